From an optimization exercise on the open Yosys and OpenROAD flow, aimed at small area, a short achievable clock period and few clock cycles per item; shortcuts taken in it are not production practice. At most, simulation tests tie the RTL to the original design; equivalence was not proved. The runs stand in the order in which they began. Some may have run side by side, so a run need not build on the results above it, and the first need not be the original design. Not every run is shown, and edits may drop behaviour that the tests do not exercise. The RTL of runs 6 to 15, 22, 23, 27 and 28 was laid out without a check of its function.

[design/flow/run.sh]
#!/bin/bash
# synth_recipe.tcl (not shown) runs the flow's synth.tcl, then flattens the netlist and writes it again
# the make line also repeats each setting of config.mk as NAME=value (left out here)
make -C /OpenROAD-flow-scripts/flow DESIGN_CONFIG=/design/flow/config.mk WORK_HOME=/design/flow/orfs CLKGATE_MAP_FILE= SYNTH_SCRIPT=/design/flow/synth_recipe.tcl finish
[design/flow/config.mk]
export PLATFORM = sky130hd
export DESIGN_NAME = LWC
export DESIGN_NICKNAME = LWC
export VERILOG_FILES = /design/flow/design.v
export SDC_FILE = /design/flow/constraint.sdc
export NUM_CORES = 4
export LEC_CHECK = 0
export CAP_MARGIN = 20
export CORE_MARGIN = 2
export CORE_UTILIZATION = 40
export SLEW_MARGIN = 20
[design/flow/constraint.sdc]
create_clock -name core_clock -period 5.5 [get_ports {clk}]
set_input_delay 1.1000 -clock core_clock [delete_from_list [all_inputs] [get_ports {clk}]]
set_output_delay 1.1000 -clock core_clock [all_outputs]
set_load 0.01 [all_outputs]
[design/flow/design.v]
module state_reg ( 
   so,
   si, skinnys, clk, rst, enc, se
   ) ;
   parameter initial_value = 0;
   parameter width = 32;   
   output reg [width-1:0] so;
   input [width-1:0]      si, skinnys;
   input 	     clk, rst, enc, se;
   always @ (posedge clk) begin
	   if (enc) begin
			if (se) so <= (rst) ? initial_value : si;
			else so <= skinnys;
		end
		else begin
		   so <= so;
		end
   end
endmodule  
module key_reg ( 
   so,
   si, skinnys, sld, clk, rst, enc, se
   ) ;
   parameter initial_value = 0;
   parameter width = 32;   
   output reg [width-1:0] so;
   input [width-1:0]      si, skinnys, sld;
   input 	     clk, rst, enc, se;
   always @ (posedge clk) begin
	   if (enc) begin
         if (se) so <= rst ? sld : si;
         else so <= skinnys;
      end
		else begin
		   so <= so;
		end
   end
endmodule  
module state_update_32b ( 
   state, pdo,
   skinny_state, pdi, clk, rst, enc, se, decrypt
   ) ;
	parameter clock_gate = 0;
   output [127:0] state;
   output [31:0]  pdo;   
   input  [127:0] skinny_state;
   input [31:0]   pdi;
   input 	  clk, rst, enc, se;
   input [3:0]	  decrypt;   
   wire [127:0]   si;
   wire [31:0]   gofs;
   wire [31:0] 	  state_buf;   
   wire [31:0] 	  pdi_eff;
   assign pdi_eff[7:0] = decrypt[0]   ? pdo[7:0] : pdi[7:0];
   assign pdi_eff[15:8] = decrypt[1]  ? pdo[15:8] : pdi[15:8];
   assign pdi_eff[23:16] = decrypt[2] ? pdo[23:16] : pdi[23:16];
   assign pdi_eff[31:24] = decrypt[3] ? pdo[31:24] : pdi[31:24];
   assign si = {state[95:0], pdi_eff^state[127:96]};
   assign state_buf = state[127:96];
   assign gofs[7:0] = {state_buf[0]^state_buf[7],state_buf[7:1]};
   assign gofs[15:8] = {state_buf[8]^state_buf[15],state_buf[15:9]};
   assign gofs[23:16] = {state_buf[16]^state_buf[23],state_buf[23:17]};
   assign gofs[31:24] = {state_buf[24]^state_buf[31],state_buf[31:25]};
   assign pdo = pdi ^ gofs;   
   generate
	if (clock_gate == 1) begin
      state_reg_cg s0 (.so(state[31:0])  ,.si(si[31:0])  ,.skinnys(skinny_state[31:0])  ,.clk(clk),.rst(rst),.enc(enc),.se(se));
      state_reg_cg s1 (.so(state[63:32]) ,.si(si[63:32]) ,.skinnys(skinny_state[63:32]) ,.clk(clk),.rst(rst),.enc(enc),.se(se));
      state_reg_cg s2 (.so(state[95:64]) ,.si(si[95:64]) ,.skinnys(skinny_state[95:64]) ,.clk(clk),.rst(rst),.enc(enc),.se(se));
      state_reg_cg s3 (.so(state[127:96]),.si(si[127:96]),.skinnys(skinny_state[127:96]),.clk(clk),.rst(rst),.enc(enc),.se(se));
   end
	else begin
      state_reg s0 (.so(state[31:0])  ,.si(si[31:0])  ,.skinnys(skinny_state[31:0])  ,.clk(clk),.rst(rst),.enc(enc),.se(se));
      state_reg s1 (.so(state[63:32]) ,.si(si[63:32]) ,.skinnys(skinny_state[63:32]) ,.clk(clk),.rst(rst),.enc(enc),.se(se));
      state_reg s2 (.so(state[95:64]) ,.si(si[95:64]) ,.skinnys(skinny_state[95:64]) ,.clk(clk),.rst(rst),.enc(enc),.se(se));
      state_reg s3 (.so(state[127:96]),.si(si[127:96]),.skinnys(skinny_state[127:96]),.clk(clk),.rst(rst),.enc(enc),.se(se));   
	end
	endgenerate
endmodule  
module tkx_update_32b ( 
   tkx,
   skinny_tkx, skinny_tkx_revert, sdi, clk, rst, enc, se
   ) ;
	parameter clock_gate = 0;
   output [127:0] tkx;
   input [127:0]  skinny_tkx;
   input [127:0]  skinny_tkx_revert;   
   input [31:0]   sdi;
   input 	  clk, rst, enc, se;
   wire [127:0]   si;
   assign si = skinny_tkx_revert;   
   generate
	if (clock_gate == 1) begin   
      key_reg_cg tkx0 (.so(tkx[31:0]),  .si(si[31:0]),  .skinnys(skinny_tkx[31:0]),  .sld(sdi),       .clk(clk),.rst(rst),.enc(enc),.se(se));
      key_reg_cg tkx1 (.so(tkx[63:32]), .si(si[63:32]), .skinnys(skinny_tkx[63:32]), .sld(tkx[31:0]), .clk(clk),.rst(rst),.enc(enc),.se(se));
      key_reg_cg tkx2 (.so(tkx[95:064]),.si(si[95:64]), .skinnys(skinny_tkx[95:64]), .sld(tkx[63:32]),.clk(clk),.rst(rst),.enc(enc),.se(se));
      key_reg_cg tkx3 (.so(tkx[127:96]),.si(si[127:96]),.skinnys(skinny_tkx[127:96]),.sld(tkx[95:64]),.clk(clk),.rst(rst),.enc(enc),.se(se));	 
   end
	else begin
   	key_reg tkx0 (.so(tkx[31:0]),  .si(si[31:0]),  .skinnys(skinny_tkx[31:0]),  .sld(sdi),       .clk(clk),.rst(rst),.enc(enc),.se(se));
      key_reg tkx1 (.so(tkx[63:32]), .si(si[63:32]), .skinnys(skinny_tkx[63:32]), .sld(tkx[31:0]), .clk(clk),.rst(rst),.enc(enc),.se(se));
      key_reg tkx2 (.so(tkx[95:064]),.si(si[95:64]), .skinnys(skinny_tkx[95:64]), .sld(tkx[63:32]),.clk(clk),.rst(rst),.enc(enc),.se(se));
      key_reg tkx3 (.so(tkx[127:96]),.si(si[127:96]),.skinnys(skinny_tkx[127:96]),.sld(tkx[95:64]),.clk(clk),.rst(rst),.enc(enc),.se(se));	 
	end
	endgenerate
endmodule  
module tky_update_32b ( 
   tky,
   skinny_tky, skinny_tky_revert, pdi, clk, rst, enc, se
   ) ;
	parameter clock_gate = 0;
   output [127:0] tky;
   input [127:0]  skinny_tky;
   input [127:0]  skinny_tky_revert;   
   input [31:0]   pdi;
   input 	  clk, rst, enc, se;
   wire [127:0]   si;
   assign si = skinny_tky_revert;   
   generate
	if (clock_gate == 1) begin   
      key_reg_cg tky0 (.so(tky[31:0]),  .si(si[31:0]),  .skinnys(skinny_tky[31:0]),  .sld(pdi),       .clk(clk),.rst(rst),.enc(enc),.se(se));
      key_reg_cg tky1 (.so(tky[63:32]), .si(si[63:32]), .skinnys(skinny_tky[63:32]), .sld(tky[31:0]), .clk(clk),.rst(rst),.enc(enc),.se(se));
      key_reg_cg tky2 (.so(tky[95:064]),.si(si[95:64]), .skinnys(skinny_tky[95:64]), .sld(tky[63:32]),.clk(clk),.rst(rst),.enc(enc),.se(se));
      key_reg_cg tky3 (.so(tky[127:96]),.si(si[127:96]),.skinnys(skinny_tky[127:96]),.sld(tky[95:64]),.clk(clk),.rst(rst),.enc(enc),.se(se));	 
   end
	else begin
      key_reg tky0 (.so(tky[31:0]),  .si(si[31:0]),  .skinnys(skinny_tky[31:0]),  .sld(pdi),       .clk(clk),.rst(rst),.enc(enc),.se(se));
      key_reg tky1 (.so(tky[63:32]), .si(si[63:32]), .skinnys(skinny_tky[63:32]), .sld(tky[31:0]), .clk(clk),.rst(rst),.enc(enc),.se(se));
      key_reg tky2 (.so(tky[95:064]),.si(si[95:64]), .skinnys(skinny_tky[95:64]), .sld(tky[63:32]),.clk(clk),.rst(rst),.enc(enc),.se(se));
      key_reg tky3 (.so(tky[127:96]),.si(si[127:96]),.skinnys(skinny_tky[127:96]),.sld(tky[95:64]),.clk(clk),.rst(rst),.enc(enc),.se(se));
	end
	endgenerate
endmodule  
module tkz_update_32b ( 
   tkz,
   skinny_tkz, skinny_tkz_revert, clk, rst, enc, se
   ) ;
	parameter clock_gate = 0;
   output [63:0] tkz;
   input [63:0]  skinny_tkz;
   input [63:0]  skinny_tkz_revert;   
   input 	  clk, rst, enc, se;
   wire [63:0]   si;
   assign si = skinny_tkz_revert;   
   generate
	if (clock_gate == 1) begin 
      state_reg_cg #(.initial_value(32'h00000000)) tkz0 (.so(tkz[31:0]),  .si(si[31:0]),  .skinnys(skinny_tkz[31:0]),  .clk(clk),.rst(rst),.enc(enc),.se(se));
      state_reg_cg #(.initial_value(32'h01000000)) tkz1 (.so(tkz[63:32]), .si(si[63:32]), .skinnys(skinny_tkz[63:32]), .clk(clk),.rst(rst),.enc(enc),.se(se));
   end
	else begin
	end
   	state_reg #(.initial_value(32'h00000000)) tkz0 (.so(tkz[31:0]),  .si(si[31:0]),  .skinnys(skinny_tkz[31:0]),  .clk(clk),.rst(rst),.enc(enc),.se(se));
      state_reg #(.initial_value(32'h01000000)) tkz1 (.so(tkz[63:32]), .si(si[63:32]), .skinnys(skinny_tkz[63:32]), .clk(clk),.rst(rst),.enc(enc),.se(se));
	endgenerate
endmodule  
module SBox (
   input  [7:0] X,
   output [7:0] Y
   ) ;
   wire [39:0] P;
   wire [31:0] O;
   assign P[7:0] = X;
   genvar i;
   generate
      for (i = 0; i < 4; i = i + 1) begin : GEN
         assign O[8*i+7:8*i+4] = {P[8*i+7:8*i+5], P[8*i+4] ^ ~(P[8*i+7] | P[8*i+6])};
         assign O[8*i+3:8*i+0] = {P[8*i+3:8*i+1], P[8*i+0] ^ ~(P[8*i+3] | P[8*i+2])};
         assign P[8*i+15:8*i+8] = {O[8*i+2], O[8*i+1], O[8*i+7], O[8*i+6],
                                   O[8*i+4], O[8*i+0], O[8*i+3], O[8*i+5]};
      end
   endgenerate
   assign Y = {O[31:27], O[25], O[26], O[24]};
endmodule  
module ShiftRows (
   input  [127:0] X,
   output [127:0] Y
   ) ;
   assign Y[127:96] = X[127:96];
   assign Y[ 95:64] = {X[71:64], X[95:72]};
   assign Y[ 63:32] = {X[47:32], X[63:48]};
   assign Y[ 31: 0] = {X[23: 0], X[31:24]};
endmodule  
module MixColumns (
   input  [127:0] X,
   output [127:0] Y
   ) ;
   wire [7:0] c1_x2x1 = X[ 95: 88] ^ X[63:56];
   wire [7:0] c2_x2x1 = X[ 87: 80] ^ X[55:48];
   wire [7:0] c3_x2x1 = X[ 79: 72] ^ X[47:40];
   wire [7:0] c4_x2x1 = X[ 71: 64] ^ X[39:32];
   wire [7:0] c1_x2x0 = X[127:120] ^ X[63:56];
   wire [7:0] c2_x2x0 = X[119:112] ^ X[55:48];
   wire [7:0] c3_x2x0 = X[111:104] ^ X[47:40];
   wire [7:0] c4_x2x0 = X[103: 96] ^ X[39:32];
   assign Y[127:120] = c1_x2x0 ^ X[31:24];
   assign Y[ 95: 88] = X[127:120];
   assign Y[ 63: 56] = c1_x2x1;
   assign Y[ 31: 24] = c1_x2x0;
   assign Y[119:112] = c2_x2x0 ^ X[23:16];
   assign Y[ 87: 80] = X[119:112];
   assign Y[ 55: 48] = c2_x2x1;
   assign Y[ 23: 16] = c2_x2x0;
   assign Y[111:104] = c3_x2x0 ^ X[15:8];
   assign Y[ 79: 72] = X[111:104];
   assign Y[ 47: 40] = c3_x2x1;
   assign Y[ 15:  8] = c3_x2x0;
   assign Y[103: 96] = c4_x2x0 ^ X[7:0];
   assign Y[ 71: 64] = X[103:96];
   assign Y[ 39: 32] = c4_x2x1;
   assign Y[  7:  0] = c4_x2x0;
endmodule  
module Permutation (
   input  [127:0] X,
   output [127:0] Y
   ) ;
   assign Y[127:120] = X[ 55: 48];
   assign Y[119:112] = X[  7:  0];
   assign Y[111:104] = X[ 63: 56];
   assign Y[103: 96] = X[ 23: 16];
   assign Y[ 95: 88] = X[ 47: 40];
   assign Y[ 87: 80] = X[ 15:  8];
   assign Y[ 79: 72] = X[ 31: 24];
   assign Y[ 71: 64] = X[ 39: 32];
   assign Y[ 63: 56] = X[127:120];
   assign Y[ 55: 48] = X[119:112];
   assign Y[ 47: 40] = X[111:104];
   assign Y[ 39: 32] = X[103: 96];
   assign Y[ 31: 24] = X[ 95: 88];
   assign Y[ 23: 16] = X[ 87: 80];
   assign Y[ 15:  8] = X[ 79: 72];
   assign Y[  7:  0] = X[ 71: 64];
endmodule  
module HPermutation (
   input  [63:0] X,
   output [63:0] Y
   ) ;
   assign Y[63:56] = X[55:48];
   assign Y[55:48] = X[ 7: 0];
   assign Y[47:40] = X[63:56];
   assign Y[39:32] = X[23:16];
   assign Y[31:24] = X[47:40];
   assign Y[23:16] = X[15: 8];
   assign Y[15: 8] = X[31:24];
   assign Y[ 7: 0] = X[39:32];
endmodule  
module RoundFunction (
   input  [383:0] ROUND_KEY,
   input  [127:0] ROUND_IN,
   output [127:0] ROUND_OUT,
   input  [5:0]   CONST_IN
   ) ;
   wire [127:0] substitution, const_addition, key_addition, shiftrows;
   genvar i;
   generate
      for (i = 0; i < 16; i = i + 1) begin : GEN
         SBox S (.X(ROUND_IN[8*i+7:8*i]), .Y(substitution[8*i+7:8*i]));
      end
   endgenerate
   assign const_addition = substitution ^
                           {4'h0, CONST_IN[3:0], 30'h0, CONST_IN[5:4], 30'h0, 1'b1, 57'h0};
   assign key_addition[127:64] = const_addition[127:64] ^ ROUND_KEY[383:320] ^
                                 ROUND_KEY[255:192] ^ ROUND_KEY[127:64];
   assign key_addition[63:0]   = const_addition[63:0];
   ShiftRows SR (.X(key_addition), .Y(shiftrows));
   MixColumns MC (.X(shiftrows), .Y(ROUND_OUT));
endmodule  
module KeyExpansion (
   input  [319:0] KEY,
   output [319:0] ROUND_KEY
   ) ;
   wire [319:0] permuted_key;
   HPermutation P1 (.X(KEY[319:256]), .Y(permuted_key[319:256]));
   assign ROUND_KEY[319:256] = permuted_key[319:256];
   Permutation P2 (.X(KEY[255:128]), .Y(permuted_key[255:128]));
   Permutation P3 (.X(KEY[127:0]), .Y(permuted_key[127:0]));
   genvar i;
   generate
      for (i = 0; i < 8; i = i + 1) begin : LFSR
         assign ROUND_KEY[128+64+8*i+7:128+64+8*i] =
                {permuted_key[128+64+8*i+6:128+64+8*i],
                 permuted_key[128+64+8*i+7] ^ permuted_key[128+64+8*i+5]};
         assign ROUND_KEY[64+8*i+7:64+8*i] =
                {permuted_key[64+8*i] ^ permuted_key[64+8*i+6],
                 permuted_key[64+8*i+7:64+8*i+1]};
      end
   endgenerate
   assign ROUND_KEY[191:128] = permuted_key[191:128];
   assign ROUND_KEY[63:0]    = permuted_key[63:0];
endmodule  
module lfsr_gf56 ( 
   so,
   si, domain
   ) ;
   output [63:0] so;
   input [55:0]  si;
   input [7:0] 	  domain;
   wire [55:0] 	  lfsr, lfsrs, lfsrn;
   assign lfsr = {si[7:0],
		  si[15:8],
		  si[23:16],
		  si[31:24],
		  si[39:32],
		  si[47:40],
		  si[55:48]
		  };
   assign lfsrs = {lfsr[54:0],lfsr[55]};
   assign lfsrn = lfsrs ^ {lfsr[55],2'b0,lfsr[55],1'b0,lfsr[55],2'b0};   
   assign so = {lfsrn[7:0],
		lfsrn[15:8],
		lfsrn[23:16],
		lfsrn[31:24],
		lfsrn[39:32],
		lfsrn[47:40],
		lfsrn[55:48],
		domain};   
endmodule  
module lfsr2_20 ( 
   so,
   si
   ) ;
   output [127:0] so;
   input [127:0]  si;
   wire [7:0] 	  m [15:0];
   wire [7:0] 	  z [15:0];
   assign m[0] = si[7:0];
   assign m[1] = si[15:8];
   assign m[2] = si[23:16];
   assign m[3] = si[31:24];
   assign m[4] = si[39:32];
   assign m[5] = si[47:40];
   assign m[6] = si[55:48];
   assign m[7] = si[63:56];
   assign m[8] = si[71:64];
   assign m[9] = si[79:72];
   assign m[10] = si[87:80];
   assign m[11] = si[95:88];
   assign m[12] = si[103:96];
   assign m[13] = si[111:104];
   assign m[14] = si[119:112];
   assign m[15] = si[127:120];
   assign z[0] = {m[0][3]^m[0][5]^m[0][7], m[0][2]^m[0][4]^m[0][6], m[0][1]^m[0][3]^m[0][5], m[0][0]^m[0][2]^m[0][4], m[0][1]^m[0][3]^m[0][5]^m[0][7], m[0][0]^m[0][2]^m[0][4]^m[0][6], m[0][1]^m[0][3]^m[0][7], m[0][0]^m[0][2]^m[0][6]};
   assign z[1] = {m[1][3]^m[1][5]^m[1][7], m[1][2]^m[1][4]^m[1][6], m[1][1]^m[1][3]^m[1][5], m[1][0]^m[1][2]^m[1][4], m[1][1]^m[1][3]^m[1][5]^m[1][7], m[1][0]^m[1][2]^m[1][4]^m[1][6], m[1][1]^m[1][3]^m[1][7], m[1][0]^m[1][2]^m[1][6]};
   assign z[2] = {m[2][3]^m[2][5]^m[2][7], m[2][2]^m[2][4]^m[2][6], m[2][1]^m[2][3]^m[2][5], m[2][0]^m[2][2]^m[2][4], m[2][1]^m[2][3]^m[2][5]^m[2][7], m[2][0]^m[2][2]^m[2][4]^m[2][6], m[2][1]^m[2][3]^m[2][7], m[2][0]^m[2][2]^m[2][6]};
   assign z[3] = {m[3][3]^m[3][5]^m[3][7], m[3][2]^m[3][4]^m[3][6], m[3][1]^m[3][3]^m[3][5], m[3][0]^m[3][2]^m[3][4], m[3][1]^m[3][3]^m[3][5]^m[3][7], m[3][0]^m[3][2]^m[3][4]^m[3][6], m[3][1]^m[3][3]^m[3][7], m[3][0]^m[3][2]^m[3][6]};
   assign z[4] = {m[4][3]^m[4][5]^m[4][7], m[4][2]^m[4][4]^m[4][6], m[4][1]^m[4][3]^m[4][5], m[4][0]^m[4][2]^m[4][4], m[4][1]^m[4][3]^m[4][5]^m[4][7], m[4][0]^m[4][2]^m[4][4]^m[4][6], m[4][1]^m[4][3]^m[4][7], m[4][0]^m[4][2]^m[4][6]};
   assign z[5] = {m[5][3]^m[5][5]^m[5][7], m[5][2]^m[5][4]^m[5][6], m[5][1]^m[5][3]^m[5][5], m[5][0]^m[5][2]^m[5][4], m[5][1]^m[5][3]^m[5][5]^m[5][7], m[5][0]^m[5][2]^m[5][4]^m[5][6], m[5][1]^m[5][3]^m[5][7], m[5][0]^m[5][2]^m[5][6]};
   assign z[6] = {m[6][3]^m[6][5]^m[6][7], m[6][2]^m[6][4]^m[6][6], m[6][1]^m[6][3]^m[6][5], m[6][0]^m[6][2]^m[6][4], m[6][1]^m[6][3]^m[6][5]^m[6][7], m[6][0]^m[6][2]^m[6][4]^m[6][6], m[6][1]^m[6][3]^m[6][7], m[6][0]^m[6][2]^m[6][6]};
   assign z[7] = {m[7][3]^m[7][5]^m[7][7], m[7][2]^m[7][4]^m[7][6], m[7][1]^m[7][3]^m[7][5], m[7][0]^m[7][2]^m[7][4], m[7][1]^m[7][3]^m[7][5]^m[7][7], m[7][0]^m[7][2]^m[7][4]^m[7][6], m[7][1]^m[7][3]^m[7][7], m[7][0]^m[7][2]^m[7][6]};
   assign z[8] = {m[8][3]^m[8][5]^m[8][7], m[8][2]^m[8][4]^m[8][6], m[8][1]^m[8][3]^m[8][5], m[8][0]^m[8][2]^m[8][4], m[8][1]^m[8][3]^m[8][5]^m[8][7], m[8][0]^m[8][2]^m[8][4]^m[8][6], m[8][1]^m[8][3]^m[8][7], m[8][0]^m[8][2]^m[8][6]};
   assign z[9] = {m[9][3]^m[9][5]^m[9][7], m[9][2]^m[9][4]^m[9][6], m[9][1]^m[9][3]^m[9][5], m[9][0]^m[9][2]^m[9][4], m[9][1]^m[9][3]^m[9][5]^m[9][7], m[9][0]^m[9][2]^m[9][4]^m[9][6], m[9][1]^m[9][3]^m[9][7], m[9][0]^m[9][2]^m[9][6]};
   assign z[10] = {m[10][3]^m[10][5]^m[10][7], m[10][2]^m[10][4]^m[10][6], m[10][1]^m[10][3]^m[10][5], m[10][0]^m[10][2]^m[10][4], m[10][1]^m[10][3]^m[10][5]^m[10][7], m[10][0]^m[10][2]^m[10][4]^m[10][6], m[10][1]^m[10][3]^m[10][7], m[10][0]^m[10][2]^m[10][6]};
   assign z[11] = {m[11][3]^m[11][5]^m[11][7], m[11][2]^m[11][4]^m[11][6], m[11][1]^m[11][3]^m[11][5], m[11][0]^m[11][2]^m[11][4], m[11][1]^m[11][3]^m[11][5]^m[11][7], m[11][0]^m[11][2]^m[11][4]^m[11][6], m[11][1]^m[11][3]^m[11][7], m[11][0]^m[11][2]^m[11][6]};
   assign z[12] = {m[12][3]^m[12][5]^m[12][7], m[12][2]^m[12][4]^m[12][6], m[12][1]^m[12][3]^m[12][5], m[12][0]^m[12][2]^m[12][4], m[12][1]^m[12][3]^m[12][5]^m[12][7], m[12][0]^m[12][2]^m[12][4]^m[12][6], m[12][1]^m[12][3]^m[12][7], m[12][0]^m[12][2]^m[12][6]};
   assign z[13] = {m[13][3]^m[13][5]^m[13][7], m[13][2]^m[13][4]^m[13][6], m[13][1]^m[13][3]^m[13][5], m[13][0]^m[13][2]^m[13][4], m[13][1]^m[13][3]^m[13][5]^m[13][7], m[13][0]^m[13][2]^m[13][4]^m[13][6], m[13][1]^m[13][3]^m[13][7], m[13][0]^m[13][2]^m[13][6]};
   assign z[14] = {m[14][3]^m[14][5]^m[14][7], m[14][2]^m[14][4]^m[14][6], m[14][1]^m[14][3]^m[14][5], m[14][0]^m[14][2]^m[14][4], m[14][1]^m[14][3]^m[14][5]^m[14][7], m[14][0]^m[14][2]^m[14][4]^m[14][6], m[14][1]^m[14][3]^m[14][7], m[14][0]^m[14][2]^m[14][6]};
   assign z[15] = {m[15][3]^m[15][5]^m[15][7], m[15][2]^m[15][4]^m[15][6], m[15][1]^m[15][3]^m[15][5], m[15][0]^m[15][2]^m[15][4], m[15][1]^m[15][3]^m[15][5]^m[15][7], m[15][0]^m[15][2]^m[15][4]^m[15][6], m[15][1]^m[15][3]^m[15][7], m[15][0]^m[15][2]^m[15][6]};
   assign so = {z[15],
		z[14],
		z[13],
		z[12],
		z[11],
		z[10],
		z[9],
		z[8],
		z[7],
		z[6],
		z[5],
		z[4],
		z[3],
		z[2],
		z[1],
		z[0]};
endmodule  
module lfsr3_20 ( 
   so,
   si
   ) ;
   output [127:0] so;
   input [127:0]  si;
   wire [7:0] 	  m [15:0];
   wire [7:0] 	  z [15:0];
   assign m[0] = si[7:0];
   assign m[1] = si[15:8];
   assign m[2] = si[23:16];
   assign m[3] = si[31:24];
   assign m[4] = si[39:32];
   assign m[5] = si[47:40];
   assign m[6] = si[55:48];
   assign m[7] = si[63:56];
   assign m[8] = si[71:64];
   assign m[9] = si[79:72];
   assign m[10] = si[87:80];
   assign m[11] = si[95:88];
   assign m[12] = si[103:96];
   assign m[13] = si[111:104];
   assign m[14] = si[119:112];
   assign m[15] = si[127:120];
   assign z[0] =  {m[0][5] ^ m[0][3], m[0][4] ^ m[0][2], m[0][3] ^ m[0][1], m[0][2] ^ m[0][0], m[0][7] ^ m[0][5] ^ m[0][1], m[0][6] ^ m[0][4] ^ m[0][0], m[0][7] ^ m[0][3], m[0][6] ^ m[0][2]};
   assign z[1] =  {m[1][5] ^ m[1][3], m[1][4] ^ m[1][2], m[1][3] ^ m[1][1], m[1][2] ^ m[1][0], m[1][7] ^ m[1][5] ^ m[1][1], m[1][6] ^ m[1][4] ^ m[1][0], m[1][7] ^ m[1][3], m[1][6] ^ m[1][2]};
   assign z[2] =  {m[2][5] ^ m[2][3], m[2][4] ^ m[2][2], m[2][3] ^ m[2][1], m[2][2] ^ m[2][0], m[2][7] ^ m[2][5] ^ m[2][1], m[2][6] ^ m[2][4] ^ m[2][0], m[2][7] ^ m[2][3], m[2][6] ^ m[2][2]};
   assign z[3] =  {m[3][5] ^ m[3][3], m[3][4] ^ m[3][2], m[3][3] ^ m[3][1], m[3][2] ^ m[3][0], m[3][7] ^ m[3][5] ^ m[3][1], m[3][6] ^ m[3][4] ^ m[3][0], m[3][7] ^ m[3][3], m[3][6] ^ m[3][2]};
   assign z[4] =  {m[4][5] ^ m[4][3], m[4][4] ^ m[4][2], m[4][3] ^ m[4][1], m[4][2] ^ m[4][0], m[4][7] ^ m[4][5] ^ m[4][1], m[4][6] ^ m[4][4] ^ m[4][0], m[4][7] ^ m[4][3], m[4][6] ^ m[4][2]};
   assign z[5] =  {m[5][5] ^ m[5][3], m[5][4] ^ m[5][2], m[5][3] ^ m[5][1], m[5][2] ^ m[5][0], m[5][7] ^ m[5][5] ^ m[5][1], m[5][6] ^ m[5][4] ^ m[5][0], m[5][7] ^ m[5][3], m[5][6] ^ m[5][2]};
   assign z[6] =  {m[6][5] ^ m[6][3], m[6][4] ^ m[6][2], m[6][3] ^ m[6][1], m[6][2] ^ m[6][0], m[6][7] ^ m[6][5] ^ m[6][1], m[6][6] ^ m[6][4] ^ m[6][0], m[6][7] ^ m[6][3], m[6][6] ^ m[6][2]};
   assign z[7] =  {m[7][5] ^ m[7][3], m[7][4] ^ m[7][2], m[7][3] ^ m[7][1], m[7][2] ^ m[7][0], m[7][7] ^ m[7][5] ^ m[7][1], m[7][6] ^ m[7][4] ^ m[7][0], m[7][7] ^ m[7][3], m[7][6] ^ m[7][2]};
   assign z[8] =  {m[8][5] ^ m[8][3], m[8][4] ^ m[8][2], m[8][3] ^ m[8][1], m[8][2] ^ m[8][0], m[8][7] ^ m[8][5] ^ m[8][1], m[8][6] ^ m[8][4] ^ m[8][0], m[8][7] ^ m[8][3], m[8][6] ^ m[8][2]};
   assign z[9] =  {m[9][5] ^ m[9][3], m[9][4] ^ m[9][2], m[9][3] ^ m[9][1], m[9][2] ^ m[9][0], m[9][7] ^ m[9][5] ^ m[9][1], m[9][6] ^ m[9][4] ^ m[9][0], m[9][7] ^ m[9][3], m[9][6] ^ m[9][2]};
   assign z[10] =  {m[10][5] ^ m[10][3], m[10][4] ^ m[10][2], m[10][3] ^ m[10][1], m[10][2] ^ m[10][0], m[10][7] ^ m[10][5] ^ m[10][1], m[10][6] ^ m[10][4] ^ m[10][0], m[10][7] ^ m[10][3], m[10][6] ^ m[10][2]};
   assign z[11] =  {m[11][5] ^ m[11][3], m[11][4] ^ m[11][2], m[11][3] ^ m[11][1], m[11][2] ^ m[11][0], m[11][7] ^ m[11][5] ^ m[11][1], m[11][6] ^ m[11][4] ^ m[11][0], m[11][7] ^ m[11][3], m[11][6] ^ m[11][2]};
   assign z[12] =  {m[12][5] ^ m[12][3], m[12][4] ^ m[12][2], m[12][3] ^ m[12][1], m[12][2] ^ m[12][0], m[12][7] ^ m[12][5] ^ m[12][1], m[12][6] ^ m[12][4] ^ m[12][0], m[12][7] ^ m[12][3], m[12][6] ^ m[12][2]};
   assign z[13] =  {m[13][5] ^ m[13][3], m[13][4] ^ m[13][2], m[13][3] ^ m[13][1], m[13][2] ^ m[13][0], m[13][7] ^ m[13][5] ^ m[13][1], m[13][6] ^ m[13][4] ^ m[13][0], m[13][7] ^ m[13][3], m[13][6] ^ m[13][2]};
   assign z[14] =  {m[14][5] ^ m[14][3], m[14][4] ^ m[14][2], m[14][3] ^ m[14][1], m[14][2] ^ m[14][0], m[14][7] ^ m[14][5] ^ m[14][1], m[14][6] ^ m[14][4] ^ m[14][0], m[14][7] ^ m[14][3], m[14][6] ^ m[14][2]};
   assign z[15] =  {m[15][5] ^ m[15][3], m[15][4] ^ m[15][2], m[15][3] ^ m[15][1], m[15][2] ^ m[15][0], m[15][7] ^ m[15][5] ^ m[15][1], m[15][6] ^ m[15][4] ^ m[15][0], m[15][7] ^ m[15][3], m[15][6] ^ m[15][2]};
   assign so = {z[15],
		z[14],
		z[13],
		z[12],
		z[11],
		z[10],
		z[9],
		z[8],
		z[7],
		z[6],
		z[5],
		z[4],
		z[3],
		z[2],
		z[1],
		z[0]};
endmodule  
module pt8 ( 
   tk1o,
   tk1i
   ) ;
   output [127:0] tk1o;
   input  [127:0] tk1i;
   wire [127:0]   tk1 [7:0];   
   Permutation p0 (.Y(tk1[0]),.X(tk1i));
   Permutation p1 (.Y(tk1[1]),.X(tk1[0]));
   Permutation p2 (.Y(tk1[2]),.X(tk1[1]));
   Permutation p3 (.Y(tk1[3]),.X(tk1[2]));
   Permutation p4 (.Y(tk1[4]),.X(tk1[3]));
   Permutation p5 (.Y(tk1[5]),.X(tk1[4]));
   Permutation p6 (.Y(tk1[6]),.X(tk1[5]));
   Permutation p7 (.Y(tk1[7]),.X(tk1[6]));
   assign tk1o = tk1[7];
endmodule  
module pt4 ( 
   tk1o,
   tk1i
   ) ;
   output [63:0] tk1o;
   input  [63:0] tk1i;
   wire [63:0]   tk1 [3:0];   
   HPermutation p0 (.Y(tk1[0]),.X(tk1i));
   HPermutation p1 (.Y(tk1[1]),.X(tk1[0]));
   HPermutation p2 (.Y(tk1[2]),.X(tk1[1]));
   HPermutation p3 (.Y(tk1[3]),.X(tk1[2]));
   assign tk1o = tk1[3];
endmodule  
module mode_top ( 
   pdo, counter,
   pdi, sdi, domain, decrypt, clk, srst, senc, sse, xrst, xenc, xse,
   yrst, yenc, yse, zrst, zenc, zse, correct_cnt, constant,
   tk1s
   ) ;
   output [31:0] pdo;
   output [55:0] counter;   
   input [31:0]  pdi;
   input [31:0]  sdi;
   input [7:0] 	 domain;
   input [3:0] 	 decrypt;   
   input 	 clk;
   input 	 srst, senc, sse;
   input 	 xrst, xenc, xse;
   input 	 yrst, yenc, yse;
   input 	 zrst, zenc, zse;
   input 	 correct_cnt;
   input [5:0] 	 constant;
   input 	 tk1s;
   wire [127:0]  tk1, tk2;
   wire [63:0] 	 tk3;
   wire [127:0]  tka, tkb;
   wire [63:0] 	 tkc;
   wire [127:0]  skinnyS;
   wire [127:0]  skinnyX, skinnyY;
   wire [63:0] 	 skinnyZ;
   wire [127:0]  S, TKX, TKY, TKZZ;
   wire [63:0] 	 TKZ, TKZN;   
   wire [55:0]  cin;   
   assign counter = TKZ[63:8];
   state_update_32b STATE (.state(S), .pdo(pdo), .skinny_state(skinnyS), .pdi(pdi),
			   .clk(clk), .rst(srst), .enc(senc), .se(sse), .decrypt(decrypt));
   tkx_update_32b TKEYX (.tkx(TKX), .skinny_tkx(skinnyX), .skinny_tkx_revert(tk2), .sdi(sdi),
			 .clk(clk), .rst(xrst), .enc(xenc), .se(xse));
   tky_update_32b TKEYY (.tky(TKY), .skinny_tky(skinnyY), .skinny_tky_revert(tk1), .pdi(pdi),
			 .clk(clk), .rst(yrst), .enc(yenc), .se(yse));
   tkz_update_32b TKEYZ (.tkz(TKZ), .skinny_tkz(TKZN), .skinny_tkz_revert(tk3),
			 .clk(clk), .rst(zrst), .enc(zenc), .se(zse));
   assign cin = correct_cnt ? TKZ[63:8] : tkc[63:8];
   assign TKZZ = tk1s ? {TKZ, 64'h0} : 128'h0;
   assign TKZN = skinnyZ;   
   pt8 permA (.tk1o(tka), .tk1i(TKX));
   pt8 permB (.tk1o(tkb), .tk1i(TKY));
   pt4 permC (.tk1o(tkc), .tk1i(TKZ));
   lfsr_gf56 CNT (.so(tk3), .si(cin), .domain(domain));
   lfsr3_20 LFSR2 (.so(tk1), .si(tkb));
   lfsr2_20 LFSR3 (.so(tk2), .si(tka));
   RoundFunction SKINNY (.ROUND_KEY({TKZZ, TKY, TKX}), 
			 .ROUND_IN(S), .ROUND_OUT(skinnyS), .CONST_IN(constant));
   KeyExpansion KEYEXP (.ROUND_KEY({skinnyZ, skinnyY, skinnyX}), .KEY({TKZ,TKY,TKX}));
endmodule  
module api ( 
   pdo_data, pdi, pdi_ready, sdi_ready, pdo_valid, do_last, domain, srst, senc,
   sse, xrst, xenc, xse, yrst, yenc, yse, zrst, zenc, zse,
   decrypt, correct_cnt, constant, tk1s,
   counter, pdi_data, pdo, sdi_data, pdi_valid, sdi_valid, pdo_ready, clk, rst
   ) ;
   parameter FINCONST = 7'b011010;
   parameter INITCTR = 56'h02000000000000;
parameter INITCTR2 = 56'h01000000000000;   
   parameter LDKEY = 4;
   parameter ACTKEY = 7;
   parameter ENC = 2;
   parameter DEC = 3;
   parameter SUCCESS = 14;
   parameter FAILURE = 15;
   parameter RSRVD1 = 0;
   parameter AD = 1;
   parameter NpubAD = 2; 
   parameter ADNpub = 3; 
   parameter PLAIN = 4; 
   parameter CIPHER = 5; 
   parameter CIPHERTAG = 6; 
   parameter RSRVD = 7; 
   parameter TAG = 8; 
   parameter RSRVD2 = 9; 
   parameter LENGTH = 10;
   parameter RSRVD3 = 11;  
   parameter KEY = 12; 
   parameter Npub = 13; 
   parameter Nsec = 14; 
   parameter ENCNsec = 15;
   parameter adnormal = 8;
   parameter adfinal = 24;
   parameter adpadded = 26;
   parameter msgnormal = 4;
   parameter msgfinal = 20;
   parameter msgpadded = 21;   
   parameter idle        = 0;
   parameter loadkey     = 1;
	parameter keyheader   = 2;   
   parameter storekey    = 3;
   parameter nonceheader = 4;
   parameter storen      = 5;
   parameter adheader    = 6;
   parameter adheader2   = 7;
   parameter msgheader   = 8;
   parameter storeadsf   = 9;
   parameter storeadtf   = 10;
   parameter storeadsp   = 11;
   parameter storeadtp   = 12;
   parameter storemf     = 13;
   parameter storemp     = 14;
   parameter encryptad   = 15;
   parameter encryptn    = 16;
   parameter encryptm    = 17;
   parameter outputtag0  = 18;
   parameter outputtag1  = 19;   
   parameter verifytag0  = 20;
   parameter verifytag1  = 21;
   parameter statuse     = 22;	
	parameter statusdf    = 23;	
	parameter statusds    = 24;	
   output reg [31:0] pdo_data, pdi;
   output reg        pdi_ready, sdi_ready, pdo_valid, do_last;
   output reg [7:0]  domain;
   output reg        srst, senc, sse;
   output reg        xrst, xenc, xse;
   output reg        yrst, yenc, yse;
   output reg        zrst, zenc, zse;
   output reg [3:0]  decrypt;
   output reg        correct_cnt;
   output  [5:0]       constant;   
   output reg        tk1s; 
   input [55:0]      counter;   
   input [31:0]      pdi_data, pdo, sdi_data;
   input             pdi_valid, sdi_valid, pdo_ready;
   input             clk, rst;
   reg [4:0]         fsm, fsmn;
   reg [15:0]         seglen, seglenn;  
   reg [3:0]         flags, flagsn;
   reg               dec, decn;
   reg [7:0]         nonce_domain, nonce_domainn;
   reg [5:0]         cnt, cntn;   
   reg               correct_cntn;
   reg               st0, st0n;
   reg               c2, c2n;
   reg               tk1sn;
   assign constant = cnt;   
   always @ (posedge clk) begin
      if (rst) begin
         fsm <= idle;
         seglen <= 0;
         flags <= 0;
         dec <= 0;
         correct_cnt <= 1;
         cnt <= 6'h01;   
         st0 <= 0;
         c2 <= 0;        
         tk1s <= 1;      
         nonce_domain <= adpadded;       
      end
      else begin
         fsm <= fsmn;
         seglen <= seglenn;
         flags <= flagsn;
         dec <= decn;
         cnt <= cntn;    
         nonce_domain <= nonce_domainn;
         st0 <= st0n;
         c2 <= c2n;
         tk1s <= tk1sn;  
         correct_cnt <= correct_cntn;    
      end
   end
   always @ ( counter or c2 or cnt or correct_cnt or dec or flags
	     or fsm or nonce_domain or pdi_data or sdi_data or pdi_valid or pdo
	     or pdo_ready or sdi_valid or seglen or st0 or tk1s) begin
      pdo_data <= 0;      
      pdi <= pdi_data;    
      do_last <= 0;		
      domain <= 0;         
      srst   <= 0;
      senc   <= 0;
      sse    <= 0;
      xrst   <= 0;
      xenc   <= 0;
      xse    <= 0;
      yrst   <= 0;
      yenc   <= 0;
      yse    <= 0;
      zrst   <= 0;
      zenc   <= 0;
      zse    <= 0;
      decrypt <= 0;      
      sdi_ready <= 0;
      pdi_ready <= 0;
      pdo_valid <= 0;
      tk1sn <= tk1s;      
      nonce_domainn <= nonce_domain;      
      fsmn <= fsm;
      seglenn <= seglen; 
      flagsn <= flags;
      decn <= dec;
      correct_cntn <= correct_cnt;
      st0n <= st0;
      c2n <= c2;           
      cntn <= cnt;      
      case (fsm) 
        idle: begin
		  pdi_ready <= 1;
	   srst <= 1;
	   sse <= 1;
	   senc <= 1;	   
           tk1sn <= 1;     
           nonce_domainn <= adpadded; 
           if (pdi_valid) begin
              pdi_ready <= 1;
              if (pdi_data[31:28] == ACTKEY) begin
                 fsmn <= loadkey;              
              end
              else if (pdi_data[31:28] == ENC) begin
                 zenc <= 1;        
                 zrst <= 1;
                 correct_cntn <= 1;           
                 zse <= 1;         
                 fsmn <= adheader;
                 decn <= 0;              
              end
              else if (pdi_data[31:28] == DEC) begin
                 zenc <= 1;        
                 zrst <= 1;
                 correct_cntn <= 1;           
                 zse <= 1;         
                 fsmn <= adheader;
                 decn <= 1;             
              end
           end     
        end  
		  loadkey: begin
           if (sdi_valid) begin
              sdi_ready <= 1;
              if (sdi_data[31:28] == LDKEY) begin
                 fsmn <= keyheader;               
              end             
           end
        end
        keyheader: begin
           if (sdi_valid) begin
              sdi_ready <= 1;
              if (sdi_data[31:28] == KEY) begin
                 fsmn <= storekey;               
              end             
           end
			  else if (pdi_valid) begin
			     if (pdi_data[31:28] == ENC) begin
                 zenc <= 1;        
                 zrst <= 1;
                 correct_cntn <= 1;           
                 zse <= 1;         
                 fsmn <= adheader;
                 decn <= 0;              
              end
              else if (pdi_data[31:28] == DEC) begin
                 zenc <= 1;        
                 zrst <= 1;
                 correct_cntn <= 1;           
                 zse <= 1;         
                 fsmn <= adheader;
                 decn <= 1;             
              end
			  end
        end
        storekey: begin
           if (sdi_valid) begin
              sdi_ready <= 1;
              xrst <= 1;
              xenc <= 1;
              xse <= 1;
              if (cnt == 5'h0F) begin
                 cntn <= 6'h01;
                 fsmn <= idle;           
              end
              else begin
                 cntn <= {cnt[4:0], cnt[5]^cnt[4]^1'b1};                
              end
           end
        end  
        nonceheader: begin
           if (pdi_valid) begin
              pdi_ready <= 1;
              if (pdi_data[31:28] == Npub) begin
                 fsmn <= storen;             
              end             
           end
        end
        storen: begin
           if (pdi_valid) begin
              pdi_ready <= 1;
              yenc <= 1;
              yse <= 1;
              yrst <= 1;              	      
              if (cnt == 5'h0F) begin
		 domain <= nonce_domain;
                 cntn <= 6'h01;
                 fsmn <= encryptn;               
              end
              else begin
                 cntn <= {cnt[4:0], cnt[5]^cnt[4]^1'b1};                
              end
           end
        end  
        adheader: begin
           if (pdi_valid) begin
              pdi_ready <= 1;
              if (pdi_data[31:28] == AD) begin
                 seglenn <= pdi_data[15:0];
                 flagsn <= pdi_data[27:24];              
                 if ((pdi_data[25] == 1) && (pdi_data[15:0] < 16)) begin
                    fsmn <= storeadsp;
                 end
                 else begin
                    fsmn <= storeadsf;
                 end
              end             
           end
        end  
        adheader2: begin
           if (pdi_valid) begin
              pdi_ready <= 1;
              if (pdi_data[31:28] == AD) begin
                 seglenn <= pdi_data[15:0];
                 flagsn <= pdi_data[27:24];              
                 if ((pdi_data[25] == 1) && (pdi_data[15:0] < 16)) begin
                    fsmn <= storeadtp;
                 end
                 else begin
                    fsmn <= storeadtf;
                 end
              end             
           end
        end  
        storeadsf: begin
           if (pdi_valid) begin
              pdi_ready <= 1;                 
              senc <= 1;
              sse <= 1;
				  if (cnt == 5'h01) begin
				     seglenn <= seglen - 16;
				  end	
              if (cnt == 5'h0F) begin
				     if (counter != INITCTR2) begin
		    xse <= 1;
		    xenc <= 1;		    
		 end 
                 cntn <= 6'h01;
		           zenc <= 1;
		           zse <= 1;
                 if (seglen == 0) begin		 
                 if (flags[1] == 1) begin
                    fsmn <= nonceheader;
		              nonce_domainn <= adfinal;
		              domain <= adfinal;		    
                 end
                 else begin
                    fsmn <= adheader2;
		              domain <= adnormal;		    
                 end
					  end
					  else if (seglen < 16) begin
					    fsmn <= storeadtp;
						 domain <= adnormal;
					  end
					  else begin
					    fsmn <= storeadtf;
						 domain <= adnormal;
					  end
              end
              else begin
                 cntn <= {cnt[4:0], cnt[5]^cnt[4]^1'b1};                
              end
           end     
        end     
        storeadsp: begin
           case (cnt) 
             6'h01: begin
                if (seglen > 0) begin
                   if (pdi_valid) begin
                      pdi_ready <= 1;                 
                      senc <= 1;
                      sse <= 1;
                      cntn <= {cnt[4:0], cnt[5]^cnt[4]^1'b1};           
                   end                     
                end  
                else begin
                   pdi <= 0;               
                   senc <= 1;
                   sse <= 1;
                   cntn <= {cnt[4:0], cnt[5]^cnt[4]^1'b1};                                 
                end  
             end  
             6'h03: begin
                if (seglen > 4) begin
                   if (pdi_valid) begin
                      pdi_ready <= 1;                 
                      senc <= 1;
                      sse <= 1;
                      cntn <= {cnt[4:0], cnt[5]^cnt[4]^1'b1};           
                   end                     
                end  
                else begin
                   pdi <= 0;               
                   senc <= 1;
                   sse <= 1;
                   cntn <= {cnt[4:0], cnt[5]^cnt[4]^1'b1};                                 
                end             
             end
             6'h07: begin
                if (seglen > 8) begin
                   if (pdi_valid) begin
                      pdi_ready <= 1;                 
                      senc <= 1;
                      sse <= 1;
                      cntn <= {cnt[4:0], cnt[5]^cnt[4]^1'b1};           
                   end                     
                end  
                else begin
                   pdi <= 0;               
                   senc <= 1;
                   sse <= 1;
                   cntn <= {cnt[4:0], cnt[5]^cnt[4]^1'b1};                                 
                end             
             end
             6'h0F: begin
				    if ((seglen <= 12) || pdi_valid) seglenn <= 0;
                if (seglen > 12) begin
                   if (pdi_valid) begin
						    if (counter != INITCTR2) begin
		    xse <= 1;
		    xenc <= 1;		    
		 end 
                      pdi_ready <= 1;
                      pdi <= {pdi_data[31:4],seglen[3:0]};                                 
                      senc <= 1;
                      sse <= 1;
		      zenc <= 1;
		      zse <= 1;	
	 	      domain <= adpadded;
		      nonce_domainn <= adpadded;		      
                      cntn <= 6'h01;
                      fsmn <= nonceheader;                    
                   end                     
                end  
                else begin
					 if (counter != INITCTR2) begin
		    xse <= 1;
		    xenc <= 1;		    
		 end 
                   pdi <= {28'h0,seglen[3:0]};                  
                   senc <= 1;
                   sse <= 1;
		   zenc <= 1;
		   zse <= 1;		 		   
	 	   domain <= (seglen == 0) ? nonce_domain : adpadded;
		   nonce_domainn <= adpadded;		      
                   cntn <= 6'h01;
                   fsmn <= nonceheader;               
                end                             
             end  
           endcase  
        end  
        storeadtf: begin
           if (pdi_valid) begin
              pdi_ready <= 1;                 
              yenc <= 1;
              yse <= 1;
              yrst <= 1;  
              if (cnt == 5'h01) begin
				     seglenn <= seglen - 16;
				  end				  
              if (cnt == 5'h0F) begin
                 cntn <= 6'h01;
		 if (flags[1] == 1) begin
		    nonce_domainn <= adfinal;		      
		 end
                 fsmn <= encryptad;
              end
              else begin
                 cntn <= {cnt[4:0], cnt[5]^cnt[4]^1'b1};                
              end
           end     
        end     
        storeadtp: begin
           case (cnt) 
             6'h01: begin
                if (seglen > 0) begin
                   if (pdi_valid) begin
                      pdi_ready <= 1;                 
                      yenc <= 1;
                      yse <= 1;
                      yrst <= 1;                      
                      cntn <= {cnt[4:0], cnt[5]^cnt[4]^1'b1};           
                   end                     
                end  
                else begin
                   pdi <= 0;
                   yenc <= 1;
                   yse <= 1;
                   yrst <= 1;                 
                   cntn <= {cnt[4:0], cnt[5]^cnt[4]^1'b1};                                 
                end  
             end  
             6'h03: begin
                if (seglen > 4) begin
                   if (pdi_valid) begin
                      pdi_ready <= 1;                 
                      yenc <= 1;
                      yse <= 1;
                      yrst <= 1;                      
                      cntn <= {cnt[4:0], cnt[5]^cnt[4]^1'b1};           
                   end                     
                end  
                else begin
                   pdi <= 0;               
                   yenc <= 1;
                   yse <= 1;
                   yrst <= 1;                 
                   cntn <= {cnt[4:0], cnt[5]^cnt[4]^1'b1};                                 
                end             
             end
             6'h07: begin
                if (seglen > 8) begin
                   if (pdi_valid) begin
                      pdi_ready <= 1;                 
                      yenc <= 1;
                      yse <= 1;
                      yrst <= 1;                      
                      cntn <= {cnt[4:0], cnt[5]^cnt[4]^1'b1};           
                   end                     
                end  
                else begin
                   pdi <= 0;               
                   yenc <= 1;
                   yse <= 1;
                   yrst <= 1;                 
                   cntn <= {cnt[4:0], cnt[5]^cnt[4]^1'b1};                                 
                end             
             end
             6'h0F: begin
				    if ((seglen <= 12) || pdi_valid) seglenn <= 0;
                if (seglen > 12) begin
                   if (pdi_valid) begin
                      pdi_ready <= 1;
                      pdi <= {pdi_data[31:4],seglen[3:0]};                 
                      yenc <= 1;
                      yse <= 1;
                      yrst <= 1;                      
                      cntn <= 6'h01;
		      nonce_domainn <= adpadded;		      
                      cntn <= 6'h01;                 		      
                      fsmn <= encryptad;                      
                   end                     
                end  
                else begin
                   pdi <= {28'h0,seglen[3:0]};                  
                   yenc <= 1;
                   yse <= 1;
                   yrst <= 1;    
		   nonce_domainn <= adpadded;		      
                   cntn <= 6'h01;
                   fsmn <= encryptad;                 
                end                             
             end  
           endcase  
        end  
        msgheader: begin
           if (pdi_valid) begin
              if (dec == 1) begin
                 if (pdi_data[31:28] == CIPHER) begin            
                    seglenn <= pdi_data[15:0];
                    flagsn <= pdi_data[27:24];           
                    if ((pdi_data[25] == 1) && (pdi_data[15:0] < 16)) begin
			              if (pdo_ready) begin
			        			  fsmn <= storemp;
			     			     pdi_ready <= 1;
			     			     pdo_valid <= 1;
			     			     pdo_data <= {PLAIN , pdi_data[27], 1'b0, pdi_data[25],pdi_data[25],pdi_data[23:0]};
			  			     end
		              end
                    else begin
		                 if (pdo_ready) begin
			  			        pdi_ready <= 1;
			  			        fsmn <= storemf;
			  			        pdo_valid <= 1;
		     			        pdo_data <= {PLAIN , pdi_data[27], 1'b0, pdi_data[25],pdi_data[25],pdi_data[23:0]};
							  end
		       		  end
                 end         
              end  
              else begin
		           seglenn <= pdi_data[15:0];
                 flagsn <= pdi_data[27:24];           
                 if ((pdi_data[25] == 1) && (pdi_data[15:0] < 16)) begin
		              if (pdo_ready) begin
			              fsmn <= storemp;
			              pdi_ready <= 1;
			              pdo_valid <= 1;
			              pdo_data <= {CIPHER , pdi_data[27], 1'b0, pdi_data[25],1'b0,pdi_data[23:0]};
		              end
				     end
                 else begin
		              if (pdo_ready) begin
		                 pdi_ready <= 1;
		                 fsmn <= storemf;
		                 pdo_valid <= 1;
		                 pdo_data <= {CIPHER , pdi_data[27], 1'b0, pdi_data[25],1'b0,pdi_data[23:0]};
						  end
     		        end  
              end  
           end  
        end  
        storemf: begin
           if (pdi_valid) begin
	           if (pdo_ready) begin
		           decrypt <= {dec,dec,dec,dec};		 
		           pdo_valid <= 1;
		           pdo_data <= pdo;		 
		           pdi_ready <= 1;                 
		           senc <= 1;
		           sse <= 1;
		           if (cnt == 5'h01) begin
		              seglenn <= seglen - 16;
		           end
		           if (cnt == 5'h0F) begin
		              zenc <= 1;
		              zse <= 1;
		              yenc <= 1;
		              yse <= 1;
		              xenc <= 1;
		              xse <= 1;
		              correct_cntn <= 1;	      
		              if ((seglen == 0) && (flags[1] == 1)) begin
		                 domain <= msgfinal;
		                 nonce_domainn <= adpadded;		       
		              end
		              else begin
		                 domain <= msgnormal;		       
		              end
                    cntn <= 6'h01;
                    fsmn <= encryptm;               
		           end
		           else begin
                    cntn <= {cnt[4:0], cnt[5]^cnt[4]^1'b1};                
		           end
              end  
	        end          
        end
        storemp: begin
           case (cnt) 
             6'h01: begin		
                if (seglen > 0) begin
		   if (pdo_ready) begin
                      if (pdi_valid) begin
			 pdo_valid <= 1;
			 case (seglen) 
			   1: begin
			      pdo_data <= {pdo[31:24],24'h0};
			      decrypt <= {dec,3'b0};		 
			   end
			   2: begin
			      pdo_data <= {pdo[31:16],16'h0};
			      decrypt <= {dec,dec,2'b0};		 
			   end
			   3: begin
			      pdo_data <= {pdo[31:8],8'h0};
			      decrypt <= {dec,dec,dec,1'b0};		 
			   end
			   default: begin
			      pdo_data <= pdo;		
			      decrypt <= {dec,dec,dec,dec};		 	      
			   end
			 endcase  
			 pdi_ready <= 1;                 
			 senc <= 1;
			 sse <= 1;
			 cntn <= {cnt[4:0], cnt[5]^cnt[4]^1'b1};           
                      end                     
                   end		   
		end		
                else begin
                   pdi <= 0;
                   senc <= 1;
                   sse <= 1;
                   cntn <= {cnt[4:0], cnt[5]^cnt[4]^1'b1};                                 
                end  
	     end  
             6'h03: begin
                if (seglen > 4) begin
		   if (pdo_ready) begin
                      if (pdi_valid) begin
			 pdo_valid <= 1;
			 case (seglen) 
			   5: begin
			      pdo_data <= {pdo[31:24],24'h0};		
			      decrypt <= {dec,3'b0};		 	      
			   end
			   6: begin
			      pdo_data <= {pdo[31:16],16'h0};
			      decrypt <= {dec,dec,2'b0};		 
			   end
			   7: begin
			      pdo_data <= {pdo[31:8],8'h0};
			      decrypt <= {dec,dec,dec,1'b0};		 
			   end
			   default: begin
			      pdo_data <= pdo;		
			      decrypt <= {dec,dec,dec,dec};		 	      
			   end
			 endcase  
			 pdi_ready <= 1;                 
			 senc <= 1;
			 sse <= 1;
			 cntn <= {cnt[4:0], cnt[5]^cnt[4]^1'b1};           
                      end               
		   end      
                end  
                else begin
                   pdi <= 0;               
                   senc <= 1;
                   sse <= 1;                  
                   cntn <= {cnt[4:0], cnt[5]^cnt[4]^1'b1};                                 
                end             
             end
             6'h07: begin
                if (seglen > 8) begin
		   if (pdo_ready) begin
                      if (pdi_valid) begin
			 pdo_valid <= 1;
			 case (seglen) 
			   9: begin
			      pdo_data <= {pdo[31:24],24'h0};		
			      decrypt <= {dec,3'b0};		 
			   end
			   10: begin
			      pdo_data <= {pdo[31:16],16'h0};
			      decrypt <= {dec,dec,2'b0};		 
			   end
			   11: begin
			      pdo_data <= {pdo[31:8],8'h0};
			      decrypt <= {dec,dec,dec,1'b0};		 
			   end
			   default: begin
			      pdo_data <= pdo;		
			      decrypt <= {dec,dec,dec,dec};		 	      
			   end
			 endcase  
			 pdi_ready <= 1;                 
			 senc <= 1;
			 sse <= 1;
			 cntn <= {cnt[4:0], cnt[5]^cnt[4]^1'b1};           
                      end               
		   end      
                end  
                else begin
                   pdi <= 0;               
                   senc <= 1;
                   sse <= 1;
                   cntn <= {cnt[4:0], cnt[5]^cnt[4]^1'b1};                                 
                end             
             end
             6'h0F: begin
				    if ((seglen <= 12) || (pdi_valid && pdo_ready)) seglenn <= 0;
                if (seglen > 12) begin
		   if (pdo_ready) begin		      
                      if (pdi_valid) begin
			 pdo_valid <= 1;
			 case (seglen) 
			   13: begin
			      pdo_data <= {pdo[31:24],24'h0};		
			      decrypt <= {dec,3'b0};		 	      
			   end
			   14: begin
			      pdo_data <= {pdo[31:16],16'h0};
			      decrypt <= {dec,dec,2'b0};		 
			   end
			   15: begin
			      pdo_data <= {pdo[31:8],8'h0};
			      decrypt <= {dec,dec,dec,1'b0};		 
			   end
			   default: begin
			      pdo_data <= pdo;		
			      decrypt <= {dec,dec,dec,dec};		 
			   end
			 endcase  
			 domain <= msgpadded;
			 zenc <= 1;
			 zse <= 1;
			 correct_cntn <= 1;	      
			 yenc <= 1;
			 yse <= 1;
			 xenc <= 1;
			 xse <= 1;	      	      		      
			 pdi_ready <= 1;
			 pdi <= {pdi_data[31:4],seglen[3:0]};                 
			 senc <= 1;
			 sse <= 1;
			 cntn <= 6'h01;
			 fsmn <= encryptm;               
                      end            
		   end         
                end  
                else begin
		   domain <= msgpadded;
		   zenc <= 1;
		   zse <= 1;
		   correct_cntn <= 1;	      
		   yenc <= 1;
		   yse <= 1;
		   xenc <= 1;
		   xse <= 1;	      	      		   
                   pdi <= {28'h0,seglen[3:0]};                  
                   senc <= 1;
                   sse <= 1;
                   cntn <= 6'h01;
                   fsmn <= encryptm;                  
                end                             
             end  
           endcase  
        end  
        encryptad: begin
           correct_cntn <= 0;
           tk1sn <= ~tk1s;         
           senc <= 1;
           xenc <= 1;
           yenc <= 1;
           zenc <= tk1s;
           cntn <= {cnt[4:0], cnt[5]^cnt[4]^1'b1};                                         
           if (cnt == FINCONST) begin
              cntn <= 6'h01;
				  if (seglen == 0) begin
              if (flags[1] == 1) begin
                 fsmn <= storeadsp;
                 seglenn <= 0;           
                 st0n <= 1;
                 c2n <= 0;               
              end
              else begin
				     correct_cntn <= 1;
		           zenc <= 1;
		           zse <= 1;		 
                 fsmn <= adheader;
                 c2n <= 1;                  
              end    
              end
              else if (seglen < 16) begin
				     correct_cntn <= 1;
				     fsmn <= storeadsp;
					  zenc <= 1;
		           zse <= 1;
                 c2n <= 1;
              end
              else begin
				     correct_cntn <= 1;
				     fsmn <= storeadsf;
					  zenc <= 1;
		           zse <= 1;
                 c2n <= 1;
              end				  
           end  
        end  
        encryptn: begin
           correct_cntn <= 0;
           tk1sn <= ~tk1s;         
           senc <= 1;
           xenc <= 1;
           yenc <= 1;
           zenc <= tk1s;
           cntn <= {cnt[4:0], cnt[5]^cnt[4]^1'b1};                                         
           if (cnt == FINCONST) begin
              cntn <= 6'h01;          
              fsmn <= msgheader;
	      zrst <= 1;
	      zenc <= 1;
	      zse <= 1;
	      correct_cntn <= 1;	      
              c2n <= 1;             
           end  
        end  
        encryptm: begin
           correct_cntn <= 0;
           tk1sn <= ~tk1s;         
           senc <= 1;
           xenc <= 1;
           yenc <= 1;
           zenc <= tk1s;
           cntn <= {cnt[4:0], cnt[5]^cnt[4]^1'b1};                                         
           if (cnt == FINCONST) begin
              cntn <= 6'h01;
              if (seglen == 0) begin				  
              if (flags[1] == 1) begin
                 if (dec == 1) begin
                    fsmn <= verifytag0;
                 end
                 else begin
                    fsmn <= outputtag0;
                 end
                 seglenn <= 0;           
                 st0n <= 1;
                 c2n <= 0;               
              end
              else begin
                 fsmn <= msgheader;
                 c2n <= 1;                  
              end
              end
              else if (seglen < 16) begin
                 fsmn <= storemp;
                 c2n <= 1;
              end
              else begin
                 fsmn <= storemf;
                 c2n <= 1;
              end				  
           end  
        end  
        outputtag0: begin
           if (pdo_ready) begin
              pdi <= 0;    
              pdo_valid <= 1;      
              pdo_data <= {TAG,4'h3,8'h0,16'h010};
              fsmn <= outputtag1;             
           end
        end
        outputtag1: begin
           if (pdo_ready) begin
              pdi <= 0;    
              senc <= 1;
              sse <= 1;
              pdo_valid <= 1;      
              pdo_data <= pdo;
              cntn <= {cnt[4:0], cnt[5]^cnt[4]^1'b1};
              if (cnt == 6'h0F) begin
                 fsmn <= statuse;
                 cntn <= 6'h01;
              end
           end  
        end  
		  statuse: begin
		     if (pdo_ready) begin
			     pdo_valid <= 1;
              pdo_data <= {SUCCESS, 28'h0};
				  do_last <= 1;
				  fsmn <= idle;
				  xse <= 1;
				  xenc <= 1;
			  end
		  end
        verifytag0: begin
           if (pdi_valid) begin
              if (pdi_data[31:28] == TAG) begin
                 fsmn <= verifytag1;
                 pdi_ready <= 1;
              end             
           end     
        end
        verifytag1: begin
           if (pdi_valid) begin
              pdi_ready <= 1;
              if (cnt == 6'h0F) begin
                 cntn <= 6'h01;
                 if ((pdo != 32'h0) || (dec == 0)) begin
                    fsmn <= statusdf;
                 end
                 else begin
                    fsmn <= statusds;
                 end  
              end  
              else begin
                 cntn <= {cnt[4:0], cnt[5]^cnt[4]^1'b1}; 
		           senc <= 1;
		           sse <= 1;
                 if (pdo != 32'h0) begin
                    decn <= 0;           
                 end
              end  
           end  
        end  
        statusds: begin
		     if (pdo_ready) begin
			     pdo_valid <= 1;
              pdo_data <= {SUCCESS, 28'h0};
				  do_last <= 1;
				  fsmn <= idle;
				  xse <= 1;
				  xenc <= 1;
		     end
        end	
        statusdf: begin
		     if (pdo_ready) begin
			     pdo_valid <= 1;
              pdo_data <= {FAILURE, 28'h0};
				  do_last <= 1;
				  fsmn <= idle;
				  xse <= 1;
				  xenc <= 1;
		     end
        end			  
      endcase  
   end
endmodule  
module LWC ( 
   do_data, pdi_ready, sdi_ready, do_valid, do_last,
   pdi_data, sdi_data, pdi_valid, sdi_valid, do_ready, clk, rst
   ) ;
   output [31:0] do_data;
   output 	 pdi_ready, sdi_ready, do_valid, do_last;
   input [31:0]  pdi_data, sdi_data;
   input 	 pdi_valid, sdi_valid, do_ready;
   input 	 clk, rst;
   wire [31:0] 	 pdo, pdi;
   wire [7:0] domain;
   wire [3:0] decrypt;
   wire		     srst, senc, sse;
   wire		     xrst, xenc, xse;
   wire		     yrst, yenc, yse;
   wire		     zrst, zenc, zse;
   wire 	     tk1s;   
   wire [55:0]      counter;
   wire [5:0] 	    constant;
   wire 	    correct_cnt;   
   mode_top datapath (
		      pdo, counter,
		      pdi, sdi_data, domain, decrypt, clk, srst, senc, sse, xrst, xenc, xse,
		      yrst, yenc, yse, zrst, zenc, zse, correct_cnt, constant, tk1s
		      ) ;
   api control (
		do_data, pdi, pdi_ready, sdi_ready, do_valid, do_last, domain,
		srst, senc, sse, xrst, xenc, xse, yrst, yenc, yse, zrst, zenc, zse, decrypt, correct_cnt, constant, tk1s,
		counter, pdi_data, pdo, sdi_data, pdi_valid, sdi_valid, do_ready,
		clk, rst
		) ;
endmodule  
==> impl_metrics.py, run 1 <==
metrics = {
    "floorplan": {
        "row_count": 110,
        "fp.dieH_um": 306,
        "coreArea_sq_um": 90100,
        "die_x_um": 306,
        "die_area_sq_um": 93500,
        "start_util": 0.404,
        "ioPinCount": 105,
    },
    "drt": {
        "dr.first_iter.drc_count": 5266,
        "drc_errors": 0,
        "num_vias": 33100,
        "drt.antenna.violating_nets": 0,
        "avgRoutedWirePerCell_um": 28.1,
        "via_per_inst": 6.13,
        "wl_mm": 152,
        "dr.pass1.iters": 7,
    },
    "synthesis": {
        "yosys_warnings": 9,
        "synth-seq-area-share": 0.387,
        "synth_flop_cell": "edfxtp_1",
        "synth_cells": 4245,
        "syn_nets": 4318,
        "ys_ff_latch": 480,
        "async_flop_share": 0,
        "synth_edf_count": 448,
        "synth.distinct_cells": 87,
        "syn_area_sq_um": 36400,
        "avgSynthCellArea_sq_um": 8.58,
    },
    "setup_path": {
        "endpoint_kind": "primary output",
        "r2r-start": "control.seglen[4]$_SDFFE_PP0P_",
        "crit_arrival_ps": 4270,
        "cp-start-kind": "flip-flop",
        "cp_max_fo": 8,
        "crit_required_ps": 4400,
        "critPathKind": "flip-flop to primary output",
        "ff2ff_setup_slack_ps": 180,
        "reg2reg_depth": 11,
        "worstReg2RegEnd": "datapath.TKEYY.genblk1.tky0.so[10]$_DFFE_PP_",
    },
    "global_routing": {
        "grt_usage": 0.317,
        "grt_max_degree": 193,
        "grt_pass1_wl_mm": 217,
        "grt_pass1_vias": 30400,
        "antenna_found_initial": 2,
        "gr-total-overflow": 0,
    },
    "final_layout": {
        "nets": 4245,
        "area_delta_synth_final_pct": 11.6,
        "drive_gt1_frac": 0.0609,
        "final_util": 0.451,
        "fillers": 8792,
    },
    "clock_network": {
        "cts_buffers": 57,
        "ctsLongestPathBuffers": 3,
        "root_buffer": "clkbuf_16",
        "clock-sinks": 480,
        "h-tree-depth": 2,
        "clock_latency_ps": 680,
        "clkTransAtPathRegs_ps": 60,
        "cts_hold_buf": 0,
        "cts_tree": "done",
    },
    "sta": {
        "report.final.slew_viol_count": 0,
        "relSlewSlack": 0.214,
        "fmax_mhz": 186,
        "worstMarginPinSlew_ps": 1170,
        "fin_crit_ps": 5370,
        "finalHoldViolations": 0,
        "rsz0062_at_grt": "false",
        "min_period_over_period": 0.977,
        "skew_ps": 47.5,
        "setup_viol": 0,
        "fin_setup_tns_ps": 0,
    },
    "place": {
        "port-buffer-count": 104,
        "routabilityCongestion": 1.03,
        "hpwlAfterDp_mm": 114,
    },
    "status": {
        "status": "timing/DRC/antenna clean",
    },
    "min_path": {
        "worst_hold_path_type": "flip-flop to flip-flop",
        "hp-start": "control.nonce_domain[1]$_SDFFE_PP1P_",
        "whs_endpoint": "control.nonce_domain[1]$_SDFFE_PP1P_",
        "holdPathStages": 2,
    },
    "flow_run": {
        "max_cap_violations": 0,
    },
}
-- layer usage --
layer	up-vias	global-route usage	part of all wire
li1	14800	-	-
met1	15900	0.448	0.41
met2	2028	0.455	0.41
met3	360	0.0555	0.11
met4	2	0.179	0.067
met5	-	0	0.000086
-- placed cells by master, fill, tap and decap left out, types with 57 or more instances in the layout --
cell	n
edfxtp_1	448
nor2_1	273
nand3_1	85
clkbuf_16	57
xnor2_1	580
a21oi_1	243
nand2_1	709
xor2_1	254
buf_4	100
mux2i_1	58
o31ai_1	135
clkdlybuf4s50_1	104
o21ai_0	452
-- through the flow --
stage	hold slack [ps]	area (sq um)	std cells	setup WS, ps
floorplan	443	36500	4245	-2350
global placement	479	38800	5288	-277
detailed placement	488	38800	5288	-243
CTS	503	40600	5394	29.3
global route	531	40600	5395	15.9
finish	505	40600	5397	125
-- kinds of logic (layout without fill, tap and decap cells) --
kind of cell,Yosys count,count (layout),share of synthesized area
AND/OR/NAND/NOR,1390,1390,0.171
AO/OA/AOI/OAI,1103,1103,0.184
XOR/XNOR,835,835,0.201
flip-flops,480,480,0.387
buffers and inverters,374,348,0.0391
multiplexers,59,59,0.0162
adder cells (fa/ha/maj),4,4,0.00137
other,0,2,0
-- synthesized netlist by cell type, drive strengths merged, types with 19 or more instances --
library cell | instances | area, sq um
a211oi | 31 | 233
a21oi | 248 | 1260
a31oi | 20 | 125
a32o | 19 | 190
and2 | 49 | 307
buf | 43 | 181
clkbuf | 307 | 1150
dfxtp | 32 | 641
edfxtp | 448 | 13500
inv | 23 | 86.3
mux2i | 58 | 581
nand2 | 711 | 2670
nand3 | 86 | 430
nand4 | 41 | 257
nor2 | 275 | 1030
nor2b | 22 | 138
nor3 | 34 | 170
nor4 | 30 | 218
o211ai | 38 | 285
o21ai | 457 | 2290
o31ai | 137 | 1030
or3 | 42 | 268
xnor2 | 580 | 5080
xor2 | 254 | 2220
-- worst max-delay path: stages, from the launching register on --
cell and delay (ps):
dfxtp_1 330, inv_1 110, ha_1 290, nor3b_4 330, a32o_1 310, a21oi_2 180
or4_1 560, buf_4 190, a32oi_4 330, xnor2_1 220, a22o_1 210, clkdlybuf4s50_1 540
-- what timing repair did --
item / in CTS / in global routing
resized for setup: 6 / 7
pin swaps: 1 / 0
endpoints found under the setup margin: 24 / 23
gates cloned: 0 / 0
buffers inserted: 0 / 1
-- registers in the layout (all words and copies together), names as in the netlist, 16 cells and up --
| name | flops |
|---|---|
| datapath.TKEYZ.tkz0.so | 32 |
| datapath.STATE.genblk1.s2.so | 32 |
| datapath.TKEYZ.tkz1.so | 32 |
| datapath.TKEYX.genblk1.tkx0.so | 32 |
| datapath.TKEYY.genblk1.tky1.so | 32 |
| datapath.STATE.genblk1.s0.so | 32 |
| datapath.STATE.genblk1.s1.so | 32 |
| datapath.TKEYY.genblk1.tky0.so | 32 |
| datapath.TKEYX.genblk1.tkx1.so | 32 |
| datapath.TKEYX.genblk1.tkx3.so | 32 |
| datapath.STATE.genblk1.s3.so | 32 |
| datapath.TKEYX.genblk1.tkx2.so | 32 |
| datapath.TKEYY.genblk1.tky3.so | 32 |
| control.seglen | 16 |
| datapath.TKEYY.genblk1.tky2.so | 32 |
-- area by class of cell --
class / instances / area, sq um / share of cell area
Clock buffer: 74 / 1500 / 0.0369
Tap cell: 1176 / 1470 / 0.0362
Multi-Input combinational cell: 3391 / 21100 / 0.519
Antenna cell: 2 / 5.00 / 0.000123
Sequential cell: 480 / 14100 / 0.347
Inverter: 24 / 90.1 / 0.00222
Timing Repair Buffer: 218 / 2070 / 0.0510
Clock inverter: 32 / 319 / 0.00785
-- worst max-delay path by stage --
stage,startpoint,endpoint,slack (ps)
2_1_floorplan,control.fsm[2]$_SDFFE_PP0P_,datapath.STATE.genblk1.s0.so[0]$_DFFE_PP_,-2350
3_3_place_gp,do_ready,datapath.TKEYY.genblk1.tky0.so[10]$_DFFE_PP_,-280
3_5_place_dp,do_ready,datapath.TKEYY.genblk1.tky0.so[10]$_DFFE_PP_,-240
4_1_cts,control.seglen[4]$_SDFFE_PP0P_,do_data[13],30
5_1_grt,control.seglen[4]$_SDFFE_PP0P_,do_data[3],20
6_report,control.seglen[4]$_SDFFE_PP0P_,do_data[3],130
Testbench counts, summed over its fixed seeds: cycles 62,602, bytes 18,726.
Power of run 1 is not shown: the default activity estimate is doubtful for this run.
==> run 2: changes to the inputs <==
==> design/flow/design.v (replaced) <==
module SBox (
   input  [7:0] X,
   output [7:0] Y
   ) ;
   wire [39:0] P;
   wire [31:0] O;
   assign P[7:0] = X;
   genvar i;
   generate
      for (i = 0; i < 4; i = i + 1) begin : GEN
         assign O[8*i+7:8*i+4] = {P[8*i+7:8*i+5], P[8*i+4] ^ ~(P[8*i+7] | P[8*i+6])};
         assign O[8*i+3:8*i+0] = {P[8*i+3:8*i+1], P[8*i+0] ^ ~(P[8*i+3] | P[8*i+2])};
         assign P[8*i+15:8*i+8] = {O[8*i+2], O[8*i+1], O[8*i+7], O[8*i+6],
                                   O[8*i+4], O[8*i+0], O[8*i+3], O[8*i+5]};
      end
   endgenerate
   assign Y = {O[31:27], O[25], O[26], O[24]};
endmodule  
module ShiftRows (
   input  [127:0] X,
   output [127:0] Y
   ) ;
   assign Y[127:96] = X[127:96];
   assign Y[ 95:64] = {X[71:64], X[95:72]};
   assign Y[ 63:32] = {X[47:32], X[63:48]};
   assign Y[ 31: 0] = {X[23: 0], X[31:24]};
endmodule  
module MixColumns (
   input  [127:0] X,
   output [127:0] Y
   ) ;
   wire [7:0] c1_x2x1 = X[ 95: 88] ^ X[63:56];
   wire [7:0] c2_x2x1 = X[ 87: 80] ^ X[55:48];
   wire [7:0] c3_x2x1 = X[ 79: 72] ^ X[47:40];
   wire [7:0] c4_x2x1 = X[ 71: 64] ^ X[39:32];
   wire [7:0] c1_x2x0 = X[127:120] ^ X[63:56];
   wire [7:0] c2_x2x0 = X[119:112] ^ X[55:48];
   wire [7:0] c3_x2x0 = X[111:104] ^ X[47:40];
   wire [7:0] c4_x2x0 = X[103: 96] ^ X[39:32];
   assign Y[127:120] = c1_x2x0 ^ X[31:24];
   assign Y[ 95: 88] = X[127:120];
   assign Y[ 63: 56] = c1_x2x1;
   assign Y[ 31: 24] = c1_x2x0;
   assign Y[119:112] = c2_x2x0 ^ X[23:16];
   assign Y[ 87: 80] = X[119:112];
   assign Y[ 55: 48] = c2_x2x1;
   assign Y[ 23: 16] = c2_x2x0;
   assign Y[111:104] = c3_x2x0 ^ X[15:8];
   assign Y[ 79: 72] = X[111:104];
   assign Y[ 47: 40] = c3_x2x1;
   assign Y[ 15:  8] = c3_x2x0;
   assign Y[103: 96] = c4_x2x0 ^ X[7:0];
   assign Y[ 71: 64] = X[103:96];
   assign Y[ 39: 32] = c4_x2x1;
   assign Y[  7:  0] = c4_x2x0;
endmodule  
module Permutation (
   input  [127:0] X,
   output [127:0] Y
   ) ;
   assign Y[127:120] = X[ 55: 48];
   assign Y[119:112] = X[  7:  0];
   assign Y[111:104] = X[ 63: 56];
   assign Y[103: 96] = X[ 23: 16];
   assign Y[ 95: 88] = X[ 47: 40];
   assign Y[ 87: 80] = X[ 15:  8];
   assign Y[ 79: 72] = X[ 31: 24];
   assign Y[ 71: 64] = X[ 39: 32];
   assign Y[ 63: 56] = X[127:120];
   assign Y[ 55: 48] = X[119:112];
   assign Y[ 47: 40] = X[111:104];
   assign Y[ 39: 32] = X[103: 96];
   assign Y[ 31: 24] = X[ 95: 88];
   assign Y[ 23: 16] = X[ 87: 80];
   assign Y[ 15:  8] = X[ 79: 72];
   assign Y[  7:  0] = X[ 71: 64];
endmodule  
module HPermutation (
   input  [63:0] X,
   output [63:0] Y
   ) ;
   assign Y[63:56] = X[55:48];
   assign Y[55:48] = X[ 7: 0];
   assign Y[47:40] = X[63:56];
   assign Y[39:32] = X[23:16];
   assign Y[31:24] = X[47:40];
   assign Y[23:16] = X[15: 8];
   assign Y[15: 8] = X[31:24];
   assign Y[ 7: 0] = X[39:32];
endmodule  
module lfsr_gf56 ( 
   so,
   si, domain
   ) ;
   output [63:0] so;
   input [55:0]  si;
   input [7:0] 	  domain;
   wire [55:0] 	  lfsr, lfsrs, lfsrn;
   assign lfsr = {si[7:0],
		  si[15:8],
		  si[23:16],
		  si[31:24],
		  si[39:32],
		  si[47:40],
		  si[55:48]
		  };
   assign lfsrs = {lfsr[54:0],lfsr[55]};
   assign lfsrn = lfsrs ^ {lfsr[55],2'b0,lfsr[55],1'b0,lfsr[55],2'b0};   
   assign so = {lfsrn[7:0],
		lfsrn[15:8],
		lfsrn[23:16],
		lfsrn[31:24],
		lfsrn[39:32],
		lfsrn[47:40],
		lfsrn[55:48],
		domain};   
endmodule  
module LWC ( 
   do_data, pdi_ready, sdi_ready, do_valid, do_last,
   pdi_data, sdi_data, pdi_valid, sdi_valid, do_ready, clk, rst
   ) ;
   output reg [31:0] do_data;
   output reg        pdi_ready, sdi_ready, do_valid, do_last;
   input [31:0]  pdi_data, sdi_data;
   input         pdi_valid, sdi_valid, do_ready;
   input         clk, rst;
   localparam IDLE = 5'd0,  KLD = 5'd1,  KHD = 5'd2,  KW  = 5'd3,
              ADH  = 5'd4,  ADS = 5'd5,  ADT = 5'd6,  NH  = 5'd7,
              NW   = 5'd8,  NWT = 5'd9,  MH  = 5'd10, MS  = 5'd11,
              TH   = 5'd12, TW  = 5'd13, ST  = 5'd14, VH  = 5'd15,
              VW   = 5'd16, VS  = 5'd17;
   localparam C_AD = 2'd0, C_N = 2'd1, C_M = 2'd2;
   reg [127:0] S, K, T3, NB, T2;
   reg [63:0]  Z;
   reg [4:0]   st;
   reg [1:0]   wc;
   reg [15:0]  seglen;
   reg         dec, fail, sclr;
   reg         tpart;
   reg         busy, first, par;
   reg [5:0]   rc;
   reg [1:0]   ctype;
   wire [127:0] tk2 = first ? NB : T2;
   wire [127:0] tk3 = first ? K  : T3;
   wire [63:0]  rk  = (par ? 64'h0 : Z) ^ tk2[127:64] ^ tk3[127:64];
   wire [127:0] sb, ka, sr, rout;
   genvar i;
   generate
      for (i = 0; i < 16; i = i + 1) begin : SBOXES
         SBox SB (.X(S[8*i+7:8*i]), .Y(sb[8*i+7:8*i]));
      end
   endgenerate
   assign ka[127:64] = sb[127:64] ^ rk ^ {4'h0, rc[3:0], 30'h0, rc[5:4], 24'h0};
   assign ka[63:0]   = sb[63:0] ^ {8'h02, 56'h0};
   ShiftRows  SR (.X(ka), .Y(sr));
   MixColumns MC (.X(sr), .Y(rout));
   wire [127:0] p2, p3, ks2, ks3;
   Permutation PT2 (.X(tk2), .Y(p2));
   Permutation PT3 (.X(tk3), .Y(p3));
   generate
      for (i = 0; i < 8; i = i + 1) begin : LFSRS
         assign ks2[64+8*i+7:64+8*i] = {p2[64+8*i+6:64+8*i], p2[64+8*i+7] ^ p2[64+8*i+5]};
         assign ks3[64+8*i+7:64+8*i] = {p3[64+8*i] ^ p3[64+8*i+6], p3[64+8*i+7:64+8*i+1]};
      end
   endgenerate
   assign ks2[63:0] = p2[63:0];
   assign ks3[63:0] = p3[63:0];
   wire [63:0] zp, zr, zr2, zr3, zr4, zrev;
   HPermutation HP0 (.X(Z),   .Y(zp));
   HPermutation HP1 (.X(zp),  .Y(zr));
   HPermutation HP2 (.X(zr),  .Y(zr2));
   HPermutation HP3 (.X(zr2), .Y(zr3));
   HPermutation HP4 (.X(zr3), .Y(zr4));
   assign zrev = zr4;                     
   reg  [7:0]  zdom;
   reg         zrevsel;
   wire [63:0] zsrc = zrevsel ? zrev : Z;
   wire [63:0] zstep;
   lfsr_gf56 CNT (.so(zstep), .si(zsrc[63:8]), .domain(zdom));
   localparam [63:0] ZINIT = 64'h0100_0000_0000_0000;
   wire [31:0] stop = S[127:96];
   wire [31:0] gofs = {stop[24]^stop[31], stop[31:25],
                       stop[16]^stop[23], stop[23:17],
                       stop[8]^stop[15],  stop[15:9],
                       stop[0]^stop[7],   stop[7:1]};
   wire        full   = |seglen[15:4];
   wire        blast  = ~|seglen[15:5] & (~seglen[4] | ~|seglen[3:0]);  
   wire        bpart  = ~full;                                          
   wire [3:0]  r4     = seglen[3:0];
   wire [3:0]  b0 = {wc, 2'b00};
   wire [3:0]  bmask = {full | (b0 < r4), full | ((b0 | 4'd1) < r4),
                        full | ((b0 | 4'd2) < r4), full | ((b0 | 4'd3) < r4)};
   wire        offered = bmask[3];
   wire [31:0] mask = {{8{bmask[3]}}, {8{bmask[2]}}, {8{bmask[1]}}, {8{bmask[0]}}};
   wire        j3part = (wc == 2'd3) & bpart;
   wire [31:0] pdo   = pdi_data ^ gofs;
   wire [31:0] wsel  = ((st == MS) & dec) ? pdo : pdi_data;
   wire [31:0] wm    = wsel & mask;
   wire [31:0] w     = {wm[31:4], j3part ? r4 : wm[3:0]};
   wire        last_rnd  = busy & (rc == 6'h1A);
   wire        can_start = ~busy | last_rnd;
   wire        pin = pdi_valid & pdi_ready;
   wire        sin = sdi_valid & sdi_ready;
   wire        dout = do_valid & do_ready;
   reg [4:0]   stn;
   reg         sh, sclrn, absw, nbsh, ksh, start;
   reg [1:0]   ctn;
   reg         wstep, zstepn, zinit;
   reg         endw;           
   always @* begin
      pdi_ready = 1'b0;
      sdi_ready = 1'b0;
      do_valid  = 1'b0;
      do_last   = 1'b0;
      do_data   = 32'h0;
      stn   = st;
      sh    = 1'b0;
      absw  = 1'b0;
      nbsh  = 1'b0;
      ksh   = 1'b0;
      start = 1'b0;
      ctn   = C_M;
      wstep = 1'b0;
      zstepn = 1'b0;
      zinit = 1'b0;
      zdom  = 8'h08;
      endw  = 1'b0;
      case (st)
        IDLE: begin
           pdi_ready = 1'b1;
        end
        KLD, KHD, KW: begin
           sdi_ready = 1'b1;
           ksh = (st == KW) & sdi_valid;
        end
        ADH, NH, VH: begin
           pdi_ready = 1'b1;
        end
        ADS: begin
           pdi_ready = offered & ~busy;
           sh   = ~busy & (pdi_valid | ~offered);
           absw = 1'b1;
           wstep = sh;
           endw = sh & (wc == 2'd3);
        end
        ADT: begin
           pdi_ready = offered;
           nbsh = pdi_valid | ~offered;
           wstep = nbsh;
           endw = nbsh & (wc == 2'd3);
        end
        NW: begin
           pdi_ready = 1'b1;
           nbsh = pdi_valid;
           wstep = nbsh;
           endw = nbsh & (wc == 2'd3);
        end
        MH: begin
           pdi_ready = do_ready;
           do_valid  = pdi_valid;
           do_data   = {dec ? 8'h43 : 8'h5A, pdi_data[23:0]};
        end
        MS: begin
           pdi_ready = offered & ~busy & do_ready;
           do_valid  = offered & ~busy & pdi_valid;
           do_data   = pdo & mask;
           sh   = ~busy & (offered ? (pdi_valid & do_ready) : 1'b1);
           absw = 1'b1;
           wstep = sh;
           endw = sh & (wc == 2'd3);
        end
        TH: begin
           do_valid = 1'b1;
           do_data  = 32'h8300_0010;
        end
        TW: begin
           do_valid = ~busy;
           do_data  = gofs;
           sh    = ~busy & do_ready;
           wstep = sh;
        end
        VW: begin
           pdi_ready = ~busy;
           sh    = ~busy & pdi_valid;
           wstep = sh;
        end
        ST, VS: begin
           do_valid = 1'b1;
           do_last  = 1'b1;
           do_data  = ((st == VS) & fail) ? 32'hF000_0000 : 32'hE000_0000;
        end
        default: ;
      endcase
      case (st)
        IDLE: if (pin) begin
           if (pdi_data[31:28] == 4'h7) stn = KLD;
           else if (pdi_data[31:28] == 4'h2 || pdi_data[31:28] == 4'h3) begin
              stn = ADH;
              zinit = 1'b1;
           end
        end
        KLD: if (sin && sdi_data[31:28] == 4'h4) stn = KHD;
        KHD: if (sin) stn = KW;
        KW:  if (sin && wc == 2'd3) stn = IDLE;
        ADH: if (pin) stn = ADS;
        ADS: if (endw) begin
           zstepn = 1'b1;
           zdom   = blast ? (bpart ? 8'd26 : 8'd24) : 8'd8;
           stn    = blast ? NH : ADT;
        end
        ADT: if (endw) begin
           start = 1'b1;
           ctn   = C_AD;
           stn   = blast ? NH : ADS;
        end
        NH:  if (pin) stn = NW;
        NW:  if (endw) begin
           if (can_start) begin
              start = 1'b1;
              ctn   = C_N;
              stn   = MH;
           end
           else stn = NWT;
        end
        NWT: if (can_start) begin
           start = 1'b1;
           ctn   = C_N;
           stn   = MH;
        end
        MH:  if (pin) stn = MS;
        MS:  if (endw) begin
           zstepn = 1'b1;
           zdom   = blast ? (bpart ? 8'd21 : 8'd20) : 8'd4;
           start  = 1'b1;
           ctn    = C_M;
           stn    = blast ? (dec ? VH : TH) : MS;
        end
        TH:  if (dout) stn = TW;
        TW:  if (sh && wc == 2'd3) stn = ST;
        ST:  if (dout) stn = IDLE;
        VH:  if (pin) stn = VW;
        VW:  if (sh && wc == 2'd3) stn = VS;
        VS:  if (dout) stn = IDLE;
        default: stn = IDLE;
      endcase
      zrevsel = last_rnd;
      if (last_rnd && ctype == C_AD) zdom = tpart ? 8'd26 : 8'd24;
   end
   always @(posedge clk) begin
      if (busy)
        S <= rout;
      else if (sh)
        S <= {S[95:0], ((absw & sclr & (st == ADS)) ? 32'h0 : stop) ^ (absw ? w : 32'h0)};
      T2 <= ks2;
      T3 <= ks3;
      if (nbsh) NB <= {NB[95:0], (st == ADT) ? w : pdi_data};
      if (ksh)  K  <= {K[95:0], sdi_data};
      if (last_rnd)
        Z <= (ctype == C_AD) ? zstep : (ctype == C_N) ? ZINIT : zrev;
      else if (busy & par)
        Z <= zp;
      else if (zstepn)
        Z <= zstep;
      else if (zinit)
        Z <= ZINIT;
   end
   always @(posedge clk) begin
      if (rst) begin
         st    <= IDLE;
         wc    <= 2'd0;
         busy  <= 1'b0;
         first <= 1'b0;
         par   <= 1'b0;
         rc    <= 6'h01;
         ctype <= C_M;
         seglen <= 16'h0;
         dec   <= 1'b0;
         fail  <= 1'b0;
         sclr  <= 1'b0;
         tpart <= 1'b0;
      end
      else begin
         st <= stn;
         if (st != stn) wc <= 2'd0;
         else if (wstep || ksh) wc <= wc + 2'd1;
         if (start) begin
            busy  <= 1'b1;
            first <= 1'b1;
            par   <= 1'b0;
            rc    <= 6'h01;
            ctype <= ctn;
         end
         else if (busy) begin
            first <= 1'b0;
            par   <= ~par;
            rc    <= {rc[4:0], rc[5] ^ rc[4] ^ 1'b1};
            if (last_rnd) busy <= 1'b0;
         end
         if (st == IDLE && pin) begin
            dec  <= pdi_data[28];
            fail <= 1'b0;
         end
         if ((st == ADH || st == MH) && pin) seglen <= pdi_data[15:0];
         if (st == ADH && pin) sclr <= 1'b1;
         if (endw && st != NW) begin
            seglen <= blast ? 16'h0 : seglen - 16'd16;
            if (st == ADS) sclr <= 1'b0;
            if (st == ADT) tpart <= bpart;
         end
         if (st == VW && sh && (pdo != 32'h0)) fail <= 1'b1;
      end
   end
endmodule  
==> run 2 against run 1 <==
  * Global-route usage is 6.1 points lower
  * Largest cell class is now sequential cells
  * Still clean
  * Non-clock buffer count is 74 lower
  * Via count down 26%
  * Synthesized cell count shrank 30%
  * Hold slack lost 65 ps
==> impl_metrics.py, run 2 <==
metrics = {
    "sta": {
        "worstMarginPinSlew_ps": 1160,
        "setup_viol": 0,
        "report.final.slew_viol_count": 0,
        "min_period_over_period": 0.924,
        "relSlewSlack": 0.225,
        "skew_ps": 40.3,
        "fmax_mhz": 197,
        "fin_ws_ps": 418,
        "finalHoldViolations": 0,
        "rsz0062_at_grt": "false",
        "fin_setup_tns_ps": 0,
        "fin_crit_ps": 5080,
        "holdWs_ps": 440,
    },
    "clock_network": {
        "cts_resized": 0,
        "clock-sinks": 742,
        "clock_latency_ps": 670,
        "ctsLongestPathBuffers": 3,
        "h-tree-depth": 3,
        "cts_tree": "done",
        "cts_hold_buf": 0,
        "root_buffer": "clkbuf_16",
        "postCtsSetupBuffers": 0,
        "clkTransAtPathRegs_ps": 60,
        "cts_buffers": 81,
    },
    "drt": {
        "drt.antenna.violating_nets": 0,
        "dr.pass1.iters": 6,
        "dr.first_iter.drc_count": 3127,
        "wl_mm": 121,
        "drc_errors": 0,
        "via_per_inst": 5.71,
        "avgRoutedWirePerCell_um": 28.2,
        "num_vias": 24400,
    },
    "final_layout": {
        "drive_gt1_frac": 0.163,
        "mostFrequentLayoutCells": "448 x edfxtp_1, 306 x mux2_2, 291 x dfxtp_1, 289 x xnor2_1, 226 x nand2_1",
        "fillers": 8196,
        "fin_cells": 4277,
        "final_common_cell": "edfxtp_1",
        "nets": 3107,
        "multi_input_area_sq_um": 16000,
        "area_delta_synth_final_pct": 14.1,
        "regArea_sq_um": 19300,
    },
    "setup_path": {
        "reg2reg_depth": 8,
        "crit_arrival_ps": 3980,
        "crit_required_ps": 4400,
        "crit_path_start": "st[3]$_SDFF_PP0_",
        "r2r-start": "st[0]$_SDFF_PP0_",
        "endpoint_kind": "primary output",
        "critPathKind": "flip-flop to primary output",
        "cp-start-kind": "flip-flop",
        "cp_max_fo": 28,
    },
    "floorplan": {
        "row_count": 110,
        "fp.dieH_um": 304,
        "ioPinCount": 105,
        "start_util": 0.402,
        "coreArea_sq_um": 89700,
        "die_x_um": 304,
        "die_area_sq_um": 92700,
    },
    "synthesis": {
        "synth.area.top_cells": "edfxtp_1 37%, dfxtp_1 16%, mux2_2 9.5%",
        "ys_ff_latch": 742,
        "avgSynthCellArea_sq_um": 12.2,
        "yosys_warnings": 1,
        "synth_flop_cell": "edfxtp_1",
        "synthMuxAreaShare": 0.117,
        "synth_largest_area_cell": "edfxtp_1",
        "synth_compound_area_frac": 0.0893,
        "synth_top_family_by_area": "XOR/XNOR gates",
        "async_flop_share": 0,
        "synth_common_cells": "448 x edfxtp_1, 306 x mux2_2, 294 x dfxtp_1",
        "netlist.area_leader.share": 0.373,
        "synthAdderAreaFrac": 0.00208,
        "synth_cells": 2970,
        "synth_edf_count": 448,
        "syn_nets": 3045,
        "yosysMostFrequentCell": "edfxtp_1",
        "synth-seq-area-share": 0.536,
        "synthXorXnorAreaFrac": 0.137,
        "syn_area_sq_um": 36100,
        "synth.distinct_cells": 84,
        "synthSimpleGateAreaFrac": 0.0952,
    },
    "place": {
        "place_ws_ps": 978,
        "routabilityCongestion": 0.926,
        "port-buffer-count": 104,
        "hpwlAfterDp_mm": 91.5,
        "dp.cells": 4125,
    },
    "global_routing": {
        "grt_pass1_wl_mm": 171,
        "grt_max_degree": 175,
        "gr-total-overflow": 0,
        "grt_pass1_vias": 23700,
        "antenna_found_initial": 7,
        "grt_usage": 0.256,
    },
    "min_path": {
        "holdPathStages": 0,
        "hp-start": "K[83]$_DFFE_PP_",
        "worst_hold_path_type": "flip-flop to flip-flop",
    },
    "status": {
        "status": "timing/DRC/antenna clean",
    },
    "flow_run": {
        "max_cap_violations": 0,
    },
}
[run 2: cell families after synthesis]
group / count (synthesis)
fa+ha+maj: 6
compound gates: 480
flops: 742
simple gates: 682
xor+xnor: 463
buf+inv: 213
mux: 384
[run 2: cell type report]
cell class                      instances  share of cell area
Sequential cell                       742               0.470
Multi-Input combinational cell       2015               0.387
Clock buffer                          108              0.0549
Tap cell                             1176              0.0357
Timing Repair Buffer                  144              0.0347
Clock inverter                         42              0.0130
Inverter                               48             0.00437
Antenna cell                            2            0.000122
[run 2: metal layers]
| metal | vias to the layer above | track usage | wire length (um) |
|---|---|---|---|
| li1 | 10900 | - | - |
| met1 | 12300 | 0.360 | 53300 |
| met2 | 1086 | 0.402 | 55100 |
| met3 | 183 | 0.0345 | 7450 |
| met4 | 2 | 0.0956 | 4900 |
| met5 | - | 0 | 12 |
[run 2: metrics by stage]
stage | util | cell area, sq um
after floorplan | - | 36100
after global placement | 0.428 | 38400
after detailed placement | 0.428 | 38400
after CTS | 0.459 | 41200
after global routing | 0.459 | 41200
final | 0.459 | 41200
[run 2: worst max-delay path, cell delays in order, from the launching register on]
cell	delay, ps
dfxtp_1	860
nor2b_1	470
nand3_1	870
o21ai_0	400
a22o_1	190
clkdlybuf4s50_1	530
[run 2: path summary, 6_finish.rpt]
| path | to | slack, ps |
|---|---|---|
| worst max-delay path | do_data[13] | 420 |
| worst min-delay path | K[115]$_DFFE_PP_ | 440 |
| worst max register to register | Z[37]$_DFFE_PP_ | 1640 |
| worst min register to register | K[115]$_DFFE_PP_ | 440 |
Testbench counts for the RTL of run 2, summed over its fixed seeds: cycles 61,408, bytes 18,726.
Power of run 2 is not shown: the default activity estimate is doubtful for this run.
==> run 3: changes to the inputs <==
--- a/design/flow/design.v
+++ b/design/flow/design.v
@@ -143,27 +143,13 @@
    wire [127:0] tk2 = first ? NB : T2;
    wire [127:0] tk3 = first ? K  : T3;
-   wire [63:0]  rk  = (par ? 64'h0 : Z) ^ tk2[127:64] ^ tk3[127:64];
-   wire [127:0] sb, ka, sr, rout;
-   genvar i;
-   generate
-      for (i = 0; i < 16; i = i + 1) begin : SBOXES
-         SBox SB (.X(S[8*i+7:8*i]), .Y(sb[8*i+7:8*i]));
-      end
-   endgenerate
-   assign ka[127:64] = sb[127:64] ^ rk ^ {4'h0, rc[3:0], 30'h0, rc[5:4], 24'h0};
-   assign ka[63:0]   = sb[63:0] ^ {8'h02, 56'h0};
-   ShiftRows  SR (.X(ka), .Y(sr));
-   MixColumns MC (.X(sr), .Y(rout));
-   wire [127:0] p2, p3, ks2, ks3;
-   Permutation PT2 (.X(tk2), .Y(p2));
-   Permutation PT3 (.X(tk3), .Y(p3));
-   generate
-      for (i = 0; i < 8; i = i + 1) begin : LFSRS
-         assign ks2[64+8*i+7:64+8*i] = {p2[64+8*i+6:64+8*i], p2[64+8*i+7] ^ p2[64+8*i+5]};
-         assign ks3[64+8*i+7:64+8*i] = {p3[64+8*i] ^ p3[64+8*i+6], p3[64+8*i+7:64+8*i+1]};
-      end
-   endgenerate
-   assign ks2[63:0] = p2[63:0];
-   assign ks3[63:0] = p3[63:0];
+   wire [63:0]  rk  = Z ^ tk2[127:64] ^ tk3[127:64];
+   wire [127:0] rout1, rout;
+   wire [5:0]   rc2 = {rc[4:0], rc[5] ^ rc[4] ^ 1'b1};
+   SkinnyRound RND1 (.X(S),     .RK(rk),  .RC(rc),  .Y(rout1));
+   wire [127:0] ks2a, ks3a, ks2, ks3;
+   TKStep KA (.T2(tk2),  .T3(tk3),  .N2(ks2a), .N3(ks3a));
+   TKStep KB (.T2(ks2a), .T3(ks3a), .N2(ks2),  .N3(ks3));
+   wire [63:0]  rkb = ks2a[127:64] ^ ks3a[127:64];
+   SkinnyRound RND2 (.X(rout1), .RK(rkb), .RC(rc2), .Y(rout));
    wire [63:0] zp, zr, zr2, zr3, zr4, zrev;
    HPermutation HP0 (.X(Z),   .Y(zp));
@@ -198,5 +184,5 @@
    wire [31:0] wm    = wsel & mask;
    wire [31:0] w     = {wm[31:4], j3part ? r4 : wm[3:0]};
-   wire        last_rnd  = busy & (rc == 6'h1A);
+   wire        last_rnd  = busy & (rc == 6'h2D);
    wire        can_start = ~busy | last_rnd;
    wire        pin = pdi_valid & pdi_ready;
@@ -358,5 +344,5 @@
       if (last_rnd)
         Z <= (ctype == C_AD) ? zstep : (ctype == C_N) ? ZINIT : zrev;
-      else if (busy & par)
+      else if (busy)
         Z <= zp;
       else if (zstepn)
@@ -394,5 +380,5 @@
             first <= 1'b0;
             par   <= ~par;
-            rc    <= {rc[4:0], rc[5] ^ rc[4] ^ 1'b1};
+            rc    <= {rc2[4:0], rc2[5] ^ rc2[4] ^ 1'b1};
             if (last_rnd) busy <= 1'b0;
          end
@@ -412,2 +398,37 @@
    end
 endmodule  
+module SkinnyRound (
+   input  [127:0] X,
+   input  [63:0]  RK,
+   input  [5:0]   RC,
+   output [127:0] Y
+   ) ;
+   wire [127:0] sb, ka, sr;
+   genvar i;
+   generate
+      for (i = 0; i < 16; i = i + 1) begin : SBOXES
+         SBox SB (.X(X[8*i+7:8*i]), .Y(sb[8*i+7:8*i]));
+      end
+   endgenerate
+   assign ka[127:64] = sb[127:64] ^ RK ^ {4'h0, RC[3:0], 30'h0, RC[5:4], 24'h0};
+   assign ka[63:0]   = sb[63:0] ^ {8'h02, 56'h0};
+   ShiftRows  SR (.X(ka), .Y(sr));
+   MixColumns MC (.X(sr), .Y(Y));
+endmodule  
+module TKStep (
+   input  [127:0] T2, T3,
+   output [127:0] N2, N3
+   ) ;
+   wire [127:0] p2, p3;
+   Permutation PT2 (.X(T2), .Y(p2));
+   Permutation PT3 (.X(T3), .Y(p3));
+   genvar i;
+   generate
+      for (i = 0; i < 8; i = i + 1) begin : LFSRS
+         assign N2[64+8*i+7:64+8*i] = {p2[64+8*i+6:64+8*i], p2[64+8*i+7] ^ p2[64+8*i+5]};
+         assign N3[64+8*i+7:64+8*i] = {p3[64+8*i] ^ p3[64+8*i+6], p3[64+8*i+7:64+8*i+1]};
+      end
+   endgenerate
+   assign N2[63:0] = p2[63:0];
+   assign N3[63:0] = p3[63:0];
+endmodule  
==> run 3 against run 2 <==
  * Count of clock-buffer cells in the layout up 8
  * Register-to-register slack worse by 1300 ps
  * Global-route usage grew 4.6 points
  * Non-clock buffer count up 108
  * Final cell count increased by 25%
==> impl_metrics.py, run 3 <==
metrics = {
    "status": {
        "status": "timing/DRC/antenna clean",
    },
    "flow_run": {
        "max_cap_violations": 0,
    },
    "synthesis": {
        "ys_ff_latch": 741,
        "syn_nets": 3795,
        "synth_flop_cell": "edfxtp_1",
        "synth.distinct_cells": 97,
        "syn_area_sq_um": 41700,
        "synth_largest_area_cell": "edfxtp_1",
        "netlist.area_leader.share": 0.323,
        "synth_cells": 3720,
        "yosysMostFrequentCell": "xnor2_1",
        "synth_common_cells": "472 x xnor2_1, 448 x edfxtp_1, 293 x dfxtp_1",
        "synth.area.top_cells": "edfxtp_1 32%, dfxtp_1 14%, xnor2_1 9.9%",
        "synth-seq-area-share": 0.464,
        "async_flop_share": 0,
        "synth_edf_count": 448,
        "yosys_warnings": 1,
        "avgSynthCellArea_sq_um": 11.2,
    },
    "setup_path": {
        "cp_common_cell": "buf_4",
        "endpoint_kind": "primary output",
        "cp-start-kind": "flip-flop",
        "worst_path_dominant_cell_family": "simple AND/OR/NAND/NOR gates",
        "reg2reg_depth": 14,
        "path_depth": 11,
        "crit_required_ps": 4400,
        "critPathKind": "flip-flop to primary output",
        "cp.buffers_inverters": 4,
        "crit_arrival_ps": 4140,
        "crit_chain": "nor4_1 > nor4b_1 > buf_4 > nand3_1 > buf_4 > nor2_1 > buf_4 > nand2b_1 > o21ai_0 > a22o_1 > clkdlybuf4s50_1",
        "cp_slowest_cell": "nor4_1",
        "cp_max_fo": 16,
        "slowest_delay_ps": 500,
    },
    "floorplan": {
        "die_area_sq_um": 107000,
        "row_count": 118,
        "fp.dieH_um": 327,
        "ioPinCount": 105,
        "coreArea_sq_um": 103000,
        "start_util": 0.403,
        "die_x_um": 327,
    },
    "clock_network": {
        "cts_tree": "done",
        "clock_latency_ps": 680,
        "clkTransAtPathRegs_ps": 60,
        "postCtsSetupBuffers": 0,
        "cts_buffers": 84,
        "ctsLongestPathBuffers": 3,
        "cts_resized": 0,
        "root_buffer": "clkbuf_16",
        "cts_hold_buf": 0,
        "h-tree-depth": 3,
        "clock-sinks": 741,
    },
    "final_layout": {
        "nets": 3954,
        "fin_cells": 5334,
        "mostFrequentLayoutCells": "470 x xnor2_1, 448 x edfxtp_1, 291 x dfxtp_1, 252 x nor2_1",
        "drive_gt1_frac": 0.148,
        "final_common_cell": "xnor2_1",
        "final_util": 0.461,
        "area_delta_synth_final_pct": 14.6,
    },
    "global_routing": {
        "grt_usage": 0.301,
        "antenna_found_initial": 17,
        "grt_max_degree": 188,
        "grt_pass1_wl_mm": 224,
        "gr-total-overflow": 0,
        "grt_pass1_vias": 28200,
    },
    "drt": {
        "via_per_inst": 5.67,
        "drc_errors": 0,
        "dr.pass1.iters": 6,
        "drt.antenna.violating_nets": 0,
        "num_vias": 30200,
        "avgRoutedWirePerCell_um": 30.7,
        "wl_mm": 164,
        "dr.first_iter.drc_count": 4095,
    },
    "sta": {
        "fin_setup_tns_ps": 0,
        "fmax_mhz": 191,
        "relSlewSlack": 0.260,
        "worstMarginPinSlew_ps": 1100,
        "rsz0062_at_grt": "false",
        "min_period_over_period": 0.953,
        "setup_viol": 0,
        "finalHoldViolations": 0,
        "fin_crit_ps": 5240,
        "skew_ps": 28.0,
        "report.final.slew_viol_count": 0,
    },
    "min_path": {
        "holdPathStages": 0,
        "worst_hold_path_type": "flip-flop to flip-flop",
    },
    "place": {
        "dp.cells": 5172,
        "hpwlAfterDp_mm": 132,
        "port-buffer-count": 104,
        "routabilityCongestion": 1.06,
    },
}
[run 3: cell types whose count changed after synthesis, moves of 39 or more]
cell | previous run | this run
a21oi_1 | 72 | 144
a22oi_1 | 26 | 65
inv_1 | 46 | 89
mux2_2 | 306 | 233
mux2i_1 | 78 | 172
nor2_1 | 122 | 254
nor2b_1 | 80 | 26
o21ai_0 | 174 | 220
xnor2_1 | 289 | 472
xor2_1 | 111 | 235
[run 3: cell type report]
type	instances	area, sq um
Clock buffer	116	2390
Timing Repair Buffer	252	2260
Multi-Input combinational cell	2710	21300
Inverter	90	343
Tap cell	1380	1730
Fill cell	9557	55700
Sequential cell	741	19300
Antenna cell	5	12.5
Clock inverter	40	450
[run 3: worst reg2reg max path: stages, from the launching register on]
cell and delay, ps:
edfxtp_1 580, o21ai_0 610, nand4_1 300, mux2i_1 380
xnor3_1 490, xor2_1 550, xnor2_1 250, nor2_1 160
xor2_1 320, a31oi_1 160, or2_1 250, xor2_1 250
xor2_1 280, xor2_1 100, mux2_2 270
[run 3: path summary, 6_finish.rpt]
kind,start,to,slack (ps)
setup / recovery,seglen[7]$_SDFFE_PP0P_,do_data[17],260
hold / removal,K[29]$_DFFE_PP_,K[61]$_DFFE_PP_,440
setup reg to reg,S[98]$_DFFE_PP_,S[97]$_DFFE_PP_,300
hold reg to reg,K[29]$_DFFE_PP_,K[61]$_DFFE_PP_,440
[run 3: cells by family after synthesis]
logic type                 Yosys count  share of synthesized area
and+or+nand+nor                    872                      0.100
xor gates and xnor gates           829                      0.212
DFF                                741                      0.464
AOI/OAI and AO/OA                  590                     0.0870
muxes                              413                      0.107
buffers and inverters              269                     0.0280
adders and majority gates            6                    0.00180
[run 3: metal layers]
| layer | part of all wire | GRT usage | routed length [um] |
|---|---|---|---|
| met4 | 0.061 | 0.169 | 10100 |
| met5 | 0.00070 | 0 | 115 |
| met2 | 0.43 | 0.449 | 71200 |
| met3 | 0.098 | 0.0697 | 16100 |
| met1 | 0.41 | 0.404 | 66600 |
[run 3: metrics by stage]
stage               cell area (sq um)  worst slack, ps  hold slack (ps)
finish                          47800              257              438
global route                    47800             3.61              452
global placement                44900              435              428
detailed placement              44900              530              429
floorplan                       41700              108              420
CTS                             47700              303              444
Testbench counts for the RTL of run 3, summed over its fixed seeds: cycles 34,408, bytes 18,726.
Power of run 3 is not shown: the default activity estimate is doubtful for this run.
==> run 4: changes to the inputs <==
==> design/flow/design.v: back to that of run 2 <==
--- a/design/flow/config.mk
+++ b/design/flow/config.mk
@@ -6,6 +6,8 @@
 export NUM_CORES = 4
 export LEC_CHECK = 0
+export ABC_CLOCK_PERIOD_IN_PS = 2800
 export CAP_MARGIN = 20
 export CORE_MARGIN = 2
 export CORE_UTILIZATION = 40
+export SETUP_SLACK_MARGIN = 2.5
 export SLEW_MARGIN = 20
==> run 4 against run 3 <==
  * First-iteration DRC count fell by 24%
  * Synthesized cell count fell by 20%
  * Global-route usage fell by 3.5 points
  * Non-clock buffer count increased by 94
  * Setup slack better by 1300 ps
  * Still clean
  * Critical endpoint is now do_data[31]
  * Via count decreased by 14%
  * Sequential share of layout area rose by 2.8 points
  * Final cell count down 16%
==> impl_metrics.py, run 4 <==
metrics = {
    "floorplan": {
        "die_x_um": 304,
        "ioPinCount": 105,
        "row_count": 110,
        "fp.dieH_um": 304,
        "start_util": 0.402,
        "coreArea_sq_um": 89700,
        "die_area_sq_um": 92700,
    },
    "global_routing": {
        "grt_pass1_vias": 24700,
        "grt_max_degree": 171,
        "grt_pass1_wl_mm": 179,
        "gr-total-overflow": 0,
        "antenna_found_initial": 7,
        "grt_usage": 0.267,
    },
    "setup_path": {
        "crit_arrival_ps": 2850,
        "worstReg2RegEnd": "seglen[11]$_SDFFE_PP0P_",
        "cp-start-kind": "flip-flop",
        "reg2reg_depth": 14,
        "ff2ff_setup_slack_ps": 2320,
        "critPathKind": "flip-flop to primary output",
        "endpoint_kind": "primary output",
        "r2r-start": "seglen[3]$_SDFFE_PP0P_",
        "cp_max_fo": 4,
        "crit_required_ps": 4400,
    },
    "final_layout": {
        "regArea_sq_um": 19400,
        "fillers": 7835,
        "drive_gt1_frac": 0.284,
        "final_common_cell": "edfxtp_1",
        "nets": 3317,
        "multi_input_area_sq_um": 17300,
        "mostFrequentLayoutCells": "448 x edfxtp_1, 304 x mux2_2, 277 x dfxtp_1, 271 x xnor2_1, 215 x nand2_1",
        "area_delta_synth_final_pct": 24.0,
    },
    "clock_network": {
        "clock-sinks": 742,
        "cts_tree": "done",
        "clock_latency_ps": 660,
        "ctsLongestPathBuffers": 3,
        "cts_buffers": 81,
        "clkTransAtPathRegs_ps": 60,
        "cts_hold_buf": 0,
        "h-tree-depth": 3,
        "root_buffer": "clkbuf_16",
    },
    "drt": {
        "via_per_inst": 5.75,
        "avgRoutedWirePerCell_um": 28.8,
        "dr.first_iter.drc_count": 3105,
        "drt.antenna.violating_nets": 0,
        "drc_errors": 0,
        "wl_mm": 129,
        "num_vias": 25800,
        "dr.pass1.iters": 6,
    },
    "sta": {
        "skew_ps": 37.1,
        "fin_crit_ps": 3950,
        "finalHoldViolations": 0,
        "fin_setup_tns_ps": 0,
        "rsz0062_at_grt": "true",
        "relSlewSlack": 0.279,
        "fmax_mhz": 253,
        "min_period_over_period": 0.718,
        "worstMarginPinSlew_ps": 1070,
        "report.final.slew_viol_count": 0,
        "setup_viol": 0,
    },
    "synthesis": {
        "async_flop_share": 0,
        "yosysMostFrequentCell": "edfxtp_1",
        "netlist.area_leader.share": 0.373,
        "synth-seq-area-share": 0.536,
        "synth.distinct_cells": 84,
        "yosys_warnings": 1,
        "synth_cells": 2970,
        "synth_flop_cell": "edfxtp_1",
        "syn_area_sq_um": 36100,
        "avgSynthCellArea_sq_um": 12.2,
        "synth.area.top_cells": "edfxtp_1 37%, dfxtp_1 16%, mux2_2 9.5%",
        "synth_largest_area_cell": "edfxtp_1",
        "synth_edf_count": 448,
        "synth_common_cells": "448 x edfxtp_1, 306 x mux2_2, 294 x dfxtp_1",
        "syn_nets": 3045,
        "ys_ff_latch": 742,
    },
    "place": {
        "routabilityCongestion": 0.941,
        "hpwlAfterDp_mm": 91.7,
        "port-buffer-count": 104,
    },
    "status": {
        "status": "timing/DRC/antenna clean",
    },
    "flow_run": {
        "max_cap_violations": 0,
    },
    "min_path": {
        "holdPathStages": 0,
        "hp-start": "NB[94]$_DFFE_PP_",
        "whs_endpoint": "NB[126]$_DFFE_PP_",
        "worst_hold_path_type": "flip-flop to flip-flop",
    },
}
[run 4: logic make-up (layout without fill, tap and decap cells)]
logic type                 count (synthesis)  after routing  synth area share
and+or+nand+nor                          682            689            0.0952
other                                      0              4                 0
adders and majority gates                  6              6           0.00208
AOI/OAI and AO/OA                        480            481            0.0893
DFF                                      742            742             0.536
muxes                                    384            384             0.117
buffers and inverters                    213            546            0.0242
xor gates and xnor gates                 463            463             0.137
[run 4: worst max-delay path by stage]
stage                     cells past startpoint  slack [ps]              end                   start
after floorplan                               7         550   Z[0]$_DFFE_PP_               pdi_valid
after detailed placement                      8        1270  Z[29]$_DFFE_PP_               pdi_valid
after global placement                        8        1310  Z[37]$_DFFE_PP_               pdi_valid
after global routing                         10        1500      do_data[31]  seglen[3]$_SDFFE_PP0P_
after CTS                                     9        1550      do_data[24]  seglen[3]$_SDFFE_PP0P_
final                                        10        1550      do_data[31]  seglen[3]$_SDFFE_PP0P_
[run 4: layout make-up]
type / count / area share
well taps: 1176 / 0.0329
repair buffers: 346 / 0.0807
multi-input cells: 2023 / 0.386
clock inverters: 37 / 0.00975
flip-flops and latches: 742 / 0.433
inverters: 48 / 0.00414
diodes: 4 / 0.000224
clock buffers: 115 / 0.0530
[run 4: stage by stage]
| step | hold slack [ps] | std cells | instance area [sq um] | worst slack [ps] | utilization |
|---|---|---|---|---|---|
| final | 442 | 4491 | 44800 | 1550 | 0.499 |
| after global routing | 451 | 4487 | 44800 | 1500 | 0.499 |
| after CTS | 441 | 4406 | 43200 | 1550 | 0.482 |
| after detailed placement | 428 | 4122 | 38500 | 1270 | 0.429 |
| after global placement | 422 | 4122 | 38500 | 1310 | 0.429 |
| after floorplan | 420 | 2970 | 36300 | 551 | - |
[run 4: worst max-delay path, stage by stage (launching register included)]
cell	delay [ps]
dfxtp_2	340
inv_2	50
ha_4	270
or4bb_4	550
and2_4	170
nor2_4	120
buf_12	120
nor2_4	40
a311oi_2	230
o21ai_1	140
buf_2	160
[run 4: what timing repair did]
| item | in CTS | in global routing |
|---|---|---|
| endpoints found under the setup margin | 506 | 263 |
| pin swaps | 62 | 92 |
| gates cloned | 14 | 15 |
| resized for setup | 327 | 196 |
| setup buffers | 118 | 66 |
[run 4: metal layers]
layer | routed length, um | track usage | vias up
met5 | 0 | 0 | -
met4 | 7060 | 0.118 | 0
met3 | 9630 | 0.0400 | 286
met1 | 54500 | 0.366 | 12900
li1 | - | - | 11300
met2 | 58100 | 0.420 | 1303
Testbench counts for the RTL of run 4, summed over its fixed seeds: cycles 61,408, bytes 18,726.
Power of run 4 is not shown: the default activity estimate is doubtful for this run.
==> run 5: changes to the inputs <==
==> design/flow/design.v: back to that of run 3 <==
--- a/design/flow/config.mk
+++ b/design/flow/config.mk
@@ -6,8 +6,8 @@
 export NUM_CORES = 4
 export LEC_CHECK = 0
-export ABC_CLOCK_PERIOD_IN_PS = 2800
+export ABC_CLOCK_PERIOD_IN_PS = 4500
 export CAP_MARGIN = 20
 export CORE_MARGIN = 2
 export CORE_UTILIZATION = 40
-export SETUP_SLACK_MARGIN = 2.5
+export SETUP_SLACK_MARGIN = 1.0
 export SLEW_MARGIN = 20
==> run 5 against run 4 <==
  * Critical path depth is 7 higher
  * Still clean on timing, DRC and antenna
  * Synthesized area up 15%
  * Routed wire length grew 29%
  * Largest cell class is now multi-input combinational cells
  * Flip-flop and latch count shrank 1
  * Hold slack gained 2.5 ps
  * First-iteration DRC count grew 35%
  * Cell area is 13% higher
  * Final cell count up 22%
  * Core utilization decreased by 1.1 points
  * Global-route usage up 3.8 points
  * Synthesized cell count is 25% higher
  * Non-clock buffer count grew 47
==> impl_metrics.py, run 5 <==
metrics = {
    "clock_network": {
        "cts_tree": "done",
        "h-tree-depth": 3,
        "root_buffer": "clkbuf_16",
        "cts_buffers": 84,
        "clock_latency_ps": 680,
        "cts_hold_buf": 0,
        "clock-sinks": 741,
        "clkTransAtPathRegs_ps": 70,
        "ctsLongestPathBuffers": 3,
    },
    "sta": {
        "relSlewSlack": 0.109,
        "holdWs_ps": 444,
        "fin_crit_ps": 4630,
        "finalHoldViolations": 0,
        "setup_viol": 0,
        "skew_ps": 39.0,
        "fin_setup_tns_ps": 0,
        "worstMarginPinSlew_ps": 1340,
        "rsz0062_at_grt": "true",
        "fmax_mhz": 216,
        "report.final.slew_viol_count": 0,
        "min_period_over_period": 0.841,
    },
    "status": {
        "status": "timing/DRC/antenna clean",
    },
    "floorplan": {
        "start_util": 0.403,
        "fp.dieH_um": 327,
        "die_area_sq_um": 107000,
        "ioPinCount": 105,
        "die_x_um": 327,
        "coreArea_sq_um": 103000,
        "row_count": 118,
    },
    "final_layout": {
        "nets": 4097,
        "final_common_cell": "edfxtp_1",
        "fillers": 9353,
        "area_delta_synth_final_pct": 21.1,
        "design_area_sq_um": 50500,
        "final_util": 0.488,
        "mostFrequentLayoutCells": "448 x edfxtp_1, 406 x xnor2_1, 288 x dfxtp_1, 263 x buf_4, 240 x nor2_1",
        "drive_gt1_frac": 0.233,
    },
    "synthesis": {
        "avgSynthCellArea_sq_um": 11.2,
        "synth.area.top_cells": "edfxtp_1 32%, dfxtp_1 14%, xnor2_1 9.9%",
        "synth_edf_count": 448,
        "synth-seq-area-share": 0.464,
        "netlist.area_leader.share": 0.323,
        "syn_nets": 3795,
        "yosys_warnings": 1,
        "synth_common_cells": "472 x xnor2_1, 448 x edfxtp_1, 293 x dfxtp_1",
        "synth.distinct_cells": 97,
        "async_flop_share": 0,
        "synth_flop_cell": "edfxtp_1",
        "yosysMostFrequentCell": "xnor2_1",
        "ys_ff_latch": 741,
        "syn_area_sq_um": 41700,
        "synth_largest_area_cell": "edfxtp_1",
        "synth_cells": 3720,
    },
    "setup_path": {
        "ff2ff_setup_slack_ps": 870,
        "endpoint_kind": "flip-flop",
        "crit_required_ps": 5920,
        "critPathKind": "flip-flop to flip-flop",
        "crit_arrival_ps": 5040,
        "cp-start-kind": "flip-flop",
        "cp_max_fo": 18,
    },
    "global_routing": {
        "grt_usage": 0.305,
        "grt_pass1_vias": 28800,
        "grt_pass1_wl_mm": 227,
        "antenna_found_initial": 6,
        "gr-total-overflow": 0,
        "grt_max_degree": 184,
    },
    "place": {
        "port-buffer-count": 104,
        "hpwlAfterDp_mm": 131,
        "routabilityCongestion": 1.05,
        "place_area_sq_um": 44700,
    },
    "drt": {
        "num_vias": 31200,
        "dr.first_iter.drc_count": 4184,
        "wl_mm": 167,
        "avgRoutedWirePerCell_um": 30.5,
        "via_per_inst": 5.69,
        "drc_errors": 0,
        "drt.antenna.violating_nets": 0,
        "dr.pass1.iters": 8,
    },
    "flow_run": {
        "max_cap_violations": 0,
    },
    "min_path": {
        "worst_hold_path_type": "flip-flop to flip-flop",
    },
}
-- run 5: cell types whose count changed in the layout (fill, tap and decap cells not counted), moves of 79 or more --
cell     change
xnor2_1    +135
nor2_1     +129
buf_4      +116
xor2_1     +104
o21ai_0     +93
a21oi_1     +79
-- run 5: cell families after synthesis --
logic type               after synthesis  share of synthesized area
AO/OA/AOI/OAI                        590                     0.0870
AND/OR/NAND/NOR                      872                      0.100
flip-flops                           741                      0.464
adder cells (fa/ha/maj)                6                    0.00180
XOR/XNOR                             829                      0.212
buffers and inverters                269                     0.0280
multiplexers                         413                      0.107
-- run 5: layout make-up --
type / instances / area (sq um) / share of cell area
flip-flops and latches: 741 / 19300 / 0.383
inverters: 90 / 342 / 0.00677
repair buffers: 393 / 3520 / 0.0697
multi-input cells: 2712 / 22700 / 0.451
clock buffers: 113 / 2330 / 0.0462
clock inverters: 44 / 467 / 0.00925
diodes: 5 / 12.5 / 0.000248
well taps: 1380 / 1730 / 0.0342
-- run 5: metrics by stage --
step | worst slack, ps | cells
after detailed placement | 445 | 5146
final | 873 | 5478
after global routing | 798 | 5473
after CTS | 974 | 5399
after floorplan | 1020 | 3720
after global placement | 435 | 5146
-- run 5: timing repair --
item / 4_1_cts / 5_1_grt
setup endpoints to repair: 92 / 75
pin swaps: 28 / 48
gates cloned: 3 / 3
buffers inserted: 93 / 71
hold endpoints to repair: 0 / 0
resized for setup: 135 / 175
-- run 5: worst max-delay path, stage by stage (launching register included) --
cell	delay (ps)
dfxtp_4	410
buf_12	150
buf_16	190
mux2_2	390
xnor2_1	280
xnor2_2	180
xor2_2	280
xor2_2	320
xor2_2	280
xnor2_4	140
nand3b_1	220
and4_1	230
or2_1	260
xor2_2	210
xor2_1	170
buf_4	170
xor2_1	160
mux2_4	270
-- run 5: path summary, 6_finish.rpt --
check,start,endpoint,cells past startpoint
max,first$_SDFFE_PP0P_,S[97]$_DFFE_PP_,17
min,NB[86]$_DFFE_PP_,NB[118]$_DFFE_PP_,0
max reg2reg,first$_SDFFE_PP0P_,S[97]$_DFFE_PP_,17
min reg2reg,NB[86]$_DFFE_PP_,NB[118]$_DFFE_PP_,0
-- run 5: per-layer routing --
layer  track usage  share of wire
met1         0.427           0.42
met2         0.468           0.44
met3        0.0516          0.088
met4         0.125          0.051
met5             0              0
Testbench counts for the RTL of run 5, summed over its fixed seeds: cycles 34,408, bytes 18,726.
Power of run 5 is not shown: the default activity estimate is doubtful for this run.
==> run 6: changes to the inputs <==
--- a/design/flow/design.v
+++ b/design/flow/design.v
@@ -120,9 +120,11 @@
    pdi_data, sdi_data, pdi_valid, sdi_valid, do_ready, clk, rst
    ) ;
-   output reg [31:0] do_data;
-   output reg        pdi_ready, sdi_ready, do_valid, do_last;
+   output [31:0] do_data;
+   output reg    pdi_ready, sdi_ready;
+   output        do_valid, do_last;
    input [31:0]  pdi_data, sdi_data;
    input         pdi_valid, sdi_valid, do_ready;
    input         clk, rst;
+   localparam R = 1;
    localparam IDLE = 5'd0,  KLD = 5'd1,  KHD = 5'd2,  KW  = 5'd3,
               ADH  = 5'd4,  ADS = 5'd5,  ADT = 5'd6,  NH  = 5'd7,
@@ -136,4 +138,6 @@
    reg [1:0]   wc;
    reg [15:0]  seglen;
+   reg [3:0]   bm;             
+   reg         blast, bpart, j3p;
    reg         dec, fail, sclr;
    reg         tpart;
@@ -141,25 +145,38 @@
    reg [5:0]   rc;
    reg [1:0]   ctype;
+   reg [31:0]  od;
+   reg         ov, ol;
+   assign do_data  = od;
+   assign do_valid = ov;
+   assign do_last  = ol;
    wire [127:0] tk2 = first ? NB : T2;
    wire [127:0] tk3 = first ? K  : T3;
-   wire [63:0]  rk  = Z ^ tk2[127:64] ^ tk3[127:64];
-   wire [127:0] rout1, rout;
+   wire [127:0] ks2a, ks3a, ks2, ks3, rout1, rout;
    wire [5:0]   rc2 = {rc[4:0], rc[5] ^ rc[4] ^ 1'b1};
-   SkinnyRound RND1 (.X(S),     .RK(rk),  .RC(rc),  .Y(rout1));
-   wire [127:0] ks2a, ks3a, ks2, ks3;
-   TKStep KA (.T2(tk2),  .T3(tk3),  .N2(ks2a), .N3(ks3a));
-   TKStep KB (.T2(ks2a), .T3(ks3a), .N2(ks2),  .N3(ks3));
-   wire [63:0]  rkb = ks2a[127:64] ^ ks3a[127:64];
-   SkinnyRound RND2 (.X(rout1), .RK(rkb), .RC(rc2), .Y(rout));
-   wire [63:0] zp, zr, zr2, zr3, zr4, zrev;
+   wire [63:0]  rk  = ((R == 1 && par) ? 64'h0 : Z) ^ tk2[127:64] ^ tk3[127:64];
+   wire         last_rnd;
+   SkinnyRound RND1 (.X(S), .RK(rk), .RC(rc), .Y(rout1));
+   TKStep KA (.T2(tk2), .T3(tk3), .N2(ks2a), .N3(ks3a));
+   generate
+      if (R == 2) begin : TWO
+         SkinnyRound RND2 (.X(rout1), .RK(ks2a[127:64] ^ ks3a[127:64]), .RC(rc2), .Y(rout));
+         TKStep KB (.T2(ks2a), .T3(ks3a), .N2(ks2), .N3(ks3));
+         assign last_rnd = busy & (rc == 6'h2D);
+      end
+      else begin : ONE
+         assign rout = rout1;
+         assign ks2  = ks2a;
+         assign ks3  = ks3a;
+         assign last_rnd = busy & (rc == 6'h1A);
+      end
+   endgenerate
+   wire [63:0] zp, zr, zr2, zr3, zrev;
    HPermutation HP0 (.X(Z),   .Y(zp));
    HPermutation HP1 (.X(zp),  .Y(zr));
    HPermutation HP2 (.X(zr),  .Y(zr2));
    HPermutation HP3 (.X(zr2), .Y(zr3));
-   HPermutation HP4 (.X(zr3), .Y(zr4));
-   assign zrev = zr4;                     
+   HPermutation HP4 (.X(zr3), .Y(zrev));    
    reg  [7:0]  zdom;
-   reg         zrevsel;
-   wire [63:0] zsrc = zrevsel ? zrev : Z;
+   wire [63:0] zsrc = last_rnd ? zrev : Z;
    wire [63:0] zstep;
    lfsr_gf56 CNT (.so(zstep), .si(zsrc[63:8]), .domain(zdom));
@@ -170,34 +187,27 @@
                        stop[8]^stop[15],  stop[15:9],
                        stop[0]^stop[7],   stop[7:1]};
-   wire        full   = |seglen[15:4];
-   wire        blast  = ~|seglen[15:5] & (~seglen[4] | ~|seglen[3:0]);  
-   wire        bpart  = ~full;                                          
-   wire [3:0]  r4     = seglen[3:0];
-   wire [3:0]  b0 = {wc, 2'b00};
-   wire [3:0]  bmask = {full | (b0 < r4), full | ((b0 | 4'd1) < r4),
-                        full | ((b0 | 4'd2) < r4), full | ((b0 | 4'd3) < r4)};
-   wire        offered = bmask[3];
-   wire [31:0] mask = {{8{bmask[3]}}, {8{bmask[2]}}, {8{bmask[1]}}, {8{bmask[0]}}};
-   wire        j3part = (wc == 2'd3) & bpart;
+   wire        offered = bm[3];
+   wire [31:0] mask = {{8{bm[3]}}, {8{bm[2]}}, {8{bm[1]}}, {8{bm[0]}}};
    wire [31:0] pdo   = pdi_data ^ gofs;
    wire [31:0] wsel  = ((st == MS) & dec) ? pdo : pdi_data;
    wire [31:0] wm    = wsel & mask;
-   wire [31:0] w     = {wm[31:4], j3part ? r4 : wm[3:0]};
-   wire        last_rnd  = busy & (rc == 6'h2D);
+   wire [31:0] w     = {wm[31:4], j3p ? seglen[3:0] : wm[3:0]};
    wire        can_start = ~busy | last_rnd;
+   wire        oready = ~ov | do_ready;
    wire        pin = pdi_valid & pdi_ready;
    wire        sin = sdi_valid & sdi_ready;
-   wire        dout = do_valid & do_ready;
    reg [4:0]   stn;
-   reg         sh, sclrn, absw, nbsh, ksh, start;
+   reg         sh, absw, nbsh, ksh, start;
    reg [1:0]   ctn;
    reg         wstep, zstepn, zinit;
    reg         endw;           
+   reg         emit, elast;
+   reg [31:0]  edata;
    always @* begin
       pdi_ready = 1'b0;
       sdi_ready = 1'b0;
-      do_valid  = 1'b0;
-      do_last   = 1'b0;
-      do_data   = 32'h0;
+      emit  = 1'b0;
+      elast = 1'b0;
+      edata = pdo & mask;
       stn   = st;
       sh    = 1'b0;
@@ -213,5 +223,5 @@
       endw  = 1'b0;
       case (st)
-        IDLE: begin
+        IDLE, ADH, NH, VH: begin
            pdi_ready = 1'b1;
         end
@@ -220,7 +230,4 @@
            ksh = (st == KW) & sdi_valid;
         end
-        ADH, NH, VH: begin
-           pdi_ready = 1'b1;
-        end
         ADS: begin
            pdi_ready = offered & ~busy;
@@ -243,13 +250,12 @@
         end
         MH: begin
-           pdi_ready = do_ready;
-           do_valid  = pdi_valid;
-           do_data   = {dec ? 8'h43 : 8'h5A, pdi_data[23:0]};
+           pdi_ready = oready;
+           emit  = pdi_valid & oready;
+           edata = {dec ? 8'h43 : 8'h5A, pdi_data[23:0]};
         end
         MS: begin
-           pdi_ready = offered & ~busy & do_ready;
-           do_valid  = offered & ~busy & pdi_valid;
-           do_data   = pdo & mask;
-           sh   = ~busy & (offered ? (pdi_valid & do_ready) : 1'b1);
+           pdi_ready = offered & ~busy & oready;
+           emit = offered & ~busy & pdi_valid & oready;
+           sh   = ~busy & (offered ? (pdi_valid & oready) : 1'b1);
            absw = 1'b1;
            wstep = sh;
@@ -257,11 +263,11 @@
         end
         TH: begin
-           do_valid = 1'b1;
-           do_data  = 32'h8300_0010;
+           emit  = oready;
+           edata = 32'h8300_0010;
         end
         TW: begin
-           do_valid = ~busy;
-           do_data  = gofs;
-           sh    = ~busy & do_ready;
+           emit  = ~busy & oready;
+           edata = gofs;
+           sh    = emit;
            wstep = sh;
         end
@@ -272,7 +278,7 @@
         end
         ST, VS: begin
-           do_valid = 1'b1;
-           do_last  = 1'b1;
-           do_data  = ((st == VS) & fail) ? 32'hF000_0000 : 32'hE000_0000;
+           emit  = oready;
+           elast = 1'b1;
+           edata = ((st == VS) & fail) ? 32'hF000_0000 : 32'hE000_0000;
         end
         default: ;
@@ -322,15 +328,31 @@
            stn    = blast ? (dec ? VH : TH) : MS;
         end
-        TH:  if (dout) stn = TW;
+        TH:  if (emit) stn = TW;
         TW:  if (sh && wc == 2'd3) stn = ST;
-        ST:  if (dout) stn = IDLE;
+        ST:  if (emit) stn = IDLE;
         VH:  if (pin) stn = VW;
         VW:  if (sh && wc == 2'd3) stn = VS;
-        VS:  if (dout) stn = IDLE;
+        VS:  if (emit) stn = IDLE;
         default: stn = IDLE;
       endcase
-      zrevsel = last_rnd;
       if (last_rnd && ctype == C_AD) zdom = tpart ? 8'd26 : 8'd24;
    end
+   reg [15:0] seglen_n;
+   reg [1:0]  wc_n;
+   always @* begin
+      seglen_n = seglen;
+      if ((st == ADH || st == MH) && pin) seglen_n = pdi_data[15:0];
+      else if (endw && st != NW) seglen_n = blast ? 16'h0 : seglen - 16'd16;
+      if (st != stn) wc_n = 2'd0;
+      else if (wstep || ksh) wc_n = wc + 2'd1;
+      else wc_n = wc;
+   end
+   wire        full_n = |seglen_n[15:4];
+   wire [3:0]  b0_n = {wc_n, 2'b00};
+   wire [3:0]  bm_n = {full_n | (b0_n < seglen_n[3:0]),
+                       full_n | ((b0_n | 4'd1) < seglen_n[3:0]),
+                       full_n | ((b0_n | 4'd2) < seglen_n[3:0]),
+                       full_n | ((b0_n | 4'd3) < seglen_n[3:0])};
+   wire        blast_n = ~|seglen_n[15:5] & (~seglen_n[4] | ~|seglen_n[3:0]);  
    always @(posedge clk) begin
       if (busy)
@@ -344,5 +366,5 @@
       if (last_rnd)
         Z <= (ctype == C_AD) ? zstep : (ctype == C_N) ? ZINIT : zrev;
-      else if (busy)
+      else if (busy & (R == 2 || par))
         Z <= zp;
       else if (zstepn)
@@ -350,4 +372,6 @@
       else if (zinit)
         Z <= ZINIT;
+      if (emit) od <= edata;
+      if (emit) ol <= elast;
    end
    always @(posedge clk) begin
@@ -361,13 +385,22 @@
          ctype <= C_M;
          seglen <= 16'h0;
+         bm    <= 4'h0;
+         blast <= 1'b1;
+         bpart <= 1'b1;
+         j3p   <= 1'b0;
          dec   <= 1'b0;
          fail  <= 1'b0;
          sclr  <= 1'b0;
          tpart <= 1'b0;
+         ov    <= 1'b0;
       end
       else begin
          st <= stn;
-         if (st != stn) wc <= 2'd0;
-         else if (wstep || ksh) wc <= wc + 2'd1;
+         wc <= wc_n;
+         seglen <= seglen_n;
+         bm    <= bm_n;
+         blast <= blast_n;
+         bpart <= ~full_n;
+         j3p   <= (wc_n == 2'd3) & ~full_n;
          if (start) begin
             busy  <= 1'b1;
@@ -380,5 +413,5 @@
             first <= 1'b0;
             par   <= ~par;
-            rc    <= {rc2[4:0], rc2[5] ^ rc2[4] ^ 1'b1};
+            rc    <= (R == 2) ? {rc2[4:0], rc2[5] ^ rc2[4] ^ 1'b1} : rc2;
             if (last_rnd) busy <= 1'b0;
          end
@@ -387,12 +420,10 @@
             fail <= 1'b0;
          end
-         if ((st == ADH || st == MH) && pin) seglen <= pdi_data[15:0];
          if (st == ADH && pin) sclr <= 1'b1;
-         if (endw && st != NW) begin
-            seglen <= blast ? 16'h0 : seglen - 16'd16;
-            if (st == ADS) sclr <= 1'b0;
-            if (st == ADT) tpart <= bpart;
-         end
+         if (endw && st == ADS) sclr <= 1'b0;
+         if (endw && st == ADT) tpart <= bpart;
          if (st == VW && sh && (pdo != 32'h0)) fail <= 1'b1;
+         if (emit) ov <= 1'b1;
+         else if (do_ready) ov <= 1'b0;
       end
    end
--- a/design/flow/config.mk
+++ b/design/flow/config.mk
@@ -6,8 +6,7 @@
 export NUM_CORES = 4
 export LEC_CHECK = 0
-export ABC_CLOCK_PERIOD_IN_PS = 4500
 export CAP_MARGIN = 20
 export CORE_MARGIN = 2
 export CORE_UTILIZATION = 40
-export SETUP_SLACK_MARGIN = 1.0
+export SETUP_SLACK_MARGIN = 2.6
 export SLEW_MARGIN = 20
==> run 6 against run 5 <==
  * Core utilization rose by 0.49 points
  * Synthesized cell count fell by 18%
  * Highest routed layer unchanged
  * Sequential share of layout area rose by 7.1 points
  * Via count fell by 18%
  * Flip-flop and latch count rose by 42
==> impl_metrics.py, run 6 <==
metrics = {
    "status": {
        "status": "timing/DRC/antenna clean",
    },
    "global_routing": {
        "grt_max_degree": 174,
        "grt_pass1_wl_mm": 174,
        "gr-total-overflow": 0,
        "antenna_found_initial": 7,
        "grt_pass1_vias": 24400,
        "grt_usage": 0.255,
    },
    "place": {
        "dp.cells": 4284,
        "hpwlAfterDp_mm": 89.3,
        "port-buffer-count": 104,
        "routabilityCongestion": 0.941,
    },
    "synthesis": {
        "synth_edf_count": 481,
        "yosysMostFrequentCell": "edfxtp_1",
        "avgSynthCellArea_sq_um": 12.1,
        "synth_common_cells": "481 x edfxtp_1, 318 x nand2_1, 305 x mux2_2",
        "synthAdderAreaFrac": 0.00202,
        "synthSimpleGateAreaFrac": 0.104,
        "async_flop_share": 0,
        "yosys_warnings": 1,
        "synth_compound_area_frac": 0.0787,
        "synth-seq-area-share": 0.553,
        "synth_cells": 3055,
        "syn_nets": 3130,
        "synthMuxAreaShare": 0.107,
        "synth_flop_cell": "edfxtp_1",
        "synth_largest_area_cell": "edfxtp_1",
        "syn_area_sq_um": 37100,
        "synth.area.top_cells": "edfxtp_1 39%, dfxtp_1 16%, mux2_2 9.3%",
        "ys_ff_latch": 783,
        "netlist.area_leader.share": 0.390,
        "synthXorXnorAreaFrac": 0.132,
        "synth.distinct_cells": 83,
        "synth_top_family_by_area": "XOR/XNOR gates",
    },
    "sta": {
        "min_period_over_period": 0.692,
        "rsz0062_at_grt": "true",
        "relSlewSlack": 0.382,
        "finalHoldViolations": 0,
        "report.final.slew_viol_count": 0,
        "worstMarginPinSlew_ps": 927,
        "setup_viol": 0,
        "skew_ps": 26.3,
        "holdWs_ps": 443,
        "fmax_mhz": 263,
        "fin_crit_ps": 3810,
    },
    "final_layout": {
        "drive_gt1_frac": 0.249,
        "mostFrequentLayoutCells": "481 x edfxtp_1, 316 x nand2_1, 305 x mux2_2, 294 x dfxtp_1, 221 x xnor2_1",
        "final_common_cell": "edfxtp_1",
        "fin_cells": 4602,
        "area_delta_synth_final_pct": 22.0,
        "fillers": 8136,
        "nets": 3359,
    },
    "clock_network": {
        "clock_latency_ps": 670,
        "root_buffer": "clkbuf_16",
        "cts_buffers": 86,
        "h-tree-depth": 3,
        "clock-sinks": 783,
        "cts_tree": "done",
        "ctsLongestPathBuffers": 3,
        "clkTransAtPathRegs_ps": 60,
    },
    "setup_path": {
        "ff2ff_setup_slack_ps": 1690,
        "endpoint_kind": "flip-flop",
        "slowest_delay_ps": 540,
        "cp-start-kind": "flip-flop",
        "crit_chain": "buf_6 > nor3_2 > and3_1 > nor2_1 > a221o_1 > a2111oi_4 > or4b_4 > nor2_4 > ha_4 > a21oi_4 > o211a_1 > a21oi_1 > a21oi_1",
        "r2r-start": "st[1]$_SDFF_PP0_",
        "cp_slowest_cell": "or4b_4",
        "worstReg2RegEnd": "bm[3]$_SDFF_PP0_",
        "worst_path_dominant_cell_family": "simple AND/OR/NAND/NOR gates",
        "reg2reg_depth": 13,
        "critPathKind": "flip-flop to flip-flop",
        "crit_required_ps": 6090,
        "crit_arrival_ps": 4400,
        "cp_max_fo": 10,
        "cp.buffers_inverters": 1,
        "cp_common_cell": "a21oi_1",
        "path_depth": 13,
    },
    "drt": {
        "wl_mm": 123,
        "top_layer": "met4",
        "dr.first_iter.drc_count": 3307,
        "via_per_inst": 5.56,
        "avgRoutedWirePerCell_um": 26.8,
        "num_vias": 25600,
        "met2_length_mm": 54.2,
        "drc_errors": 0,
        "drt.antenna.violating_nets": 0,
        "wl_met3_mm": 9.74,
        "wl_met1_mm": 53.7,
        "dr.pass1.iters": 8,
    },
    "min_path": {
        "holdPathStages": 0,
        "whs_endpoint": "K[105]$_DFFE_PP_",
        "worst_hold_path_type": "flip-flop to flip-flop",
        "hp-start": "K[73]$_DFFE_PP_",
    },
    "flow_run": {
        "max_cap_violations": 0,
    },
    "floorplan": {
        "ioPinCount": 105,
        "row_count": 111,
        "fp.dieH_um": 308,
        "start_util": 0.404,
        "die_area_sq_um": 95100,
        "die_x_um": 308,
        "coreArea_sq_um": 91800,
    },
}
==> run 6: per-stage QoR <==
stage / TNS [ps] / worst slack, ps / cell area, sq um / util
6_report: 0 / 1690 / 45200 / 0.492
5_1_grt: 0 / 1620 / 45200 / 0.492
4_1_cts: 0 / 1750 / 44200 / 0.481
3_5_place_dp: 0 / 303 / 39700 / 0.432
3_3_place_gp: 0 / 239 / 39700 / 0.432
2_1_floorplan: -1540 / -460 / 37200 / -
==> run 6: how the worst max path moves through the flow <==
stage	from	to
3_3_place_gp	sdi_data[28]	bm[1]$_SDFF_PP0_
6_report	st[1]$_SDFF_PP0_	bm[3]$_SDFF_PP0_
5_1_grt	st[0]$_SDFF_PP0_	bm[3]$_SDFF_PP0_
2_1_floorplan	sdi_valid	bm[1]$_SDFF_PP0_
4_1_cts	st[0]$_SDFF_PP0_	bm[1]$_SDFF_PP0_
3_5_place_dp	sdi_data[28]	bm[1]$_SDFF_PP0_
==> run 6: cell families (layout without fill, tap and decap cells) <==
| family | Yosys count | in the layout |
|---|---|---|
| AOI/OAI and AO/OA | 445 | 445 |
| other | 0 | 4 |
| xor gates and xnor gates | 452 | 452 |
| adders and majority gates | 6 | 6 |
| muxes | 358 | 358 |
| buffers and inverters | 219 | 518 |
| and+or+nand+nor | 792 | 793 |
| DFF | 783 | 783 |
==> run 6: what timing repair did <==
action,CTS,global route
pin swaps,35,58
gates resized for setup,168,113
hold buffers,0,0
setup buffers,93,52
endpoints found under the setup margin,490,302
cloned,7,2
==> run 6: area by class of cell <==
cell class | instances | area, sq um | area share
clock buffer | 138 | 2690 | 0.0594
multi-input combinational | 2054 | 16900 | 0.374
tap | 1243 | 1560 | 0.0344
sequential | 783 | 20500 | 0.454
clock inverter | 21 | 233 | 0.00515
antenna | 4 | 10.0 | 0.000221
timing repair buffer | 313 | 3130 | 0.0692
inverter | 46 | 185 | 0.00410
==> run 6: routing by layer <==
| metal | vias up | global-route usage |
|---|---|---|
| met4 | 0 | 0.0977 |
| met2 | 1203 | 0.390 |
| met5 | - | 0 |
| li1 | 11500 | - |
| met1 | 12700 | 0.363 |
| met3 | 222 | 0.0421 |
==> run 6: worst reg2reg max path, cell delays in order, from the launching register on <==
cell       delay (ps)
dfxtp_4           370
buf_6             150
nor3_2            500
and3_1            440
nor2_1            100
a221o_1           400
a2111oi_4         360
or4b_4            540
nor2_4            120
ha_4              220
a21oi_4           150
o211a_1           190
a21oi_1            50
a21oi_1           140
Power of run 6 is not shown: the default activity estimate is doubtful for this run.
==> run 7: changes to the inputs <==
--- a/design/flow/design.v
+++ b/design/flow/design.v
@@ -126,5 +126,5 @@
    input         pdi_valid, sdi_valid, do_ready;
    input         clk, rst;
-   localparam R = 1;
+   localparam R = 2;
    localparam IDLE = 5'd0,  KLD = 5'd1,  KHD = 5'd2,  KW  = 5'd3,
               ADH  = 5'd4,  ADS = 5'd5,  ADT = 5'd6,  NH  = 5'd7,
--- a/design/flow/config.mk
+++ b/design/flow/config.mk
@@ -9,4 +9,4 @@
 export CORE_MARGIN = 2
 export CORE_UTILIZATION = 40
-export SETUP_SLACK_MARGIN = 2.6
+export SETUP_SLACK_MARGIN = 1.3
 export SLEW_MARGIN = 20
==> run 7 against run 6 <==
  * Hold slack worse by 4.5 ps
  * Non-clock buffer count grew 277
  * Routed wire length is 51% higher
  * Final cell count is 26% higher
  * Global-route usage grew 6.6 points
  * Synthesized cell count increased by 26%
  * Synthesized area grew 17%
  * First-iteration DRC count rose by 37%
  * Largest cell class is now multi-input combinational cells
==> impl_metrics.py, run 7 <==
metrics = {
    "status": {
        "status": "timing/DRC/antenna clean",
    },
    "synthesis": {
        "synth.area.top_cells": "edfxtp_1 33%, dfxtp_1 14%, xnor2_1 9.2%",
        "syn_area_sq_um": 43400,
        "yosys_warnings": 1,
        "ys_ff_latch": 782,
        "synth_cells": 3852,
        "async_flop_share": 0,
        "yosysMostFrequentCell": "edfxtp_1",
        "syn_nets": 3927,
        "synth_edf_count": 481,
        "synth_largest_area_cell": "edfxtp_1",
        "avgSynthCellArea_sq_um": 11.3,
        "synth-seq-area-share": 0.471,
        "synth.distinct_cells": 98,
        "netlist.area_leader.share": 0.333,
        "synth_flop_cell": "edfxtp_1",
        "synth_common_cells": "481 x edfxtp_1, 455 x xnor2_1, 301 x dfxtp_1",
    },
    "floorplan": {
        "row_count": 120,
        "coreArea_sq_um": 107000,
        "fp.dieH_um": 333,
        "ioPinCount": 105,
        "start_util": 0.404,
        "die_x_um": 333,
        "die_area_sq_um": 111000,
    },
    "setup_path": {
        "crit_path_end": "S[113]$_DFFE_PP_",
        "crit_arrival_ps": 4990,
        "worst_path_dominant_cell_family": "XOR/XNOR gates",
        "cp-start-kind": "flip-flop",
        "endpoint_kind": "flip-flop",
        "cp_common_cell": "xnor3_2",
        "r2r-start": "first$_SDFFE_PP0P_",
        "crit_path_start": "first$_SDFFE_PP0P_",
        "cp_slowest_cell": "xnor3_2",
        "ff2ff_setup_slack_ps": 890,
        "path_depth": 15,
        "reg2reg_depth": 15,
        "worstReg2RegEnd": "S[113]$_DFFE_PP_",
        "cp_max_fo": 5,
        "crit_required_ps": 5880,
        "cp.buffers_inverters": 3,
        "critPathKind": "flip-flop to flip-flop",
        "slowest_delay_ps": 580,
        "crit_chain": "buf_4 > buf_12 > mux2_4 > xor2_4 > xnor3_2 > xnor3_2 > nor2b_4 > xnor3_2 > nor2_4 > mux2i_2 > buf_4 > xnor3_2 > xnor2_4 > xor2_1 > o21ai_1",
    },
    "global_routing": {
        "grt_max_degree": 156,
        "grt_usage": 0.321,
        "grt_pass1_wl_mm": 247,
        "grt_pass1_vias": 30600,
        "antenna_found_initial": 16,
        "gr-total-overflow": 0,
    },
    "flow_run": {
        "max_cap_violations": 0,
    },
    "drt": {
        "dr.first_iter.drc_count": 4538,
        "avgRoutedWirePerCell_um": 31.9,
        "via_per_inst": 5.81,
        "dr.pass1.iters": 5,
        "drt.antenna.violating_nets": 0,
        "drc_errors": 0,
        "wl_mm": 186,
        "num_vias": 33800,
    },
    "sta": {
        "report.final.slew_viol_count": 0,
        "skew_ps": 66.2,
        "worstMarginPinSlew_ps": 1120,
        "finalHoldViolations": 0,
        "rsz0062_at_grt": "true",
        "fin_ws_ps": 895,
        "min_period_over_period": 0.837,
        "setup_viol": 0,
        "fin_setup_tns_ps": 0,
        "fin_crit_ps": 4610,
        "fmax_mhz": 217,
        "holdWs_ps": 438,
        "relSlewSlack": 0.243,
    },
    "clock_network": {
        "h-tree-depth": 3,
        "cts_buffers": 88,
        "cts_hold_buf": 0,
        "clock-sinks": 782,
        "cts_tree": "done",
        "ctsLongestPathBuffers": 3,
        "clock_latency_ps": 710,
        "root_buffer": "clkbuf_16",
        "clkTransAtPathRegs_ps": 60,
    },
    "final_layout": {
        "final_common_cell": "edfxtp_1",
        "nets": 4404,
        "mostFrequentLayoutCells": "481 x edfxtp_1, 427 x buf_4, 331 x xnor2_1, 295 x dfxtp_1, 256 x nor2_1",
        "multi_input_area_sq_um": 25000,
        "fillers": 9293,
        "drive_gt1_frac": 0.297,
        "design_area_sq_um": 55800,
        "regArea_sq_um": 20500,
        "area_delta_synth_final_pct": 28.6,
    },
    "min_path": {
        "worst_hold_path_type": "flip-flop to flip-flop",
    },
    "place": {
        "routabilityCongestion": 1.05,
        "place_area_sq_um": 47000,
        "port-buffer-count": 104,
        "hpwlAfterDp_mm": 143,
        "place_ws_ps": 321,
    },
}
[run 7: cell types whose count changed in the layout (fill, tap and decap cells not counted), moves of 41 or more]
cell	before	now
nor2_1	119	256
xnor2_1	221	331
buf_4	152	427
xnor3_2	4	47
xnor2_2	30	94
nor2b_1	73	23
a21oi_1	61	127
a22oi_1	21	67
xor2_1	107	178
nand2_1	316	252
mux2i_1	53	127
o21ai_0	174	215
mux2_2	305	195
[run 7: how the worst min path moves through the flow]
stage,start,slack [ps],cells past startpoint,to
global route,NB[57]$_DFFE_PP_,450,0,NB[89]$_DFFE_PP_
floorplan,K[68]$_DFFE_PP_,420,0,K[100]$_DFFE_PP_
global placement,NB[57]$_DFFE_PP_,430,0,NB[89]$_DFFE_PP_
finish,NB[64]$_DFFE_PP_,440,0,NB[96]$_DFFE_PP_
CTS,NB[64]$_DFFE_PP_,440,0,NB[96]$_DFFE_PP_
detailed placement,NB[57]$_DFFE_PP_,430,0,NB[89]$_DFFE_PP_
[run 7: final cells by class]
| cell class | instances | share of cell area |
|---|---|---|
| multi-input combinational | 2792 | 0.448 |
| sequential | 782 | 0.367 |
| timing repair buffer | 590 | 0.0935 |
| clock buffer | 121 | 0.0445 |
| tap | 1403 | 0.0314 |
| clock inverter | 45 | 0.00993 |
| inverter | 75 | 0.00504 |
| antenna | 6 | 0.000269 |
[run 7: repair_timing]
item                                    4_1_cts  5_1_grt
hold endpoints to repair                      0        0
setup buffers                               137      173
pin swaps                                    74      138
cloned                                        2        3
endpoints found under the setup margin       99       92
gates resized for setup                     281      322
[run 7: logic make-up (layout without fill, tap and decap cells)]
logic type,after synthesis,count (layout),share of synthesized area
flops,782,782,0.471
xor+xnor,813,813,0.204
mux,389,389,0.0978
simple gates,952,952,0.105
fa+ha+maj,6,6,0.00173
buf+inv,278,831,0.0281
other cells,0,6,0
compound gates,632,632,0.0918
[run 7: metal layers]
metal	wire, um	up-vias	part of all wire	track usage
met5	22	-	0.00012	0
met4	12600	4	0.068	0.174
met3	17800	409	0.096	0.0572
met2	79300	1871	0.43	0.477
met1	75900	16900	0.41	0.445
li1	-	14600	-	-
[run 7: metrics by stage]
| step | utilization | std cells |
|---|---|---|
| 2_1_floorplan | - | 3852 |
| 6_report | 0.520 | 5814 |
| 5_1_grt | 0.520 | 5808 |
| 3_5_place_dp | 0.437 | 5327 |
| 3_3_place_gp | 0.437 | 5327 |
| 4_1_cts | 0.490 | 5632 |
Power of run 7 is not shown: the default activity estimate is doubtful for this run.
==> run 8: changes to the inputs <==
--- a/design/flow/design.v
+++ b/design/flow/design.v
@@ -137,4 +137,5 @@
    reg [4:0]   st;
    reg [1:0]   wc;
+   reg [1:0]   g;              
    reg [15:0]  seglen;
    reg [3:0]   bm;             
@@ -142,5 +143,5 @@
    reg         dec, fail, sclr;
    reg         tpart;
-   reg         busy, first, par;
+   reg         busy, par;
    reg [5:0]   rc;
    reg [1:0]   ctype;
@@ -150,6 +151,6 @@
    assign do_valid = ov;
    assign do_last  = ol;
-   wire [127:0] tk2 = first ? NB : T2;
-   wire [127:0] tk3 = first ? K  : T3;
+   wire [127:0] tk2 = T2;
+   wire [127:0] tk3 = T3;
    wire [127:0] ks2a, ks3a, ks2, ks3, rout1, rout;
    wire [5:0]   rc2 = {rc[4:0], rc[5] ^ rc[4] ^ 1'b1};
@@ -204,4 +205,7 @@
    reg         emit, elast;
    reg [31:0]  edata;
+   wire         ph = (g == wc);
+   wire [127:0] nb_n = {NB[95:0], nbsh ? ((st == ADT) ? w : pdi_data) : NB[127:96]};
+   wire [127:0] k_n  = {K[95:0], ksh ? sdi_data : K[127:96]};
    always @* begin
       pdi_ready = 1'b0;
@@ -226,7 +230,10 @@
            pdi_ready = 1'b1;
         end
-        KLD, KHD, KW: begin
+        KLD, KHD: begin
            sdi_ready = 1'b1;
-           ksh = (st == KW) & sdi_valid;
+        end
+        KW: begin
+           sdi_ready = ph;
+           ksh = ph & sdi_valid;
         end
         ADS: begin
@@ -238,12 +245,12 @@
         end
         ADT: begin
-           pdi_ready = offered;
-           nbsh = pdi_valid | ~offered;
+           pdi_ready = offered & ph;
+           nbsh = ph & (pdi_valid | ~offered);
            wstep = nbsh;
            endw = nbsh & (wc == 2'd3);
         end
         NW: begin
-           pdi_ready = 1'b1;
-           nbsh = pdi_valid;
+           pdi_ready = ph;
+           nbsh = ph & pdi_valid;
            wstep = nbsh;
            endw = nbsh & (wc == 2'd3);
@@ -255,7 +262,7 @@
         end
         MS: begin
-           pdi_ready = offered & ~busy & oready;
-           emit = offered & ~busy & pdi_valid & oready;
-           sh   = ~busy & (offered ? (pdi_valid & oready) : 1'b1);
+           pdi_ready = offered & ~busy & ph & oready;
+           emit = offered & ~busy & ph & pdi_valid & oready;
+           sh   = ~busy & ph & (offered ? (pdi_valid & oready) : 1'b1);
            absw = 1'b1;
            wstep = sh;
@@ -315,5 +322,5 @@
            else stn = NWT;
         end
-        NWT: if (can_start) begin
+        NWT: if (can_start && g == 2'd3) begin
            start = 1'b1;
            ctn   = C_N;
@@ -360,8 +367,8 @@
       else if (sh)
         S <= {S[95:0], ((absw & sclr & (st == ADS)) ? 32'h0 : stop) ^ (absw ? w : 32'h0)};
-      T2 <= ks2;
-      T3 <= ks3;
-      if (nbsh) NB <= {NB[95:0], (st == ADT) ? w : pdi_data};
-      if (ksh)  K  <= {K[95:0], sdi_data};
+      T2 <= start ? nb_n : ks2;
+      T3 <= start ? k_n : ks3;
+      NB <= nb_n;
+      K  <= k_n;
       if (last_rnd)
         Z <= (ctype == C_AD) ? zstep : (ctype == C_N) ? ZINIT : zrev;
@@ -378,7 +385,7 @@
       if (rst) begin
          st    <= IDLE;
+         g     <= 2'd0;
          wc    <= 2'd0;
          busy  <= 1'b0;
-         first <= 1'b0;
          par   <= 1'b0;
          rc    <= 6'h01;
@@ -397,4 +404,5 @@
       else begin
          st <= stn;
+         g  <= g + 2'd1;
          wc <= wc_n;
          seglen <= seglen_n;
@@ -405,5 +413,4 @@
          if (start) begin
             busy  <= 1'b1;
-            first <= 1'b1;
             par   <= 1'b0;
             rc    <= 6'h01;
@@ -411,5 +418,4 @@
          end
          else if (busy) begin
-            first <= 1'b0;
             par   <= ~par;
             rc    <= (R == 2) ? {rc2[4:0], rc2[5] ^ rc2[4] ^ 1'b1} : rc2;
--- a/design/flow/config.mk
+++ b/design/flow/config.mk
@@ -9,4 +9,4 @@
 export CORE_MARGIN = 2
 export CORE_UTILIZATION = 40
-export SETUP_SLACK_MARGIN = 1.3
+export SETUP_SLACK_MARGIN = 0.4
 export SLEW_MARGIN = 20
==> run 8 against run 7 <==
  * Critical path depth is 1 lower
  * Clock skew is 32 ps lower
  * Non-clock buffer count is 361 lower
  * Count of clock-buffer cells in the layout is 2 higher
  * Via count is 0.50% lower
  * Highest routed layer unchanged
  * Register-to-register slack worse by 360 ps
  * Routed wire length is 10% lower
  * Setup slack worse by 360 ps
  * First-iteration DRC count is 0.29% higher
  * Fmax is 7.2% lower
  * Global-route usage is 0.80 points lower
  * Flip-flop and latch count is 1 higher
==> impl_metrics.py, run 8 <==
metrics = {
    "floorplan": {
        "ioPinCount": 105,
        "row_count": 117,
        "die_area_sq_um": 105000,
        "start_util": 0.403,
        "coreArea_sq_um": 102000,
        "die_x_um": 324,
        "fp.dieH_um": 324,
    },
    "sta": {
        "fin_setup_tns_ps": 0,
        "rsz0062_at_grt": "false",
        "fin_crit_ps": 4960,
        "worstMarginPinSlew_ps": 1140,
        "report.final.slew_viol_count": 0,
        "holdWs_ps": 345,
        "setup_viol": 0,
        "fmax_mhz": 202,
        "skew_ps": 34.5,
        "relSlewSlack": 0.240,
        "finalHoldViolations": 0,
        "min_period_over_period": 0.902,
    },
    "synthesis": {
        "synth_cells": 4474,
        "synth_common_cells": "994 x nand2_1, 585 x xnor2_1, 558 x dfxtp_1",
        "ys_ff_latch": 783,
        "yosysMostFrequentCell": "nand2_1",
        "syn_nets": 4550,
        "synth_edf_count": 225,
        "avgSynthCellArea_sq_um": 9.14,
        "netlist.area_leader.share": 0.273,
        "synth.area.top_cells": "dfxtp_1 27%, edfxtp_1 17%, xnor2_1 13%",
        "synth_flop_cell": "dfxtp_1",
        "synth-seq-area-share": 0.438,
        "syn_area_sq_um": 40900,
        "synth_largest_area_cell": "dfxtp_1",
        "synth.distinct_cells": 106,
        "yosys_warnings": 1,
        "async_flop_share": 0,
    },
    "clock_network": {
        "root_buffer": "clkbuf_16",
        "ctsLongestPathBuffers": 3,
        "cts_buffers": 85,
        "h-tree-depth": 3,
        "cts_tree": "done",
        "cts_hold_buf": 0,
        "clkTransAtPathRegs_ps": 60,
        "clock_latency_ps": 680,
        "clock-sinks": 783,
    },
    "status": {
        "status": "timing/DRC/antenna clean",
    },
    "final_layout": {
        "nets": 4633,
        "area_delta_synth_final_pct": 14.5,
        "mostFrequentLayoutCells": "992 x nand2_1, 579 x xnor2_1, 557 x dfxtp_1, 326 x nor2_1, 238 x o21ai_0",
        "final_common_cell": "nand2_1",
        "fin_cells": 5994,
        "drive_gt1_frac": 0.0971,
    },
    "setup_path": {
        "cp_max_fo": 5,
        "crit_arrival_ps": 5400,
        "cp-start-kind": "flip-flop",
        "ff2ff_setup_slack_ps": 540,
        "endpoint_kind": "flip-flop",
        "crit_required_ps": 5940,
        "critPathKind": "flip-flop to flip-flop",
    },
    "global_routing": {
        "gr-total-overflow": 0,
        "grt_pass1_wl_mm": 231,
        "grt_usage": 0.313,
        "grt_pass1_vias": 31000,
        "grt_max_degree": 85,
        "antenna_found_initial": 8,
    },
    "drt": {
        "dr.first_iter.drc_count": 4551,
        "drt.antenna.violating_nets": 0,
        "avgRoutedWirePerCell_um": 27.8,
        "dr.pass1.iters": 8,
        "num_vias": 33600,
        "drc_errors": 0,
        "via_per_inst": 5.61,
        "wl_mm": 167,
    },
    "min_path": {
        "worst_hold_path_type": "flip-flop to flip-flop",
    },
    "place": {
        "port-buffer-count": 104,
        "dp.cells": 5831,
        "routabilityCongestion": 0.989,
        "hpwlAfterDp_mm": 133,
    },
    "flow_run": {
        "max_cap_violations": 0,
    },
}
-- run 8: per-stage QoR --
stage	worst slack (ps)	area, sq um	util
5_1_grt	416	46800	0.461
3_5_place_dp	311	43800	0.431
4_1_cts	443	46700	0.460
3_3_place_gp	310	43800	0.431
2_1_floorplan	467	40900	-
6_report	539	46800	0.461
-- run 8: what timing repair did --
action | 4_1_cts | 5_1_grt
setup endpoints to repair | 2 | 14
gates resized for setup | 1 | 8
setup buffers | 0 | 7
-- run 8: per-layer routing --
metal,vias to the layer above,track usage,wire length [um]
met2,1709,0.478,72400
met5,-,0,57
met3,319,0.0468,14000
li1,15300,-,-
met4,10,0.153,9590
met1,16300,0.433,70900
-- run 8: kinds of logic after synthesis --
| kind of cell | Yosys count | synth area share |
|---|---|---|
| AOI/OAI and AO/OA | 690 | 0.107 |
| xor gates and xnor gates | 877 | 0.208 |
| adders and majority gates | 7 | 0.00214 |
| buffers and inverters | 274 | 0.0263 |
| DFF | 783 | 0.438 |
| muxes | 134 | 0.0362 |
| and+or+nand+nor | 1709 | 0.182 |
-- run 8: area by class of cell --
type | instances | area, sq um
repair buffers | 229 | 2060
diodes | 1 | 2.50
clock buffers | 123 | 2520
inverters | 41 | 154
clock inverters | 32 | 428
flip-flops and latches | 783 | 17900
well taps | 1368 | 1710
multi-input cells | 3417 | 22000
fillers | 9864 | 54800
-- run 8: worst paths after layout --
path	depth (start not counted)	from	to
worst max-delay path	14	Z[43]$_DFFE_PP_	S[104]$_DFFE_PP_
worst max register to register	14	Z[43]$_DFFE_PP_	S[104]$_DFFE_PP_
worst min register to register	0	K[23]$_DFF_P_	K[55]$_DFF_P_
worst min-delay path	0	K[23]$_DFF_P_	K[55]$_DFF_P_
-- run 8: worst max-delay path, stage by stage (launching register included) --
cell	delay [ps]
edfxtp_1	440
xor2_1	500
xnor2_1	310
xnor3_1	460
xnor3_1	440
o21ai_1	100
or3_1	340
a211o_1	340
and4_4	210
or4_1	520
a211oi_2	250
xnor2_1	190
xor2_1	250
xnor2_1	100
mux2_2	270
Power of run 8 is not shown: the default activity estimate is doubtful for this run.
==> run 9: changes to the inputs <==
--- a/design/flow/config.mk
+++ b/design/flow/config.mk
@@ -9,4 +9,4 @@
 export CORE_MARGIN = 2
 export CORE_UTILIZATION = 40
-export SETUP_SLACK_MARGIN = 0.4
+export SETUP_SLACK_MARGIN = 0.8
 export SLEW_MARGIN = 20
==> run 9 against run 8 <==
  * First-iteration DRC count shrank 1.6%
  * Sequential share of layout area shrank 0.97 points
  * Global-route usage shrank 0.17 points
  * Final cell count grew 1.2%
  * Critical endpoint is now S[107]$_DFFE_PP_
  * Critical path depth is the same
  * Via count grew 1.3%
==> impl_metrics.py, run 9 <==
metrics = {
    "status": {
        "status": "timing/DRC/antenna clean",
    },
    "synthesis": {
        "syn_area_sq_um": 40900,
        "yosysMostFrequentCell": "nand2_1",
        "avgSynthCellArea_sq_um": 9.14,
        "async_flop_share": 0,
        "synth.area.top_cells": "dfxtp_1 27%, edfxtp_1 17%, xnor2_1 13%",
        "synth_largest_area_cell": "dfxtp_1",
        "synth_cells": 4474,
        "synth_edf_count": 225,
        "yosys_warnings": 1,
        "ys_ff_latch": 783,
        "synth-seq-area-share": 0.438,
        "netlist.area_leader.share": 0.273,
        "synth_flop_cell": "dfxtp_1",
        "syn_nets": 4550,
        "synth.distinct_cells": 106,
        "synth_common_cells": "994 x nand2_1, 585 x xnor2_1, 558 x dfxtp_1",
    },
    "clock_network": {
        "root_buffer": "clkbuf_16",
        "clkTransAtPathRegs_ps": 60,
        "cts_buffers": 83,
        "cts_tree": "done",
        "clock_latency_ps": 670,
        "clock-sinks": 783,
        "h-tree-depth": 3,
        "ctsLongestPathBuffers": 3,
    },
    "sta": {
        "worstMarginPinSlew_ps": 1150,
        "report.final.slew_viol_count": 0,
        "min_period_over_period": 0.852,
        "finalHoldViolations": 0,
        "rsz0062_at_grt": "true",
        "setup_viol": 0,
        "fin_setup_tns_ps": 0,
        "fin_crit_ps": 4690,
        "fmax_mhz": 213,
        "relSlewSlack": 0.236,
        "skew_ps": 45.4,
    },
    "floorplan": {
        "start_util": 0.403,
        "die_x_um": 324,
        "row_count": 117,
        "coreArea_sq_um": 102000,
        "die_area_sq_um": 105000,
        "ioPinCount": 105,
        "fp.dieH_um": 324,
    },
    "final_layout": {
        "fillers": 9705,
        "nets": 4707,
        "mostFrequentLayoutCells": "992 x nand2_1, 553 x dfxtp_1, 545 x xnor2_1, 323 x nor2_1, 231 x o21ai_0",
        "drive_gt1_frac": 0.131,
        "final_common_cell": "nand2_1",
        "area_delta_synth_final_pct": 17.5,
    },
    "global_routing": {
        "grt_pass1_vias": 30700,
        "gr-total-overflow": 0,
        "grt_max_degree": 187,
        "grt_usage": 0.312,
        "grt_pass1_wl_mm": 230,
        "antenna_found_initial": 6,
    },
    "drt": {
        "top_layer": "met5",
        "dr.first_iter.drc_count": 4477,
        "wl_met1_mm": 70.3,
        "dr.pass1.iters": 7,
        "via_per_inst": 5.61,
        "wl_mm": 168,
        "wl_met3_mm": 14.8,
        "met2_length_mm": 71.6,
        "avgRoutedWirePerCell_um": 27.6,
        "num_vias": 34000,
        "drc_errors": 0,
        "drt.antenna.violating_nets": 0,
    },
    "setup_path": {
        "crit_path_end": "S[107]$_DFFE_PP_",
        "ff2ff_setup_slack_ps": 810,
        "crit_arrival_ps": 5100,
        "cp_max_fo": 4,
        "worstReg2RegEnd": "S[107]$_DFFE_PP_",
        "crit_path_start": "Z[43]$_DFFE_PP_",
        "critPathKind": "flip-flop to flip-flop",
        "reg2reg_depth": 14,
        "cp-start-kind": "flip-flop",
        "crit_required_ps": 5910,
        "r2r-start": "Z[43]$_DFFE_PP_",
        "endpoint_kind": "flip-flop",
    },
    "min_path": {
        "hp-start": "NB[60]$_DFF_P_",
        "worst_hold_path_type": "flip-flop to flip-flop",
    },
    "place": {
        "port-buffer-count": 104,
        "hpwlAfterDp_mm": 132,
        "routabilityCongestion": 1.05,
    },
    "flow_run": {
        "max_cap_violations": 0,
    },
}
[run 9: changes by cell type in the layout (fill, tap and decap cells not counted), moves of 11 or more]
cell	previous run	this run
xor2_1	227	213
xnor2_2	14	39
xnor2_1	579	545
buf_4	118	191
xor2_2	4	15
[run 9: worst max-delay path, stage by stage, from the launching register on]
cell and delay (ps):
edfxtp_1 420, xor2_2 240, xnor2_2 390, xnor3_2 410, xnor3_2 380, o21ai_1 90
or3_1 340, a211o_1 320, and2_0 250, a21oi_1 360, nor2_1 180, xnor2_1 400
xnor2_1 190, xor2_1 170, mux2_2 260
[run 9: how the worst min path moves through the flow]
| stage | endpoint | depth (start not counted) |
|---|---|---|
| finish | NB[92]$_DFF_P_ | 0 |
| global route | NB[100]$_DFF_P_ | 0 |
| CTS | NB[92]$_DFF_P_ | 0 |
| detailed placement | NB[105]$_DFF_P_ | 0 |
| global placement | NB[49]$_DFF_P_ | 0 |
| floorplan | K[100]$_DFF_P_ | 0 |
[run 9: cells by family (layout without fill, tap and decap cells)]
logic type / count (synthesis) / in the layout / share of synthesized area
fa+ha+maj: 7 / 7 / 0.00214
buf+inv: 274 / 494 / 0.0263
other cells: 0 / 2 / 0
simple gates: 1709 / 1709 / 0.182
mux: 134 / 134 / 0.0362
compound gates: 690 / 690 / 0.107
xor+xnor: 877 / 877 / 0.208
flops: 783 / 783 / 0.438
[run 9: routing by layer]
metal,vias up,global-route usage
met2,1798,0.467
met5,-,0
met4,8,0.167
li1,15400,-
met3,361,0.0479
met1,16400,0.431
[run 9: repair_timing]
item / CTS / global route
pin swaps: 3 / 27
resized for setup: 26 / 106
endpoints found under the setup margin: 28 / 45
setup buffers: 10 / 63
hold buffers: 0 / 0
[run 9: final cells by class]
| cell class | count | area (sq um) | area share |
|---|---|---|---|
| multi-input combinational | 3417 | 22800 | 0.473 |
| clock buffer | 112 | 2440 | 0.0508 |
| sequential | 783 | 17900 | 0.373 |
| clock inverter | 36 | 398 | 0.00828 |
| tap | 1368 | 1710 | 0.0356 |
| antenna | 2 | 5.00 | 0.000104 |
| inverter | 41 | 154 | 0.00320 |
| timing repair buffer | 305 | 2660 | 0.0554 |
[run 9: metrics by stage]
stage               cells  cell area [sq um]   util  hold WS [ps]  setup WS [ps]
finish               6064              48100  0.473           346            813
global route         6062              48100  0.473           354            727
CTS                  5999              47000  0.462           346            760
detailed placement   5841              43900  0.432           334           94.6
global placement     5841              43900  0.432           332           83.4
floorplan            4474              40900      -           331            804
Power of run 9 is not shown: the default activity estimate is doubtful for this run.
==> run 10: changes to the inputs <==
==> design/flow/design.v (replaced) <==
module SBox (
   input  [7:0] X,
   output [7:0] Y
   ) ;
   wire [39:0] P;
   wire [31:0] O;
   assign P[7:0] = X;
   genvar i;
   generate
      for (i = 0; i < 4; i = i + 1) begin : GEN
         assign O[8*i+7:8*i+4] = {P[8*i+7:8*i+5], P[8*i+4] ^ ~(P[8*i+7] | P[8*i+6])};
         assign O[8*i+3:8*i+0] = {P[8*i+3:8*i+1], P[8*i+0] ^ ~(P[8*i+3] | P[8*i+2])};
         assign P[8*i+15:8*i+8] = {O[8*i+2], O[8*i+1], O[8*i+7], O[8*i+6],
                                   O[8*i+4], O[8*i+0], O[8*i+3], O[8*i+5]};
      end
   endgenerate
   assign Y = {O[31:27], O[25], O[26], O[24]};
endmodule  
module ShiftRows (
   input  [127:0] X,
   output [127:0] Y
   ) ;
   assign Y[127:96] = X[127:96];
   assign Y[ 95:64] = {X[71:64], X[95:72]};
   assign Y[ 63:32] = {X[47:32], X[63:48]};
   assign Y[ 31: 0] = {X[23: 0], X[31:24]};
endmodule  
module MixColumns (
   input  [127:0] X,
   output [127:0] Y
   ) ;
   wire [7:0] c1_x2x1 = X[ 95: 88] ^ X[63:56];
   wire [7:0] c2_x2x1 = X[ 87: 80] ^ X[55:48];
   wire [7:0] c3_x2x1 = X[ 79: 72] ^ X[47:40];
   wire [7:0] c4_x2x1 = X[ 71: 64] ^ X[39:32];
   wire [7:0] c1_x2x0 = X[127:120] ^ X[63:56];
   wire [7:0] c2_x2x0 = X[119:112] ^ X[55:48];
   wire [7:0] c3_x2x0 = X[111:104] ^ X[47:40];
   wire [7:0] c4_x2x0 = X[103: 96] ^ X[39:32];
   assign Y[127:120] = c1_x2x0 ^ X[31:24];
   assign Y[ 95: 88] = X[127:120];
   assign Y[ 63: 56] = c1_x2x1;
   assign Y[ 31: 24] = c1_x2x0;
   assign Y[119:112] = c2_x2x0 ^ X[23:16];
   assign Y[ 87: 80] = X[119:112];
   assign Y[ 55: 48] = c2_x2x1;
   assign Y[ 23: 16] = c2_x2x0;
   assign Y[111:104] = c3_x2x0 ^ X[15:8];
   assign Y[ 79: 72] = X[111:104];
   assign Y[ 47: 40] = c3_x2x1;
   assign Y[ 15:  8] = c3_x2x0;
   assign Y[103: 96] = c4_x2x0 ^ X[7:0];
   assign Y[ 71: 64] = X[103:96];
   assign Y[ 39: 32] = c4_x2x1;
   assign Y[  7:  0] = c4_x2x0;
endmodule  
module Permutation (
   input  [127:0] X,
   output [127:0] Y
   ) ;
   assign Y[127:120] = X[ 55: 48];
   assign Y[119:112] = X[  7:  0];
   assign Y[111:104] = X[ 63: 56];
   assign Y[103: 96] = X[ 23: 16];
   assign Y[ 95: 88] = X[ 47: 40];
   assign Y[ 87: 80] = X[ 15:  8];
   assign Y[ 79: 72] = X[ 31: 24];
   assign Y[ 71: 64] = X[ 39: 32];
   assign Y[ 63: 56] = X[127:120];
   assign Y[ 55: 48] = X[119:112];
   assign Y[ 47: 40] = X[111:104];
   assign Y[ 39: 32] = X[103: 96];
   assign Y[ 31: 24] = X[ 95: 88];
   assign Y[ 23: 16] = X[ 87: 80];
   assign Y[ 15:  8] = X[ 79: 72];
   assign Y[  7:  0] = X[ 71: 64];
endmodule  
module HPermutation (
   input  [63:0] X,
   output [63:0] Y
   ) ;
   assign Y[63:56] = X[55:48];
   assign Y[55:48] = X[ 7: 0];
   assign Y[47:40] = X[63:56];
   assign Y[39:32] = X[23:16];
   assign Y[31:24] = X[47:40];
   assign Y[23:16] = X[15: 8];
   assign Y[15: 8] = X[31:24];
   assign Y[ 7: 0] = X[39:32];
endmodule  
module lfsr_gf56 ( 
   so,
   si, domain
   ) ;
   output [63:0] so;
   input [55:0]  si;
   input [7:0] 	  domain;
   wire [55:0] 	  lfsr, lfsrs, lfsrn;
   assign lfsr = {si[7:0],
		  si[15:8],
		  si[23:16],
		  si[31:24],
		  si[39:32],
		  si[47:40],
		  si[55:48]
		  };
   assign lfsrs = {lfsr[54:0],lfsr[55]};
   assign lfsrn = lfsrs ^ {lfsr[55],2'b0,lfsr[55],1'b0,lfsr[55],2'b0};   
   assign so = {lfsrn[7:0],
		lfsrn[15:8],
		lfsrn[23:16],
		lfsrn[31:24],
		lfsrn[39:32],
		lfsrn[47:40],
		lfsrn[55:48],
		domain};   
endmodule  
module LWC ( 
   do_data, pdi_ready, sdi_ready, do_valid, do_last,
   pdi_data, sdi_data, pdi_valid, sdi_valid, do_ready, clk, rst
   ) ;
   output [31:0] do_data;
   output        pdi_ready, sdi_ready;
   output        do_valid, do_last;
   input [31:0]  pdi_data, sdi_data;
   input         pdi_valid, sdi_valid, do_ready;
   input         clk, rst;
   localparam R = 2;
   localparam IDLE = 0,  KLD = 1,  KHD = 2,  KW  = 3,
              ADH  = 4,  ADS = 5,  ADT = 6,  NH  = 7,
              NW   = 8,  NWT = 9,  MH  = 10, MS  = 11,
              TH   = 12, TW  = 13, ST  = 14, VH  = 15,
              VW   = 16, VS  = 17;
   localparam NS = 18;
   localparam C_AD = 2'd0, C_N = 2'd1, C_M = 2'd2;
   reg [127:0] S, K, T3, NB, T2;
   reg [63:0]  Z;
   reg [NS-1:0] st;
   reg [1:0]   g;              
   reg [1:0]   wc;             
   reg [11:0]  hi;             
   reg [3:0]   lo;             
   reg         full, blast;    
   reg         dec, fail, sclr;
   reg         tpart;
   reg         busy, par;
   reg [5:0]   rc;
   reg [1:0]   ctype;
   reg [31:0]  od;
   reg         ov, ol;
   assign do_data  = od;
   assign do_valid = ov;
   assign do_last  = ol;
   wire [127:0] ks2a, ks3a, ks2, ks3, rout1, rout;
   wire [5:0]   rc2 = {rc[4:0], rc[5] ^ rc[4] ^ 1'b1};
   wire [63:0]  rk  = ((R == 1 && par) ? 64'h0 : Z) ^ T2[127:64] ^ T3[127:64];
   wire         last_rnd;
   SkinnyRound RND1 (.X(S), .RK(rk), .RC(rc), .Y(rout1));
   TKStep KA (.T2(T2), .T3(T3), .N2(ks2a), .N3(ks3a));
   generate
      if (R == 2) begin : TWO
         SkinnyRound RND2 (.X(rout1), .RK(ks2a[127:64] ^ ks3a[127:64]), .RC(rc2), .Y(rout));
         TKStep KB (.T2(ks2a), .T3(ks3a), .N2(ks2), .N3(ks3));
         assign last_rnd = busy & (rc == 6'h2D);
      end
      else begin : ONE
         assign rout = rout1;
         assign ks2  = ks2a;
         assign ks3  = ks3a;
         assign last_rnd = busy & (rc == 6'h1A);
      end
   endgenerate
   wire [63:0] zp, zr, zr2, zr3, zrev;
   HPermutation HP0 (.X(Z),   .Y(zp));
   HPermutation HP1 (.X(zp),  .Y(zr));
   HPermutation HP2 (.X(zr),  .Y(zr2));
   HPermutation HP3 (.X(zr2), .Y(zr3));
   HPermutation HP4 (.X(zr3), .Y(zrev));    
   wire [31:0] stop = S[127:96];
   wire [31:0] gofs = {stop[24]^stop[31], stop[31:25],
                       stop[16]^stop[23], stop[23:17],
                       stop[8]^stop[15],  stop[15:9],
                       stop[0]^stop[7],   stop[7:1]};
   wire [1:0]  wi = wc;
   wire [3:0]  b0 = {wi, 2'b00};
   wire [3:0]  bm = {full | (b0 < lo), full | ((b0 | 4'd1) < lo),
                     full | ((b0 | 4'd2) < lo), full | ((b0 | 4'd3) < lo)};
   wire        off  = bm[3];                     
   wire        w3   = (wi == 2'd3);
   wire [31:0] mask = {{8{bm[3]}}, {8{bm[2]}}, {8{bm[1]}}, {8{bm[0]}}};
   wire [31:0] pdo  = pdi_data ^ gofs;
   wire [31:0] wm   = (st[MS] & dec ? pdo : pdi_data) & mask;
   wire [31:0] w    = {wm[31:4], (w3 & ~full) ? lo : wm[3:0]};
   wire        g3 = (g == 2'd3);
   wire        ph = (g == wi);
   wire        can_start = ~busy | last_rnd;
   wire        oready = ~ov | do_ready;
   wire x_ads = st[ADS] & ~busy & (pdi_valid | ~off);           
   wire x_adt = st[ADT] & ph & (pdi_valid | ~off);               
   wire x_nw  = st[NW] & ph & pdi_valid;                         
   wire x_ms  = st[MS] & ~busy & ph & (~off | (pdi_valid & oready));
   wire x_tw  = st[TW] & ~busy & oready;
   wire x_vw  = st[VW] & ~busy & pdi_valid;
   wire x_kw  = st[KW] & ph & sdi_valid;
   wire x_hdr = (st[IDLE] | st[ADH] | st[NH] | st[VH]) & pdi_valid;
   wire x_mh  = st[MH] & pdi_valid & oready;
   wire x_out = (st[TH] | st[ST] | st[VS]) & oready;
   assign pdi_ready = st[IDLE] | st[ADH] | st[NH] | st[VH]
                    | (st[ADS] & ~busy & off)
                    | ((st[ADT] | st[NW]) & ph & (off | st[NW]))
                    | (st[MS] & ~busy & ph & off & oready)
                    | (st[MH] & oready)
                    | (st[VW] & ~busy);
   assign sdi_ready = st[KLD] | st[KHD] | (st[KW] & ph);
   wire sh   = x_ads | x_ms | x_tw | x_vw;            
   wire nbsh = x_adt | x_nw;
   wire endb = (x_ads | x_adt | x_nw | x_ms) & w3;    
   wire start = g3 & ((x_adt | x_ms | (x_nw & can_start)) | (st[NWT] & can_start));
   wire emit  = x_mh | (x_ms & off) | x_tw | x_out;
   wire [3:0] inst = pdi_data[31:28];
   wire go_key = st[IDLE] & pdi_valid & (inst == 4'h7);
   wire go_op  = st[IDLE] & pdi_valid & (inst == 4'h2 || inst == 4'h3);
   reg [NS-1:0] stn;
   always @* begin
      stn = st;
      if (go_key) begin stn[IDLE] = 1'b0; stn[KLD] = 1'b1; end
      if (go_op)  begin stn[IDLE] = 1'b0; stn[ADH] = 1'b1; end
      if (st[KLD] & sdi_valid & (sdi_data[31:28] == 4'h4)) begin stn[KLD] = 1'b0; stn[KHD] = 1'b1; end
      if (st[KHD] & sdi_valid) begin stn[KHD] = 1'b0; stn[KW] = 1'b1; end
      if (x_kw & w3) begin stn[KW] = 1'b0; stn[IDLE] = 1'b1; end
      if (st[ADH] & pdi_valid) begin stn[ADH] = 1'b0; stn[ADS] = 1'b1; end
      if (x_ads & w3) begin stn[ADS] = 1'b0; stn[NH] = blast; stn[ADT] = ~blast; end
      if (x_adt & w3) begin stn[ADT] = 1'b0; stn[NH] = blast; stn[ADS] = ~blast; end
      if (st[NH] & pdi_valid) begin stn[NH] = 1'b0; stn[NW] = 1'b1; end
      if (x_nw & w3) begin stn[NW] = 1'b0; stn[MH] = can_start; stn[NWT] = ~can_start; end
      if (st[NWT] & can_start & g3) begin stn[NWT] = 1'b0; stn[MH] = 1'b1; end
      if (x_mh) begin stn[MH] = 1'b0; stn[MS] = 1'b1; end
      if (x_ms & w3 & blast) begin stn[MS] = 1'b0; stn[VH] = dec; stn[TH] = ~dec; end
      if (st[TH] & oready) begin stn[TH] = 1'b0; stn[TW] = 1'b1; end
      if (x_tw & w3) begin stn[TW] = 1'b0; stn[ST] = 1'b1; end
      if (st[ST] & oready) begin stn[ST] = 1'b0; stn[IDLE] = 1'b1; end
      if (st[VH] & pdi_valid) begin stn[VH] = 1'b0; stn[VW] = 1'b1; end
      if (x_vw & w3) begin stn[VW] = 1'b0; stn[VS] = 1'b1; end
      if (st[VS] & oready) begin stn[VS] = 1'b0; stn[IDLE] = 1'b1; end
   end
   wire [31:0] edata = ({32{st[MH]}} & {dec ? 8'h43 : 8'h5A, pdi_data[23:0]})
                     | ({32{st[MS]}} & pdo & mask)
                     | ({32{st[TH]}} & 32'h8300_0010)
                     | ({32{st[TW]}} & gofs)
                     | ({32{st[ST] | st[VS]}} & {3'b111, st[VS] & fail, 28'h0});
   wire        zstepn = (x_ads | x_ms) & w3;
   wire [7:0]  zdom = last_rnd ? (tpart ? 8'd26 : 8'd24)
                    : st[ADS] ? (blast ? (full ? 8'd24 : 8'd26) : 8'd8)
                    : (blast ? (full ? 8'd20 : 8'd21) : 8'd4);
   wire [63:0] zsrc = last_rnd ? zrev : Z;
   wire [63:0] zstep;
   lfsr_gf56 CNT (.so(zstep), .si(zsrc[63:8]), .domain(zdom));
   localparam [63:0] ZINIT = 64'h0100_0000_0000_0000;
   wire [127:0] nb_n = {NB[95:0], nbsh ? (st[ADT] ? w : pdi_data) : NB[127:96]};
   wire [127:0] k_n  = {K[95:0], x_kw ? sdi_data : K[127:96]};
   always @(posedge clk) begin
      if (busy)
        S <= rout;
      else if (sh)
        S <= {S[95:0], ((st[ADS] & sclr) ? 32'h0 : stop) ^ ((st[TW] | st[VW]) ? 32'h0 : w)};
      T2 <= start ? nb_n : ks2;
      T3 <= start ? k_n : ks3;
      NB <= nb_n;
      K  <= k_n;
      if (last_rnd)
        Z <= (ctype == C_AD) ? zstep : (ctype == C_N) ? ZINIT : zrev;
      else if (busy & (R == 2 || par))
        Z <= zp;
      else if (zstepn)
        Z <= zstep;
      else if (go_op)
        Z <= ZINIT;
      if (emit) od <= edata;
      if (emit) ol <= st[ST] | st[VS];
   end
   wire [11:0] hin  = pdi_data[15:4];
   wire [3:0]  lon  = pdi_data[3:0];
   wire        ldlen = (st[ADH] | st[MH]) & pdi_valid & (st[ADH] | oready);
   wire        endlen = (x_ads | x_adt | x_ms) & w3;
   always @(posedge clk) begin
      if (rst) begin
         st    <= {{(NS-1){1'b0}}, 1'b1};
         g     <= 2'd0;
         wc    <= 2'd0;
         busy  <= 1'b0;
         par   <= 1'b0;
         rc    <= 6'h01;
         ctype <= C_M;
         hi    <= 12'h0;
         lo    <= 4'h0;
         full  <= 1'b0;
         blast <= 1'b1;
         dec   <= 1'b0;
         fail  <= 1'b0;
         sclr  <= 1'b0;
         tpart <= 1'b0;
         ov    <= 1'b0;
      end
      else begin
         st <= stn;
         g  <= g + 2'd1;
         if (sh | nbsh | x_kw) wc <= wc + 2'd1;
         if (ldlen) begin
            hi    <= hin;
            lo    <= lon;
            full  <= |hin;
            blast <= ~|hin[11:1] & (~hin[0] | ~|lon);
         end
         else if (endlen) begin
            hi    <= blast ? 12'h0 : hi - 12'd1;
            full  <= ~blast & |hi[11:1];
            blast <= blast | (~|hi[11:2] & (hi[1] ? (~hi[0] & ~|lo) : hi[0]));
         end
         if (start) begin
            busy  <= 1'b1;
            par   <= 1'b0;
            rc    <= 6'h01;
            ctype <= st[ADT] ? C_AD : st[MS] ? C_M : C_N;
         end
         else if (busy) begin
            par   <= ~par;
            rc    <= (R == 2) ? {rc2[4:0], rc2[5] ^ rc2[4] ^ 1'b1} : rc2;
            if (last_rnd) busy <= 1'b0;
         end
         if (go_op) begin
            dec  <= pdi_data[28];
            fail <= 1'b0;
         end
         if (st[ADH] & pdi_valid) sclr <= 1'b1;
         if (x_ads & w3) sclr <= 1'b0;
         if (x_adt & w3) tpart <= ~full;
         if (x_vw && (pdo != 32'h0)) fail <= 1'b1;
         if (emit) ov <= 1'b1;
         else if (do_ready) ov <= 1'b0;
      end
   end
endmodule  
module SkinnyRound (
   input  [127:0] X,
   input  [63:0]  RK,
   input  [5:0]   RC,
   output [127:0] Y
   ) ;
   wire [127:0] sb, ka, sr;
   genvar i;
   generate
      for (i = 0; i < 16; i = i + 1) begin : SBOXES
         SBox SB (.X(X[8*i+7:8*i]), .Y(sb[8*i+7:8*i]));
      end
   endgenerate
   assign ka[127:64] = sb[127:64] ^ RK ^ {4'h0, RC[3:0], 30'h0, RC[5:4], 24'h0};
   assign ka[63:0]   = sb[63:0] ^ {8'h02, 56'h0};
   ShiftRows  SR (.X(ka), .Y(sr));
   MixColumns MC (.X(sr), .Y(Y));
endmodule  
module TKStep (
   input  [127:0] T2, T3,
   output [127:0] N2, N3
   ) ;
   wire [127:0] p2, p3;
   Permutation PT2 (.X(T2), .Y(p2));
   Permutation PT3 (.X(T3), .Y(p3));
   genvar i;
   generate
      for (i = 0; i < 8; i = i + 1) begin : LFSRS
         assign N2[64+8*i+7:64+8*i] = {p2[64+8*i+6:64+8*i], p2[64+8*i+7] ^ p2[64+8*i+5]};
         assign N3[64+8*i+7:64+8*i] = {p3[64+8*i] ^ p3[64+8*i+6], p3[64+8*i+7:64+8*i+1]};
      end
   endgenerate
   assign N2[63:0] = p2[63:0];
   assign N3[63:0] = p3[63:0];
endmodule  
--- a/design/flow/config.mk
+++ b/design/flow/config.mk
@@ -9,4 +9,4 @@
 export CORE_MARGIN = 2
 export CORE_UTILIZATION = 40
-export SETUP_SLACK_MARGIN = 0.8
+export SETUP_SLACK_MARGIN = 1.0
 export SLEW_MARGIN = 20
==> run 10 against run 9 <==
  * Setup slack improved by 190 ps
  * Via count decreased by 1.5%
  * Synthesized cell count decreased by 0.49%
  * Count of clock-buffer cells in the layout increased by 9
  * Flip-flop and latch count increased by 8
  * Core utilization increased by 0.92 points
  * Non-clock buffer count increased by 15
  * Global-route usage decreased by 1.1 points
  * Sequential share of layout area increased by 0.087 points
  * Synthesized area decreased by 0.77%
==> impl_metrics.py, run 10 <==
metrics = {
    "final_layout": {
        "antennaDiodeCount": 0,
        "nets": 4703,
        "final_util": 0.482,
        "drive_gt1_frac": 0.141,
        "area_delta_synth_final_pct": 19.1,
        "final_common_cell": "nand2_1",
        "fillers": 9388,
        "mostFrequentLayoutCells": "885 x nand2_1, 564 x dfxtp_1, 543 x xnor2_1, 485 x nor2_1, 252 x o21ai_0",
    },
    "drt": {
        "avgRoutedWirePerCell_um": 26.5,
        "dr.pass1.iters": 7,
        "num_vias": 33500,
        "wl_mm": 160,
        "via_per_inst": 5.54,
        "dr.first_iter.drc_count": 4244,
        "drt.antenna.violating_nets": 0,
        "drc_errors": 0,
    },
    "synthesis": {
        "synth.area.top_cells": "dfxtp_1 28%, edfxtp_1 17%, xnor2_1 13%",
        "synth_edf_count": 225,
        "synth_flop_cell": "dfxtp_1",
        "avgSynthCellArea_sq_um": 9.12,
        "synth-seq-area-share": 0.446,
        "yosysMostFrequentCell": "nand2_1",
        "yosys_warnings": 1,
        "syn_area_sq_um": 40600,
        "async_flop_share": 0,
        "synth_cells": 4452,
        "ys_ff_latch": 791,
        "synth_largest_area_cell": "dfxtp_1",
        "synth_common_cells": "891 x nand2_1, 603 x xnor2_1, 566 x dfxtp_1",
        "netlist.area_leader.share": 0.279,
        "syn_nets": 4528,
        "synth.distinct_cells": 100,
    },
    "sta": {
        "relSlewSlack": 0.186,
        "finalHoldViolations": 0,
        "rsz0062_at_grt": "true",
        "worstMarginPinSlew_ps": 1190,
        "fin_crit_ps": 4500,
        "skew_ps": 29.2,
        "setup_viol": 0,
        "min_period_over_period": 0.819,
        "report.final.slew_viol_count": 0,
        "fin_setup_tns_ps": 0,
        "fmax_mhz": 222,
    },
    "floorplan": {
        "fp.dieH_um": 323,
        "ioPinCount": 105,
        "die_area_sq_um": 104000,
        "coreArea_sq_um": 100000,
        "start_util": 0.405,
        "die_x_um": 323,
        "row_count": 116,
    },
    "setup_path": {
        "cp-start-kind": "flip-flop",
        "cp_max_fo": 6,
        "crit_chain": "xor2_1 > xnor2_2 > xor2_4 > xnor2_4 > nor2_2 > xnor2_4 > or4_4 > and4_1 > a2111o_1 > a22oi_2 > buf_6 > nor4_1 > a31o_1 > a2111o_1",
        "crit_required_ps": 5910,
        "slowest_delay_ps": 540,
        "critPathKind": "flip-flop to flip-flop",
        "crit_arrival_ps": 4910,
        "endpoint_kind": "flip-flop",
        "cp_slowest_cell": "or4_4",
    },
    "clock_network": {
        "root_buffer": "clkbuf_16",
        "clkTransAtPathRegs_ps": 60,
        "h-tree-depth": 3,
        "ctsLongestPathBuffers": 3,
        "clock-sinks": 791,
        "cts_tree": "done",
        "clock_latency_ps": 680,
        "cts_buffers": 83,
    },
    "place": {
        "routabilityCongestion": 1.05,
        "port-buffer-count": 104,
        "hpwlAfterDp_mm": 125,
    },
    "flow_run": {
        "max_cap_violations": 0,
    },
    "global_routing": {
        "grt_pass1_wl_mm": 222,
        "grt_max_degree": 178,
        "grt_pass1_vias": 30400,
        "grt_usage": 0.300,
        "gr-total-overflow": 0,
        "antenna_found_initial": 4,
    },
    "status": {
        "status": "timing/DRC/antenna clean",
    },
    "min_path": {
        "worst_hold_path_type": "flip-flop to flip-flop",
    },
}
run 10: final cells by class:
type                       count  area, sq um  area share
multi-input combinational   3383        22700       0.469
sequential                   791        18100       0.374
timing repair buffer         320         2790      0.0577
clock buffer                 121         2410      0.0497
tap                         1357         1700      0.0351
clock inverter                31          498      0.0103
inverter                      48          180     0.00373
run 10: per-stage QoR:
stage	hold slack, ps	cells	worst slack, ps	cell area, sq um
2_1_floorplan	331	4452	1330	40600
3_3_place_gp	331	5768	-306	43200
3_5_place_dp	335	5768	-279	43200
4_1_cts	330	5973	853	47000
5_1_grt	350	6051	930	48400
6_report	339	6051	998	48400
run 10: metal layers:
| metal | share of wire | global-route usage | vias to the layer above |
|---|---|---|---|
| met4 | 0.061 | 0.161 | 4 |
| met5 | 0.00013 | 0 | - |
| met1 | 0.41 | 0.410 | 16300 |
| met2 | 0.43 | 0.446 | 1670 |
| met3 | 0.097 | 0.0622 | 321 |
| li1 | - | - | 15300 |
run 10: path summary, 6_finish.rpt:
check | startpoint | to | slack [ps] | cells after the start
max | Z[46]$_DFFE_PP_ | S[112]$_DFFE_PP_ | 1000 | 14
min | NB[94]$_DFF_P_ | NB[126]$_DFF_P_ | 340 | 0
max reg2reg | Z[46]$_DFFE_PP_ | S[112]$_DFFE_PP_ | 1000 | 14
min reg2reg | NB[94]$_DFF_P_ | NB[126]$_DFF_P_ | 340 | 0
run 10: critical path: cells and delay by family, from the launching register on:
family | cells | cell delay [ps]
flops | 1 | 480
buf+inv | 1 | 150
xor+xnor | 5 | 1570
simple gates | 4 | 940
compound gates | 4 | 1060
run 10: cell families (layout without fill, tap and decap cells):
logic type                 count (synthesis)  after routing  share of synthesized area
and+or+nand+nor                         1686           1686                      0.175
xor gates and xnor gates                 893            893                      0.210
DFF                                      791            791                      0.446
AOI/OAI and AO/OA                        640            640                     0.0983
buffers and inverters                    278            520                     0.0268
muxes                                    157            157                     0.0418
adders and majority gates                  7              7                    0.00216
run 10: what timing repair did:
action,in CTS,in global routing
pin swaps,14,49
buffers inserted,53,78
setup endpoints to repair,50,41
hold buffers,0,0
resized for setup,66,126
Power of run 10 is not shown: the default activity estimate is doubtful for this run.
==> run 11: changes to the inputs <==
--- a/design/flow/design.v
+++ b/design/flow/design.v
@@ -126,5 +126,5 @@
    input         pdi_valid, sdi_valid, do_ready;
    input         clk, rst;
-   localparam R = 2;
+   localparam R = 1;
    localparam IDLE = 0,  KLD = 1,  KHD = 2,  KW  = 3,
               ADH  = 4,  ADS = 5,  ADT = 6,  NH  = 7,
--- a/design/flow/config.mk
+++ b/design/flow/config.mk
@@ -9,4 +9,4 @@
 export CORE_MARGIN = 2
 export CORE_UTILIZATION = 40
-export SETUP_SLACK_MARGIN = 1.0
+export SETUP_SLACK_MARGIN = 2.6
 export SLEW_MARGIN = 20
==> run 11 against run 10 <==
  * Clock skew decreased by 7.1 ps
  * First-iteration DRC count decreased by 26%
  * Fmax increased by 35%
  * Synthesized area decreased by 14%
  * Critical endpoint is now pdi_ready
==> impl_metrics.py, run 11 <==
metrics = {
    "global_routing": {
        "grt_max_degree": 83,
        "antenna_found_initial": 8,
        "gr-total-overflow": 0,
        "grt_usage": 0.258,
        "grt_pass1_vias": 25000,
        "grt_pass1_wl_mm": 171,
    },
    "final_layout": {
        "area_delta_synth_final_pct": 28.2,
        "nets": 3561,
        "final_common_cell": "dfxtp_1",
        "drive_gt1_frac": 0.278,
        "mostFrequentLayoutCells": "558 x dfxtp_1, 402 x xnor2_1, 345 x mux2_2, 240 x nor2_1, 225 x edfxtp_1",
    },
    "sta": {
        "relSlewSlack": 0.132,
        "fin_ws_ps": 2160,
        "rsz0062_at_grt": "true",
        "fmax_mhz": 299,
        "worstMarginPinSlew_ps": 1300,
        "min_period_over_period": 0.607,
        "setup_viol": 0,
        "fin_crit_ps": 3340,
        "fin_setup_tns_ps": 0,
        "skew_ps": 22.1,
        "finalHoldViolations": 0,
        "report.final.slew_viol_count": 0,
    },
    "setup_path": {
        "cp_slowest_cell": "dfxtp_1",
        "crit_chain": "nor2b_1 > a221oi_2 > o2111ai_2 > buf_2",
        "worst_path_dominant_cell_family": "flip-flops",
        "crit_required_ps": 4400,
        "critPathKind": "flip-flop to primary output",
        "cp-start-kind": "flip-flop",
        "crit_arrival_ps": 2240,
        "cp_max_fo": 9,
        "cp.buffers_inverters": 1,
        "endpoint_kind": "primary output",
        "slowest_delay_ps": 630,
    },
    "synthesis": {
        "synth.area.top_cells": "dfxtp_1 32%, edfxtp_1 19%, mux2_2 11%",
        "synth_edf_count": 225,
        "synth_common_cells": "567 x dfxtp_1, 416 x xnor2_1, 357 x mux2_2",
        "synth_flop_cell": "dfxtp_1",
        "async_flop_share": 0,
        "syn_nets": 3307,
        "synth_largest_area_cell": "dfxtp_1",
        "ys_ff_latch": 792,
        "avgSynthCellArea_sq_um": 10.8,
        "synth-seq-area-share": 0.517,
        "synth.distinct_cells": 74,
        "yosys_warnings": 1,
        "netlist.area_leader.share": 0.324,
        "yosysMostFrequentCell": "dfxtp_1",
        "syn_area_sq_um": 35000,
        "synth_cells": 3231,
    },
    "clock_network": {
        "cts_buffers": 82,
        "clock_latency_ps": 670,
        "root_buffer": "clkbuf_16",
        "clkTransAtPathRegs_ps": 70,
        "cts_tree": "done",
        "clock-sinks": 792,
        "ctsLongestPathBuffers": 3,
        "h-tree-depth": 3,
        "cts_hold_buf": 0,
    },
    "place": {
        "hpwlAfterDp_mm": 81.2,
        "routabilityCongestion": 0.948,
        "place_ws_ps": 1510,
        "port-buffer-count": 104,
    },
    "flow_run": {
        "max_cap_violations": 0,
    },
    "floorplan": {
        "row_count": 108,
        "fp.dieH_um": 300,
        "ioPinCount": 105,
        "die_x_um": 300,
        "coreArea_sq_um": 86800,
        "die_area_sq_um": 90000,
        "start_util": 0.404,
    },
    "drt": {
        "num_vias": 26500,
        "avgRoutedWirePerCell_um": 26.3,
        "drc_errors": 0,
        "wl_mm": 124,
        "via_per_inst": 5.64,
        "dr.first_iter.drc_count": 3152,
        "dr.pass1.iters": 6,
        "drt.antenna.violating_nets": 0,
    },
    "min_path": {
        "worst_hold_path_type": "flip-flop to flip-flop",
    },
    "status": {
        "status": "timing/DRC/antenna clean",
    },
}
run 11: cell families after synthesis:
group	count (synthesis)	synth area share
AO/OA/AOI/OAI	511	0.0938
XOR/XNOR	524	0.134
adder cells (fa/ha/maj)	7	0.00250
buffers and inverters	247	0.0285
flip-flops	792	0.517
multiplexers	391	0.125
AND/OR/NAND/NOR	759	0.0996
run 11: repair_timing:
item / 4_1_cts / 5_1_grt
endpoints found under the setup margin: 518 / 572
gates cloned: 42 / 35
buffers inserted: 101 / 55
resized for setup: 183 / 239
pin swaps: 24 / 88
run 11: metal layers:
layer / GRT usage / part of all wire / wire (um)
met4: 0.119 / 0.059 / 7340
met2: 0.399 / 0.44 / 54200
met1: 0.345 / 0.41 / 51300
met3: 0.0558 / 0.088 / 10900
met5: 0 / 0.00061 / 75
run 11: cell type report:
cell class	instances	area, sq um
tap	1155	1450
timing repair buffer	360	4700
antenna	3	7.51
sequential	792	18100
fill	7520	41800
clock buffer	113	2370
inverter	42	158
clock inverter	38	558
multi-input combinational	2207	17500
run 11: metrics by stage:
step / hold slack (ps) / util / instance area, sq um / instances
floorplan: 327 / - / 35100 / 3231
global placement: 329 / 0.428 / 37100 / 4322
detailed placement: 333 / 0.428 / 37200 / 4323
CTS: 340 / 0.493 / 42800 / 4617
global route: 352 / 0.518 / 44900 / 4707
finish: 337 / 0.518 / 44900 / 4710
run 11: path summary, 6_finish.rpt:
check / startpoint / end / slack [ps] / cells past startpoint
min reg2reg: NB[88]$_DFF_P_ / NB[120]$_DFF_P_ / 340 / 0
min: NB[88]$_DFF_P_ / NB[120]$_DFF_P_ / 340 / 0
max reg2reg: wc[0]$_SDFFE_PP0P_ / T3[64]$_DFF_P_ / 2240 / 16
max: st[5]$_SDFFE_PP0P_ / pdi_ready / 2160 / 4
Power of run 11 is not shown: the default activity estimate is doubtful for this run.
==> run 12: changes to the inputs <==
--- a/design/flow/design.v
+++ b/design/flow/design.v
@@ -126,5 +126,5 @@
    input         pdi_valid, sdi_valid, do_ready;
    input         clk, rst;
-   localparam R = 1;
+   localparam R = 2;
    localparam IDLE = 0,  KLD = 1,  KHD = 2,  KW  = 3,
               ADH  = 4,  ADS = 5,  ADT = 6,  NH  = 7,
@@ -347,5 +347,5 @@
    output [127:0] Y
    ) ;
-   wire [127:0] sb, ka, sr;
+   wire [127:0] sb, sr, mc, kv, ksr, kmc;
    genvar i;
    generate
@@ -354,8 +354,10 @@
       end
    endgenerate
-   assign ka[127:64] = sb[127:64] ^ RK ^ {4'h0, RC[3:0], 30'h0, RC[5:4], 24'h0};
-   assign ka[63:0]   = sb[63:0] ^ {8'h02, 56'h0};
-   ShiftRows  SR (.X(ka), .Y(sr));
-   MixColumns MC (.X(sr), .Y(Y));
+   ShiftRows  SR (.X(sb), .Y(sr));
+   MixColumns MC (.X(sr), .Y(mc));
+   assign kv = {RK ^ {4'h0, RC[3:0], 30'h0, RC[5:4], 24'h0}, 8'h02, 56'h0};
+   ShiftRows  KSR (.X(kv), .Y(ksr));
+   MixColumns KMC (.X(ksr), .Y(kmc));
+   assign Y = mc ^ kmc;
 endmodule  
 module TKStep (
--- a/design/flow/config.mk
+++ b/design/flow/config.mk
@@ -9,4 +9,4 @@
 export CORE_MARGIN = 2
 export CORE_UTILIZATION = 40
-export SETUP_SLACK_MARGIN = 2.6
+export SETUP_SLACK_MARGIN = 1.0
 export SLEW_MARGIN = 20
==> run 12 against run 11 <==
  * Still clean
  * Die area grew 14%
  * Hold slack gained 2.3 ps
  * Final cell count is 25% higher
  * Non-clock buffer count is 103 lower
  * Via count up 23%
  * First-iteration DRC count increased by 34%
  * Setup slack worse by 1100 ps
  * Critical path depth rose by 9
  * Register-to-register slack lost 1200 ps
  * Critical path type is now flip-flop to flip-flop
==> impl_metrics.py, run 12 <==
metrics = {
    "sta": {
        "fmax_mhz": 223,
        "report.final.slew_viol_count": 0,
        "min_period_over_period": 0.815,
        "holdWs_ps": 339,
        "setup_viol": 0,
        "rsz0062_at_grt": "true",
        "relSlewSlack": 0.135,
        "fin_setup_tns_ps": 0,
        "worstMarginPinSlew_ps": 1260,
        "fin_crit_ps": 4480,
        "finalHoldViolations": 0,
        "skew_ps": 29.4,
    },
    "floorplan": {
        "ioPinCount": 105,
        "start_util": 0.402,
        "coreArea_sq_um": 99700,
        "die_area_sq_um": 103000,
        "row_count": 116,
        "fp.dieH_um": 321,
        "die_x_um": 321,
    },
    "final_layout": {
        "fin_cells": 5883,
        "area_delta_synth_final_pct": 16.7,
        "final_common_cell": "nand2_1",
        "nets": 4585,
        "mostFrequentLayoutCells": "885 x nand2_1, 564 x dfxtp_1, 546 x xnor2_1, 452 x nor2_1, 254 x o21ai_0",
        "drive_gt1_frac": 0.116,
    },
    "synthesis": {
        "netlist.area_leader.share": 0.282,
        "ys_ff_latch": 791,
        "synth.distinct_cells": 89,
        "synth_edf_count": 225,
        "synth_flop_cell": "dfxtp_1",
        "async_flop_share": 0,
        "synth_largest_area_cell": "dfxtp_1",
        "avgSynthCellArea_sq_um": 9.13,
        "syn_area_sq_um": 40100,
        "synth-seq-area-share": 0.451,
        "yosysMostFrequentCell": "nand2_1",
        "synth_common_cells": "887 x nand2_1, 585 x xnor2_1, 566 x dfxtp_1",
        "synth.area.top_cells": "dfxtp_1 28%, edfxtp_1 17%, xnor2_1 13%",
        "syn_nets": 4472,
        "synth_cells": 4396,
        "yosys_warnings": 1,
    },
    "drt": {
        "num_vias": 32700,
        "dr.first_iter.drc_count": 4237,
        "wl_mm": 156,
        "dr.pass1.iters": 6,
        "via_per_inst": 5.56,
        "drc_errors": 0,
        "avgRoutedWirePerCell_um": 26.6,
        "drt.antenna.violating_nets": 0,
    },
    "status": {
        "status": "timing/DRC/antenna clean",
    },
    "global_routing": {
        "gr-total-overflow": 0,
        "grt_pass1_wl_mm": 217,
        "grt_usage": 0.296,
        "grt_pass1_vias": 30000,
        "antenna_found_initial": 8,
        "grt_max_degree": 105,
    },
    "setup_path": {
        "cp_slowest_cell": "xnor2_1",
        "slowest_delay_ps": 640,
        "crit_arrival_ps": 4880,
        "crit_chain": "xnor2_1 > xnor2_1 > xnor2_1 > xnor2_1 > nor2_1 > xnor2_4 > nor2_1 > xnor2_2 > nor2b_1 > xnor2_2 > xnor2_2 > xnor2_1 > mux2_2",
        "critPathKind": "flip-flop to flip-flop",
        "cp_max_fo": 6,
        "crit_required_ps": 5900,
        "endpoint_kind": "flip-flop",
        "cp-start-kind": "flip-flop",
        "cp_common_cell": "xnor2_1",
    },
    "place": {
        "port-buffer-count": 104,
        "routabilityCongestion": 1.05,
        "hpwlAfterDp_mm": 123,
        "dp.cells": 5634,
    },
    "flow_run": {
        "max_cap_violations": 0,
    },
    "clock_network": {
        "clock_latency_ps": 680,
        "clkTransAtPathRegs_ps": 70,
        "root_buffer": "clkbuf_16",
        "h-tree-depth": 3,
        "cts_hold_buf": 0,
        "cts_buffers": 85,
        "cts_tree": "done",
        "clock-sinks": 791,
        "ctsLongestPathBuffers": 3,
    },
    "min_path": {
        "worst_hold_path_type": "flip-flop to flip-flop",
    },
}
==> run 12: cell families after synthesis <==
family,Yosys count,share of synthesized area
XOR/XNOR,889,0.211
multiplexers,153,0.0410
AO/OA/AOI/OAI,621,0.0937
flip-flops,791,0.451
buffers and inverters,279,0.0268
adder cells (fa/ha/maj),7,0.00218
AND/OR/NAND/NOR,1656,0.174
==> run 12: layout make-up <==
class / count / area, sq um
fillers: 9445 / 52900
multi-input cells: 3326 / 21600
flip-flops and latches: 791 / 18100
clock buffers: 122 / 2460
repair buffers: 257 / 2260
well taps: 1298 / 1620
clock inverters: 35 / 554
inverters: 48 / 180
diodes: 6 / 15.0
==> run 12: routing by layer <==
layer / track usage / share of wire / routed length, um
met1: 0.395 / 0.41 / 64000
met2: 0.446 / 0.43 / 67600
met3: 0.0602 / 0.093 / 14500
met4: 0.165 / 0.065 / 10100
met5: 0 / 0.00047 / 73
==> run 12: repair_timing <==
item                                    CTS  global route
hold endpoints to repair                  0             0
endpoints found under the setup margin   27            37
pin swaps                                 6            16
resized for setup                        22            71
cloned                                    0             0
setup buffers                            43            43
==> run 12: path summary, 6_finish.rpt <==
check                           slack [ps]       startpoint               end  cells after the start
worst max register to register        1020  Z[19]$_DFFE_PP_  S[124]$_DFFE_PP_                     13
worst min-delay path                   340    K[15]$_DFF_P_     K[47]$_DFF_P_                      0
worst max-delay path                  1020  Z[19]$_DFFE_PP_  S[124]$_DFFE_PP_                     13
worst min register to register         340    K[15]$_DFF_P_     K[47]$_DFF_P_                      0
==> run 12: metrics by stage <==
step / instance area (sq um) / worst slack [ps] / utilization
2_1_floorplan: 40100 / 1310 / -
3_3_place_gp: 42500 / 850 / 0.427
3_5_place_dp: 42600 / 793 / 0.427
4_1_cts: 46000 / 953 / 0.462
5_1_grt: 46800 / 955 / 0.469
6_report: 46800 / 1020 / 0.469
==> run 12: worst max-delay path: cells and delay by family, from the launching register on <==
| family | cells | cell delay [ps] |
|---|---|---|
| flops | 1 | 600 |
| xor+xnor | 9 | 2700 |
| mux | 1 | 300 |
| simple gates | 3 | 600 |
Power of run 12 is not shown: the default activity estimate is doubtful for this run.
==> run 13: changes to the inputs <==
--- a/design/flow/design.v
+++ b/design/flow/design.v
@@ -126,5 +126,5 @@
    input         pdi_valid, sdi_valid, do_ready;
    input         clk, rst;
-   localparam R = 2;
+   localparam R = 1;
    localparam IDLE = 0,  KLD = 1,  KHD = 2,  KW  = 3,
               ADH  = 4,  ADS = 5,  ADT = 6,  NH  = 7,
--- a/design/flow/config.mk
+++ b/design/flow/config.mk
@@ -9,4 +9,4 @@
 export CORE_MARGIN = 2
 export CORE_UTILIZATION = 40
-export SETUP_SLACK_MARGIN = 1.0
+export SETUP_SLACK_MARGIN = 2.6
 export SLEW_MARGIN = 20
==> run 13 against run 12 <==
  * Still clean
  * Critical path type is now flip-flop to primary output
  * Register-to-register slack gained 1500 ps
  * Global-route usage is 5.4 points lower
  * Cell area shrank 12%
==> impl_metrics.py, run 13 <==
metrics = {
    "final_layout": {
        "area_delta_synth_final_pct": 16.6,
        "nets": 3414,
        "fillers": 7960,
        "mostFrequentLayoutCells": "555 x dfxtp_1, 404 x xnor2_1, 357 x mux2_2, 232 x nand2_1, 225 x edfxtp_1",
        "final_common_cell": "dfxtp_1",
        "drive_gt1_frac": 0.205,
        "regArea_sq_um": 18100,
        "multi_input_area_sq_um": 16600,
        "design_area_sq_um": 41000,
    },
    "floorplan": {
        "coreArea_sq_um": 86900,
        "fp.dieH_um": 300,
        "ioPinCount": 105,
        "row_count": 108,
        "start_util": 0.405,
        "die_area_sq_um": 90300,
        "die_x_um": 300,
    },
    "synthesis": {
        "synth.distinct_cells": 69,
        "synth_cells": 3247,
        "syn_area_sq_um": 35200,
        "synth-seq-area-share": 0.515,
        "synth_edf_count": 225,
        "synth_largest_area_cell": "dfxtp_1",
        "yosysMostFrequentCell": "dfxtp_1",
        "synth_common_cells": "567 x dfxtp_1, 413 x xnor2_1, 357 x mux2_2",
        "ys_ff_latch": 792,
        "avgSynthCellArea_sq_um": 10.8,
        "syn_nets": 3323,
        "netlist.area_leader.share": 0.323,
        "synth_flop_cell": "dfxtp_1",
        "yosys_warnings": 1,
        "async_flop_share": 0,
        "synth.area.top_cells": "dfxtp_1 32%, edfxtp_1 19%, mux2_2 11%",
    },
    "clock_network": {
        "h-tree-depth": 3,
        "clkTransAtPathRegs_ps": 60,
        "cts_buffers": 79,
        "ctsLongestPathBuffers": 3,
        "clock_latency_ps": 670,
        "root_buffer": "clkbuf_16",
        "clock-sinks": 792,
        "cts_tree": "done",
        "cts_hold_buf": 0,
    },
    "setup_path": {
        "crit_required_ps": 4400,
        "endpoint_kind": "primary output",
        "cp_max_fo": 7,
        "cp-start-kind": "flip-flop",
        "crit_arrival_ps": 2110,
        "critPathKind": "flip-flop to primary output",
    },
    "sta": {
        "fin_crit_ps": 3210,
        "min_period_over_period": 0.584,
        "report.final.slew_viol_count": 0,
        "skew_ps": 39.2,
        "setup_viol": 0,
        "finalHoldViolations": 0,
        "fmax_mhz": 311,
        "worstMarginPinSlew_ps": 1080,
        "fin_setup_tns_ps": 0,
        "holdWs_ps": 334,
        "relSlewSlack": 0.279,
        "rsz0062_at_grt": "true",
    },
    "drt": {
        "dr.first_iter.drc_count": 2955,
        "drt.antenna.violating_nets": 0,
        "avgRoutedWirePerCell_um": 24.8,
        "dr.pass1.iters": 6,
        "num_vias": 25300,
        "wl_mm": 113,
        "via_per_inst": 5.55,
        "drc_errors": 0,
    },
    "min_path": {
        "worst_hold_path_type": "flip-flop to flip-flop",
    },
    "global_routing": {
        "gr-total-overflow": 0,
        "grt_usage": 0.242,
        "grt_max_degree": 126,
        "grt_pass1_wl_mm": 160,
        "antenna_found_initial": 5,
        "grt_pass1_vias": 23300,
    },
    "place": {
        "hpwlAfterDp_mm": 80.6,
        "routabilityCongestion": 0.959,
        "port-buffer-count": 104,
        "place_area_sq_um": 37100,
    },
    "flow_run": {
        "max_cap_violations": 0,
    },
    "status": {
        "status": "timing/DRC/antenna clean",
    },
}
run 13: changes by cell type in the layout (fill, tap and decap cells not counted), sizes merged, moves of 30 or more:
cell / delta
nand2: -653
mux2i: -30
nor2b: +47
nor2: -248
xnor2: -193
o21ai: -101
buf: -41
mux2: +268
xor2: -141
a221oi: +53
run 13: metal layers:
metal,GRT usage,wire length [um]
met5,0,24
met1,0.329,47700
met3,0.0478,9610
met2,0.377,50700
met4,0.0961,4980
run 13: final timing paths:
check | startpoint | to | slack (ps) | depth (start not counted)
max reg2reg | wc[0]$_SDFFE_PP0P_ | T2[11]$_DFF_P_ | 2550 | 9
min | NB[24]$_DFF_P_ | NB[56]$_DFF_P_ | 330 | 0
max | st[11]$_SDFFE_PP0P_ | pdi_ready | 2290 | 5
min reg2reg | NB[24]$_DFF_P_ | NB[56]$_DFF_P_ | 330 | 0
run 13: per-stage QoR:
stage,util,setup WS (ps),cells
after floorplan,-,2570,3247
after global placement,0.427,1550,4320
after detailed placement,0.427,1530,4320
after CTS,0.465,2280,4514
after global routing,0.472,2230,4556
final,0.472,2290,4559
run 13: cell type report:
class                           count  area share
Sequential cell                   792       0.442
Multi-Input combinational cell   2213       0.404
Clock buffer                      110      0.0560
Timing Repair Buffer              216      0.0499
Tap cell                         1155      0.0352
Clock inverter                     34     0.00891
Inverter                           35     0.00345
Timing Repair inverter              1    0.000183
Antenna cell                        3    0.000183
run 13: logic make-up after synthesis:
group | Yosys count | synth area share
buffers and inverters | 248 | 0.0288
multiplexers | 391 | 0.124
AO/OA/AOI/OAI | 563 | 0.0991
AND/OR/NAND/NOR | 720 | 0.0970
flip-flops | 792 | 0.515
adder cells (fa/ha/maj) | 7 | 0.00249
XOR/XNOR | 526 | 0.133
run 13: critical path, cell delays in order, from the launching register on:
cell,delay (ps)
dfxtp_4,420
clkinvlp_4,140
nor4_4,390
a221oi_2,120
o2111ai_2,220
buf_2,160
run 13: timing repair:
action | in CTS | in global routing
setup buffers | 45 | 38
pin swaps | 13 | 8
endpoints found under the setup margin | 548 | 510
gates cloned | 5 | 4
resized for setup | 72 | 46
Power of run 13 is not shown: the default activity estimate is doubtful for this run.
==> run 14: changes to the inputs <==
--- a/design/flow/design.v
+++ b/design/flow/design.v
@@ -126,5 +126,5 @@
    input         pdi_valid, sdi_valid, do_ready;
    input         clk, rst;
-   localparam R = 1;
+   localparam R = 2;
    localparam IDLE = 0,  KLD = 1,  KHD = 2,  KW  = 3,
               ADH  = 4,  ADS = 5,  ADT = 6,  NH  = 7,
@@ -147,9 +147,4 @@
    reg [5:0]   rc;
    reg [1:0]   ctype;
-   reg [31:0]  od;
-   reg         ov, ol;
-   assign do_data  = od;
-   assign do_valid = ov;
-   assign do_last  = ol;
    wire [127:0] ks2a, ks3a, ks2, ks3, rout1, rout;
    wire [5:0]   rc2 = {rc[4:0], rc[5] ^ rc[4] ^ 1'b1};
@@ -195,5 +190,5 @@
    wire        ph = (g == wi);
    wire        can_start = ~busy | last_rnd;
-   wire        oready = ~ov | do_ready;
+   wire        oready = do_ready;
    wire x_ads = st[ADS] & ~busy & (pdi_valid | ~off);           
    wire x_adt = st[ADT] & ph & (pdi_valid | ~off);               
@@ -217,5 +212,7 @@
    wire endb = (x_ads | x_adt | x_nw | x_ms) & w3;    
    wire start = g3 & ((x_adt | x_ms | (x_nw & can_start)) | (st[NWT] & can_start));
-   wire emit  = x_mh | (x_ms & off) | x_tw | x_out;
+   assign do_valid = (st[MH] & pdi_valid) | (st[MS] & ~busy & ph & off & pdi_valid)
+                   | (st[TW] & ~busy) | st[TH] | st[ST] | st[VS];
+   assign do_last  = st[ST] | st[VS];
    wire [3:0] inst = pdi_data[31:28];
    wire go_key = st[IDLE] & pdi_valid & (inst == 4'h7);
@@ -244,5 +241,5 @@
       if (st[VS] & oready) begin stn[VS] = 1'b0; stn[IDLE] = 1'b1; end
    end
-   wire [31:0] edata = ({32{st[MH]}} & {dec ? 8'h43 : 8'h5A, pdi_data[23:0]})
+   assign do_data    = ({32{st[MH]}} & {dec ? 8'h43 : 8'h5A, pdi_data[23:0]})
                      | ({32{st[MS]}} & pdo & mask)
                      | ({32{st[TH]}} & 32'h8300_0010)
@@ -276,6 +273,4 @@
       else if (go_op)
         Z <= ZINIT;
-      if (emit) od <= edata;
-      if (emit) ol <= st[ST] | st[VS];
    end
    wire [11:0] hin  = pdi_data[15:4];
@@ -300,5 +295,4 @@
          sclr  <= 1'b0;
          tpart <= 1'b0;
-         ov    <= 1'b0;
       end
       else begin
@@ -336,6 +330,4 @@
          if (x_adt & w3) tpart <= ~full;
          if (x_vw && (pdo != 32'h0)) fail <= 1'b1;
-         if (emit) ov <= 1'b1;
-         else if (do_ready) ov <= 1'b0;
       end
    end
--- a/design/flow/config.mk
+++ b/design/flow/config.mk
@@ -9,4 +9,4 @@
 export CORE_MARGIN = 2
 export CORE_UTILIZATION = 40
-export SETUP_SLACK_MARGIN = 2.6
+export SETUP_SLACK_MARGIN = 1.0
 export SLEW_MARGIN = 20
==> run 14 against run 13 <==
  * Synthesized area increased by 13%
  * Non-clock buffer count increased by 76
  * Sequential share of layout area fell by 7.5 points
  * Final cell count up 30%
  * Critical path type is now flip-flop to flip-flop
==> impl_metrics.py, run 14 <==
metrics = {
    "status": {
        "status": "timing/DRC/antenna clean",
    },
    "global_routing": {
        "grt_usage": 0.307,
        "gr-total-overflow": 0,
        "grt_pass1_vias": 30100,
        "grt_pass1_wl_mm": 223,
        "antenna_found_initial": 7,
        "grt_max_degree": 97,
    },
    "sta": {
        "fin_crit_ps": 4580,
        "skew_ps": 27.6,
        "relSlewSlack": 0.249,
        "worstMarginPinSlew_ps": 1120,
        "fmax_mhz": 218,
        "fin_ws_ps": 916,
        "setup_viol": 0,
        "finalHoldViolations": 0,
        "report.final.slew_viol_count": 0,
        "fin_setup_tns_ps": 0,
        "rsz0062_at_grt": "true",
        "min_period_over_period": 0.833,
    },
    "min_path": {
        "worst_hold_path_type": "flip-flop to flip-flop",
        "hp-start": "NB[19]$_DFF_P_",
    },
    "floorplan": {
        "die_area_sq_um": 102000,
        "row_count": 115,
        "die_x_um": 319,
        "coreArea_sq_um": 98400,
        "start_util": 0.404,
        "fp.dieH_um": 319,
        "ioPinCount": 105,
    },
    "final_layout": {
        "final_common_cell": "nand2_1",
        "drive_gt1_frac": 0.128,
        "design_area_sq_um": 46500,
        "nets": 4633,
        "mostFrequentLayoutCells": "892 x nand2_1, 561 x dfxtp_1, 559 x xnor2_1, 508 x nor2_1, 211 x xor2_1",
        "area_delta_synth_final_pct": 17.2,
        "fillers": 9455,
    },
    "synthesis": {
        "synth_compound_area_frac": 0.0956,
        "yosys_warnings": 1,
        "synth_top_family_by_area": "XOR/XNOR gates",
        "synth.area.top_cells": "dfxtp_1 28%, edfxtp_1 15%, xnor2_1 13%",
        "synthSimpleGateAreaFrac": 0.189,
        "synth_edf_count": 192,
        "async_flop_share": 0,
        "synth_flop_cell": "dfxtp_1",
        "synthAdderAreaFrac": 0.00221,
        "netlist.area_leader.share": 0.285,
        "syn_area_sq_um": 39700,
        "synth_common_cells": "895 x nand2_1, 611 x xnor2_1, 565 x dfxtp_1",
        "synth-seq-area-share": 0.430,
        "synth_largest_area_cell": "dfxtp_1",
        "avgSynthCellArea_sq_um": 9.01,
        "yosysMostFrequentCell": "nand2_1",
        "synthMuxAreaShare": 0.0386,
        "ys_ff_latch": 757,
        "synth.distinct_cells": 103,
        "synth_cells": 4409,
        "synthXorXnorAreaFrac": 0.218,
        "syn_nets": 4485,
    },
    "place": {
        "port-buffer-count": 104,
        "place_ws_ps": 361,
        "hpwlAfterDp_mm": 126,
        "routabilityCongestion": 1.01,
        "place_area_sq_um": 42200,
    },
    "clock_network": {
        "clock-sinks": 757,
        "ctsLongestPathBuffers": 3,
        "cts_hold_buf": 0,
        "root_buffer": "clkbuf_16",
        "clkTransAtPathRegs_ps": 70,
        "clock_latency_ps": 660,
        "cts_tree": "done",
        "h-tree-depth": 3,
        "cts_buffers": 81,
    },
    "drt": {
        "dr.pass1.iters": 8,
        "dr.first_iter.drc_count": 4319,
        "num_vias": 33200,
        "avgRoutedWirePerCell_um": 27.3,
        "drt.antenna.violating_nets": 0,
        "drc_errors": 0,
        "via_per_inst": 5.62,
        "wl_mm": 161,
    },
    "flow_run": {
        "max_cap_violations": 0,
    },
    "setup_path": {
        "crit_arrival_ps": 5050,
        "crit_required_ps": 5970,
        "critPathKind": "flip-flop to flip-flop",
        "endpoint_kind": "flip-flop",
        "cp_slowest_cell": "edfxtp_1",
        "crit_chain": "or3_4 > nand4_1 > xor2_2 > buf_4 > buf_4 > nand3_1 > nor3b_2 > xnor2_2 > xnor3_2 > xnor2_4 > o41a_1 > nand4_1 > or2_1 > xor3_1 > xor2_1 > a21oi_2",
        "slowest_delay_ps": 480,
        "cp_max_fo": 5,
        "cp-start-kind": "flip-flop",
        "r2r-start": "S[127]$_DFFE_PP_",
        "crit_path_start": "S[127]$_DFFE_PP_",
    },
}
[run 14: changes by cell type in the layout (fill, tap and decap cells not counted), moves of 50 or more]
cell and delta:
a21oi_1 -50, nand2_1 +660, xnor2_1 +155, xnor2_2 +50, xor2_1 +109, mux2_2 -265
nor2_1 +304, buf_4 +82
[run 14: layout make-up]
type,instances,area (sq um),share of cell area
Antenna cell,3,7.51,0.000161
Clock buffer,116,2330,0.0501
Clock inverter,33,330,0.00710
Inverter,40,150,0.00323
Multi-Input combinational cell,3385,22500,0.483
Sequential cell,757,17100,0.367
Tap cell,1287,1610,0.0346
Timing Repair Buffer,292,2540,0.0546
[run 14: routing by layer]
layer | up-vias | global-route usage | share of wire
met5 | - | 0 | 0.00028
met4 | 8 | 0.150 | 0.062
met3 | 363 | 0.0573 | 0.097
met2 | 1885 | 0.473 | 0.44
met1 | 15900 | 0.413 | 0.41
li1 | 15000 | - | -
[run 14: logic make-up after synthesis]
kind of cell / count (synthesis)
xor gates and xnor gates: 896
adders and majority gates: 7
muxes: 141
and+or+nand+nor: 1755
DFF: 757
buffers and inverters: 267
AOI/OAI and AO/OA: 586
[run 14: per-stage QoR]
stage	utilization	hold WS [ps]	instances
detailed placement	0.429	334	5659
global placement	0.429	333	5659
CTS	0.463	340	5854
floorplan	-	331	4409
global route	0.473	345	5910
finish	0.473	333	5913
[run 14: critical path: cells and delay by family (launching register included)]
kind	cells	cell delay [ps]
AND/OR/NAND/NOR	6	1270
flip-flops	1	480
buffers and inverters	2	290
XOR/XNOR	6	1640
AO/OA/AOI/OAI	2	700
[run 14: worst paths after layout]
check	endpoint	slack [ps]	depth (start not counted)
worst max register to register	S[120]$_DFFE_PP_	920	16
worst min-delay path	NB[51]$_DFF_P_	330	0
worst min register to register	NB[51]$_DFF_P_	330	0
worst max-delay path	S[120]$_DFFE_PP_	920	16
[run 14: timing repair]
action / 4_1_cts / 5_1_grt
resized for setup: 51 / 88
gates cloned: 0 / 0
endpoints found under the setup margin: 47 / 53
setup buffers: 46 / 56
pin swaps: 7 / 29
Power of run 14 is not shown: the default activity estimate is doubtful for this run.
==> run 15: changes to the inputs <==
--- a/design/flow/config.mk
+++ b/design/flow/config.mk
@@ -9,4 +9,4 @@
 export CORE_MARGIN = 2
 export CORE_UTILIZATION = 40
-export SETUP_SLACK_MARGIN = 1.0
+export SETUP_SLACK_MARGIN = 1.3
 export SLEW_MARGIN = 20
==> run 15 against run 14 <==
  * Routed wire length grew 1.6%
  * Sequential share of layout area shrank 1.9 points
  * Count of clock-buffer cells in the layout up 8
  * Synthesized area unchanged
  * Cell area rose by 5.4%
  * Register-to-register slack improved by 200 ps
  * Critical path depth shrank 1
  * Flip-flop and latch count stayed put
  * Synthesized cell count did not move
  * Clock skew increased by 23 ps
  * Final cell count grew 2.0%
  * Highest routed layer is now met4
==> impl_metrics.py, run 15 <==
metrics = {
    "sta": {
        "fin_setup_tns_ps": 0,
        "skew_ps": 50.2,
        "worstMarginPinSlew_ps": 1050,
        "finalHoldViolations": 0,
        "report.final.slew_viol_count": 0,
        "setup_viol": 0,
        "min_period_over_period": 0.797,
        "relSlewSlack": 0.297,
        "fmax_mhz": 228,
        "fin_crit_ps": 4390,
        "rsz0062_at_grt": "true",
    },
    "clock_network": {
        "ctsLongestPathBuffers": 3,
        "clock_latency_ps": 680,
        "clkTransAtPathRegs_ps": 60,
        "root_buffer": "clkbuf_16",
        "cts_buffers": 83,
        "h-tree-depth": 3,
        "cts_hold_buf": 0,
        "cts_tree": "done",
        "clock-sinks": 757,
    },
    "global_routing": {
        "grt_max_degree": 105,
        "grt_usage": 0.309,
        "antenna_found_initial": 3,
        "gr-total-overflow": 0,
        "grt_pass1_vias": 31300,
        "grt_pass1_wl_mm": 225,
    },
    "floorplan": {
        "coreArea_sq_um": 98400,
        "ioPinCount": 105,
        "start_util": 0.404,
        "die_area_sq_um": 102000,
        "row_count": 115,
        "fp.dieH_um": 319,
        "die_x_um": 319,
    },
    "final_layout": {
        "mostFrequentLayoutCells": "886 x nand2_1, 560 x dfxtp_1, 497 x xnor2_1, 494 x nor2_1, 280 x buf_4",
        "nets": 4746,
        "fillers": 9260,
        "area_delta_synth_final_pct": 23.6,
        "final_common_cell": "nand2_1",
        "drive_gt1_frac": 0.185,
    },
    "place": {
        "port-buffer-count": 104,
        "hpwlAfterDp_mm": 127,
        "routabilityCongestion": 1.04,
    },
    "flow_run": {
        "max_cap_violations": 0,
    },
    "synthesis": {
        "synth_largest_area_cell": "dfxtp_1",
        "ys_ff_latch": 757,
        "synth_flop_cell": "dfxtp_1",
        "syn_area_sq_um": 39700,
        "synth_common_cells": "895 x nand2_1, 611 x xnor2_1, 565 x dfxtp_1",
        "netlist.area_leader.share": 0.285,
        "synth.distinct_cells": 103,
        "avgSynthCellArea_sq_um": 9.01,
        "yosysMostFrequentCell": "nand2_1",
        "async_flop_share": 0,
        "synth-seq-area-share": 0.430,
        "synth_cells": 4409,
        "synth.area.top_cells": "dfxtp_1 28%, edfxtp_1 15%, xnor2_1 13%",
        "syn_nets": 4485,
        "synth_edf_count": 192,
        "yosys_warnings": 1,
    },
    "min_path": {
        "worst_hold_path_type": "flip-flop to flip-flop",
    },
    "setup_path": {
        "slowest_delay_ps": 480,
        "cp_max_fo": 4,
        "crit_chain": "or3_4 > nand4_4 > xor2_4 > buf_6 > a211o_4 > and3_4 > nor2_8 > xnor3_2 > xnor2_4 > a221oi_4 > or3b_4 > and4_4 > or3_4 > and3_4 > o31ai_2",
        "cp-start-kind": "flip-flop",
        "endpoint_kind": "flip-flop",
        "cp_slowest_cell": "edfxtp_1",
        "crit_arrival_ps": 4850,
        "crit_required_ps": 5960,
        "critPathKind": "flip-flop to flip-flop",
    },
    "drt": {
        "dr.first_iter.drc_count": 4164,
        "drc_errors": 0,
        "avgRoutedWirePerCell_um": 27.2,
        "wl_mm": 164,
        "via_per_inst": 5.64,
        "num_vias": 34000,
        "dr.pass1.iters": 9,
        "drt.antenna.violating_nets": 0,
    },
    "status": {
        "status": "timing/DRC/antenna clean",
    },
}
[run 15: cell count changes in the layout (fill, tap and decap cells not counted), sizes merged, moves of 3 or more]
cell,change
inv,-4
buf,+110
dlymetal6s2s,+7
clkbuf,+8
bufinv,+3
dlygate4sd2,+5
clkdlybuf4s50,-13
[run 15: critical path: cells and delay by family, from the launching register on]
kind	cells	cell delay, ps
AOI/OAI and AO/OA	3	630
xor gates and xnor gates	3	780
and+or+nand+nor	8	2130
buffers and inverters	1	150
DFF	1	480
[run 15: through the flow]
step	std cells	hold WS (ps)	setup WS [ps]	util	cell area [sq um]
floorplan	4409	331	1420	-	39700
global placement	5662	331	585	0.429	42200
detailed placement	5662	335	579	0.429	42200
CTS	5948	331	1200	0.481	47400
global route	6027	342	1040	0.499	49100
finish	6029	337	1110	0.499	49100
[run 15: logic make-up after synthesis]
| group | share of synthesized area |
|---|---|
| compound gates | 0.0956 |
| xor+xnor | 0.218 |
| fa+ha+maj | 0.00221 |
| buf+inv | 0.0269 |
| flops | 0.430 |
| mux | 0.0386 |
| simple gates | 0.189 |
[run 15: timing repair]
action / CTS / global route
buffers inserted: 131 / 78
cloned: 0 / 1
endpoints found under the setup margin: 95 / 70
endpoints found under the hold margin: 0 / 0
gates resized for setup: 197 / 203
pin swaps: 55 / 91
[run 15: metal layers]
layer  part of all wire  wire length, um  track usage
met3              0.098            16000       0.0577
met1               0.40            65500        0.411
met2               0.43            69900        0.463
met4              0.077            12600        0.196
met5                  0                0            0
[run 15: area by class of cell]
| cell class | instances | area (sq um) | share of cell area |
|---|---|---|---|
| timing repair buffer | 402 | 3410 | 0.0696 |
| tap | 1287 | 1610 | 0.0328 |
| clock buffer | 124 | 2480 | 0.0506 |
| inverter | 40 | 153 | 0.00311 |
| clock inverter | 31 | 460 | 0.00938 |
| antenna | 2 | 5.00 | 0.000102 |
| multi-input combinational | 3386 | 23900 | 0.486 |
| sequential | 757 | 17100 | 0.348 |
[run 15: final timing paths]
path	startpoint	endpoint	slack [ps]	cells past startpoint
worst max register to register	S[59]$_DFFE_PP_	S[104]$_DFFE_PP_	1110	15
worst min-delay path	K[61]$_DFF_P_	K[93]$_DFF_P_	340	0
worst max-delay path	S[59]$_DFFE_PP_	S[104]$_DFFE_PP_	1110	15
worst min register to register	K[61]$_DFF_P_	K[93]$_DFF_P_	340	0
Power of run 15 is not shown: the default activity estimate is doubtful for this run.
==> run 16: changes to the inputs <==
--- a/design/flow/design.v
+++ b/design/flow/design.v
@@ -147,4 +147,6 @@
    reg [5:0]   rc;
    reg [1:0]   ctype;
+   reg [1:0]   twc;            
+   reg         tth, ttw, tst, tvs;    
    wire [127:0] ks2a, ks3a, ks2, ks3, rout1, rout;
    wire [5:0]   rc2 = {rc[4:0], rc[5] ^ rc[4] ^ 1'b1};
@@ -191,19 +193,21 @@
    wire        can_start = ~busy | last_rnd;
    wire        oready = do_ready;
-   wire x_ads = st[ADS] & ~busy & (pdi_valid | ~off);           
+   wire tbusy = tth | ttw | tst | tvs;
+   wire adsok = st[ADS] & ~busy & ~tth & (pdi_valid | ~off);
+   wire x_ads = adsok & (~ttw | oready);                        
    wire x_adt = st[ADT] & ph & (pdi_valid | ~off);               
    wire x_nw  = st[NW] & ph & pdi_valid;                         
    wire x_ms  = st[MS] & ~busy & ph & (~off | (pdi_valid & oready));
-   wire x_tw  = st[TW] & ~busy & oready;
+   wire twok  = ttw & ~busy & (~st[ADS] | (~tth & (pdi_valid | ~off)));
+   wire x_tw  = twok & oready;
    wire x_vw  = st[VW] & ~busy & pdi_valid;
    wire x_kw  = st[KW] & ph & sdi_valid;
    wire x_hdr = (st[IDLE] | st[ADH] | st[NH] | st[VH]) & pdi_valid;
-   wire x_mh  = st[MH] & pdi_valid & oready;
-   wire x_out = (st[TH] | st[ST] | st[VS]) & oready;
+   wire x_mh  = st[MH] & ~tbusy & pdi_valid & oready;
    assign pdi_ready = st[IDLE] | st[ADH] | st[NH] | st[VH]
-                    | (st[ADS] & ~busy & off)
+                    | (st[ADS] & ~busy & ~tth & off & (~ttw | oready))
                     | ((st[ADT] | st[NW]) & ph & (off | st[NW]))
                     | (st[MS] & ~busy & ph & off & oready)
-                    | (st[MH] & oready)
+                    | (st[MH] & ~tbusy & oready)
                     | (st[VW] & ~busy);
    assign sdi_ready = st[KLD] | st[KHD] | (st[KW] & ph);
@@ -212,7 +216,7 @@
    wire endb = (x_ads | x_adt | x_nw | x_ms) & w3;    
    wire start = g3 & ((x_adt | x_ms | (x_nw & can_start)) | (st[NWT] & can_start));
-   assign do_valid = (st[MH] & pdi_valid) | (st[MS] & ~busy & ph & off & pdi_valid)
-                   | (st[TW] & ~busy) | st[TH] | st[ST] | st[VS];
-   assign do_last  = st[ST] | st[VS];
+   assign do_valid = (st[MH] & ~tbusy & pdi_valid) | (st[MS] & ~busy & ph & off & pdi_valid)
+                   | twok | tth | tst | tvs;
+   assign do_last  = tst | tvs;
    wire [3:0] inst = pdi_data[31:28];
    wire go_key = st[IDLE] & pdi_valid & (inst == 4'h7);
@@ -233,17 +237,13 @@
       if (st[NWT] & can_start & g3) begin stn[NWT] = 1'b0; stn[MH] = 1'b1; end
       if (x_mh) begin stn[MH] = 1'b0; stn[MS] = 1'b1; end
-      if (x_ms & w3 & blast) begin stn[MS] = 1'b0; stn[VH] = dec; stn[TH] = ~dec; end
-      if (st[TH] & oready) begin stn[TH] = 1'b0; stn[TW] = 1'b1; end
-      if (x_tw & w3) begin stn[TW] = 1'b0; stn[ST] = 1'b1; end
-      if (st[ST] & oready) begin stn[ST] = 1'b0; stn[IDLE] = 1'b1; end
+      if (x_ms & w3 & blast) begin stn[MS] = 1'b0; stn[VH] = dec; stn[IDLE] = ~dec; end
       if (st[VH] & pdi_valid) begin stn[VH] = 1'b0; stn[VW] = 1'b1; end
-      if (x_vw & w3) begin stn[VW] = 1'b0; stn[VS] = 1'b1; end
-      if (st[VS] & oready) begin stn[VS] = 1'b0; stn[IDLE] = 1'b1; end
+      if (x_vw & w3) begin stn[VW] = 1'b0; stn[IDLE] = 1'b1; end
    end
-   assign do_data    = ({32{st[MH]}} & {dec ? 8'h43 : 8'h5A, pdi_data[23:0]})
-                     | ({32{st[MS]}} & pdo & mask)
-                     | ({32{st[TH]}} & 32'h8300_0010)
-                     | ({32{st[TW]}} & gofs)
-                     | ({32{st[ST] | st[VS]}} & {3'b111, st[VS] & fail, 28'h0});
+   assign do_data    = tbusy ? (({32{tth}} & 32'h8300_0010)
+                              | ({32{ttw}} & gofs)
+                              | ({32{tst | tvs}} & {3'b111, tvs & fail, 28'h0}))
+                     : (({32{st[MH]}} & {dec ? 8'h43 : 8'h5A, pdi_data[23:0]})
+                              | ({32{st[MS]}} & pdo & mask));
    wire        zstepn = (x_ads | x_ms) & w3;
    wire [7:0]  zdom = last_rnd ? (tpart ? 8'd26 : 8'd24)
@@ -260,5 +260,5 @@
         S <= rout;
       else if (sh)
-        S <= {S[95:0], ((st[ADS] & sclr) ? 32'h0 : stop) ^ ((st[TW] | st[VW]) ? 32'h0 : w)};
+        S <= {S[95:0], (x_ads | x_ms) ? (((st[ADS] & sclr) ? 32'h0 : stop) ^ w) : stop};
       T2 <= start ? nb_n : ks2;
       T3 <= start ? k_n : ks3;
@@ -271,5 +271,5 @@
       else if (zstepn)
         Z <= zstep;
-      else if (go_op)
+      else if (go_op & ~busy)
         Z <= ZINIT;
    end
@@ -295,9 +295,23 @@
          sclr  <= 1'b0;
          tpart <= 1'b0;
+         twc   <= 2'd0;
+         tth   <= 1'b0;
+         ttw   <= 1'b0;
+         tst   <= 1'b0;
+         tvs   <= 1'b0;
       end
       else begin
          st <= stn;
          g  <= g + 2'd1;
-         if (sh | nbsh | x_kw) wc <= wc + 2'd1;
+         if (x_ads | x_ms | x_vw | nbsh | x_kw) wc <= wc + 2'd1;
+         if (x_tw) twc <= twc + 2'd1;
+         if (x_ms & w3 & blast & ~dec) tth <= 1'b1;
+         else if (tth & oready) tth <= 1'b0;
+         if (tth & oready) ttw <= 1'b1;
+         else if (x_tw & (twc == 2'd3)) ttw <= 1'b0;
+         if (x_tw & (twc == 2'd3)) tst <= 1'b1;
+         else if (oready) tst <= 1'b0;
+         if (x_vw & w3) tvs <= 1'b1;
+         else if (oready) tvs <= 1'b0;
          if (ldlen) begin
             hi    <= hin;
@@ -315,5 +329,5 @@
             par   <= 1'b0;
             rc    <= 6'h01;
-            ctype <= st[ADT] ? C_AD : st[MS] ? C_M : C_N;
+            ctype <= st[ADT] ? C_AD : (st[MS] & ~blast) ? C_M : C_N;
          end
          else if (busy) begin
@@ -322,8 +336,6 @@
             if (last_rnd) busy <= 1'b0;
          end
-         if (go_op) begin
-            dec  <= pdi_data[28];
-            fail <= 1'b0;
-         end
+         if (go_op) dec <= pdi_data[28];
+         if (x_ms & w3 & blast) fail <= 1'b0;
          if (st[ADH] & pdi_valid) sclr <= 1'b1;
          if (x_ads & w3) sclr <= 1'b0;
--- a/design/flow/config.mk
+++ b/design/flow/config.mk
@@ -8,5 +8,5 @@
 export CAP_MARGIN = 20
 export CORE_MARGIN = 2
-export CORE_UTILIZATION = 40
-export SETUP_SLACK_MARGIN = 1.3
+export CORE_UTILIZATION = 55
+export SETUP_SLACK_MARGIN = 1.0
 export SLEW_MARGIN = 20
==> run 16 against run 15 <==
  * Register-to-register slack lost 50 ps
  * Critical path type unchanged
  * Largest cell class unchanged
  * Routed wire length shrank 4.1%
  * First-iteration DRC count grew 11%
  * Global-route usage grew 10 points
  * Still clean on timing, DRC and antenna
==> impl_metrics.py, run 16 <==
metrics = {
    "status": {
        "status": "timing/DRC/antenna clean",
    },
    "drt": {
        "wl_mm": 157,
        "dr.pass1.iters": 7,
        "dr.first_iter.drc_count": 4630,
        "drt.antenna.violating_nets": 0,
        "avgRoutedWirePerCell_um": 28.3,
        "via_per_inst": 5.97,
        "num_vias": 33200,
        "drc_errors": 0,
    },
    "min_path": {
        "worst_hold_path_type": "flip-flop to flip-flop",
    },
    "final_layout": {
        "mostFrequentLayoutCells": "946 x nand2_1, 563 x dfxtp_1, 531 x xnor2_1, 424 x nor2_1, 225 x o21ai_0",
        "nets": 4620,
        "drive_gt1_frac": 0.121,
        "area_delta_synth_final_pct": 16.1,
        "final_common_cell": "nand2_1",
    },
    "sta": {
        "skew_ps": 46.5,
        "report.final.slew_viol_count": 0,
        "fin_crit_ps": 4440,
        "fmax_mhz": 225,
        "min_period_over_period": 0.807,
        "relSlewSlack": 0.184,
        "setup_viol": 0,
        "fin_setup_tns_ps": 0,
        "rsz0062_at_grt": "true",
        "worstMarginPinSlew_ps": 1190,
        "finalHoldViolations": 0,
    },
    "synthesis": {
        "avgSynthCellArea_sq_um": 8.98,
        "netlist.area_leader.share": 0.286,
        "synth_largest_area_cell": "dfxtp_1",
        "yosysMostFrequentCell": "nand2_1",
        "synth-seq-area-share": 0.432,
        "synth_cells": 4416,
        "synth_edf_count": 192,
        "synth.distinct_cells": 93,
        "synth.area.top_cells": "dfxtp_1 29%, edfxtp_1 15%, xnor2_1 13%",
        "syn_area_sq_um": 39700,
        "synth_common_cells": "950 x nand2_1, 571 x xnor2_1, 567 x dfxtp_1",
        "syn_nets": 4493,
        "async_flop_share": 0,
        "yosys_warnings": 1,
        "synth_flop_cell": "dfxtp_1",
        "ys_ff_latch": 759,
    },
    "clock_network": {
        "ctsLongestPathBuffers": 3,
        "cts_hold_buf": 0,
        "clock_latency_ps": 670,
        "root_buffer": "clkbuf_16",
        "clkTransAtPathRegs_ps": 70,
        "cts_tree": "done",
        "cts_buffers": 81,
        "h-tree-depth": 3,
        "clock-sinks": 759,
    },
    "floorplan": {
        "fp.dieH_um": 273,
        "coreArea_sq_um": 71500,
        "die_area_sq_um": 74300,
        "row_count": 98,
        "start_util": 0.555,
        "ioPinCount": 105,
        "die_x_um": 273,
    },
    "setup_path": {
        "cp-start-kind": "flip-flop",
        "crit_required_ps": 5730,
        "endpoint_kind": "flip-flop",
        "cp_max_fo": 5,
        "critPathKind": "flip-flop to flip-flop",
        "crit_arrival_ps": 4670,
    },
    "place": {
        "port-buffer-count": 104,
        "hpwlAfterDp_mm": 123,
        "routabilityCongestion": 1.09,
    },
    "global_routing": {
        "grt_pass1_wl_mm": 218,
        "grt_busiest_layer": "met2",
        "grt_max_degree": 84,
        "antenna_found_initial": 12,
        "grt_pass1_vias": 30200,
        "gr-total-overflow": 0,
        "grt_usage": 0.414,
        "grtUsageMet1": 0.533,
        "gr-usage-met2": 0.637,
        "grt_use_met3": 0.0852,
    },
    "flow_run": {
        "max_cap_violations": 0,
    },
}
-- run 16: cell types whose count changed in the layout (fill, tap and decap cells not counted), moves of 38 or more --
cell,change
nand2_1,+60
buf_4,-114
xnor2_2,-72
nor2_1,-70
o21ai_0,+66
xor2_1,+38
a21oi_1,+47
-- run 16: critical path, stage by stage (launching register included) --
cell,delay (ps)
edfxtp_1,440
or3_4,430
nand4_2,130
mux2i_2,290
mux2i_1,270
xnor2_1,170
buf_4,210
xnor3_2,300
xor3_2,480
xnor2_1,480
xnor2_1,190
xor2_1,170
nand2_1,80
o21ai_0,390
-- run 16: logic make-up (layout without fill, tap and decap cells) --
family	after synthesis	count (layout)	synth area share
XOR/XNOR	872	872	0.214
adder cells (fa/ha/maj)	8	8	0.00252
AND/OR/NAND/NOR	1708	1708	0.183
flip-flops	759	759	0.432
buffers and inverters	269	464	0.0263
multiplexers	152	152	0.0413
AO/OA/AOI/OAI	648	648	0.101
other	0	4	0
-- run 16: metrics by stage --
step	instances	util	hold slack, ps	setup slack [ps]	instance area [sq um]
after detailed placement	5322	0.584	335	601	41700
after floorplan	4416	-	331	1090	39700
after global placement	5322	0.584	332	690	41700
after global routing	5561	0.644	327	941	46000
after CTS	5520	0.633	319	872	45200
final	5565	0.644	326	1060	46000
-- run 16: cell type report --
class	instances	area, sq um
diodes	4	10.0
clock buffers	114	2370
clock inverters	37	465
fillers	6042	25500
inverters	38	143
multi-input cells	3388	22400
flip-flops and latches	759	17100
well taps	950	1190
repair buffers	275	2380
-- run 16: routing by layer --
| layer | vias to the layer above | wire length, um |
|---|---|---|
| met4 | 12 | 12200 |
| li1 | 15000 | - |
| met5 | - | 77 |
| met3 | 403 | 15600 |
| met2 | 1875 | 69000 |
| met1 | 15900 | 60400 |
-- run 16: timing repair --
| action | in CTS | in global routing |
|---|---|---|
| buffers inserted | 47 | 41 |
| pin swaps | 7 | 16 |
| gates resized for setup | 64 | 89 |
| gates cloned | 0 | 0 |
| endpoints found under the hold margin | 0 | 0 |
| endpoints found under the setup margin | 55 | 68 |
-- run 16: worst paths after layout --
kind	slack (ps)	cells after the start	start	endpoint
max	1060	13	S[62]$_DFFE_PP_	S[109]$_DFFE_PP_
min	330	0	NB[73]$_DFF_P_	NB[105]$_DFF_P_
max reg2reg	1060	13	S[62]$_DFFE_PP_	S[109]$_DFFE_PP_
min reg2reg	330	0	NB[73]$_DFF_P_	NB[105]$_DFF_P_
Testbench counts for the RTL of run 16, summed over its fixed seeds: cycles 33,956, bytes 18,726.
Power of run 16 is not shown: the default activity estimate is doubtful for this run.
==> run 17: changes to the inputs <==
--- a/design/flow/config.mk
+++ b/design/flow/config.mk
@@ -8,5 +8,5 @@
 export CAP_MARGIN = 20
 export CORE_MARGIN = 2
-export CORE_UTILIZATION = 55
+export CORE_UTILIZATION = 40
 export SETUP_SLACK_MARGIN = 1.0
 export SLEW_MARGIN = 20
==> run 17 against run 16 <==
  * Critical path type unchanged
  * Cell area up 0.55%
  * Non-clock buffer count down 28
  * Synthesized cell count unchanged
  * Routed wire length about the same
  * Critical path depth unchanged
  * Largest cell class unchanged
  * Core utilization down 17 points
  * Global-route usage down 12 points
  * Still clean on timing, DRC and antenna
  * Synthesized area unchanged
  * Final cell count up 5.4%
  * First-iteration DRC count down 17%
  * Die area up 37%
  * Register-to-register slack worse by 70 ps
==> impl_metrics.py, run 17 <==
metrics = {
    "floorplan": {
        "die_area_sq_um": 102000,
        "start_util": 0.404,
        "row_count": 115,
        "ioPinCount": 105,
        "die_x_um": 319,
        "fp.dieH_um": 319,
        "coreArea_sq_um": 98300,
    },
    "final_layout": {
        "final_common_cell": "nand2_1",
        "drive_gt1_frac": 0.116,
        "mostFrequentLayoutCells": "946 x nand2_1, 563 x dfxtp_1, 522 x xnor2_1, 425 x nor2_1, 228 x o21ai_0",
        "area_delta_synth_final_pct": 16.7,
        "nets": 4591,
    },
    "sta": {
        "worstMarginPinSlew_ps": 1240,
        "fmax_mhz": 222,
        "fin_setup_tns_ps": 0,
        "fin_crit_ps": 4510,
        "skew_ps": 26.8,
        "relSlewSlack": 0.169,
        "min_period_over_period": 0.819,
        "setup_viol": 0,
        "report.final.slew_viol_count": 0,
        "finalHoldViolations": 0,
        "rsz0062_at_grt": "true",
    },
    "status": {
        "status": "timing/DRC/antenna clean",
    },
    "synthesis": {
        "synth_flop_cell": "dfxtp_1",
        "synth_common_cells": "950 x nand2_1, 571 x xnor2_1, 567 x dfxtp_1",
        "synth.area.top_cells": "dfxtp_1 29%, edfxtp_1 15%, xnor2_1 13%",
        "synth_cells": 4416,
        "yosys_warnings": 1,
        "synth_edf_count": 192,
        "synth_largest_area_cell": "dfxtp_1",
        "async_flop_share": 0,
        "syn_nets": 4493,
        "avgSynthCellArea_sq_um": 8.98,
        "syn_area_sq_um": 39700,
        "synth-seq-area-share": 0.432,
        "ys_ff_latch": 759,
        "netlist.area_leader.share": 0.286,
        "synth.distinct_cells": 93,
        "yosysMostFrequentCell": "nand2_1",
    },
    "place": {
        "routabilityCongestion": 1.03,
        "port-buffer-count": 104,
        "hpwlAfterDp_mm": 123,
    },
    "min_path": {
        "worst_hold_path_type": "flip-flop to flip-flop",
    },
    "drt": {
        "num_vias": 32700,
        "wl_mm": 157,
        "drt.antenna.violating_nets": 0,
        "dr.pass1.iters": 9,
        "via_per_inst": 5.57,
        "avgRoutedWirePerCell_um": 26.8,
        "drc_errors": 0,
        "dr.first_iter.drc_count": 3862,
    },
    "clock_network": {
        "cts_buffers": 80,
        "cts_tree": "done",
        "ctsLongestPathBuffers": 3,
        "clock-sinks": 759,
        "clkTransAtPathRegs_ps": 70,
        "root_buffer": "clkbuf_16",
        "clock_latency_ps": 670,
        "h-tree-depth": 3,
    },
    "setup_path": {
        "endpoint_kind": "flip-flop",
        "crit_arrival_ps": 4910,
        "critPathKind": "flip-flop to flip-flop",
        "cp_max_fo": 5,
        "cp-start-kind": "flip-flop",
        "ff2ff_setup_slack_ps": 990,
        "crit_required_ps": 5910,
    },
    "global_routing": {
        "antenna_found_initial": 13,
        "grt_max_degree": 193,
        "gr-total-overflow": 0,
        "grt_pass1_vias": 29900,
        "grt_pass1_wl_mm": 218,
        "grt_usage": 0.299,
    },
    "flow_run": {
        "max_cap_violations": 0,
    },
}
==> run 17: cells by family after synthesis <==
family,after synthesis,share of synthesized area
AO/OA/AOI/OAI,648,0.101
XOR/XNOR,872,0.214
adder cells (fa/ha/maj),8,0.00252
buffers and inverters,269,0.0263
flip-flops,759,0.432
multiplexers,152,0.0413
AND/OR/NAND/NOR,1708,0.183
==> run 17: cell type report <==
cell class                 count  area [sq um]
antenna                        2          5.00
clock buffer                 106          2290
clock inverter                41           447
fill                        9444         52000
inverter                      38           143
multi-input combinational   3388         22400
sequential                   759         17100
tap                         1287          1610
timing repair buffer         247          2230
==> run 17: critical path, cell delays in order, from the launching register on <==
cell,delay [ps]
edfxtp_1,510
xor2_2,310
xnor2_2,180
xnor3_2,390
xnor3_1,470
nor2_1,200
xnor3_1,420
xnor2_4,190
and3_1,220
or4_1,510
and4_1,270
o211a_1,250
o2111ai_1,170
o311ai_1,120
==> run 17: worst paths after layout <==
| path | startpoint | end | cells after the start |
|---|---|---|---|
| setup / recovery | Z[51]$_DFFE_PP_ | S[112]$_DFFE_PP_ | 13 |
| hold / removal | NB[24]$_DFF_P_ | NB[56]$_DFF_P_ | 0 |
| setup reg to reg | Z[51]$_DFFE_PP_ | S[112]$_DFFE_PP_ | 13 |
| hold reg to reg | NB[24]$_DFF_P_ | NB[56]$_DFF_P_ | 0 |
==> run 17: per-stage QoR <==
stage | std cells | setup slack, ps | hold WS (ps) | util | instance area [sq um]
after floorplan | 4416 | 1090 | 331 | - | 39700
after global placement | 5652 | 383 | 333 | 0.429 | 42200
after detailed placement | 5652 | 385 | 335 | 0.429 | 42200
after CTS | 5827 | 982 | 339 | 0.462 | 45400
after global routing | 5866 | 878 | 348 | 0.471 | 46300
final | 5868 | 993 | 340 | 0.471 | 46300
==> run 17: per-layer routing <==
metal	vias up	track usage	wire length, um
met5	-	0	121
met4	18	0.158	9940
met3	360	0.0654	15300
met2	1614	0.453	68100
met1	15700	0.397	63800
li1	15000	-	-
==> run 17: what timing repair did <==
| action | in CTS | in global routing |
|---|---|---|
| pin swaps | 4 | 14 |
| setup buffers | 28 | 39 |
| hold buffers | 0 | 0 |
| cloned | 0 | 0 |
| endpoints found under the setup margin | 103 | 76 |
| gates resized for setup | 52 | 99 |
Power of run 17 is not shown: the default activity estimate is doubtful for this run.
==> run 18: changes to the inputs <==
--- a/design/flow/config.mk
+++ b/design/flow/config.mk
@@ -6,7 +6,8 @@
 export NUM_CORES = 4
 export LEC_CHECK = 0
+export ABC_AREA = 1
 export CAP_MARGIN = 20
 export CORE_MARGIN = 2
-export CORE_UTILIZATION = 40
+export CORE_UTILIZATION = 55
 export SETUP_SLACK_MARGIN = 1.0
 export SLEW_MARGIN = 20
==> run 18 against run 17 <==
  * Die area decreased by 26%
  * Fmax down 1.7%
  * Synthesized area increased by 1.3%
  * Synthesized cell count is 20% higher
  * Still clean on timing, DRC and antenna
  * First-iteration DRC count rose by 60%
  * Flip-flop and latch count unchanged
  * Highest routed layer unchanged
  * Non-clock buffer count shrank 97
  * Setup slack lost 78 ps
  * Cell area is 2.7% lower
  * Routed wire length increased by 13%
==> impl_metrics.py, run 18 <==
metrics = {
    "status": {
        "status": "timing/DRC/antenna clean",
    },
    "synthesis": {
        "synth_edf_count": 192,
        "netlist.area_leader.share": 0.282,
        "syn_area_sq_um": 40200,
        "avgSynthCellArea_sq_um": 7.60,
        "synth_common_cells": "1824 x nand2_1, 567 x dfxtp_1, 417 x inv_1",
        "yosysMostFrequentCell": "nand2_1",
        "synth_cells": 5284,
        "synth_largest_area_cell": "dfxtp_1",
        "synth-seq-area-share": 0.426,
        "yosys_warnings": 1,
        "synth.distinct_cells": 62,
        "synth.area.top_cells": "dfxtp_1 28%, nand2_1 17%, edfxtp_1 14%",
        "async_flop_share": 0,
        "synth_flop_cell": "dfxtp_1",
        "syn_nets": 5361,
        "ys_ff_latch": 759,
    },
    "setup_path": {
        "endpoint_kind": "flip-flop",
        "crit_arrival_ps": 4920,
        "reg2reg_depth": 17,
        "critPathKind": "flip-flop to flip-flop",
        "crit_required_ps": 5840,
        "cp_max_fo": 4,
        "cp-start-kind": "flip-flop",
    },
    "clock_network": {
        "h-tree-depth": 3,
        "root_buffer": "clkbuf_16",
        "clock_latency_ps": 680,
        "cts_buffers": 79,
        "clkTransAtPathRegs_ps": 60,
        "ctsLongestPathBuffers": 3,
        "cts_tree": "done",
        "clock-sinks": 759,
    },
    "sta": {
        "min_period_over_period": 0.834,
        "setup_viol": 0,
        "rsz0062_at_grt": "true",
        "fmax_mhz": 218,
        "report.final.slew_viol_count": 0,
        "fin_crit_ps": 4580,
        "finalHoldViolations": 0,
        "relSlewSlack": 0.150,
        "worstMarginPinSlew_ps": 1260,
        "fin_setup_tns_ps": 0,
        "skew_ps": 43.1,
    },
    "drt": {
        "dr.pass1.iters": 9,
        "drt.antenna.violating_nets": 0,
        "top_layer": "met5",
        "met2_length_mm": 75.9,
        "wl_met1_mm": 65.4,
        "wl_mm": 178,
        "wl_met3_mm": 20.8,
        "num_vias": 38200,
        "drc_errors": 0,
        "avgRoutedWirePerCell_um": 28.0,
        "via_per_inst": 6.01,
        "dr.first_iter.drc_count": 6164,
    },
    "final_layout": {
        "area_delta_synth_final_pct": 12.1,
        "drive_gt1_frac": 0.0735,
        "fillers": 6457,
        "final_common_cell": "nand2_1",
        "nets": 5412,
        "mostFrequentLayoutCells": "1822 x nand2_1, 564 x dfxtp_1, 414 x inv_1, 365 x nand3_1, 271 x xor2_1",
    },
    "place": {
        "hpwlAfterDp_mm": 143,
        "port-buffer-count": 104,
        "routabilityCongestion": 1.07,
    },
    "min_path": {
        "holdPathStages": 0,
        "worst_hold_path_type": "flip-flop to flip-flop",
    },
    "global_routing": {
        "grt_pass1_wl_mm": 244,
        "grt_max_degree": 194,
        "grt_usage": 0.464,
        "antenna_found_initial": 7,
        "grt_pass1_vias": 33900,
        "gr-total-overflow": 0,
    },
    "floorplan": {
        "coreArea_sq_um": 72600,
        "fp.dieH_um": 274,
        "die_area_sq_um": 75200,
        "row_count": 99,
        "start_util": 0.554,
        "ioPinCount": 105,
        "die_x_um": 274,
    },
    "flow_run": {
        "max_cap_violations": 0,
    },
}
run 18: what timing repair did:
item | in CTS | in global routing
gates resized for setup | 1 | 14
hold buffers | 0 | 0
endpoints found under the setup margin | 6 | 44
pin swaps | 0 | 0
hold endpoints to repair | 0 | 0
buffers inserted | 0 | 2
cloned | 0 | 0
run 18: routing by layer:
layer,track usage,vias up
met2,0.696,2546
li1,-,17200
met4,0.348,4
met3,0.102,551
met5,0,-
met1,0.587,17900
run 18: logic make-up (layout without fill, tap and decap cells):
family	Yosys count	after routing	share of synthesized area
simple gates	2686	2686	0.284
flops	759	759	0.426
buf+inv	625	741	0.0593
compound gates	624	624	0.0933
xor+xnor	581	581	0.135
fa+ha+maj	8	8	0.00249
mux	1	1	0.000249
other cells	0	4	0
run 18: layout make-up:
type	instances	area [sq um]	area share
antenna	4	10.0	0.000222
sequential	759	17100	0.380
inverter	445	1680	0.0374
timing repair buffer	150	1440	0.0319
tap	959	1200	0.0266
clock inverter	41	532	0.0118
multi-input combinational	3900	20800	0.461
clock buffer	105	2280	0.0506
run 18: worst max-delay path, cell delays in order (launching register included):
cell      delay (ps)
edfxtp_1         450
nand2_1          100
nand2_1           80
xnor2_1          760
nand3_2          380
nand2_4          210
nand2_2           70
nand2_2          180
nand2_1           90
nand2_2          120
nand2_1           70
nand2_1           80
nand3_1           90
nand2_2          170
xor2_1           250
or2_2            150
nand3_1          230
o21ai_0          760
run 18: path summary, 6_finish.rpt:
kind / startpoint / endpoint / slack (ps)
max: Z[43]$_DFFE_PP_ / S[109]$_DFFE_PP_ / 920
min: K[58]$_DFF_P_ / K[90]$_DFF_P_ / 320
max reg2reg: Z[43]$_DFFE_PP_ / S[109]$_DFFE_PP_ / 920
min reg2reg: K[58]$_DFF_P_ / K[90]$_DFF_P_ / 320
run 18: stage by stage:
| step | setup WS, ps | area, sq um | hold WS (ps) | instances | util |
|---|---|---|---|---|---|
| final | 916 | 45100 | 322 | 6363 | 0.621 |
| after global routing | 984 | 45000 | 328 | 6359 | 0.621 |
| after CTS | 1010 | 45000 | 322 | 6357 | 0.619 |
| after detailed placement | 697 | 42100 | 337 | 6211 | 0.581 |
| after global placement | 822 | 42100 | 333 | 6211 | 0.581 |
| after floorplan | 1030 | 40200 | 331 | 5284 | - |
Power of run 18 is not shown: the default activity estimate is doubtful for this run.
==> run 19: changes to the inputs <==
--- a/design/flow/design.v
+++ b/design/flow/design.v
@@ -194,21 +194,23 @@
    wire        oready = do_ready;
    wire tbusy = tth | ttw | tst | tvs;
-   wire adsok = st[ADS] & ~busy & ~tth & (pdi_valid | ~off);
-   wire x_ads = adsok & (~ttw | oready);                        
+   wire adsok = st[ADS] & ~busy & ~tth & ph & (pdi_valid | ~off);
+   wire tagok = ~ttw | (twc > wc) | ((twc == wc) & oready);
+   wire x_ads = adsok & tagok;                                  
    wire x_adt = st[ADT] & ph & (pdi_valid | ~off);               
    wire x_nw  = st[NW] & ph & pdi_valid;                         
    wire x_ms  = st[MS] & ~busy & ph & (~off | (pdi_valid & oready));
-   wire twok  = ttw & ~busy & (~st[ADS] | (~tth & (pdi_valid | ~off)));
+   wire tph   = (g == twc);
+   wire twok  = ttw & ~busy & tph;
    wire x_tw  = twok & oready;
-   wire x_vw  = st[VW] & ~busy & pdi_valid;
+   wire x_vw  = st[VW] & ~busy & ph & pdi_valid;
    wire x_kw  = st[KW] & ph & sdi_valid;
    wire x_hdr = (st[IDLE] | st[ADH] | st[NH] | st[VH]) & pdi_valid;
    wire x_mh  = st[MH] & ~tbusy & pdi_valid & oready;
    assign pdi_ready = st[IDLE] | st[ADH] | st[NH] | st[VH]
-                    | (st[ADS] & ~busy & ~tth & off & (~ttw | oready))
+                    | (st[ADS] & ~busy & ~tth & ph & off & tagok)
                     | ((st[ADT] | st[NW]) & ph & (off | st[NW]))
                     | (st[MS] & ~busy & ph & off & oready)
                     | (st[MH] & ~tbusy & oready)
-                    | (st[VW] & ~busy);
+                    | (st[VW] & ~busy & ph);
    assign sdi_ready = st[KLD] | st[KHD] | (st[KW] & ph);
    wire sh   = x_ads | x_ms | x_tw | x_vw;            
@@ -257,8 +259,5 @@
    wire [127:0] k_n  = {K[95:0], x_kw ? sdi_data : K[127:96]};
    always @(posedge clk) begin
-      if (busy)
-        S <= rout;
-      else if (sh)
-        S <= {S[95:0], (x_ads | x_ms) ? (((st[ADS] & sclr) ? 32'h0 : stop) ^ w) : stop};
+      S <= busy ? rout : {S[95:0], (x_ads | x_ms) ? (((st[ADS] & sclr) ? 32'h0 : stop) ^ w) : stop};
       T2 <= start ? nb_n : ks2;
       T3 <= start ? k_n : ks3;
--- a/design/flow/config.mk
+++ b/design/flow/config.mk
@@ -6,5 +6,4 @@
 export NUM_CORES = 4
 export LEC_CHECK = 0
-export ABC_AREA = 1
 export CAP_MARGIN = 20
 export CORE_MARGIN = 2
==> run 19 against run 18 <==
  * Still clean
  * Non-clock buffer count grew 40
  * Register-to-register slack gained 160 ps
  * Clock skew grew 5.2 ps
  * Critical path type unchanged
  * Highest routed layer unchanged
==> impl_metrics.py, run 19 <==
metrics = {
    "status": {
        "status": "timing/DRC/antenna clean",
    },
    "drt": {
        "wl_mm": 151,
        "dr.first_iter.drc_count": 4365,
        "dr.pass1.iters": 7,
        "avgRoutedWirePerCell_um": 28.3,
        "via_per_inst": 5.94,
        "num_vias": 31600,
        "drc_errors": 0,
        "drt.antenna.violating_nets": 0,
    },
    "final_layout": {
        "mostFrequentLayoutCells": "919 x nand2_1, 670 x dfxtp_1, 575 x xnor2_1, 423 x nor2_1, 268 x o21ai_0",
        "area_delta_synth_final_pct": 14.1,
        "final_common_cell": "nand2_1",
        "nets": 4453,
        "drive_gt1_frac": 0.107,
    },
    "place": {
        "routabilityCongestion": 1.05,
        "port-buffer-count": 104,
        "hpwlAfterDp_mm": 119,
    },
    "sta": {
        "finalHoldViolations": 0,
        "relSlewSlack": 0.0501,
        "setup_viol": 0,
        "worstMarginPinSlew_ps": 1410,
        "skew_ps": 48.3,
        "min_period_over_period": 0.805,
        "report.final.slew_viol_count": 0,
        "fin_setup_tns_ps": 0,
        "fmax_mhz": 226,
        "fin_crit_ps": 4430,
        "rsz0062_at_grt": "true",
    },
    "setup_path": {
        "endpoint_kind": "flip-flop",
        "critPathKind": "flip-flop to flip-flop",
        "reg2reg_depth": 11,
        "crit_arrival_ps": 4920,
        "cp-start-kind": "flip-flop",
        "cp_max_fo": 5,
        "crit_required_ps": 5990,
    },
    "synthesis": {
        "syn_nets": 4408,
        "synth_cells": 4329,
        "avgSynthCellArea_sq_um": 8.78,
        "syn_area_sq_um": 38000,
        "async_flop_share": 0,
        "synth_common_cells": "921 x nand2_1, 695 x dfxtp_1, 602 x xnor2_1",
        "ys_ff_latch": 759,
        "synth.distinct_cells": 97,
        "synth-seq-area-share": 0.417,
        "yosysMostFrequentCell": "nand2_1",
        "netlist.area_leader.share": 0.366,
        "synth_flop_cell": "dfxtp_1",
        "synth_largest_area_cell": "dfxtp_1",
        "yosys_warnings": 1,
        "synth.area.top_cells": "dfxtp_1 37%, xnor2_1 14%, nand2_1 9.1%",
        "synth_edf_count": 64,
    },
    "global_routing": {
        "grt_pass1_vias": 28300,
        "grt_max_degree": 193,
        "grt_pass1_wl_mm": 207,
        "antenna_found_initial": 5,
        "grt_busiest_layer": "met2",
        "gr-usage-met2": 0.619,
        "grt_use_met3": 0.0861,
        "gr-total-overflow": 0,
        "grt_usage": 0.416,
        "grtUsageMet1": 0.552,
    },
    "floorplan": {
        "ioPinCount": 105,
        "die_area_sq_um": 71200,
        "die_x_um": 267,
        "coreArea_sq_um": 68500,
        "row_count": 96,
        "start_util": 0.555,
        "fp.dieH_um": 267,
    },
    "clock_network": {
        "clock-sinks": 759,
        "clkTransAtPathRegs_ps": 60,
        "h-tree-depth": 3,
        "root_buffer": "clkbuf_16",
        "clock_latency_ps": 680,
        "cts_buffers": 79,
        "cts_tree": "done",
        "ctsLongestPathBuffers": 3,
    },
    "min_path": {
        "holdPathStages": 0,
        "worst_hold_path_type": "flip-flop to flip-flop",
    },
    "flow_run": {
        "max_cap_violations": 0,
    },
}
-- run 19: cell types whose count changed after synthesis, moves of 196 or more --
| cell | previous run | this run |
|---|---|---|
| xnor2_1 | 269 | 602 |
| inv_1 | 417 | 47 |
| nor2_1 | 231 | 427 |
| nand2_1 | 1824 | 921 |
| nand3_1 | 369 | 39 |
-- run 19: timing repair --
item,in CTS,in global routing
gates cloned,0,1
endpoints found under the setup margin,47,59
pin swaps,2,11
resized for setup,34,86
hold buffers,0,0
buffers inserted,5,13
-- run 19: routing by layer --
layer | vias to the layer above | share of wire
li1 | 14400 | -
met1 | 15000 | 0.40
met2 | 1790 | 0.42
met3 | 418 | 0.10
met4 | 2 | 0.077
met5 | - | 0.000060
-- run 19: critical path: stages, from the launching register on --
cell,delay [ps]
edfxtp_1,540
xnor2_1,620
xnor2_1,380
xnor2_1,790
xor2_1,420
nand3_1,260
and4_4,280
o22ai_1,250
o41ai_4,180
xnor2_1,270
xnor2_1,150
a21oi_1,90
-- run 19: metrics by stage --
stage	instances	hold slack (ps)	setup slack, ps	util	instance area [sq um]
after detailed placement	5155	335	639	0.582	39900
after global placement	5155	332	663	0.582	39900
after floorplan	4329	331	1240	-	38000
after CTS	5303	332	955	0.626	42900
after global routing	5318	338	887	0.634	43400
final	5320	332	1070	0.634	43400
-- run 19: area by class of cell --
type | instances | area (sq um)
Tap cell | 882 | 1100
Inverter | 47 | 176
Clock buffer | 112 | 2310
Timing Repair Buffer | 190 | 1770
Sequential cell | 759 | 15900
Antenna cell | 2 | 5.00
Multi-Input combinational cell | 3297 | 21700
Fill cell | 5919 | 25100
Clock inverter | 31 | 474
-- run 19: cell families after synthesis --
| group | count (synthesis) | share of synthesized area |
|---|---|---|
| AOI/OAI and AO/OA | 589 | 0.0946 |
| buffers and inverters | 274 | 0.0283 |
| DFF | 759 | 0.417 |
| adders and majority gates | 10 | 0.00329 |
| muxes | 157 | 0.0451 |
| xor gates and xnor gates | 890 | 0.228 |
| and+or+nand+nor | 1650 | 0.184 |
-- run 19: worst paths after layout --
kind / startpoint / endpoint / slack [ps]
worst max-delay path: Z[37]$_DFFE_PP_ / S[97]$_DFF_P_ / 1070
worst min-delay path: K[64]$_DFF_P_ / K[96]$_DFF_P_ / 330
worst max register to register: Z[37]$_DFFE_PP_ / S[97]$_DFF_P_ / 1070
worst min register to register: K[64]$_DFF_P_ / K[96]$_DFF_P_ / 330
Testbench counts for the RTL of run 19, summed over its fixed seeds: cycles 34,200, bytes 18,726.
Power of run 19 is not shown: the default activity estimate is doubtful for this run.
==> run 20: changes to the inputs <==
--- a/design/flow/config.mk
+++ b/design/flow/config.mk
@@ -6,4 +6,5 @@
 export NUM_CORES = 4
 export LEC_CHECK = 0
+export ABC_AREA = 1
 export CAP_MARGIN = 20
 export CORE_MARGIN = 2
==> run 20 against run 19 <==
  * Routed wire length increased by 8.0%
  * Flip-flop and latch count unchanged
  * Cell area decreased by 0.35%
  * Core utilization decreased by 0.55 points
  * Die area increased by 1.1%
  * Fmax increased by 1.3%
  * Critical endpoint is now S[108]$_DFF_P_
==> impl_metrics.py, run 20 <==
metrics = {
    "synthesis": {
        "yosysMostFrequentCell": "nand2_1",
        "syn_area_sq_um": 38400,
        "netlist.area_leader.share": 0.362,
        "avgSynthCellArea_sq_um": 7.55,
        "synth.area.top_cells": "dfxtp_1 36%, nand2_1 17%, xor2_1 7.3%",
        "synth_flop_cell": "dfxtp_1",
        "synth_largest_area_cell": "dfxtp_1",
        "synth_common_cells": "1713 x nand2_1, 695 x dfxtp_1, 390 x inv_1",
        "yosys_warnings": 1,
        "syn_nets": 5169,
        "synth_edf_count": 64,
        "ys_ff_latch": 759,
        "async_flop_share": 0,
        "synth.distinct_cells": 65,
        "synth_cells": 5090,
        "synth-seq-area-share": 0.412,
    },
    "place": {
        "port-buffer-count": 104,
        "routabilityCongestion": 1.10,
        "dp.cells": 5982,
        "hpwlAfterDp_mm": 130,
        "place_ws_ps": 859,
    },
    "floorplan": {
        "coreArea_sq_um": 68800,
        "die_area_sq_um": 72000,
        "fp.dieH_um": 268,
        "die_x_um": 268,
        "start_util": 0.558,
        "row_count": 96,
        "ioPinCount": 105,
    },
    "clock_network": {
        "clkTransAtPathRegs_ps": 70,
        "cts_buffers": 79,
        "clock-sinks": 759,
        "h-tree-depth": 3,
        "ctsLongestPathBuffers": 3,
        "cts_tree": "done",
        "clock_latency_ps": 680,
        "root_buffer": "clkbuf_16",
    },
    "status": {
        "status": "timing/DRC/antenna clean",
    },
    "drt": {
        "num_vias": 35800,
        "drt.antenna.violating_nets": 0,
        "dr.first_iter.drc_count": 5047,
        "via_per_inst": 5.83,
        "wl_mm": 163,
        "dr.pass1.iters": 9,
        "drc_errors": 0,
        "avgRoutedWirePerCell_um": 26.5,
    },
    "sta": {
        "relSlewSlack": 0.187,
        "fin_crit_ps": 4370,
        "min_period_over_period": 0.795,
        "setup_viol": 0,
        "fin_setup_tns_ps": 0,
        "skew_ps": 73.7,
        "report.final.slew_viol_count": 0,
        "worstMarginPinSlew_ps": 1220,
        "fin_ws_ps": 1130,
        "fmax_mhz": 229,
        "finalHoldViolations": 0,
        "rsz0062_at_grt": "false",
    },
    "final_layout": {
        "drive_gt1_frac": 0.0721,
        "final_common_cell": "nand2_1",
        "area_delta_synth_final_pct": 12.5,
        "fin_cells": 6136,
        "nets": 5212,
        "mostFrequentLayoutCells": "1711 x nand2_1, 694 x dfxtp_1, 388 x inv_1, 321 x xor2_1, 311 x nand3_1",
    },
    "setup_path": {
        "cp-start-kind": "flip-flop",
        "endpoint_kind": "flip-flop",
        "critPathKind": "flip-flop to flip-flop",
        "crit_arrival_ps": 4830,
        "cp_max_fo": 4,
        "crit_required_ps": 5960,
    },
    "global_routing": {
        "gr-total-overflow": 0,
        "grt_usage": 0.445,
        "antenna_found_initial": 7,
        "grt_pass1_wl_mm": 225,
        "grt_max_degree": 196,
        "grt_pass1_vias": 32200,
    },
    "flow_run": {
        "max_cap_violations": 0,
    },
    "min_path": {
        "worst_hold_path_type": "flip-flop to flip-flop",
    },
}
-- run 20: cell types whose count changed after synthesis, moves of 54 or more --
cell,delta
nand2_1,+792
nand2_2,+59
mux2_2,-99
mux2i_1,-54
inv_1,+343
xor2_1,+102
nor2_1,-219
o211ai_1,+59
nand3_1,+273
xnor2_1,-329
-- run 20: kinds of logic after synthesis --
group | count (synthesis) | synth area share
flip-flops | 759 | 0.412
XOR/XNOR | 643 | 0.159
AND/OR/NAND/NOR | 2440 | 0.265
buffers and inverters | 603 | 0.0599
AO/OA/AOI/OAI | 633 | 0.100
adder cells (fa/ha/maj) | 10 | 0.00326
multiplexers | 2 | 0.000553
-- run 20: worst paths after layout --
| check | end | cells after the start | start | slack [ps] |
|---|---|---|---|---|
| worst max-delay path | S[108]$_DFF_P_ | 19 | Z[47]$_DFFE_PP_ | 1130 |
| worst min-delay path | NB[91]$_DFF_P_ | 0 | NB[59]$_DFF_P_ | 330 |
| worst min register to register | NB[91]$_DFF_P_ | 0 | NB[59]$_DFF_P_ | 330 |
| worst max register to register | S[108]$_DFF_P_ | 19 | Z[47]$_DFFE_PP_ | 1130 |
-- run 20: area by class of cell --
class                      instances  area [sq um]
clock buffer                     112          2390
fill                            6296         25600
antenna                            7          17.5
sequential                       759         15800
inverter                         419          1580
clock inverter                    34           470
multi-input combinational       3728         20400
tap                              931          1160
timing repair buffer             146          1400
-- run 20: what timing repair did --
action                     in CTS  in global routing
setup endpoints to repair      10                 18
hold buffers                    0                  0
setup buffers                   0                  1
gates resized for setup         3                 10
-- run 20: critical path, stage by stage, from the launching register on --
cell and delay [ps]:
edfxtp_1 450, xnor2_1 450, xor2_1 640, nand3_1 230
nand2_2 170, nand2_1 140, nand2_2 130, nand2_1 80
nand3_1 80, nand3_1 110, nand2_1 170, nand4_1 180
nand2_2 150, a21oi_2 40, or2_1 210, nand2_2 110
xor2_2 160, nand2_1 280, nand2_1 140, nand2_1 210
-- run 20: stage by stage --
step                      utilization  area, sq um  hold WS (ps)
after global routing            0.628        43200           345
after floorplan                     -        38400           331
after global placement          0.586        40300           332
after detailed placement        0.586        40300           335
after CTS                       0.627        43200           330
final                           0.628        43200           334
-- run 20: routing by layer --
layer,track usage,wire (um),vias to the layer above
li1,-,-,16400
met1,0.575,62200,16800
met2,0.672,69300,2140
met3,0.0898,17800,437
met4,0.303,13200,4
met5,0,29,-
Power of run 20 is left out: the tool's default activity adds up to more than one toggle a clock period on the data nets, which glitch-free logic cannot reach.
==> run 21: changes to the inputs <==
--- a/design/flow/config.mk
+++ b/design/flow/config.mk
@@ -10,4 +10,5 @@
 export CORE_MARGIN = 2
 export CORE_UTILIZATION = 55
+export CTS_BUF_LIST = sky130_fd_sc_hd__clkbuf_4 sky130_fd_sc_hd__clkbuf_8
 export SETUP_SLACK_MARGIN = 1.0
 export SLEW_MARGIN = 20
==> run 21 against run 20 <==
  * Die area is the same
  * Fmax shrank 2.0%
  * Critical endpoint is now do_data[25]
  * Setup slack lost 91 ps
  * Hold slack lost 57 ps
  * Via count is essentially flat
  * Non-clock buffer count is the same
  * Still clean on timing, DRC and antenna
  * Register-to-register slack is essentially flat
==> impl_metrics.py, run 21 <==
metrics = {
    "place": {
        "hpwlAfterDp_mm": 130,
        "port-buffer-count": 104,
        "routabilityCongestion": 1.10,
    },
    "synthesis": {
        "synth_largest_area_cell": "dfxtp_1",
        "synth_flop_cell": "dfxtp_1",
        "yosys_warnings": 1,
        "synth_edf_count": 64,
        "synth.distinct_cells": 65,
        "netlist.area_leader.share": 0.362,
        "synth_cells": 5090,
        "synth.area.top_cells": "dfxtp_1 36%, nand2_1 17%, xor2_1 7.3%",
        "yosysMostFrequentCell": "nand2_1",
        "avgSynthCellArea_sq_um": 7.55,
        "syn_nets": 5169,
        "synth-seq-area-share": 0.412,
        "async_flop_share": 0,
        "synth_common_cells": "1713 x nand2_1, 695 x dfxtp_1, 390 x inv_1",
        "syn_area_sq_um": 38400,
        "ys_ff_latch": 759,
    },
    "setup_path": {
        "reg2reg_depth": 19,
        "crit_arrival_ps": 3360,
        "cp-start-kind": "flip-flop",
        "r2r-start": "Z[47]$_DFFE_PP_",
        "crit_required_ps": 4400,
        "worstReg2RegEnd": "S[108]$_DFF_P_",
        "cp_max_fo": 9,
        "critPathKind": "flip-flop to primary output",
        "crit_path_start": "lo[3]$_SDFFE_PP0P_",
        "endpoint_kind": "primary output",
        "crit_path_end": "do_data[25]",
        "ff2ff_setup_slack_ps": 1140,
    },
    "global_routing": {
        "grt_pass1_wl_mm": 225,
        "grt_usage": 0.443,
        "grt_max_degree": 196,
        "gr-total-overflow": 0,
        "grt_pass1_vias": 32500,
        "antenna_found_initial": 13,
    },
    "drt": {
        "num_vias": 35800,
        "avgRoutedWirePerCell_um": 26.1,
        "drt.antenna.violating_nets": 0,
        "via_per_inst": 5.77,
        "drc_errors": 0,
        "dr.pass1.iters": 9,
        "dr.first_iter.drc_count": 4993,
        "wl_mm": 162,
    },
    "floorplan": {
        "start_util": 0.558,
        "die_area_sq_um": 72000,
        "die_x_um": 268,
        "ioPinCount": 105,
        "row_count": 96,
        "coreArea_sq_um": 68800,
        "fp.dieH_um": 268,
    },
    "clock_network": {
        "cts_buffers": 119,
        "cts_tree": "done",
        "root_buffer": "clkbuf_8",
        "h-tree-depth": 3,
        "clock_latency_ps": 830,
        "ctsLongestPathBuffers": 3,
        "clkTransAtPathRegs_ps": 60,
        "clock-sinks": 759,
    },
    "sta": {
        "finalHoldViolations": 0,
        "fin_crit_ps": 4460,
        "worstMarginPinSlew_ps": 1170,
        "setup_viol": 0,
        "fin_setup_tns_ps": 0,
        "report.final.slew_viol_count": 0,
        "relSlewSlack": 0.219,
        "min_period_over_period": 0.811,
        "skew_ps": 98.2,
        "rsz0062_at_grt": "true",
        "fmax_mhz": 224,
    },
    "final_layout": {
        "final_common_cell": "nand2_1",
        "drive_gt1_frac": 0.0871,
        "final_util": 0.629,
        "area_delta_synth_final_pct": 12.6,
        "nets": 5252,
        "mostFrequentLayoutCells": "1711 x nand2_1, 692 x dfxtp_1, 388 x inv_1, 321 x xor2_1, 311 x nand3_1",
    },
    "status": {
        "status": "timing/DRC/antenna clean",
    },
    "min_path": {
        "worst_hold_path_type": "flip-flop to flip-flop",
    },
    "flow_run": {
        "max_cap_violations": 0,
    },
}
-- run 21: cell types whose count changed in the layout (fill, tap and decap cells not counted), moves of 5 or more --
cell	previous run	this run
clkbuf_4	0	36
clkbuf_1	9	0
bufinv_16	4	9
clkbuf_16	83	0
diode_2	7	2
clkbuf_8	20	153
dlymetal6s2s_1	2	7
inv_6	7	0
clkdlybuf4s50_1	102	96
-- run 21: how the worst min path moves through the flow --
stage                     slack, ps           start               to  cells past startpoint
after global placement          330  NB[50]$_DFF_P_   NB[82]$_DFF_P_                      0
after CTS                       270   K[62]$_DFF_P_    K[94]$_DFF_P_                      0
after detailed placement        330  NB[94]$_DFF_P_  NB[126]$_DFF_P_                      0
after global routing            290  NB[52]$_DFF_P_   NB[84]$_DFF_P_                      0
final                           280  NB[94]$_DFF_P_  NB[126]$_DFF_P_                      0
after floorplan                 330   K[68]$_DFF_P_   K[100]$_DFF_P_                      0
-- run 21: layer usage --
| layer | track usage | share of wire |
|---|---|---|
| met5 | 0 | 0.00070 |
| met4 | 0.326 | 0.087 |
| met1 | 0.560 | 0.38 |
| met3 | 0.108 | 0.11 |
| met2 | 0.659 | 0.42 |
-- run 21: through the flow --
step | instances | hold slack, ps | area [sq um] | setup WS, ps
2_1_floorplan | 5090 | 331 | 38400 | 1680
3_3_place_gp | 5982 | 332 | 40300 | 943
3_5_place_dp | 5982 | 335 | 40300 | 859
4_1_cts | 6200 | 272 | 43200 | 1040
5_1_grt | 6203 | 289 | 43300 | 908
6_report | 6203 | 277 | 43300 | 1040
-- run 21: critical path: stages, from the launching register on --
cell             delay (ps)
dfxtp_1                 330
inv_1                    80
ha_1                    330
nand2_1                  80
a21oi_1                 120
a21oi_1                 150
buf_4                   200
inv_1                   150
nor2_1                  160
inv_1                   110
o211ai_1                260
clkdlybuf4s50_1         610
-- run 21: area by class of cell --
cell class	instances	area, sq um
Tap cell	931	1160
Clock buffer	189	2380
Clock inverter	29	510
Antenna cell	2	5.00
Sequential cell	759	15800
Inverter	419	1580
Fill cell	6304	25600
Multi-Input combinational cell	3728	20400
Timing Repair Buffer	146	1410
-- run 21: timing repair --
action / 4_1_cts / 5_1_grt
buffers inserted: 0 / 1
gates cloned: 0 / 0
resized for setup: 13 / 9
pin swaps: 0 / 0
endpoints found under the setup margin: 20 / 20
hold buffers: 0 / 0
-- run 21: logic make-up after synthesis --
kind of cell / share of synthesized area
compound gates: 0.100
fa+ha+maj: 0.00326
mux: 0.000553
flops: 0.412
simple gates: 0.265
buf+inv: 0.0599
xor+xnor: 0.159
Power of run 21 is left out for the same reason.
==> run 22: changes to the inputs <==
--- a/design/flow/design.v
+++ b/design/flow/design.v
@@ -151,5 +151,5 @@
    wire [127:0] ks2a, ks3a, ks2, ks3, rout1, rout;
    wire [5:0]   rc2 = {rc[4:0], rc[5] ^ rc[4] ^ 1'b1};
-   wire [63:0]  rk  = ((R == 1 && par) ? 64'h0 : Z) ^ T2[127:64] ^ T3[127:64];
+   reg  [63:0]  rk;            
    wire         last_rnd;
    SkinnyRound RND1 (.X(S), .RK(rk), .RC(rc), .Y(rout1));
@@ -256,20 +256,22 @@
    lfsr_gf56 CNT (.so(zstep), .si(zsrc[63:8]), .domain(zdom));
    localparam [63:0] ZINIT = 64'h0100_0000_0000_0000;
+   wire [127:0] t2_n, t3_n;
+   wire [63:0]  z_n = last_rnd ? ((ctype == C_AD) ? zstep : (ctype == C_N) ? ZINIT : zrev)
+                    : (busy & (R == 2 || par)) ? zp
+                    : zstepn ? zstep
+                    : (go_op & ~busy) ? ZINIT : Z;
+   wire         par_n = start ? 1'b0 : busy ? ~par : par;
    wire [127:0] nb_n = {NB[95:0], nbsh ? (st[ADT] ? w : pdi_data) : NB[127:96]};
    wire [127:0] k_n  = {K[95:0], x_kw ? sdi_data : K[127:96]};
+   assign t2_n = start ? nb_n : ks2;
+   assign t3_n = start ? k_n : ks3;
    always @(posedge clk) begin
       S <= busy ? rout : {S[95:0], (x_ads | x_ms) ? (((st[ADS] & sclr) ? 32'h0 : stop) ^ w) : stop};
-      T2 <= start ? nb_n : ks2;
-      T3 <= start ? k_n : ks3;
+      T2 <= t2_n;
+      T3 <= t3_n;
+      rk <= ((R == 1) ? (par_n ? 64'h0 : z_n) : z_n) ^ t2_n[127:64] ^ t3_n[127:64];
       NB <= nb_n;
       K  <= k_n;
-      if (last_rnd)
-        Z <= (ctype == C_AD) ? zstep : (ctype == C_N) ? ZINIT : zrev;
-      else if (busy & (R == 2 || par))
-        Z <= zp;
-      else if (zstepn)
-        Z <= zstep;
-      else if (go_op & ~busy)
-        Z <= ZINIT;
+      Z <= z_n;
    end
    wire [11:0] hin  = pdi_data[15:4];
--- a/design/flow/config.mk
+++ b/design/flow/config.mk
@@ -10,5 +10,4 @@
 export CORE_MARGIN = 2
 export CORE_UTILIZATION = 55
-export CTS_BUF_LIST = sky130_fd_sc_hd__clkbuf_4 sky130_fd_sc_hd__clkbuf_8
 export SETUP_SLACK_MARGIN = 1.0
 export SLEW_MARGIN = 20
==> run 22 against run 21 <==
  * Still clean on timing, DRC and antenna
  * First-iteration DRC count shrank 2.2%
  * Synthesized cell count rose by 3.6%
  * Sequential share of layout area is 0.29 points higher
  * Critical path depth fell by 2
  * Critical endpoint is now do_data[7]
==> impl_metrics.py, run 22 <==
metrics = {
    "status": {
        "status": "timing/DRC/antenna clean",
    },
    "synthesis": {
        "netlist.area_leader.share": 0.415,
        "synth_edf_count": 0,
        "avgSynthCellArea_sq_um": 7.52,
        "yosys_warnings": 1,
        "synth_cells": 5271,
        "synth_largest_area_cell": "dfxtp_1",
        "ys_ff_latch": 823,
        "synth.distinct_cells": 60,
        "synth_flop_cell": "dfxtp_1",
        "synth.area.top_cells": "dfxtp_1 42%, nand2_1 17%, xor2_1 8.3%",
        "synth-seq-area-share": 0.415,
        "syn_nets": 5350,
        "syn_area_sq_um": 39700,
        "synth_common_cells": "1788 x nand2_1, 823 x dfxtp_1, 404 x inv_1",
        "async_flop_share": 0,
        "yosysMostFrequentCell": "nand2_1",
    },
    "clock_network": {
        "ctsLongestPathBuffers": 3,
        "cts_tree": "done",
        "clkTransAtPathRegs_ps": 60,
        "clock-sinks": 823,
        "root_buffer": "clkbuf_16",
        "clock_latency_ps": 700,
        "h-tree-depth": 3,
        "cts_buffers": 85,
        "cts_hold_buf": 0,
    },
    "setup_path": {
        "cp.buffers_inverters": 3,
        "cp_max_fo": 8,
        "slowest_delay_ps": 600,
        "reg2reg_depth": 20,
        "crit_arrival_ps": 3320,
        "ff2ff_setup_slack_ps": 1210,
        "worst_path_dominant_cell_family": "simple AND/OR/NAND/NOR gates",
        "crit_required_ps": 4400,
        "critPathKind": "flip-flop to primary output",
        "endpoint_kind": "primary output",
        "path_depth": 9,
        "cp-start-kind": "flip-flop",
        "cp_slowest_cell": "clkdlybuf4s50_1",
        "crit_chain": "nor2_1 > inv_1 > nor2_1 > nand2_1 > nor2_2 > inv_1 > or2_2 > o221ai_1 > clkdlybuf4s50_1",
    },
    "final_layout": {
        "final_util": 0.625,
        "fillers": 6495,
        "nets": 5398,
        "fin_cells": 6343,
        "mostFrequentLayoutCells": "1787 x nand2_1, 822 x dfxtp_1, 401 x inv_1, 375 x xor2_1, 304 x nand3_1",
        "area_delta_synth_final_pct": 12.6,
        "drive_gt1_frac": 0.0731,
        "final_common_cell": "nand2_1",
    },
    "global_routing": {
        "antenna_found_initial": 7,
        "grt_busiest_layer": "met2",
        "grt_max_degree": 144,
        "grt_pass1_wl_mm": 234,
        "grt_pass1_vias": 33700,
        "grt_use_met3": 0.0955,
        "grtUsageMet1": 0.533,
        "gr-usage-met2": 0.687,
        "gr-total-overflow": 0,
        "grt_usage": 0.442,
    },
    "drt": {
        "dr.pass1.iters": 8,
        "num_vias": 36900,
        "wl_mm": 168,
        "drc_errors": 0,
        "avgRoutedWirePerCell_um": 26.5,
        "via_per_inst": 5.82,
        "drt.antenna.violating_nets": 0,
        "dr.first_iter.drc_count": 4882,
    },
    "floorplan": {
        "row_count": 98,
        "fp.dieH_um": 273,
        "ioPinCount": 105,
        "coreArea_sq_um": 71500,
        "die_x_um": 273,
        "die_area_sq_um": 74300,
        "start_util": 0.555,
    },
    "sta": {
        "setup_viol": 0,
        "fin_setup_tns_ps": 0,
        "min_period_over_period": 0.803,
        "fin_ws_ps": 1080,
        "finalHoldViolations": 0,
        "report.final.slew_viol_count": 0,
        "rsz0062_at_grt": "true",
        "relSlewSlack": 0.186,
        "skew_ps": 68.4,
        "worstMarginPinSlew_ps": 1220,
        "fmax_mhz": 226,
        "fin_crit_ps": 4420,
    },
    "min_path": {
        "worst_hold_path_type": "flip-flop to flip-flop",
        "holdPathStages": 0,
    },
    "place": {
        "place_ws_ps": 858,
        "hpwlAfterDp_mm": 137,
        "dp.cells": 6179,
        "port-buffer-count": 104,
        "routabilityCongestion": 1.11,
    },
    "flow_run": {
        "max_cap_violations": 0,
    },
}
[run 22: changes by cell type after synthesis, moves of 15 or more]
cell      change
dfxtp_1     +128
buf_2        +30
o211ai_1     -15
clkbuf_1     -39
o221ai_1     +31
xnor2_1      -51
a21oi_1      -30
o21ai_0      +27
xor2_1       +54
nand2_1      +75
edfxtp_1     -64
o22ai_1      -16
a32oi_1      +26
[run 22: metrics by stage]
| stage | cell area, sq um | hold slack (ps) |
|---|---|---|
| after floorplan | 39700 | 326 |
| after global placement | 41400 | 332 |
| after detailed placement | 41400 | 333 |
| after CTS | 44600 | 306 |
| after global routing | 44600 | 332 |
| final | 44700 | 318 |
[run 22: worst paths after layout]
check,startpoint,endpoint
worst max-delay path,tvs$_SDFFE_PP0P_,do_data[7]
worst min-delay path,K[61]$_DFF_P_,K[93]$_DFF_P_
worst min register to register,K[61]$_DFF_P_,K[93]$_DFF_P_
worst max register to register,S[110]$_DFF_P_,S[110]$_DFF_P_
[run 22: metal layers]
metal / routed length [um] / vias up / share of wire
met5: 28 / - / 0.00017
met4: 15700 / 4 / 0.093
met3: 16600 / 539 / 0.099
met2: 73700 / 2154 / 0.44
met1: 62300 / 17300 / 0.37
li1: - / 17000 / -
[run 22: layout make-up]
| cell class | instances | area (sq um) | area share |
|---|---|---|---|
| clock buffers | 114 | 2380 | 0.0532 |
| diodes | 6 | 15.0 | 0.000336 |
| inverters | 435 | 1650 | 0.0370 |
| flip-flops and latches | 823 | 16500 | 0.369 |
| repair buffers | 153 | 1430 | 0.0321 |
| clock inverters | 41 | 763 | 0.0171 |
| multi-input cells | 3821 | 20700 | 0.465 |
| well taps | 950 | 1190 | 0.0266 |
[run 22: worst reg2reg max path, stage by stage, from the launching register on]
cell,delay (ps)
dfxtp_1,570
o21bai_1,160
nand2_2,230
xor2_1,600
inv_2,130
nand2_1,120
nand2_1,160
nand2_1,100
nand2_1,110
nor2_1,110
nand2_1,60
nand2_1,90
nor2_1,70
nor2_4,200
inv_1,90
or2_2,270
nand2_1,90
xor2_1,580
or2_2,220
nand3_1,70
nand2_1,180
[run 22: timing repair]
item                                    CTS  global route
pin swaps                                 0             0
buffers inserted                          0             3
endpoints found under the setup margin   15            32
resized for setup                         3             5
[run 22: cell families (layout without fill, tap and decap cells)]
logic type	Yosys count	after routing	share of synthesized area
mux	1	1	0.000252
fa+ha+maj	10	10	0.00316
other cells	0	6	0
xor+xnor	636	636	0.150
simple gates	2541	2541	0.269
compound gates	633	633	0.0998
flops	823	823	0.415
buf+inv	627	743	0.0627
Power of run 22 is left out for the same reason.
==> run 23: changes to the inputs <==
--- a/design/flow/config.mk
+++ b/design/flow/config.mk
@@ -10,4 +10,4 @@
 export CORE_MARGIN = 2
 export CORE_UTILIZATION = 55
-export SETUP_SLACK_MARGIN = 1.0
+export SETUP_SLACK_MARGIN = 1.25
 export SLEW_MARGIN = 20
==> run 23 against run 22 <==
  * Non-clock buffer count grew 5
  * Die area is the same
  * Global-route usage is essentially flat
  * Via count shrank 0.23%
  * Flip-flop and latch count is the same
  * Clock skew shrank 5.6 ps
  * Register-to-register slack gained 200 ps
  * Count of clock-buffer cells in the layout is the same
  * Routed wire length is essentially flat
  * First-iteration DRC count grew 0.41%
==> impl_metrics.py, run 23 <==
metrics = {
    "status": {
        "status": "timing/DRC/antenna clean",
    },
    "sta": {
        "relSlewSlack": 0.197,
        "worstMarginPinSlew_ps": 1200,
        "holdWs_ps": 317,
        "min_period_over_period": 0.759,
        "setup_viol": 0,
        "finalHoldViolations": 0,
        "fin_crit_ps": 4170,
        "fmax_mhz": 240,
        "report.final.slew_viol_count": 0,
        "fin_setup_tns_ps": 0,
        "rsz0062_at_grt": "true",
        "skew_ps": 62.8,
    },
    "setup_path": {
        "cp_max_fo": 8,
        "cp_slowest_cell": "clkdlybuf4s50_1",
        "critPathKind": "flip-flop to primary output",
        "cp_common_cell": "nand2_1",
        "crit_required_ps": 4400,
        "crit_chain": "inv_1 > ha_1 > nand2_1 > a21oi_1 > a21oi_2 > buf_4 > nand2_1 > o21ai_0 > clkdlybuf4s50_1",
        "reg2reg_depth": 22,
        "slowest_delay_ps": 610,
        "crit_arrival_ps": 3070,
        "endpoint_kind": "primary output",
        "cp-start-kind": "flip-flop",
    },
    "clock_network": {
        "ctsLongestPathBuffers": 3,
        "cts_buffers": 85,
        "clock_latency_ps": 690,
        "root_buffer": "clkbuf_16",
        "clkTransAtPathRegs_ps": 70,
        "cts_hold_buf": 0,
        "cts_tree": "done",
        "h-tree-depth": 3,
        "clock-sinks": 823,
    },
    "synthesis": {
        "synth_edf_count": 0,
        "ys_ff_latch": 823,
        "yosysMostFrequentCell": "nand2_1",
        "netlist.area_leader.share": 0.415,
        "avgSynthCellArea_sq_um": 7.52,
        "synth.area.top_cells": "dfxtp_1 42%, nand2_1 17%, xor2_1 8.3%",
        "synth_flop_cell": "dfxtp_1",
        "syn_nets": 5350,
        "synth_largest_area_cell": "dfxtp_1",
        "async_flop_share": 0,
        "synth-seq-area-share": 0.415,
        "synth_cells": 5271,
        "synth_common_cells": "1788 x nand2_1, 823 x dfxtp_1, 404 x inv_1",
        "yosys_warnings": 1,
        "synth.distinct_cells": 60,
        "syn_area_sq_um": 39700,
    },
    "global_routing": {
        "antenna_found_initial": 5,
        "grt_usage": 0.442,
        "grt_max_degree": 144,
        "gr-total-overflow": 0,
        "grt_pass1_wl_mm": 234,
        "grt_pass1_vias": 33700,
    },
    "drt": {
        "avgRoutedWirePerCell_um": 26.5,
        "num_vias": 36900,
        "dr.pass1.iters": 6,
        "drt.antenna.violating_nets": 0,
        "dr.first_iter.drc_count": 4902,
        "drc_errors": 0,
        "via_per_inst": 5.81,
        "wl_mm": 168,
    },
    "final_layout": {
        "final_common_cell": "nand2_1",
        "area_delta_synth_final_pct": 13.0,
        "drive_gt1_frac": 0.0773,
        "mostFrequentLayoutCells": "1784 x nand2_1, 818 x dfxtp_1, 401 x inv_1, 371 x xor2_1, 304 x nand3_1",
        "fillers": 6496,
        "nets": 5403,
    },
    "min_path": {
        "holdPathStages": 0,
        "worst_hold_path_type": "flip-flop to flip-flop",
    },
    "place": {
        "port-buffer-count": 104,
        "hpwlAfterDp_mm": 137,
        "routabilityCongestion": 1.11,
    },
    "floorplan": {
        "fp.dieH_um": 273,
        "die_x_um": 273,
        "row_count": 98,
        "start_util": 0.555,
        "die_area_sq_um": 74300,
        "coreArea_sq_um": 71500,
        "ioPinCount": 105,
    },
    "flow_run": {
        "max_cap_violations": 0,
    },
}
==> run 23: cell counts after synthesis <==
Identical to the previous run, type by type.
==> run 23: worst max-delay path: cells and delay by family (launching register included) <==
kind	cells	cell delay [ps]
fa+ha+maj	1	320
flops	1	330
simple gates	2	250
compound gates	3	670
buf+inv	3	830
==> run 23: timing repair <==
item                       4_1_cts  5_1_grt
setup endpoints to repair       33       55
setup buffers                    3        5
resized for setup               10       29
pin swaps                        0        4
==> run 23: area by class of cell <==
cell class                 count  area, sq um  share of cell area
antenna                        3         7.51            0.000168
clock buffer                 114         2380              0.0530
clock inverter                41          763              0.0170
inverter                     435         1650              0.0369
multi-input combinational   3821        20800               0.465
sequential                   823        16500               0.368
tap                          950         1190              0.0265
timing repair buffer         158         1500              0.0334
==> run 23: metal layers <==
metal | vias to the layer above | share of wire | global-route usage | wire [um]
met3 | 537 | 0.097 | 0.0957 | 16300
li1 | 17000 | - | - | -
met4 | 0 | 0.095 | 0.345 | 16100
met1 | 17200 | 0.37 | 0.534 | 62700
met2 | 2088 | 0.44 | 0.688 | 73300
met5 | - | 0 | 0 | 0
==> run 23: worst paths after layout <==
| path | slack (ps) | from | to |
|---|---|---|---|
| worst max-delay path | 1330 | lo[3]$_SDFFE_PP0P_ | do_data[18] |
| worst min-delay path | 320 | K[61]$_DFF_P_ | K[93]$_DFF_P_ |
| worst max register to register | 1410 | S[123]$_DFF_P_ | S[123]$_DFF_P_ |
| worst min register to register | 320 | K[61]$_DFF_P_ | K[93]$_DFF_P_ |
==> run 23: cells by family (layout without fill, tap and decap cells) <==
family | after synthesis | count (layout) | synth area share
compound gates | 633 | 633 | 0.0998
xor+xnor | 636 | 636 | 0.150
fa+ha+maj | 10 | 10 | 0.00316
buf+inv | 627 | 748 | 0.0627
flops | 823 | 823 | 0.415
mux | 1 | 1 | 0.000252
other cells | 0 | 3 | 0
simple gates | 2541 | 2541 | 0.269
==> run 23: per-stage QoR <==
stage,area (sq um),setup slack [ps],cells,util
3_5_place_dp,41400,858,6179,0.580
3_3_place_gp,41400,851,6179,0.580
2_1_floorplan,39700,2270,5271,-
5_1_grt,44800,1220,6342,0.627
6_report,44800,1330,6345,0.627
4_1_cts,44600,1220,6337,0.624
Power of run 23 is left out for the same reason.
==> run 24: changes to the inputs <==
--- a/design/flow/design.v
+++ b/design/flow/design.v
@@ -151,5 +151,5 @@
    wire [127:0] ks2a, ks3a, ks2, ks3, rout1, rout;
    wire [5:0]   rc2 = {rc[4:0], rc[5] ^ rc[4] ^ 1'b1};
-   reg  [63:0]  rk;            
+   wire [63:0]  rk  = ((R == 1 && par) ? 64'h0 : Z) ^ T2[127:64] ^ T3[127:64];
    wire         last_rnd;
    SkinnyRound RND1 (.X(S), .RK(rk), .RC(rc), .Y(rout1));
@@ -256,22 +256,20 @@
    lfsr_gf56 CNT (.so(zstep), .si(zsrc[63:8]), .domain(zdom));
    localparam [63:0] ZINIT = 64'h0100_0000_0000_0000;
-   wire [127:0] t2_n, t3_n;
-   wire [63:0]  z_n = last_rnd ? ((ctype == C_AD) ? zstep : (ctype == C_N) ? ZINIT : zrev)
-                    : (busy & (R == 2 || par)) ? zp
-                    : zstepn ? zstep
-                    : (go_op & ~busy) ? ZINIT : Z;
-   wire         par_n = start ? 1'b0 : busy ? ~par : par;
    wire [127:0] nb_n = {NB[95:0], nbsh ? (st[ADT] ? w : pdi_data) : NB[127:96]};
    wire [127:0] k_n  = {K[95:0], x_kw ? sdi_data : K[127:96]};
-   assign t2_n = start ? nb_n : ks2;
-   assign t3_n = start ? k_n : ks3;
    always @(posedge clk) begin
       S <= busy ? rout : {S[95:0], (x_ads | x_ms) ? (((st[ADS] & sclr) ? 32'h0 : stop) ^ w) : stop};
-      T2 <= t2_n;
-      T3 <= t3_n;
-      rk <= ((R == 1) ? (par_n ? 64'h0 : z_n) : z_n) ^ t2_n[127:64] ^ t3_n[127:64];
+      T2 <= start ? nb_n : ks2;
+      T3 <= start ? k_n : ks3;
       NB <= nb_n;
       K  <= k_n;
-      Z <= z_n;
+      if (last_rnd)
+        Z <= (ctype == C_AD) ? zstep : (ctype == C_N) ? ZINIT : zrev;
+      else if (busy & (R == 2 || par))
+        Z <= zp;
+      else if (zstepn)
+        Z <= zstep;
+      else if (go_op & ~busy)
+        Z <= ZINIT;
    end
    wire [11:0] hin  = pdi_data[15:4];
==> run 24 against run 23 <==
  * Still clean on timing, DRC and antenna
  * Via count decreased by 2.9%
  * Core utilization increased by 0.37 points
  * Non-clock buffer count decreased by 9
  * Highest routed layer is now met5
==> impl_metrics.py, run 24 <==
metrics = {
    "status": {
        "status": "timing/DRC/antenna clean",
    },
    "place": {
        "place_ws_ps": 859,
        "hpwlAfterDp_mm": 130,
        "place_area_sq_um": 40300,
        "routabilityCongestion": 1.10,
        "port-buffer-count": 104,
    },
    "synthesis": {
        "synthXorXnorAreaFrac": 0.159,
        "synth.distinct_cells": 65,
        "netlist.area_leader.share": 0.362,
        "ys_ff_latch": 759,
        "async_flop_share": 0,
        "synthMuxAreaShare": 0.000553,
        "synth-seq-area-share": 0.412,
        "yosysMostFrequentCell": "nand2_1",
        "synthSimpleGateAreaFrac": 0.265,
        "synthAdderAreaFrac": 0.00326,
        "synth_edf_count": 64,
        "synth.area.top_cells": "dfxtp_1 36%, nand2_1 17%, xor2_1 7.3%",
        "synth_flop_cell": "dfxtp_1",
        "synth_largest_area_cell": "dfxtp_1",
        "yosys_warnings": 1,
        "syn_area_sq_um": 38400,
        "synth_compound_area_frac": 0.100,
        "synth_common_cells": "1713 x nand2_1, 695 x dfxtp_1, 390 x inv_1",
        "syn_nets": 5169,
        "synth_cells": 5090,
        "avgSynthCellArea_sq_um": 7.55,
        "synth_top_family_by_area": "simple AND/OR/NAND/NOR gates",
    },
    "global_routing": {
        "grt_max_degree": 196,
        "grt_usage": 0.446,
        "grt_pass1_wl_mm": 226,
        "antenna_found_initial": 7,
        "gr-total-overflow": 0,
        "grt_pass1_vias": 32200,
    },
    "drt": {
        "drc_errors": 0,
        "drt.antenna.violating_nets": 0,
        "via_per_inst": 5.83,
        "dr.first_iter.drc_count": 5259,
        "num_vias": 35800,
        "wl_mm": 163,
        "avgRoutedWirePerCell_um": 26.5,
        "dr.pass1.iters": 8,
    },
    "clock_network": {
        "cts_tree": "done",
        "root_buffer": "clkbuf_16",
        "h-tree-depth": 3,
        "clock_latency_ps": 690,
        "clkTransAtPathRegs_ps": 70,
        "clock-sinks": 759,
        "ctsLongestPathBuffers": 3,
        "cts_buffers": 79,
        "cts_hold_buf": 0,
    },
    "sta": {
        "min_period_over_period": 0.759,
        "setup_viol": 0,
        "fmax_mhz": 240,
        "skew_ps": 74.4,
        "rsz0062_at_grt": "false",
        "holdWs_ps": 340,
        "fin_setup_tns_ps": 0,
        "report.final.slew_viol_count": 0,
        "worstMarginPinSlew_ps": 1130,
        "fin_crit_ps": 4170,
        "finalHoldViolations": 0,
        "fin_ws_ps": 1330,
        "relSlewSlack": 0.238,
    },
    "min_path": {
        "worst_hold_path_type": "flip-flop to flip-flop",
    },
    "floorplan": {
        "die_x_um": 268,
        "row_count": 96,
        "ioPinCount": 105,
        "die_area_sq_um": 72000,
        "fp.dieH_um": 268,
        "coreArea_sq_um": 68800,
        "start_util": 0.558,
    },
    "final_layout": {
        "design_area_sq_um": 43400,
        "area_delta_synth_final_pct": 12.9,
        "drive_gt1_frac": 0.0761,
        "final_common_cell": "nand2_1",
        "nets": 5216,
        "mostFrequentLayoutCells": "1711 x nand2_1, 694 x dfxtp_1, 386 x inv_1, 313 x xor2_1, 311 x nand3_1",
    },
    "setup_path": {
        "cp_max_fo": 8,
        "cp-start-kind": "flip-flop",
        "crit_arrival_ps": 3070,
        "crit_required_ps": 4400,
        "critPathKind": "flip-flop to primary output",
        "endpoint_kind": "primary output",
    },
    "flow_run": {
        "max_cap_violations": 0,
    },
}
-- run 24: cell types whose count changed after synthesis, moves of 14 or more --
cell / delta
dfxtp_1: -128
nand2_1: -75
edfxtp_1: +64
xor2_1: -54
xnor2_1: +51
clkbuf_1: +39
o221ai_1: -31
a21oi_1: +30
buf_2: -30
o21ai_0: -27
a32oi_1: -26
o22ai_1: +16
o211ai_1: +15
inv_1: -14
-- run 24: cell type report --
class,count,area (sq um)
timing repair inverter,1,5.00
multi-input combinational,3728,20500
inverter,419,1590
clock buffer,112,2390
clock inverter,34,470
fill,6276,25400
timing repair buffer,149,1430
antenna,6,15.0
tap,931,1160
sequential,759,15800
-- run 24: worst max-delay path: stages (launching register included) --
cell             delay, ps
dfxtp_1                320
nor2_2                 180
inv_1                  100
nor2_2                 180
nand2_1                170
nor2_4                 160
inv_1                   70
or2_2                  370
o211ai_1               260
clkdlybuf4s50_1        590
-- run 24: cell families after synthesis --
kind of cell	count (synthesis)
AND/OR/NAND/NOR	2440
multiplexers	2
flip-flops	759
XOR/XNOR	643
adder cells (fa/ha/maj)	10
buffers and inverters	603
AO/OA/AOI/OAI	633
-- run 24: final timing paths --
path	cells past startpoint	to	startpoint	slack (ps)
hold reg to reg	0	K[68]$_DFF_P_	K[36]$_DFF_P_	340
setup / recovery	9	do_data[4]	tst$_SDFFE_PP0P_	1330
setup reg to reg	19	S[108]$_DFF_P_	Z[0]$_DFFE_PP_	1360
hold / removal	0	K[68]$_DFF_P_	K[36]$_DFF_P_	340
-- run 24: per-layer routing --
layer / up-vias / track usage / part of all wire
met4: 4 / 0.302 / 0.081
met5: - / 0 / 0.00017
met2: 2142 / 0.674 / 0.43
met3: 442 / 0.0915 / 0.11
li1: 16400 / - / -
met1: 16800 / 0.574 / 0.38
-- run 24: per-stage QoR --
stage | util | std cells
global route | 0.630 | 6133
finish | 0.630 | 6139
detailed placement | 0.586 | 5982
floorplan | - | 5090
global placement | 0.586 | 5982
CTS | 0.628 | 6129
-- run 24: repair_timing --
action                     CTS  global route
setup endpoints to repair   25            60
pin swaps                    0             1
gates resized for setup     22            25
cloned                       0             1
setup buffers                1             3
Testbench counts for the RTL of run 24, summed over its fixed seeds: cycles 34,200, bytes 18,726.
Power of run 24 is left out for the same reason.
==> run 25: changes to the inputs <==
--- a/design/flow/config.mk
+++ b/design/flow/config.mk
@@ -9,5 +9,5 @@
 export CAP_MARGIN = 20
 export CORE_MARGIN = 2
-export CORE_UTILIZATION = 55
-export SETUP_SLACK_MARGIN = 1.25
+export CORE_UTILIZATION = 70
+export SETUP_SLACK_MARGIN = 1.0
 export SLEW_MARGIN = 20
==> run 25 against run 24 <==
  * Synthesized cell count did not move
  * The run now fails in global routing (5_1_grt)
  * Synthesized area is the same
==> impl_metrics.py, run 25 <==
metrics = {
    "synthesis": {
        "synth_edf_count": 64,
        "synth_flop_cell": "dfxtp_1",
        "synth_largest_area_cell": "dfxtp_1",
        "syn_area_sq_um": 38400,
        "netlist.area_leader.share": 0.362,
        "synth.distinct_cells": 65,
        "synth_cells": 5090,
        "yosys_warnings": 1,
        "ys_ff_latch": 759,
        "synth.area.top_cells": "dfxtp_1 36%, nand2_1 17%, xor2_1 7.3%",
        "async_flop_share": 0,
        "syn_nets": 5169,
        "synth-seq-area-share": 0.412,
        "yosysMostFrequentCell": "nand2_1",
        "synth_common_cells": "1713 x nand2_1, 695 x dfxtp_1, 390 x inv_1",
        "avgSynthCellArea_sq_um": 7.55,
    },
    "status": {
        "stop_stage": "global routing (5_1_grt)",
        "status": "aborted with a tool error",
        "error": "[ERROR GRT-0116] Global routing finished with congestion. Check the congestion regions in the DRC Viewer.",
    },
    "global_routing": {
        "grt_pass1_wl_mm": 286,
        "grt_max_degree": 155,
        "grt_usage": 0.697,
        "grt_pass1_vias": 41000,
        "gr-total-overflow": 8,
    },
    "clock_network": {
        "postCtsSetupBuffers": 0,
        "ctsLongestPathBuffers": 3,
        "root_buffer": "clkbuf_16",
        "cts_buffers": 75,
        "clock-sinks": 759,
        "h-tree-depth": 3,
    },
    "place": {
        "hpwlAfterDp_mm": 128,
        "port-buffer-count": 104,
        "routabilityCongestion": 1.14,
    },
    "floorplan": {
        "row_count": 85,
        "ioPinCount": 105,
        "die_x_um": 238,
        "fp.dieH_um": 238,
        "start_util": 0.711,
    },
}
==> run 25: cells by family after synthesis <==
kind of cell	after synthesis	synth area share
fa+ha+maj	10	0.00326
xor+xnor	643	0.159
simple gates	2440	0.265
compound gates	633	0.100
mux	2	0.000553
flops	759	0.412
buf+inv	603	0.0599
==> run 25: timing repair <==
action	4_1_cts
hold buffers	0
gates resized for setup	1
setup endpoints to repair	6
==> run 25: metal layers <==
metal  GRT overflow  global-route usage
met1              0               0.723
met2              2               0.899
met3              0               0.500
met4              6               0.660
met5              0              0.0658
==> run 25: through the flow <==
step	setup WS (ps)	hold WS [ps]	cell area, sq um	std cells
floorplan	1680	331	38400	5090
global placement	1180	333	40100	5755
detailed placement	1120	335	40100	5755
CTS	1020	345	42700	5888
==> run 25: worst min path at each step <==
stage	slack, ps	end	from
2_1_floorplan	330	K[100]$_DFF_P_	K[68]$_DFF_P_
3_3_place_gp	330	K[50]$_DFF_P_	K[18]$_DFF_P_
3_5_place_dp	340	NB[38]$_DFF_P_	NB[6]$_DFF_P_
4_1_cts	340	NB[47]$_DFF_P_	NB[15]$_DFF_P_
==> run 26: changes to the inputs <==
--- a/design/flow/config.mk
+++ b/design/flow/config.mk
@@ -9,5 +9,5 @@
 export CAP_MARGIN = 20
 export CORE_MARGIN = 2
-export CORE_UTILIZATION = 70
-export SETUP_SLACK_MARGIN = 1.0
+export CORE_UTILIZATION = 55
+export SETUP_SLACK_MARGIN = 1.5
 export SLEW_MARGIN = 20
==> run 26 against run 25 <==
  * The run now finishes clean
  * Synthesized cell count did not move
  * Synthesized area did not move
==> impl_metrics.py, run 26 <==
metrics = {
    "status": {
        "status": "timing/DRC/antenna clean",
    },
    "global_routing": {
        "grt_usage": 0.446,
        "antenna_found_initial": 11,
        "gr-total-overflow": 0,
        "grt_max_degree": 196,
        "grt_pass1_wl_mm": 226,
        "grt_pass1_vias": 32200,
    },
    "setup_path": {
        "crit_arrival_ps": 4550,
        "endpoint_kind": "flip-flop",
        "cp-start-kind": "flip-flop",
        "worst_path_dominant_cell_family": "XOR/XNOR gates",
        "crit_chain": "xnor2_1 > xor2_1 > xor2_1 > inv_1 > nor2_1 > nand3_1 > nand2_1 > nand2_1 > nand2_1 > nand2_2 > nand2_1 > xor2_2 > xor2_2 > nand2_2 > nand2_1 > nand2_1",
        "ff2ff_setup_slack_ps": 1410,
        "cp_slowest_cell": "xor2_1",
        "cp_max_fo": 6,
        "worstReg2RegEnd": "S[108]$_DFF_P_",
        "cp.buffers_inverters": 1,
        "r2r-start": "Z[6]$_DFFE_PP_",
        "slowest_delay_ps": 630,
        "cp_common_cell": "nand2_1",
        "crit_path_start": "Z[6]$_DFFE_PP_",
        "path_depth": 16,
        "critPathKind": "flip-flop to flip-flop",
        "crit_required_ps": 5960,
        "reg2reg_depth": 16,
    },
    "min_path": {
        "whs_endpoint": "NB[91]$_DFF_P_",
        "hp-start": "NB[59]$_DFF_P_",
        "worst_hold_path_type": "flip-flop to flip-flop",
        "holdPathStages": 0,
    },
    "floorplan": {
        "die_area_sq_um": 72000,
        "start_util": 0.558,
        "row_count": 96,
        "ioPinCount": 105,
        "coreArea_sq_um": 68800,
        "die_x_um": 268,
        "fp.dieH_um": 268,
    },
    "place": {
        "hpwlAfterDp_mm": 130,
        "port-buffer-count": 104,
        "routabilityCongestion": 1.10,
    },
    "synthesis": {
        "synth_common_cells": "1713 x nand2_1, 695 x dfxtp_1, 390 x inv_1",
        "syn_nets": 5169,
        "synth-seq-area-share": 0.412,
        "synth.area.top_cells": "dfxtp_1 36%, nand2_1 17%, xor2_1 7.3%",
        "synth_cells": 5090,
        "yosys_warnings": 1,
        "syn_area_sq_um": 38400,
        "async_flop_share": 0,
        "ys_ff_latch": 759,
        "synth_edf_count": 64,
        "synth.distinct_cells": 65,
        "synth_largest_area_cell": "dfxtp_1",
        "avgSynthCellArea_sq_um": 7.55,
        "netlist.area_leader.share": 0.362,
        "synth_flop_cell": "dfxtp_1",
        "yosysMostFrequentCell": "nand2_1",
    },
    "final_layout": {
        "area_delta_synth_final_pct": 14.5,
        "mostFrequentLayoutCells": "1703 x nand2_1, 682 x dfxtp_1, 381 x inv_1, 310 x nand3_1, 288 x xor2_1",
        "drive_gt1_frac": 0.0949,
        "nets": 5232,
        "final_common_cell": "nand2_1",
    },
    "drt": {
        "via_per_inst": 5.84,
        "num_vias": 35900,
        "drt.antenna.violating_nets": 0,
        "dr.pass1.iters": 6,
        "wl_mm": 163,
        "drc_errors": 0,
        "dr.first_iter.drc_count": 5097,
        "avgRoutedWirePerCell_um": 26.6,
    },
    "sta": {
        "report.final.slew_viol_count": 0,
        "fin_setup_tns_ps": 0,
        "fin_crit_ps": 4090,
        "relSlewSlack": 0.238,
        "min_period_over_period": 0.744,
        "rsz0062_at_grt": "true",
        "skew_ps": 74.5,
        "setup_viol": 0,
        "worstMarginPinSlew_ps": 1140,
        "finalHoldViolations": 0,
        "fmax_mhz": 244,
    },
    "clock_network": {
        "root_buffer": "clkbuf_16",
        "h-tree-depth": 3,
        "ctsLongestPathBuffers": 3,
        "cts_tree": "done",
        "cts_buffers": 79,
        "clock_latency_ps": 690,
        "clock-sinks": 759,
        "cts_hold_buf": 0,
        "clkTransAtPathRegs_ps": 70,
    },
    "flow_run": {
        "max_cap_violations": 0,
    },
}
-- run 26: cell counts after synthesis --
Identical to the previous run, type by type.
-- run 26: worst max path at each step --
stage / end / slack (ps)
detailed placement: Z[17]$_DFFE_PP_ / 860
global placement: Z[17]$_DFFE_PP_ / 940
finish: S[108]$_DFF_P_ / 1410
global route: S[108]$_DFF_P_ / 1390
floorplan: Z[0]$_DFFE_PP_ / 1680
CTS: do_data[7] / 1460
-- run 26: area by class of cell --
class	instances	area, sq um
clock buffer	112	2390
sequential	759	15900
antenna	5	12.5
multi-input combinational	3728	21000
timing repair buffer	164	1500
clock inverter	34	470
fill	6196	24800
timing repair inverter	2	10.0
tap	931	1160
inverter	419	1600
-- run 26: routing by layer --
layer | track usage | vias to the layer above | wire length [um] | part of all wire
met2 | 0.668 | 2154 | 69200 | 0.42
met5 | 0 | - | 83 | 0.00051
met1 | 0.569 | 16800 | 61900 | 0.38
li1 | - | 16400 | - | -
met4 | 0.312 | 12 | 13900 | 0.085
met3 | 0.103 | 486 | 18400 | 0.11
-- run 26: cell families (layout without fill, tap and decap cells) --
family	count (synthesis)	after routing	synth area share
AO/OA/AOI/OAI	633	633	0.100
XOR/XNOR	643	643	0.159
adder cells (fa/ha/maj)	10	10	0.00326
buffers and inverters	603	731	0.0599
flip-flops	759	759	0.412
multiplexers	2	2	0.000553
other	0	5	0
AND/OR/NAND/NOR	2440	2440	0.265
-- run 26: per-stage QoR --
step / cell area, sq um / worst slack, ps / hold slack [ps] / util / instances
floorplan: 38400 / 1680 / 331 / - / 5090
global placement: 40300 / 943 / 332 / 0.586 / 5982
detailed placement: 40300 / 859 / 335 / 0.586 / 5982
CTS: 43300 / 1460 / 330 / 0.629 / 6131
global route: 44000 / 1390 / 345 / 0.639 / 6149
finish: 44000 / 1410 / 333 / 0.639 / 6154
-- run 26: timing repair --
action | in CTS | in global routing
buffers inserted | 3 | 16
cloned | 0 | 2
gates resized for setup | 55 | 114
setup endpoints to repair | 47 | 168
pin swaps | 3 | 7
-- run 26: worst reg2reg max path: cells and delay by family (launching register included) --
kind | cells | cell delay (ps)
XOR/XNOR | 5 | 1880
AND/OR/NAND/NOR | 10 | 1340
flip-flops | 1 | 530
buffers and inverters | 1 | 100
Power of run 26 is left out for the same reason.
==> run 27: changes to the inputs <==
--- a/design/flow/design.v
+++ b/design/flow/design.v
@@ -148,4 +148,9 @@
    reg [1:0]   ctype;
    reg [1:0]   twc;            
+   reg [31:0]  od;             
+   reg         ov, ol;
+   assign do_data  = od;
+   assign do_valid = ov;
+   assign do_last  = ol;
    reg         tth, ttw, tst, tvs;    
    wire [127:0] ks2a, ks3a, ks2, ks3, rout1, rout;
@@ -192,5 +197,5 @@
    wire        ph = (g == wi);
    wire        can_start = ~busy | last_rnd;
-   wire        oready = do_ready;
+   wire        oready = ~ov | do_ready;    
    wire tbusy = tth | ttw | tst | tvs;
    wire adsok = st[ADS] & ~busy & ~tth & ph & (pdi_valid | ~off);
@@ -218,7 +223,7 @@
    wire endb = (x_ads | x_adt | x_nw | x_ms) & w3;    
    wire start = g3 & ((x_adt | x_ms | (x_nw & can_start)) | (st[NWT] & can_start));
-   assign do_valid = (st[MH] & ~tbusy & pdi_valid) | (st[MS] & ~busy & ph & off & pdi_valid)
+   wire   cvalid   = (st[MH] & ~tbusy & pdi_valid) | (st[MS] & ~busy & ph & off & pdi_valid)
                    | twok | tth | tst | tvs;
-   assign do_last  = tst | tvs;
+   wire   emit     = cvalid & oready;
    wire [3:0] inst = pdi_data[31:28];
    wire go_key = st[IDLE] & pdi_valid & (inst == 4'h7);
@@ -243,5 +248,5 @@
       if (x_vw & w3) begin stn[VW] = 1'b0; stn[IDLE] = 1'b1; end
    end
-   assign do_data    = tbusy ? (({32{tth}} & 32'h8300_0010)
+   wire [31:0] edata = tbusy ? (({32{tth}} & 32'h8300_0010)
                               | ({32{ttw}} & gofs)
                               | ({32{tst | tvs}} & {3'b111, tvs & fail, 28'h0}))
@@ -260,4 +265,8 @@
    always @(posedge clk) begin
       S <= busy ? rout : {S[95:0], (x_ads | x_ms) ? (((st[ADS] & sclr) ? 32'h0 : stop) ^ w) : stop};
+      if (emit) begin
+         od <= edata;
+         ol <= tst | tvs;
+      end
       T2 <= start ? nb_n : ks2;
       T3 <= start ? k_n : ks3;
@@ -295,4 +304,5 @@
          tpart <= 1'b0;
          twc   <= 2'd0;
+         ov    <= 1'b0;
          tth   <= 1'b0;
          ttw   <= 1'b0;
@@ -304,4 +314,6 @@
          g  <= g + 2'd1;
          if (x_ads | x_ms | x_vw | nbsh | x_kw) wc <= wc + 2'd1;
+         if (emit) ov <= 1'b1;
+         else if (do_ready) ov <= 1'b0;
          if (x_tw) twc <= twc + 2'd1;
          if (x_ms & w3 & blast & ~dec) tth <= 1'b1;
--- a/design/flow/config.mk
+++ b/design/flow/config.mk
@@ -10,4 +10,4 @@
 export CORE_MARGIN = 2
 export CORE_UTILIZATION = 55
-export SETUP_SLACK_MARGIN = 1.5
+export SETUP_SLACK_MARGIN = 1.8
 export SLEW_MARGIN = 20
==> run 27 against run 26 <==
  * Global-route usage is 0.19 points higher
  * Non-clock buffer count is 42 higher
  * Register-to-register slack better by 370 ps
  * Cell area is 7.0% higher
  * Final cell count is 3.1% higher
  * Via count is 3.2% higher
  * Synthesized area is 4.2% higher
  * Setup slack better by 370 ps
  * Hold slack worse by 18 ps
  * First-iteration DRC count is 7.4% higher
  * Still clean
  * Sequential share of layout area is 0.12 points lower
  * Count of clock-buffer cells in the layout is 4 higher
==> impl_metrics.py, run 27 <==
metrics = {
    "status": {
        "status": "timing/DRC/antenna clean",
    },
    "place": {
        "place_ws_ps": 959,
        "hpwlAfterDp_mm": 136,
        "routabilityCongestion": 1.08,
        "port-buffer-count": 104,
    },
    "setup_path": {
        "worstReg2RegEnd": "S[119]$_DFF_P_",
        "slowest_delay_ps": 520,
        "crit_chain": "xnor2_1 > xor2_2 > xor2_2 > xor2_2 > xor2_1 > inv_1 > nand2_1 > nand2_2 > xor2_2 > inv_1 > nand2_1 > nand2_1 > nand2_1 > a31oi_2",
        "r2r-start": "Z[53]$_DFFE_PP_",
        "cp_slowest_cell": "edfxtp_1",
        "crit_required_ps": 6050,
        "cp.buffers_inverters": 2,
        "endpoint_kind": "flip-flop",
        "crit_arrival_ps": 4270,
        "reg2reg_depth": 14,
        "critPathKind": "flip-flop to flip-flop",
        "worst_path_dominant_cell_family": "XOR/XNOR gates",
        "ff2ff_setup_slack_ps": 1780,
        "cp_max_fo": 4,
        "cp-start-kind": "flip-flop",
    },
    "drt": {
        "avgRoutedWirePerCell_um": 27.0,
        "via_per_inst": 5.84,
        "drt.antenna.violating_nets": 0,
        "drc_errors": 0,
        "num_vias": 37000,
        "wl_mm": 171,
        "dr.first_iter.drc_count": 5473,
        "dr.pass1.iters": 6,
    },
    "synthesis": {
        "yosys_warnings": 1,
        "syn_nets": 5283,
        "avgSynthCellArea_sq_um": 7.70,
        "synth_largest_area_cell": "dfxtp_1",
        "synth.distinct_cells": 67,
        "synth_common_cells": "1722 x nand2_1, 696 x dfxtp_1, 408 x inv_1",
        "synth_flop_cell": "dfxtp_1",
        "async_flop_share": 0,
        "synth_cells": 5204,
        "synth.area.top_cells": "dfxtp_1 35%, nand2_1 16%, edfxtp_1 7.3%",
        "netlist.area_leader.share": 0.348,
        "ys_ff_latch": 793,
        "synth_edf_count": 97,
        "yosysMostFrequentCell": "nand2_1",
        "synth-seq-area-share": 0.421,
        "syn_area_sq_um": 40000,
    },
    "sta": {
        "report.final.slew_viol_count": 0,
        "fin_ws_ps": 1780,
        "rsz0062_at_grt": "true",
        "relSlewSlack": 0.147,
        "fin_crit_ps": 3720,
        "finalHoldViolations": 0,
        "setup_viol": 0,
        "worstMarginPinSlew_ps": 1270,
        "skew_ps": 53.3,
        "fmax_mhz": 269,
        "min_period_over_period": 0.676,
        "fin_setup_tns_ps": 0,
    },
    "floorplan": {
        "fp.dieH_um": 274,
        "die_x_um": 274,
        "start_util": 0.558,
        "die_area_sq_um": 75000,
        "row_count": 98,
        "coreArea_sq_um": 71700,
        "ioPinCount": 105,
    },
    "min_path": {
        "hp-start": "K[94]$_DFF_P_",
        "worst_hold_path_type": "flip-flop to flip-flop",
        "whs_endpoint": "K[126]$_DFF_P_",
        "holdPathStages": 0,
    },
    "global_routing": {
        "grt_pass1_wl_mm": 236,
        "grt_pass1_vias": 33200,
        "grt_usage": 0.448,
        "gr-total-overflow": 0,
        "antenna_found_initial": 6,
        "grt_max_degree": 186,
    },
    "final_layout": {
        "mostFrequentLayoutCells": "1677 x nand2_1, 656 x dfxtp_1, 400 x inv_1, 311 x nand3_1, 245 x xor2_1",
        "fillers": 6163,
        "multi_input_area_sq_um": 22400,
        "drive_gt1_frac": 0.131,
        "nets": 5398,
        "regArea_sq_um": 16900,
        "area_delta_synth_final_pct": 17.5,
        "final_common_cell": "nand2_1",
    },
    "clock_network": {
        "cts_tree": "done",
        "ctsLongestPathBuffers": 3,
        "clock-sinks": 793,
        "root_buffer": "clkbuf_16",
        "h-tree-depth": 3,
        "clkTransAtPathRegs_ps": 70,
        "cts_hold_buf": 0,
        "clock_latency_ps": 700,
        "cts_buffers": 83,
    },
    "flow_run": {
        "max_cap_violations": 0,
    },
}
run 27: cell types whose count changed in the layout (fill, tap and decap cells not counted), moves of 20 or more:
| cell | delta |
|---|---|
| buf_4 | +39 |
| clkdlybuf4s50_1 | +24 |
| dfxtp_1 | -26 |
| dfxtp_2 | +25 |
| edfxtp_1 | +33 |
| nand2_1 | -26 |
| nand2_2 | +42 |
| nor2_1 | +31 |
| o221ai_1 | +20 |
| xnor2_1 | -36 |
| xnor2_2 | +21 |
| xor2_1 | -43 |
run 27: cell families after synthesis:
logic type / Yosys count / share of synthesized area
compound gates: 614 / 0.0928
xor+xnor: 638 / 0.155
fa+ha+maj: 10 / 0.00312
buf+inv: 624 / 0.0620
flops: 793 / 0.421
mux: 2 / 0.000531
simple gates: 2523 / 0.266
run 27: metal layers:
| layer | GRT usage | routed length, um | up-vias |
|---|---|---|---|
| li1 | - | - | 16900 |
| met1 | 0.571 | 65200 | 17300 |
| met2 | 0.668 | 71800 | 2334 |
| met3 | 0.101 | 18600 | 513 |
| met4 | 0.323 | 15600 | 4 |
| met5 | 0 | 27 | - |
run 27: worst reg2reg max path: cells and delay by family, from the launching register on:
family                    cells  cell delay, ps
and+or+nand+nor               5             560
xor gates and xnor gates      6            2060
buffers and inverters         2             180
AOI/OAI and AO/OA             1             260
DFF                           1             520
run 27: repair_timing:
item | 4_1_cts | 5_1_grt
buffers inserted | 12 | 43
gates resized for setup | 110 | 187
pin swaps | 8 | 39
setup endpoints to repair | 435 | 189
cloned | 3 | 1
run 27: cell type report:
type | count | share of cell area
Antenna cell | 8 | 0.000425
Timing Repair inverter | 1 | 0.000159
Tap cell | 950 | 0.0253
Clock inverter | 36 | 0.0114
Multi-Input combinational cell | 3790 | 0.476
Inverter | 444 | 0.0361
Timing Repair Buffer | 206 | 0.0404
Sequential cell | 793 | 0.359
Clock buffer | 116 | 0.0510
run 27: through the flow:
step | hold slack (ps) | std cells | util | area [sq um]
floorplan | 331 | 5204 | - | 40100
global placement | 333 | 6124 | 0.584 | 41900
detailed placement | 335 | 6124 | 0.584 | 41900
CTS | 310 | 6291 | 0.637 | 45700
global route | 320 | 6336 | 0.656 | 47100
finish | 315 | 6344 | 0.656 | 47100
run 27: worst max-delay path by stage:
stage | startpoint | end | slack, ps | cells after the start
2_1_floorplan | do_ready | Z[0]$_DFFE_PP_ | 1840 | 13
3_3_place_gp | do_ready | Z[7]$_DFFE_PP_ | 990 | 13
3_5_place_dp | do_ready | Z[63]$_DFFE_PP_ | 960 | 13
4_1_cts | do_ready | pdi_ready | 1680 | 8
5_1_grt | S[34]$_DFF_P_ | S[119]$_DFF_P_ | 1730 | 25
6_report | Z[53]$_DFFE_PP_ | S[119]$_DFF_P_ | 1780 | 14
Power of run 27 is left out for the same reason.
==> run 28: changes to the inputs <==
--- a/design/flow/config.mk
+++ b/design/flow/config.mk
@@ -10,4 +10,4 @@
 export CORE_MARGIN = 2
 export CORE_UTILIZATION = 55
-export SETUP_SLACK_MARGIN = 1.8
+export SETUP_SLACK_MARGIN = 2.0
 export SLEW_MARGIN = 20
==> run 28 against run 27 <==
  * Synthesized cell count unchanged
  * Setup slack improved by 180 ps
  * Register-to-register slack improved by 180 ps
  * Highest routed layer unchanged
  * Largest cell class unchanged
  * Critical path depth increased by 1
  * Die area unchanged
  * Synthesized area unchanged
  * Final cell count increased by 0.98%
  * Routed wire length about the same
  * Hold slack improved by 31 ps
  * Non-clock buffer count increased by 65
  * Via count increased by 1.3%
  * Count of clock-buffer cells in the layout decreased by 4
  * Critical path type unchanged
==> impl_metrics.py, run 28 <==
metrics = {
    "status": {
        "status": "timing/DRC/antenna clean",
    },
    "sta": {
        "fin_crit_ps": 3540,
        "setup_viol": 0,
        "finalHoldViolations": 0,
        "rsz0062_at_grt": "true",
        "skew_ps": 49.3,
        "worstMarginPinSlew_ps": 1300,
        "fin_setup_tns_ps": 0,
        "report.final.slew_viol_count": 0,
        "min_period_over_period": 0.644,
        "fmax_mhz": 282,
        "relSlewSlack": 0.129,
    },
    "global_routing": {
        "grt_usage": 0.443,
        "gr-total-overflow": 0,
        "antenna_found_initial": 10,
        "grt_max_degree": 137,
        "grt_pass1_wl_mm": 234,
        "grt_pass1_vias": 33400,
    },
    "synthesis": {
        "synth_cells": 5204,
        "yosys_warnings": 1,
        "yosysMostFrequentCell": "nand2_1",
        "synth.distinct_cells": 67,
        "async_flop_share": 0,
        "synth_largest_area_cell": "dfxtp_1",
        "synth_edf_count": 97,
        "ys_ff_latch": 793,
        "synth_flop_cell": "dfxtp_1",
        "synth-seq-area-share": 0.421,
        "netlist.area_leader.share": 0.348,
        "syn_nets": 5283,
        "syn_area_sq_um": 40000,
        "avgSynthCellArea_sq_um": 7.70,
        "synth_common_cells": "1722 x nand2_1, 696 x dfxtp_1, 408 x inv_1",
        "synth.area.top_cells": "dfxtp_1 35%, nand2_1 16%, edfxtp_1 7.3%",
    },
    "floorplan": {
        "die_x_um": 274,
        "fp.dieH_um": 274,
        "row_count": 98,
        "die_area_sq_um": 75000,
        "coreArea_sq_um": 71700,
        "start_util": 0.558,
        "ioPinCount": 105,
    },
    "final_layout": {
        "final_common_cell": "nand2_1",
        "drive_gt1_frac": 0.165,
        "nets": 5462,
        "design_area_sq_um": 48500,
        "mostFrequentLayoutCells": "1639 x nand2_1, 629 x dfxtp_1, 396 x inv_1, 298 x nand3_1, 229 x o21ai_0",
        "area_delta_synth_final_pct": 21.1,
        "fin_cells": 6406,
    },
    "setup_path": {
        "crit_chain": "buf_4 > nor2_4 > xor2_4 > buf_4 > xnor2_2 > xnor2_2 > xor2_2 > nand3b_1 > xnor2_2 > buf_4 > xor2_2 > xor2_2 > or2_1 > nand3_1 > o21ai_1",
        "r2r-start": "S[106]$_DFF_P_",
        "cp_slowest_cell": "xnor2_2",
        "worstReg2RegEnd": "S[106]$_DFF_P_",
        "ff2ff_setup_slack_ps": 1960,
        "reg2reg_depth": 15,
        "critPathKind": "flip-flop to flip-flop",
        "endpoint_kind": "flip-flop",
        "cp_max_fo": 5,
        "crit_required_ps": 5970,
        "slowest_delay_ps": 360,
        "cp-start-kind": "flip-flop",
        "crit_arrival_ps": 4020,
    },
    "min_path": {
        "holdPathStages": 0,
        "whs_endpoint": "K[71]$_DFF_P_",
        "worst_hold_path_type": "flip-flop to flip-flop",
        "hp-start": "K[39]$_DFF_P_",
    },
    "flow_run": {
        "max_cap_violations": 0,
    },
    "place": {
        "dp.cells": 6112,
        "hpwlAfterDp_mm": 133,
        "place_area_sq_um": 41800,
        "routabilityCongestion": 1.08,
        "port-buffer-count": 104,
    },
    "drt": {
        "drc_errors": 0,
        "avgRoutedWirePerCell_um": 26.7,
        "drt.antenna.violating_nets": 0,
        "via_per_inst": 5.85,
        "num_vias": 37500,
        "wl_mm": 171,
        "dr.first_iter.drc_count": 5122,
        "dr.pass1.iters": 6,
    },
    "clock_network": {
        "clock-sinks": 793,
        "cts_hold_buf": 0,
        "h-tree-depth": 3,
        "cts_buffers": 83,
        "root_buffer": "clkbuf_16",
        "cts_tree": "done",
        "clock_latency_ps": 690,
        "clkTransAtPathRegs_ps": 60,
        "ctsLongestPathBuffers": 3,
    },
}
run 28: routing by layer:
metal  vias up  routed length, um  GRT usage
met5         -                 70          0
met2      2387              71600      0.658
met3       552              19700     0.0946
met1     17600              63800      0.568
li1      17000                  -          -
met4        10              15900      0.327
run 28: repair_timing:
item / CTS / global route
pin swaps: 30 / 103
resized for setup: 194 / 304
setup endpoints to repair: 516 / 316
setup buffers: 44 / 87
cloned: 3 / 1
run 28: area by class of cell:
cell class,instances,area [sq um]
Fill cell,6106,23200
Multi-Input combinational cell,3789,23100
Sequential cell,793,17000
Timing Repair Buffer,271,2540
Clock buffer,112,2350
Inverter,444,1720
Tap cell,950,1190
Clock inverter,41,588
Antenna cell,5,12.5
Timing Repair inverter,1,7.51
run 28: metrics by stage:
stage | hold WS, ps | utilization | setup slack (ps)
2_1_floorplan | 331 | - | 2040
3_3_place_gp | 334 | 0.583 | 938
3_5_place_dp | 335 | 0.583 | 909
4_1_cts | 336 | 0.645 | 1840
5_1_grt | 346 | 0.676 | 1930
6_report | 345 | 0.676 | 1960
run 28: worst max-delay path by stage:
stage / from / endpoint / slack (ps)
2_1_floorplan: do_ready / Z[0]$_DFFE_PP_ / 2040
3_3_place_gp: do_ready / Z[18]$_DFFE_PP_ / 940
3_5_place_dp: do_ready / Z[43]$_DFFE_PP_ / 910
4_1_cts: Z[53]$_DFFE_PP_ / S[119]$_DFF_P_ / 1840
5_1_grt: S[122]$_DFF_P_ / S[120]$_DFF_P_ / 1930
6_report: S[106]$_DFF_P_ / S[106]$_DFF_P_ / 1960
run 28: cells by family (layout without fill, tap and decap cells):
logic type	Yosys count	in the layout	share of synthesized area
compound gates	614	614	0.0928
flops	793	793	0.421
mux	2	2	0.000531
xor+xnor	638	638	0.155
simple gates	2523	2525	0.266
other cells	0	5	0
buf+inv	624	869	0.0620
fa+ha+maj	10	10	0.00312
run 28: worst max-delay path: cells and delay by family, from the launching register on:
family / cells / cell delay [ps]
buffers and inverters: 3 / 570
AO/OA/AOI/OAI: 1 / 140
AND/OR/NAND/NOR: 4 / 680
XOR/XNOR: 7 / 1600
flip-flops: 1 / 350
Power of run 28 is left out for the same reason.
==> run 29: changes to the inputs <==
--- a/design/flow/design.v
+++ b/design/flow/design.v
@@ -148,9 +148,4 @@
    reg [1:0]   ctype;
    reg [1:0]   twc;            
-   reg [31:0]  od;             
-   reg         ov, ol;
-   assign do_data  = od;
-   assign do_valid = ov;
-   assign do_last  = ol;
    reg         tth, ttw, tst, tvs;    
    wire [127:0] ks2a, ks3a, ks2, ks3, rout1, rout;
@@ -197,5 +192,5 @@
    wire        ph = (g == wi);
    wire        can_start = ~busy | last_rnd;
-   wire        oready = ~ov | do_ready;    
+   wire        oready = do_ready;
    wire tbusy = tth | ttw | tst | tvs;
    wire adsok = st[ADS] & ~busy & ~tth & ph & (pdi_valid | ~off);
@@ -223,7 +218,7 @@
    wire endb = (x_ads | x_adt | x_nw | x_ms) & w3;    
    wire start = g3 & ((x_adt | x_ms | (x_nw & can_start)) | (st[NWT] & can_start));
-   wire   cvalid   = (st[MH] & ~tbusy & pdi_valid) | (st[MS] & ~busy & ph & off & pdi_valid)
+   assign do_valid = (st[MH] & ~tbusy & pdi_valid) | (st[MS] & ~busy & ph & off & pdi_valid)
                    | twok | tth | tst | tvs;
-   wire   emit     = cvalid & oready;
+   assign do_last  = tst | tvs;
    wire [3:0] inst = pdi_data[31:28];
    wire go_key = st[IDLE] & pdi_valid & (inst == 4'h7);
@@ -248,5 +243,5 @@
       if (x_vw & w3) begin stn[VW] = 1'b0; stn[IDLE] = 1'b1; end
    end
-   wire [31:0] edata = tbusy ? (({32{tth}} & 32'h8300_0010)
+   assign do_data    = tbusy ? (({32{tth}} & 32'h8300_0010)
                               | ({32{ttw}} & gofs)
                               | ({32{tst | tvs}} & {3'b111, tvs & fail, 28'h0}))
@@ -265,8 +260,4 @@
    always @(posedge clk) begin
       S <= busy ? rout : {S[95:0], (x_ads | x_ms) ? (((st[ADS] & sclr) ? 32'h0 : stop) ^ w) : stop};
-      if (emit) begin
-         od <= edata;
-         ol <= tst | tvs;
-      end
       T2 <= start ? nb_n : ks2;
       T3 <= start ? k_n : ks3;
@@ -304,5 +295,4 @@
          tpart <= 1'b0;
          twc   <= 2'd0;
-         ov    <= 1'b0;
          tth   <= 1'b0;
          ttw   <= 1'b0;
@@ -314,6 +304,4 @@
          g  <= g + 2'd1;
          if (x_ads | x_ms | x_vw | nbsh | x_kw) wc <= wc + 2'd1;
-         if (emit) ov <= 1'b1;
-         else if (do_ready) ov <= 1'b0;
          if (x_tw) twc <= twc + 2'd1;
          if (x_ms & w3 & blast & ~dec) tth <= 1'b1;
--- a/design/flow/config.mk
+++ b/design/flow/config.mk
@@ -10,4 +10,4 @@
 export CORE_MARGIN = 2
 export CORE_UTILIZATION = 55
-export SETUP_SLACK_MARGIN = 2.0
+export SETUP_SLACK_MARGIN = 1.8
 export SLEW_MARGIN = 20
==> run 29 against run 28 <==
  * Largest cell class unchanged
  * Critical path depth shrank 4
  * Clock skew grew 2.3 ps
  * Routed wire length shrank 4.6%
  * Still clean on timing, DRC and antenna
  * Sequential share of layout area shrank 0.090 points
  * Core utilization shrank 1.4 points
  * Synthesized area shrank 4.0%
==> impl_metrics.py, run 29 <==
metrics = {
    "status": {
        "status": "timing/DRC/antenna clean",
    },
    "final_layout": {
        "nets": 5301,
        "mostFrequentLayoutCells": "1672 x nand2_1, 655 x dfxtp_1, 374 x inv_1, 299 x nand3_1, 252 x xor2_1",
        "fillers": 6090,
        "area_delta_synth_final_pct": 18.6,
        "design_area_sq_um": 45600,
        "final_common_cell": "nand2_1",
        "drive_gt1_frac": 0.136,
        "fin_cells": 6222,
    },
    "global_routing": {
        "grt_usage": 0.443,
        "gr-total-overflow": 0,
        "antenna_found_initial": 8,
        "grt_pass1_vias": 32300,
        "grt_pass1_wl_mm": 225,
        "grt_max_degree": 196,
    },
    "sta": {
        "setup_viol": 0,
        "min_period_over_period": 0.669,
        "relSlewSlack": 0.166,
        "worstMarginPinSlew_ps": 1240,
        "fin_setup_tns_ps": 0,
        "rsz0062_at_grt": "true",
        "fin_ws_ps": 1820,
        "finalHoldViolations": 0,
        "fin_crit_ps": 3680,
        "skew_ps": 51.5,
        "report.final.slew_viol_count": 0,
        "fmax_mhz": 272,
    },
    "drt": {
        "num_vias": 36100,
        "dr.pass1.iters": 7,
        "dr.first_iter.drc_count": 5055,
        "avgRoutedWirePerCell_um": 26.2,
        "drt.antenna.violating_nets": 0,
        "drc_errors": 0,
        "wl_mm": 163,
        "via_per_inst": 5.81,
    },
    "clock_network": {
        "clock-sinks": 759,
        "clock_latency_ps": 680,
        "clkTransAtPathRegs_ps": 70,
        "ctsLongestPathBuffers": 3,
        "cts_tree": "done",
        "h-tree-depth": 3,
        "root_buffer": "clkbuf_16",
        "cts_buffers": 82,
    },
    "min_path": {
        "worst_hold_path_type": "flip-flop to flip-flop",
    },
    "synthesis": {
        "syn_nets": 5169,
        "synth_largest_area_cell": "dfxtp_1",
        "synth_cells": 5090,
        "synth-seq-area-share": 0.412,
        "syn_area_sq_um": 38400,
        "synth.area.top_cells": "dfxtp_1 36%, nand2_1 17%, xor2_1 7.3%",
        "synth_flop_cell": "dfxtp_1",
        "ys_ff_latch": 759,
        "synth_common_cells": "1713 x nand2_1, 695 x dfxtp_1, 390 x inv_1",
        "synth.distinct_cells": 65,
        "netlist.area_leader.share": 0.362,
        "avgSynthCellArea_sq_um": 7.55,
        "async_flop_share": 0,
        "yosysMostFrequentCell": "nand2_1",
        "synth_edf_count": 64,
        "yosys_warnings": 1,
    },
    "setup_path": {
        "ff2ff_setup_slack_ps": 1860,
        "cp_max_fo": 5,
        "endpoint_kind": "primary output",
        "crit_arrival_ps": 2580,
        "crit_required_ps": 4400,
        "critPathKind": "flip-flop to primary output",
        "cp-start-kind": "flip-flop",
    },
    "floorplan": {
        "fp.dieH_um": 268,
        "row_count": 96,
        "coreArea_sq_um": 68800,
        "ioPinCount": 105,
        "start_util": 0.558,
        "die_area_sq_um": 72000,
        "die_x_um": 268,
    },
    "flow_run": {
        "max_cap_violations": 0,
    },
    "place": {
        "place_area_sq_um": 40300,
        "dp.cells": 5983,
        "hpwlAfterDp_mm": 128,
        "routabilityCongestion": 1.09,
        "port-buffer-count": 104,
        "place_ws_ps": 1240,
    },
}
==> run 29: changes by cell type in the layout (fill, tap and decap cells not counted), moves of 18 or more <==
cell             delta
clkdlybuf4s50_1    -35
xor2_1             +24
nand2_1            +33
buf_4              -36
edfxtp_1           -33
o221ai_1           -23
dfxtp_1            +26
inv_1              -22
xnor2_1            +18
nor2_1             -24
nand2_2            -31
nand2_4            -32
dfxtp_2            -19
==> run 29: stage by stage <==
step	utilization	hold slack, ps
floorplan	-	331
global placement	0.586	333
detailed placement	0.586	335
CTS	0.641	318
global route	0.662	332
finish	0.662	322
==> run 29: timing repair <==
action                     in CTS  in global routing
pin swaps                      14                 45
hold endpoints to repair        0                  0
resized for setup             212                211
hold buffers                    0                  0
setup buffers                  26                 58
gates cloned                    0                  1
setup endpoints to repair      95                143
==> run 29: final timing paths <==
| check | from | to | cells after the start |
|---|---|---|---|
| worst max-delay path | full$_SDFFE_PP0P_ | do_data[29] | 11 |
| worst min-delay path | NB[28]$_DFF_P_ | NB[60]$_DFF_P_ | 0 |
| worst max register to register | S[42]$_DFF_P_ | S[123]$_DFF_P_ | 21 |
| worst min register to register | NB[28]$_DFF_P_ | NB[60]$_DFF_P_ | 0 |
==> run 29: metal layers <==
layer | up-vias | track usage | part of all wire
li1 | 16500 | - | -
met1 | 16900 | 0.568 | 0.38
met2 | 2177 | 0.666 | 0.42
met3 | 509 | 0.0899 | 0.11
met4 | 10 | 0.320 | 0.090
met5 | - | 0 | 0.00063
==> run 29: cell type report <==
type	instances	area [sq um]	share of cell area
diodes	1	2.50	0.0000549
clock buffers	123	2450	0.0537
clock inverters	29	438	0.00961
inverters	419	1610	0.0354
multi-input cells	3728	21900	0.481
flip-flops and latches	759	15900	0.349
well taps	931	1160	0.0256
repair buffers	231	2060	0.0453
repair inverters	1	5.00	0.000110
==> run 29: worst max-delay path: stages, from the launching register on <==
cell        delay [ps]
dfxtp_2            320
buf_6              130
clkinvlp_4         170
nand3_2            130
inv_4               60
a21oi_4            120
buf_6              130
clkinvlp_4         160
nor2_4             190
inv_4               70
o211ai_1           250
buf_2              190
==> run 29: kinds of logic after synthesis <==
group                    share of synthesized area
AO/OA/AOI/OAI                                0.100
XOR/XNOR                                     0.159
adder cells (fa/ha/maj)                    0.00326
buffers and inverters                       0.0599
flip-flops                                   0.412
multiplexers                              0.000553
AND/OR/NAND/NOR                              0.265
Testbench counts for the RTL of run 29, summed over its fixed seeds: cycles 34,200, bytes 18,726.
Power of run 29 is left out for the same reason.
==> run 30: changes to the inputs <==
--- a/design/flow/config.mk
+++ b/design/flow/config.mk
@@ -6,5 +6,4 @@
 export NUM_CORES = 4
 export LEC_CHECK = 0
-export ABC_AREA = 1
 export CAP_MARGIN = 20
 export CORE_MARGIN = 2
==> run 30 against run 29 <==
  * Critical path type is now flip-flop to flip-flop
  * Setup slack got worse by 500 ps
  * Synthesized area decreased by 1.1%
  * Routed wire length decreased by 6.1%
  * Global-route usage decreased by 2.5 points
  * Register-to-register slack got worse by 540 ps
==> impl_metrics.py, run 30 <==
metrics = {
    "sta": {
        "relSlewSlack": 0.143,
        "rsz0062_at_grt": "true",
        "min_period_over_period": 0.759,
        "report.final.slew_viol_count": 0,
        "fin_crit_ps": 4180,
        "fmax_mhz": 240,
        "worstMarginPinSlew_ps": 1280,
        "finalHoldViolations": 0,
        "fin_setup_tns_ps": 0,
        "skew_ps": 37.5,
        "setup_viol": 0,
    },
    "setup_path": {
        "critPathKind": "flip-flop to flip-flop",
        "crit_chain": "or3_1 > nand4_1 > xor2_4 > a211o_1 > a21o_1 > and2_1 > xnor3_2 > mux2_4 > a311o_1 > xnor2_2 > nand2b_4 > xnor2_4 > xnor3_1 > mux2_2",
        "cp_slowest_cell": "xnor3_2",
        "worst_path_dominant_cell_family": "XOR/XNOR gates",
        "cp_max_fo": 4,
        "ff2ff_setup_slack_ps": 1320,
        "cp-start-kind": "flip-flop",
        "endpoint_kind": "flip-flop",
        "cp.buffers_inverters": 0,
        "crit_required_ps": 6050,
        "crit_arrival_ps": 4720,
        "slowest_delay_ps": 460,
    },
    "floorplan": {
        "die_area_sq_um": 71200,
        "ioPinCount": 105,
        "coreArea_sq_um": 68500,
        "die_x_um": 267,
        "row_count": 96,
        "start_util": 0.555,
        "fp.dieH_um": 267,
    },
    "synthesis": {
        "synth_cells": 4329,
        "synth_edf_count": 64,
        "yosysMostFrequentCell": "nand2_1",
        "synth_largest_area_cell": "dfxtp_1",
        "yosys_warnings": 1,
        "synth-seq-area-share": 0.417,
        "syn_nets": 4408,
        "syn_area_sq_um": 38000,
        "synth_common_cells": "921 x nand2_1, 695 x dfxtp_1, 602 x xnor2_1",
        "async_flop_share": 0,
        "synth.distinct_cells": 97,
        "synth_flop_cell": "dfxtp_1",
        "synth.area.top_cells": "dfxtp_1 37%, xnor2_1 14%, nand2_1 9.1%",
        "avgSynthCellArea_sq_um": 8.78,
        "netlist.area_leader.share": 0.366,
        "ys_ff_latch": 759,
    },
    "clock_network": {
        "root_buffer": "clkbuf_16",
        "cts_hold_buf": 0,
        "clock-sinks": 759,
        "ctsLongestPathBuffers": 3,
        "cts_tree": "done",
        "h-tree-depth": 3,
        "clkTransAtPathRegs_ps": 60,
        "cts_buffers": 80,
        "clock_latency_ps": 660,
    },
    "global_routing": {
        "grt_pass1_wl_mm": 210,
        "gr-total-overflow": 0,
        "grt_max_degree": 205,
        "grt_pass1_vias": 29500,
        "grt_usage": 0.418,
        "antenna_found_initial": 9,
    },
    "min_path": {
        "worst_hold_path_type": "flip-flop to flip-flop",
    },
    "drt": {
        "drt.antenna.violating_nets": 0,
        "drc_errors": 0,
        "dr.pass1.iters": 7,
        "dr.first_iter.drc_count": 4347,
        "avgRoutedWirePerCell_um": 27.9,
        "via_per_inst": 5.92,
        "wl_mm": 153,
        "num_vias": 32600,
    },
    "final_layout": {
        "nets": 4633,
        "final_common_cell": "nand2_1",
        "area_delta_synth_final_pct": 24.1,
        "mostFrequentLayoutCells": "906 x nand2_1, 630 x dfxtp_1, 459 x xnor2_1, 406 x nor2_1, 227 x buf_4",
        "drive_gt1_frac": 0.218,
    },
    "flow_run": {
        "max_cap_violations": 0,
    },
    "place": {
        "hpwlAfterDp_mm": 117,
        "port-buffer-count": 104,
        "routabilityCongestion": 1.05,
    },
    "status": {
        "status": "timing/DRC/antenna clean",
    },
}
[run 30: cell count changes after synthesis, moves of 37 or more]
cell and change:
nand2_1 -792, inv_1 -343, xnor2_1 +329, nand3_1 -273, nor2_1 +219, xor2_1 -102, mux2_2 +99, nand2_2 -59
o211ai_1 -59, mux2i_1 +54, clkbuf_1 +49, o21ai_0 +44, xnor3_1 +37
[run 30: cells by family after synthesis]
| group | Yosys count | synth area share |
|---|---|---|
| buffers and inverters | 274 | 0.0283 |
| DFF | 759 | 0.417 |
| AOI/OAI and AO/OA | 589 | 0.0946 |
| muxes | 157 | 0.0451 |
| xor gates and xnor gates | 890 | 0.228 |
| adders and majority gates | 10 | 0.00329 |
| and+or+nand+nor | 1650 | 0.184 |
[run 30: routing by layer]
metal	routed length (um)	track usage	part of all wire
met1	60100	0.545	0.39
met2	64200	0.617	0.42
met4	13500	0.291	0.088
met3	15400	0.0922	0.10
met5	97	0	0.00063
[run 30: final timing paths]
check,start,end,cells past startpoint
max,S[46]$_DFF_P_,S[120]$_DFF_P_,14
min,NB[81]$_DFF_P_,NB[113]$_DFF_P_,0
max reg2reg,S[46]$_DFF_P_,S[120]$_DFF_P_,14
min reg2reg,NB[81]$_DFF_P_,NB[113]$_DFF_P_,0
[run 30: timing repair]
item | CTS | global route
setup endpoints to repair | 350 | 269
resized for setup | 428 | 284
cloned | 1 | 2
pin swaps | 97 | 113
buffers inserted | 127 | 79
[run 30: metrics by stage]
step	cells	setup WS, ps	util	hold WS, ps	instance area [sq um]
floorplan	4329	1590	-	331	38200
global placement	5145	234	0.584	332	40000
detailed placement	5145	368	0.584	334	40000
CTS	5420	1350	0.663	335	45400
global route	5501	1270	0.689	342	47200
finish	5502	1320	0.689	331	47200
[run 30: cell type report]
type,instances,area (sq um)
Sequential cell,759,16000
Fill cell,5495,21300
Tap cell,882,1100
Antenna cell,1,2.50
Clock inverter,37,567
Inverter,47,176
Multi-Input combinational cell,3299,24000
Clock buffer,110,2240
Timing Repair Buffer,367,3090
[run 30: worst register-to-register path, stage by stage (launching register included)]
cell	delay, ps
dfxtp_1	360
or3_1	410
nand4_1	190
xor2_4	120
a211o_1	280
a21o_1	210
and2_1	200
xnor3_2	460
mux2_4	330
a311o_1	310
xnor2_2	330
nand2b_4	230
xnor2_4	140
xnor3_1	240
mux2_2	260
Power of run 30 is not shown: the default activity estimate is doubtful for this run.
==> run 31: changes to the inputs <==
--- a/design/flow/config.mk
+++ b/design/flow/config.mk
@@ -6,7 +6,8 @@
 export NUM_CORES = 4
 export LEC_CHECK = 0
+export ABC_AREA = 1
 export CAP_MARGIN = 20
 export CORE_MARGIN = 2
 export CORE_UTILIZATION = 55
-export SETUP_SLACK_MARGIN = 1.8
+export SETUP_SLACK_MARGIN = 1.65
 export SLEW_MARGIN = 20
==> run 31 against run 30 <==
  * First-iteration DRC count rose by 20%
  * Critical path depth grew 2
  * Final cell count grew 12%
  * Flip-flop and latch count is the same
  * Still clean on timing, DRC and antenna
  * Critical endpoint is now S[112]$_DFF_P_
  * Critical path type unchanged
  * Via count rose by 11%
  * Fmax up 6.9%
==> impl_metrics.py, run 31 <==
metrics = {
    "sta": {
        "worstMarginPinSlew_ps": 1200,
        "finalHoldViolations": 0,
        "fin_crit_ps": 3910,
        "setup_viol": 0,
        "fin_setup_tns_ps": 0,
        "rsz0062_at_grt": "true",
        "fin_ws_ps": 1590,
        "report.final.slew_viol_count": 0,
        "relSlewSlack": 0.200,
        "fmax_mhz": 256,
        "skew_ps": 74.4,
        "min_period_over_period": 0.710,
    },
    "floorplan": {
        "start_util": 0.558,
        "row_count": 96,
        "die_x_um": 268,
        "coreArea_sq_um": 68800,
        "die_area_sq_um": 72000,
        "ioPinCount": 105,
        "fp.dieH_um": 268,
    },
    "min_path": {
        "worst_hold_path_type": "flip-flop to flip-flop",
        "holdPathStages": 0,
    },
    "setup_path": {
        "cp-start-kind": "flip-flop",
        "reg2reg_depth": 16,
        "crit_required_ps": 6080,
        "cp_max_fo": 5,
        "endpoint_kind": "flip-flop",
        "critPathKind": "flip-flop to flip-flop",
        "crit_arrival_ps": 4490,
    },
    "clock_network": {
        "ctsLongestPathBuffers": 3,
        "h-tree-depth": 3,
        "cts_buffers": 79,
        "cts_tree": "done",
        "root_buffer": "clkbuf_16",
        "clock_latency_ps": 690,
        "clkTransAtPathRegs_ps": 70,
        "clock-sinks": 759,
    },
    "final_layout": {
        "area_delta_synth_final_pct": 16.1,
        "final_util": 0.648,
        "mostFrequentLayoutCells": "1691 x nand2_1, 672 x dfxtp_1, 378 x inv_1, 308 x nand3_1, 269 x xor2_1",
        "drive_gt1_frac": 0.112,
        "design_area_sq_um": 44600,
        "nets": 5250,
        "final_common_cell": "nand2_1",
    },
    "synthesis": {
        "syn_area_sq_um": 38400,
        "synth.distinct_cells": 65,
        "synth-seq-area-share": 0.412,
        "synth_largest_area_cell": "dfxtp_1",
        "netlist.area_leader.share": 0.362,
        "synth_edf_count": 64,
        "syn_nets": 5169,
        "yosysMostFrequentCell": "nand2_1",
        "async_flop_share": 0,
        "avgSynthCellArea_sq_um": 7.55,
        "yosys_warnings": 1,
        "synth_flop_cell": "dfxtp_1",
        "synth_common_cells": "1713 x nand2_1, 695 x dfxtp_1, 390 x inv_1",
        "synth_cells": 5090,
        "ys_ff_latch": 759,
        "synth.area.top_cells": "dfxtp_1 36%, nand2_1 17%, xor2_1 7.3%",
    },
    "global_routing": {
        "grt_max_degree": 196,
        "gr-total-overflow": 0,
        "grt_usage": 0.447,
        "grt_pass1_wl_mm": 226,
        "antenna_found_initial": 11,
        "grt_pass1_vias": 32300,
    },
    "place": {
        "place_ws_ps": 859,
        "routabilityCongestion": 1.10,
        "place_area_sq_um": 40300,
        "port-buffer-count": 104,
        "hpwlAfterDp_mm": 130,
    },
    "drt": {
        "via_per_inst": 5.85,
        "dr.first_iter.drc_count": 5237,
        "drc_errors": 0,
        "wl_mm": 164,
        "avgRoutedWirePerCell_um": 26.6,
        "num_vias": 36100,
        "drt.antenna.violating_nets": 0,
        "dr.pass1.iters": 7,
    },
    "status": {
        "status": "timing/DRC/antenna clean",
    },
    "flow_run": {
        "max_cap_violations": 0,
    },
}
[run 31: changes by cell type in the layout (fill, tap and decap cells not counted), sizes merged, moves of 59 or more]
cell    change
xor2      +121
buf       -202
inv       +369
o211ai     +59
nor2      -204
mux2      -100
nand3     +286
xnor2     -320
nand2     +854
[run 31: path summary, 6_finish.rpt]
kind                                     start             end  slack, ps
worst max-delay path            Z[9]$_DFFE_PP_  S[112]$_DFF_P_       1590
worst min-delay path            NB[59]$_DFF_P_  NB[91]$_DFF_P_        330
worst max register to register  Z[9]$_DFFE_PP_  S[112]$_DFF_P_       1590
worst min register to register  NB[59]$_DFF_P_  NB[91]$_DFF_P_        330
[run 31: kinds of logic (layout without fill, tap and decap cells)]
group,after synthesis,after routing,synth area share
AOI/OAI and AO/OA,633,633,0.100
xor gates and xnor gates,643,643,0.159
adders and majority gates,10,10,0.00326
buffers and inverters,603,749,0.0599
DFF,759,759,0.412
muxes,2,2,0.000553
other,0,1,0
and+or+nand+nor,2440,2440,0.265
[run 31: metrics by stage]
stage | std cells | hold slack (ps)
floorplan | 5090 | 331
global placement | 5982 | 332
detailed placement | 5982 | 335
CTS | 6141 | 330
global route | 6167 | 345
finish | 6168 | 332
[run 31: cell type report]
cell class,instances,area [sq um]
timing repair buffer,182,1660
multi-input combinational,3728,21400
fill,6134,24200
clock buffer,112,2390
sequential,759,15900
timing repair inverter,2,12.5
inverter,419,1600
antenna,1,2.50
tap,931,1160
clock inverter,34,470
[run 31: critical path, stage by stage, from the launching register on]
cell and delay (ps):
edfxtp_1 490, xnor2_1 640, xor2_1 770, nand3_1 240, nand3_1 140, nand2_1 50, nand2_1 200, nand3_1 140
nand2_1 80, nand2_1 150, nand3_1 110, nand2_1 130, nand3_1 100, nand3_1 190, nand2_1 140, nand2_1 70
inv_2 160
[run 31: what timing repair did]
item / CTS / global route
setup endpoints to repair: 95 / 178
hold buffers: 0 / 0
setup buffers: 13 / 23
resized for setup: 124 / 158
pin swaps: 5 / 19
endpoints found under the hold margin: 0 / 0
cloned: 0 / 3
[run 31: metal layers]
metal / up-vias / wire length, um / part of all wire / track usage
met2: 2184 / 70200 / 0.43 / 0.673
met3: 472 / 17800 / 0.11 / 0.0914
li1: 16400 / - / - / -
met1: 17000 / 62500 / 0.38 / 0.576
met5: - / 56 / 0.00034 / 0
met4: 8 / 13500 / 0.082 / 0.306
Power of run 31 is left out: the tool's default activity adds up to more than one toggle a clock period on the data nets, which glitch-free logic cannot reach.
==> run 32: changes to the inputs <==
--- a/design/flow/config.mk
+++ b/design/flow/config.mk
@@ -10,4 +10,4 @@
 export CORE_MARGIN = 2
 export CORE_UTILIZATION = 55
-export SETUP_SLACK_MARGIN = 1.65
+export SETUP_SLACK_MARGIN = 2.0
 export SLEW_MARGIN = 20
==> run 32 against run 31 <==
  * Synthesized area unchanged
  * Critical path depth down 12
  * Cell area up 6.8%
  * Highest routed layer unchanged
==> impl_metrics.py, run 32 <==
metrics = {
    "global_routing": {
        "grt_usage": 0.448,
        "gr-total-overflow": 0,
        "grt_max_degree": 196,
        "grt_pass1_wl_mm": 228,
        "grt_pass1_vias": 32700,
        "antenna_found_initial": 8,
    },
    "drt": {
        "via_per_inst": 5.86,
        "dr.first_iter.drc_count": 4953,
        "wl_mm": 167,
        "num_vias": 37100,
        "drc_errors": 0,
        "avgRoutedWirePerCell_um": 26.5,
        "dr.pass1.iters": 9,
        "drt.antenna.violating_nets": 0,
    },
    "setup_path": {
        "crit_required_ps": 4400,
        "cp-start-kind": "primary input",
        "critPathKind": "primary input to primary output",
        "cp_slowest_cell": "clkdlybuf4s50_1",
        "cp.buffers_inverters": 2,
        "slowest_delay_ps": 560,
        "crit_chain": "clkdlybuf4s50_1 > xnor2_1 > o211ai_1 > buf_2",
        "cp_max_fo": 5,
        "crit_arrival_ps": 2570,
        "worst_path_dominant_cell_family": "buffers and inverters",
        "endpoint_kind": "primary output",
    },
    "synthesis": {
        "synth_edf_count": 64,
        "synth.distinct_cells": 65,
        "synth-seq-area-share": 0.412,
        "synth_common_cells": "1713 x nand2_1, 695 x dfxtp_1, 390 x inv_1",
        "synth_compound_area_frac": 0.100,
        "synthXorXnorAreaFrac": 0.159,
        "avgSynthCellArea_sq_um": 7.55,
        "synth_top_family_by_area": "simple AND/OR/NAND/NOR gates",
        "synthAdderAreaFrac": 0.00326,
        "yosys_warnings": 1,
        "syn_nets": 5169,
        "synthMuxAreaShare": 0.000553,
        "synth_largest_area_cell": "dfxtp_1",
        "netlist.area_leader.share": 0.362,
        "synthSimpleGateAreaFrac": 0.265,
        "yosysMostFrequentCell": "nand2_1",
        "ys_ff_latch": 759,
        "syn_area_sq_um": 38400,
        "synth_cells": 5090,
        "async_flop_share": 0,
        "synth.area.top_cells": "dfxtp_1 36%, nand2_1 17%, xor2_1 7.3%",
        "synth_flop_cell": "dfxtp_1",
    },
    "flow_run": {
        "max_cap_violations": 0,
    },
    "clock_network": {
        "clkTransAtPathRegs_ps": 70,
        "cts_tree": "done",
        "cts_buffers": 82,
        "h-tree-depth": 3,
        "clock_latency_ps": 680,
        "cts_hold_buf": 0,
        "ctsLongestPathBuffers": 3,
        "clock-sinks": 759,
        "root_buffer": "clkbuf_16",
    },
    "final_layout": {
        "mostFrequentLayoutCells": "1619 x nand2_1, 636 x dfxtp_1, 364 x inv_1, 277 x nand3_1, 230 x xor2_1",
        "drive_gt1_frac": 0.187,
        "area_delta_synth_final_pct": 24.0,
        "fin_cells": 6318,
        "final_common_cell": "nand2_1",
        "fillers": 5818,
        "nets": 5397,
    },
    "place": {
        "routabilityCongestion": 1.09,
        "dp.cells": 5983,
        "port-buffer-count": 104,
        "hpwlAfterDp_mm": 128,
    },
    "sta": {
        "setup_viol": 0,
        "fmax_mhz": 273,
        "report.final.slew_viol_count": 0,
        "fin_crit_ps": 3670,
        "worstMarginPinSlew_ps": 1210,
        "finalHoldViolations": 0,
        "relSlewSlack": 0.186,
        "rsz0062_at_grt": "true",
        "skew_ps": 50.2,
        "fin_setup_tns_ps": 0,
        "min_period_over_period": 0.667,
    },
    "floorplan": {
        "start_util": 0.558,
        "die_area_sq_um": 72000,
        "die_x_um": 268,
        "fp.dieH_um": 268,
        "ioPinCount": 105,
        "row_count": 96,
        "coreArea_sq_um": 68800,
    },
    "status": {
        "status": "timing/DRC/antenna clean",
    },
    "min_path": {
        "worst_hold_path_type": "flip-flop to flip-flop",
    },
}
[run 32: cell counts after synthesis]
No cell type changed its count.
[run 32: per-layer routing]
| layer | wire (um) | share of wire | global-route usage |
|---|---|---|---|
| met1 | 62200 | 0.37 | 0.569 |
| met2 | 70100 | 0.42 | 0.666 |
| met3 | 19100 | 0.11 | 0.0992 |
| met4 | 15900 | 0.095 | 0.337 |
| met5 | 39 | 0.00023 | 0 |
[run 32: layout make-up]
| type | instances | area (sq um) | area share |
|---|---|---|---|
| inverters | 419 | 1620 | 0.0341 |
| clock buffers | 123 | 2450 | 0.0514 |
| diodes | 1 | 2.50 | 0.0000525 |
| repair inverters | 2 | 12.5 | 0.000263 |
| repair buffers | 324 | 2840 | 0.0596 |
| flip-flops and latches | 759 | 15900 | 0.335 |
| well taps | 931 | 1160 | 0.0245 |
| multi-input cells | 3730 | 23200 | 0.486 |
| clock inverters | 29 | 438 | 0.00919 |
[run 32: stage by stage]
stage	hold WS, ps	utilization	cell area (sq um)	worst slack, ps
floorplan	331	-	38400	2130
global placement	333	0.586	40300	1280
detailed placement	335	0.586	40300	1240
CTS	318	0.657	45200	1910
global route	329	0.692	47600	1830
finish	323	0.692	47600	1830
[run 32: what timing repair did]
item                                    in CTS  in global routing
resized for setup                          384                334
buffers inserted                            74                102
endpoints found under the setup margin     194                185
cloned                                       1                  5
pin swaps                                   44                139
[run 32: logic make-up after synthesis]
group,count (synthesis)
AO/OA/AOI/OAI,633
XOR/XNOR,643
adder cells (fa/ha/maj),10
buffers and inverters,603
flip-flops,759
multiplexers,2
AND/OR/NAND/NOR,2440
[run 32: final timing paths]
kind | start | end | slack, ps | depth (start not counted)
setup / recovery | pdi_data[29] | do_data[29] | 1830 | 4
hold / removal | NB[28]$_DFF_P_ | NB[60]$_DFF_P_ | 320 | 0
setup reg to reg | S[127]$_DFF_P_ | S[125]$_DFF_P_ | 2030 | 16
hold reg to reg | NB[28]$_DFF_P_ | NB[60]$_DFF_P_ | 320 | 0
Power of run 32 is left out for the same reason.

-- port drivers added, routing unchanged --
Ports are ideal in the flow. The routed layouts listed here were re-timed in OpenROAD.
Step 1 sets driving cells, clkbuf_16 on the clock port and buf_2 on the other inputs (assumed; they add their load-dependent delay and slew).
Step 2 times the ports against the registers' clock, not the clock port: input delays grow and output delays shrink by t, the midpoint of the rising clock arrivals with the driver on.
Three values: no drivers, after step 1, after step 2; two values: the first two.
| run | t, ns | slack for setup (ns) | worst slew at a driven data input, ns |
|---|---|---|---|
| run 1 | 0.730 | 0.125 / 0.052 / -0.336 | 0.05 |
| run 2 | 0.714 | 0.418 / 0.351 / 0.996 | 0.06 |
| run 3 | 0.738 | 0.257 / 0.185 / 0.297 | 0.05 |
| run 4 | 0.714 | 1.553 / 1.484 / 1.706 | 0.05 |
| run 5 | 0.734 | 0.873 / 0.873 / 0.873 | 0.05 |
| run 6 | 0.724 | 1.695 / 1.695 / 1.097 | 0.10 |
| run 7 | 0.756 | 0.895 / 0.895 / 0.682 | 0.12 |
| run 8 | 0.741 | 0.539 / 0.539 / 0.274 | 0.09 |
| run 9 | 0.718 | 0.813 / 0.813 / 0.514 | 0.09 |
| run 10 | 0.730 | 0.998 / 0.998 / 0.998 | 0.08 |
| run 11 | 0.720 | 2.160 / 2.097 / 1.623 | 0.10 |
| run 12 | 0.737 | 1.020 / 1.020 / 1.020 | 0.07 |
| run 13 | 0.712 | 2.289 / 2.224 / 1.880 | 0.06 |
| run 14 | 0.724 | 0.916 / 0.916 / 0.916 | 0.08 |
| run 15 | 0.718 | 1.114 / 1.114 / 1.055 | 0.08 |
| run 16 | 0.714 | 1.061 / 1.061 / 1.061 | 0.09 |
| run 17 | 0.730 | 0.993 / 0.993 / 0.864 | 0.07 |
| run 18 | 0.731 | 0.916 / 0.916 / 0.658 | 0.10 |
| run 19 | 0.724 | 1.071 / 1.004 / 1.071 | 0.09 |
| run 20 | 0.715 | 1.129 / 1.073 / 0.654 | 0.07 |
| run 21 | 0.851 | 1.038 / 0.971 / 0.635 | 0.07 |
| run 22 | 0.733 | 1.081 / 1.013 / 0.769 | 0.06 |
| run 23 | 0.726 | 1.327 / 1.262 / 0.774 | 0.06 |
| run 24 | 0.720 | 1.327 / 1.256 / 0.917 | 0.07 |
| run 26 | 0.724 | 1.408 / 1.408 / 1.080 | 0.07 |
| run 27 | 0.745 | 1.780 / 1.780 / 1.362 | 0.08 |
| run 28 | 0.738 | 1.956 / 1.956 / 1.396 | 0.05 |
| run 29 | 0.726 | 1.821 / 1.748 / 1.374 | 0.06 |
| run 30 | 0.714 | 1.325 / 1.325 / 1.325 | 0.06 |
| run 31 | 0.720 | 1.594 / 1.594 / 1.204 | 0.07 |
| run 32 | 0.728 | 1.831 / 1.766 / 1.604 | 0.06 |
With both steps, setup timing fails in run 1, where it was met with ideal ports. The setup slack of run 6, which loses most, moves by 0.000 ns with the drivers and by -0.598 ns with both steps.
